Source: an optimization exercise on an open RTL-to-GDS flow (aim: small area, a short achievable clock period and few clock cycles). Production flows keep margins and buffers that such runs may drop. Where RTL was checked, it was by simulation tests only, not by an equivalence proof against the original. Runs are listed by start time; runs that overlapped did not see each other's results, and the first one shown may already differ from the original design. The series may have gaps, and a smaller design here may also do less where the tests do not look. The RTL of runs 7 and 8 was laid out without a check of its function.

## design/flow/run.sh

```bash
#!/bin/bash
# synth_recipe.tcl (not shown) runs the flow's synth.tcl, then flattens the netlist and writes it again
# the make line also repeats each setting of config.mk as NAME=value (left out here)
make -C /OpenROAD-flow-scripts/flow DESIGN_CONFIG=/design/flow/config.mk WORK_HOME=/design/flow/orfs CLKGATE_MAP_FILE= SYNTH_SCRIPT=/design/flow/synth_recipe.tcl finish
```

## design/flow/design.v

```verilog
`timescale 1ns/100ps
`default_nettype none
module Milestone_1 (
	input  logic            Clock,
	input  logic            resetn,
	input  logic            start,
	input  logic   [15:0]   SRAM_read_data,
	output logic   [17:0]   SRAM_address,
	output logic   [15:0]   SRAM_write_data,
	output logic            SRAM_we_n,
	output logic            stop
);
localparam [17:0] U_BASE = 18'd38400;
localparam [17:0] V_BASE = 18'd57600;
localparam [17:0] RGB_BASE = 18'd146944;
logic        run;
logic [3:0]  ph;
logic [6:0]  m;
logic [15:0] ycnt;
logic [17:0] waddr;
logic [15:0] yreg;
logic [7:0]  uw [0:5];
logic [7:0]  vw [0:5];
logic [7:0]  ulo, vlo;
logic [8:0]  opu, opv;
logic        negu, negv;
logic [7:0]  bhold;
logic [3:0] nph;
logic [6:0] nm;
logic       row_end, last_row;
assign row_end  = (ph == 4'd3) && (m == 7'd81);
assign last_row = (ycnt == 16'd38400);
always_comb begin
	if (ph == 4'd9) begin
		nph = 4'd0;
		nm  = m + 7'd1;
	end else if (row_end) begin
		nph = 4'd9;
		nm  = 7'd0;
	end else begin
		nph = ph + 4'd1;
		nm  = m;
	end
end
logic        n_rd_y, n_wr, n_rd_uv;
logic [17:0] uv_addr;
logic [1:0]  uv_off;
logic        uv_isv;
always_comb begin
	n_rd_y  = 1'b0;
	n_wr    = 1'b0;
	n_rd_uv = 1'b0;
	uv_off  = 2'd0;
	uv_isv  = 1'b0;
	case (nph)
		4'd0: n_rd_y = (nm <= 7'd80);
		4'd1: begin
			if (nm == 7'd1) begin n_rd_uv = 1'b1; uv_isv = 1'b1; uv_off = 2'd0; end
			else n_wr = 1'b1;
		end
		4'd2: begin
			if (nm == 7'd1) begin n_rd_uv = 1'b1; uv_isv = 1'b0; uv_off = 2'd1; end
			else n_wr = 1'b1;
		end
		4'd3: begin
			if (nm == 7'd1) begin n_rd_uv = 1'b1; uv_isv = 1'b1; uv_off = 2'd1; end
			else n_wr = 1'b1;
		end
		4'd4: begin n_rd_uv = (nm <= 7'd78); uv_isv = 1'b0; uv_off = 2'd2; end
		4'd5: begin n_rd_uv = (nm <= 7'd78); uv_isv = 1'b1; uv_off = 2'd2; end
		4'd6: n_rd_y = 1'b1;
		4'd7, 4'd8: n_wr = 1'b1;
		4'd9: begin
			if (nm == 7'd0) begin n_rd_uv = 1'b1; uv_isv = 1'b0; uv_off = 2'd0; end
			else n_wr = 1'b1;
		end
		default: ;
	endcase
end
assign uv_addr = {3'd0, ycnt[15:1]} + (uv_isv ? V_BASE : U_BASE) + {16'd0, uv_off};
always_ff @(posedge Clock or negedge resetn) begin
	if (~resetn) begin
		run <= 1'b0;
		stop <= 1'b0;
		ph <= 4'd0;
		m <= 7'd0;
		ycnt <= 16'd0;
		waddr <= RGB_BASE;
		SRAM_address <= 18'd0;
		SRAM_we_n <= 1'b1;
	end else begin
		SRAM_we_n <= 1'b1;
		if (!run) begin
			if (start && !stop) begin
				run <= 1'b1;
				ph <= 4'd9;
				m <= 7'd0;
				SRAM_address <= U_BASE;  
			end
		end else if (row_end && last_row) begin
			run <= 1'b0;
			stop <= 1'b1;
		end else begin
			ph <= nph;
			m <= nm;
			if (n_rd_y) begin
				SRAM_address <= {2'd0, ycnt};
				ycnt <= ycnt + 16'd1;
			end else if (n_wr) begin
				SRAM_address <= waddr;
				waddr <= waddr + 18'd1;
				SRAM_we_n <= 1'b0;
			end else if (n_rd_uv) begin
				SRAM_address <= uv_addr;
			end
		end
	end
end
logic [7:0] rd_hi, rd_lo;
assign rd_hi = SRAM_read_data[15:8];
assign rd_lo = SRAM_read_data[7:0];
always_ff @(posedge Clock) begin
	if (ph == 4'd2 || ph == 4'd8) yreg <= SRAM_read_data;
	if (m == 7'd1 && ph == 4'd1) begin
		uw[0] <= rd_hi; uw[1] <= rd_hi; uw[2] <= rd_hi; uw[3] <= rd_lo;
	end else if (m == 7'd1 && ph == 4'd4) begin
		uw[4] <= rd_hi; uw[5] <= rd_lo;
	end else if (ph == 4'd1 || ph == 4'd6) begin
		uw[0] <= uw[1]; uw[1] <= uw[2]; uw[2] <= uw[3]; uw[3] <= uw[4]; uw[4] <= uw[5];
		if (ph == 4'd1) uw[5] <= (m >= 7'd80) ? uw[5] : ulo;
		else            uw[5] <= (m >= 7'd79) ? uw[5] : rd_hi;
	end
	if (ph == 4'd6) ulo <= rd_lo;
	if (m == 7'd1 && ph == 4'd3) begin
		vw[0] <= rd_hi; vw[1] <= rd_hi; vw[2] <= rd_hi; vw[3] <= rd_lo;
	end else if (m == 7'd1 && ph == 4'd5) begin
		vw[4] <= rd_hi; vw[5] <= rd_lo;
	end else if ((ph == 4'd1 && m != 7'd1) || ph == 4'd7) begin
		vw[0] <= vw[1]; vw[1] <= vw[2]; vw[2] <= vw[3]; vw[3] <= vw[4]; vw[4] <= vw[5];
		if (ph == 4'd1) vw[5] <= (m >= 7'd80) ? vw[5] : vlo;
		else            vw[5] <= (m >= 7'd79) ? vw[5] : rd_hi;
	end
	if (ph == 4'd7) vlo <= rd_lo;
end
logic        isel_v, ifirst;
logic [7:0]  ia, ib, ic, id, ie, ig;
logic [8:0]  p1, p2, p3;
logic signed [18:0] T, Tm, S, sp1, sp2, sp3, tlo;
assign isel_v = (ph == 4'd0) || (ph == 4'd6);
assign ifirst = (m == 7'd1) && (ph == 4'd5 || ph == 4'd6);
always_comb begin
	if (isel_v) begin
		ia = vw[0]; ib = vw[1]; ic = vw[2]; id = vw[3]; ie = vw[4]; ig = vw[5];
	end else begin
		ia = uw[0]; ib = uw[1]; ic = uw[2]; id = uw[3]; ie = uw[4]; ig = uw[5];
	end
	p1 = {1'b0, ia} + {1'b0, ig};
	p2 = {1'b0, ib} + {1'b0, ie};
	p3 = {1'b0, ic} + {1'b0, id};
	sp1 = {10'd0, p1};
	sp2 = {10'd0, p2};
	sp3 = {10'd0, p3};
	T  = sp3 * 19'sd159 - sp2 * 19'sd52;
	tlo = {3'd0, T[15:0]};
	if (ifirst && !isel_v)
		Tm = tlo;
	else if (ifirst && isel_v && p3 >= 9'd413)
		Tm = T - 19'sd65536;
	else
		Tm = T;
	S = Tm + sp1 * 19'sd21 + 19'sd128;
end
always_ff @(posedge Clock) begin
	if (ph == 4'd9 || ph == 4'd5) begin
		opu  <= S[16:8] - 9'd128;
		negu <= S[18];
	end
	if (ph == 4'd0 || ph == 4'd6) begin
		opv  <= S[16:8] - 9'd128;
		negv <= S[18];
	end
end
logic        e_even, e_first;
logic [7:0]  ey;
logic signed [8:0] ys, ou, ov, eyx, eu, ev, sopu, sopv;
logic signed [26:0] yt, sr, sg, sb;
logic [7:0]  cr, cg, cb, fr, fg, fb;
assign e_even  = (ph == 4'd0) || (ph == 4'd6);
assign e_first = (m == 7'd1);
always_comb begin
	ey = e_even ? yreg[15:8] : yreg[7:0];
	eyx = {1'b0, ey};
	eu = {{2{~uw[2][7]}}, uw[2][6:0]};
	ev = {{2{~vw[2][7]}}, vw[2][6:0]};
	sopu = opu;
	sopv = opv;
	ys = eyx - 9'sd16;
	ou = e_even ? eu : sopu;
	ov = e_even ? ev : sopv;
	yt = ys * 27'sd76284;
	sr = yt + ov * 27'sd104595;
	sg = yt - ou * 27'sd25624 - ov * 27'sd53281;
	sb = yt + ou * 27'sd132251;
end
function automatic [7:0] clip27(input logic signed [26:0] s);
	clip27 = s[26] ? 8'd0 : (|s[25:24]) ? 8'd255 : s[23:16];
endfunction
always_comb begin
	cr = clip27(sr);
	cg = clip27(sg);
	cb = clip27(sb);
	fr = cr; fg = cg; fb = cb;
	if (!e_even) begin
		if (negv) fr = 8'd0;
		if (negu) fb = 8'd255;
		if (negu) fg = 8'd0;
		else if (negv) fg = e_first ? 8'd0 : 8'd255;
	end
end
always_ff @(posedge Clock) begin
	bhold <= fb;
	if (e_even)
		SRAM_write_data <= {fr, fg};
	else if (ph == 4'd1 || ph == 4'd7)
		SRAM_write_data <= {bhold, fr};
	else
		SRAM_write_data <= {fg, fb};
end
endmodule
```

## design/flow/constraint.sdc

```tcl
create_clock -name core_clock -period 11.0 [get_ports {Clock}]
set_input_delay 2.2000 -clock core_clock [delete_from_list [all_inputs] [get_ports {Clock}]]
set_output_delay 2.2000 -clock core_clock [all_outputs]
set_load 0.01 [all_outputs]
```

## design/flow/config.mk

```make
export PLATFORM = sky130hd
export DESIGN_NAME = Milestone_1
export DESIGN_NICKNAME = Milestone_1
export VERILOG_FILES = /design/flow/design.v
export SDC_FILE = /design/flow/constraint.sdc
export NUM_CORES = 4
export LEC_CHECK = 0
export CAP_MARGIN = 20
export CORE_MARGIN = 2
export CORE_UTILIZATION = 40
export SLEW_MARGIN = 20
```

==> results of run 1 <==
==> state kept, by name, summed over array words and instances, names as in the netlist, 4 cells and up <==
register	flops
uw	48
vw	48
SRAM_address	18
waddr	18
SRAM_write_data	16
ycnt	16
yreg	16
opu	9
opv	9
bhold	8
ulo	8
vlo	8
m	7
ph	4
==> cell usage in the layout, fill, tap and decap left out, types with 14 or more instances in the layout <==
master,n
nor2b_1,18
nor3_1,42
mux2_2,22
edfxtp_1,148
a21o_1,42
o21a_1,17
fa_1,230
nand3_1,53
xor2_1,54
clkbuf_16,28
ha_1,569
dfrtp_1,59
dfxtp_1,24
nand4_1,14
nor2_1,129
a21oi_1,153
clkdlybuf4s50_1,53
o21bai_1,25
and3_1,22
mux2i_1,21
buf_4,53
o211ai_1,19
nand2b_1,25
o21ai_0,85
nand2_1,455
xnor2_1,100
inv_1,555
and2_1,33
==> final cells by class <==
type                    instances  area [um^2]
inverters                     557         2090
multi-input cells            2312        20500
clock inverters                12          106
flip-flops and latches        238         6590
fillers                      7116        40500
well taps                     959         1200
clock buffers                  40          806
repair buffers                111          990
==> critical path: cells and delay by family (launching register included) <==
kind | cells | cell delay (ns)
XOR/XNOR | 2 | 0.38
multiplexers | 2 | 0.71
flip-flops | 1 | 0.44
AO/OA/AOI/OAI | 7 | 1.48
buffers and inverters | 9 | 1.24
adder cells (fa/ha/maj) | 13 | 5.15
AND/OR/NAND/NOR | 6 | 0.89
==> through the flow <==
stage	setup slack, ns	util (%)	cell area [um^2]	instances	hold WS (ns)
2_1_floorplan	0.395	-	29400	3179	0.430
3_3_place_gp	0.414	43.0	31300	4177	0.461
3_5_place_dp	0.302	43.0	31300	4177	0.469
4_1_cts	0.306	44.2	32200	4229	0.486
5_1_grt	0.00767	44.3	32300	4229	0.506
6_report	0.583	44.3	32300	4229	0.486
==> routing by layer <==
metal / part of all wire [%] / vias to the layer above
met5: 0 / -
met4: 2.2 / 0
met3: 5.3 / 74
met2: 45 / 465
met1: 48 / 10443
li1: - / 10716
==> timing repair <==
| action | 4_1_cts | 5_1_grt |
|---|---|---|
| setup buffers | 0 | 0 |
| gates resized for setup | 0 | 18 |
| hold endpoints to repair | 0 | 0 |
| endpoints found under the setup margin | 0 | 22 |
==> kinds of logic (layout without fill, tap and decap cells) <==
family	Yosys count	count (layout)	share of synthesized area, %
xor+xnor	160	160	4.82
compound gates	453	453	9.97
mux	47	47	1.74
fa+ha+maj	799	799	39.9
flops	238	238	22.4
buf+inv	629	720	8.08
simple gates	853	853	13.1
==> worst max path at each step <==
stage	startpoint	endpoint	slack, ns	depth (start not counted)
4_1_cts	ph[1]	negu	0.31	45
5_1_grt	ph[1]	SRAM_write_data[15]	0.008	42
3_5_place_dp	ph[1]	negu	0.30	45
6_report	ph[1]	SRAM_write_data[15]	0.58	39
2_1_floorplan	ph[0]	SRAM_write_data[15]	0.40	50
3_3_place_gp	ph[1]	negu	0.41	45
==> flow_metrics.tcl, run 1 <==
set metrics [dict create \
    syn-cell-area_um2 29400 \
    syn-mean-instance-area_um2 9.24 \
    drt_pass1_iterations 5 \
    reg2reg_depth 39 \
    area.growth.synth_to_final_pct 9.92 \
    timing.final.crit_period_ns 10.42 \
    cp_slowest_cell "mux2i_1" \
    syn-instance-count 3179 \
    ctsHtreeMaxLevel 1 \
    hold_depth 1 \
    report.final.setup_viol 0 \
    worstHoldPathType "reg2reg" \
    overflow 0 \
    cap_violations 0 \
    die_w_um 275 \
    drc 0 \
    worst_r2r_endpoint "SRAM_write_data[15]" \
    gpl.final_weighted_congestion 0.904 \
    timing.slew.headroom_pct 33.8 \
    worst-setup-path-type "reg2reg" \
    syn_nets 3997 \
    use_met2_pct 33.1 \
    rows 99 \
    root_buffer "clkbuf_16" \
    ctsLongestPathBuffers 3 \
    tritoncts_num_sinks 238 \
    crit_path_end_kind "flop" \
    crit_path_max_incr_delay_ns 0.55 \
    met3_usage_pct 2.37 \
    yosys-top-cells-count "569 x ha_1, 556 x inv_1, 456 x nand2_1" \
    cts_hold_buffers 0 \
    die_height_um 275 \
    clk_pin_slew_worst_paths_ns 0.07 \
    hold_end "SRAM_address[15]" \
    num_io_pins 55 \
    yosysTopAreaCellShare_pct 24.2 \
    via_per_inst 5.13 \
    cp_data_arrival_time_ns 10.89 \
    grt_pass1_vias 21242 \
    totalWireLength_um 76100 \
    worstMarginPinSlew_ns 0.981 \
    dr.first_iter.drc_count 1491 \
    synthMostInstantiatedCell "ha_1" \
    hold_viol 0 \
    postSynth.asyncResetShare_pct 27.7 \
    cts_tree "done" \
    setup_repair_after_global_routing_missed_its_margin "false" \
    status "complete, no violations" \
    grtUsageMet1_pct 29.2 \
    antenna_found_initial 0 \
    drive_gt1_share_pct 5.38 \
    cpMostUsedCell "ha_1" \
    rrSetupSlack_ns 0.58 \
    number_of_pins_with_negative_max_slew_slack_in_the_final_report 0 \
    worstPathMaxFanout 36 \
    maximum_number_of_pins_on_one_net_before_global_route_repair 67 \
    synth_cell_type_count 81 \
    synth.yosys.warnings 3 \
    diodes 0 \
    max_clock_freq_mhz 96.0 \
    synth-edff-count 148 \
    grt-busiest-layer "met2" \
    per_cell_routed_wire_length_um 18.0 \
    fin_worst_skew_ns 0.0585 \
    reg2reg_from "ph[1]" \
    synth_top_cells_by_area "ha_1 24%, fa_1 16%, edfxtp_1 15%" \
    final_min_period_over_clock_period_pct 94.7 \
    via_count 21698 \
    place_hpwl_um 63500 \
    clock_latency_ns 0.61 \
    ant_nets 0 \
    floorplan.die_area_um2 75600 \
    postSynth.topFlopCell "edfxtp_1" \
    hp-start "SRAM_address[15]" \
    grt_pass1_wl_um 120000 \
    gr-usage-all-layers_pct 20.4 \
    setup.worst_path.start_class "flop" \
    yosys_register_bits 238 \
    core_region_area_um2 72800 \
    setup_total_negative_slack_ns 0 \
    timing.critical_path.required_ns 11.47 \
    synth_top_cell_by_area "ha_1" \
    cts-buffers-inserted 28 \
    initial_utilization_pct 40.3 \
    port_buffers 54 \
    design.final.nets 4066 \
    yosysSeqAreaShare_pct 22.4 \
]
Testbench counts, summed over its fixed seeds: cycles 772,804.
Power of run 1 is not shown: the default activity estimate is doubtful for this run.
==> run 2: changes to the inputs <==
--- a/design/flow/design.v
+++ b/design/flow/design.v
@@ -37,3 +37,3 @@
 	end else if (row_end) begin
-		nph = 4'd9;
+		nph = 4'd8;
 		nm  = 7'd0;
@@ -61,6 +61,2 @@
 		4'd2: begin
-			if (nm == 7'd1) begin n_rd_uv = 1'b1; uv_isv = 1'b0; uv_off = 2'd1; end
-			else n_wr = 1'b1;
-		end
-		4'd3: begin
 			if (nm == 7'd1) begin n_rd_uv = 1'b1; uv_isv = 1'b1; uv_off = 2'd1; end
@@ -68,2 +64,3 @@
 		end
+		4'd3: n_wr = (nm != 7'd1);
 		4'd4: begin n_rd_uv = (nm <= 7'd78); uv_isv = 1'b0; uv_off = 2'd2; end
@@ -71,5 +68,9 @@
 		4'd6: n_rd_y = 1'b1;
-		4'd7, 4'd8: n_wr = 1'b1;
+		4'd7: n_wr = 1'b1;
+		4'd8: begin
+			if (nm == 7'd0) begin n_rd_uv = 1'b1; uv_isv = 1'b0; uv_off = 2'd0; end
+			else n_wr = 1'b1;
+		end
 		4'd9: begin
-			if (nm == 7'd0) begin n_rd_uv = 1'b1; uv_isv = 1'b0; uv_off = 2'd0; end
+			if (nm == 7'd0) begin n_rd_uv = 1'b1; uv_isv = 1'b0; uv_off = 2'd1; end
 			else n_wr = 1'b1;
@@ -95,3 +96,3 @@
 				run <= 1'b1;
-				ph <= 4'd9;
+				ph <= 4'd8;
 				m <= 7'd0;
@@ -118,2 +119,15 @@
 end
+logic c_isel_v, c_tmode, c_first_i, c_ld_opu, c_ld_opv;
+logic c_cap_even, c_first_e, c_wsel_rg, c_wsel_bhr;
+always_ff @(posedge Clock) begin
+	c_isel_v   <= (nph == 4'd9) || (nph == 4'd5);
+	c_tmode    <= (nph == 4'd2) && (nm == 7'd1);
+	c_first_i  <= (nph == 4'd4 || nph == 4'd5) && (nm == 7'd1);
+	c_ld_opu   <= (nph == 4'd8) || (nph == 4'd4);
+	c_ld_opv   <= (nph == 4'd9) || (nph == 4'd5);
+	c_cap_even <= (nph == 4'd9) || (nph == 4'd5);
+	c_first_e  <= (nm == 7'd1);
+	c_wsel_rg  <= (nph == 4'd0) || (nph == 4'd6);
+	c_wsel_bhr <= (nph == 4'd1) || (nph == 4'd7);
+end
 logic [7:0] rd_hi, rd_lo;
@@ -123,5 +137,5 @@
 	if (ph == 4'd2 || ph == 4'd8) yreg <= SRAM_read_data;
-	if (m == 7'd1 && ph == 4'd1) begin
+	if (m == 7'd1 && ph == 4'd0) begin
 		uw[0] <= rd_hi; uw[1] <= rd_hi; uw[2] <= rd_hi; uw[3] <= rd_lo;
-	end else if (m == 7'd1 && ph == 4'd4) begin
+	end else if (m == 7'd1 && ph == 4'd1) begin
 		uw[4] <= rd_hi; uw[5] <= rd_lo;
@@ -135,5 +149,5 @@
 		vw[0] <= rd_hi; vw[1] <= rd_hi; vw[2] <= rd_hi; vw[3] <= rd_lo;
-	end else if (m == 7'd1 && ph == 4'd5) begin
+	end else if (m == 7'd1 && ph == 4'd4) begin
 		vw[4] <= rd_hi; vw[5] <= rd_lo;
-	end else if ((ph == 4'd1 && m != 7'd1) || ph == 4'd7) begin
+	end else if (ph == 4'd1 || ph == 4'd7) begin
 		vw[0] <= vw[1]; vw[1] <= vw[2]; vw[2] <= vw[3]; vw[3] <= vw[4]; vw[4] <= vw[5];
@@ -144,10 +158,10 @@
 end
-logic        isel_v, ifirst;
+logic        uadj;
 logic [7:0]  ia, ib, ic, id, ie, ig;
-logic [8:0]  p1, p2, p3;
-logic signed [18:0] T, Tm, S, sp1, sp2, sp3, tlo;
-assign isel_v = (ph == 4'd0) || (ph == 4'd6);
-assign ifirst = (m == 7'd1) && (ph == 4'd5 || ph == 4'd6);
-always_comb begin
-	if (isel_v) begin
+logic [8:0]  p1, p2, p3, p1m;
+logic [18:0] s_core, S;
+logic [8:0]  iop;
+logic        ineg, p3big;
+always_comb begin
+	if (c_isel_v) begin
 		ia = vw[0]; ib = vw[1]; ic = vw[2]; id = vw[3]; ie = vw[4]; ig = vw[5];
@@ -159,48 +173,101 @@
 	p3 = {1'b0, ic} + {1'b0, id};
-	sp1 = {10'd0, p1};
-	sp2 = {10'd0, p2};
-	sp3 = {10'd0, p3};
-	T  = sp3 * 19'sd159 - sp2 * 19'sd52;
-	tlo = {3'd0, T[15:0]};
-	if (ifirst && !isel_v)
-		Tm = tlo;
-	else if (ifirst && isel_v && p3 >= 9'd413)
-		Tm = T - 19'sd65536;
-	else
-		Tm = T;
-	S = Tm + sp1 * 19'sd21 + 19'sd128;
-end
-always_ff @(posedge Clock) begin
-	if (ph == 4'd9 || ph == 4'd5) begin
-		opu  <= S[16:8] - 9'd128;
-		negu <= S[18];
-	end
-	if (ph == 4'd0 || ph == 4'd6) begin
-		opv  <= S[16:8] - 9'd128;
-		negv <= S[18];
-	end
-end
-logic        e_even, e_first;
+	p1m = c_tmode ? 9'd0 : p1;
+end
+	assign s_core = {10'd0, ~p3}
+		+ {5'd0, p3, 5'd0}
+		+ {3'd0, p3, 7'd0}
+		+ {8'd0, ~p2, 2'd0}
+		+ {6'd0, p2, 4'd0}
+		+ {4'd0, ~p2, 6'd0}
+		+ {10'd0, p1m}
+		+ {8'd0, p1m, 2'd0}
+		+ {6'd0, p1m, 4'd0}
+		+ 19'd489029;
+assign S = s_core + (c_tmode ? 19'd0 : 19'd128);
+assign p3big = (p3 >= 9'd413);
+always_comb begin
+	iop  = S[16:8] - 9'd128;
+	ineg = S[18];
+	if (c_first_i && !c_isel_v) begin
+		iop[8] = iop[8] ^ uadj;
+		ineg = 1'b0;
+	end else if (c_first_i && c_isel_v && p3big) begin
+		iop[8] = ~iop[8];
+		ineg = ~(~S[18] & S[16]);
+	end
+end
+always_ff @(posedge Clock) begin
+	if (c_tmode) uadj <= S[18] | S[17] | S[16];
+	if (c_ld_opu) begin
+		opu  <= iop;
+		negu <= ineg;
+	end
+	if (c_ld_opv) begin
+		opv  <= iop;
+		negv <= ineg;
+	end
+end
+logic        e_even, e_negu, e_negv, e_first;
 logic [7:0]  ey;
-logic signed [8:0] ys, ou, ov, eyx, eu, ev, sopu, sopv;
-logic signed [26:0] yt, sr, sg, sb;
+logic [8:0]  xu, xv;
+logic [26:0] sr, sg, sb;
 logic [7:0]  cr, cg, cb, fr, fg, fb;
-assign e_even  = (ph == 4'd0) || (ph == 4'd6);
-assign e_first = (m == 7'd1);
-always_comb begin
-	ey = e_even ? yreg[15:8] : yreg[7:0];
-	eyx = {1'b0, ey};
-	eu = {{2{~uw[2][7]}}, uw[2][6:0]};
-	ev = {{2{~vw[2][7]}}, vw[2][6:0]};
-	sopu = opu;
-	sopv = opv;
-	ys = eyx - 9'sd16;
-	ou = e_even ? eu : sopu;
-	ov = e_even ? ev : sopv;
-	yt = ys * 27'sd76284;
-	sr = yt + ov * 27'sd104595;
-	sg = yt - ou * 27'sd25624 - ov * 27'sd53281;
-	sb = yt + ou * 27'sd132251;
-end
-function automatic [7:0] clip27(input logic signed [26:0] s);
+always_ff @(posedge Clock) begin
+	e_even  <= c_cap_even;
+	e_negu  <= negu;
+	e_negv  <= negv;
+	e_first <= c_first_e;
+	if (c_cap_even) begin
+		ey <= yreg[15:8];
+		xu <= {uw[2][7], ~uw[2][7], uw[2][6:0]};
+		xv <= {vw[2][7], ~vw[2][7], vw[2][6:0]};
+	end else begin
+		ey <= yreg[7:0];
+		xu <= {~opu[8], opu[7:0]};
+		xv <= {~opv[8], opv[7:0]};
+	end
+end
+	assign sr = {17'd0, ~ey, 2'd0}
+		+ {10'd0, ey, 9'd0}
+		+ {8'd0, ey, 11'd0}
+		+ {6'd0, ey, 13'd0}
+		+ {3'd0, ey, 16'd0}
+		+ {18'd0, ~xv}
+		+ {16'd0, xv, 2'd0}
+		+ {14'd0, xv, 4'd0}
+		+ {11'd0, xv, 7'd0}
+		+ {7'd0, ~xv, 11'd0}
+		+ {5'd0, xv, 13'd0}
+		+ {3'd0, ~xv, 15'd0}
+		+ {1'd0, xv, 17'd0}
+		+ 27'd88428357;
+	assign sg = {17'd0, ~ey, 2'd0}
+		+ {10'd0, ey, 9'd0}
+		+ {8'd0, ey, 11'd0}
+		+ {6'd0, ey, 13'd0}
+		+ {3'd0, ey, 16'd0}
+		+ {15'd0, xu, 3'd0}
+		+ {13'd0, ~xu, 5'd0}
+		+ {8'd0, ~xu, 10'd0}
+		+ {5'd0, xu, 13'd0}
+		+ {3'd0, ~xu, 15'd0}
+		+ {18'd0, ~xv}
+		+ {13'd0, ~xv, 5'd0}
+		+ {6'd0, ~xv, 12'd0}
+		+ {4'd0, xv, 14'd0}
+		+ {2'd0, ~xv, 16'd0}
+		+ 27'd100312965;
+	assign sb = {17'd0, ~ey, 2'd0}
+		+ {10'd0, ey, 9'd0}
+		+ {8'd0, ey, 11'd0}
+		+ {6'd0, ey, 13'd0}
+		+ {3'd0, ey, 16'd0}
+		+ {18'd0, ~xu}
+		+ {16'd0, ~xu, 2'd0}
+		+ {13'd0, xu, 5'd0}
+		+ {11'd0, xu, 7'd0}
+		+ {8'd0, xu, 10'd0}
+		+ {1'd0, xu, 17'd0}
+		+ 27'd99137353;
+function automatic [7:0] clip27(input logic [26:0] s);
 	clip27 = s[26] ? 8'd0 : (|s[25:24]) ? 8'd255 : s[23:16];
@@ -213,6 +280,6 @@
 	if (!e_even) begin
-		if (negv) fr = 8'd0;
-		if (negu) fb = 8'd255;
-		if (negu) fg = 8'd0;
-		else if (negv) fg = e_first ? 8'd0 : 8'd255;
+		if (e_negv) fr = 8'd0;
+		if (e_negu) fb = 8'd255;
+		if (e_negu) fg = 8'd0;
+		else if (e_negv) fg = e_first ? 8'd0 : 8'd255;
 	end
@@ -221,5 +288,5 @@
 	bhold <= fb;
-	if (e_even)
+	if (c_wsel_rg)
 		SRAM_write_data <= {fr, fg};
-	else if (ph == 4'd1 || ph == 4'd7)
+	else if (c_wsel_bhr)
 		SRAM_write_data <= {bhold, fr};
==> flow_metrics.tcl, run 2 <==
set metrics [dict create \
    status "complete, no violations" \
    number_of_pins_with_negative_max_slew_slack_in_the_final_report 0 \
    setup_total_negative_slack_ns 0 \
    postSynth.topFlopCell "edfxtp_1" \
    post-place-cells 3163 \
    cp_data_arrival_time_ns 8.79 \
    cts_tree "done" \
    timing.final.crit_period_ns 8.45 \
    die_w_um 250 \
    num_io_pins 55 \
    syn_nets 2906 \
    floorplan.die_area_um2 62700 \
    grt_pass1_vias 17630 \
    place_hpwl_um 48200 \
    drive_gt1_share_pct 7.34 \
    initial_utilization_pct 40.3 \
    overflow 0 \
    dr.first_iter.drc_count 1171 \
    diodes 0 \
    synthMostInstantiatedCell "inv_1" \
    hold_viol 0 \
    finalWorstSetupSlack_ns 2.55 \
    timing.critical_path.required_ns 11.34 \
    finalNonFillerCells 3222 \
    synth_top_cell_by_area "edfxtp_1" \
    worstMarginPinSlew_ns 1.07 \
    cpMostUsedCell "fa_1" \
    worstHoldPathType "reg2reg" \
    report.final.setup_viol 0 \
    critPathBufInv 3 \
    final.fill_count 5642 \
    multi_input_gate_area_um2 15400 \
    crit_path_max_incr_delay_ns 0.82 \
    ant_nets 0 \
    gr-usage-all-layers_pct 19.5 \
    crit_path_cell_trace "buf_4, mux2_2, ha_1, nand3_1, o2111ai_1, o211ai_1, xor2_1, inv_1, fa_1, fa_1, fa_1, inv_1, fa_1, fa_1, ha_1, a21o_1, a21o_1, o311ai_0, nand3b_1, a21oi_1, xor2_1, xnor2_1, xnor2_1" \
    yosys-top-cells-count "340 x inv_1, 303 x ha_1, 255 x nand2_1" \
    design.final.nets 2940 \
    syn-cell-area_um2 24300 \
    rows 90 \
    synth_top_cells_by_area "edfxtp_1 18%, fa_1 17%, ha_1 16%" \
    via_count 17225 \
    clk_pin_slew_worst_paths_ns 0.06 \
    drc 0 \
    yosysTopAreaCellShare_pct 18.4 \
    via_per_inst 5.35 \
    syn-instance-count 2381 \
    final_min_period_over_clock_period_pct 76.8 \
    postSynth.asyncResetShare_pct 23.9 \
    mostFrequentLayoutCell "inv_1" \
    synth_cell_type_count 89 \
    antenna_found_initial 3 \
    layout_common_cells "340 x inv_1, 303 x ha_1, 255 x nand2_1, 203 x fa_1, 149 x edfxtp_1" \
    die_height_um 250 \
    max_clock_freq_mhz 118 \
    ctsHtreeMaxLevel 1 \
    worst-setup-path-type "reg2reg" \
    fin_worst_skew_ns 0.0202 \
    cts_repair_resize_count 0 \
    setup_repair_after_global_routing_missed_its_margin "false" \
    reg_top3 "uw (48), vw (48)" \
    grt_pass1_wl_um 97000 \
    area.growth.synth_to_final_pct 9.68 \
    port_buffers 54 \
    smallest_hold_slack_ns 0.326 \
    timing.slew.headroom_pct 28.5 \
    cp_slowest_cell "o311ai_0" \
    per_cell_routed_wire_length_um 18.9 \
    synth-edff-count 149 \
    sequential_cell_area_um2 7360 \
    place_ws_ns 2.48 \
    ctsLongestPathBuffers 3 \
    crit_path_end_kind "flop" \
    cts_hold_buffers 0 \
    cp_top_family "adder cells" \
    totalWireLength_um 60700 \
    synth.yosys.warnings 3 \
    core_region_area_um2 60200 \
    yosysSeqAreaShare_pct 30.3 \
    syn-mean-instance-area_um2 10.2 \
    maximum_number_of_pins_on_one_net_before_global_route_repair 67 \
    worstPathMaxFanout 57 \
    clock_latency_ns 0.61 \
    root_buffer "clkbuf_16" \
    tritoncts_num_sinks 276 \
    cts-buffers-inserted 31 \
    gpl.final_weighted_congestion 0.892 \
    cap_violations 0 \
    setup.worst_path.start_class "flop" \
    post_cts.repair.setup_buffers 0 \
    drt_pass1_iterations 6 \
    yosys_register_bits 276 \
]
-- run 2: metal layers --
metal / up-vias / track usage (%) / wire length [um]
met4: 4 / 4.47 / 1290
met3: 76 / 2.51 / 2890
met1: 8535 / 27.2 / 28000
met5: - / 0 / 27
met2: 361 / 32.1 / 28500
li1: 8249 / - / -
-- run 2: logic make-up (layout without fill, tap and decap cells) --
kind of cell	Yosys count	after routing	share of synthesized area (%)
AO/OA/AOI/OAI	398	398	10.8
XOR/XNOR	113	113	4.07
adder cells (fa/ha/maj)	506	506	32.3
buffers and inverters	406	465	6.51
flip-flops	276	276	30.3
multiplexers	103	103	4.64
AND/OR/NAND/NOR	579	579	11.4
-- run 2: path summary, 6_finish.rpt --
check / start / to / slack (ns) / depth (start not counted)
min in group asynchronous: resetn / SRAM_address[17] / 1.79 / 2
setup reg to reg: c_cap_even / opv[8] / 2.55 / 23
setup / recovery: c_cap_even / opv[8] / 2.55 / 23
hold / removal: c_first_e / e_first / 0.33 / 0
max in group asynchronous: resetn / m[2] / 8.64 / 2
hold reg to reg: c_first_e / e_first / 0.33 / 0
-- run 2: final cells by class --
cell class              instances  area share (%)
multi-input cells            1699            57.8
flip-flops and latches        276            27.6
inverters                     341            4.80
well taps                     782            3.67
clock buffers                  43            3.19
repair buffers                 66            2.42
clock inverters                15           0.503
-- run 2: per-stage QoR --
stage,cell area (um^2),utilization (%)
after floorplan,24300,-
after global placement,25600,42.5
final,26600,44.2
after detailed placement,25600,42.5
after global routing,26600,44.2
after CTS,26600,44.2
Testbench counts for the RTL of run 2, summed over its fixed seeds: cycles 773,764.
Power of run 2 is not shown: the default activity estimate is doubtful for this run.
==> run 3: changes to the inputs <==
--- a/design/flow/design.v
+++ b/design/flow/design.v
@@ -55,5 +55,8 @@
 	case (nph)
-		4'd0: n_rd_y = (nm <= 7'd80);
+		4'd0: begin
+			if (nm == 7'd1) begin n_rd_uv = 1'b1; uv_isv = 1'b1; uv_off = 2'd0; end
+			else n_rd_y = (nm <= 7'd80);
+		end
 		4'd1: begin
-			if (nm == 7'd1) begin n_rd_uv = 1'b1; uv_isv = 1'b1; uv_off = 2'd0; end
+			if (nm == 7'd1) begin n_rd_uv = 1'b1; uv_isv = 1'b1; uv_off = 2'd1; end
 			else n_wr = 1'b1;
@@ -61,3 +64,3 @@
 		4'd2: begin
-			if (nm == 7'd1) begin n_rd_uv = 1'b1; uv_isv = 1'b1; uv_off = 2'd1; end
+			if (nm == 7'd1) n_rd_y = 1'b1;
 			else n_wr = 1'b1;
@@ -119,7 +122,10 @@
 end
-logic c_isel_v, c_tmode, c_first_i, c_ld_opu, c_ld_opv;
+logic c_isel_v, c_tmode, c_tmode2, c_isv2, c_first_i, c_ld_opu, c_ld_opv, c_ld_uadj;
 logic c_cap_even, c_first_e, c_wsel_rg, c_wsel_bhr;
 always_ff @(posedge Clock) begin
-	c_isel_v   <= (nph == 4'd9) || (nph == 4'd5);
+	c_isel_v   <= (nph == 4'd8) || (nph == 4'd4);
 	c_tmode    <= (nph == 4'd2) && (nm == 7'd1);
+	c_tmode2   <= c_tmode;
+	c_ld_uadj  <= c_tmode;
+	c_isv2     <= (nph == 4'd9) || (nph == 4'd5);
 	c_first_i  <= (nph == 4'd4 || nph == 4'd5) && (nm == 7'd1);
@@ -136,3 +142,3 @@
 always_ff @(posedge Clock) begin
-	if (ph == 4'd2 || ph == 4'd8) yreg <= SRAM_read_data;
+	if (ph == 4'd8 || (ph == 4'd2 && m != 7'd1) || (ph == 4'd4 && m == 7'd1)) yreg <= SRAM_read_data;
 	if (m == 7'd1 && ph == 4'd0) begin
@@ -147,5 +153,5 @@
 	if (ph == 4'd6) ulo <= rd_lo;
-	if (m == 7'd1 && ph == 4'd3) begin
+	if (m == 7'd1 && ph == 4'd2) begin
 		vw[0] <= rd_hi; vw[1] <= rd_hi; vw[2] <= rd_hi; vw[3] <= rd_lo;
-	end else if (m == 7'd1 && ph == 4'd4) begin
+	end else if (m == 7'd1 && ph == 4'd3) begin
 		vw[4] <= rd_hi; vw[5] <= rd_lo;
@@ -160,3 +166,3 @@
 logic [7:0]  ia, ib, ic, id, ie, ig;
-logic [8:0]  p1, p2, p3, p1m;
+logic [8:0]  q1, q2, q3, p1m, p2, p3;
 logic [18:0] s_core, S;
@@ -170,6 +176,11 @@
 	end
-	p1 = {1'b0, ia} + {1'b0, ig};
-	p2 = {1'b0, ib} + {1'b0, ie};
-	p3 = {1'b0, ic} + {1'b0, id};
-	p1m = c_tmode ? 9'd0 : p1;
+	q1 = {1'b0, ia} + {1'b0, ig};
+	q2 = {1'b0, ib} + {1'b0, ie};
+	q3 = {1'b0, ic} + {1'b0, id};
+end
+always_ff @(posedge Clock) begin
+	p1m   <= c_tmode ? 9'd0 : q1;
+	p2    <= q2;
+	p3    <= q3;
+	p3big <= (q3 >= 9'd413);
 end
@@ -185,4 +196,3 @@
 		+ 19'd489029;
-assign S = s_core + (c_tmode ? 19'd0 : 19'd128);
-assign p3big = (p3 >= 9'd413);
+assign S = s_core + (c_tmode2 ? 19'd0 : 19'd128);
 always_comb begin
@@ -190,6 +200,6 @@
 	ineg = S[18];
-	if (c_first_i && !c_isel_v) begin
+	if (c_first_i && !c_isv2) begin
 		iop[8] = iop[8] ^ uadj;
 		ineg = 1'b0;
-	end else if (c_first_i && c_isel_v && p3big) begin
+	end else if (c_first_i && c_isv2 && p3big) begin
 		iop[8] = ~iop[8];
@@ -199,3 +209,3 @@
 always_ff @(posedge Clock) begin
-	if (c_tmode) uadj <= S[18] | S[17] | S[16];
+	if (c_ld_uadj) uadj <= S[18] | S[17] | S[16];
 	if (c_ld_opu) begin
@@ -210,3 +220,4 @@
 logic        e_even, e_negu, e_negv, e_first;
-logic [7:0]  ey;
+logic [7:0]  cy;
+logic [24:0] yt_n, yt;
 logic [8:0]  xu, xv;
@@ -219,4 +230,4 @@
 	e_first <= c_first_e;
+	yt <= yt_n;
 	if (c_cap_even) begin
-		ey <= yreg[15:8];
 		xu <= {uw[2][7], ~uw[2][7], uw[2][6:0]};
@@ -224,3 +235,2 @@
 	end else begin
-		ey <= yreg[7:0];
 		xu <= {~opu[8], opu[7:0]};
@@ -229,7 +239,10 @@
 end
-	assign sr = {17'd0, ~ey, 2'd0}
-		+ {10'd0, ey, 9'd0}
-		+ {8'd0, ey, 11'd0}
-		+ {6'd0, ey, 13'd0}
-		+ {3'd0, ey, 16'd0}
+assign cy = c_cap_even ? yreg[15:8] : yreg[7:0];
+	assign yt_n = {15'd0, ~cy, 2'd0}
+		+ {8'd0, cy, 9'd0}
+		+ {6'd0, cy, 11'd0}
+		+ {4'd0, cy, 13'd0}
+		+ {1'd0, cy, 16'd0}
+		+ 25'd33553412;
+	assign sr = {2'd0, yt}
 		+ {18'd0, ~xv}
@@ -242,8 +255,4 @@
 		+ {1'd0, xv, 17'd0}
-		+ 27'd88428357;
-	assign sg = {17'd0, ~ey, 2'd0}
-		+ {10'd0, ey, 9'd0}
-		+ {8'd0, ey, 11'd0}
-		+ {6'd0, ey, 13'd0}
-		+ {3'd0, ey, 16'd0}
+		+ 27'd88429377;
+	assign sg = {2'd0, yt}
 		+ {15'd0, xu, 3'd0}
@@ -258,8 +267,4 @@
 		+ {2'd0, ~xv, 16'd0}
-		+ 27'd100312965;
-	assign sb = {17'd0, ~ey, 2'd0}
-		+ {10'd0, ey, 9'd0}
-		+ {8'd0, ey, 11'd0}
-		+ {6'd0, ey, 13'd0}
-		+ {3'd0, ey, 16'd0}
+		+ 27'd100313985;
+	assign sb = {2'd0, yt}
 		+ {18'd0, ~xu}
@@ -270,3 +275,3 @@
 		+ {1'd0, xu, 17'd0}
-		+ 27'd99137353;
+		+ 27'd99138373;
 function automatic [7:0] clip27(input logic [26:0] s);
--- a/design/flow/config.mk
+++ b/design/flow/config.mk
@@ -7,2 +7,3 @@
 export LEC_CHECK = 0
+export ABC_CLOCK_PERIOD_IN_PS = 4500
 export CAP_MARGIN = 20
@@ -10,2 +11,3 @@
 export CORE_UTILIZATION = 40
+export SETUP_SLACK_MARGIN = 5
 export SLEW_MARGIN = 20
==> flow_metrics.tcl, run 3 <==
set metrics [dict create \
    status "complete, no violations" \
    cts-buffers-inserted 37 \
    overflow 0 \
    die_height_um 255 \
    area.growth.synth_to_final_pct 11.1 \
    reg_top3 "uw (48), vw (48), yt (23)" \
    synth_top_cells_by_area "edfxtp_1 18%, ha_1 16%, fa_1 16%" \
    cp_slowest_cell "or4_1" \
    finalCoreUtilization_pct 44.8 \
    totalWireLength_um 62500 \
    num_io_pins 55 \
    max_clock_freq_mhz 177 \
    postSynth.topFlopCell "edfxtp_1" \
    drc 0 \
    number_of_pins_with_negative_max_slew_slack_in_the_final_report 0 \
    crit_path_cell_trace "inv_1, fa_1, inv_1, fa_1, inv_1, fa_1, inv_1, fa_1, ha_1, and3_1, a221oi_1, o31ai_2, o21ai_2, a21oi_1, or4_1, and2_1, o21ai_0, o221a_2" \
    postSynth.asyncResetShare_pct 20.6 \
    timing.final.crit_period_ns 5.64 \
    reg2reg_from "xu[1]" \
    worstHoldPathType "reg2reg" \
    reg2reg_depth 18 \
    diodes 0 \
    dr.first_iter.drc_count 1211 \
    cts_hold_buffers 0 \
    cts_tree "done" \
    maximum_number_of_pins_on_one_net_before_global_route_repair 67 \
    rows 92 \
    worstMarginPinSlew_ns 1.07 \
    via_per_inst 5.25 \
    yosys_register_bits 320 \
    yosysSeqAreaShare_pct 32.6 \
    drt_pass1_iterations 6 \
    syn_nets 2979 \
    core_region_area_um2 62700 \
    clock_latency_ns 0.55 \
    ctsHtreeMaxLevel 2 \
    setup.worst_path.start_class "flop" \
    crit_path_end_kind "flop" \
    drive_gt1_share_pct 8.02 \
    final.fill_count 5895 \
    layout.cell_area.non_filler_um2 28100 \
    ant_nets 0 \
    floorplan.die_area_um2 65300 \
    clk_pin_slew_worst_paths_ns 0.06 \
    worst-setup-path-type "reg2reg" \
    layout_common_cells "351 x inv_1, 326 x ha_1, 260 x nand2_1, 203 x fa_1, 149 x edfxtp_1" \
    timing.critical_path.required_ns 11.49 \
    cap_violations 0 \
    report.final.setup_viol 0 \
    worst_setup_path_startpoint "xu[1]" \
    worstPathMaxFanout 6 \
    synthMostInstantiatedCell "inv_1" \
    syn-mean-instance-area_um2 10.4 \
    root_buffer "clkbuf_16" \
    synth-edff-count 149 \
    mostFrequentLayoutCell "inv_1" \
    syn-instance-count 2431 \
    place_hpwl_um 49500 \
    grt_pass1_wl_um 99700 \
    place_ws_ns 4.77 \
    setup_repair_after_global_routing_missed_its_margin "false" \
    design.final.nets 3025 \
    hold_depth 0 \
    cp_data_arrival_time_ns 6.13 \
    gpl.final_weighted_congestion 0.902 \
    die_w_um 255 \
    yosys-top-cells-count "352 x inv_1, 326 x ha_1, 261 x nand2_1" \
    yosysTopAreaCellShare_pct 17.7 \
    gr-usage-all-layers_pct 19.1 \
    initial_utilization_pct 40.3 \
    synth_cell_type_count 85 \
    syn-cell-area_um2 25300 \
    timing.slew.headroom_pct 28.5 \
    per_cell_routed_wire_length_um 18.6 \
    fin_worst_skew_ns 0.0128 \
    dpl-instance-area_um2 26700 \
    setup_total_negative_slack_ns 0 \
    ctsLongestPathBuffers 3 \
    antenna_found_initial 0 \
    final_min_period_over_clock_period_pct 51.2 \
    hp-start "c_first_e" \
    hold_viol 0 \
    grt_pass1_vias 18153 \
    finalWorstSetupSlack_ns 5.36 \
    synth.yosys.warnings 3 \
    via_count 17611 \
    synth_top_cell_by_area "edfxtp_1" \
    tritoncts_num_sinks 320 \
    crit_path_max_incr_delay_ns 0.60 \
    port_buffers 54 \
]
[run 3: kinds of logic after synthesis]
| family | Yosys count | synth area share, % |
|---|---|---|
| XOR/XNOR | 107 | 3.71 |
| adder cells (fa/ha/maj) | 529 | 32.2 |
| AND/OR/NAND/NOR | 545 | 10.0 |
| multiplexers | 105 | 4.54 |
| AO/OA/AOI/OAI | 407 | 10.6 |
| buffers and inverters | 418 | 6.32 |
| flip-flops | 320 | 32.6 |
[run 3: path summary, 6_finish.rpt]
| kind | to | slack, ns |
|---|---|---|
| max reg2reg | SRAM_write_data[4] | 5.36 |
| min | e_first | 0.32 |
| min in group asynchronous | m[6] | 1.83 |
| min reg2reg | e_first | 0.32 |
| max | SRAM_write_data[4] | 5.36 |
| max in group asynchronous | SRAM_address[12] | 8.59 |
[run 3: critical path, delay by kind of cell (launching register included)]
kind / cells / cell delay, ns
buf+inv: 4 / 0.38
compound gates: 6 / 1.30
flops: 1 / 0.45
fa+ha+maj: 5 / 2.40
simple gates: 3 / 1.03
[run 3: metal layers]
| metal | up-vias | share of wire [%] | track usage, % |
|---|---|---|---|
| li1 | 8416 | - | - |
| met1 | 8739 | 46 | 26.4 |
| met2 | 391 | 48 | 32.1 |
| met3 | 65 | 4.2 | 2.19 |
| met4 | 0 | 1.9 | 4.61 |
| met5 | - | 0 | 0 |
[run 3: final cells by class]
type,instances,area [um^2],area share [%]
timing repair buffer,73,678,2.41
inverter,352,1330,4.72
clock inverter,15,148,0.525
clock buffer,53,1140,4.07
tap,846,1060,3.77
sequential,320,8240,29.3
multi-input combinational,1693,15500,55.2
[run 3: timing repair]
| item | CTS | global route |
|---|---|---|
| setup buffers | 0 | 5 |
| resized for setup | 4 | 12 |
| pin swaps | 0 | 0 |
| cloned | 0 | 0 |
| endpoints found under the setup margin | 15 | 21 |
[run 3: per-stage QoR]
stage                     std cells  hold WS [ns]
after global routing           3352         0.338
after floorplan                2431         0.310
after CTS                      3347         0.327
after detailed placement       3279         0.314
final                          3352         0.324
after global placement         3279         0.314
Testbench counts for the RTL of run 3, summed over its fixed seeds: cycles 773,764.
Power of run 3 is left out: the tool's default activity adds up to more than one toggle a clock period on the data nets, which glitch-free logic cannot reach.
==> run 4: changes to the inputs <==
==> design/flow/design.v (replaced) <==
`timescale 1ns/100ps
`default_nettype none
module Milestone_1 (
	input  logic            Clock,
	input  logic            resetn,
	input  logic            start,
	input  logic   [15:0]   SRAM_read_data,
	output logic   [17:0]   SRAM_address,
	output logic   [15:0]   SRAM_write_data,
	output logic            SRAM_we_n,
	output logic            stop
);
localparam [17:0] U_BASE = 18'd38400;
localparam [17:0] V_BASE = 18'd57600;
localparam [17:0] RGB_BASE = 18'd146944;
logic        run, pre, xg, xga;
logic [2:0]  p, pa;
logic [7:0]  kk, kka;
logic [15:0] ycnt;
logic [17:0] waddr;
logic [15:0] yreg;
logic [7:0]  uw [0:5];
logic [7:0]  vw [0:5];
logic [7:0]  uhi, ulo, vlo;
logic [8:0]  opu, opv;
logic        negu, negv;
logic [7:0]  bhold;
logic [2:0] np;
logic [7:0] nkk;
logic       nxg, row_end, last_row;
assign row_end  = (p == 3'd4) && (kk == 8'd160) && !xg;
assign last_row = (ycnt == 16'd38400) && !pre;
always_comb begin
	nxg = 1'b0;
	nkk = kka;
	np  = pa + 3'd1;
	if (xga) begin
		nkk = 8'd0;
		np  = 3'd0;
	end else if (pa == 3'd4) begin
		np = 3'd0;
		if (kka == 8'd160) begin
			nxg = 1'b1;
			np  = 3'd7;
		end else begin
			nkk = kka + 8'd1;
		end
	end
end
logic        n_rd_y, n_wr, n_rd_uv;
logic [17:0] uv_addr;
logic [1:0]  uv_off;
logic        uv_isv;
always_comb begin
	n_rd_y  = 1'b0;
	n_wr    = 1'b0;
	n_rd_uv = 1'b0;
	uv_off  = 2'd2;
	uv_isv  = 1'b0;
	if (xga) begin
		n_rd_uv = 1'b1; uv_isv = 1'b1; uv_off = 2'd0;
	end else if (kka == 8'd0) begin
		case (pa)
			3'd0: begin n_rd_uv = 1'b1; uv_isv = 1'b1; uv_off = 2'd1; end
			3'd1: n_rd_y = 1'b1;
			3'd2: begin n_rd_uv = 1'b1; uv_isv = 1'b0; uv_off = 2'd2; end
			default: ;
		endcase
	end else begin
		case (pa)
			3'd0: begin
				if (!kka[0]) begin
					uv_isv = 1'b0;
					if (kka == 8'd160) begin n_rd_uv = 1'b1; uv_off = 2'd0; end
					else n_rd_uv = (kka <= 8'd154);
				end else begin
					uv_isv = 1'b1;
					n_rd_uv = (kka <= 8'd155);
				end
			end
			3'd1: begin
				if (kka == 8'd160) begin n_rd_uv = 1'b1; uv_isv = 1'b0; uv_off = 2'd1; end
				else n_rd_y = 1'b1;
			end
			default: n_wr = !pre;
		endcase
	end
end
assign uv_addr = {3'd0, ycnt[15:1]} + (uv_isv ? V_BASE : U_BASE) + {16'd0, uv_off};
always_ff @(posedge Clock or negedge resetn) begin
	if (~resetn) begin
		run <= 1'b0;
		stop <= 1'b0;
		pre <= 1'b0;
		xg <= 1'b0;
		p <= 3'd0;
		kk <= 8'd0;
		pa <= 3'd0;
		kka <= 8'd0;
		xga <= 1'b0;
		ycnt <= 16'd0;
		waddr <= RGB_BASE;
		SRAM_address <= 18'd0;
		SRAM_we_n <= 1'b1;
	end else begin
		SRAM_we_n <= 1'b1;
		if (!run) begin
			if (start && !stop) begin
				run <= 1'b1;
				pre <= 1'b1;
				p <= 3'd0;
				kk <= 8'd160;
				pa <= 3'd1;
				kka <= 8'd160;
				SRAM_address <= U_BASE;
			end
		end else if (row_end && last_row) begin
			run <= 1'b0;
			stop <= 1'b1;
		end else begin
			p <= pa;
			kk <= kka;
			xg <= xga;
			pa <= np;
			kka <= nkk;
			xga <= nxg;
			if (xga) pre <= 1'b0;
			if (n_rd_y) begin
				SRAM_address <= {2'd0, ycnt};
				ycnt <= ycnt + 16'd1;
			end else if (n_wr) begin
				SRAM_address <= waddr;
				waddr <= waddr + 18'd1;
				SRAM_we_n <= 1'b0;
			end else if (n_rd_uv) begin
				SRAM_address <= uv_addr;
			end
		end
	end
end
logic c_s1v, c_tmode, c_tm2, c_isv2, c_first_i, c_ld_opu, c_ld_opv;
logic c_cap_even, c_first_e, c_w1, c_w2;
always_ff @(posedge Clock) begin
	c_s1v      <= (pa == 3'd3);
	c_tmode    <= (pa == 3'd1) && (kka == 8'd0);
	c_tm2      <= c_tmode;
	c_isv2     <= (pa == 3'd4);
	c_first_i  <= (kka == 8'd0) && !xga;
	c_ld_opu   <= (pa == 3'd3);
	c_ld_opv   <= (pa == 3'd4);
	c_cap_even <= (pa == 3'd4);
	c_first_e  <= (kka == 8'd1);
	c_w1       <= (pa == 3'd1);
	c_w2       <= (pa == 3'd2);
end
logic [7:0] rd_hi, rd_lo;
assign rd_hi = SRAM_read_data[15:8];
assign rd_lo = SRAM_read_data[7:0];
always_ff @(posedge Clock) begin
	if (p == 3'd3 && kk <= 8'd159 && !xg) yreg <= SRAM_read_data;
	if (kk == 8'd160 && p == 3'd2 && !xg) begin
		uw[0] <= rd_hi; uw[1] <= rd_hi; uw[2] <= rd_hi; uw[3] <= rd_lo;
	end else if (kk == 8'd160 && p == 3'd3 && !xg) begin
		uw[4] <= rd_hi; uw[5] <= rd_lo;
	end else if (p == 3'd1 && kk != 8'd0 && !xg) begin
		uw[0] <= uw[1]; uw[1] <= uw[2]; uw[2] <= uw[3]; uw[3] <= uw[4]; uw[4] <= uw[5];
		uw[5] <= (kk >= 8'd157) ? uw[5] : (kk[0] ? uhi : ulo);
	end
	if (!xg && ((p == 3'd2 && !kk[0] && kk != 8'd0 && kk <= 8'd154) || (p == 3'd4 && kk == 8'd0))) begin
		uhi <= rd_hi;
		ulo <= rd_lo;
	end
	if (kk == 8'd0 && p == 3'd1 && !xg) begin
		vw[0] <= rd_hi; vw[1] <= rd_hi; vw[2] <= rd_hi; vw[3] <= rd_lo;
	end else if (kk == 8'd0 && p == 3'd2 && !xg) begin
		vw[4] <= rd_hi; vw[5] <= rd_lo;
	end else if (p == 3'd2 && kk != 8'd0 && !xg) begin
		vw[0] <= vw[1]; vw[1] <= vw[2]; vw[2] <= vw[3]; vw[3] <= vw[4]; vw[4] <= vw[5];
		vw[5] <= (kk >= 8'd157) ? vw[5] : (kk[0] ? rd_hi : vlo);
	end
	if (p == 3'd2 && kk[0] && kk <= 8'd155 && !xg) vlo <= rd_lo;
end
logic        uadj;
logic [7:0]  ia, ib, ic, id, ie, ig;
logic [8:0]  q1, q2, q3, p1m, p2, p3;
logic [0:0]  ntm;
logic [18:0] ira, irb, S;
logic [8:0]  iop;
logic        ineg, p3big;
always_comb begin
	if (c_s1v) begin
		ia = vw[0]; ib = vw[1]; ic = vw[2]; id = vw[3]; ie = vw[4]; ig = vw[5];
	end else begin
		ia = uw[0]; ib = uw[1]; ic = uw[2]; id = uw[3]; ie = uw[4]; ig = uw[5];
	end
	q1 = {1'b0, ia} + {1'b0, ig};
	q2 = {1'b0, ib} + {1'b0, ie};
	q3 = {1'b0, ic} + {1'b0, id};
end
always_ff @(posedge Clock) begin
	p1m   <= c_tmode ? 9'd0 : q1;
	p2    <= q2;
	p3    <= q3;
	p3big <= (q3 >= 9'd413);
end
assign ntm = ~c_tm2;
wire it_s0, it_c0, it_s1, it_c1, it_s2, it_c2, it_s3, it_c3, it_s4, it_c4, it_s5, it_c5, it_s6, it_c6, it_s7, it_c7, it_s8, it_c8, it_s9, it_c9, it_s10, it_c10, it_s11, it_c11, it_s12, it_c12, it_s13, it_c13, it_s14, it_c14, it_s15, it_c15, it_s16, it_c16, it_s17, it_c17, it_s18, it_c18, it_s19, it_c19, it_s20, it_c20, it_s21, it_c21, it_s22, it_c22, it_s23, it_c23, it_s24, it_c24, it_s25, it_c25, it_s26, it_c26, it_s27, it_c27, it_s28, it_c28, it_s29, it_c29, it_s30, it_c30, it_s31, it_c31, it_s32, it_c32, it_s33, it_c33, it_s34, it_c34, it_s35, it_c35, it_s36, it_c36, it_s37, it_c37, it_s38, it_c38, it_s39, it_c39, it_s40, it_c40, it_s41, it_c41, it_s42, it_c42, it_s43, it_c43, it_s44, it_c44, it_s45, it_c45, it_s46, it_c46, it_s47, it_c47, it_s48, it_c48, it_s49, it_c49, it_s50, it_c50, it_s51, it_c51, it_s52, it_c52, it_s53, it_c53, it_s54, it_c54, it_s55, it_c55, it_s56, it_c56, it_s57, it_c57, it_s58, it_c58, it_s59, it_c59, it_s60, it_c60, it_s61, it_c61, it_s62, it_c62, it_s63, it_c63, it_s64, it_c64, it_s65, it_c65, it_s66, it_c66, it_s67, it_c67, it_s68, it_c68, it_s69, it_c69, it_s70, it_c70;
assign it_s0 = ~p3[7] ^ p3[2];
assign it_c0 = ~p3[7] & p3[2];
assign it_s1 = ~p3[8] ^ p3[3];
assign it_c1 = ~p3[8] & p3[3];
assign it_s2 = ~p3[5] ^ p3[0];
assign it_c2 = ~p3[5] & p3[0];
assign it_s3 = ~p3[6] ^ p3[1] ^ ~p2[4];
assign it_c3 = (~p3[6] & p3[1]) | (~p3[6] & ~p2[4]) | (p3[1] & ~p2[4]);
assign it_s4 = p2[2] ^ ~p2[0] ^ p1m[6];
assign it_c4 = (p2[2] & ~p2[0]) | (p2[2] & p1m[6]) | (~p2[0] & p1m[6]);
assign it_s5 = p3[0] ^ ~p2[5] ^ p2[3];
assign it_c5 = (p3[0] & ~p2[5]) | (p3[0] & p2[3]) | (~p2[5] & p2[3]);
assign it_s6 = ~p2[1] ^ p1m[7] ^ p1m[5];
assign it_c6 = (~p2[1] & p1m[7]) | (~p2[1] & p1m[5]) | (p1m[7] & p1m[5]);
assign it_s7 = p1m[3] ^ ntm[0];
assign it_c7 = p1m[3] & ntm[0];
assign it_s8 = p3[1] ^ ~p2[6] ^ p2[4];
assign it_c8 = (p3[1] & ~p2[6]) | (p3[1] & p2[4]) | (~p2[6] & p2[4]);
assign it_s9 = ~p2[2] ^ p1m[8] ^ p1m[6];
assign it_c9 = (~p2[2] & p1m[8]) | (~p2[2] & p1m[6]) | (p1m[8] & p1m[6]);
assign it_s10 = p1m[4] ^ it_c0 ^ it_s1;
assign it_c10 = (p1m[4] & it_c0) | (p1m[4] & it_s1) | (it_c0 & it_s1);
assign it_s11 = p3[4] ^ p3[2] ^ ~p2[7];
assign it_c11 = (p3[4] & p3[2]) | (p3[4] & ~p2[7]) | (p3[2] & ~p2[7]);
assign it_s12 = p2[5] ^ ~p2[3] ^ p1m[7];
assign it_c12 = (p2[5] & ~p2[3]) | (p2[5] & p1m[7]) | (~p2[3] & p1m[7]);
assign it_s13 = p1m[5] ^ 1'b1 ^ it_c1;
assign it_c13 = (p1m[5] & 1'b1) | (p1m[5] & it_c1) | (1'b1 & it_c1);
assign it_s14 = p3[5] ^ p3[3] ^ ~p2[8];
assign it_c14 = (p3[5] & p3[3]) | (p3[5] & ~p2[8]) | (p3[3] & ~p2[8]);
assign it_s15 = p2[6] ^ ~p2[4] ^ p1m[8];
assign it_c15 = (p2[6] & ~p2[4]) | (p2[6] & p1m[8]) | (~p2[4] & p1m[8]);
assign it_s16 = p1m[6] ^ 1'b1;
assign it_c16 = p1m[6] & 1'b1;
assign it_s17 = p3[6] ^ p3[4] ^ p2[7];
assign it_c17 = (p3[6] & p3[4]) | (p3[6] & p2[7]) | (p3[4] & p2[7]);
assign it_s18 = p3[7] ^ p3[5];
assign it_c18 = p3[7] & p3[5];
assign it_s19 = ~p3[2] ^ ~p2[0];
assign it_c19 = ~p3[2] & ~p2[0];
assign it_s20 = ~p3[3] ^ ~p2[1];
assign it_c20 = ~p3[3] & ~p2[1];
assign it_s21 = ~p3[4] ^ ~p2[2] ^ p2[0];
assign it_c21 = (~p3[4] & ~p2[2]) | (~p3[4] & p2[0]) | (~p2[2] & p2[0]);
assign it_s22 = p1m[4] ^ p1m[2];
assign it_c22 = p1m[4] & p1m[2];
assign it_s23 = ~p2[3] ^ p2[1] ^ p1m[5];
assign it_c23 = (~p2[3] & p2[1]) | (~p2[3] & p1m[5]) | (p2[1] & p1m[5]);
assign it_s24 = p1m[3] ^ p1m[1] ^ it_s2;
assign it_c24 = (p1m[3] & p1m[1]) | (p1m[3] & it_s2) | (p1m[1] & it_s2);
assign it_s25 = p1m[4] ^ p1m[2] ^ 1'b1;
assign it_c25 = (p1m[4] & p1m[2]) | (p1m[4] & 1'b1) | (p1m[2] & 1'b1);
assign it_s26 = it_c2 ^ it_s3 ^ it_s4;
assign it_c26 = (it_c2 & it_s3) | (it_c2 & it_s4) | (it_s3 & it_s4);
assign it_s27 = it_s0 ^ it_c3 ^ it_c4;
assign it_c27 = (it_s0 & it_c3) | (it_s0 & it_c4) | (it_c3 & it_c4);
assign it_s28 = it_s5 ^ it_s6 ^ it_s7;
assign it_c28 = (it_s5 & it_s6) | (it_s5 & it_s7) | (it_s6 & it_s7);
assign it_s29 = it_c5 ^ it_c6 ^ it_c7;
assign it_c29 = (it_c5 & it_c6) | (it_c5 & it_c7) | (it_c6 & it_c7);
assign it_s30 = it_s8 ^ it_s9 ^ it_s10;
assign it_c30 = (it_s8 & it_s9) | (it_s8 & it_s10) | (it_s9 & it_s10);
assign it_s31 = it_c8 ^ it_c9 ^ it_c10;
assign it_c31 = (it_c8 & it_c9) | (it_c8 & it_c10) | (it_c9 & it_c10);
assign it_s32 = it_s11 ^ it_s12 ^ it_s13;
assign it_c32 = (it_s11 & it_s12) | (it_s11 & it_s13) | (it_s12 & it_s13);
assign it_s33 = it_c11 ^ it_c12 ^ it_c13;
assign it_c33 = (it_c11 & it_c12) | (it_c11 & it_c13) | (it_c12 & it_c13);
assign it_s34 = it_s14 ^ it_s15 ^ it_s16;
assign it_c34 = (it_s14 & it_s15) | (it_s14 & it_s16) | (it_s15 & it_s16);
assign it_s35 = ~p2[5] ^ p1m[7] ^ it_c14;
assign it_c35 = (~p2[5] & p1m[7]) | (~p2[5] & it_c14) | (p1m[7] & it_c14);
assign it_s36 = it_c15 ^ it_c16 ^ it_s17;
assign it_c36 = (it_c15 & it_c16) | (it_c15 & it_s17) | (it_c16 & it_s17);
assign it_s37 = p2[8] ^ ~p2[6] ^ p1m[8];
assign it_c37 = (p2[8] & ~p2[6]) | (p2[8] & p1m[8]) | (~p2[6] & p1m[8]);
assign it_s38 = 1'b1 ^ it_c17 ^ it_s18;
assign it_c38 = (1'b1 & it_c17) | (1'b1 & it_s18) | (it_c17 & it_s18);
assign it_s39 = p3[8] ^ p3[6] ^ ~p2[7];
assign it_c39 = (p3[8] & p3[6]) | (p3[8] & ~p2[7]) | (p3[6] & ~p2[7]);
assign it_s40 = 1'b1 ^ it_c18;
assign it_c40 = 1'b1 & it_c18;
assign it_s41 = p3[7] ^ ~p2[8];
assign it_c41 = p3[7] & ~p2[8];
assign it_s42 = p1m[2] ^ p1m[0];
assign it_c42 = p1m[2] & p1m[0];
assign it_s43 = p1m[3] ^ p1m[1] ^ it_c19;
assign it_c43 = (p1m[3] & p1m[1]) | (p1m[3] & it_c19) | (p1m[1] & it_c19);
assign it_s44 = p1m[0] ^ it_c20 ^ it_s21;
assign it_c44 = (p1m[0] & it_c20) | (p1m[0] & it_s21) | (it_c20 & it_s21);
assign it_s45 = it_c21 ^ it_c22 ^ it_s23;
assign it_c45 = (it_c21 & it_c22) | (it_c21 & it_s23) | (it_c22 & it_s23);
assign it_s46 = it_c23 ^ it_c24 ^ it_s25;
assign it_c46 = (it_c23 & it_c24) | (it_c23 & it_s25) | (it_c24 & it_s25);
assign it_s47 = it_c25 ^ it_c26 ^ it_s27;
assign it_c47 = (it_c25 & it_c26) | (it_c25 & it_s27) | (it_c26 & it_s27);
assign it_s48 = it_c27 ^ it_c28 ^ it_s29;
assign it_c48 = (it_c27 & it_c28) | (it_c27 & it_s29) | (it_c28 & it_s29);
assign it_s49 = it_c29 ^ it_c30 ^ it_s31;
assign it_c49 = (it_c29 & it_c30) | (it_c29 & it_s31) | (it_c30 & it_s31);
assign it_s50 = it_c31 ^ it_c32 ^ it_s33;
assign it_c50 = (it_c31 & it_c32) | (it_c31 & it_s33) | (it_c32 & it_s33);
assign it_s51 = it_c33 ^ it_c34 ^ it_s35;
assign it_c51 = (it_c33 & it_c34) | (it_c33 & it_s35) | (it_c34 & it_s35);
assign it_s52 = it_c35 ^ it_c36 ^ it_s37;
assign it_c52 = (it_c35 & it_c36) | (it_c35 & it_s37) | (it_c36 & it_s37);
assign it_s53 = it_c37 ^ it_c38 ^ it_s39;
assign it_c53 = (it_c37 & it_c38) | (it_c37 & it_s39) | (it_c38 & it_s39);
assign it_s54 = 1'b1 ^ it_c39 ^ it_c40;
assign it_c54 = (1'b1 & it_c39) | (1'b1 & it_c40) | (it_c39 & it_c40);
assign it_s55 = ~p3[0] ^ p1m[0];
assign it_c55 = ~p3[0] & p1m[0];
assign it_s56 = ~p3[1] ^ p1m[1];
assign it_c56 = ~p3[1] & p1m[1];
assign it_s57 = 1'b1 ^ it_s19 ^ it_s42;
assign it_c57 = (1'b1 & it_s19) | (1'b1 & it_s42) | (it_s19 & it_s42);
assign it_s58 = it_s20 ^ it_c42 ^ it_s43;
assign it_c58 = (it_s20 & it_c42) | (it_s20 & it_s43) | (it_c42 & it_s43);
assign it_s59 = it_s22 ^ it_c43 ^ it_s44;
assign it_c59 = (it_s22 & it_c43) | (it_s22 & it_s44) | (it_c43 & it_s44);
assign it_s60 = it_s24 ^ it_c44 ^ it_s45;
assign it_c60 = (it_s24 & it_c44) | (it_s24 & it_s45) | (it_c44 & it_s45);
assign it_s61 = it_s26 ^ it_c45 ^ it_s46;
assign it_c61 = (it_s26 & it_c45) | (it_s26 & it_s46) | (it_c45 & it_s46);
assign it_s62 = it_s28 ^ it_c46 ^ it_s47;
assign it_c62 = (it_s28 & it_c46) | (it_s28 & it_s47) | (it_c46 & it_s47);
assign it_s63 = it_s30 ^ it_c47 ^ it_s48;
assign it_c63 = (it_s30 & it_c47) | (it_s30 & it_s48) | (it_c47 & it_s48);
assign it_s64 = it_s32 ^ it_c48 ^ it_s49;
assign it_c64 = (it_s32 & it_c48) | (it_s32 & it_s49) | (it_c48 & it_s49);
assign it_s65 = it_s34 ^ it_c49 ^ it_s50;
assign it_c65 = (it_s34 & it_c49) | (it_s34 & it_s50) | (it_c49 & it_s50);
assign it_s66 = it_s36 ^ it_c50 ^ it_s51;
assign it_c66 = (it_s36 & it_c50) | (it_s36 & it_s51) | (it_c50 & it_s51);
assign it_s67 = it_s38 ^ it_c51 ^ it_s52;
assign it_c67 = (it_s38 & it_c51) | (it_s38 & it_s52) | (it_c51 & it_s52);
assign it_s68 = it_s40 ^ it_c52 ^ it_s53;
assign it_c68 = (it_s40 & it_c52) | (it_s40 & it_s53) | (it_c52 & it_s53);
assign it_s69 = it_s41 ^ it_c53 ^ it_s54;
assign it_c69 = (it_s41 & it_c53) | (it_s41 & it_s54) | (it_c53 & it_s54);
assign it_s70 = p3[8] ^ it_c41 ^ it_c54;
assign it_c70 = (p3[8] & it_c41) | (p3[8] & it_c54) | (it_c41 & it_c54);
assign ira = {1'b1, 1'b1, 1'b1, it_c69, it_c68, it_c67, it_c66, it_c65, it_c64, it_c63, it_c62, it_c61, it_c60, it_c59, it_c58, it_c57, it_c56, it_c55, 1'b1};
assign irb = {1'b0, 1'b0, it_c70, it_s70, it_s69, it_s68, it_s67, it_s66, it_s65, it_s64, it_s63, it_s62, it_s61, it_s60, it_s59, it_s58, it_s57, it_s56, it_s55};
assign S = ira + irb;
always_comb begin
	iop  = S[16:8] - 9'd128;
	ineg = S[18];
	if (c_first_i && !c_isv2) begin
		iop[8] = iop[8] ^ uadj;
		ineg = 1'b0;
	end else if (c_first_i && c_isv2 && p3big) begin
		iop[8] = ~iop[8];
		ineg = ~(~S[18] & S[16]);
	end
end
always_ff @(posedge Clock) begin
	if (c_tm2) uadj <= S[18] | S[17] | S[16];
	if (c_ld_opu) begin
		opu  <= iop;
		negu <= ineg;
	end
	if (c_ld_opv) begin
		opv  <= iop;
		negv <= ineg;
	end
end
logic        e_even, e_negu, e_negv, e_first;
logic [7:0]  cy;
logic [24:0] yta, ytb, yt_n, yt;
logic [8:0]  xu, xv;
assign cy = c_cap_even ? yreg[15:8] : yreg[7:0];
wire ey_s0, ey_c0, ey_s1, ey_c1, ey_s2, ey_c2, ey_s3, ey_c3, ey_s4, ey_c4, ey_s5, ey_c5, ey_s6, ey_c6, ey_s7, ey_c7, ey_s8, ey_c8, ey_s9, ey_c9, ey_s10, ey_c10, ey_s11, ey_c11, ey_s12, ey_c12, ey_s13, ey_c13, ey_s14, ey_c14, ey_s15, ey_c15, ey_s16, ey_c16, ey_s17, ey_c17, ey_s18, ey_c18, ey_s19, ey_c19, ey_s20, ey_c20, ey_s21, ey_c21, ey_s22, ey_c22, ey_s23, ey_c23;
assign ey_s0 = cy[7] ^ cy[5];
assign ey_c0 = cy[7] & cy[5];
assign ey_s1 = cy[6] ^ cy[4];
assign ey_c1 = cy[6] & cy[4];
assign ey_s2 = cy[7] ^ cy[5];
assign ey_c2 = cy[7] & cy[5];
assign ey_s3 = cy[4] ^ cy[2];
assign ey_c3 = cy[4] & cy[2];
assign ey_s4 = cy[5] ^ cy[3] ^ cy[1];
assign ey_c4 = (cy[5] & cy[3]) | (cy[5] & cy[1]) | (cy[3] & cy[1]);
assign ey_s5 = cy[6] ^ cy[4] ^ cy[2];
assign ey_c5 = (cy[6] & cy[4]) | (cy[6] & cy[2]) | (cy[4] & cy[2]);
assign ey_s6 = cy[3] ^ cy[0] ^ 1'b1;
assign ey_c6 = (cy[3] & cy[0]) | (cy[3] & 1'b1) | (cy[0] & 1'b1);
assign ey_s7 = cy[1] ^ 1'b1 ^ ey_c0;
assign ey_c7 = (cy[1] & 1'b1) | (cy[1] & ey_c0) | (1'b1 & ey_c0);
assign ey_s8 = cy[2] ^ 1'b1 ^ ey_c1;
assign ey_c8 = (cy[2] & 1'b1) | (cy[2] & ey_c1) | (1'b1 & ey_c1);
assign ey_s9 = cy[6] ^ cy[3] ^ 1'b1;
assign ey_c9 = (cy[6] & cy[3]) | (cy[6] & 1'b1) | (cy[3] & 1'b1);
assign ey_s10 = cy[7] ^ cy[4];
assign ey_c10 = cy[7] & cy[4];
assign ey_s11 = cy[2] ^ cy[0];
assign ey_c11 = cy[2] & cy[0];
assign ey_s12 = cy[3] ^ cy[1] ^ 1'b1;
assign ey_c12 = (cy[3] & cy[1]) | (cy[3] & 1'b1) | (cy[1] & 1'b1);
assign ey_s13 = cy[0] ^ 1'b1 ^ ey_s3;
assign ey_c13 = (cy[0] & 1'b1) | (cy[0] & ey_s3) | (1'b1 & ey_s3);
assign ey_s14 = 1'b1 ^ ey_c3 ^ ey_s4;
assign ey_c14 = (1'b1 & ey_c3) | (1'b1 & ey_s4) | (ey_c3 & ey_s4);
assign ey_s15 = 1'b1 ^ ey_c4 ^ ey_s5;
assign ey_c15 = (1'b1 & ey_c4) | (1'b1 & ey_s5) | (ey_c4 & ey_s5);
assign ey_s16 = ey_s0 ^ ey_c5 ^ ey_s6;
assign ey_c16 = (ey_s0 & ey_c5) | (ey_s0 & ey_s6) | (ey_c5 & ey_s6);
assign ey_s17 = ey_s1 ^ ey_c6 ^ ey_s7;
assign ey_c17 = (ey_s1 & ey_c6) | (ey_s1 & ey_s7) | (ey_c6 & ey_s7);
assign ey_s18 = ey_s2 ^ ey_c7 ^ ey_s8;
assign ey_c18 = (ey_s2 & ey_c7) | (ey_s2 & ey_s8) | (ey_c7 & ey_s8);
assign ey_s19 = ey_c2 ^ ey_c8 ^ ey_s9;
assign ey_c19 = (ey_c2 & ey_c8) | (ey_c2 & ey_s9) | (ey_c8 & ey_s9);
assign ey_s20 = 1'b1 ^ ey_c9 ^ ey_s10;
assign ey_c20 = (1'b1 & ey_c9) | (1'b1 & ey_s10) | (ey_c9 & ey_s10);
assign ey_s21 = cy[5] ^ 1'b1 ^ ey_c10;
assign ey_c21 = (cy[5] & 1'b1) | (cy[5] & ey_c10) | (1'b1 & ey_c10);
assign ey_s22 = cy[6] ^ 1'b1;
assign ey_c22 = cy[6] & 1'b1;
assign ey_s23 = cy[7] ^ 1'b1;
assign ey_c23 = cy[7] & 1'b1;
assign yta = {1'b1, ey_c22, ey_c21, ey_c20, ey_c19, ey_c18, ey_c17, ey_c16, ey_c15, ey_c14, ey_c13, ey_c12, ey_c11, 1'b1, cy[1], ~cy[7], ~cy[6], ~cy[5], ~cy[4], ~cy[3], ~cy[2], ~cy[1], ~cy[0], 1'b0, 1'b0};
assign ytb = {ey_c23, ey_s23, ey_s22, ey_s21, ey_s20, ey_s19, ey_s18, ey_s17, ey_s16, ey_s15, ey_s14, ey_s13, ey_s12, ey_s11, 1'b1, cy[0], 1'b0, 1'b0, 1'b0, 1'b0, 1'b0, 1'b0, 1'b1, 1'b0, 1'b0};
assign yt_n = yta + ytb;
always_ff @(posedge Clock) begin
	e_even  <= c_cap_even;
	e_negu  <= negu;
	e_negv  <= negv;
	e_first <= c_first_e;
	yt <= yt_n;
	if (c_cap_even) begin
		xu <= {uw[2][7], ~uw[2][7], uw[2][6:0]};
		xv <= {vw[2][7], ~vw[2][7], vw[2][6:0]};
	end else begin
		xu <= {~opu[8], opu[7:0]};
		xv <= {~opv[8], opv[7:0]};
	end
end
logic [26:0] ra, rb, ga, gb, ba, bb;
logic [16:0] rlo, glo, blo;
wire er_s0, er_c0, er_s1, er_c1, er_s2, er_c2, er_s3, er_c3, er_s4, er_c4, er_s5, er_c5, er_s6, er_c6, er_s7, er_c7, er_s8, er_c8, er_s9, er_c9, er_s10, er_c10, er_s11, er_c11, er_s12, er_c12, er_s13, er_c13, er_s14, er_c14, er_s15, er_c15, er_s16, er_c16, er_s17, er_c17, er_s18, er_c18, er_s19, er_c19, er_s20, er_c20, er_s21, er_c21, er_s22, er_c22, er_s23, er_c23, er_s24, er_c24, er_s25, er_c25, er_s26, er_c26, er_s27, er_c27, er_s28, er_c28, er_s29, er_c29, er_s30, er_c30, er_s31, er_c31, er_s32, er_c32, er_s33, er_c33, er_s34, er_c34, er_s35, er_c35, er_s36, er_c36, er_s37, er_c37, er_s38, er_c38, er_s39, er_c39, er_s40, er_c40, er_s41, er_c41, er_s42, er_c42, er_s43, er_c43, er_s44, er_c44, er_s45, er_c45, er_s46, er_c46, er_s47, er_c47, er_s48, er_c48, er_s49, er_c49, er_s50, er_c50, er_s51, er_c51, er_s52, er_c52, er_s53, er_c53, er_s54, er_c54, er_s55, er_c55, er_s56, er_c56, er_s57, er_c57, er_s58, er_c58, er_s59, er_c59, er_s60, er_c60, er_s61, er_c61, er_s62, er_c62, er_s63, er_c63, er_s64, er_c64, er_s65, er_c65, er_s66, er_c66, er_s67, er_c67;
assign er_s0 = yt[6] ^ ~xv[6];
assign er_c0 = yt[6] & ~xv[6];
assign er_s1 = yt[7] ^ ~xv[7] ^ xv[5];
assign er_c1 = (yt[7] & ~xv[7]) | (yt[7] & xv[5]) | (~xv[7] & xv[5]);
assign er_s2 = yt[8] ^ ~xv[8] ^ xv[6];
assign er_c2 = (yt[8] & ~xv[8]) | (yt[8] & xv[6]) | (~xv[8] & xv[6]);
assign er_s3 = xv[4] ^ xv[1];
assign er_c3 = xv[4] & xv[1];
assign er_s4 = yt[9] ^ xv[7] ^ xv[5];
assign er_c4 = (yt[9] & xv[7]) | (yt[9] & xv[5]) | (xv[7] & xv[5]);
assign er_s5 = xv[2] ^ 1'b1;
assign er_c5 = xv[2] & 1'b1;
assign er_s6 = yt[10] ^ xv[8] ^ xv[6];
assign er_c6 = (yt[10] & xv[8]) | (yt[10] & xv[6]) | (xv[8] & xv[6]);
assign er_s7 = yt[11] ^ xv[7];
assign er_c7 = yt[11] & xv[7];
assign er_s8 = yt[12] ^ xv[8] ^ xv[5];
assign er_c8 = (yt[12] & xv[8]) | (yt[12] & xv[5]) | (xv[8] & xv[5]);
assign er_s9 = yt[13] ^ xv[6];
assign er_c9 = yt[13] & xv[6];
assign er_s10 = yt[14] ^ xv[7] ^ ~xv[3];
assign er_c10 = (yt[14] & xv[7]) | (yt[14] & ~xv[3]) | (xv[7] & ~xv[3]);
assign er_s11 = yt[15] ^ xv[8] ^ ~xv[4];
assign er_c11 = (yt[15] & xv[8]) | (yt[15] & ~xv[4]) | (xv[8] & ~xv[4]);
assign er_s12 = yt[16] ^ ~xv[5] ^ xv[3];
assign er_c12 = (yt[16] & ~xv[5]) | (yt[16] & xv[3]) | (~xv[5] & xv[3]);
assign er_s13 = yt[17] ^ ~xv[6] ^ xv[4];
assign er_c13 = (yt[17] & ~xv[6]) | (yt[17] & xv[4]) | (~xv[6] & xv[4]);
assign er_s14 = yt[18] ^ ~xv[7] ^ xv[5];
assign er_c14 = (yt[18] & ~xv[7]) | (yt[18] & xv[5]) | (~xv[7] & xv[5]);
assign er_s15 = ~xv[3] ^ xv[1];
assign er_c15 = ~xv[3] & xv[1];
assign er_s16 = yt[19] ^ ~xv[8] ^ xv[6];
assign er_c16 = (yt[19] & ~xv[8]) | (yt[19] & xv[6]) | (~xv[8] & xv[6]);
assign er_s17 = ~xv[4] ^ xv[2];
assign er_c17 = ~xv[4] & xv[2];
assign er_s18 = yt[20] ^ xv[7] ^ ~xv[5];
assign er_c18 = (yt[20] & xv[7]) | (yt[20] & ~xv[5]) | (xv[7] & ~xv[5]);
assign er_s19 = yt[21] ^ xv[8];
assign er_c19 = yt[21] & xv[8];
assign er_s20 = yt[22] ^ ~xv[7];
assign er_c20 = yt[22] & ~xv[7];
assign er_s21 = yt[4] ^ ~xv[4];
assign er_c21 = yt[4] & ~xv[4];
assign er_s22 = yt[5] ^ ~xv[5] ^ xv[3];
assign er_c22 = (yt[5] & ~xv[5]) | (yt[5] & xv[3]) | (~xv[5] & xv[3]);
assign er_s23 = xv[4] ^ xv[2] ^ 1'b1;
assign er_c23 = (xv[4] & xv[2]) | (xv[4] & 1'b1) | (xv[2] & 1'b1);
assign er_s24 = xv[3] ^ xv[0] ^ er_c0;
assign er_c24 = (xv[3] & xv[0]) | (xv[3] & er_c0) | (xv[0] & er_c0);
assign er_s25 = 1'b1 ^ er_c1 ^ er_s2;
assign er_c25 = (1'b1 & er_c1) | (1'b1 & er_s2) | (er_c1 & er_s2);
assign er_s26 = er_c2 ^ er_c3 ^ er_s4;
assign er_c26 = (er_c2 & er_c3) | (er_c2 & er_s4) | (er_c3 & er_s4);
assign er_s27 = xv[3] ^ er_c4 ^ er_c5;
assign er_c27 = (xv[3] & er_c4) | (xv[3] & er_c5) | (er_c4 & er_c5);
assign er_s28 = xv[4] ^ ~xv[0] ^ er_c6;
assign er_c28 = (xv[4] & ~xv[0]) | (xv[4] & er_c6) | (~xv[0] & er_c6);
assign er_s29 = ~xv[1] ^ 1'b1 ^ er_c7;
assign er_c29 = (~xv[1] & 1'b1) | (~xv[1] & er_c7) | (1'b1 & er_c7);
assign er_s30 = ~xv[2] ^ xv[0] ^ er_c8;
assign er_c30 = (~xv[2] & xv[0]) | (~xv[2] & er_c8) | (xv[0] & er_c8);
assign er_s31 = xv[1] ^ 1'b1 ^ er_c9;
assign er_c31 = (xv[1] & 1'b1) | (xv[1] & er_c9) | (1'b1 & er_c9);
assign er_s32 = xv[2] ^ ~xv[0] ^ er_c10;
assign er_c32 = (xv[2] & ~xv[0]) | (xv[2] & er_c10) | (~xv[0] & er_c10);
assign er_s33 = ~xv[1] ^ 1'b1 ^ er_c11;
assign er_c33 = (~xv[1] & 1'b1) | (~xv[1] & er_c11) | (1'b1 & er_c11);
assign er_s34 = ~xv[2] ^ xv[0] ^ er_c12;
assign er_c34 = (~xv[2] & xv[0]) | (~xv[2] & er_c12) | (xv[0] & er_c12);
assign er_s35 = 1'b1 ^ er_c13 ^ er_s14;
assign er_c35 = (1'b1 & er_c13) | (1'b1 & er_s14) | (er_c13 & er_s14);
assign er_s36 = er_c14 ^ er_c15 ^ er_s16;
assign er_c36 = (er_c14 & er_c15) | (er_c14 & er_s16) | (er_c15 & er_s16);
assign er_s37 = xv[3] ^ er_c16 ^ er_c17;
assign er_c37 = (xv[3] & er_c16) | (xv[3] & er_c17) | (er_c16 & er_c17);
assign er_s38 = ~xv[6] ^ xv[4] ^ er_c18;
assign er_c38 = (~xv[6] & xv[4]) | (~xv[6] & er_c18) | (xv[4] & er_c18);
assign er_s39 = xv[5] ^ 1'b1 ^ er_c19;
assign er_c39 = (xv[5] & 1'b1) | (xv[5] & er_c19) | (1'b1 & er_c19);
assign er_s40 = yt[23] ^ ~xv[8] ^ xv[6];
assign er_c40 = (yt[23] & ~xv[8]) | (yt[23] & xv[6]) | (~xv[8] & xv[6]);
assign er_s41 = yt[24] ^ xv[7];
assign er_c41 = yt[24] & xv[7];
assign er_s42 = yt[0] ^ ~xv[0];
assign er_c42 = yt[0] & ~xv[0];
assign er_s43 = yt[1] ^ ~xv[1];
assign er_c43 = yt[1] & ~xv[1];
assign er_s44 = yt[2] ^ ~xv[2] ^ xv[0];
assign er_c44 = (yt[2] & ~xv[2]) | (yt[2] & xv[0]) | (~xv[2] & xv[0]);
assign er_s45 = yt[3] ^ ~xv[3] ^ xv[1];
assign er_c45 = (yt[3] & ~xv[3]) | (yt[3] & xv[1]) | (~xv[3] & xv[1]);
assign er_s46 = xv[2] ^ xv[0] ^ er_s21;
assign er_c46 = (xv[2] & xv[0]) | (xv[2] & er_s21) | (xv[0] & er_s21);
assign er_s47 = xv[1] ^ er_c21 ^ er_s22;
assign er_c47 = (xv[1] & er_c21) | (xv[1] & er_s22) | (er_c21 & er_s22);
assign er_s48 = er_s0 ^ er_c22 ^ er_s23;
assign er_c48 = (er_s0 & er_c22) | (er_s0 & er_s23) | (er_c22 & er_s23);
assign er_s49 = er_s1 ^ er_c23 ^ er_s24;
assign er_c49 = (er_s1 & er_c23) | (er_s1 & er_s24) | (er_c23 & er_s24);
assign er_s50 = er_s3 ^ er_c24 ^ er_s25;
assign er_c50 = (er_s3 & er_c24) | (er_s3 & er_s25) | (er_c24 & er_s25);
assign er_s51 = er_s5 ^ er_c25 ^ er_s26;
assign er_c51 = (er_s5 & er_c25) | (er_s5 & er_s26) | (er_c25 & er_s26);
assign er_s52 = er_s6 ^ er_c26 ^ er_s27;
assign er_c52 = (er_s6 & er_c26) | (er_s6 & er_s27) | (er_c26 & er_s27);
assign er_s53 = er_s7 ^ er_c27 ^ er_s28;
assign er_c53 = (er_s7 & er_c27) | (er_s7 & er_s28) | (er_c27 & er_s28);
assign er_s54 = er_s8 ^ er_c28 ^ er_s29;
assign er_c54 = (er_s8 & er_c28) | (er_s8 & er_s29) | (er_c28 & er_s29);
assign er_s55 = er_s9 ^ er_c29 ^ er_s30;
assign er_c55 = (er_s9 & er_c29) | (er_s9 & er_s30) | (er_c29 & er_s30);
assign er_s56 = er_s10 ^ er_c30 ^ er_s31;
assign er_c56 = (er_s10 & er_c30) | (er_s10 & er_s31) | (er_c30 & er_s31);
assign er_s57 = er_s11 ^ er_c31 ^ er_s32;
assign er_c57 = (er_s11 & er_c31) | (er_s11 & er_s32) | (er_c31 & er_s32);
assign er_s58 = er_s12 ^ er_c32 ^ er_s33;
assign er_c58 = (er_s12 & er_c32) | (er_s12 & er_s33) | (er_c32 & er_s33);
assign er_s59 = er_s13 ^ er_c33 ^ er_s34;
assign er_c59 = (er_s13 & er_c33) | (er_s13 & er_s34) | (er_c33 & er_s34);
assign er_s60 = er_s15 ^ er_c34 ^ er_s35;
assign er_c60 = (er_s15 & er_c34) | (er_s15 & er_s35) | (er_c34 & er_s35);
assign er_s61 = er_s17 ^ er_c35 ^ er_s36;
assign er_c61 = (er_s17 & er_c35) | (er_s17 & er_s36) | (er_c35 & er_s36);
assign er_s62 = er_s18 ^ er_c36 ^ er_s37;
assign er_c62 = (er_s18 & er_c36) | (er_s18 & er_s37) | (er_c36 & er_s37);
assign er_s63 = er_s19 ^ er_c37 ^ er_s38;
assign er_c63 = (er_s19 & er_c37) | (er_s19 & er_s38) | (er_c37 & er_s38);
assign er_s64 = er_s20 ^ er_c38 ^ er_s39;
assign er_c64 = (er_s20 & er_c38) | (er_s20 & er_s39) | (er_c38 & er_s39);
assign er_s65 = er_c20 ^ er_c39 ^ er_s40;
assign er_c65 = (er_c20 & er_c39) | (er_c20 & er_s40) | (er_c39 & er_s40);
assign er_s66 = 1'b1 ^ er_c40 ^ er_s41;
assign er_c66 = (1'b1 & er_c40) | (1'b1 & er_s41) | (er_c40 & er_s41);
assign er_s67 = xv[8] ^ er_c41;
assign er_c67 = xv[8] & er_c41;
assign ra = {1'b1, er_c66, er_c65, er_c64, er_c63, er_c62, er_c61, er_c60, er_c59, er_c58, er_c57, er_c56, er_c55, er_c54, er_c53, er_c52, er_c51, er_c50, er_c49, er_c48, er_c47, er_c46, er_c45, er_c44, er_c43, er_c42, 1'b1};
assign rb = {er_c67, er_s67, er_s66, er_s65, er_s64, er_s63, er_s62, er_s61, er_s60, er_s59, er_s58, er_s57, er_s56, er_s55, er_s54, er_s53, er_s52, er_s51, er_s50, er_s49, er_s48, er_s47, er_s46, er_s45, er_s44, er_s43, er_s42};
wire eg_s0, eg_c0, eg_s1, eg_c1, eg_s2, eg_c2, eg_s3, eg_c3, eg_s4, eg_c4, eg_s5, eg_c5, eg_s6, eg_c6, eg_s7, eg_c7, eg_s8, eg_c8, eg_s9, eg_c9, eg_s10, eg_c10, eg_s11, eg_c11, eg_s12, eg_c12, eg_s13, eg_c13, eg_s14, eg_c14, eg_s15, eg_c15, eg_s16, eg_c16, eg_s17, eg_c17, eg_s18, eg_c18, eg_s19, eg_c19, eg_s20, eg_c20, eg_s21, eg_c21, eg_s22, eg_c22, eg_s23, eg_c23, eg_s24, eg_c24, eg_s25, eg_c25, eg_s26, eg_c26, eg_s27, eg_c27, eg_s28, eg_c28, eg_s29, eg_c29, eg_s30, eg_c30, eg_s31, eg_c31, eg_s32, eg_c32, eg_s33, eg_c33, eg_s34, eg_c34, eg_s35, eg_c35, eg_s36, eg_c36, eg_s37, eg_c37, eg_s38, eg_c38, eg_s39, eg_c39, eg_s40, eg_c40, eg_s41, eg_c41, eg_s42, eg_c42, eg_s43, eg_c43, eg_s44, eg_c44, eg_s45, eg_c45, eg_s46, eg_c46, eg_s47, eg_c47, eg_s48, eg_c48, eg_s49, eg_c49, eg_s50, eg_c50, eg_s51, eg_c51, eg_s52, eg_c52, eg_s53, eg_c53, eg_s54, eg_c54, eg_s55, eg_c55, eg_s56, eg_c56, eg_s57, eg_c57, eg_s58, eg_c58, eg_s59, eg_c59, eg_s60, eg_c60, eg_s61, eg_c61, eg_s62, eg_c62, eg_s63, eg_c63, eg_s64, eg_c64, eg_s65, eg_c65, eg_s66, eg_c66, eg_s67, eg_c67, eg_s68, eg_c68, eg_s69, eg_c69, eg_s70, eg_c70, eg_s71, eg_c71, eg_s72, eg_c72, eg_s73, eg_c73, eg_s74, eg_c74, eg_s75, eg_c75, eg_s76, eg_c76, eg_s77, eg_c77, eg_s78, eg_c78, eg_s79, eg_c79, eg_s80, eg_c80, eg_s81, eg_c81, eg_s82, eg_c82, eg_s83, eg_c83, eg_s84, eg_c84, eg_s85, eg_c85, eg_s86, eg_c86, eg_s87, eg_c87, eg_s88, eg_c88, eg_s89, eg_c89, eg_s90, eg_c90, eg_s91, eg_c91;
assign eg_s0 = yt[13] ^ ~xu[8];
assign eg_c0 = yt[13] & ~xu[8];
assign eg_s1 = yt[15] ^ ~xu[5];
assign eg_c1 = yt[15] & ~xu[5];
assign eg_s2 = yt[16] ^ ~xu[6] ^ xu[3];
assign eg_c2 = (yt[16] & ~xu[6]) | (yt[16] & xu[3]) | (~xu[6] & xu[3]);
assign eg_s3 = yt[17] ^ ~xu[7] ^ xu[4];
assign eg_c3 = (yt[17] & ~xu[7]) | (yt[17] & xu[4]) | (~xu[7] & xu[4]);
assign eg_s4 = ~xu[2] ^ ~xv[5];
assign eg_c4 = ~xu[2] & ~xv[5];
assign eg_s5 = yt[18] ^ ~xu[8] ^ xu[5];
assign eg_c5 = (yt[18] & ~xu[8]) | (yt[18] & xu[5]) | (~xu[8] & xu[5]);
assign eg_s6 = ~xu[3] ^ ~xv[6];
assign eg_c6 = ~xu[3] & ~xv[6];
assign eg_s7 = yt[19] ^ xu[6] ^ ~xu[4];
assign eg_c7 = (yt[19] & xu[6]) | (yt[19] & ~xu[4]) | (xu[6] & ~xu[4]);
assign eg_s8 = ~xv[7] ^ xv[5];
assign eg_c8 = ~xv[7] & xv[5];
assign eg_s9 = yt[20] ^ xu[7] ^ ~xu[5];
assign eg_c9 = (yt[20] & xu[7]) | (yt[20] & ~xu[5]) | (xu[7] & ~xu[5]);
assign eg_s10 = ~xv[8] ^ xv[6];
assign eg_c10 = ~xv[8] & xv[6];
assign eg_s11 = yt[21] ^ xu[8] ^ ~xu[6];
assign eg_c11 = (yt[21] & xu[8]) | (yt[21] & ~xu[6]) | (xu[8] & ~xu[6]);
assign eg_s12 = yt[5] ^ xu[2];
assign eg_c12 = yt[5] & xu[2];
assign eg_s13 = yt[6] ^ xu[3] ^ ~xu[1];
assign eg_c13 = (yt[6] & xu[3]) | (yt[6] & ~xu[1]) | (xu[3] & ~xu[1]);
assign eg_s14 = yt[7] ^ xu[4] ^ ~xu[2];
assign eg_c14 = (yt[7] & xu[4]) | (yt[7] & ~xu[2]) | (xu[4] & ~xu[2]);
assign eg_s15 = ~xv[7] ^ ~xv[2];
assign eg_c15 = ~xv[7] & ~xv[2];
assign eg_s16 = yt[8] ^ xu[5] ^ ~xu[3];
assign eg_c16 = (yt[8] & xu[5]) | (yt[8] & ~xu[3]) | (xu[5] & ~xu[3]);
assign eg_s17 = ~xv[8] ^ ~xv[3] ^ 1'b1;
assign eg_c17 = (~xv[8] & ~xv[3]) | (~xv[8] & 1'b1) | (~xv[3] & 1'b1);
assign eg_s18 = yt[9] ^ xu[6] ^ ~xu[4];
assign eg_c18 = (yt[9] & xu[6]) | (yt[9] & ~xu[4]) | (xu[6] & ~xu[4]);
assign eg_s19 = ~xv[4] ^ 1'b1;
assign eg_c19 = ~xv[4] & 1'b1;
assign eg_s20 = yt[10] ^ xu[7] ^ ~xu[5];
assign eg_c20 = (yt[10] & xu[7]) | (yt[10] & ~xu[5]) | (xu[7] & ~xu[5]);
assign eg_s21 = ~xu[0] ^ ~xv[5];
assign eg_c21 = ~xu[0] & ~xv[5];
assign eg_s22 = yt[11] ^ xu[8] ^ ~xu[6];
assign eg_c22 = (yt[11] & xu[8]) | (yt[11] & ~xu[6]) | (xu[8] & ~xu[6]);
assign eg_s23 = ~xu[1] ^ ~xv[6] ^ 1'b1;
assign eg_c23 = (~xu[1] & ~xv[6]) | (~xu[1] & 1'b1) | (~xv[6] & 1'b1);
assign eg_s24 = yt[12] ^ ~xu[7] ^ ~xu[2];
assign eg_c24 = (yt[12] & ~xu[7]) | (yt[12] & ~xu[2]) | (~xu[7] & ~xu[2]);
assign eg_s25 = ~xv[7] ^ ~xv[0];
assign eg_c25 = ~xv[7] & ~xv[0];
assign eg_s26 = ~xu[3] ^ xu[0] ^ ~xv[8];
assign eg_c26 = (~xu[3] & xu[0]) | (~xu[3] & ~xv[8]) | (xu[0] & ~xv[8]);
assign eg_s27 = ~xv[1] ^ 1'b1 ^ eg_s0;
assign eg_c27 = (~xv[1] & 1'b1) | (~xv[1] & eg_s0) | (1'b1 & eg_s0);
assign eg_s28 = yt[14] ^ ~xu[4] ^ xu[1];
assign eg_c28 = (yt[14] & ~xu[4]) | (yt[14] & xu[1]) | (~xu[4] & xu[1]);
assign eg_s29 = ~xv[2] ^ xv[0] ^ eg_c0;
assign eg_c29 = (~xv[2] & xv[0]) | (~xv[2] & eg_c0) | (xv[0] & eg_c0);
assign eg_s30 = xu[2] ^ ~xu[0] ^ ~xv[3];
assign eg_c30 = (xu[2] & ~xu[0]) | (xu[2] & ~xv[3]) | (~xu[0] & ~xv[3]);
assign eg_s31 = xv[1] ^ 1'b1 ^ eg_s1;
assign eg_c31 = (xv[1] & 1'b1) | (xv[1] & eg_s1) | (1'b1 & eg_s1);
assign eg_s32 = ~xu[1] ^ ~xv[4] ^ xv[2];
assign eg_c32 = (~xu[1] & ~xv[4]) | (~xu[1] & xv[2]) | (~xv[4] & xv[2]);
assign eg_s33 = ~xv[0] ^ eg_c1 ^ eg_s2;
assign eg_c33 = (~xv[0] & eg_c1) | (~xv[0] & eg_s2) | (eg_c1 & eg_s2);
assign eg_s34 = xv[3] ^ ~xv[1] ^ 1'b1;
assign eg_c34 = (xv[3] & ~xv[1]) | (xv[3] & 1'b1) | (~xv[1] & 1'b1);
assign eg_s35 = eg_c2 ^ eg_s3 ^ eg_s4;
assign eg_c35 = (eg_c2 & eg_s3) | (eg_c2 & eg_s4) | (eg_s3 & eg_s4);
assign eg_s36 = xv[4] ^ ~xv[2] ^ eg_c3;
assign eg_c36 = (xv[4] & ~xv[2]) | (xv[4] & eg_c3) | (~xv[2] & eg_c3);
assign eg_s37 = eg_c4 ^ eg_s5 ^ eg_s6;
assign eg_c37 = (eg_c4 & eg_s5) | (eg_c4 & eg_s6) | (eg_s5 & eg_s6);
assign eg_s38 = ~xv[3] ^ 1'b1 ^ eg_c5;
assign eg_c38 = (~xv[3] & 1'b1) | (~xv[3] & eg_c5) | (1'b1 & eg_c5);
assign eg_s39 = eg_c6 ^ eg_s7 ^ eg_s8;
assign eg_c39 = (eg_c6 & eg_s7) | (eg_c6 & eg_s8) | (eg_s7 & eg_s8);
assign eg_s40 = ~xv[4] ^ 1'b1 ^ eg_c7;
assign eg_c40 = (~xv[4] & 1'b1) | (~xv[4] & eg_c7) | (1'b1 & eg_c7);
assign eg_s41 = eg_c8 ^ eg_s9 ^ eg_s10;
assign eg_c41 = (eg_c8 & eg_s9) | (eg_c8 & eg_s10) | (eg_s9 & eg_s10);
assign eg_s42 = xv[7] ^ ~xv[5] ^ 1'b1;
assign eg_c42 = (xv[7] & ~xv[5]) | (xv[7] & 1'b1) | (~xv[5] & 1'b1);
assign eg_s43 = eg_c9 ^ eg_c10 ^ eg_s11;
assign eg_c43 = (eg_c9 & eg_c10) | (eg_c9 & eg_s11) | (eg_c10 & eg_s11);
assign eg_s44 = yt[22] ^ ~xu[7] ^ xv[8];
assign eg_c44 = (yt[22] & ~xu[7]) | (yt[22] & xv[8]) | (~xu[7] & xv[8]);
assign eg_s45 = ~xv[6] ^ 1'b1 ^ eg_c11;
assign eg_c45 = (~xv[6] & 1'b1) | (~xv[6] & eg_c11) | (1'b1 & eg_c11);
assign eg_s46 = yt[23] ^ ~xu[8] ^ ~xv[7];
assign eg_c46 = (yt[23] & ~xu[8]) | (yt[23] & ~xv[7]) | (~xu[8] & ~xv[7]);
assign eg_s47 = ~xu[0] ^ ~xv[5];
assign eg_c47 = ~xu[0] & ~xv[5];
assign eg_s48 = ~xv[6] ^ ~xv[1] ^ eg_c12;
assign eg_c48 = (~xv[6] & ~xv[1]) | (~xv[6] & eg_c12) | (~xv[1] & eg_c12);
assign eg_s49 = 1'b1 ^ eg_c13 ^ eg_s14;
assign eg_c49 = (1'b1 & eg_c13) | (1'b1 & eg_s14) | (eg_c13 & eg_s14);
assign eg_s50 = eg_c14 ^ eg_c15 ^ eg_s16;
assign eg_c50 = (eg_c14 & eg_c15) | (eg_c14 & eg_s16) | (eg_c15 & eg_s16);
assign eg_s51 = eg_c16 ^ eg_c17 ^ eg_s18;
assign eg_c51 = (eg_c16 & eg_c17) | (eg_c16 & eg_s18) | (eg_c17 & eg_s18);
assign eg_s52 = eg_c18 ^ eg_c19 ^ eg_s20;
assign eg_c52 = (eg_c18 & eg_c19) | (eg_c18 & eg_s20) | (eg_c19 & eg_s20);
assign eg_s53 = eg_c20 ^ eg_c21 ^ eg_s22;
assign eg_c53 = (eg_c20 & eg_c21) | (eg_c20 & eg_s22) | (eg_c21 & eg_s22);
assign eg_s54 = eg_c22 ^ eg_c23 ^ eg_s24;
assign eg_c54 = (eg_c22 & eg_c23) | (eg_c22 & eg_s24) | (eg_c23 & eg_s24);
assign eg_s55 = eg_c24 ^ eg_c25 ^ eg_s26;
assign eg_c55 = (eg_c24 & eg_c25) | (eg_c24 & eg_s26) | (eg_c25 & eg_s26);
assign eg_s56 = eg_c26 ^ eg_c27 ^ eg_s28;
assign eg_c56 = (eg_c26 & eg_c27) | (eg_c26 & eg_s28) | (eg_c27 & eg_s28);
assign eg_s57 = eg_c28 ^ eg_c29 ^ eg_s30;
assign eg_c57 = (eg_c28 & eg_c29) | (eg_c28 & eg_s30) | (eg_c29 & eg_s30);
assign eg_s58 = eg_c30 ^ eg_c31 ^ eg_s32;
assign eg_c58 = (eg_c30 & eg_c31) | (eg_c30 & eg_s32) | (eg_c31 & eg_s32);
assign eg_s59 = eg_c32 ^ eg_c33 ^ eg_s34;
assign eg_c59 = (eg_c32 & eg_c33) | (eg_c32 & eg_s34) | (eg_c33 & eg_s34);
assign eg_s60 = eg_c34 ^ eg_c35 ^ eg_s36;
assign eg_c60 = (eg_c34 & eg_c35) | (eg_c34 & eg_s36) | (eg_c35 & eg_s36);
assign eg_s61 = eg_c36 ^ eg_c37 ^ eg_s38;
assign eg_c61 = (eg_c36 & eg_c37) | (eg_c36 & eg_s38) | (eg_c37 & eg_s38);
assign eg_s62 = eg_c38 ^ eg_c39 ^ eg_s40;
assign eg_c62 = (eg_c38 & eg_c39) | (eg_c38 & eg_s40) | (eg_c39 & eg_s40);
assign eg_s63 = eg_c40 ^ eg_c41 ^ eg_s42;
assign eg_c63 = (eg_c40 & eg_c41) | (eg_c40 & eg_s42) | (eg_c41 & eg_s42);
assign eg_s64 = eg_c42 ^ eg_c43 ^ eg_s44;
assign eg_c64 = (eg_c42 & eg_c43) | (eg_c42 & eg_s44) | (eg_c43 & eg_s44);
assign eg_s65 = 1'b1 ^ eg_c44 ^ eg_c45;
assign eg_c65 = (1'b1 & eg_c44) | (1'b1 & eg_c45) | (eg_c44 & eg_c45);
assign eg_s66 = yt[24] ^ ~xv[8] ^ 1'b1;
assign eg_c66 = (yt[24] & ~xv[8]) | (yt[24] & 1'b1) | (~xv[8] & 1'b1);
assign eg_s67 = yt[0] ^ ~xv[0];
assign eg_c67 = yt[0] & ~xv[0];
assign eg_s68 = yt[1] ^ ~xv[1];
assign eg_c68 = yt[1] & ~xv[1];
assign eg_s69 = yt[2] ^ ~xv[2];
assign eg_c69 = yt[2] & ~xv[2];
assign eg_s70 = yt[3] ^ xu[0] ^ ~xv[3];
assign eg_c70 = (yt[3] & xu[0]) | (yt[3] & ~xv[3]) | (xu[0] & ~xv[3]);
assign eg_s71 = yt[4] ^ xu[1] ^ ~xv[4];
assign eg_c71 = (yt[4] & xu[1]) | (yt[4] & ~xv[4]) | (xu[1] & ~xv[4]);
assign eg_s72 = ~xv[0] ^ eg_s12 ^ eg_s47;
assign eg_c72 = (~xv[0] & eg_s12) | (~xv[0] & eg_s47) | (eg_s12 & eg_s47);
assign eg_s73 = eg_s13 ^ eg_c47 ^ eg_s48;
assign eg_c73 = (eg_s13 & eg_c47) | (eg_s13 & eg_s48) | (eg_c47 & eg_s48);
assign eg_s74 = eg_s15 ^ eg_c48 ^ eg_s49;
assign eg_c74 = (eg_s15 & eg_c48) | (eg_s15 & eg_s49) | (eg_c48 & eg_s49);
assign eg_s75 = eg_s17 ^ eg_c49 ^ eg_s50;
assign eg_c75 = (eg_s17 & eg_c49) | (eg_s17 & eg_s50) | (eg_c49 & eg_s50);
assign eg_s76 = eg_s19 ^ eg_c50 ^ eg_s51;
assign eg_c76 = (eg_s19 & eg_c50) | (eg_s19 & eg_s51) | (eg_c50 & eg_s51);
assign eg_s77 = eg_s21 ^ eg_c51 ^ eg_s52;
assign eg_c77 = (eg_s21 & eg_c51) | (eg_s21 & eg_s52) | (eg_c51 & eg_s52);
assign eg_s78 = eg_s23 ^ eg_c52 ^ eg_s53;
assign eg_c78 = (eg_s23 & eg_c52) | (eg_s23 & eg_s53) | (eg_c52 & eg_s53);
assign eg_s79 = eg_s25 ^ eg_c53 ^ eg_s54;
assign eg_c79 = (eg_s25 & eg_c53) | (eg_s25 & eg_s54) | (eg_c53 & eg_s54);
assign eg_s80 = eg_s27 ^ eg_c54 ^ eg_s55;
assign eg_c80 = (eg_s27 & eg_c54) | (eg_s27 & eg_s55) | (eg_c54 & eg_s55);
assign eg_s81 = eg_s29 ^ eg_c55 ^ eg_s56;
assign eg_c81 = (eg_s29 & eg_c55) | (eg_s29 & eg_s56) | (eg_c55 & eg_s56);
assign eg_s82 = eg_s31 ^ eg_c56 ^ eg_s57;
assign eg_c82 = (eg_s31 & eg_c56) | (eg_s31 & eg_s57) | (eg_c56 & eg_s57);
assign eg_s83 = eg_s33 ^ eg_c57 ^ eg_s58;
assign eg_c83 = (eg_s33 & eg_c57) | (eg_s33 & eg_s58) | (eg_c57 & eg_s58);
assign eg_s84 = eg_s35 ^ eg_c58 ^ eg_s59;
assign eg_c84 = (eg_s35 & eg_c58) | (eg_s35 & eg_s59) | (eg_c58 & eg_s59);
assign eg_s85 = eg_s37 ^ eg_c59 ^ eg_s60;
assign eg_c85 = (eg_s37 & eg_c59) | (eg_s37 & eg_s60) | (eg_c59 & eg_s60);
assign eg_s86 = eg_s39 ^ eg_c60 ^ eg_s61;
assign eg_c86 = (eg_s39 & eg_c60) | (eg_s39 & eg_s61) | (eg_c60 & eg_s61);
assign eg_s87 = eg_s41 ^ eg_c61 ^ eg_s62;
assign eg_c87 = (eg_s41 & eg_c61) | (eg_s41 & eg_s62) | (eg_c61 & eg_s62);
assign eg_s88 = eg_s43 ^ eg_c62 ^ eg_s63;
assign eg_c88 = (eg_s43 & eg_c62) | (eg_s43 & eg_s63) | (eg_c62 & eg_s63);
assign eg_s89 = eg_s45 ^ eg_c63 ^ eg_s64;
assign eg_c89 = (eg_s45 & eg_c63) | (eg_s45 & eg_s64) | (eg_c63 & eg_s64);
assign eg_s90 = eg_s46 ^ eg_c64 ^ eg_s65;
assign eg_c90 = (eg_s46 & eg_c64) | (eg_s46 & eg_s65) | (eg_c64 & eg_s65);
assign eg_s91 = eg_c46 ^ eg_c65 ^ eg_s66;
assign eg_c91 = (eg_c46 & eg_c65) | (eg_c46 & eg_s66) | (eg_c65 & eg_s66);
assign ga = {1'b1, eg_c66, eg_c90, eg_c89, eg_c88, eg_c87, eg_c86, eg_c85, eg_c84, eg_c83, eg_c82, eg_c81, eg_c80, eg_c79, eg_c78, eg_c77, eg_c76, eg_c75, eg_c74, eg_c73, eg_c72, eg_c71, eg_c70, eg_c69, eg_c68, eg_c67, 1'b1};
assign gb = {1'b0, eg_c91, eg_s91, eg_s90, eg_s89, eg_s88, eg_s87, eg_s86, eg_s85, eg_s84, eg_s83, eg_s82, eg_s81, eg_s80, eg_s79, eg_s78, eg_s77, eg_s76, eg_s75, eg_s74, eg_s73, eg_s72, eg_s71, eg_s70, eg_s69, eg_s68, eg_s67};
wire eb_s0, eb_c0, eb_s1, eb_c1, eb_s2, eb_c2, eb_s3, eb_c3, eb_s4, eb_c4, eb_s5, eb_c5, eb_s6, eb_c6, eb_s7, eb_c7, eb_s8, eb_c8, eb_s9, eb_c9, eb_s10, eb_c10, eb_s11, eb_c11, eb_s12, eb_c12, eb_s13, eb_c13, eb_s14, eb_c14, eb_s15, eb_c15, eb_s16, eb_c16, eb_s17, eb_c17, eb_s18, eb_c18, eb_s19, eb_c19, eb_s20, eb_c20, eb_s21, eb_c21, eb_s22, eb_c22, eb_s23, eb_c23, eb_s24, eb_c24, eb_s25, eb_c25, eb_s26, eb_c26, eb_s27, eb_c27, eb_s28, eb_c28, eb_s29, eb_c29, eb_s30, eb_c30, eb_s31, eb_c31, eb_s32, eb_c32, eb_s33, eb_c33, eb_s34, eb_c34, eb_s35, eb_c35, eb_s36, eb_c36, eb_s37, eb_c37, eb_s38, eb_c38, eb_s39, eb_c39, eb_s40, eb_c40, eb_s41, eb_c41, eb_s42, eb_c42, eb_s43, eb_c43, eb_s44, eb_c44, eb_s45, eb_c45, eb_s46, eb_c46, eb_s47, eb_c47, eb_s48, eb_c48, eb_s49, eb_c49, eb_s50, eb_c50, eb_s51, eb_c51, eb_s52, eb_c52, eb_s53, eb_c53, eb_s54, eb_c54, eb_s55, eb_c55, eb_s56, eb_c56, eb_s57, eb_c57, eb_s58, eb_c58;
assign eb_s0 = yt[6] ^ ~xu[6];
assign eb_c0 = yt[6] & ~xu[6];
assign eb_s1 = yt[7] ^ ~xu[7] ^ ~xu[5];
assign eb_c1 = (yt[7] & ~xu[7]) | (yt[7] & ~xu[5]) | (~xu[7] & ~xu[5]);
assign eb_s2 = yt[8] ^ ~xu[8] ^ ~xu[6];
assign eb_c2 = (yt[8] & ~xu[8]) | (yt[8] & ~xu[6]) | (~xu[8] & ~xu[6]);
assign eb_s3 = xu[3] ^ xu[1];
assign eb_c3 = xu[3] & xu[1];
assign eb_s4 = yt[9] ^ ~xu[7] ^ xu[4];
assign eb_c4 = (yt[9] & ~xu[7]) | (yt[9] & xu[4]) | (~xu[7] & xu[4]);
assign eb_s5 = xu[2] ^ 1'b1;
assign eb_c5 = xu[2] & 1'b1;
assign eb_s6 = yt[10] ^ ~xu[8] ^ xu[5];
assign eb_c6 = (yt[10] & ~xu[8]) | (yt[10] & xu[5]) | (~xu[8] & xu[5]);
assign eb_s7 = xu[3] ^ xu[0];
assign eb_c7 = xu[3] & xu[0];
assign eb_s8 = yt[11] ^ xu[6] ^ xu[4];
assign eb_c8 = (yt[11] & xu[6]) | (yt[11] & xu[4]) | (xu[6] & xu[4]);
assign eb_s9 = xu[1] ^ 1'b1;
assign eb_c9 = xu[1] & 1'b1;
assign eb_s10 = yt[12] ^ xu[7] ^ xu[5];
assign eb_c10 = (yt[12] & xu[7]) | (yt[12] & xu[5]) | (xu[7] & xu[5]);
assign eb_s11 = xu[2] ^ 1'b1;
assign eb_c11 = xu[2] & 1'b1;
assign eb_s12 = yt[13] ^ xu[8] ^ xu[6];
assign eb_c12 = (yt[13] & xu[8]) | (yt[13] & xu[6]) | (xu[8] & xu[6]);
assign eb_s13 = xu[3] ^ 1'b1;
assign eb_c13 = xu[3] & 1'b1;
assign eb_s14 = yt[14] ^ xu[7];
assign eb_c14 = yt[14] & xu[7];
assign eb_s15 = yt[15] ^ xu[8];
assign eb_c15 = yt[15] & xu[8];
assign eb_s16 = yt[2] ^ ~xu[2];
assign eb_c16 = yt[2] & ~xu[2];
assign eb_s17 = yt[3] ^ ~xu[3];
assign eb_c17 = yt[3] & ~xu[3];
assign eb_s18 = yt[4] ^ ~xu[4];
assign eb_c18 = yt[4] & ~xu[4];
assign eb_s19 = yt[5] ^ ~xu[5] ^ ~xu[3];
assign eb_c19 = (yt[5] & ~xu[5]) | (yt[5] & ~xu[3]) | (~xu[5] & ~xu[3]);
assign eb_s20 = ~xu[4] ^ xu[1] ^ 1'b1;
assign eb_c20 = (~xu[4] & xu[1]) | (~xu[4] & 1'b1) | (xu[1] & 1'b1);
assign eb_s21 = xu[2] ^ xu[0] ^ eb_c0;
assign eb_c21 = (xu[2] & xu[0]) | (xu[2] & eb_c0) | (xu[0] & eb_c0);
assign eb_s22 = 1'b1 ^ eb_c1 ^ eb_s2;
assign eb_c22 = (1'b1 & eb_c1) | (1'b1 & eb_s2) | (eb_c1 & eb_s2);
assign eb_s23 = eb_c2 ^ eb_c3 ^ eb_s4;
assign eb_c23 = (eb_c2 & eb_c3) | (eb_c2 & eb_s4) | (eb_c3 & eb_s4);
assign eb_s24 = eb_c4 ^ eb_c5 ^ eb_s6;
assign eb_c24 = (eb_c4 & eb_c5) | (eb_c4 & eb_s6) | (eb_c5 & eb_s6);
assign eb_s25 = eb_c6 ^ eb_c7 ^ eb_s8;
assign eb_c25 = (eb_c6 & eb_c7) | (eb_c6 & eb_s8) | (eb_c7 & eb_s8);
assign eb_s26 = eb_c8 ^ eb_c9 ^ eb_s10;
assign eb_c26 = (eb_c8 & eb_c9) | (eb_c8 & eb_s10) | (eb_c9 & eb_s10);
assign eb_s27 = eb_c10 ^ eb_c11 ^ eb_s12;
assign eb_c27 = (eb_c10 & eb_c11) | (eb_c10 & eb_s12) | (eb_c11 & eb_s12);
assign eb_s28 = xu[4] ^ eb_c12 ^ eb_c13;
assign eb_c28 = (xu[4] & eb_c12) | (xu[4] & eb_c13) | (eb_c12 & eb_c13);
assign eb_s29 = xu[5] ^ 1'b1 ^ eb_c14;
assign eb_c29 = (xu[5] & 1'b1) | (xu[5] & eb_c14) | (1'b1 & eb_c14);
assign eb_s30 = yt[16] ^ xu[6];
assign eb_c30 = yt[16] & xu[6];
assign eb_s31 = yt[17] ^ xu[7];
assign eb_c31 = yt[17] & xu[7];
assign eb_s32 = yt[18] ^ xu[8];
assign eb_c32 = yt[18] & xu[8];
assign eb_s33 = yt[19] ^ xu[2];
assign eb_c33 = yt[19] & xu[2];
assign eb_s34 = yt[0] ^ ~xu[0];
assign eb_c34 = yt[0] & ~xu[0];
assign eb_s35 = yt[1] ^ ~xu[1];
assign eb_c35 = yt[1] & ~xu[1];
assign eb_s36 = ~xu[0] ^ 1'b1 ^ eb_s16;
assign eb_c36 = (~xu[0] & 1'b1) | (~xu[0] & eb_s16) | (1'b1 & eb_s16);
assign eb_s37 = ~xu[1] ^ eb_c16 ^ eb_s17;
assign eb_c37 = (~xu[1] & eb_c16) | (~xu[1] & eb_s17) | (eb_c16 & eb_s17);
assign eb_s38 = ~xu[2] ^ eb_c17 ^ eb_s18;
assign eb_c38 = (~xu[2] & eb_c17) | (~xu[2] & eb_s18) | (eb_c17 & eb_s18);
assign eb_s39 = xu[0] ^ eb_c18 ^ eb_s19;
assign eb_c39 = (xu[0] & eb_c18) | (xu[0] & eb_s19) | (eb_c18 & eb_s19);
assign eb_s40 = eb_s0 ^ eb_c19 ^ eb_s20;
assign eb_c40 = (eb_s0 & eb_c19) | (eb_s0 & eb_s20) | (eb_c19 & eb_s20);
assign eb_s41 = eb_s1 ^ eb_c20 ^ eb_s21;
assign eb_c41 = (eb_s1 & eb_c20) | (eb_s1 & eb_s21) | (eb_c20 & eb_s21);
assign eb_s42 = eb_s3 ^ eb_c21 ^ eb_s22;
assign eb_c42 = (eb_s3 & eb_c21) | (eb_s3 & eb_s22) | (eb_c21 & eb_s22);
assign eb_s43 = eb_s5 ^ eb_c22 ^ eb_s23;
assign eb_c43 = (eb_s5 & eb_c22) | (eb_s5 & eb_s23) | (eb_c22 & eb_s23);
assign eb_s44 = eb_s7 ^ eb_c23 ^ eb_s24;
assign eb_c44 = (eb_s7 & eb_c23) | (eb_s7 & eb_s24) | (eb_c23 & eb_s24);
assign eb_s45 = eb_s9 ^ eb_c24 ^ eb_s25;
assign eb_c45 = (eb_s9 & eb_c24) | (eb_s9 & eb_s25) | (eb_c24 & eb_s25);
assign eb_s46 = eb_s11 ^ eb_c25 ^ eb_s26;
assign eb_c46 = (eb_s11 & eb_c25) | (eb_s11 & eb_s26) | (eb_c25 & eb_s26);
assign eb_s47 = eb_s13 ^ eb_c26 ^ eb_s27;
assign eb_c47 = (eb_s13 & eb_c26) | (eb_s13 & eb_s27) | (eb_c26 & eb_s27);
assign eb_s48 = eb_s14 ^ eb_c27 ^ eb_s28;
assign eb_c48 = (eb_s14 & eb_c27) | (eb_s14 & eb_s28) | (eb_c27 & eb_s28);
assign eb_s49 = eb_s15 ^ eb_c28 ^ eb_s29;
assign eb_c49 = (eb_s15 & eb_c28) | (eb_s15 & eb_s29) | (eb_c28 & eb_s29);
assign eb_s50 = eb_c15 ^ eb_c29 ^ eb_s30;
assign eb_c50 = (eb_c15 & eb_c29) | (eb_c15 & eb_s30) | (eb_c29 & eb_s30);
assign eb_s51 = xu[0] ^ eb_c30 ^ eb_s31;
assign eb_c51 = (xu[0] & eb_c30) | (xu[0] & eb_s31) | (eb_c30 & eb_s31);
assign eb_s52 = xu[1] ^ eb_c31 ^ eb_s32;
assign eb_c52 = (xu[1] & eb_c31) | (xu[1] & eb_s32) | (eb_c31 & eb_s32);
assign eb_s53 = 1'b1 ^ eb_c32 ^ eb_s33;
assign eb_c53 = (1'b1 & eb_c32) | (1'b1 & eb_s33) | (eb_c32 & eb_s33);
assign eb_s54 = yt[20] ^ xu[3] ^ eb_c33;
assign eb_c54 = (yt[20] & xu[3]) | (yt[20] & eb_c33) | (xu[3] & eb_c33);
assign eb_s55 = yt[21] ^ xu[4] ^ 1'b1;
assign eb_c55 = (yt[21] & xu[4]) | (yt[21] & 1'b1) | (xu[4] & 1'b1);
assign eb_s56 = yt[22] ^ xu[5] ^ 1'b1;
assign eb_c56 = (yt[22] & xu[5]) | (yt[22] & 1'b1) | (xu[5] & 1'b1);
assign eb_s57 = yt[23] ^ xu[6] ^ 1'b1;
assign eb_c57 = (yt[23] & xu[6]) | (yt[23] & 1'b1) | (xu[6] & 1'b1);
assign eb_s58 = yt[24] ^ xu[7] ^ 1'b1;
assign eb_c58 = (yt[24] & xu[7]) | (yt[24] & 1'b1) | (xu[7] & 1'b1);
assign ba = {1'b1, xu[8], eb_c57, eb_c56, eb_c55, eb_c54, eb_c53, eb_c52, eb_c51, eb_c50, eb_c49, eb_c48, eb_c47, eb_c46, eb_c45, eb_c44, eb_c43, eb_c42, eb_c41, eb_c40, eb_c39, eb_c38, eb_c37, eb_c36, eb_c35, eb_c34, 1'b1};
assign bb = {1'b0, eb_c58, eb_s58, eb_s57, eb_s56, eb_s55, eb_s54, eb_s53, eb_s52, eb_s51, eb_s50, eb_s49, eb_s48, eb_s47, eb_s46, eb_s45, eb_s44, eb_s43, eb_s42, eb_s41, eb_s40, eb_s39, eb_s38, eb_s37, eb_s36, eb_s35, eb_s34};
assign rlo = {1'b0, ra[15:0]} + {1'b0, rb[15:0]};
assign glo = {1'b0, ga[15:0]} + {1'b0, gb[15:0]};
assign blo = {1'b0, ba[15:0]} + {1'b0, bb[15:0]};
logic [10:0] rha, rhb, gha, ghb, bha, bhb;
logic        rc, gc, bc;
logic        e2_even, e2_negu, e2_negv, e2_first;
always_ff @(posedge Clock) begin
	rha <= ra[26:16]; rhb <= rb[26:16]; rc <= rlo[16];
	gha <= ga[26:16]; ghb <= gb[26:16]; gc <= glo[16];
	bha <= ba[26:16]; bhb <= bb[26:16]; bc <= blo[16];
	e2_even  <= e_even;
	e2_negu  <= e_negu;
	e2_negv  <= e_negv;
	e2_first <= e_first;
end
logic [10:0] hr, hg, hb;
logic [7:0]  cr, cg, cb, fr, fg, fb;
assign hr = rha + rhb + {10'd0, rc};
assign hg = gha + ghb + {10'd0, gc};
assign hb = bha + bhb + {10'd0, bc};
function automatic [7:0] clip11(input logic [10:0] h);
	clip11 = h[10] ? 8'd0 : (|h[9:8]) ? 8'd255 : h[7:0];
endfunction
always_comb begin
	cr = clip11(hr);
	cg = clip11(hg);
	cb = clip11(hb);
	fr = cr; fg = cg; fb = cb;
	if (!e2_even) begin
		if (e2_negv) fr = 8'd0;
		if (e2_negu) fb = 8'd255;
		if (e2_negu) fg = 8'd0;
		else if (e2_negv) fg = e2_first ? 8'd0 : 8'd255;
	end
end
always_ff @(posedge Clock) begin
	bhold <= fb;
	if (c_w1)
		SRAM_write_data <= {fr, fg};
	else if (c_w2)
		SRAM_write_data <= {bhold, fr};
	else
		SRAM_write_data <= {fg, fb};
end
endmodule
==> flow_metrics.tcl, run 4 <==
set metrics [dict create \
    ctsLongestPathBuffers 3 \
    sequential_cell_area_um2 10200 \
    initial_utilization_pct 40.6 \
    cts_hold_buffers 0 \
    gpl.final_weighted_congestion 0.897 \
    yosysTopAreaCellShare_pct 18.0 \
    die_w_um 260 \
    worst-setup-path-type "reg2reg" \
    rows 93 \
    synth_top_cell_by_area "edfxtp_1" \
    postSynth.asyncResetShare_pct 19.5 \
    post_cts.repair.setup_buffers 0 \
    reg_top3 "uw (48), vw (48), yt (23)" \
    clock_latency_ns 0.60 \
    antenna_found_initial 1 \
    timing.slew.headroom_pct 33.1 \
    multi_input_gate_area_um2 14200 \
    syn-cell-area_um2 26200 \
    ctsHtreeMaxLevel 2 \
    per_cell_routed_wire_length_um 18.5 \
    synth_top_cells_by_area "edfxtp_1 18%, fa_1 16%, dfxtp_1 13%" \
    worstHoldPathType "reg2reg" \
    crit_path_end_kind "flop" \
    hold_viol 0 \
    syn-instance-count 2463 \
    cap_violations 0 \
    layout_common_cells "426 x inv_1, 252 x nand2_1, 239 x ha_1, 211 x fa_1, 171 x dfxtp_1" \
    die_height_um 260 \
    worstMarginPinSlew_ns 1.00 \
    smallest_hold_slack_ns 0.325 \
    drc 0 \
    setup_total_negative_slack_ns 0 \
    drive_gt1_share_pct 7.49 \
    gr-usage-all-layers_pct 19.1 \
    final.fill_count 5990 \
    floorplan.die_area_um2 67500 \
    yosys_register_bits 410 \
    grt_pass1_vias 17703 \
    setup.worst_path.start_class "flop" \
    port_buffers 54 \
    setup_repair_after_global_routing_missed_its_margin "false" \
    syn-mean-instance-area_um2 10.6 \
    place_hpwl_um 48900 \
    synth.yosys.warnings 3 \
    timing.final.crit_period_ns 4.99 \
    totalWireLength_um 63400 \
    maximum_number_of_pins_on_one_net_before_global_route_repair 81 \
    cp_data_arrival_time_ns 5.34 \
    clk_pin_slew_worst_paths_ns 0.06 \
    tritoncts_num_sinks 410 \
    design.final.nets 2998 \
    syn_nets 2932 \
    finalCoreUtilization_pct 45.2 \
    postSynth.topFlopCell "dfxtp_1" \
    yosysSeqAreaShare_pct 38.9 \
    cts_repair_resize_count 0 \
    synth_cell_type_count 77 \
    area.growth.synth_to_final_pct 11.4 \
    drt_pass1_iterations 5 \
    core_region_area_um2 64600 \
    via_count 17350 \
    cts_tree "done" \
    yosys-top-cells-count "426 x inv_1, 253 x nand2_1, 239 x ha_1" \
    grt_pass1_wl_um 100000 \
    max_clock_freq_mhz 200 \
    number_of_pins_with_negative_max_slew_slack_in_the_final_report 0 \
    fin_worst_skew_ns 0.0445 \
    ant_nets 0 \
    overflow 0 \
    report.final.setup_viol 0 \
    num_io_pins 55 \
    mostFrequentLayoutCell "inv_1" \
    root_buffer "clkbuf_16" \
    via_per_inst 5.07 \
    timing.critical_path.required_ns 11.35 \
    dr.first_iter.drc_count 867 \
    cts-buffers-inserted 46 \
    synthMostInstantiatedCell "inv_1" \
    status "complete, no violations" \
    synth-edff-count 157 \
    final_min_period_over_clock_period_pct 45.3 \
    worstPathMaxFanout 4 \
]
[run 4: cells by family after synthesis]
kind of cell | count (synthesis) | share of synthesized area (%)
AO/OA/AOI/OAI | 352 | 9.05
XOR/XNOR | 102 | 3.41
adder cells (fa/ha/maj) | 451 | 27.6
buffers and inverters | 478 | 6.87
flip-flops | 410 | 38.9
multiplexers | 107 | 4.47
AND/OR/NAND/NOR | 563 | 9.71
[run 4: area by class of cell]
| cell class | instances | share of cell area (%) |
|---|---|---|
| multi-input combinational | 1575 | 48.7 |
| sequential | 410 | 34.9 |
| inverter | 426 | 5.48 |
| clock buffer | 63 | 4.37 |
| tap | 855 | 3.67 |
| timing repair buffer | 70 | 2.27 |
| clock inverter | 20 | 0.545 |
| antenna | 1 | 0.00858 |
[run 4: layer usage]
metal / wire (um) / vias up / track usage [%]
li1: - / 8338 / -
met1: 29400 / 8561 / 26.3
met2: 29800 / 364 / 31.8
met3: 2560 / 87 / 2.27
met4: 1570 / 0 / 5.51
met5: 0 / - / 0
[run 4: metrics by stage]
stage / instances / instance area, um^2 / setup slack (ns)
floorplan: 2463 / 26200 / 6.38
global placement: 3336 / 27700 / 6.16
detailed placement: 3336 / 27700 / 6.08
CTS: 3419 / 29200 / 6.00
global route: 3419 / 29200 / 5.73
finish: 3420 / 29200 / 6.01
[run 4: final timing paths]
check,start,to,slack (ns),cells after the start
worst max-delay path,p3[8],negu,6.01,17
worst min-delay path,e_first,e2_first,0.32,0
worst max register to register,p3[8],negu,6.01,17
worst min register to register,e_first,e2_first,0.32,0
max in group asynchronous,resetn,kka[5],8.84,1
min in group asynchronous,resetn,kk[3],1.62,1
[run 4: critical path, stage by stage, from the launching register on]
cell and delay, ns:
dfxtp_1 0.31, inv_1 0.08, ha_1 0.31, inv_1 0.05, fa_1 0.47, inv_1 0.05, fa_1 0.40, fa_1 0.53
fa_1 0.41, ha_1 0.34, a211oi_1 0.29, nand2b_1 0.08, a211o_1 0.27, a31o_2 0.26, a21oi_1 0.23, o21bai_1 0.14
maj3_1 0.34, o32ai_1 0.17
Testbench counts for the RTL of run 4, summed over its fixed seeds: cycles 773,784.
Power of run 4 is not shown: the default activity estimate is doubtful for this run.
==> run 5: too many edits to list; what changed since run 4 <==
design/flow/design.v: 939 -> 983 lines; modules unchanged: 0
  Milestone_1: edited, 937 -> 981 lines, shown in part
==> module Milestone_1, changes in run 5, first 59 of 1163 lines <==
@@ -18,3 +18,3 @@
 logic [17:0] waddr;
-logic [15:0] yreg;
+logic [7:0]  cyr, ylo;
 logic [7:0]  uw [0:5];
@@ -34,3 +34,6 @@
 	np  = pa + 3'd1;
-	if (xga) begin
+	if (xga && pa == 3'd5) begin
+		nxg = 1'b1;
+		np  = 3'd6;
+	end else if (xga) begin
 		nkk = 8'd0;
@@ -41,3 +44,3 @@
 			nxg = 1'b1;
-			np  = 3'd7;
+			np  = 3'd5;
 		end else begin
@@ -58,6 +61,5 @@
 	if (xga) begin
-		n_rd_uv = 1'b1; uv_isv = 1'b1; uv_off = 2'd0;
+		n_rd_uv = 1'b1; uv_isv = 1'b1; uv_off = (pa == 3'd5) ? 2'd0 : 2'd1;
 	end else if (kka == 8'd0) begin
 		case (pa)
-			3'd0: begin n_rd_uv = 1'b1; uv_isv = 1'b1; uv_off = 2'd1; end
 			3'd1: n_rd_y = 1'b1;
@@ -138,9 +140,10 @@
 end
-logic c_s1v, c_tmode, c_tm2, c_isv2, c_first_i, c_ld_opu, c_ld_opv;
+logic c_s1v, c_tmode, c_tm2, c_tm3, c_isv3, c_first_i, c_ld_opu, c_ld_opv;
 logic c_cap_even, c_first_e, c_w1, c_w2;
 always_ff @(posedge Clock) begin
-	c_s1v      <= (pa == 3'd3);
-	c_tmode    <= (pa == 3'd1) && (kka == 8'd0);
+	c_s1v      <= (pa == 3'd2);
+	c_tmode    <= (pa == 3'd0) && (kka == 8'd0) && !xga;
 	c_tm2      <= c_tmode;
-	c_isv2     <= (pa == 3'd4);
+	c_tm3      <= c_tm2;
+	c_isv3     <= (pa == 3'd4);
 	c_first_i  <= (kka == 8'd0) && !xga;
@@ -153,7 +156,13 @@
 end
-logic [7:0] rd_hi, rd_lo;
+logic [7:0] rd_hi, rd_lo, vin;
 assign rd_hi = SRAM_read_data[15:8];
 assign rd_lo = SRAM_read_data[7:0];
+assign vin = (kk >= 8'd157) ? vw[5] : (kk[0] ? rd_hi : vlo);
 always_ff @(posedge Clock) begin
-	if (p == 3'd3 && kk <= 8'd159 && !xg) yreg <= SRAM_read_data;
+	if (p == 3'd3 && kk <= 8'd159 && !xg) begin
+		cyr <= rd_hi;
+		ylo <= rd_lo;
+	end else if (p == 3'd4 && !xg) begin
+		cyr <= ylo;
+	end
 	if (kk == 8'd160 && p == 3'd2 && !xg) begin
@@ -162,3 +171,3 @@
 		uw[4] <= rd_hi; uw[5] <= rd_lo;
==> flow_metrics.tcl, run 5 <==
set metrics [dict create \
    timing.final.crit_period_ns 4.67 \
    per_cell_routed_wire_length_um 19.0 \
    max_clock_freq_mhz 214 \
    postSynth.asyncResetShare_pct 19.0 \
    cap_violations 0 \
    yosys-top-cells-count "412 x inv_1, 303 x nand2_1, 245 x fa_1" \
    floorplan.die_area_um2 68000 \
    synth_cell_type_count 77 \
    cts_tree "done" \
    syn-instance-count 2461 \
    worst-setup-path-type "reg2reg" \
    die_w_um 261 \
    timing.critical_path.required_ns 11.49 \
    registers.top_by_ff_count "uw" \
    synth-edff-count 149 \
    grt_pass1_wl_um 104000 \
    synth.yosys.warnings 3 \
    antenna_found_initial 2 \
    layout.cell_area.non_filler_um2 29600 \
    hold_viol 0 \
    yosys_register_bits 420 \
    grt_pass1_vias 18329 \
    status "complete, no violations" \
    maximum_number_of_pins_on_one_net_before_global_route_repair 81 \
    synth_top_cell_by_area "fa_1" \
    final_min_period_over_clock_period_pct 42.5 \
    setup.worst_path.start_class "flop" \
    area.growth.synth_to_final_pct 12.2 \
    port_buffers 54 \
    ctsHtreeMaxLevel 2 \
    timing.slew.headroom_pct 30.8 \
    gpl.final_weighted_congestion 0.905 \
    cp_data_arrival_time_ns 5.16 \
    num_io_pins 55 \
    smallest_hold_slack_ns 0.322 \
    totalWireLength_um 65300 \
    number_of_pins_with_negative_max_slew_slack_in_the_final_report 0 \
    yosysTopAreaCellShare_pct 18.6 \
    mostFrequentLayoutCell "inv_1" \
    yosysSeqAreaShare_pct 39.1 \
    setup_repair_after_global_routing_missed_its_margin "false" \
    syn_nets 2940 \
    drive_gt1_share_pct 7.67 \
    rows 94 \
    reg_top3 "uw (48), vw (40)" \
    postSynth.topFlopCell "dfxtp_1" \
    cts_hold_buffers 0 \
    worstHoldPathType "reg2reg" \
    ctsLongestPathBuffers 3 \
    drc 0 \
    layout_common_cells "412 x inv_1, 303 x nand2_1, 245 x fa_1, 215 x ha_1, 190 x dfxtp_1" \
    via_count 17434 \
    root_buffer "clkbuf_16" \
    worstPathMaxFanout 8 \
    report.final.setup_viol 0 \
    core_region_area_um2 65500 \
    syn-cell-area_um2 26400 \
    synth_top_cells_by_area "fa_1 19%, edfxtp_1 17%, dfxtp_1 15%" \
    post_cts.repair.setup_buffers 0 \
    cts_repair_resize_count 0 \
    place_hpwl_um 50400 \
    sequential_cell_area_um2 10300 \
    dpl-instance-area_um2 27900 \
    hold_depth 0 \
    worstMarginPinSlew_ns 1.03 \
    initial_utilization_pct 40.2 \
    multi_input_gate_area_um2 14300 \
    via_per_inst 5.08 \
    flip_flop_count_of_the_largest_register_all_copies_and_words_added 48 \
    finalCoreUtilization_pct 45.1 \
    synthMostInstantiatedCell "inv_1" \
    tritoncts_num_sinks 420 \
    design.final.nets 3006 \
    reg2reg_depth 15 \
    syn-mean-instance-area_um2 10.7 \
    cts-buffers-inserted 49 \
    overflow 0 \
    clk_pin_slew_worst_paths_ns 0.07 \
    clock_latency_ns 0.60 \
    final.fill_count 6026 \
    drt_pass1_iterations 8 \
    fin_worst_skew_ns 0.0168 \
    ant_nets 0 \
    gr-usage-all-layers_pct 19.8 \
    die_height_um 261 \
    setup_total_negative_slack_ns 0 \
    dr.first_iter.drc_count 990 \
    crit_path_end_kind "flop" \
]
[run 5: changes by cell type after synthesis, moves of 12 or more]
cell	change
dfxtp_1	+18
fa_1	+34
ha_1	-24
inv_1	-14
mux2_2	-12
nand2_1	+50
nor2_1	-22
nor3_1	-18
o21ai_0	+17
o221ai_1	-15
[run 5: stage by stage]
stage	worst slack, ns	cells
after floorplan	6.84	2461
after global placement	5.85	3340
after detailed placement	5.79	3340
after CTS	6.39	3431
after global routing	5.87	3431
final	6.33	3433
[run 5: kinds of logic (layout without fill, tap and decap cells)]
family / Yosys count / count (layout) / share of synthesized area [%]
AND/OR/NAND/NOR: 585 / 585 / 10.1
XOR/XNOR: 86 / 86 / 2.86
flip-flops: 420 / 420 / 39.1
other: 0 / 2 / 0
buffers and inverters: 474 / 580 / 6.80
AO/OA/AOI/OAI: 344 / 344 / 8.48
multiplexers: 91 / 91 / 3.76
adder cells (fa/ha/maj): 461 / 461 / 28.9
[run 5: worst paths after layout]
check / from / endpoint / slack [ns]
setup / recovery: kka[0] / SRAM_address[16] / 6.33
hold / removal: e_negv / e2_negv / 0.32
setup reg to reg: kka[0] / SRAM_address[16] / 6.33
hold reg to reg: e_negv / e2_negv / 0.32
max in group asynchronous: resetn / ycnt[2] / 8.86
min in group asynchronous: resetn / kk[2] / 1.62
[run 5: cell type report]
class	instances	area share [%]
timing repair buffer	76	2.39
tap	864	3.66
antenna	2	0.0169
clock inverter	25	1.01
clock buffer	66	4.60
inverter	413	5.24
sequential	420	34.9
multi-input combinational	1567	48.2
[run 5: per-layer routing]
metal  vias up  share of wire (%)  wire length, um  global-route usage, %
met3       108                3.6             2360                   2.61
li1       8241                  -                -                      -
met5         -                  0                0                      0
met1      8741                 43            27900                   25.0
met2       344                 51            33200                   35.4
met4         0                2.8             1830                   5.51
[run 5: critical path: stages (launching register included)]
cell and delay (ns):
dfrtp_1 0.45, inv_1 0.16, ha_1 0.17, or4b_4 0.50, nor3_1 0.75, nand2_1 0.12
o21ai_0 0.11, a21oi_1 0.15, fa_1 0.48, and4_1 0.26, a31oi_1 0.24, o21ai_0 0.18
a221o_1 0.37, a211oi_1 0.27, nor3_1 0.07, mux2_2 0.28
Testbench counts for the RTL of run 5, summed over its fixed seeds: cycles 774,744.
Power of run 5 is not shown: the default activity estimate is doubtful for this run.
==> run 6: changes to the inputs <==
--- a/design/flow/design.v
+++ b/design/flow/design.v
@@ -52,3 +52,4 @@
 end
-logic        n_rd_y, n_wr, n_rd_uv;
+logic        n_rd_y, n_wr, n_rd_uv, b_rd_y, b_wr, b_rd_uv, b_isv;
+logic [1:0]  b_off;
 logic [17:0] uv_addr;
@@ -62,6 +63,6 @@
 	uv_isv  = 1'b0;
-	if (xga) begin
-		n_rd_uv = 1'b1; uv_isv = 1'b1; uv_off = (pa == 3'd5) ? 2'd0 : 2'd1;
-	end else if (kka == 8'd0) begin
-		case (pa)
+	if (nxg) begin
+		n_rd_uv = 1'b1; uv_isv = 1'b1; uv_off = (np == 3'd5) ? 2'd0 : 2'd1;
+	end else if (nkk == 8'd0) begin
+		case (np)
 			3'd1: n_rd_y = 1'b1;
@@ -71,11 +72,11 @@
 	end else begin
-		case (pa)
+		case (np)
 			3'd0: begin
-				if (!kka[0]) begin
+				if (!nkk[0]) begin
 					uv_isv = 1'b0;
-					if (kka == 8'd160) begin n_rd_uv = 1'b1; uv_off = 2'd0; end
-					else n_rd_uv = (kka <= 8'd154);
+					if (nkk == 8'd160) begin n_rd_uv = 1'b1; uv_off = 2'd0; end
+					else n_rd_uv = (nkk <= 8'd154);
 				end else begin
 					uv_isv = 1'b1;
-					n_rd_uv = (kka <= 8'd155);
+					n_rd_uv = (nkk <= 8'd155);
 				end
@@ -83,6 +84,6 @@
 			3'd1: begin
-				if (kka == 8'd160) begin n_rd_uv = 1'b1; uv_isv = 1'b0; uv_off = 2'd1; end
+				if (nkk == 8'd160) begin n_rd_uv = 1'b1; uv_isv = 1'b0; uv_off = 2'd1; end
 				else n_rd_y = 1'b1;
 			end
-			default: n_wr = !pre;
+			default: n_wr = 1'b1;
 		endcase
@@ -90,3 +91,3 @@
 end
-assign uv_addr = {3'd0, ycnt[15:1]} + (uv_isv ? V_BASE : U_BASE) + {16'd0, uv_off};
+assign uv_addr = {3'd0, ycnt[15:1]} + (b_isv ? V_BASE : U_BASE) + {16'd0, b_off};
 always_ff @(posedge Clock or negedge resetn) begin
@@ -104,2 +105,7 @@
 		waddr <= RGB_BASE;
+		b_rd_y <= 1'b0;
+		b_wr <= 1'b0;
+		b_rd_uv <= 1'b0;
+		b_isv <= 1'b0;
+		b_off <= 2'd0;
 		SRAM_address <= 18'd0;
@@ -117,2 +123,7 @@
 				SRAM_address <= U_BASE;
+				b_rd_y <= 1'b0;
+				b_wr <= 1'b0;
+				b_rd_uv <= 1'b1;
+				b_isv <= 1'b0;
+				b_off <= 2'd1;
 			end
@@ -129,6 +140,11 @@
 			if (xga) pre <= 1'b0;
-			if (n_rd_y) begin
+			b_rd_y <= n_rd_y;
+			b_wr <= n_wr;
+			b_rd_uv <= n_rd_uv;
+			b_isv <= uv_isv;
+			b_off <= uv_off;
+			if (b_rd_y) begin
 				SRAM_address <= {2'd0, ycnt};
 				ycnt <= ycnt + 16'd1;
-			end else if (n_wr) begin
+			end else if (b_wr && !pre) begin
 				SRAM_address <= waddr;
@@ -136,3 +152,3 @@
 				SRAM_we_n <= 1'b0;
-			end else if (n_rd_uv) begin
+			end else if (b_rd_uv) begin
 				SRAM_address <= uv_addr;
==> flow_metrics.tcl, run 6 <==
set metrics [dict create \
    synth_top_cell_by_area "fa_1" \
    worstMarginPinSlew_ns 0.942 \
    timing.final.crit_period_ns 4.43 \
    drt_pass1_iterations 5 \
    die_w_um 262 \
    cp_data_arrival_time_ns 4.91 \
    ctsHtreeMaxLevel 2 \
    setup_repair_after_global_routing_missed_its_margin "false" \
    final_min_period_over_clock_period_pct 40.3 \
    worstPathMaxFanout 7 \
    setup.worst_path.start_class "primary input" \
    overflow 0 \
    post_cts.repair.setup_buffers 0 \
    yosys-top-cells-count "418 x inv_1, 329 x nand2_1, 245 x fa_1" \
    postSynth.topFlopCell "dfxtp_1" \
    synth-edff-count 149 \
    ant_nets 0 \
    finalCoreUtilization_pct 45.3 \
    die_height_um 262 \
    cap_violations 0 \
    drc 0 \
    root_buffer "clkbuf_16" \
    layout_common_cells "418 x inv_1, 329 x nand2_1, 245 x fa_1, 214 x ha_1, 190 x dfxtp_1" \
    crit_path_max_incr_delay_ns 0.54 \
    timing.critical_path.required_ns 11.48 \
    cp_slowest_cell "clkdlybuf4s50_1" \
    totalWireLength_um 65100 \
    tritoncts_num_sinks 426 \
    crit_path_end_kind "flop" \
    clk_pin_slew_worst_paths_ns 0.06 \
    gr-usage-all-layers_pct 19.6 \
    fin_worst_skew_ns 0.0289 \
    syn_nets 2999 \
    registers.top_by_ff_count "uw" \
    syn-mean-instance-area_um2 10.6 \
    synth.yosys.warnings 3 \
    max_clock_freq_mhz 226 \
    cts_tree "done" \
    grt_pass1_wl_um 104000 \
    clock_latency_ns 0.62 \
    place_hpwl_um 50600 \
    sequential_cell_area_um2 10500 \
    number_of_pins_with_negative_max_slew_slack_in_the_final_report 0 \
    synth_top_cells_by_area "fa_1 18%, edfxtp_1 17%, dfxtp_1 14%" \
    synth_cell_type_count 78 \
    via_per_inst 5.08 \
    cpMostUsedCell "a21oi_1" \
    drive_gt1_share_pct 6.98 \
    synthMostInstantiatedCell "inv_1" \
    rows 94 \
    via_count 17734 \
    area.growth.synth_to_final_pct 12.0 \
    per_cell_routed_wire_length_um 18.7 \
    yosysTopAreaCellShare_pct 18.4 \
    grt_pass1_vias 18720 \
    cts-buffers-inserted 50 \
    cp_top_family "compound AO/OA/AOI/OAI gates" \
    status "complete, no violations" \
    floorplan.die_area_um2 68700 \
    syn-cell-area_um2 26600 \
    setup_total_negative_slack_ns 0 \
    ctsLongestPathBuffers 3 \
    mostFrequentLayoutCell "inv_1" \
    maximum_number_of_pins_on_one_net_before_global_route_repair 53 \
    final.fill_count 6163 \
    report.final.setup_viol 0 \
    design.final.nets 3059 \
    port_buffers 54 \
    hold_viol 0 \
    core_region_area_um2 65900 \
    gpl.final_weighted_congestion 0.935 \
    crit_path_cell_trace "clkdlybuf4s50_1, mux2i_1, nand2_1, o21ai_0, mux2i_1, ha_1, fa_1, a21o_1, a21oi_1, o21bai_1, a21oi_1, o21bai_1, a21oi_1, nor2_1" \
    yosys_register_bits 426 \
    dr.first_iter.drc_count 1017 \
    flip_flop_count_of_the_largest_register_all_copies_and_words_added 48 \
    cts_repair_resize_count 0 \
    timing.slew.headroom_pct 37.1 \
    cts_hold_buffers 0 \
    multi_input_gate_area_um2 14300 \
    worstHoldPathType "reg2reg" \
    num_io_pins 55 \
    reg_top3 "uw (48), vw (40)" \
    postSynth.asyncResetShare_pct 20.2 \
    initial_utilization_pct 40.4 \
    syn-instance-count 2521 \
    worst-setup-path-type "in2reg" \
    critPathBufInv 1 \
    yosysSeqAreaShare_pct 39.3 \
    antenna_found_initial 3 \
]
[run 6: path summary, 6_finish.rpt]
kind,start,to,slack (ns),cells past startpoint
setup / recovery,SRAM_read_data[8],p1m[8],6.57,14
hold / removal,c_first_e,e_first,0.33,0
setup reg to reg,ey[0],gc,6.78,12
hold reg to reg,c_first_e,e_first,0.33,0
max in group asynchronous,resetn,ycnt[11],8.44,2
min in group asynchronous,resetn,SRAM_address[4],1.52,1
[run 6: area by class of cell]
cell class / instances / area share (%)
flip-flops and latches: 426 / 35.1
repair buffers: 78 / 2.41
well taps: 864 / 3.62
clock inverters: 38 / 1.19
multi-input cells: 1604 / 48.0
clock buffers: 56 / 4.41
diodes: 1 / 0.00839
inverters: 421 / 5.30
[run 6: cells by family after synthesis]
kind of cell | share of synthesized area [%]
DFF | 39.3
muxes | 3.61
buffers and inverters | 7.04
xor gates and xnor gates | 2.79
adders and majority gates | 28.5
and+or+nand+nor | 10.5
AOI/OAI and AO/OA | 8.26
[run 6: metal layers]
metal	global-route usage (%)	vias up	wire, um
met2	33.0	443	31200
met5	0	-	0
met1	25.6	8780	28700
met4	6.69	0	2130
li1	-	8382	-
met3	3.40	129	3040
[run 6: worst reg2reg max path, stage by stage, from the launching register on]
cell and delay, ns:
dfxtp_1 0.75, inv_1 0.37, fa_1 0.56, fa_1 0.49
inv_1 0.05, fa_1 0.45, ha_1 0.34, a21o_1 0.18
a21o_1 0.17, a221oi_1 0.30, o21ai_0 0.17, a31oi_1 0.19
o21ai_0 0.10
[run 6: per-stage QoR]
step / cell area, um^2 / worst slack, ns / std cells / hold slack (ns)
after floorplan: 26600 / 6.84 / 2521 / 0.310
after detailed placement: 28200 / 5.95 / 3393 / 0.312
after global placement: 28200 / 6.02 / 3393 / 0.314
after CTS: 29800 / 6.59 / 3487 / 0.325
final: 29800 / 6.57 / 3488 / 0.327
after global routing: 29800 / 6.31 / 3487 / 0.335
Testbench counts for the RTL of run 6, summed over its fixed seeds: cycles 774,744.
Power of run 6 is not shown: default switching activity piles up to over one toggle a cycle in this logic, so the estimate is an artifact.
==> run 7: changes to the inputs <==
==> design/flow/design.v (replaced) <==
`timescale 1ns/100ps
`default_nettype none
module Milestone_1 (
	input  logic            Clock,
	input  logic            resetn,
	input  logic            start,
	input  logic   [15:0]   SRAM_read_data,
	output logic   [17:0]   SRAM_address,
	output logic   [15:0]   SRAM_write_data,
	output logic            SRAM_we_n,
	output logic            stop
);
localparam [17:0] U_BASE = 18'd38400;
localparam [17:0] V_BASE = 18'd57600;
localparam [17:0] RGB_BASE = 18'd146944;
logic        run, pre, xg, xga;
logic [2:0]  p, pa;
logic [7:0]  kk, kka;
logic [15:0] ycnt;
logic [17:0] waddr;
logic [7:0]  cyr, ylo;
logic [7:0]  uw [0:5];
logic [7:0]  vw [0:5];
logic [7:0]  uhi, ulo, vlo;
logic [8:0]  opu, opv;
logic        negu, negv;
logic [7:0]  bhold;
logic [2:0] np;
logic [7:0] nkk;
logic       nxg, row_end, last_row;
assign row_end  = (p == 3'd4) && (kk == 8'd160) && !xg;
assign last_row = (ycnt == 16'd38400) && !pre;
always_comb begin
	nxg = 1'b0;
	nkk = kka;
	np  = pa + 3'd1;
	if (xga && pa == 3'd5) begin
		nxg = 1'b1;
		np  = 3'd6;
	end else if (xga) begin
		nkk = 8'd0;
		np  = 3'd0;
	end else if (pa == 3'd4) begin
		np = 3'd0;
		if (kka == 8'd160) begin
			nxg = 1'b1;
			np  = 3'd5;
		end else begin
			nkk = kka + 8'd1;
		end
	end
end
logic        n_rd_y, n_wr, n_rd_uv, b_rd_y, b_wr, b_rd_uv, b_isv;
logic [1:0]  b_off;
logic [17:0] uv_addr;
logic [1:0]  uv_off;
logic        uv_isv;
always_comb begin
	n_rd_y  = 1'b0;
	n_wr    = 1'b0;
	n_rd_uv = 1'b0;
	uv_off  = 2'd2;
	uv_isv  = 1'b0;
	if (nxg) begin
		n_rd_uv = 1'b1; uv_isv = 1'b1; uv_off = (np == 3'd5) ? 2'd0 : 2'd1;
	end else if (nkk == 8'd0) begin
		case (np)
			3'd1: n_rd_y = 1'b1;
			3'd2: begin n_rd_uv = 1'b1; uv_isv = 1'b0; uv_off = 2'd2; end
			default: ;
		endcase
	end else begin
		case (np)
			3'd0: begin
				if (!nkk[0]) begin
					uv_isv = 1'b0;
					if (nkk == 8'd160) begin n_rd_uv = 1'b1; uv_off = 2'd0; end
					else n_rd_uv = (nkk <= 8'd154);
				end else begin
					uv_isv = 1'b1;
					n_rd_uv = (nkk <= 8'd155);
				end
			end
			3'd1: begin
				if (nkk == 8'd160) begin n_rd_uv = 1'b1; uv_isv = 1'b0; uv_off = 2'd1; end
				else n_rd_y = 1'b1;
			end
			default: n_wr = 1'b1;
		endcase
	end
end
assign uv_addr = {3'd0, ycnt[15:1]} + (b_isv ? V_BASE : U_BASE) + {16'd0, b_off};
always_ff @(posedge Clock or negedge resetn) begin
	if (~resetn) begin
		run <= 1'b0;
		stop <= 1'b0;
		pre <= 1'b0;
		xg <= 1'b0;
		p <= 3'd0;
		kk <= 8'd0;
		pa <= 3'd0;
		kka <= 8'd0;
		xga <= 1'b0;
		ycnt <= 16'd0;
		waddr <= RGB_BASE;
		b_rd_y <= 1'b0;
		b_wr <= 1'b0;
		b_rd_uv <= 1'b0;
		b_isv <= 1'b0;
		b_off <= 2'd0;
		SRAM_address <= 18'd0;
		SRAM_we_n <= 1'b1;
	end else begin
		SRAM_we_n <= 1'b1;
		if (!run) begin
			if (start && !stop) begin
				run <= 1'b1;
				pre <= 1'b1;
				p <= 3'd0;
				kk <= 8'd160;
				pa <= 3'd1;
				kka <= 8'd160;
				SRAM_address <= U_BASE;
				b_rd_y <= 1'b0;
				b_wr <= 1'b0;
				b_rd_uv <= 1'b1;
				b_isv <= 1'b0;
				b_off <= 2'd1;
			end
		end else if (row_end && last_row) begin
			run <= 1'b0;
			stop <= 1'b1;
		end else begin
			p <= pa;
			kk <= kka;
			xg <= xga;
			pa <= np;
			kka <= nkk;
			xga <= nxg;
			if (xga) pre <= 1'b0;
			b_rd_y <= n_rd_y;
			b_wr <= n_wr;
			b_rd_uv <= n_rd_uv;
			b_isv <= uv_isv;
			b_off <= uv_off;
			if (b_rd_y) begin
				SRAM_address <= {2'd0, ycnt};
				ycnt <= ycnt + 16'd1;
			end else if (b_wr && !pre) begin
				SRAM_address <= waddr;
				waddr <= waddr + 18'd1;
				SRAM_we_n <= 1'b0;
			end else if (b_rd_uv) begin
				SRAM_address <= uv_addr;
			end
		end
	end
end
logic c_s1v, c_tmode, c_tm2, c_tm3, c_isv3, c_first_i, c_ld_opu, c_ld_opv;
logic c_cap_even, c_first_e, c_w1, c_w2;
always_ff @(posedge Clock) begin
	c_s1v      <= (pa == 3'd2);
	c_tmode    <= (pa == 3'd0) && (kka == 8'd0) && !xga;
	c_tm2      <= c_tmode;
	c_tm3      <= c_tm2;
	c_isv3     <= (pa == 3'd4);
	c_first_i  <= (kka == 8'd0) && !xga;
	c_ld_opu   <= (pa == 3'd3);
	c_ld_opv   <= (pa == 3'd4);
	c_cap_even <= (pa == 3'd4);
	c_first_e  <= (kka == 8'd1);
	c_w1       <= (pa == 3'd1);
	c_w2       <= (pa == 3'd2);
end
logic [7:0] rd_hi, rd_lo, vin;
assign rd_hi = SRAM_read_data[15:8];
assign rd_lo = SRAM_read_data[7:0];
assign vin = (kk >= 8'd157) ? vw[5] : (kk[0] ? rd_hi : vlo);
always_ff @(posedge Clock) begin
	if (p == 3'd3 && kk <= 8'd159 && !xg) begin
		cyr <= rd_hi;
		ylo <= rd_lo;
	end else if (p == 3'd4 && !xg) begin
		cyr <= ylo;
	end
	if (kk == 8'd160 && p == 3'd2 && !xg) begin
		uw[0] <= rd_hi; uw[1] <= rd_hi; uw[2] <= rd_hi; uw[3] <= rd_lo;
	end else if (kk == 8'd160 && p == 3'd3 && !xg) begin
		uw[4] <= rd_hi; uw[5] <= rd_lo;
	end else if (p == 3'd0 && kk != 8'd0 && !xg) begin
		uw[0] <= uw[1]; uw[1] <= uw[2]; uw[2] <= uw[3]; uw[3] <= uw[4]; uw[4] <= uw[5];
		uw[5] <= (kk >= 8'd157) ? uw[5] : (kk[0] ? uhi : ulo);
	end
	if (!xg && ((p == 3'd2 && !kk[0] && kk != 8'd0 && kk <= 8'd154) || (p == 3'd4 && kk == 8'd0))) begin
		uhi <= rd_hi;
		ulo <= rd_lo;
	end
	if (kk == 8'd0 && p == 3'd0 && !xg) begin
		vw[1] <= rd_hi; vw[2] <= rd_hi; vw[3] <= rd_hi; vw[4] <= rd_lo;
	end else if (kk == 8'd0 && p == 3'd1 && !xg) begin
		vw[5] <= rd_hi;
	end else if (p == 3'd2 && !xg) begin
		vw[0] <= vw[1]; vw[1] <= vw[2]; vw[2] <= vw[3]; vw[3] <= vw[4]; vw[4] <= vw[5];
		vw[5] <= vin;
	end
	if (!xg && ((p == 3'd2 && kk[0] && kk <= 8'd155) || (p == 3'd1 && kk == 8'd0))) vlo <= rd_lo;
end
logic        uadj;
logic [7:0]  ia, ib, ic, id, ie, ig;
logic [8:0]  q1, q2, q3, p1, p1m, p2, p3;
logic [0:0]  ntm;
logic [18:0] ira, irb, ira_r, irb_r, S;
logic [8:0]  iop;
logic        ineg, p3big, p3big2;
always_comb begin
	if (c_s1v) begin
		ia = vw[1]; ib = vw[2]; ic = vw[3]; id = vw[4]; ie = vw[5]; ig = vin;
	end else begin
		ia = uw[0]; ib = uw[1]; ic = uw[2]; id = uw[3]; ie = uw[4]; ig = uw[5];
	end
	q1 = {1'b0, ia} + {1'b0, ig};
	q2 = {1'b0, ib} + {1'b0, ie};
	q3 = {1'b0, ic} + {1'b0, id};
end
always_ff @(posedge Clock) begin
	p1    <= q1;
	p2    <= q2;
	p3    <= q3;
	p3big <= (q3 >= 9'd413);
end
assign ntm = ~c_tm2;
assign p1m = c_tm2 ? 9'd0 : p1;
wire it_s0, it_c0, it_s1, it_c1, it_s2, it_c2, it_s3, it_c3, it_s4, it_c4, it_s5, it_c5, it_s6, it_c6, it_s7, it_c7, it_s8, it_c8, it_s9, it_c9, it_s10, it_c10, it_s11, it_c11, it_s12, it_c12, it_s13, it_c13, it_s14, it_c14, it_s15, it_c15, it_s16, it_c16, it_s17, it_c17, it_s18, it_c18, it_s19, it_c19, it_s20, it_c20, it_s21, it_c21, it_s22, it_c22, it_s23, it_c23, it_s24, it_c24, it_s25, it_c25, it_s26, it_c26, it_s27, it_c27, it_s28, it_c28, it_s29, it_c29, it_s30, it_c30, it_s31, it_c31, it_s32, it_c32, it_s33, it_c33, it_s34, it_c34, it_s35, it_c35, it_s36, it_c36, it_s37, it_c37, it_s38, it_c38, it_s39, it_c39, it_s40, it_c40, it_s41, it_c41, it_s42, it_c42, it_s43, it_c43, it_s44, it_c44, it_s45, it_c45, it_s46, it_c46, it_s47, it_c47, it_s48, it_c48, it_s49, it_c49, it_s50, it_c50, it_s51, it_c51, it_s52, it_c52, it_s53, it_c53, it_s54, it_c54, it_s55, it_c55, it_s56, it_c56, it_s57, it_c57, it_s58, it_c58, it_s59, it_c59, it_s60, it_c60, it_s61, it_c61, it_s62, it_c62, it_s63, it_c63, it_s64, it_c64, it_s65, it_c65, it_s66, it_c66, it_s67, it_c67, it_s68, it_c68, it_s69, it_c69, it_s70, it_c70;
assign it_s0 = ~p3[7] ^ p3[2];
assign it_c0 = ~p3[7] & p3[2];
assign it_s1 = ~p3[8] ^ p3[3];
assign it_c1 = ~p3[8] & p3[3];
assign it_s2 = ~p3[5] ^ p3[0];
assign it_c2 = ~p3[5] & p3[0];
assign it_s3 = ~p3[6] ^ p3[1] ^ ~p2[4];
assign it_c3 = (~p3[6] & p3[1]) | (~p3[6] & ~p2[4]) | (p3[1] & ~p2[4]);
assign it_s4 = p2[2] ^ ~p2[0] ^ p1m[6];
assign it_c4 = (p2[2] & ~p2[0]) | (p2[2] & p1m[6]) | (~p2[0] & p1m[6]);
assign it_s5 = p3[0] ^ ~p2[5] ^ p2[3];
assign it_c5 = (p3[0] & ~p2[5]) | (p3[0] & p2[3]) | (~p2[5] & p2[3]);
assign it_s6 = ~p2[1] ^ p1m[7] ^ p1m[5];
assign it_c6 = (~p2[1] & p1m[7]) | (~p2[1] & p1m[5]) | (p1m[7] & p1m[5]);
assign it_s7 = p1m[3] ^ ntm[0];
assign it_c7 = p1m[3] & ntm[0];
assign it_s8 = p3[1] ^ ~p2[6] ^ p2[4];
assign it_c8 = (p3[1] & ~p2[6]) | (p3[1] & p2[4]) | (~p2[6] & p2[4]);
assign it_s9 = ~p2[2] ^ p1m[8] ^ p1m[6];
assign it_c9 = (~p2[2] & p1m[8]) | (~p2[2] & p1m[6]) | (p1m[8] & p1m[6]);
assign it_s10 = p1m[4] ^ it_c0 ^ it_s1;
assign it_c10 = (p1m[4] & it_c0) | (p1m[4] & it_s1) | (it_c0 & it_s1);
assign it_s11 = p3[4] ^ p3[2] ^ ~p2[7];
assign it_c11 = (p3[4] & p3[2]) | (p3[4] & ~p2[7]) | (p3[2] & ~p2[7]);
assign it_s12 = p2[5] ^ ~p2[3] ^ p1m[7];
assign it_c12 = (p2[5] & ~p2[3]) | (p2[5] & p1m[7]) | (~p2[3] & p1m[7]);
assign it_s13 = p1m[5] ^ 1'b1 ^ it_c1;
assign it_c13 = (p1m[5] & 1'b1) | (p1m[5] & it_c1) | (1'b1 & it_c1);
assign it_s14 = p3[5] ^ p3[3] ^ ~p2[8];
assign it_c14 = (p3[5] & p3[3]) | (p3[5] & ~p2[8]) | (p3[3] & ~p2[8]);
assign it_s15 = p2[6] ^ ~p2[4] ^ p1m[8];
assign it_c15 = (p2[6] & ~p2[4]) | (p2[6] & p1m[8]) | (~p2[4] & p1m[8]);
assign it_s16 = p1m[6] ^ 1'b1;
assign it_c16 = p1m[6] & 1'b1;
assign it_s17 = p3[6] ^ p3[4] ^ p2[7];
assign it_c17 = (p3[6] & p3[4]) | (p3[6] & p2[7]) | (p3[4] & p2[7]);
assign it_s18 = p3[7] ^ p3[5];
assign it_c18 = p3[7] & p3[5];
assign it_s19 = ~p3[2] ^ ~p2[0];
assign it_c19 = ~p3[2] & ~p2[0];
assign it_s20 = ~p3[3] ^ ~p2[1];
assign it_c20 = ~p3[3] & ~p2[1];
assign it_s21 = ~p3[4] ^ ~p2[2] ^ p2[0];
assign it_c21 = (~p3[4] & ~p2[2]) | (~p3[4] & p2[0]) | (~p2[2] & p2[0]);
assign it_s22 = p1m[4] ^ p1m[2];
assign it_c22 = p1m[4] & p1m[2];
assign it_s23 = ~p2[3] ^ p2[1] ^ p1m[5];
assign it_c23 = (~p2[3] & p2[1]) | (~p2[3] & p1m[5]) | (p2[1] & p1m[5]);
assign it_s24 = p1m[3] ^ p1m[1] ^ it_s2;
assign it_c24 = (p1m[3] & p1m[1]) | (p1m[3] & it_s2) | (p1m[1] & it_s2);
assign it_s25 = p1m[4] ^ p1m[2] ^ 1'b1;
assign it_c25 = (p1m[4] & p1m[2]) | (p1m[4] & 1'b1) | (p1m[2] & 1'b1);
assign it_s26 = it_c2 ^ it_s3 ^ it_s4;
assign it_c26 = (it_c2 & it_s3) | (it_c2 & it_s4) | (it_s3 & it_s4);
assign it_s27 = it_s0 ^ it_c3 ^ it_c4;
assign it_c27 = (it_s0 & it_c3) | (it_s0 & it_c4) | (it_c3 & it_c4);
assign it_s28 = it_s5 ^ it_s6 ^ it_s7;
assign it_c28 = (it_s5 & it_s6) | (it_s5 & it_s7) | (it_s6 & it_s7);
assign it_s29 = it_c5 ^ it_c6 ^ it_c7;
assign it_c29 = (it_c5 & it_c6) | (it_c5 & it_c7) | (it_c6 & it_c7);
assign it_s30 = it_s8 ^ it_s9 ^ it_s10;
assign it_c30 = (it_s8 & it_s9) | (it_s8 & it_s10) | (it_s9 & it_s10);
assign it_s31 = it_c8 ^ it_c9 ^ it_c10;
assign it_c31 = (it_c8 & it_c9) | (it_c8 & it_c10) | (it_c9 & it_c10);
assign it_s32 = it_s11 ^ it_s12 ^ it_s13;
assign it_c32 = (it_s11 & it_s12) | (it_s11 & it_s13) | (it_s12 & it_s13);
assign it_s33 = it_c11 ^ it_c12 ^ it_c13;
assign it_c33 = (it_c11 & it_c12) | (it_c11 & it_c13) | (it_c12 & it_c13);
assign it_s34 = it_s14 ^ it_s15 ^ it_s16;
assign it_c34 = (it_s14 & it_s15) | (it_s14 & it_s16) | (it_s15 & it_s16);
assign it_s35 = ~p2[5] ^ p1m[7] ^ it_c14;
assign it_c35 = (~p2[5] & p1m[7]) | (~p2[5] & it_c14) | (p1m[7] & it_c14);
assign it_s36 = it_c15 ^ it_c16 ^ it_s17;
assign it_c36 = (it_c15 & it_c16) | (it_c15 & it_s17) | (it_c16 & it_s17);
assign it_s37 = p2[8] ^ ~p2[6] ^ p1m[8];
assign it_c37 = (p2[8] & ~p2[6]) | (p2[8] & p1m[8]) | (~p2[6] & p1m[8]);
assign it_s38 = 1'b1 ^ it_c17 ^ it_s18;
assign it_c38 = (1'b1 & it_c17) | (1'b1 & it_s18) | (it_c17 & it_s18);
assign it_s39 = p3[8] ^ p3[6] ^ ~p2[7];
assign it_c39 = (p3[8] & p3[6]) | (p3[8] & ~p2[7]) | (p3[6] & ~p2[7]);
assign it_s40 = 1'b1 ^ it_c18;
assign it_c40 = 1'b1 & it_c18;
assign it_s41 = p3[7] ^ ~p2[8];
assign it_c41 = p3[7] & ~p2[8];
assign it_s42 = p1m[2] ^ p1m[0];
assign it_c42 = p1m[2] & p1m[0];
assign it_s43 = p1m[3] ^ p1m[1] ^ it_c19;
assign it_c43 = (p1m[3] & p1m[1]) | (p1m[3] & it_c19) | (p1m[1] & it_c19);
assign it_s44 = p1m[0] ^ it_c20 ^ it_s21;
assign it_c44 = (p1m[0] & it_c20) | (p1m[0] & it_s21) | (it_c20 & it_s21);
assign it_s45 = it_c21 ^ it_c22 ^ it_s23;
assign it_c45 = (it_c21 & it_c22) | (it_c21 & it_s23) | (it_c22 & it_s23);
assign it_s46 = it_c23 ^ it_c24 ^ it_s25;
assign it_c46 = (it_c23 & it_c24) | (it_c23 & it_s25) | (it_c24 & it_s25);
assign it_s47 = it_c25 ^ it_c26 ^ it_s27;
assign it_c47 = (it_c25 & it_c26) | (it_c25 & it_s27) | (it_c26 & it_s27);
assign it_s48 = it_c27 ^ it_c28 ^ it_s29;
assign it_c48 = (it_c27 & it_c28) | (it_c27 & it_s29) | (it_c28 & it_s29);
assign it_s49 = it_c29 ^ it_c30 ^ it_s31;
assign it_c49 = (it_c29 & it_c30) | (it_c29 & it_s31) | (it_c30 & it_s31);
assign it_s50 = it_c31 ^ it_c32 ^ it_s33;
assign it_c50 = (it_c31 & it_c32) | (it_c31 & it_s33) | (it_c32 & it_s33);
assign it_s51 = it_c33 ^ it_c34 ^ it_s35;
assign it_c51 = (it_c33 & it_c34) | (it_c33 & it_s35) | (it_c34 & it_s35);
assign it_s52 = it_c35 ^ it_c36 ^ it_s37;
assign it_c52 = (it_c35 & it_c36) | (it_c35 & it_s37) | (it_c36 & it_s37);
assign it_s53 = it_c37 ^ it_c38 ^ it_s39;
assign it_c53 = (it_c37 & it_c38) | (it_c37 & it_s39) | (it_c38 & it_s39);
assign it_s54 = 1'b1 ^ it_c39 ^ it_c40;
assign it_c54 = (1'b1 & it_c39) | (1'b1 & it_c40) | (it_c39 & it_c40);
assign it_s55 = ~p3[0] ^ p1m[0];
assign it_c55 = ~p3[0] & p1m[0];
assign it_s56 = ~p3[1] ^ p1m[1];
assign it_c56 = ~p3[1] & p1m[1];
assign it_s57 = 1'b1 ^ it_s19 ^ it_s42;
assign it_c57 = (1'b1 & it_s19) | (1'b1 & it_s42) | (it_s19 & it_s42);
assign it_s58 = it_s20 ^ it_c42 ^ it_s43;
assign it_c58 = (it_s20 & it_c42) | (it_s20 & it_s43) | (it_c42 & it_s43);
assign it_s59 = it_s22 ^ it_c43 ^ it_s44;
assign it_c59 = (it_s22 & it_c43) | (it_s22 & it_s44) | (it_c43 & it_s44);
assign it_s60 = it_s24 ^ it_c44 ^ it_s45;
assign it_c60 = (it_s24 & it_c44) | (it_s24 & it_s45) | (it_c44 & it_s45);
assign it_s61 = it_s26 ^ it_c45 ^ it_s46;
assign it_c61 = (it_s26 & it_c45) | (it_s26 & it_s46) | (it_c45 & it_s46);
assign it_s62 = it_s28 ^ it_c46 ^ it_s47;
assign it_c62 = (it_s28 & it_c46) | (it_s28 & it_s47) | (it_c46 & it_s47);
assign it_s63 = it_s30 ^ it_c47 ^ it_s48;
assign it_c63 = (it_s30 & it_c47) | (it_s30 & it_s48) | (it_c47 & it_s48);
assign it_s64 = it_s32 ^ it_c48 ^ it_s49;
assign it_c64 = (it_s32 & it_c48) | (it_s32 & it_s49) | (it_c48 & it_s49);
assign it_s65 = it_s34 ^ it_c49 ^ it_s50;
assign it_c65 = (it_s34 & it_c49) | (it_s34 & it_s50) | (it_c49 & it_s50);
assign it_s66 = it_s36 ^ it_c50 ^ it_s51;
assign it_c66 = (it_s36 & it_c50) | (it_s36 & it_s51) | (it_c50 & it_s51);
assign it_s67 = it_s38 ^ it_c51 ^ it_s52;
assign it_c67 = (it_s38 & it_c51) | (it_s38 & it_s52) | (it_c51 & it_s52);
assign it_s68 = it_s40 ^ it_c52 ^ it_s53;
assign it_c68 = (it_s40 & it_c52) | (it_s40 & it_s53) | (it_c52 & it_s53);
assign it_s69 = it_s41 ^ it_c53 ^ it_s54;
assign it_c69 = (it_s41 & it_c53) | (it_s41 & it_s54) | (it_c53 & it_s54);
assign it_s70 = p3[8] ^ it_c41 ^ it_c54;
assign it_c70 = (p3[8] & it_c41) | (p3[8] & it_c54) | (it_c41 & it_c54);
assign ira = {1'b1, 1'b1, 1'b1, it_c69, it_c68, it_c67, it_c66, it_c65, it_c64, it_c63, it_c62, it_c61, it_c60, it_c59, it_c58, it_c57, it_c56, it_c55, 1'b1};
assign irb = {1'b0, 1'b0, it_c70, it_s70, it_s69, it_s68, it_s67, it_s66, it_s65, it_s64, it_s63, it_s62, it_s61, it_s60, it_s59, it_s58, it_s57, it_s56, it_s55};
always_ff @(posedge Clock) begin
	ira_r  <= ira;
	irb_r  <= irb;
	p3big2 <= p3big;
end
assign S = ira_r + irb_r;
always_comb begin
	iop  = S[16:8] - 9'd128;
	ineg = S[18];
	if (c_first_i && !c_isv3) begin
		iop[8] = iop[8] ^ uadj;
		ineg = 1'b0;
	end else if (c_first_i && c_isv3 && p3big2) begin
		iop[8] = ~iop[8];
		ineg = ~(~S[18] & S[16]);
	end
end
always_ff @(posedge Clock) begin
	if (c_tm3) uadj <= S[18] | S[17] | S[16];
	if (c_ld_opu) begin
		opu  <= iop;
		negu <= ineg;
	end
	if (c_ld_opv) begin
		opv  <= iop;
		negv <= ineg;
	end
end
logic        e_even, e_negu, e_negv, e_first;
logic [24:0] yta, ytb, yt_n, yt;
logic [8:0]  xu, xv;
always_ff @(posedge Clock) begin
	e_even  <= c_cap_even;
	e_negu  <= negu;
	e_negv  <= negv;
	e_first <= c_first_e;
	yt <= yt_n;
	if (c_cap_even) begin
		xu <= {uw[2][7], ~uw[2][7], uw[2][6:0]};
		xv <= {vw[2][7], ~vw[2][7], vw[2][6:0]};
	end else begin
		xu <= {~opu[8], opu[7:0]};
		xv <= {~opv[8], opv[7:0]};
	end
end
wire ey_s0, ey_c0, ey_s1, ey_c1, ey_s2, ey_c2, ey_s3, ey_c3, ey_s4, ey_c4, ey_s5, ey_c5, ey_s6, ey_c6, ey_s7, ey_c7, ey_s8, ey_c8, ey_s9, ey_c9, ey_s10, ey_c10, ey_s11, ey_c11, ey_s12, ey_c12, ey_s13, ey_c13, ey_s14, ey_c14, ey_s15, ey_c15, ey_s16, ey_c16, ey_s17, ey_c17, ey_s18, ey_c18, ey_s19, ey_c19, ey_s20, ey_c20, ey_s21, ey_c21, ey_s22, ey_c22, ey_s23, ey_c23;
assign ey_s0 = cyr[7] ^ cyr[5];
assign ey_c0 = cyr[7] & cyr[5];
assign ey_s1 = cyr[6] ^ cyr[4];
assign ey_c1 = cyr[6] & cyr[4];
assign ey_s2 = cyr[7] ^ cyr[5];
assign ey_c2 = cyr[7] & cyr[5];
assign ey_s3 = cyr[4] ^ cyr[2];
assign ey_c3 = cyr[4] & cyr[2];
assign ey_s4 = cyr[5] ^ cyr[3] ^ cyr[1];
assign ey_c4 = (cyr[5] & cyr[3]) | (cyr[5] & cyr[1]) | (cyr[3] & cyr[1]);
assign ey_s5 = cyr[6] ^ cyr[4] ^ cyr[2];
assign ey_c5 = (cyr[6] & cyr[4]) | (cyr[6] & cyr[2]) | (cyr[4] & cyr[2]);
assign ey_s6 = cyr[3] ^ cyr[0] ^ 1'b1;
assign ey_c6 = (cyr[3] & cyr[0]) | (cyr[3] & 1'b1) | (cyr[0] & 1'b1);
assign ey_s7 = cyr[1] ^ 1'b1 ^ ey_c0;
assign ey_c7 = (cyr[1] & 1'b1) | (cyr[1] & ey_c0) | (1'b1 & ey_c0);
assign ey_s8 = cyr[2] ^ 1'b1 ^ ey_c1;
assign ey_c8 = (cyr[2] & 1'b1) | (cyr[2] & ey_c1) | (1'b1 & ey_c1);
assign ey_s9 = cyr[6] ^ cyr[3] ^ 1'b1;
assign ey_c9 = (cyr[6] & cyr[3]) | (cyr[6] & 1'b1) | (cyr[3] & 1'b1);
assign ey_s10 = cyr[7] ^ cyr[4];
assign ey_c10 = cyr[7] & cyr[4];
assign ey_s11 = cyr[2] ^ cyr[0];
assign ey_c11 = cyr[2] & cyr[0];
assign ey_s12 = cyr[3] ^ cyr[1] ^ 1'b1;
assign ey_c12 = (cyr[3] & cyr[1]) | (cyr[3] & 1'b1) | (cyr[1] & 1'b1);
assign ey_s13 = cyr[0] ^ 1'b1 ^ ey_s3;
assign ey_c13 = (cyr[0] & 1'b1) | (cyr[0] & ey_s3) | (1'b1 & ey_s3);
assign ey_s14 = 1'b1 ^ ey_c3 ^ ey_s4;
assign ey_c14 = (1'b1 & ey_c3) | (1'b1 & ey_s4) | (ey_c3 & ey_s4);
assign ey_s15 = 1'b1 ^ ey_c4 ^ ey_s5;
assign ey_c15 = (1'b1 & ey_c4) | (1'b1 & ey_s5) | (ey_c4 & ey_s5);
assign ey_s16 = ey_s0 ^ ey_c5 ^ ey_s6;
assign ey_c16 = (ey_s0 & ey_c5) | (ey_s0 & ey_s6) | (ey_c5 & ey_s6);
assign ey_s17 = ey_s1 ^ ey_c6 ^ ey_s7;
assign ey_c17 = (ey_s1 & ey_c6) | (ey_s1 & ey_s7) | (ey_c6 & ey_s7);
assign ey_s18 = ey_s2 ^ ey_c7 ^ ey_s8;
assign ey_c18 = (ey_s2 & ey_c7) | (ey_s2 & ey_s8) | (ey_c7 & ey_s8);
assign ey_s19 = ey_c2 ^ ey_c8 ^ ey_s9;
assign ey_c19 = (ey_c2 & ey_c8) | (ey_c2 & ey_s9) | (ey_c8 & ey_s9);
assign ey_s20 = 1'b1 ^ ey_c9 ^ ey_s10;
assign ey_c20 = (1'b1 & ey_c9) | (1'b1 & ey_s10) | (ey_c9 & ey_s10);
assign ey_s21 = cyr[5] ^ 1'b1 ^ ey_c10;
assign ey_c21 = (cyr[5] & 1'b1) | (cyr[5] & ey_c10) | (1'b1 & ey_c10);
assign ey_s22 = cyr[6] ^ 1'b1;
assign ey_c22 = cyr[6] & 1'b1;
assign ey_s23 = cyr[7] ^ 1'b1;
assign ey_c23 = cyr[7] & 1'b1;
assign yta = {1'b1, ey_c22, ey_c21, ey_c20, ey_c19, ey_c18, ey_c17, ey_c16, ey_c15, ey_c14, ey_c13, ey_c12, ey_c11, 1'b1, cyr[1], ~cyr[7], ~cyr[6], ~cyr[5], ~cyr[4], ~cyr[3], ~cyr[2], ~cyr[1], ~cyr[0], 1'b0, 1'b0};
assign ytb = {ey_c23, ey_s23, ey_s22, ey_s21, ey_s20, ey_s19, ey_s18, ey_s17, ey_s16, ey_s15, ey_s14, ey_s13, ey_s12, ey_s11, 1'b1, cyr[0], 1'b0, 1'b0, 1'b0, 1'b0, 1'b0, 1'b0, 1'b1, 1'b0, 1'b0};
assign yt_n = yta + ytb;
logic [26:0] ra, rb, ga, gb, ba, bb;
logic [16:0] rlo, glo, blo;
wire er_s0, er_c0, er_s1, er_c1, er_s2, er_c2, er_s3, er_c3, er_s4, er_c4, er_s5, er_c5, er_s6, er_c6, er_s7, er_c7, er_s8, er_c8, er_s9, er_c9, er_s10, er_c10, er_s11, er_c11, er_s12, er_c12, er_s13, er_c13, er_s14, er_c14, er_s15, er_c15, er_s16, er_c16, er_s17, er_c17, er_s18, er_c18, er_s19, er_c19, er_s20, er_c20, er_s21, er_c21, er_s22, er_c22, er_s23, er_c23, er_s24, er_c24, er_s25, er_c25, er_s26, er_c26, er_s27, er_c27, er_s28, er_c28, er_s29, er_c29, er_s30, er_c30, er_s31, er_c31, er_s32, er_c32, er_s33, er_c33, er_s34, er_c34, er_s35, er_c35, er_s36, er_c36, er_s37, er_c37, er_s38, er_c38, er_s39, er_c39, er_s40, er_c40, er_s41, er_c41, er_s42, er_c42, er_s43, er_c43, er_s44, er_c44, er_s45, er_c45, er_s46, er_c46, er_s47, er_c47, er_s48, er_c48, er_s49, er_c49, er_s50, er_c50, er_s51, er_c51, er_s52, er_c52, er_s53, er_c53, er_s54, er_c54, er_s55, er_c55, er_s56, er_c56, er_s57, er_c57, er_s58, er_c58, er_s59, er_c59, er_s60, er_c60, er_s61, er_c61, er_s62, er_c62, er_s63, er_c63, er_s64, er_c64, er_s65, er_c65, er_s66, er_c66, er_s67, er_c67;
assign er_s0 = yt[6] ^ ~xv[6];
assign er_c0 = yt[6] & ~xv[6];
assign er_s1 = yt[7] ^ ~xv[7] ^ xv[5];
assign er_c1 = (yt[7] & ~xv[7]) | (yt[7] & xv[5]) | (~xv[7] & xv[5]);
assign er_s2 = yt[8] ^ ~xv[8] ^ xv[6];
assign er_c2 = (yt[8] & ~xv[8]) | (yt[8] & xv[6]) | (~xv[8] & xv[6]);
assign er_s3 = xv[4] ^ xv[1];
assign er_c3 = xv[4] & xv[1];
assign er_s4 = yt[9] ^ xv[7] ^ xv[5];
assign er_c4 = (yt[9] & xv[7]) | (yt[9] & xv[5]) | (xv[7] & xv[5]);
assign er_s5 = xv[2] ^ 1'b1;
assign er_c5 = xv[2] & 1'b1;
assign er_s6 = yt[10] ^ xv[8] ^ xv[6];
assign er_c6 = (yt[10] & xv[8]) | (yt[10] & xv[6]) | (xv[8] & xv[6]);
assign er_s7 = yt[11] ^ xv[7];
assign er_c7 = yt[11] & xv[7];
assign er_s8 = yt[12] ^ xv[8] ^ xv[5];
assign er_c8 = (yt[12] & xv[8]) | (yt[12] & xv[5]) | (xv[8] & xv[5]);
assign er_s9 = yt[13] ^ xv[6];
assign er_c9 = yt[13] & xv[6];
assign er_s10 = yt[14] ^ xv[7] ^ ~xv[3];
assign er_c10 = (yt[14] & xv[7]) | (yt[14] & ~xv[3]) | (xv[7] & ~xv[3]);
assign er_s11 = yt[15] ^ xv[8] ^ ~xv[4];
assign er_c11 = (yt[15] & xv[8]) | (yt[15] & ~xv[4]) | (xv[8] & ~xv[4]);
assign er_s12 = yt[16] ^ ~xv[5] ^ xv[3];
assign er_c12 = (yt[16] & ~xv[5]) | (yt[16] & xv[3]) | (~xv[5] & xv[3]);
assign er_s13 = yt[17] ^ ~xv[6] ^ xv[4];
assign er_c13 = (yt[17] & ~xv[6]) | (yt[17] & xv[4]) | (~xv[6] & xv[4]);
assign er_s14 = yt[18] ^ ~xv[7] ^ xv[5];
assign er_c14 = (yt[18] & ~xv[7]) | (yt[18] & xv[5]) | (~xv[7] & xv[5]);
assign er_s15 = ~xv[3] ^ xv[1];
assign er_c15 = ~xv[3] & xv[1];
assign er_s16 = yt[19] ^ ~xv[8] ^ xv[6];
assign er_c16 = (yt[19] & ~xv[8]) | (yt[19] & xv[6]) | (~xv[8] & xv[6]);
assign er_s17 = ~xv[4] ^ xv[2];
assign er_c17 = ~xv[4] & xv[2];
assign er_s18 = yt[20] ^ xv[7] ^ ~xv[5];
assign er_c18 = (yt[20] & xv[7]) | (yt[20] & ~xv[5]) | (xv[7] & ~xv[5]);
assign er_s19 = yt[21] ^ xv[8];
assign er_c19 = yt[21] & xv[8];
assign er_s20 = yt[22] ^ ~xv[7];
assign er_c20 = yt[22] & ~xv[7];
assign er_s21 = yt[4] ^ ~xv[4];
assign er_c21 = yt[4] & ~xv[4];
assign er_s22 = yt[5] ^ ~xv[5] ^ xv[3];
assign er_c22 = (yt[5] & ~xv[5]) | (yt[5] & xv[3]) | (~xv[5] & xv[3]);
assign er_s23 = xv[4] ^ xv[2] ^ 1'b1;
assign er_c23 = (xv[4] & xv[2]) | (xv[4] & 1'b1) | (xv[2] & 1'b1);
assign er_s24 = xv[3] ^ xv[0] ^ er_c0;
assign er_c24 = (xv[3] & xv[0]) | (xv[3] & er_c0) | (xv[0] & er_c0);
assign er_s25 = 1'b1 ^ er_c1 ^ er_s2;
assign er_c25 = (1'b1 & er_c1) | (1'b1 & er_s2) | (er_c1 & er_s2);
assign er_s26 = er_c2 ^ er_c3 ^ er_s4;
assign er_c26 = (er_c2 & er_c3) | (er_c2 & er_s4) | (er_c3 & er_s4);
assign er_s27 = xv[3] ^ er_c4 ^ er_c5;
assign er_c27 = (xv[3] & er_c4) | (xv[3] & er_c5) | (er_c4 & er_c5);
assign er_s28 = xv[4] ^ ~xv[0] ^ er_c6;
assign er_c28 = (xv[4] & ~xv[0]) | (xv[4] & er_c6) | (~xv[0] & er_c6);
assign er_s29 = ~xv[1] ^ 1'b1 ^ er_c7;
assign er_c29 = (~xv[1] & 1'b1) | (~xv[1] & er_c7) | (1'b1 & er_c7);
assign er_s30 = ~xv[2] ^ xv[0] ^ er_c8;
assign er_c30 = (~xv[2] & xv[0]) | (~xv[2] & er_c8) | (xv[0] & er_c8);
assign er_s31 = xv[1] ^ 1'b1 ^ er_c9;
assign er_c31 = (xv[1] & 1'b1) | (xv[1] & er_c9) | (1'b1 & er_c9);
assign er_s32 = xv[2] ^ ~xv[0] ^ er_c10;
assign er_c32 = (xv[2] & ~xv[0]) | (xv[2] & er_c10) | (~xv[0] & er_c10);
assign er_s33 = ~xv[1] ^ 1'b1 ^ er_c11;
assign er_c33 = (~xv[1] & 1'b1) | (~xv[1] & er_c11) | (1'b1 & er_c11);
assign er_s34 = ~xv[2] ^ xv[0] ^ er_c12;
assign er_c34 = (~xv[2] & xv[0]) | (~xv[2] & er_c12) | (xv[0] & er_c12);
assign er_s35 = 1'b1 ^ er_c13 ^ er_s14;
assign er_c35 = (1'b1 & er_c13) | (1'b1 & er_s14) | (er_c13 & er_s14);
assign er_s36 = er_c14 ^ er_c15 ^ er_s16;
assign er_c36 = (er_c14 & er_c15) | (er_c14 & er_s16) | (er_c15 & er_s16);
assign er_s37 = xv[3] ^ er_c16 ^ er_c17;
assign er_c37 = (xv[3] & er_c16) | (xv[3] & er_c17) | (er_c16 & er_c17);
assign er_s38 = ~xv[6] ^ xv[4] ^ er_c18;
assign er_c38 = (~xv[6] & xv[4]) | (~xv[6] & er_c18) | (xv[4] & er_c18);
assign er_s39 = xv[5] ^ 1'b1 ^ er_c19;
assign er_c39 = (xv[5] & 1'b1) | (xv[5] & er_c19) | (1'b1 & er_c19);
assign er_s40 = yt[23] ^ ~xv[8] ^ xv[6];
assign er_c40 = (yt[23] & ~xv[8]) | (yt[23] & xv[6]) | (~xv[8] & xv[6]);
assign er_s41 = yt[24] ^ xv[7];
assign er_c41 = yt[24] & xv[7];
assign er_s42 = yt[0] ^ ~xv[0];
assign er_c42 = yt[0] & ~xv[0];
assign er_s43 = yt[1] ^ ~xv[1];
assign er_c43 = yt[1] & ~xv[1];
assign er_s44 = yt[2] ^ ~xv[2] ^ xv[0];
assign er_c44 = (yt[2] & ~xv[2]) | (yt[2] & xv[0]) | (~xv[2] & xv[0]);
assign er_s45 = yt[3] ^ ~xv[3] ^ xv[1];
assign er_c45 = (yt[3] & ~xv[3]) | (yt[3] & xv[1]) | (~xv[3] & xv[1]);
assign er_s46 = xv[2] ^ xv[0] ^ er_s21;
assign er_c46 = (xv[2] & xv[0]) | (xv[2] & er_s21) | (xv[0] & er_s21);
assign er_s47 = xv[1] ^ er_c21 ^ er_s22;
assign er_c47 = (xv[1] & er_c21) | (xv[1] & er_s22) | (er_c21 & er_s22);
assign er_s48 = er_s0 ^ er_c22 ^ er_s23;
assign er_c48 = (er_s0 & er_c22) | (er_s0 & er_s23) | (er_c22 & er_s23);
assign er_s49 = er_s1 ^ er_c23 ^ er_s24;
assign er_c49 = (er_s1 & er_c23) | (er_s1 & er_s24) | (er_c23 & er_s24);
assign er_s50 = er_s3 ^ er_c24 ^ er_s25;
assign er_c50 = (er_s3 & er_c24) | (er_s3 & er_s25) | (er_c24 & er_s25);
assign er_s51 = er_s5 ^ er_c25 ^ er_s26;
assign er_c51 = (er_s5 & er_c25) | (er_s5 & er_s26) | (er_c25 & er_s26);
assign er_s52 = er_s6 ^ er_c26 ^ er_s27;
assign er_c52 = (er_s6 & er_c26) | (er_s6 & er_s27) | (er_c26 & er_s27);
assign er_s53 = er_s7 ^ er_c27 ^ er_s28;
assign er_c53 = (er_s7 & er_c27) | (er_s7 & er_s28) | (er_c27 & er_s28);
assign er_s54 = er_s8 ^ er_c28 ^ er_s29;
assign er_c54 = (er_s8 & er_c28) | (er_s8 & er_s29) | (er_c28 & er_s29);
assign er_s55 = er_s9 ^ er_c29 ^ er_s30;
assign er_c55 = (er_s9 & er_c29) | (er_s9 & er_s30) | (er_c29 & er_s30);
assign er_s56 = er_s10 ^ er_c30 ^ er_s31;
assign er_c56 = (er_s10 & er_c30) | (er_s10 & er_s31) | (er_c30 & er_s31);
assign er_s57 = er_s11 ^ er_c31 ^ er_s32;
assign er_c57 = (er_s11 & er_c31) | (er_s11 & er_s32) | (er_c31 & er_s32);
assign er_s58 = er_s12 ^ er_c32 ^ er_s33;
assign er_c58 = (er_s12 & er_c32) | (er_s12 & er_s33) | (er_c32 & er_s33);
assign er_s59 = er_s13 ^ er_c33 ^ er_s34;
assign er_c59 = (er_s13 & er_c33) | (er_s13 & er_s34) | (er_c33 & er_s34);
assign er_s60 = er_s15 ^ er_c34 ^ er_s35;
assign er_c60 = (er_s15 & er_c34) | (er_s15 & er_s35) | (er_c34 & er_s35);
assign er_s61 = er_s17 ^ er_c35 ^ er_s36;
assign er_c61 = (er_s17 & er_c35) | (er_s17 & er_s36) | (er_c35 & er_s36);
assign er_s62 = er_s18 ^ er_c36 ^ er_s37;
assign er_c62 = (er_s18 & er_c36) | (er_s18 & er_s37) | (er_c36 & er_s37);
assign er_s63 = er_s19 ^ er_c37 ^ er_s38;
assign er_c63 = (er_s19 & er_c37) | (er_s19 & er_s38) | (er_c37 & er_s38);
assign er_s64 = er_s20 ^ er_c38 ^ er_s39;
assign er_c64 = (er_s20 & er_c38) | (er_s20 & er_s39) | (er_c38 & er_s39);
assign er_s65 = er_c20 ^ er_c39 ^ er_s40;
assign er_c65 = (er_c20 & er_c39) | (er_c20 & er_s40) | (er_c39 & er_s40);
assign er_s66 = 1'b1 ^ er_c40 ^ er_s41;
assign er_c66 = (1'b1 & er_c40) | (1'b1 & er_s41) | (er_c40 & er_s41);
assign er_s67 = xv[8] ^ er_c41;
assign er_c67 = xv[8] & er_c41;
assign ra = {1'b1, er_c66, er_c65, er_c64, er_c63, er_c62, er_c61, er_c60, er_c59, er_c58, er_c57, er_c56, er_c55, er_c54, er_c53, er_c52, er_c51, er_c50, er_c49, er_c48, er_c47, er_c46, er_c45, er_c44, er_c43, er_c42, 1'b1};
assign rb = {er_c67, er_s67, er_s66, er_s65, er_s64, er_s63, er_s62, er_s61, er_s60, er_s59, er_s58, er_s57, er_s56, er_s55, er_s54, er_s53, er_s52, er_s51, er_s50, er_s49, er_s48, er_s47, er_s46, er_s45, er_s44, er_s43, er_s42};
wire eg_s0, eg_c0, eg_s1, eg_c1, eg_s2, eg_c2, eg_s3, eg_c3, eg_s4, eg_c4, eg_s5, eg_c5, eg_s6, eg_c6, eg_s7, eg_c7, eg_s8, eg_c8, eg_s9, eg_c9, eg_s10, eg_c10, eg_s11, eg_c11, eg_s12, eg_c12, eg_s13, eg_c13, eg_s14, eg_c14, eg_s15, eg_c15, eg_s16, eg_c16, eg_s17, eg_c17, eg_s18, eg_c18, eg_s19, eg_c19, eg_s20, eg_c20, eg_s21, eg_c21, eg_s22, eg_c22, eg_s23, eg_c23, eg_s24, eg_c24, eg_s25, eg_c25, eg_s26, eg_c26, eg_s27, eg_c27, eg_s28, eg_c28, eg_s29, eg_c29, eg_s30, eg_c30, eg_s31, eg_c31, eg_s32, eg_c32, eg_s33, eg_c33, eg_s34, eg_c34, eg_s35, eg_c35, eg_s36, eg_c36, eg_s37, eg_c37, eg_s38, eg_c38, eg_s39, eg_c39, eg_s40, eg_c40, eg_s41, eg_c41, eg_s42, eg_c42, eg_s43, eg_c43, eg_s44, eg_c44, eg_s45, eg_c45, eg_s46, eg_c46, eg_s47, eg_c47, eg_s48, eg_c48, eg_s49, eg_c49, eg_s50, eg_c50, eg_s51, eg_c51, eg_s52, eg_c52, eg_s53, eg_c53, eg_s54, eg_c54, eg_s55, eg_c55, eg_s56, eg_c56, eg_s57, eg_c57, eg_s58, eg_c58, eg_s59, eg_c59, eg_s60, eg_c60, eg_s61, eg_c61, eg_s62, eg_c62, eg_s63, eg_c63, eg_s64, eg_c64, eg_s65, eg_c65, eg_s66, eg_c66, eg_s67, eg_c67, eg_s68, eg_c68, eg_s69, eg_c69, eg_s70, eg_c70, eg_s71, eg_c71, eg_s72, eg_c72, eg_s73, eg_c73, eg_s74, eg_c74, eg_s75, eg_c75, eg_s76, eg_c76, eg_s77, eg_c77, eg_s78, eg_c78, eg_s79, eg_c79, eg_s80, eg_c80, eg_s81, eg_c81, eg_s82, eg_c82, eg_s83, eg_c83, eg_s84, eg_c84, eg_s85, eg_c85, eg_s86, eg_c86, eg_s87, eg_c87, eg_s88, eg_c88, eg_s89, eg_c89, eg_s90, eg_c90, eg_s91, eg_c91;
assign eg_s0 = yt[13] ^ ~xu[8];
assign eg_c0 = yt[13] & ~xu[8];
assign eg_s1 = yt[15] ^ ~xu[5];
assign eg_c1 = yt[15] & ~xu[5];
assign eg_s2 = yt[16] ^ ~xu[6] ^ xu[3];
assign eg_c2 = (yt[16] & ~xu[6]) | (yt[16] & xu[3]) | (~xu[6] & xu[3]);
assign eg_s3 = yt[17] ^ ~xu[7] ^ xu[4];
assign eg_c3 = (yt[17] & ~xu[7]) | (yt[17] & xu[4]) | (~xu[7] & xu[4]);
assign eg_s4 = ~xu[2] ^ ~xv[5];
assign eg_c4 = ~xu[2] & ~xv[5];
assign eg_s5 = yt[18] ^ ~xu[8] ^ xu[5];
assign eg_c5 = (yt[18] & ~xu[8]) | (yt[18] & xu[5]) | (~xu[8] & xu[5]);
assign eg_s6 = ~xu[3] ^ ~xv[6];
assign eg_c6 = ~xu[3] & ~xv[6];
assign eg_s7 = yt[19] ^ xu[6] ^ ~xu[4];
assign eg_c7 = (yt[19] & xu[6]) | (yt[19] & ~xu[4]) | (xu[6] & ~xu[4]);
assign eg_s8 = ~xv[7] ^ xv[5];
assign eg_c8 = ~xv[7] & xv[5];
assign eg_s9 = yt[20] ^ xu[7] ^ ~xu[5];
assign eg_c9 = (yt[20] & xu[7]) | (yt[20] & ~xu[5]) | (xu[7] & ~xu[5]);
assign eg_s10 = ~xv[8] ^ xv[6];
assign eg_c10 = ~xv[8] & xv[6];
assign eg_s11 = yt[21] ^ xu[8] ^ ~xu[6];
assign eg_c11 = (yt[21] & xu[8]) | (yt[21] & ~xu[6]) | (xu[8] & ~xu[6]);
assign eg_s12 = yt[5] ^ xu[2];
assign eg_c12 = yt[5] & xu[2];
assign eg_s13 = yt[6] ^ xu[3] ^ ~xu[1];
assign eg_c13 = (yt[6] & xu[3]) | (yt[6] & ~xu[1]) | (xu[3] & ~xu[1]);
assign eg_s14 = yt[7] ^ xu[4] ^ ~xu[2];
assign eg_c14 = (yt[7] & xu[4]) | (yt[7] & ~xu[2]) | (xu[4] & ~xu[2]);
assign eg_s15 = ~xv[7] ^ ~xv[2];
assign eg_c15 = ~xv[7] & ~xv[2];
assign eg_s16 = yt[8] ^ xu[5] ^ ~xu[3];
assign eg_c16 = (yt[8] & xu[5]) | (yt[8] & ~xu[3]) | (xu[5] & ~xu[3]);
assign eg_s17 = ~xv[8] ^ ~xv[3] ^ 1'b1;
assign eg_c17 = (~xv[8] & ~xv[3]) | (~xv[8] & 1'b1) | (~xv[3] & 1'b1);
assign eg_s18 = yt[9] ^ xu[6] ^ ~xu[4];
assign eg_c18 = (yt[9] & xu[6]) | (yt[9] & ~xu[4]) | (xu[6] & ~xu[4]);
assign eg_s19 = ~xv[4] ^ 1'b1;
assign eg_c19 = ~xv[4] & 1'b1;
assign eg_s20 = yt[10] ^ xu[7] ^ ~xu[5];
assign eg_c20 = (yt[10] & xu[7]) | (yt[10] & ~xu[5]) | (xu[7] & ~xu[5]);
assign eg_s21 = ~xu[0] ^ ~xv[5];
assign eg_c21 = ~xu[0] & ~xv[5];
assign eg_s22 = yt[11] ^ xu[8] ^ ~xu[6];
assign eg_c22 = (yt[11] & xu[8]) | (yt[11] & ~xu[6]) | (xu[8] & ~xu[6]);
assign eg_s23 = ~xu[1] ^ ~xv[6] ^ 1'b1;
assign eg_c23 = (~xu[1] & ~xv[6]) | (~xu[1] & 1'b1) | (~xv[6] & 1'b1);
assign eg_s24 = yt[12] ^ ~xu[7] ^ ~xu[2];
assign eg_c24 = (yt[12] & ~xu[7]) | (yt[12] & ~xu[2]) | (~xu[7] & ~xu[2]);
assign eg_s25 = ~xv[7] ^ ~xv[0];
assign eg_c25 = ~xv[7] & ~xv[0];
assign eg_s26 = ~xu[3] ^ xu[0] ^ ~xv[8];
assign eg_c26 = (~xu[3] & xu[0]) | (~xu[3] & ~xv[8]) | (xu[0] & ~xv[8]);
assign eg_s27 = ~xv[1] ^ 1'b1 ^ eg_s0;
assign eg_c27 = (~xv[1] & 1'b1) | (~xv[1] & eg_s0) | (1'b1 & eg_s0);
assign eg_s28 = yt[14] ^ ~xu[4] ^ xu[1];
assign eg_c28 = (yt[14] & ~xu[4]) | (yt[14] & xu[1]) | (~xu[4] & xu[1]);
assign eg_s29 = ~xv[2] ^ xv[0] ^ eg_c0;
assign eg_c29 = (~xv[2] & xv[0]) | (~xv[2] & eg_c0) | (xv[0] & eg_c0);
assign eg_s30 = xu[2] ^ ~xu[0] ^ ~xv[3];
assign eg_c30 = (xu[2] & ~xu[0]) | (xu[2] & ~xv[3]) | (~xu[0] & ~xv[3]);
assign eg_s31 = xv[1] ^ 1'b1 ^ eg_s1;
assign eg_c31 = (xv[1] & 1'b1) | (xv[1] & eg_s1) | (1'b1 & eg_s1);
assign eg_s32 = ~xu[1] ^ ~xv[4] ^ xv[2];
assign eg_c32 = (~xu[1] & ~xv[4]) | (~xu[1] & xv[2]) | (~xv[4] & xv[2]);
assign eg_s33 = ~xv[0] ^ eg_c1 ^ eg_s2;
assign eg_c33 = (~xv[0] & eg_c1) | (~xv[0] & eg_s2) | (eg_c1 & eg_s2);
assign eg_s34 = xv[3] ^ ~xv[1] ^ 1'b1;
assign eg_c34 = (xv[3] & ~xv[1]) | (xv[3] & 1'b1) | (~xv[1] & 1'b1);
assign eg_s35 = eg_c2 ^ eg_s3 ^ eg_s4;
assign eg_c35 = (eg_c2 & eg_s3) | (eg_c2 & eg_s4) | (eg_s3 & eg_s4);
assign eg_s36 = xv[4] ^ ~xv[2] ^ eg_c3;
assign eg_c36 = (xv[4] & ~xv[2]) | (xv[4] & eg_c3) | (~xv[2] & eg_c3);
assign eg_s37 = eg_c4 ^ eg_s5 ^ eg_s6;
assign eg_c37 = (eg_c4 & eg_s5) | (eg_c4 & eg_s6) | (eg_s5 & eg_s6);
assign eg_s38 = ~xv[3] ^ 1'b1 ^ eg_c5;
assign eg_c38 = (~xv[3] & 1'b1) | (~xv[3] & eg_c5) | (1'b1 & eg_c5);
assign eg_s39 = eg_c6 ^ eg_s7 ^ eg_s8;
assign eg_c39 = (eg_c6 & eg_s7) | (eg_c6 & eg_s8) | (eg_s7 & eg_s8);
assign eg_s40 = ~xv[4] ^ 1'b1 ^ eg_c7;
assign eg_c40 = (~xv[4] & 1'b1) | (~xv[4] & eg_c7) | (1'b1 & eg_c7);
assign eg_s41 = eg_c8 ^ eg_s9 ^ eg_s10;
assign eg_c41 = (eg_c8 & eg_s9) | (eg_c8 & eg_s10) | (eg_s9 & eg_s10);
assign eg_s42 = xv[7] ^ ~xv[5] ^ 1'b1;
assign eg_c42 = (xv[7] & ~xv[5]) | (xv[7] & 1'b1) | (~xv[5] & 1'b1);
assign eg_s43 = eg_c9 ^ eg_c10 ^ eg_s11;
assign eg_c43 = (eg_c9 & eg_c10) | (eg_c9 & eg_s11) | (eg_c10 & eg_s11);
assign eg_s44 = yt[22] ^ ~xu[7] ^ xv[8];
assign eg_c44 = (yt[22] & ~xu[7]) | (yt[22] & xv[8]) | (~xu[7] & xv[8]);
assign eg_s45 = ~xv[6] ^ 1'b1 ^ eg_c11;
assign eg_c45 = (~xv[6] & 1'b1) | (~xv[6] & eg_c11) | (1'b1 & eg_c11);
assign eg_s46 = yt[23] ^ ~xu[8] ^ ~xv[7];
assign eg_c46 = (yt[23] & ~xu[8]) | (yt[23] & ~xv[7]) | (~xu[8] & ~xv[7]);
assign eg_s47 = ~xu[0] ^ ~xv[5];
assign eg_c47 = ~xu[0] & ~xv[5];
assign eg_s48 = ~xv[6] ^ ~xv[1] ^ eg_c12;
assign eg_c48 = (~xv[6] & ~xv[1]) | (~xv[6] & eg_c12) | (~xv[1] & eg_c12);
assign eg_s49 = 1'b1 ^ eg_c13 ^ eg_s14;
assign eg_c49 = (1'b1 & eg_c13) | (1'b1 & eg_s14) | (eg_c13 & eg_s14);
assign eg_s50 = eg_c14 ^ eg_c15 ^ eg_s16;
assign eg_c50 = (eg_c14 & eg_c15) | (eg_c14 & eg_s16) | (eg_c15 & eg_s16);
assign eg_s51 = eg_c16 ^ eg_c17 ^ eg_s18;
assign eg_c51 = (eg_c16 & eg_c17) | (eg_c16 & eg_s18) | (eg_c17 & eg_s18);
assign eg_s52 = eg_c18 ^ eg_c19 ^ eg_s20;
assign eg_c52 = (eg_c18 & eg_c19) | (eg_c18 & eg_s20) | (eg_c19 & eg_s20);
assign eg_s53 = eg_c20 ^ eg_c21 ^ eg_s22;
assign eg_c53 = (eg_c20 & eg_c21) | (eg_c20 & eg_s22) | (eg_c21 & eg_s22);
assign eg_s54 = eg_c22 ^ eg_c23 ^ eg_s24;
assign eg_c54 = (eg_c22 & eg_c23) | (eg_c22 & eg_s24) | (eg_c23 & eg_s24);
assign eg_s55 = eg_c24 ^ eg_c25 ^ eg_s26;
assign eg_c55 = (eg_c24 & eg_c25) | (eg_c24 & eg_s26) | (eg_c25 & eg_s26);
assign eg_s56 = eg_c26 ^ eg_c27 ^ eg_s28;
assign eg_c56 = (eg_c26 & eg_c27) | (eg_c26 & eg_s28) | (eg_c27 & eg_s28);
assign eg_s57 = eg_c28 ^ eg_c29 ^ eg_s30;
assign eg_c57 = (eg_c28 & eg_c29) | (eg_c28 & eg_s30) | (eg_c29 & eg_s30);
assign eg_s58 = eg_c30 ^ eg_c31 ^ eg_s32;
assign eg_c58 = (eg_c30 & eg_c31) | (eg_c30 & eg_s32) | (eg_c31 & eg_s32);
assign eg_s59 = eg_c32 ^ eg_c33 ^ eg_s34;
assign eg_c59 = (eg_c32 & eg_c33) | (eg_c32 & eg_s34) | (eg_c33 & eg_s34);
assign eg_s60 = eg_c34 ^ eg_c35 ^ eg_s36;
assign eg_c60 = (eg_c34 & eg_c35) | (eg_c34 & eg_s36) | (eg_c35 & eg_s36);
assign eg_s61 = eg_c36 ^ eg_c37 ^ eg_s38;
assign eg_c61 = (eg_c36 & eg_c37) | (eg_c36 & eg_s38) | (eg_c37 & eg_s38);
assign eg_s62 = eg_c38 ^ eg_c39 ^ eg_s40;
assign eg_c62 = (eg_c38 & eg_c39) | (eg_c38 & eg_s40) | (eg_c39 & eg_s40);
assign eg_s63 = eg_c40 ^ eg_c41 ^ eg_s42;
assign eg_c63 = (eg_c40 & eg_c41) | (eg_c40 & eg_s42) | (eg_c41 & eg_s42);
assign eg_s64 = eg_c42 ^ eg_c43 ^ eg_s44;
assign eg_c64 = (eg_c42 & eg_c43) | (eg_c42 & eg_s44) | (eg_c43 & eg_s44);
assign eg_s65 = 1'b1 ^ eg_c44 ^ eg_c45;
assign eg_c65 = (1'b1 & eg_c44) | (1'b1 & eg_c45) | (eg_c44 & eg_c45);
assign eg_s66 = yt[24] ^ ~xv[8] ^ 1'b1;
assign eg_c66 = (yt[24] & ~xv[8]) | (yt[24] & 1'b1) | (~xv[8] & 1'b1);
assign eg_s67 = yt[0] ^ ~xv[0];
assign eg_c67 = yt[0] & ~xv[0];
assign eg_s68 = yt[1] ^ ~xv[1];
assign eg_c68 = yt[1] & ~xv[1];
assign eg_s69 = yt[2] ^ ~xv[2];
assign eg_c69 = yt[2] & ~xv[2];
assign eg_s70 = yt[3] ^ xu[0] ^ ~xv[3];
assign eg_c70 = (yt[3] & xu[0]) | (yt[3] & ~xv[3]) | (xu[0] & ~xv[3]);
assign eg_s71 = yt[4] ^ xu[1] ^ ~xv[4];
assign eg_c71 = (yt[4] & xu[1]) | (yt[4] & ~xv[4]) | (xu[1] & ~xv[4]);
assign eg_s72 = ~xv[0] ^ eg_s12 ^ eg_s47;
assign eg_c72 = (~xv[0] & eg_s12) | (~xv[0] & eg_s47) | (eg_s12 & eg_s47);
assign eg_s73 = eg_s13 ^ eg_c47 ^ eg_s48;
assign eg_c73 = (eg_s13 & eg_c47) | (eg_s13 & eg_s48) | (eg_c47 & eg_s48);
assign eg_s74 = eg_s15 ^ eg_c48 ^ eg_s49;
assign eg_c74 = (eg_s15 & eg_c48) | (eg_s15 & eg_s49) | (eg_c48 & eg_s49);
assign eg_s75 = eg_s17 ^ eg_c49 ^ eg_s50;
assign eg_c75 = (eg_s17 & eg_c49) | (eg_s17 & eg_s50) | (eg_c49 & eg_s50);
assign eg_s76 = eg_s19 ^ eg_c50 ^ eg_s51;
assign eg_c76 = (eg_s19 & eg_c50) | (eg_s19 & eg_s51) | (eg_c50 & eg_s51);
assign eg_s77 = eg_s21 ^ eg_c51 ^ eg_s52;
assign eg_c77 = (eg_s21 & eg_c51) | (eg_s21 & eg_s52) | (eg_c51 & eg_s52);
assign eg_s78 = eg_s23 ^ eg_c52 ^ eg_s53;
assign eg_c78 = (eg_s23 & eg_c52) | (eg_s23 & eg_s53) | (eg_c52 & eg_s53);
assign eg_s79 = eg_s25 ^ eg_c53 ^ eg_s54;
assign eg_c79 = (eg_s25 & eg_c53) | (eg_s25 & eg_s54) | (eg_c53 & eg_s54);
assign eg_s80 = eg_s27 ^ eg_c54 ^ eg_s55;
assign eg_c80 = (eg_s27 & eg_c54) | (eg_s27 & eg_s55) | (eg_c54 & eg_s55);
assign eg_s81 = eg_s29 ^ eg_c55 ^ eg_s56;
assign eg_c81 = (eg_s29 & eg_c55) | (eg_s29 & eg_s56) | (eg_c55 & eg_s56);
assign eg_s82 = eg_s31 ^ eg_c56 ^ eg_s57;
assign eg_c82 = (eg_s31 & eg_c56) | (eg_s31 & eg_s57) | (eg_c56 & eg_s57);
assign eg_s83 = eg_s33 ^ eg_c57 ^ eg_s58;
assign eg_c83 = (eg_s33 & eg_c57) | (eg_s33 & eg_s58) | (eg_c57 & eg_s58);
assign eg_s84 = eg_s35 ^ eg_c58 ^ eg_s59;
assign eg_c84 = (eg_s35 & eg_c58) | (eg_s35 & eg_s59) | (eg_c58 & eg_s59);
assign eg_s85 = eg_s37 ^ eg_c59 ^ eg_s60;
assign eg_c85 = (eg_s37 & eg_c59) | (eg_s37 & eg_s60) | (eg_c59 & eg_s60);
assign eg_s86 = eg_s39 ^ eg_c60 ^ eg_s61;
assign eg_c86 = (eg_s39 & eg_c60) | (eg_s39 & eg_s61) | (eg_c60 & eg_s61);
assign eg_s87 = eg_s41 ^ eg_c61 ^ eg_s62;
assign eg_c87 = (eg_s41 & eg_c61) | (eg_s41 & eg_s62) | (eg_c61 & eg_s62);
assign eg_s88 = eg_s43 ^ eg_c62 ^ eg_s63;
assign eg_c88 = (eg_s43 & eg_c62) | (eg_s43 & eg_s63) | (eg_c62 & eg_s63);
assign eg_s89 = eg_s45 ^ eg_c63 ^ eg_s64;
assign eg_c89 = (eg_s45 & eg_c63) | (eg_s45 & eg_s64) | (eg_c63 & eg_s64);
assign eg_s90 = eg_s46 ^ eg_c64 ^ eg_s65;
assign eg_c90 = (eg_s46 & eg_c64) | (eg_s46 & eg_s65) | (eg_c64 & eg_s65);
assign eg_s91 = eg_c46 ^ eg_c65 ^ eg_s66;
assign eg_c91 = (eg_c46 & eg_c65) | (eg_c46 & eg_s66) | (eg_c65 & eg_s66);
assign ga = {1'b1, eg_c66, eg_c90, eg_c89, eg_c88, eg_c87, eg_c86, eg_c85, eg_c84, eg_c83, eg_c82, eg_c81, eg_c80, eg_c79, eg_c78, eg_c77, eg_c76, eg_c75, eg_c74, eg_c73, eg_c72, eg_c71, eg_c70, eg_c69, eg_c68, eg_c67, 1'b1};
assign gb = {1'b0, eg_c91, eg_s91, eg_s90, eg_s89, eg_s88, eg_s87, eg_s86, eg_s85, eg_s84, eg_s83, eg_s82, eg_s81, eg_s80, eg_s79, eg_s78, eg_s77, eg_s76, eg_s75, eg_s74, eg_s73, eg_s72, eg_s71, eg_s70, eg_s69, eg_s68, eg_s67};
wire eb_s0, eb_c0, eb_s1, eb_c1, eb_s2, eb_c2, eb_s3, eb_c3, eb_s4, eb_c4, eb_s5, eb_c5, eb_s6, eb_c6, eb_s7, eb_c7, eb_s8, eb_c8, eb_s9, eb_c9, eb_s10, eb_c10, eb_s11, eb_c11, eb_s12, eb_c12, eb_s13, eb_c13, eb_s14, eb_c14, eb_s15, eb_c15, eb_s16, eb_c16, eb_s17, eb_c17, eb_s18, eb_c18, eb_s19, eb_c19, eb_s20, eb_c20, eb_s21, eb_c21, eb_s22, eb_c22, eb_s23, eb_c23, eb_s24, eb_c24, eb_s25, eb_c25, eb_s26, eb_c26, eb_s27, eb_c27, eb_s28, eb_c28, eb_s29, eb_c29, eb_s30, eb_c30, eb_s31, eb_c31, eb_s32, eb_c32, eb_s33, eb_c33, eb_s34, eb_c34, eb_s35, eb_c35, eb_s36, eb_c36, eb_s37, eb_c37, eb_s38, eb_c38, eb_s39, eb_c39, eb_s40, eb_c40, eb_s41, eb_c41, eb_s42, eb_c42, eb_s43, eb_c43, eb_s44, eb_c44, eb_s45, eb_c45, eb_s46, eb_c46, eb_s47, eb_c47, eb_s48, eb_c48, eb_s49, eb_c49, eb_s50, eb_c50, eb_s51, eb_c51, eb_s52, eb_c52, eb_s53, eb_c53, eb_s54, eb_c54, eb_s55, eb_c55, eb_s56, eb_c56, eb_s57, eb_c57, eb_s58, eb_c58;
assign eb_s0 = yt[6] ^ ~xu[6];
assign eb_c0 = yt[6] & ~xu[6];
assign eb_s1 = yt[7] ^ ~xu[7] ^ ~xu[5];
assign eb_c1 = (yt[7] & ~xu[7]) | (yt[7] & ~xu[5]) | (~xu[7] & ~xu[5]);
assign eb_s2 = yt[8] ^ ~xu[8] ^ ~xu[6];
assign eb_c2 = (yt[8] & ~xu[8]) | (yt[8] & ~xu[6]) | (~xu[8] & ~xu[6]);
assign eb_s3 = xu[3] ^ xu[1];
assign eb_c3 = xu[3] & xu[1];
assign eb_s4 = yt[9] ^ ~xu[7] ^ xu[4];
assign eb_c4 = (yt[9] & ~xu[7]) | (yt[9] & xu[4]) | (~xu[7] & xu[4]);
assign eb_s5 = xu[2] ^ 1'b1;
assign eb_c5 = xu[2] & 1'b1;
assign eb_s6 = yt[10] ^ ~xu[8] ^ xu[5];
assign eb_c6 = (yt[10] & ~xu[8]) | (yt[10] & xu[5]) | (~xu[8] & xu[5]);
assign eb_s7 = xu[3] ^ xu[0];
assign eb_c7 = xu[3] & xu[0];
assign eb_s8 = yt[11] ^ xu[6] ^ xu[4];
assign eb_c8 = (yt[11] & xu[6]) | (yt[11] & xu[4]) | (xu[6] & xu[4]);
assign eb_s9 = xu[1] ^ 1'b1;
assign eb_c9 = xu[1] & 1'b1;
assign eb_s10 = yt[12] ^ xu[7] ^ xu[5];
assign eb_c10 = (yt[12] & xu[7]) | (yt[12] & xu[5]) | (xu[7] & xu[5]);
assign eb_s11 = xu[2] ^ 1'b1;
assign eb_c11 = xu[2] & 1'b1;
assign eb_s12 = yt[13] ^ xu[8] ^ xu[6];
assign eb_c12 = (yt[13] & xu[8]) | (yt[13] & xu[6]) | (xu[8] & xu[6]);
assign eb_s13 = xu[3] ^ 1'b1;
assign eb_c13 = xu[3] & 1'b1;
assign eb_s14 = yt[14] ^ xu[7];
assign eb_c14 = yt[14] & xu[7];
assign eb_s15 = yt[15] ^ xu[8];
assign eb_c15 = yt[15] & xu[8];
assign eb_s16 = yt[2] ^ ~xu[2];
assign eb_c16 = yt[2] & ~xu[2];
assign eb_s17 = yt[3] ^ ~xu[3];
assign eb_c17 = yt[3] & ~xu[3];
assign eb_s18 = yt[4] ^ ~xu[4];
assign eb_c18 = yt[4] & ~xu[4];
assign eb_s19 = yt[5] ^ ~xu[5] ^ ~xu[3];
assign eb_c19 = (yt[5] & ~xu[5]) | (yt[5] & ~xu[3]) | (~xu[5] & ~xu[3]);
assign eb_s20 = ~xu[4] ^ xu[1] ^ 1'b1;
assign eb_c20 = (~xu[4] & xu[1]) | (~xu[4] & 1'b1) | (xu[1] & 1'b1);
assign eb_s21 = xu[2] ^ xu[0] ^ eb_c0;
assign eb_c21 = (xu[2] & xu[0]) | (xu[2] & eb_c0) | (xu[0] & eb_c0);
assign eb_s22 = 1'b1 ^ eb_c1 ^ eb_s2;
assign eb_c22 = (1'b1 & eb_c1) | (1'b1 & eb_s2) | (eb_c1 & eb_s2);
assign eb_s23 = eb_c2 ^ eb_c3 ^ eb_s4;
assign eb_c23 = (eb_c2 & eb_c3) | (eb_c2 & eb_s4) | (eb_c3 & eb_s4);
assign eb_s24 = eb_c4 ^ eb_c5 ^ eb_s6;
assign eb_c24 = (eb_c4 & eb_c5) | (eb_c4 & eb_s6) | (eb_c5 & eb_s6);
assign eb_s25 = eb_c6 ^ eb_c7 ^ eb_s8;
assign eb_c25 = (eb_c6 & eb_c7) | (eb_c6 & eb_s8) | (eb_c7 & eb_s8);
assign eb_s26 = eb_c8 ^ eb_c9 ^ eb_s10;
assign eb_c26 = (eb_c8 & eb_c9) | (eb_c8 & eb_s10) | (eb_c9 & eb_s10);
assign eb_s27 = eb_c10 ^ eb_c11 ^ eb_s12;
assign eb_c27 = (eb_c10 & eb_c11) | (eb_c10 & eb_s12) | (eb_c11 & eb_s12);
assign eb_s28 = xu[4] ^ eb_c12 ^ eb_c13;
assign eb_c28 = (xu[4] & eb_c12) | (xu[4] & eb_c13) | (eb_c12 & eb_c13);
assign eb_s29 = xu[5] ^ 1'b1 ^ eb_c14;
assign eb_c29 = (xu[5] & 1'b1) | (xu[5] & eb_c14) | (1'b1 & eb_c14);
assign eb_s30 = yt[16] ^ xu[6];
assign eb_c30 = yt[16] & xu[6];
assign eb_s31 = yt[17] ^ xu[7];
assign eb_c31 = yt[17] & xu[7];
assign eb_s32 = yt[18] ^ xu[8];
assign eb_c32 = yt[18] & xu[8];
assign eb_s33 = yt[19] ^ xu[2];
assign eb_c33 = yt[19] & xu[2];
assign eb_s34 = yt[0] ^ ~xu[0];
assign eb_c34 = yt[0] & ~xu[0];
assign eb_s35 = yt[1] ^ ~xu[1];
assign eb_c35 = yt[1] & ~xu[1];
assign eb_s36 = ~xu[0] ^ 1'b1 ^ eb_s16;
assign eb_c36 = (~xu[0] & 1'b1) | (~xu[0] & eb_s16) | (1'b1 & eb_s16);
assign eb_s37 = ~xu[1] ^ eb_c16 ^ eb_s17;
assign eb_c37 = (~xu[1] & eb_c16) | (~xu[1] & eb_s17) | (eb_c16 & eb_s17);
assign eb_s38 = ~xu[2] ^ eb_c17 ^ eb_s18;
assign eb_c38 = (~xu[2] & eb_c17) | (~xu[2] & eb_s18) | (eb_c17 & eb_s18);
assign eb_s39 = xu[0] ^ eb_c18 ^ eb_s19;
assign eb_c39 = (xu[0] & eb_c18) | (xu[0] & eb_s19) | (eb_c18 & eb_s19);
assign eb_s40 = eb_s0 ^ eb_c19 ^ eb_s20;
assign eb_c40 = (eb_s0 & eb_c19) | (eb_s0 & eb_s20) | (eb_c19 & eb_s20);
assign eb_s41 = eb_s1 ^ eb_c20 ^ eb_s21;
assign eb_c41 = (eb_s1 & eb_c20) | (eb_s1 & eb_s21) | (eb_c20 & eb_s21);
assign eb_s42 = eb_s3 ^ eb_c21 ^ eb_s22;
assign eb_c42 = (eb_s3 & eb_c21) | (eb_s3 & eb_s22) | (eb_c21 & eb_s22);
assign eb_s43 = eb_s5 ^ eb_c22 ^ eb_s23;
assign eb_c43 = (eb_s5 & eb_c22) | (eb_s5 & eb_s23) | (eb_c22 & eb_s23);
assign eb_s44 = eb_s7 ^ eb_c23 ^ eb_s24;
assign eb_c44 = (eb_s7 & eb_c23) | (eb_s7 & eb_s24) | (eb_c23 & eb_s24);
assign eb_s45 = eb_s9 ^ eb_c24 ^ eb_s25;
assign eb_c45 = (eb_s9 & eb_c24) | (eb_s9 & eb_s25) | (eb_c24 & eb_s25);
assign eb_s46 = eb_s11 ^ eb_c25 ^ eb_s26;
assign eb_c46 = (eb_s11 & eb_c25) | (eb_s11 & eb_s26) | (eb_c25 & eb_s26);
assign eb_s47 = eb_s13 ^ eb_c26 ^ eb_s27;
assign eb_c47 = (eb_s13 & eb_c26) | (eb_s13 & eb_s27) | (eb_c26 & eb_s27);
assign eb_s48 = eb_s14 ^ eb_c27 ^ eb_s28;
assign eb_c48 = (eb_s14 & eb_c27) | (eb_s14 & eb_s28) | (eb_c27 & eb_s28);
assign eb_s49 = eb_s15 ^ eb_c28 ^ eb_s29;
assign eb_c49 = (eb_s15 & eb_c28) | (eb_s15 & eb_s29) | (eb_c28 & eb_s29);
assign eb_s50 = eb_c15 ^ eb_c29 ^ eb_s30;
assign eb_c50 = (eb_c15 & eb_c29) | (eb_c15 & eb_s30) | (eb_c29 & eb_s30);
assign eb_s51 = xu[0] ^ eb_c30 ^ eb_s31;
assign eb_c51 = (xu[0] & eb_c30) | (xu[0] & eb_s31) | (eb_c30 & eb_s31);
assign eb_s52 = xu[1] ^ eb_c31 ^ eb_s32;
assign eb_c52 = (xu[1] & eb_c31) | (xu[1] & eb_s32) | (eb_c31 & eb_s32);
assign eb_s53 = 1'b1 ^ eb_c32 ^ eb_s33;
assign eb_c53 = (1'b1 & eb_c32) | (1'b1 & eb_s33) | (eb_c32 & eb_s33);
assign eb_s54 = yt[20] ^ xu[3] ^ eb_c33;
assign eb_c54 = (yt[20] & xu[3]) | (yt[20] & eb_c33) | (xu[3] & eb_c33);
assign eb_s55 = yt[21] ^ xu[4] ^ 1'b1;
assign eb_c55 = (yt[21] & xu[4]) | (yt[21] & 1'b1) | (xu[4] & 1'b1);
assign eb_s56 = yt[22] ^ xu[5] ^ 1'b1;
assign eb_c56 = (yt[22] & xu[5]) | (yt[22] & 1'b1) | (xu[5] & 1'b1);
assign eb_s57 = yt[23] ^ xu[6] ^ 1'b1;
assign eb_c57 = (yt[23] & xu[6]) | (yt[23] & 1'b1) | (xu[6] & 1'b1);
assign eb_s58 = yt[24] ^ xu[7] ^ 1'b1;
assign eb_c58 = (yt[24] & xu[7]) | (yt[24] & 1'b1) | (xu[7] & 1'b1);
assign ba = {1'b1, xu[8], eb_c57, eb_c56, eb_c55, eb_c54, eb_c53, eb_c52, eb_c51, eb_c50, eb_c49, eb_c48, eb_c47, eb_c46, eb_c45, eb_c44, eb_c43, eb_c42, eb_c41, eb_c40, eb_c39, eb_c38, eb_c37, eb_c36, eb_c35, eb_c34, 1'b1};
assign bb = {1'b0, eb_c58, eb_s58, eb_s57, eb_s56, eb_s55, eb_s54, eb_s53, eb_s52, eb_s51, eb_s50, eb_s49, eb_s48, eb_s47, eb_s46, eb_s45, eb_s44, eb_s43, eb_s42, eb_s41, eb_s40, eb_s39, eb_s38, eb_s37, eb_s36, eb_s35, eb_s34};
assign rlo = {1'b0, ra[15:0]} + {1'b0, rb[15:0]};
assign glo = {1'b0, ga[15:0]} + {1'b0, gb[15:0]};
assign blo = {1'b0, ba[15:0]} + {1'b0, bb[15:0]};
logic [10:0] rha, rhb, gha, ghb, bha, bhb;
logic        rc, gc, bc;
logic        e2_even, e2_negu, e2_negv, e2_first;
always_ff @(posedge Clock) begin
	rha <= ra[26:16]; rhb <= rb[26:16]; rc <= rlo[16];
	gha <= ga[26:16]; ghb <= gb[26:16]; gc <= glo[16];
	bha <= ba[26:16]; bhb <= bb[26:16]; bc <= blo[16];
	e2_even  <= e_even;
	e2_negu  <= e_negu;
	e2_negv  <= e_negv;
	e2_first <= e_first;
end
logic [10:0] hr, hg, hb;
logic [7:0]  cr, cg, cb, fr, fg, fb;
assign hr = rha + rhb + {10'd0, rc};
assign hg = gha + ghb + {10'd0, gc};
assign hb = bha + bhb + {10'd0, bc};
function automatic [7:0] clip11(input logic [10:0] h);
	clip11 = h[10] ? 8'd0 : (|h[9:8]) ? 8'd255 : h[7:0];
endfunction
always_comb begin
	cr = clip11(hr);
	cg = clip11(hg);
	cb = clip11(hb);
	fr = cr; fg = cg; fb = cb;
	if (!e2_even) begin
		if (e2_negv) fr = 8'd0;
		if (e2_negu) fb = 8'd255;
		if (e2_negu) fg = 8'd0;
		else if (e2_negv) fg = e2_first ? 8'd0 : 8'd255;
	end
end
always_ff @(posedge Clock) begin
	bhold <= fb;
	if (c_w1)
		SRAM_write_data <= {fr, fg};
	else if (c_w2)
		SRAM_write_data <= {bhold, fr};
	else
		SRAM_write_data <= {fg, fb};
end
endmodule
==> flow_metrics.tcl, run 7 <==
set metrics [dict create \
    status "complete, no violations" \
    ctsHtreeMaxLevel 2 \
    registers.top_by_ff_count "uw" \
    crit_path_end_kind "flop" \
    ctsLongestPathBuffers 3 \
    cts_tree "done" \
    core_region_area_um2 67000 \
    grt_pass1_vias 18573 \
    top_signal_layer_used "met4" \
    synth_top_family_by_area "adder cells" \
    timing.slew.headroom_pct 30.1 \
    synth_top_cell_by_area "edfxtp_1" \
    die_w_um 264 \
    cp_data_arrival_time_ns 5.03 \
    worst-setup-path-type "in2reg" \
    overflow 0 \
    syn-cell-area_um2 27000 \
    cap_violations 0 \
    yosysSeqAreaShare_pct 39.9 \
    rows 95 \
    timing.final.crit_period_ns 4.51 \
    synth_top_cells_by_area "edfxtp_1 17%, fa_1 16%, dfxtp_1 15%" \
    max_clock_freq_mhz 222 \
    setup_repair_after_global_routing_missed_its_margin "false" \
    number_of_pins_with_negative_max_slew_slack_in_the_final_report 0 \
    syn-instance-count 2567 \
    postSynth.topFlopCell "dfxtp_1" \
    synth-edff-count 149 \
    gr-usage-all-layers_pct 18.6 \
    num_io_pins 55 \
    hold_viol 0 \
    setup_total_negative_slack_ns 0 \
    cts_repair_resize_count 0 \
    diodes 0 \
    per_cell_routed_wire_length_um 18.1 \
    synthAdderAreaFrac_pct 26.6 \
    routedLengthMet1_um 27700 \
    die_height_um 264 \
    met2WireLength_um 31600 \
    cts-buffers-inserted 50 \
    port_buffers 54 \
    grt_pass1_wl_um 102000 \
    worstHoldPathType "reg2reg" \
    synth.yosys.warnings 3 \
    place_ws_ns 5.86 \
    via_count 17979 \
    ant_nets 0 \
    report.final.setup_viol 0 \
    reg_top3 "uw (48), vw (40), yt (23)" \
    flip_flop_count_of_the_largest_register_all_copies_and_words_added 48 \
    yosys_register_bits 442 \
    clock_latency_ns 0.63 \
    final_min_period_over_clock_period_pct 41.0 \
    synth-compound-area-share_pct 8.27 \
    post_synth_xor_area_fraction_pct 3.30 \
    yosys-top-cells-count "421 x inv_1, 306 x nand2_1, 237 x ha_1" \
    yosys.area_share.simple_pct 10.9 \
    gpl.final_weighted_congestion 0.890 \
    drc 0 \
    worstMarginPinSlew_ns 1.05 \
    yosysTopAreaCellShare_pct 16.5 \
    initial_utilization_pct 40.3 \
    drive_gt1_share_pct 7.60 \
    met3_length_um 2310 \
    postSynth.asyncResetShare_pct 19.5 \
    syn_nets 3034 \
    post_cts.repair.setup_buffers 0 \
    clk_pin_slew_worst_paths_ns 0.06 \
    design.final.nets 3095 \
    tritoncts_num_sinks 442 \
    finalWorstSetupSlack_ns 6.49 \
    totalWireLength_um 64100 \
    layout_common_cells "421 x inv_1, 306 x nand2_1, 237 x ha_1, 211 x fa_1, 206 x dfxtp_1" \
    root_buffer "clkbuf_16" \
    synthMostInstantiatedCell "inv_1" \
    fin_worst_skew_ns 0.0378 \
    floorplan.die_area_um2 69700 \
    dr.first_iter.drc_count 1034 \
    syn-mean-instance-area_um2 10.5 \
    synth_cell_type_count 86 \
    worstPathMaxFanout 7 \
    timing.critical_path.required_ns 11.51 \
    place_hpwl_um 49800 \
    mostFrequentLayoutCell "inv_1" \
    setup.worst_path.start_class "primary input" \
    synth_mux_area_share_pct 4.33 \
    via_per_inst 5.07 \
    drt_pass1_iterations 7 \
    area.growth.synth_to_final_pct 12.0 \
    cts_hold_buffers 0 \
    maximum_number_of_pins_on_one_net_before_global_route_repair 75 \
    antenna_found_initial 0 \
]
[run 7: metal layers]
metal | GRT usage [%] | vias to the layer above
met2 | 32.4 | 393
met3 | 2.44 | 137
met4 | 7.60 | 0
li1 | - | 8618
met1 | 23.4 | 8831
met5 | 0 | -
[run 7: cell families (layout without fill, tap and decap cells)]
kind of cell,count (synthesis),in the layout
AOI/OAI and AO/OA,348,348
xor gates and xnor gates,102,102
adders and majority gates,449,449
buffers and inverters,480,583
DFF,442,442
muxes,107,107
and+or+nand+nor,639,639
[run 7: final timing paths]
check | startpoint | endpoint | slack (ns) | cells after the start
setup / recovery | SRAM_read_data[8] | p1[8] | 6.49 | 14
hold / removal | c_tmode | c_tm2 | 0.32 | 0
setup reg to reg | bha[0] | SRAM_write_data[4] | 7.05 | 12
hold reg to reg | c_tmode | c_tm2 | 0.32 | 0
max in group asynchronous | resetn | pa[2] | 8.37 | 2
min in group asynchronous | resetn | kk[7] | 1.41 | 1
[run 7: area by class of cell]
| type | instances | area (um^2) |
|---|---|---|
| Clock buffer | 74 | 1510 |
| Clock inverter | 20 | 244 |
| Fill cell | 6271 | 36700 |
| Inverter | 423 | 1590 |
| Multi-Input combinational cell | 1645 | 14500 |
| Sequential cell | 442 | 10800 |
| Tap cell | 873 | 1090 |
| Timing Repair Buffer | 66 | 628 |
[run 7: critical path, cell delays in order]
cell	delay, ns
clkdlybuf4s50_1	0.56
mux2i_1	0.21
a21oi_1	0.10
mux2_2	0.31
ha_1	0.20
fa_1	0.40
a21oi_1	0.16
nor2_1	0.05
nor2_1	0.15
o21bai_1	0.09
a21oi_1	0.24
nor2b_1	0.08
o21ai_0	0.19
nand2b_1	0.08
[run 7: stage by stage]
stage	utilization, %	cell area [um^2]	std cells	hold WS [ns]
after CTS	45.2	30300	3543	0.326
after global routing	45.2	30300	3543	0.332
final	45.2	30300	3543	0.324
after global placement	42.6	28500	3449	0.310
after detailed placement	42.6	28500	3449	0.312
after floorplan	-	27000	2567	0.310
Power of run 7 is left out for the same reason.
--- run 8: outline of the changes from run 7 ---
design/flow/design.v: 968 -> 1042 lines; modules unchanged: 0
  Milestone_1: edited, 966 -> 1040 lines, shown in part
==> module Milestone_1, changes in run 8, first 26 of 1397 lines <==
@@ -207,3 +207,4 @@
 logic [7:0]  ia, ib, ic, id, ie, ig;
-logic [8:0]  q1, q2, q3, p1, p1m, p2, p3;
+logic [8:0]  q2, q3, p2, p3;
+logic [7:0]  ar, gr, am, gm;
 logic [0:0]  ntm;
@@ -218,3 +219,2 @@
 	end
-	q1 = {1'b0, ia} + {1'b0, ig};
 	q2 = {1'b0, ib} + {1'b0, ie};
@@ -223,3 +223,4 @@
 always_ff @(posedge Clock) begin
-	p1    <= q1;
+	ar    <= ia;
+	gr    <= ig;
 	p2    <= q2;
@@ -229,148 +230,189 @@
 assign ntm = ~c_tm2;
-assign p1m = c_tm2 ? 9'd0 : p1;
-wire it_s0, it_c0, it_s1, it_c1, it_s2, it_c2, it_s3, it_c3, it_s4, it_c4, it_s5, it_c5, it_s6, it_c6, it_s7, it_c7, it_s8, it_c8, it_s9, it_c9, it_s10, it_c10, it_s11, it_c11, it_s12, it_c12, it_s13, it_c13, it_s14, it_c14, it_s15, it_c15, it_s16, it_c16, it_s17, it_c17, it_s18, it_c18, it_s19, it_c19, it_s20, it_c20, it_s21, it_c21, it_s22, it_c22, it_s23, it_c23, it_s24, it_c24, it_s25, it_c25, it_s26, it_c26, it_s27, it_c27, it_s28, it_c28, it_s29, it_c29, it_s30, it_c30, it_s31, it_c31, it_s32, it_c32, it_s33, it_c33, it_s34, it_c34, it_s35, it_c35, it_s36, it_c36, it_s37, it_c37, it_s38, it_c38, it_s39, it_c39, it_s40, it_c40, it_s41, it_c41, it_s42, it_c42, it_s43, it_c43, it_s44, it_c44, it_s45, it_c45, it_s46, it_c46, it_s47, it_c47, it_s48, it_c48, it_s49, it_c49, it_s50, it_c50, it_s51, it_c51, it_s52, it_c52, it_s53, it_c53, it_s54, it_c54, it_s55, it_c55, it_s56, it_c56, it_s57, it_c57, it_s58, it_c58, it_s59, it_c59, it_s60, it_c60, it_s61, it_c61, it_s62, it_c62, it_s63, it_c63, it_s64, it_c64, it_s65, it_c65, it_s66, it_c66, it_s67, it_c67, it_s68, it_c68, it_s69, it_c69, it_s70, it_c70;
-assign it_s0 = ~p3[7] ^ p3[2];
-assign it_c0 = ~p3[7] & p3[2];
-assign it_s1 = ~p3[8] ^ p3[3];
-assign it_c1 = ~p3[8] & p3[3];
-assign it_s2 = ~p3[5] ^ p3[0];
-assign it_c2 = ~p3[5] & p3[0];
==> flow_metrics.tcl, run 8 <==
set metrics [dict create \
    overflow 0 \
    timing.slew.headroom_pct 29.9 \
    final_min_period_over_clock_period_pct 39.0 \
    ctsHtreeMaxLevel 2 \
    core_region_area_um2 68200 \
    drive_gt1_share_pct 7.57 \
    port_buffers 54 \
    worstPathMaxFanout 27 \
    place_hpwl_um 50100 \
    root_buffer "clkbuf_16" \
    clk_pin_slew_worst_paths_ns 0.06 \
    worstMarginPinSlew_ns 1.05 \
    cts_hold_buffers 0 \
    hold_viol 0 \
    dr.first_iter.drc_count 1218 \
    status "complete, no violations" \
    layout.cell_area.non_filler_um2 30600 \
    max_clock_freq_mhz 233 \
    fin_worst_skew_ns 0.0676 \
    worstHoldPathType "reg2reg" \
    maximum_number_of_pins_on_one_net_before_global_route_repair 77 \
    drt_pass1_iterations 7 \
    diodes 0 \
    per_cell_routed_wire_length_um 18.4 \
    synth_top_cells_by_area "fa_1 19%, edfxtp_1 16%, dfxtp_1 15%" \
    syn_nets 3050 \
    synth-compound-area-share_pct 8.71 \
    via_count 17822 \
    cp_data_arrival_time_ns 4.78 \
    yosysSeqAreaShare_pct 38.7 \
    synth-edff-count 149 \
    rrSetupSlack_ns 6.90 \
    cts_repair_resize_count 0 \
    worst_setup_path_startpoint "start" \
    synth_cell_type_count 107 \
    synthAdderAreaFrac_pct 28.7 \
    syn-cell-area_um2 27500 \
    synth_mux_area_share_pct 3.47 \
    setup.worst_path.start_class "primary input" \
    setup_total_negative_slack_ns 0 \
    worst-setup-path-type "in2reg" \
    yosys_register_bits 434 \
    syn-mean-instance-area_um2 10.7 \
    die_height_um 266 \
    number_of_pins_with_negative_max_slew_slack_in_the_final_report 0 \
    area.growth.synth_to_final_pct 11.3 \
    antenna_found_initial 1 \
    design.final.nets 3102 \
    final.fill_count 6410 \
    ant_nets 0 \
    layout_common_cells "447 x inv_1, 316 x nand2_1, 264 x fa_1, 207 x ha_1, 198 x dfxtp_1" \
    gpl.final_weighted_congestion 0.966 \
    num_io_pins 55 \
    report.final.setup_viol 0 \
    rows 96 \
    postSynth.asyncResetShare_pct 19.8 \
    timing.final.crit_period_ns 4.29 \
    registers.top_by_ff_count "uw" \
    reg2reg_from "ey[7]" \
    sequential_cell_area_um2 10600 \
    tritoncts_num_sinks 434 \
    cts-buffers-inserted 50 \
    reg_top3 "uw (48), vw (40)" \
    flip_flop_count_of_the_largest_register_all_copies_and_words_added 48 \
    timing.critical_path.required_ns 11.49 \
    cts_tree "done" \
    ctsLongestPathBuffers 3 \
    crit_path_end_kind "flop" \
    synth_top_cell_by_area "fa_1" \
    post_synth_xor_area_fraction_pct 2.58 \
    setup_repair_after_global_routing_missed_its_margin "false" \
    cp-endpoint "SRAM_address[15]" \
    via_per_inst 5.04 \
    cap_violations 0 \
    gr-usage-all-layers_pct 18.9 \
    dpl-instance-area_um2 28900 \
    synth.yosys.warnings 3 \
    totalWireLength_um 65100 \
    grt_pass1_vias 18523 \
    yosys.area_share.simple_pct 10.5 \
    grt_pass1_wl_um 104000 \
    synthMostInstantiatedCell "inv_1" \
    post_cts.repair.setup_buffers 0 \
    initial_utilization_pct 40.3 \
    yosysTopAreaCellShare_pct 19.2 \
    drc 0 \
    worst_r2r_endpoint "gc" \
    mostFrequentLayoutCell "inv_1" \
    multi_input_gate_area_um2 14800 \
    floorplan.die_area_um2 70800 \
    syn-instance-count 2560 \
    reg2reg_depth 13 \
    clock_latency_ns 0.64 \
    postSynth.topFlopCell "dfxtp_1" \
    die_w_um 266 \
    yosys-top-cells-count "447 x inv_1, 316 x nand2_1, 264 x fa_1" \
    synth_top_family_by_area "adder cells" \
]
==> run 8: cell types whose count changed in the layout (fill, tap and decap cells not counted), moves of 10 or more <==
cell / previous run / this run
o21ai_0: 91 / 109
inv_1: 421 / 447
a21o_1: 15 / 27
nand3_1: 53 / 41
fa_1: 211 / 264
ha_1: 237 / 207
xnor2_1: 71 / 50
mux2_2: 80 / 57
nor2_1: 113 / 77
nand2_1: 306 / 316
==> run 8: worst min-delay path by stage <==
stage               startpoint  endpoint  slack (ns)  cells past startpoint
CTS                     e_even   e2_even        0.33                      0
detailed placement      e_even   e2_even        0.31                      0
global route            e_even   e2_even        0.33                      0
floorplan              c_tmode     c_tm2        0.31                      0
global placement       c_tmode     c_tm2        0.31                      0
finish                  e_even   e2_even        0.32                      0
==> run 8: critical path, stage by stage <==
cell	delay (ns)
clkdlybuf4s50_1	0.46
nor3b_1	0.70
nor2_4	0.12
or2_1	0.62
a2111oi_0	0.53
a21oi_1	0.14
==> run 8: cell type report <==
| cell class | instances | share of cell area, % |
|---|---|---|
| clock buffer | 64 | 4.40 |
| clock inverter | 30 | 1.16 |
| inverter | 450 | 5.54 |
| multi-input combinational | 1610 | 48.5 |
| sequential | 434 | 34.7 |
| tap | 882 | 3.61 |
| timing repair buffer | 66 | 2.05 |
==> run 8: cells by family after synthesis <==
| family | after synthesis |
|---|---|
| buffers and inverters | 516 |
| XOR/XNOR | 81 |
| adder cells (fa/ha/maj) | 472 |
| multiplexers | 88 |
| AND/OR/NAND/NOR | 602 |
| flip-flops | 434 |
| AO/OA/AOI/OAI | 367 |
==> run 8: stage by stage <==
stage          hold slack, ns  utilization [%]  setup slack, ns  cells
6_report                0.325             44.8             6.71   3536
5_1_grt                 0.329             44.8             6.55   3536
4_1_cts                 0.325             44.8             6.74   3536
3_5_place_dp            0.312             42.3             6.09   3442
3_3_place_gp            0.313             42.3             6.13   3442
2_1_floorplan           0.310                -             7.23   2560
==> run 8: per-layer routing <==
metal / global-route usage, % / share of wire (%)
met5: 0 / 0.020
met3: 2.95 / 3.9
met1: 25.7 / 46
met2: 31.7 / 48
met4: 4.56 / 2.1
Power of run 8 is left out for the same reason.
==> run 9: changes to the inputs <==
==> design/flow/design.v (replaced) <==
`timescale 1ns/100ps
`default_nettype none
module Milestone_1 (
	input  logic            Clock,
	input  logic            resetn,
	input  logic            start,
	input  logic   [15:0]   SRAM_read_data,
	output logic   [17:0]   SRAM_address,
	output logic   [15:0]   SRAM_write_data,
	output logic            SRAM_we_n,
	output logic            stop
);
localparam [17:0] U_BASE = 18'd38400;
localparam [17:0] V_BASE = 18'd57600;
localparam [17:0] RGB_BASE = 18'd146944;
logic        run, pre, xg, xga;
logic [2:0]  p, pa;
logic [7:0]  kk, kka;
logic [15:0] ycnt;
logic [17:0] waddr;
logic [7:0]  cyr, ylo;
logic [7:0]  uw [0:5];
logic [7:0]  vw [0:5];
logic [7:0]  uhi, ulo, vlo;
logic [8:0]  opu, opv;
logic        negu, negv;
logic [7:0]  bhold;
logic [2:0] np;
logic [7:0] nkk;
logic       nxg, row_end, last_row;
assign row_end  = (p == 3'd4) && (kk == 8'd160) && !xg;
assign last_row = (ycnt == 16'd38400) && !pre;
always_comb begin
	nxg = 1'b0;
	nkk = kka;
	np  = pa + 3'd1;
	if (xga && pa == 3'd5) begin
		nxg = 1'b1;
		np  = 3'd6;
	end else if (xga) begin
		nkk = 8'd0;
		np  = 3'd0;
	end else if (pa == 3'd4) begin
		np = 3'd0;
		if (kka == 8'd160) begin
			nxg = 1'b1;
			np  = 3'd5;
		end else begin
			nkk = kka + 8'd1;
		end
	end
end
logic        n_rd_y, n_wr, n_rd_uv, b_rd_y, b_wr, b_rd_uv, b_isv;
logic [1:0]  b_off;
logic [17:0] uv_addr;
logic [1:0]  uv_off;
logic        uv_isv;
always_comb begin
	n_rd_y  = 1'b0;
	n_wr    = 1'b0;
	n_rd_uv = 1'b0;
	uv_off  = 2'd2;
	uv_isv  = 1'b0;
	if (nxg) begin
		n_rd_uv = 1'b1; uv_isv = 1'b1; uv_off = (np == 3'd5) ? 2'd0 : 2'd1;
	end else if (nkk == 8'd0) begin
		case (np)
			3'd1: n_rd_y = 1'b1;
			3'd2: begin n_rd_uv = 1'b1; uv_isv = 1'b0; uv_off = 2'd2; end
			default: ;
		endcase
	end else begin
		case (np)
			3'd0: begin
				if (!nkk[0]) begin
					uv_isv = 1'b0;
					if (nkk == 8'd160) begin n_rd_uv = 1'b1; uv_off = 2'd0; end
					else n_rd_uv = (nkk <= 8'd154);
				end else begin
					uv_isv = 1'b1;
					n_rd_uv = (nkk <= 8'd155);
				end
			end
			3'd1: begin
				if (nkk == 8'd160) begin n_rd_uv = 1'b1; uv_isv = 1'b0; uv_off = 2'd1; end
				else n_rd_y = 1'b1;
			end
			default: n_wr = 1'b1;
		endcase
	end
end
assign uv_addr = {3'd0, ycnt[15:1]} + (b_isv ? V_BASE : U_BASE) + {16'd0, b_off};
always_ff @(posedge Clock or negedge resetn) begin
	if (~resetn) begin
		run <= 1'b0;
		stop <= 1'b0;
		pre <= 1'b0;
		xg <= 1'b0;
		p <= 3'd0;
		kk <= 8'd0;
		pa <= 3'd0;
		kka <= 8'd0;
		xga <= 1'b0;
		ycnt <= 16'd0;
		waddr <= RGB_BASE;
		b_rd_y <= 1'b0;
		b_wr <= 1'b0;
		b_rd_uv <= 1'b0;
		b_isv <= 1'b0;
		b_off <= 2'd0;
		SRAM_address <= 18'd0;
		SRAM_we_n <= 1'b1;
	end else begin
		SRAM_we_n <= 1'b1;
		if (!run) begin
			run <= start && !stop;
			pre <= 1'b1;
			begin
				p <= 3'd0;
				kk <= 8'd160;
				pa <= 3'd1;
				kka <= 8'd160;
				SRAM_address <= U_BASE;
				b_rd_y <= 1'b0;
				b_wr <= 1'b0;
				b_rd_uv <= 1'b1;
				b_isv <= 1'b0;
				b_off <= 2'd1;
			end
		end else if (row_end && last_row) begin
			run <= 1'b0;
			stop <= 1'b1;
		end else begin
			p <= pa;
			kk <= kka;
			xg <= xga;
			pa <= np;
			kka <= nkk;
			xga <= nxg;
			if (xga) pre <= 1'b0;
			b_rd_y <= n_rd_y;
			b_wr <= n_wr;
			b_rd_uv <= n_rd_uv;
			b_isv <= uv_isv;
			b_off <= uv_off;
			if (b_rd_y) begin
				SRAM_address <= {2'd0, ycnt};
				ycnt <= ycnt + 16'd1;
			end else if (b_wr && !pre) begin
				SRAM_address <= waddr;
				waddr <= waddr + 18'd1;
				SRAM_we_n <= 1'b0;
			end else if (b_rd_uv) begin
				SRAM_address <= uv_addr;
			end
		end
	end
end
logic c_s1v, c_tmode, c_tm2, c_tm3, c_isv3, c_first_i, c_ld_opu, c_ld_opv;
logic c_cap_even, c_first_e, c_w1, c_w2;
always_ff @(posedge Clock) begin
	c_s1v      <= (pa == 3'd2);
	c_tmode    <= (pa == 3'd0) && (kka == 8'd0) && !xga;
	c_tm2      <= c_tmode;
	c_tm3      <= c_tm2;
	c_isv3     <= (pa == 3'd4);
	c_first_i  <= (kka == 8'd0) && !xga;
	c_ld_opu   <= (pa == 3'd3);
	c_ld_opv   <= (pa == 3'd4);
	c_cap_even <= (pa == 3'd4);
	c_first_e  <= (kka == 8'd1);
	c_w1       <= (pa == 3'd1);
	c_w2       <= (pa == 3'd2);
end
logic [7:0] rd_hi, rd_lo, vin;
assign rd_hi = SRAM_read_data[15:8];
assign rd_lo = SRAM_read_data[7:0];
assign vin = (kk >= 8'd157) ? vw[5] : (kk[0] ? rd_hi : vlo);
always_ff @(posedge Clock) begin
	if (p == 3'd3 && kk <= 8'd159 && !xg) begin
		cyr <= rd_hi;
		ylo <= rd_lo;
	end else if (p == 3'd4 && !xg) begin
		cyr <= ylo;
	end
	if (kk == 8'd160 && p == 3'd2 && !xg) begin
		uw[0] <= rd_hi; uw[1] <= rd_hi; uw[2] <= rd_hi; uw[3] <= rd_lo;
	end else if (kk == 8'd160 && p == 3'd3 && !xg) begin
		uw[4] <= rd_hi; uw[5] <= rd_lo;
	end else if (p == 3'd0 && kk != 8'd0 && !xg) begin
		uw[0] <= uw[1]; uw[1] <= uw[2]; uw[2] <= uw[3]; uw[3] <= uw[4]; uw[4] <= uw[5];
		uw[5] <= (kk >= 8'd157) ? uw[5] : (kk[0] ? uhi : ulo);
	end
	if (!xg && ((p == 3'd2 && !kk[0] && kk != 8'd0 && kk <= 8'd154) || (p == 3'd4 && kk == 8'd0))) begin
		uhi <= rd_hi;
		ulo <= rd_lo;
	end
	if (kk == 8'd0 && p == 3'd0 && !xg) begin
		vw[1] <= rd_hi; vw[2] <= rd_hi; vw[3] <= rd_hi; vw[4] <= rd_lo;
	end else if (kk == 8'd0 && p == 3'd1 && !xg) begin
		vw[5] <= rd_hi;
	end else if (p == 3'd2 && !xg) begin
		vw[0] <= vw[1]; vw[1] <= vw[2]; vw[2] <= vw[3]; vw[3] <= vw[4]; vw[4] <= vw[5];
		vw[5] <= vin;
	end
	if (!xg && ((p == 3'd2 && kk[0] && kk <= 8'd155) || (p == 3'd1 && kk == 8'd0))) vlo <= rd_lo;
end
logic        uadj;
logic [7:0]  ia, ib, ic, id, ie, ig;
logic [8:0]  q2, q3, p2, p3;
logic [7:0]  ar, gr, am, gm;
logic [0:0]  ntm;
logic [18:0] ira, irb, ira_r, irb_r, S;
logic [8:0]  iop;
logic        ineg, p3big, p3big2;
always_comb begin
	if (c_s1v) begin
		ia = vw[1]; ib = vw[2]; ic = vw[3]; id = vw[4]; ie = vw[5]; ig = vin;
	end else begin
		ia = uw[0]; ib = uw[1]; ic = uw[2]; id = uw[3]; ie = uw[4]; ig = uw[5];
	end
	q2 = {1'b0, ib} + {1'b0, ie};
	q3 = {1'b0, ic} + {1'b0, id};
end
always_ff @(posedge Clock) begin
	ar    <= ia;
	gr    <= ig;
	p2    <= q2;
	p3    <= q3;
	p3big <= (q3 >= 9'd413);
end
assign ntm = ~c_tm2;
assign am = c_tm2 ? 8'd0 : ar;
assign gm = c_tm2 ? 8'd0 : gr;
wire it_s0, it_c0, it_s1, it_c1, it_s2, it_c2, it_s3, it_c3, it_s4, it_c4, it_s5, it_c5, it_s6, it_c6, it_s7, it_c7, it_s8, it_c8, it_s9, it_c9, it_s10, it_c10, it_s11, it_c11, it_s12, it_c12, it_s13, it_c13, it_s14, it_c14, it_s15, it_c15, it_s16, it_c16, it_s17, it_c17, it_s18, it_c18, it_s19, it_c19, it_s20, it_c20, it_s21, it_c21, it_s22, it_c22, it_s23, it_c23, it_s24, it_c24, it_s25, it_c25, it_s26, it_c26, it_s27, it_c27, it_s28, it_c28, it_s29, it_c29, it_s30, it_c30, it_s31, it_c31, it_s32, it_c32, it_s33, it_c33, it_s34, it_c34, it_s35, it_c35, it_s36, it_c36, it_s37, it_c37, it_s38, it_c38, it_s39, it_c39, it_s40, it_c40, it_s41, it_c41, it_s42, it_c42, it_s43, it_c43, it_s44, it_c44, it_s45, it_c45, it_s46, it_c46, it_s47, it_c47, it_s48, it_c48, it_s49, it_c49, it_s50, it_c50, it_s51, it_c51, it_s52, it_c52, it_s53, it_c53, it_s54, it_c54, it_s55, it_c55, it_s56, it_c56, it_s57, it_c57, it_s58, it_c58, it_s59, it_c59, it_s60, it_c60, it_s61, it_c61, it_s62, it_c62, it_s63, it_c63, it_s64, it_c64, it_s65, it_c65, it_s66, it_c66, it_s67, it_c67, it_s68, it_c68, it_s69, it_c69, it_s70, it_c70, it_s71, it_c71, it_s72, it_c72, it_s73, it_c73, it_s74, it_c74, it_s75, it_c75, it_s76, it_c76, it_s77, it_c77, it_s78, it_c78, it_s79, it_c79, it_s80, it_c80, it_s81, it_c81, it_s82, it_c82, it_s83, it_c83, it_s84, it_c84, it_s85, it_c85, it_s86, it_c86, it_s87, it_c87, it_s88, it_c88, it_s89, it_c89, it_s90, it_c90;
assign it_s0 = ~p3[5] ^ p3[0];
assign it_c0 = ~p3[5] & p3[0];
assign it_s1 = ~p3[6] ^ p3[1] ^ ~p2[4];
assign it_c1 = (~p3[6] & p3[1]) | (~p3[6] & ~p2[4]) | (p3[1] & ~p2[4]);
assign it_s2 = p2[2] ^ ~p2[0] ^ am[6];
assign it_c2 = (p2[2] & ~p2[0]) | (p2[2] & am[6]) | (~p2[0] & am[6]);
assign it_s3 = ~p3[7] ^ p3[2] ^ p3[0];
assign it_c3 = (~p3[7] & p3[2]) | (~p3[7] & p3[0]) | (p3[2] & p3[0]);
assign it_s4 = ~p2[5] ^ p2[3] ^ ~p2[1];
assign it_c4 = (~p2[5] & p2[3]) | (~p2[5] & ~p2[1]) | (p2[3] & ~p2[1]);
assign it_s5 = am[7] ^ am[5] ^ am[3];
assign it_c5 = (am[7] & am[5]) | (am[7] & am[3]) | (am[5] & am[3]);
assign it_s6 = ~p3[8] ^ p3[3] ^ p3[1];
assign it_c6 = (~p3[8] & p3[3]) | (~p3[8] & p3[1]) | (p3[3] & p3[1]);
assign it_s7 = ~p2[6] ^ p2[4] ^ ~p2[2];
assign it_c7 = (~p2[6] & p2[4]) | (~p2[6] & ~p2[2]) | (p2[4] & ~p2[2]);
assign it_s8 = p3[4] ^ p3[2] ^ ~p2[7];
assign it_c8 = (p3[4] & p3[2]) | (p3[4] & ~p2[7]) | (p3[2] & ~p2[7]);
assign it_s9 = p2[5] ^ ~p2[3];
assign it_c9 = p2[5] & ~p2[3];
assign it_s10 = p3[5] ^ p3[3];
assign it_c10 = p3[5] & p3[3];
assign it_s11 = ~p3[2] ^ ~p2[0];
assign it_c11 = ~p3[2] & ~p2[0];
assign it_s12 = ~p3[3] ^ ~p2[1];
assign it_c12 = ~p3[3] & ~p2[1];
assign it_s13 = ~p3[4] ^ ~p2[2] ^ p2[0];
assign it_c13 = (~p3[4] & ~p2[2]) | (~p3[4] & p2[0]) | (~p2[2] & p2[0]);
assign it_s14 = am[4] ^ am[2] ^ am[0];
assign it_c14 = (am[4] & am[2]) | (am[4] & am[0]) | (am[2] & am[0]);
assign it_s15 = ~p2[3] ^ p2[1] ^ am[5];
assign it_c15 = (~p2[3] & p2[1]) | (~p2[3] & am[5]) | (p2[1] & am[5]);
assign it_s16 = am[3] ^ am[1] ^ gm[5];
assign it_c16 = (am[3] & am[1]) | (am[3] & gm[5]) | (am[1] & gm[5]);
assign it_s17 = gm[3] ^ gm[1];
assign it_c17 = gm[3] & gm[1];
assign it_s18 = am[4] ^ am[2] ^ gm[6];
assign it_c18 = (am[4] & am[2]) | (am[4] & gm[6]) | (am[2] & gm[6]);
assign it_s19 = gm[4] ^ gm[2] ^ 1'b1;
assign it_c19 = (gm[4] & gm[2]) | (gm[4] & 1'b1) | (gm[2] & 1'b1);
assign it_s20 = it_c0 ^ it_s1 ^ it_s2;
assign it_c20 = (it_c0 & it_s1) | (it_c0 & it_s2) | (it_s1 & it_s2);
assign it_s21 = gm[7] ^ gm[5] ^ gm[3];
assign it_c21 = (gm[7] & gm[5]) | (gm[7] & gm[3]) | (gm[5] & gm[3]);
assign it_s22 = ntm[0] ^ it_c1 ^ it_c2;
assign it_c22 = (ntm[0] & it_c1) | (ntm[0] & it_c2) | (it_c1 & it_c2);
assign it_s23 = it_s3 ^ it_s4 ^ it_s5;
assign it_c23 = (it_s3 & it_s4) | (it_s3 & it_s5) | (it_s4 & it_s5);
assign it_s24 = am[6] ^ am[4] ^ gm[6];
assign it_c24 = (am[6] & am[4]) | (am[6] & gm[6]) | (am[4] & gm[6]);
assign it_s25 = gm[4] ^ it_c3 ^ it_c4;
assign it_c25 = (gm[4] & it_c3) | (gm[4] & it_c4) | (it_c3 & it_c4);
assign it_s26 = it_c5 ^ it_s6 ^ it_s7;
assign it_c26 = (it_c5 & it_s6) | (it_c5 & it_s7) | (it_s6 & it_s7);
assign it_s27 = am[7] ^ am[5] ^ gm[7];
assign it_c27 = (am[7] & am[5]) | (am[7] & gm[7]) | (am[5] & gm[7]);
assign it_s28 = gm[5] ^ 1'b1 ^ it_c6;
assign it_c28 = (gm[5] & 1'b1) | (gm[5] & it_c6) | (1'b1 & it_c6);
assign it_s29 = it_c7 ^ it_s8 ^ it_s9;
assign it_c29 = (it_c7 & it_s8) | (it_c7 & it_s9) | (it_s8 & it_s9);
assign it_s30 = ~p2[8] ^ p2[6] ^ ~p2[4];
assign it_c30 = (~p2[8] & p2[6]) | (~p2[8] & ~p2[4]) | (p2[6] & ~p2[4]);
assign it_s31 = am[6] ^ gm[6] ^ 1'b1;
assign it_c31 = (am[6] & gm[6]) | (am[6] & 1'b1) | (gm[6] & 1'b1);
assign it_s32 = it_c8 ^ it_c9 ^ it_s10;
assign it_c32 = (it_c8 & it_c9) | (it_c8 & it_s10) | (it_c9 & it_s10);
assign it_s33 = p3[6] ^ p3[4] ^ p2[7];
assign it_c33 = (p3[6] & p3[4]) | (p3[6] & p2[7]) | (p3[4] & p2[7]);
assign it_s34 = ~p2[5] ^ am[7] ^ gm[7];
assign it_c34 = (~p2[5] & am[7]) | (~p2[5] & gm[7]) | (am[7] & gm[7]);
assign it_s35 = p3[7] ^ p3[5];
assign it_c35 = p3[7] & p3[5];
assign it_s36 = am[2] ^ am[0] ^ gm[2];
assign it_c36 = (am[2] & am[0]) | (am[2] & gm[2]) | (am[0] & gm[2]);
assign it_s37 = am[3] ^ am[1] ^ gm[3];
assign it_c37 = (am[3] & am[1]) | (am[3] & gm[3]) | (am[1] & gm[3]);
assign it_s38 = gm[1] ^ it_c11;
assign it_c38 = gm[1] & it_c11;
assign it_s39 = gm[4] ^ gm[2] ^ gm[0];
assign it_c39 = (gm[4] & gm[2]) | (gm[4] & gm[0]) | (gm[2] & gm[0]);
assign it_s40 = it_c12 ^ it_s13 ^ it_s14;
assign it_c40 = (it_c12 & it_s13) | (it_c12 & it_s14) | (it_s13 & it_s14);
assign it_s41 = it_s0 ^ it_c13 ^ it_c14;
assign it_c41 = (it_s0 & it_c13) | (it_s0 & it_c14) | (it_c13 & it_c14);
assign it_s42 = it_s15 ^ it_s16 ^ it_s17;
assign it_c42 = (it_s15 & it_s16) | (it_s15 & it_s17) | (it_s16 & it_s17);
assign it_s43 = it_c15 ^ it_c16 ^ it_c17;
assign it_c43 = (it_c15 & it_c16) | (it_c15 & it_c17) | (it_c16 & it_c17);
assign it_s44 = it_s18 ^ it_s19 ^ it_s20;
assign it_c44 = (it_s18 & it_s19) | (it_s18 & it_s20) | (it_s19 & it_s20);
assign it_s45 = it_c18 ^ it_c19 ^ it_c20;
assign it_c45 = (it_c18 & it_c19) | (it_c18 & it_c20) | (it_c19 & it_c20);
assign it_s46 = it_s21 ^ it_s22 ^ it_s23;
assign it_c46 = (it_s21 & it_s22) | (it_s21 & it_s23) | (it_s22 & it_s23);
assign it_s47 = it_c21 ^ it_c22 ^ it_c23;
assign it_c47 = (it_c21 & it_c22) | (it_c21 & it_c23) | (it_c22 & it_c23);
assign it_s48 = it_s24 ^ it_s25 ^ it_s26;
assign it_c48 = (it_s24 & it_s25) | (it_s24 & it_s26) | (it_s25 & it_s26);
assign it_s49 = it_c24 ^ it_c25 ^ it_c26;
assign it_c49 = (it_c24 & it_c25) | (it_c24 & it_c26) | (it_c25 & it_c26);
assign it_s50 = it_s27 ^ it_s28 ^ it_s29;
assign it_c50 = (it_s27 & it_s28) | (it_s27 & it_s29) | (it_s28 & it_s29);
assign it_s51 = it_c27 ^ it_c28 ^ it_c29;
assign it_c51 = (it_c27 & it_c28) | (it_c27 & it_c29) | (it_c28 & it_c29);
assign it_s52 = it_s30 ^ it_s31 ^ it_s32;
assign it_c52 = (it_s30 & it_s31) | (it_s30 & it_s32) | (it_s31 & it_s32);
assign it_s53 = it_c10 ^ it_c30 ^ it_c31;
assign it_c53 = (it_c10 & it_c30) | (it_c10 & it_c31) | (it_c30 & it_c31);
assign it_s54 = it_c32 ^ it_s33 ^ it_s34;
assign it_c54 = (it_c32 & it_s33) | (it_c32 & it_s34) | (it_s33 & it_s34);
assign it_s55 = p2[8] ^ ~p2[6] ^ 1'b1;
assign it_c55 = (p2[8] & ~p2[6]) | (p2[8] & 1'b1) | (~p2[6] & 1'b1);
assign it_s56 = it_c33 ^ it_c34 ^ it_s35;
assign it_c56 = (it_c33 & it_c34) | (it_c33 & it_s35) | (it_c34 & it_s35);
assign it_s57 = p3[8] ^ p3[6] ^ ~p2[7];
assign it_c57 = (p3[8] & p3[6]) | (p3[8] & ~p2[7]) | (p3[6] & ~p2[7]);
assign it_s58 = 1'b1 ^ it_c35;
assign it_c58 = 1'b1 & it_c35;
assign it_s59 = p3[7] ^ ~p2[8];
assign it_c59 = p3[7] & ~p2[8];
assign it_s60 = ~p3[0] ^ am[0];
assign it_c60 = ~p3[0] & am[0];
assign it_s61 = ~p3[1] ^ am[1];
assign it_c61 = ~p3[1] & am[1];
assign it_s62 = gm[0] ^ 1'b1 ^ it_s11;
assign it_c62 = (gm[0] & 1'b1) | (gm[0] & it_s11) | (1'b1 & it_s11);
assign it_s63 = it_s12 ^ it_c36 ^ it_s37;
assign it_c63 = (it_s12 & it_c36) | (it_s12 & it_s37) | (it_c36 & it_s37);
assign it_s64 = it_c37 ^ it_c38 ^ it_s39;
assign it_c64 = (it_c37 & it_c38) | (it_c37 & it_s39) | (it_c38 & it_s39);
assign it_s65 = it_c39 ^ it_c40 ^ it_s41;
assign it_c65 = (it_c39 & it_c40) | (it_c39 & it_s41) | (it_c40 & it_s41);
assign it_s66 = it_c41 ^ it_c42 ^ it_s43;
assign it_c66 = (it_c41 & it_c42) | (it_c41 & it_s43) | (it_c42 & it_s43);
assign it_s67 = it_c43 ^ it_c44 ^ it_s45;
assign it_c67 = (it_c43 & it_c44) | (it_c43 & it_s45) | (it_c44 & it_s45);
assign it_s68 = it_c45 ^ it_c46 ^ it_s47;
assign it_c68 = (it_c45 & it_c46) | (it_c45 & it_s47) | (it_c46 & it_s47);
assign it_s69 = it_c47 ^ it_c48 ^ it_s49;
assign it_c69 = (it_c47 & it_c48) | (it_c47 & it_s49) | (it_c48 & it_s49);
assign it_s70 = it_c49 ^ it_c50 ^ it_s51;
assign it_c70 = (it_c49 & it_c50) | (it_c49 & it_s51) | (it_c50 & it_s51);
assign it_s71 = it_c51 ^ it_c52 ^ it_s53;
assign it_c71 = (it_c51 & it_c52) | (it_c51 & it_s53) | (it_c52 & it_s53);
assign it_s72 = it_c53 ^ it_c54 ^ it_s55;
assign it_c72 = (it_c53 & it_c54) | (it_c53 & it_s55) | (it_c54 & it_s55);
assign it_s73 = it_c55 ^ it_c56 ^ it_s57;
assign it_c73 = (it_c55 & it_c56) | (it_c55 & it_s57) | (it_c56 & it_s57);
assign it_s74 = 1'b1 ^ it_c57 ^ it_c58;
assign it_c74 = (1'b1 & it_c57) | (1'b1 & it_c58) | (it_c57 & it_c58);
assign it_s75 = gm[0] ^ 1'b1;
assign it_c75 = gm[0] & 1'b1;
assign it_s76 = gm[1] ^ it_c60 ^ it_s61;
assign it_c76 = (gm[1] & it_c60) | (gm[1] & it_s61) | (it_c60 & it_s61);
assign it_s77 = it_s36 ^ it_c61 ^ it_s62;
assign it_c77 = (it_s36 & it_c61) | (it_s36 & it_s62) | (it_c61 & it_s62);
assign it_s78 = it_s38 ^ it_c62 ^ it_s63;
assign it_c78 = (it_s38 & it_c62) | (it_s38 & it_s63) | (it_c62 & it_s63);
assign it_s79 = it_s40 ^ it_c63 ^ it_s64;
assign it_c79 = (it_s40 & it_c63) | (it_s40 & it_s64) | (it_c63 & it_s64);
assign it_s80 = it_s42 ^ it_c64 ^ it_s65;
assign it_c80 = (it_s42 & it_c64) | (it_s42 & it_s65) | (it_c64 & it_s65);
assign it_s81 = it_s44 ^ it_c65 ^ it_s66;
assign it_c81 = (it_s44 & it_c65) | (it_s44 & it_s66) | (it_c65 & it_s66);
assign it_s82 = it_s46 ^ it_c66 ^ it_s67;
assign it_c82 = (it_s46 & it_c66) | (it_s46 & it_s67) | (it_c66 & it_s67);
assign it_s83 = it_s48 ^ it_c67 ^ it_s68;
assign it_c83 = (it_s48 & it_c67) | (it_s48 & it_s68) | (it_c67 & it_s68);
assign it_s84 = it_s50 ^ it_c68 ^ it_s69;
assign it_c84 = (it_s50 & it_c68) | (it_s50 & it_s69) | (it_c68 & it_s69);
assign it_s85 = it_s52 ^ it_c69 ^ it_s70;
assign it_c85 = (it_s52 & it_c69) | (it_s52 & it_s70) | (it_c69 & it_s70);
assign it_s86 = it_s54 ^ it_c70 ^ it_s71;
assign it_c86 = (it_s54 & it_c70) | (it_s54 & it_s71) | (it_c70 & it_s71);
assign it_s87 = it_s56 ^ it_c71 ^ it_s72;
assign it_c87 = (it_s56 & it_c71) | (it_s56 & it_s72) | (it_c71 & it_s72);
assign it_s88 = it_s58 ^ it_c72 ^ it_s73;
assign it_c88 = (it_s58 & it_c72) | (it_s58 & it_s73) | (it_c72 & it_s73);
assign it_s89 = it_s59 ^ it_c73 ^ it_s74;
assign it_c89 = (it_s59 & it_c73) | (it_s59 & it_s74) | (it_c73 & it_s74);
assign it_s90 = p3[8] ^ it_c59 ^ it_c74;
assign it_c90 = (p3[8] & it_c59) | (p3[8] & it_c74) | (it_c59 & it_c74);
assign ira = {1'b1, 1'b1, 1'b1, it_c89, it_c88, it_c87, it_c86, it_c85, it_c84, it_c83, it_c82, it_c81, it_c80, it_c79, it_c78, it_c77, it_c76, it_c75, it_s60};
assign irb = {1'b0, 1'b0, it_c90, it_s90, it_s89, it_s88, it_s87, it_s86, it_s85, it_s84, it_s83, it_s82, it_s81, it_s80, it_s79, it_s78, it_s77, it_s76, it_s75};
always_ff @(posedge Clock) begin
	ira_r  <= ira;
	irb_r  <= irb;
	p3big2 <= p3big;
end
assign S = ira_r + irb_r;
always_comb begin
	iop  = S[16:8] - 9'd128;
	ineg = S[18];
	if (c_first_i && !c_isv3) begin
		iop[8] = iop[8] ^ uadj;
		ineg = 1'b0;
	end else if (c_first_i && c_isv3 && p3big2) begin
		iop[8] = ~iop[8];
		ineg = ~(~S[18] & S[16]);
	end
end
always_ff @(posedge Clock) begin
	if (c_tm3) uadj <= S[18] | S[17] | S[16];
	if (c_ld_opu) begin
		opu  <= iop;
		negu <= ineg;
	end
	if (c_ld_opv) begin
		opv  <= iop;
		negv <= ineg;
	end
end
logic        e_even, e_negu, e_negv, e_first;
logic [24:0] yta, ytb, yt_n, yt;
logic [8:0]  xu, xv;
always_ff @(posedge Clock) begin
	e_even  <= c_cap_even;
	e_negu  <= negu;
	e_negv  <= negv;
	e_first <= c_first_e;
	yt <= yt_n;
	if (c_cap_even) begin
		xu <= {uw[2][7], ~uw[2][7], uw[2][6:0]};
		xv <= {vw[2][7], ~vw[2][7], vw[2][6:0]};
	end else begin
		xu <= {~opu[8], opu[7:0]};
		xv <= {~opv[8], opv[7:0]};
	end
end
wire ey_s0, ey_c0, ey_s1, ey_c1, ey_s2, ey_c2, ey_s3, ey_c3, ey_s4, ey_c4, ey_s5, ey_c5, ey_s6, ey_c6, ey_s7, ey_c7, ey_s8, ey_c8, ey_s9, ey_c9, ey_s10, ey_c10, ey_s11, ey_c11, ey_s12, ey_c12, ey_s13, ey_c13, ey_s14, ey_c14, ey_s15, ey_c15, ey_s16, ey_c16, ey_s17, ey_c17, ey_s18, ey_c18, ey_s19, ey_c19, ey_s20, ey_c20, ey_s21, ey_c21, ey_s22, ey_c22, ey_s23, ey_c23;
assign ey_s0 = cyr[7] ^ cyr[5];
assign ey_c0 = cyr[7] & cyr[5];
assign ey_s1 = cyr[6] ^ cyr[4];
assign ey_c1 = cyr[6] & cyr[4];
assign ey_s2 = cyr[7] ^ cyr[5];
assign ey_c2 = cyr[7] & cyr[5];
assign ey_s3 = cyr[4] ^ cyr[2];
assign ey_c3 = cyr[4] & cyr[2];
assign ey_s4 = cyr[5] ^ cyr[3] ^ cyr[1];
assign ey_c4 = (cyr[5] & cyr[3]) | (cyr[5] & cyr[1]) | (cyr[3] & cyr[1]);
assign ey_s5 = cyr[6] ^ cyr[4] ^ cyr[2];
assign ey_c5 = (cyr[6] & cyr[4]) | (cyr[6] & cyr[2]) | (cyr[4] & cyr[2]);
assign ey_s6 = cyr[3] ^ cyr[0] ^ 1'b1;
assign ey_c6 = (cyr[3] & cyr[0]) | (cyr[3] & 1'b1) | (cyr[0] & 1'b1);
assign ey_s7 = cyr[1] ^ 1'b1 ^ ey_c0;
assign ey_c7 = (cyr[1] & 1'b1) | (cyr[1] & ey_c0) | (1'b1 & ey_c0);
assign ey_s8 = cyr[2] ^ 1'b1 ^ ey_c1;
assign ey_c8 = (cyr[2] & 1'b1) | (cyr[2] & ey_c1) | (1'b1 & ey_c1);
assign ey_s9 = cyr[6] ^ cyr[3] ^ 1'b1;
assign ey_c9 = (cyr[6] & cyr[3]) | (cyr[6] & 1'b1) | (cyr[3] & 1'b1);
assign ey_s10 = cyr[7] ^ cyr[4];
assign ey_c10 = cyr[7] & cyr[4];
assign ey_s11 = cyr[2] ^ cyr[0];
assign ey_c11 = cyr[2] & cyr[0];
assign ey_s12 = cyr[3] ^ cyr[1] ^ 1'b1;
assign ey_c12 = (cyr[3] & cyr[1]) | (cyr[3] & 1'b1) | (cyr[1] & 1'b1);
assign ey_s13 = cyr[0] ^ 1'b1 ^ ey_s3;
assign ey_c13 = (cyr[0] & 1'b1) | (cyr[0] & ey_s3) | (1'b1 & ey_s3);
assign ey_s14 = 1'b1 ^ ey_c3 ^ ey_s4;
assign ey_c14 = (1'b1 & ey_c3) | (1'b1 & ey_s4) | (ey_c3 & ey_s4);
assign ey_s15 = 1'b1 ^ ey_c4 ^ ey_s5;
assign ey_c15 = (1'b1 & ey_c4) | (1'b1 & ey_s5) | (ey_c4 & ey_s5);
assign ey_s16 = ey_s0 ^ ey_c5 ^ ey_s6;
assign ey_c16 = (ey_s0 & ey_c5) | (ey_s0 & ey_s6) | (ey_c5 & ey_s6);
assign ey_s17 = ey_s1 ^ ey_c6 ^ ey_s7;
assign ey_c17 = (ey_s1 & ey_c6) | (ey_s1 & ey_s7) | (ey_c6 & ey_s7);
assign ey_s18 = ey_s2 ^ ey_c7 ^ ey_s8;
assign ey_c18 = (ey_s2 & ey_c7) | (ey_s2 & ey_s8) | (ey_c7 & ey_s8);
assign ey_s19 = ey_c2 ^ ey_c8 ^ ey_s9;
assign ey_c19 = (ey_c2 & ey_c8) | (ey_c2 & ey_s9) | (ey_c8 & ey_s9);
assign ey_s20 = 1'b1 ^ ey_c9 ^ ey_s10;
assign ey_c20 = (1'b1 & ey_c9) | (1'b1 & ey_s10) | (ey_c9 & ey_s10);
assign ey_s21 = cyr[5] ^ 1'b1 ^ ey_c10;
assign ey_c21 = (cyr[5] & 1'b1) | (cyr[5] & ey_c10) | (1'b1 & ey_c10);
assign ey_s22 = cyr[6] ^ 1'b1;
assign ey_c22 = cyr[6] & 1'b1;
assign ey_s23 = cyr[7] ^ 1'b1;
assign ey_c23 = cyr[7] & 1'b1;
assign yta = {1'b1, ey_c22, ey_c21, ey_c20, ey_c19, ey_c18, ey_c17, ey_c16, ey_c15, ey_c14, ey_c13, ey_c12, ey_c11, 1'b1, cyr[1], ~cyr[7], ~cyr[6], ~cyr[5], ~cyr[4], ~cyr[3], ~cyr[2], ~cyr[1], ~cyr[0], 1'b0, 1'b0};
assign ytb = {ey_c23, ey_s23, ey_s22, ey_s21, ey_s20, ey_s19, ey_s18, ey_s17, ey_s16, ey_s15, ey_s14, ey_s13, ey_s12, ey_s11, 1'b1, cyr[0], 1'b0, 1'b0, 1'b0, 1'b0, 1'b0, 1'b0, 1'b1, 1'b0, 1'b0};
assign yt_n = yta + ytb;
logic [26:0] ra, rb, ga, gb, ba, bb;
logic [16:0] rlo, glo, blo;
wire er_s0, er_c0, er_s1, er_c1, er_s2, er_c2, er_s3, er_c3, er_s4, er_c4, er_s5, er_c5, er_s6, er_c6, er_s7, er_c7, er_s8, er_c8, er_s9, er_c9, er_s10, er_c10, er_s11, er_c11, er_s12, er_c12, er_s13, er_c13, er_s14, er_c14, er_s15, er_c15, er_s16, er_c16, er_s17, er_c17, er_s18, er_c18, er_s19, er_c19, er_s20, er_c20, er_s21, er_c21, er_s22, er_c22, er_s23, er_c23, er_s24, er_c24, er_s25, er_c25, er_s26, er_c26, er_s27, er_c27, er_s28, er_c28, er_s29, er_c29, er_s30, er_c30, er_s31, er_c31, er_s32, er_c32, er_s33, er_c33, er_s34, er_c34, er_s35, er_c35, er_s36, er_c36, er_s37, er_c37, er_s38, er_c38, er_s39, er_c39, er_s40, er_c40, er_s41, er_c41, er_s42, er_c42, er_s43, er_c43, er_s44, er_c44, er_s45, er_c45, er_s46, er_c46, er_s47, er_c47, er_s48, er_c48, er_s49, er_c49, er_s50, er_c50, er_s51, er_c51, er_s52, er_c52, er_s53, er_c53, er_s54, er_c54, er_s55, er_c55, er_s56, er_c56, er_s57, er_c57, er_s58, er_c58, er_s59, er_c59, er_s60, er_c60, er_s61, er_c61, er_s62, er_c62, er_s63, er_c63, er_s64, er_c64, er_s65, er_c65, er_s66, er_c66, er_s67, er_c67;
assign er_s0 = yt[6] ^ ~xv[6];
assign er_c0 = yt[6] & ~xv[6];
assign er_s1 = yt[7] ^ ~xv[7] ^ xv[5];
assign er_c1 = (yt[7] & ~xv[7]) | (yt[7] & xv[5]) | (~xv[7] & xv[5]);
assign er_s2 = yt[8] ^ ~xv[8] ^ xv[6];
assign er_c2 = (yt[8] & ~xv[8]) | (yt[8] & xv[6]) | (~xv[8] & xv[6]);
assign er_s3 = xv[4] ^ xv[1];
assign er_c3 = xv[4] & xv[1];
assign er_s4 = yt[9] ^ xv[7] ^ xv[5];
assign er_c4 = (yt[9] & xv[7]) | (yt[9] & xv[5]) | (xv[7] & xv[5]);
assign er_s5 = xv[2] ^ 1'b1;
assign er_c5 = xv[2] & 1'b1;
assign er_s6 = yt[10] ^ xv[8] ^ xv[6];
assign er_c6 = (yt[10] & xv[8]) | (yt[10] & xv[6]) | (xv[8] & xv[6]);
assign er_s7 = yt[11] ^ xv[7];
assign er_c7 = yt[11] & xv[7];
assign er_s8 = yt[12] ^ xv[8] ^ xv[5];
assign er_c8 = (yt[12] & xv[8]) | (yt[12] & xv[5]) | (xv[8] & xv[5]);
assign er_s9 = yt[13] ^ xv[6];
assign er_c9 = yt[13] & xv[6];
assign er_s10 = yt[14] ^ xv[7] ^ ~xv[3];
assign er_c10 = (yt[14] & xv[7]) | (yt[14] & ~xv[3]) | (xv[7] & ~xv[3]);
assign er_s11 = yt[15] ^ xv[8] ^ ~xv[4];
assign er_c11 = (yt[15] & xv[8]) | (yt[15] & ~xv[4]) | (xv[8] & ~xv[4]);
assign er_s12 = yt[16] ^ ~xv[5] ^ xv[3];
assign er_c12 = (yt[16] & ~xv[5]) | (yt[16] & xv[3]) | (~xv[5] & xv[3]);
assign er_s13 = yt[17] ^ ~xv[6] ^ xv[4];
assign er_c13 = (yt[17] & ~xv[6]) | (yt[17] & xv[4]) | (~xv[6] & xv[4]);
assign er_s14 = yt[18] ^ ~xv[7] ^ xv[5];
assign er_c14 = (yt[18] & ~xv[7]) | (yt[18] & xv[5]) | (~xv[7] & xv[5]);
assign er_s15 = ~xv[3] ^ xv[1];
assign er_c15 = ~xv[3] & xv[1];
assign er_s16 = yt[19] ^ ~xv[8] ^ xv[6];
assign er_c16 = (yt[19] & ~xv[8]) | (yt[19] & xv[6]) | (~xv[8] & xv[6]);
assign er_s17 = ~xv[4] ^ xv[2];
assign er_c17 = ~xv[4] & xv[2];
assign er_s18 = yt[20] ^ xv[7] ^ ~xv[5];
assign er_c18 = (yt[20] & xv[7]) | (yt[20] & ~xv[5]) | (xv[7] & ~xv[5]);
assign er_s19 = yt[21] ^ xv[8];
assign er_c19 = yt[21] & xv[8];
assign er_s20 = yt[22] ^ ~xv[7];
assign er_c20 = yt[22] & ~xv[7];
assign er_s21 = yt[4] ^ ~xv[4];
assign er_c21 = yt[4] & ~xv[4];
assign er_s22 = yt[5] ^ ~xv[5] ^ xv[3];
assign er_c22 = (yt[5] & ~xv[5]) | (yt[5] & xv[3]) | (~xv[5] & xv[3]);
assign er_s23 = xv[4] ^ xv[2] ^ 1'b1;
assign er_c23 = (xv[4] & xv[2]) | (xv[4] & 1'b1) | (xv[2] & 1'b1);
assign er_s24 = xv[3] ^ xv[0] ^ er_c0;
assign er_c24 = (xv[3] & xv[0]) | (xv[3] & er_c0) | (xv[0] & er_c0);
assign er_s25 = 1'b1 ^ er_c1 ^ er_s2;
assign er_c25 = (1'b1 & er_c1) | (1'b1 & er_s2) | (er_c1 & er_s2);
assign er_s26 = er_c2 ^ er_c3 ^ er_s4;
assign er_c26 = (er_c2 & er_c3) | (er_c2 & er_s4) | (er_c3 & er_s4);
assign er_s27 = xv[3] ^ er_c4 ^ er_c5;
assign er_c27 = (xv[3] & er_c4) | (xv[3] & er_c5) | (er_c4 & er_c5);
assign er_s28 = xv[4] ^ ~xv[0] ^ er_c6;
assign er_c28 = (xv[4] & ~xv[0]) | (xv[4] & er_c6) | (~xv[0] & er_c6);
assign er_s29 = ~xv[1] ^ 1'b1 ^ er_c7;
assign er_c29 = (~xv[1] & 1'b1) | (~xv[1] & er_c7) | (1'b1 & er_c7);
assign er_s30 = ~xv[2] ^ xv[0] ^ er_c8;
assign er_c30 = (~xv[2] & xv[0]) | (~xv[2] & er_c8) | (xv[0] & er_c8);
assign er_s31 = xv[1] ^ 1'b1 ^ er_c9;
assign er_c31 = (xv[1] & 1'b1) | (xv[1] & er_c9) | (1'b1 & er_c9);
assign er_s32 = xv[2] ^ ~xv[0] ^ er_c10;
assign er_c32 = (xv[2] & ~xv[0]) | (xv[2] & er_c10) | (~xv[0] & er_c10);
assign er_s33 = ~xv[1] ^ 1'b1 ^ er_c11;
assign er_c33 = (~xv[1] & 1'b1) | (~xv[1] & er_c11) | (1'b1 & er_c11);
assign er_s34 = ~xv[2] ^ xv[0] ^ er_c12;
assign er_c34 = (~xv[2] & xv[0]) | (~xv[2] & er_c12) | (xv[0] & er_c12);
assign er_s35 = 1'b1 ^ er_c13 ^ er_s14;
assign er_c35 = (1'b1 & er_c13) | (1'b1 & er_s14) | (er_c13 & er_s14);
assign er_s36 = er_c14 ^ er_c15 ^ er_s16;
assign er_c36 = (er_c14 & er_c15) | (er_c14 & er_s16) | (er_c15 & er_s16);
assign er_s37 = xv[3] ^ er_c16 ^ er_c17;
assign er_c37 = (xv[3] & er_c16) | (xv[3] & er_c17) | (er_c16 & er_c17);
assign er_s38 = ~xv[6] ^ xv[4] ^ er_c18;
assign er_c38 = (~xv[6] & xv[4]) | (~xv[6] & er_c18) | (xv[4] & er_c18);
assign er_s39 = xv[5] ^ 1'b1 ^ er_c19;
assign er_c39 = (xv[5] & 1'b1) | (xv[5] & er_c19) | (1'b1 & er_c19);
assign er_s40 = yt[23] ^ ~xv[8] ^ xv[6];
assign er_c40 = (yt[23] & ~xv[8]) | (yt[23] & xv[6]) | (~xv[8] & xv[6]);
assign er_s41 = yt[24] ^ xv[7];
assign er_c41 = yt[24] & xv[7];
assign er_s42 = yt[0] ^ ~xv[0];
assign er_c42 = yt[0] & ~xv[0];
assign er_s43 = yt[1] ^ ~xv[1];
assign er_c43 = yt[1] & ~xv[1];
assign er_s44 = yt[2] ^ ~xv[2] ^ xv[0];
assign er_c44 = (yt[2] & ~xv[2]) | (yt[2] & xv[0]) | (~xv[2] & xv[0]);
assign er_s45 = yt[3] ^ ~xv[3] ^ xv[1];
assign er_c45 = (yt[3] & ~xv[3]) | (yt[3] & xv[1]) | (~xv[3] & xv[1]);
assign er_s46 = xv[2] ^ xv[0] ^ er_s21;
assign er_c46 = (xv[2] & xv[0]) | (xv[2] & er_s21) | (xv[0] & er_s21);
assign er_s47 = xv[1] ^ er_c21 ^ er_s22;
assign er_c47 = (xv[1] & er_c21) | (xv[1] & er_s22) | (er_c21 & er_s22);
assign er_s48 = er_s0 ^ er_c22 ^ er_s23;
assign er_c48 = (er_s0 & er_c22) | (er_s0 & er_s23) | (er_c22 & er_s23);
assign er_s49 = er_s1 ^ er_c23 ^ er_s24;
assign er_c49 = (er_s1 & er_c23) | (er_s1 & er_s24) | (er_c23 & er_s24);
assign er_s50 = er_s3 ^ er_c24 ^ er_s25;
assign er_c50 = (er_s3 & er_c24) | (er_s3 & er_s25) | (er_c24 & er_s25);
assign er_s51 = er_s5 ^ er_c25 ^ er_s26;
assign er_c51 = (er_s5 & er_c25) | (er_s5 & er_s26) | (er_c25 & er_s26);
assign er_s52 = er_s6 ^ er_c26 ^ er_s27;
assign er_c52 = (er_s6 & er_c26) | (er_s6 & er_s27) | (er_c26 & er_s27);
assign er_s53 = er_s7 ^ er_c27 ^ er_s28;
assign er_c53 = (er_s7 & er_c27) | (er_s7 & er_s28) | (er_c27 & er_s28);
assign er_s54 = er_s8 ^ er_c28 ^ er_s29;
assign er_c54 = (er_s8 & er_c28) | (er_s8 & er_s29) | (er_c28 & er_s29);
assign er_s55 = er_s9 ^ er_c29 ^ er_s30;
assign er_c55 = (er_s9 & er_c29) | (er_s9 & er_s30) | (er_c29 & er_s30);
assign er_s56 = er_s10 ^ er_c30 ^ er_s31;
assign er_c56 = (er_s10 & er_c30) | (er_s10 & er_s31) | (er_c30 & er_s31);
assign er_s57 = er_s11 ^ er_c31 ^ er_s32;
assign er_c57 = (er_s11 & er_c31) | (er_s11 & er_s32) | (er_c31 & er_s32);
assign er_s58 = er_s12 ^ er_c32 ^ er_s33;
assign er_c58 = (er_s12 & er_c32) | (er_s12 & er_s33) | (er_c32 & er_s33);
assign er_s59 = er_s13 ^ er_c33 ^ er_s34;
assign er_c59 = (er_s13 & er_c33) | (er_s13 & er_s34) | (er_c33 & er_s34);
assign er_s60 = er_s15 ^ er_c34 ^ er_s35;
assign er_c60 = (er_s15 & er_c34) | (er_s15 & er_s35) | (er_c34 & er_s35);
assign er_s61 = er_s17 ^ er_c35 ^ er_s36;
assign er_c61 = (er_s17 & er_c35) | (er_s17 & er_s36) | (er_c35 & er_s36);
assign er_s62 = er_s18 ^ er_c36 ^ er_s37;
assign er_c62 = (er_s18 & er_c36) | (er_s18 & er_s37) | (er_c36 & er_s37);
assign er_s63 = er_s19 ^ er_c37 ^ er_s38;
assign er_c63 = (er_s19 & er_c37) | (er_s19 & er_s38) | (er_c37 & er_s38);
assign er_s64 = er_s20 ^ er_c38 ^ er_s39;
assign er_c64 = (er_s20 & er_c38) | (er_s20 & er_s39) | (er_c38 & er_s39);
assign er_s65 = er_c20 ^ er_c39 ^ er_s40;
assign er_c65 = (er_c20 & er_c39) | (er_c20 & er_s40) | (er_c39 & er_s40);
assign er_s66 = 1'b1 ^ er_c40 ^ er_s41;
assign er_c66 = (1'b1 & er_c40) | (1'b1 & er_s41) | (er_c40 & er_s41);
assign er_s67 = xv[8] ^ er_c41;
assign er_c67 = xv[8] & er_c41;
assign ra = {1'b1, er_c66, er_c65, er_c64, er_c63, er_c62, er_c61, er_c60, er_c59, er_c58, er_c57, er_c56, er_c55, er_c54, er_c53, er_c52, er_c51, er_c50, er_c49, er_c48, er_c47, er_c46, er_c45, er_c44, er_c43, er_c42, 1'b1};
assign rb = {er_c67, er_s67, er_s66, er_s65, er_s64, er_s63, er_s62, er_s61, er_s60, er_s59, er_s58, er_s57, er_s56, er_s55, er_s54, er_s53, er_s52, er_s51, er_s50, er_s49, er_s48, er_s47, er_s46, er_s45, er_s44, er_s43, er_s42};
wire eg_s0, eg_c0, eg_s1, eg_c1, eg_s2, eg_c2, eg_s3, eg_c3, eg_s4, eg_c4, eg_s5, eg_c5, eg_s6, eg_c6, eg_s7, eg_c7, eg_s8, eg_c8, eg_s9, eg_c9, eg_s10, eg_c10, eg_s11, eg_c11, eg_s12, eg_c12, eg_s13, eg_c13, eg_s14, eg_c14, eg_s15, eg_c15, eg_s16, eg_c16, eg_s17, eg_c17, eg_s18, eg_c18, eg_s19, eg_c19, eg_s20, eg_c20, eg_s21, eg_c21, eg_s22, eg_c22, eg_s23, eg_c23, eg_s24, eg_c24, eg_s25, eg_c25, eg_s26, eg_c26, eg_s27, eg_c27, eg_s28, eg_c28, eg_s29, eg_c29, eg_s30, eg_c30, eg_s31, eg_c31, eg_s32, eg_c32, eg_s33, eg_c33, eg_s34, eg_c34, eg_s35, eg_c35, eg_s36, eg_c36, eg_s37, eg_c37, eg_s38, eg_c38, eg_s39, eg_c39, eg_s40, eg_c40, eg_s41, eg_c41, eg_s42, eg_c42, eg_s43, eg_c43, eg_s44, eg_c44, eg_s45, eg_c45, eg_s46, eg_c46, eg_s47, eg_c47, eg_s48, eg_c48, eg_s49, eg_c49, eg_s50, eg_c50, eg_s51, eg_c51, eg_s52, eg_c52, eg_s53, eg_c53, eg_s54, eg_c54, eg_s55, eg_c55, eg_s56, eg_c56, eg_s57, eg_c57, eg_s58, eg_c58, eg_s59, eg_c59, eg_s60, eg_c60, eg_s61, eg_c61, eg_s62, eg_c62, eg_s63, eg_c63, eg_s64, eg_c64, eg_s65, eg_c65, eg_s66, eg_c66, eg_s67, eg_c67, eg_s68, eg_c68, eg_s69, eg_c69, eg_s70, eg_c70, eg_s71, eg_c71, eg_s72, eg_c72, eg_s73, eg_c73, eg_s74, eg_c74, eg_s75, eg_c75, eg_s76, eg_c76, eg_s77, eg_c77, eg_s78, eg_c78, eg_s79, eg_c79, eg_s80, eg_c80, eg_s81, eg_c81, eg_s82, eg_c82, eg_s83, eg_c83, eg_s84, eg_c84, eg_s85, eg_c85, eg_s86, eg_c86, eg_s87, eg_c87, eg_s88, eg_c88, eg_s89, eg_c89, eg_s90, eg_c90, eg_s91, eg_c91;
assign eg_s0 = yt[13] ^ ~xu[8];
assign eg_c0 = yt[13] & ~xu[8];
assign eg_s1 = yt[15] ^ ~xu[5];
assign eg_c1 = yt[15] & ~xu[5];
assign eg_s2 = yt[16] ^ ~xu[6] ^ xu[3];
assign eg_c2 = (yt[16] & ~xu[6]) | (yt[16] & xu[3]) | (~xu[6] & xu[3]);
assign eg_s3 = yt[17] ^ ~xu[7] ^ xu[4];
assign eg_c3 = (yt[17] & ~xu[7]) | (yt[17] & xu[4]) | (~xu[7] & xu[4]);
assign eg_s4 = ~xu[2] ^ ~xv[5];
assign eg_c4 = ~xu[2] & ~xv[5];
assign eg_s5 = yt[18] ^ ~xu[8] ^ xu[5];
assign eg_c5 = (yt[18] & ~xu[8]) | (yt[18] & xu[5]) | (~xu[8] & xu[5]);
assign eg_s6 = ~xu[3] ^ ~xv[6];
assign eg_c6 = ~xu[3] & ~xv[6];
assign eg_s7 = yt[19] ^ xu[6] ^ ~xu[4];
assign eg_c7 = (yt[19] & xu[6]) | (yt[19] & ~xu[4]) | (xu[6] & ~xu[4]);
assign eg_s8 = ~xv[7] ^ xv[5];
assign eg_c8 = ~xv[7] & xv[5];
assign eg_s9 = yt[20] ^ xu[7] ^ ~xu[5];
assign eg_c9 = (yt[20] & xu[7]) | (yt[20] & ~xu[5]) | (xu[7] & ~xu[5]);
assign eg_s10 = ~xv[8] ^ xv[6];
assign eg_c10 = ~xv[8] & xv[6];
assign eg_s11 = yt[21] ^ xu[8] ^ ~xu[6];
assign eg_c11 = (yt[21] & xu[8]) | (yt[21] & ~xu[6]) | (xu[8] & ~xu[6]);
assign eg_s12 = yt[5] ^ xu[2];
assign eg_c12 = yt[5] & xu[2];
assign eg_s13 = yt[6] ^ xu[3] ^ ~xu[1];
assign eg_c13 = (yt[6] & xu[3]) | (yt[6] & ~xu[1]) | (xu[3] & ~xu[1]);
assign eg_s14 = yt[7] ^ xu[4] ^ ~xu[2];
assign eg_c14 = (yt[7] & xu[4]) | (yt[7] & ~xu[2]) | (xu[4] & ~xu[2]);
assign eg_s15 = ~xv[7] ^ ~xv[2];
assign eg_c15 = ~xv[7] & ~xv[2];
assign eg_s16 = yt[8] ^ xu[5] ^ ~xu[3];
assign eg_c16 = (yt[8] & xu[5]) | (yt[8] & ~xu[3]) | (xu[5] & ~xu[3]);
assign eg_s17 = ~xv[8] ^ ~xv[3] ^ 1'b1;
assign eg_c17 = (~xv[8] & ~xv[3]) | (~xv[8] & 1'b1) | (~xv[3] & 1'b1);
assign eg_s18 = yt[9] ^ xu[6] ^ ~xu[4];
assign eg_c18 = (yt[9] & xu[6]) | (yt[9] & ~xu[4]) | (xu[6] & ~xu[4]);
assign eg_s19 = ~xv[4] ^ 1'b1;
assign eg_c19 = ~xv[4] & 1'b1;
assign eg_s20 = yt[10] ^ xu[7] ^ ~xu[5];
assign eg_c20 = (yt[10] & xu[7]) | (yt[10] & ~xu[5]) | (xu[7] & ~xu[5]);
assign eg_s21 = ~xu[0] ^ ~xv[5];
assign eg_c21 = ~xu[0] & ~xv[5];
assign eg_s22 = yt[11] ^ xu[8] ^ ~xu[6];
assign eg_c22 = (yt[11] & xu[8]) | (yt[11] & ~xu[6]) | (xu[8] & ~xu[6]);
assign eg_s23 = ~xu[1] ^ ~xv[6] ^ 1'b1;
assign eg_c23 = (~xu[1] & ~xv[6]) | (~xu[1] & 1'b1) | (~xv[6] & 1'b1);
assign eg_s24 = yt[12] ^ ~xu[7] ^ ~xu[2];
assign eg_c24 = (yt[12] & ~xu[7]) | (yt[12] & ~xu[2]) | (~xu[7] & ~xu[2]);
assign eg_s25 = ~xv[7] ^ ~xv[0];
assign eg_c25 = ~xv[7] & ~xv[0];
assign eg_s26 = ~xu[3] ^ xu[0] ^ ~xv[8];
assign eg_c26 = (~xu[3] & xu[0]) | (~xu[3] & ~xv[8]) | (xu[0] & ~xv[8]);
assign eg_s27 = ~xv[1] ^ 1'b1 ^ eg_s0;
assign eg_c27 = (~xv[1] & 1'b1) | (~xv[1] & eg_s0) | (1'b1 & eg_s0);
assign eg_s28 = yt[14] ^ ~xu[4] ^ xu[1];
assign eg_c28 = (yt[14] & ~xu[4]) | (yt[14] & xu[1]) | (~xu[4] & xu[1]);
assign eg_s29 = ~xv[2] ^ xv[0] ^ eg_c0;
assign eg_c29 = (~xv[2] & xv[0]) | (~xv[2] & eg_c0) | (xv[0] & eg_c0);
assign eg_s30 = xu[2] ^ ~xu[0] ^ ~xv[3];
assign eg_c30 = (xu[2] & ~xu[0]) | (xu[2] & ~xv[3]) | (~xu[0] & ~xv[3]);
assign eg_s31 = xv[1] ^ 1'b1 ^ eg_s1;
assign eg_c31 = (xv[1] & 1'b1) | (xv[1] & eg_s1) | (1'b1 & eg_s1);
assign eg_s32 = ~xu[1] ^ ~xv[4] ^ xv[2];
assign eg_c32 = (~xu[1] & ~xv[4]) | (~xu[1] & xv[2]) | (~xv[4] & xv[2]);
assign eg_s33 = ~xv[0] ^ eg_c1 ^ eg_s2;
assign eg_c33 = (~xv[0] & eg_c1) | (~xv[0] & eg_s2) | (eg_c1 & eg_s2);
assign eg_s34 = xv[3] ^ ~xv[1] ^ 1'b1;
assign eg_c34 = (xv[3] & ~xv[1]) | (xv[3] & 1'b1) | (~xv[1] & 1'b1);
assign eg_s35 = eg_c2 ^ eg_s3 ^ eg_s4;
assign eg_c35 = (eg_c2 & eg_s3) | (eg_c2 & eg_s4) | (eg_s3 & eg_s4);
assign eg_s36 = xv[4] ^ ~xv[2] ^ eg_c3;
assign eg_c36 = (xv[4] & ~xv[2]) | (xv[4] & eg_c3) | (~xv[2] & eg_c3);
assign eg_s37 = eg_c4 ^ eg_s5 ^ eg_s6;
assign eg_c37 = (eg_c4 & eg_s5) | (eg_c4 & eg_s6) | (eg_s5 & eg_s6);
assign eg_s38 = ~xv[3] ^ 1'b1 ^ eg_c5;
assign eg_c38 = (~xv[3] & 1'b1) | (~xv[3] & eg_c5) | (1'b1 & eg_c5);
assign eg_s39 = eg_c6 ^ eg_s7 ^ eg_s8;
assign eg_c39 = (eg_c6 & eg_s7) | (eg_c6 & eg_s8) | (eg_s7 & eg_s8);
assign eg_s40 = ~xv[4] ^ 1'b1 ^ eg_c7;
assign eg_c40 = (~xv[4] & 1'b1) | (~xv[4] & eg_c7) | (1'b1 & eg_c7);
assign eg_s41 = eg_c8 ^ eg_s9 ^ eg_s10;
assign eg_c41 = (eg_c8 & eg_s9) | (eg_c8 & eg_s10) | (eg_s9 & eg_s10);
assign eg_s42 = xv[7] ^ ~xv[5] ^ 1'b1;
assign eg_c42 = (xv[7] & ~xv[5]) | (xv[7] & 1'b1) | (~xv[5] & 1'b1);
assign eg_s43 = eg_c9 ^ eg_c10 ^ eg_s11;
assign eg_c43 = (eg_c9 & eg_c10) | (eg_c9 & eg_s11) | (eg_c10 & eg_s11);
assign eg_s44 = yt[22] ^ ~xu[7] ^ xv[8];
assign eg_c44 = (yt[22] & ~xu[7]) | (yt[22] & xv[8]) | (~xu[7] & xv[8]);
assign eg_s45 = ~xv[6] ^ 1'b1 ^ eg_c11;
assign eg_c45 = (~xv[6] & 1'b1) | (~xv[6] & eg_c11) | (1'b1 & eg_c11);
assign eg_s46 = yt[23] ^ ~xu[8] ^ ~xv[7];
assign eg_c46 = (yt[23] & ~xu[8]) | (yt[23] & ~xv[7]) | (~xu[8] & ~xv[7]);
assign eg_s47 = ~xu[0] ^ ~xv[5];
assign eg_c47 = ~xu[0] & ~xv[5];
assign eg_s48 = ~xv[6] ^ ~xv[1] ^ eg_c12;
assign eg_c48 = (~xv[6] & ~xv[1]) | (~xv[6] & eg_c12) | (~xv[1] & eg_c12);
assign eg_s49 = 1'b1 ^ eg_c13 ^ eg_s14;
assign eg_c49 = (1'b1 & eg_c13) | (1'b1 & eg_s14) | (eg_c13 & eg_s14);
assign eg_s50 = eg_c14 ^ eg_c15 ^ eg_s16;
assign eg_c50 = (eg_c14 & eg_c15) | (eg_c14 & eg_s16) | (eg_c15 & eg_s16);
assign eg_s51 = eg_c16 ^ eg_c17 ^ eg_s18;
assign eg_c51 = (eg_c16 & eg_c17) | (eg_c16 & eg_s18) | (eg_c17 & eg_s18);
assign eg_s52 = eg_c18 ^ eg_c19 ^ eg_s20;
assign eg_c52 = (eg_c18 & eg_c19) | (eg_c18 & eg_s20) | (eg_c19 & eg_s20);
assign eg_s53 = eg_c20 ^ eg_c21 ^ eg_s22;
assign eg_c53 = (eg_c20 & eg_c21) | (eg_c20 & eg_s22) | (eg_c21 & eg_s22);
assign eg_s54 = eg_c22 ^ eg_c23 ^ eg_s24;
assign eg_c54 = (eg_c22 & eg_c23) | (eg_c22 & eg_s24) | (eg_c23 & eg_s24);
assign eg_s55 = eg_c24 ^ eg_c25 ^ eg_s26;
assign eg_c55 = (eg_c24 & eg_c25) | (eg_c24 & eg_s26) | (eg_c25 & eg_s26);
assign eg_s56 = eg_c26 ^ eg_c27 ^ eg_s28;
assign eg_c56 = (eg_c26 & eg_c27) | (eg_c26 & eg_s28) | (eg_c27 & eg_s28);
assign eg_s57 = eg_c28 ^ eg_c29 ^ eg_s30;
assign eg_c57 = (eg_c28 & eg_c29) | (eg_c28 & eg_s30) | (eg_c29 & eg_s30);
assign eg_s58 = eg_c30 ^ eg_c31 ^ eg_s32;
assign eg_c58 = (eg_c30 & eg_c31) | (eg_c30 & eg_s32) | (eg_c31 & eg_s32);
assign eg_s59 = eg_c32 ^ eg_c33 ^ eg_s34;
assign eg_c59 = (eg_c32 & eg_c33) | (eg_c32 & eg_s34) | (eg_c33 & eg_s34);
assign eg_s60 = eg_c34 ^ eg_c35 ^ eg_s36;
assign eg_c60 = (eg_c34 & eg_c35) | (eg_c34 & eg_s36) | (eg_c35 & eg_s36);
assign eg_s61 = eg_c36 ^ eg_c37 ^ eg_s38;
assign eg_c61 = (eg_c36 & eg_c37) | (eg_c36 & eg_s38) | (eg_c37 & eg_s38);
assign eg_s62 = eg_c38 ^ eg_c39 ^ eg_s40;
assign eg_c62 = (eg_c38 & eg_c39) | (eg_c38 & eg_s40) | (eg_c39 & eg_s40);
assign eg_s63 = eg_c40 ^ eg_c41 ^ eg_s42;
assign eg_c63 = (eg_c40 & eg_c41) | (eg_c40 & eg_s42) | (eg_c41 & eg_s42);
assign eg_s64 = eg_c42 ^ eg_c43 ^ eg_s44;
assign eg_c64 = (eg_c42 & eg_c43) | (eg_c42 & eg_s44) | (eg_c43 & eg_s44);
assign eg_s65 = 1'b1 ^ eg_c44 ^ eg_c45;
assign eg_c65 = (1'b1 & eg_c44) | (1'b1 & eg_c45) | (eg_c44 & eg_c45);
assign eg_s66 = yt[24] ^ ~xv[8] ^ 1'b1;
assign eg_c66 = (yt[24] & ~xv[8]) | (yt[24] & 1'b1) | (~xv[8] & 1'b1);
assign eg_s67 = yt[0] ^ ~xv[0];
assign eg_c67 = yt[0] & ~xv[0];
assign eg_s68 = yt[1] ^ ~xv[1];
assign eg_c68 = yt[1] & ~xv[1];
assign eg_s69 = yt[2] ^ ~xv[2];
assign eg_c69 = yt[2] & ~xv[2];
assign eg_s70 = yt[3] ^ xu[0] ^ ~xv[3];
assign eg_c70 = (yt[3] & xu[0]) | (yt[3] & ~xv[3]) | (xu[0] & ~xv[3]);
assign eg_s71 = yt[4] ^ xu[1] ^ ~xv[4];
assign eg_c71 = (yt[4] & xu[1]) | (yt[4] & ~xv[4]) | (xu[1] & ~xv[4]);
assign eg_s72 = ~xv[0] ^ eg_s12 ^ eg_s47;
assign eg_c72 = (~xv[0] & eg_s12) | (~xv[0] & eg_s47) | (eg_s12 & eg_s47);
assign eg_s73 = eg_s13 ^ eg_c47 ^ eg_s48;
assign eg_c73 = (eg_s13 & eg_c47) | (eg_s13 & eg_s48) | (eg_c47 & eg_s48);
assign eg_s74 = eg_s15 ^ eg_c48 ^ eg_s49;
assign eg_c74 = (eg_s15 & eg_c48) | (eg_s15 & eg_s49) | (eg_c48 & eg_s49);
assign eg_s75 = eg_s17 ^ eg_c49 ^ eg_s50;
assign eg_c75 = (eg_s17 & eg_c49) | (eg_s17 & eg_s50) | (eg_c49 & eg_s50);
assign eg_s76 = eg_s19 ^ eg_c50 ^ eg_s51;
assign eg_c76 = (eg_s19 & eg_c50) | (eg_s19 & eg_s51) | (eg_c50 & eg_s51);
assign eg_s77 = eg_s21 ^ eg_c51 ^ eg_s52;
assign eg_c77 = (eg_s21 & eg_c51) | (eg_s21 & eg_s52) | (eg_c51 & eg_s52);
assign eg_s78 = eg_s23 ^ eg_c52 ^ eg_s53;
assign eg_c78 = (eg_s23 & eg_c52) | (eg_s23 & eg_s53) | (eg_c52 & eg_s53);
assign eg_s79 = eg_s25 ^ eg_c53 ^ eg_s54;
assign eg_c79 = (eg_s25 & eg_c53) | (eg_s25 & eg_s54) | (eg_c53 & eg_s54);
assign eg_s80 = eg_s27 ^ eg_c54 ^ eg_s55;
assign eg_c80 = (eg_s27 & eg_c54) | (eg_s27 & eg_s55) | (eg_c54 & eg_s55);
assign eg_s81 = eg_s29 ^ eg_c55 ^ eg_s56;
assign eg_c81 = (eg_s29 & eg_c55) | (eg_s29 & eg_s56) | (eg_c55 & eg_s56);
assign eg_s82 = eg_s31 ^ eg_c56 ^ eg_s57;
assign eg_c82 = (eg_s31 & eg_c56) | (eg_s31 & eg_s57) | (eg_c56 & eg_s57);
assign eg_s83 = eg_s33 ^ eg_c57 ^ eg_s58;
assign eg_c83 = (eg_s33 & eg_c57) | (eg_s33 & eg_s58) | (eg_c57 & eg_s58);
assign eg_s84 = eg_s35 ^ eg_c58 ^ eg_s59;
assign eg_c84 = (eg_s35 & eg_c58) | (eg_s35 & eg_s59) | (eg_c58 & eg_s59);
assign eg_s85 = eg_s37 ^ eg_c59 ^ eg_s60;
assign eg_c85 = (eg_s37 & eg_c59) | (eg_s37 & eg_s60) | (eg_c59 & eg_s60);
assign eg_s86 = eg_s39 ^ eg_c60 ^ eg_s61;
assign eg_c86 = (eg_s39 & eg_c60) | (eg_s39 & eg_s61) | (eg_c60 & eg_s61);
assign eg_s87 = eg_s41 ^ eg_c61 ^ eg_s62;
assign eg_c87 = (eg_s41 & eg_c61) | (eg_s41 & eg_s62) | (eg_c61 & eg_s62);
assign eg_s88 = eg_s43 ^ eg_c62 ^ eg_s63;
assign eg_c88 = (eg_s43 & eg_c62) | (eg_s43 & eg_s63) | (eg_c62 & eg_s63);
assign eg_s89 = eg_s45 ^ eg_c63 ^ eg_s64;
assign eg_c89 = (eg_s45 & eg_c63) | (eg_s45 & eg_s64) | (eg_c63 & eg_s64);
assign eg_s90 = eg_s46 ^ eg_c64 ^ eg_s65;
assign eg_c90 = (eg_s46 & eg_c64) | (eg_s46 & eg_s65) | (eg_c64 & eg_s65);
assign eg_s91 = eg_c46 ^ eg_c65 ^ eg_s66;
assign eg_c91 = (eg_c46 & eg_c65) | (eg_c46 & eg_s66) | (eg_c65 & eg_s66);
assign ga = {1'b1, eg_c66, eg_c90, eg_c89, eg_c88, eg_c87, eg_c86, eg_c85, eg_c84, eg_c83, eg_c82, eg_c81, eg_c80, eg_c79, eg_c78, eg_c77, eg_c76, eg_c75, eg_c74, eg_c73, eg_c72, eg_c71, eg_c70, eg_c69, eg_c68, eg_c67, 1'b1};
assign gb = {1'b0, eg_c91, eg_s91, eg_s90, eg_s89, eg_s88, eg_s87, eg_s86, eg_s85, eg_s84, eg_s83, eg_s82, eg_s81, eg_s80, eg_s79, eg_s78, eg_s77, eg_s76, eg_s75, eg_s74, eg_s73, eg_s72, eg_s71, eg_s70, eg_s69, eg_s68, eg_s67};
wire eb_s0, eb_c0, eb_s1, eb_c1, eb_s2, eb_c2, eb_s3, eb_c3, eb_s4, eb_c4, eb_s5, eb_c5, eb_s6, eb_c6, eb_s7, eb_c7, eb_s8, eb_c8, eb_s9, eb_c9, eb_s10, eb_c10, eb_s11, eb_c11, eb_s12, eb_c12, eb_s13, eb_c13, eb_s14, eb_c14, eb_s15, eb_c15, eb_s16, eb_c16, eb_s17, eb_c17, eb_s18, eb_c18, eb_s19, eb_c19, eb_s20, eb_c20, eb_s21, eb_c21, eb_s22, eb_c22, eb_s23, eb_c23, eb_s24, eb_c24, eb_s25, eb_c25, eb_s26, eb_c26, eb_s27, eb_c27, eb_s28, eb_c28, eb_s29, eb_c29, eb_s30, eb_c30, eb_s31, eb_c31, eb_s32, eb_c32, eb_s33, eb_c33, eb_s34, eb_c34, eb_s35, eb_c35, eb_s36, eb_c36, eb_s37, eb_c37, eb_s38, eb_c38, eb_s39, eb_c39, eb_s40, eb_c40, eb_s41, eb_c41, eb_s42, eb_c42, eb_s43, eb_c43, eb_s44, eb_c44, eb_s45, eb_c45, eb_s46, eb_c46, eb_s47, eb_c47, eb_s48, eb_c48, eb_s49, eb_c49, eb_s50, eb_c50, eb_s51, eb_c51, eb_s52, eb_c52, eb_s53, eb_c53, eb_s54, eb_c54, eb_s55, eb_c55, eb_s56, eb_c56, eb_s57, eb_c57, eb_s58, eb_c58;
assign eb_s0 = yt[6] ^ ~xu[6];
assign eb_c0 = yt[6] & ~xu[6];
assign eb_s1 = yt[7] ^ ~xu[7] ^ ~xu[5];
assign eb_c1 = (yt[7] & ~xu[7]) | (yt[7] & ~xu[5]) | (~xu[7] & ~xu[5]);
assign eb_s2 = yt[8] ^ ~xu[8] ^ ~xu[6];
assign eb_c2 = (yt[8] & ~xu[8]) | (yt[8] & ~xu[6]) | (~xu[8] & ~xu[6]);
assign eb_s3 = xu[3] ^ xu[1];
assign eb_c3 = xu[3] & xu[1];
assign eb_s4 = yt[9] ^ ~xu[7] ^ xu[4];
assign eb_c4 = (yt[9] & ~xu[7]) | (yt[9] & xu[4]) | (~xu[7] & xu[4]);
assign eb_s5 = xu[2] ^ 1'b1;
assign eb_c5 = xu[2] & 1'b1;
assign eb_s6 = yt[10] ^ ~xu[8] ^ xu[5];
assign eb_c6 = (yt[10] & ~xu[8]) | (yt[10] & xu[5]) | (~xu[8] & xu[5]);
assign eb_s7 = xu[3] ^ xu[0];
assign eb_c7 = xu[3] & xu[0];
assign eb_s8 = yt[11] ^ xu[6] ^ xu[4];
assign eb_c8 = (yt[11] & xu[6]) | (yt[11] & xu[4]) | (xu[6] & xu[4]);
assign eb_s9 = xu[1] ^ 1'b1;
assign eb_c9 = xu[1] & 1'b1;
assign eb_s10 = yt[12] ^ xu[7] ^ xu[5];
assign eb_c10 = (yt[12] & xu[7]) | (yt[12] & xu[5]) | (xu[7] & xu[5]);
assign eb_s11 = xu[2] ^ 1'b1;
assign eb_c11 = xu[2] & 1'b1;
assign eb_s12 = yt[13] ^ xu[8] ^ xu[6];
assign eb_c12 = (yt[13] & xu[8]) | (yt[13] & xu[6]) | (xu[8] & xu[6]);
assign eb_s13 = xu[3] ^ 1'b1;
assign eb_c13 = xu[3] & 1'b1;
assign eb_s14 = yt[14] ^ xu[7];
assign eb_c14 = yt[14] & xu[7];
assign eb_s15 = yt[15] ^ xu[8];
assign eb_c15 = yt[15] & xu[8];
assign eb_s16 = yt[2] ^ ~xu[2];
assign eb_c16 = yt[2] & ~xu[2];
assign eb_s17 = yt[3] ^ ~xu[3];
assign eb_c17 = yt[3] & ~xu[3];
assign eb_s18 = yt[4] ^ ~xu[4];
assign eb_c18 = yt[4] & ~xu[4];
assign eb_s19 = yt[5] ^ ~xu[5] ^ ~xu[3];
assign eb_c19 = (yt[5] & ~xu[5]) | (yt[5] & ~xu[3]) | (~xu[5] & ~xu[3]);
assign eb_s20 = ~xu[4] ^ xu[1] ^ 1'b1;
assign eb_c20 = (~xu[4] & xu[1]) | (~xu[4] & 1'b1) | (xu[1] & 1'b1);
assign eb_s21 = xu[2] ^ xu[0] ^ eb_c0;
assign eb_c21 = (xu[2] & xu[0]) | (xu[2] & eb_c0) | (xu[0] & eb_c0);
assign eb_s22 = 1'b1 ^ eb_c1 ^ eb_s2;
assign eb_c22 = (1'b1 & eb_c1) | (1'b1 & eb_s2) | (eb_c1 & eb_s2);
assign eb_s23 = eb_c2 ^ eb_c3 ^ eb_s4;
assign eb_c23 = (eb_c2 & eb_c3) | (eb_c2 & eb_s4) | (eb_c3 & eb_s4);
assign eb_s24 = eb_c4 ^ eb_c5 ^ eb_s6;
assign eb_c24 = (eb_c4 & eb_c5) | (eb_c4 & eb_s6) | (eb_c5 & eb_s6);
assign eb_s25 = eb_c6 ^ eb_c7 ^ eb_s8;
assign eb_c25 = (eb_c6 & eb_c7) | (eb_c6 & eb_s8) | (eb_c7 & eb_s8);
assign eb_s26 = eb_c8 ^ eb_c9 ^ eb_s10;
assign eb_c26 = (eb_c8 & eb_c9) | (eb_c8 & eb_s10) | (eb_c9 & eb_s10);
assign eb_s27 = eb_c10 ^ eb_c11 ^ eb_s12;
assign eb_c27 = (eb_c10 & eb_c11) | (eb_c10 & eb_s12) | (eb_c11 & eb_s12);
assign eb_s28 = xu[4] ^ eb_c12 ^ eb_c13;
assign eb_c28 = (xu[4] & eb_c12) | (xu[4] & eb_c13) | (eb_c12 & eb_c13);
assign eb_s29 = xu[5] ^ 1'b1 ^ eb_c14;
assign eb_c29 = (xu[5] & 1'b1) | (xu[5] & eb_c14) | (1'b1 & eb_c14);
assign eb_s30 = yt[16] ^ xu[6];
assign eb_c30 = yt[16] & xu[6];
assign eb_s31 = yt[17] ^ xu[7];
assign eb_c31 = yt[17] & xu[7];
assign eb_s32 = yt[18] ^ xu[8];
assign eb_c32 = yt[18] & xu[8];
assign eb_s33 = yt[19] ^ xu[2];
assign eb_c33 = yt[19] & xu[2];
assign eb_s34 = yt[0] ^ ~xu[0];
assign eb_c34 = yt[0] & ~xu[0];
assign eb_s35 = yt[1] ^ ~xu[1];
assign eb_c35 = yt[1] & ~xu[1];
assign eb_s36 = ~xu[0] ^ 1'b1 ^ eb_s16;
assign eb_c36 = (~xu[0] & 1'b1) | (~xu[0] & eb_s16) | (1'b1 & eb_s16);
assign eb_s37 = ~xu[1] ^ eb_c16 ^ eb_s17;
assign eb_c37 = (~xu[1] & eb_c16) | (~xu[1] & eb_s17) | (eb_c16 & eb_s17);
assign eb_s38 = ~xu[2] ^ eb_c17 ^ eb_s18;
assign eb_c38 = (~xu[2] & eb_c17) | (~xu[2] & eb_s18) | (eb_c17 & eb_s18);
assign eb_s39 = xu[0] ^ eb_c18 ^ eb_s19;
assign eb_c39 = (xu[0] & eb_c18) | (xu[0] & eb_s19) | (eb_c18 & eb_s19);
assign eb_s40 = eb_s0 ^ eb_c19 ^ eb_s20;
assign eb_c40 = (eb_s0 & eb_c19) | (eb_s0 & eb_s20) | (eb_c19 & eb_s20);
assign eb_s41 = eb_s1 ^ eb_c20 ^ eb_s21;
assign eb_c41 = (eb_s1 & eb_c20) | (eb_s1 & eb_s21) | (eb_c20 & eb_s21);
assign eb_s42 = eb_s3 ^ eb_c21 ^ eb_s22;
assign eb_c42 = (eb_s3 & eb_c21) | (eb_s3 & eb_s22) | (eb_c21 & eb_s22);
assign eb_s43 = eb_s5 ^ eb_c22 ^ eb_s23;
assign eb_c43 = (eb_s5 & eb_c22) | (eb_s5 & eb_s23) | (eb_c22 & eb_s23);
assign eb_s44 = eb_s7 ^ eb_c23 ^ eb_s24;
assign eb_c44 = (eb_s7 & eb_c23) | (eb_s7 & eb_s24) | (eb_c23 & eb_s24);
assign eb_s45 = eb_s9 ^ eb_c24 ^ eb_s25;
assign eb_c45 = (eb_s9 & eb_c24) | (eb_s9 & eb_s25) | (eb_c24 & eb_s25);
assign eb_s46 = eb_s11 ^ eb_c25 ^ eb_s26;
assign eb_c46 = (eb_s11 & eb_c25) | (eb_s11 & eb_s26) | (eb_c25 & eb_s26);
assign eb_s47 = eb_s13 ^ eb_c26 ^ eb_s27;
assign eb_c47 = (eb_s13 & eb_c26) | (eb_s13 & eb_s27) | (eb_c26 & eb_s27);
assign eb_s48 = eb_s14 ^ eb_c27 ^ eb_s28;
assign eb_c48 = (eb_s14 & eb_c27) | (eb_s14 & eb_s28) | (eb_c27 & eb_s28);
assign eb_s49 = eb_s15 ^ eb_c28 ^ eb_s29;
assign eb_c49 = (eb_s15 & eb_c28) | (eb_s15 & eb_s29) | (eb_c28 & eb_s29);
assign eb_s50 = eb_c15 ^ eb_c29 ^ eb_s30;
assign eb_c50 = (eb_c15 & eb_c29) | (eb_c15 & eb_s30) | (eb_c29 & eb_s30);
assign eb_s51 = xu[0] ^ eb_c30 ^ eb_s31;
assign eb_c51 = (xu[0] & eb_c30) | (xu[0] & eb_s31) | (eb_c30 & eb_s31);
assign eb_s52 = xu[1] ^ eb_c31 ^ eb_s32;
assign eb_c52 = (xu[1] & eb_c31) | (xu[1] & eb_s32) | (eb_c31 & eb_s32);
assign eb_s53 = 1'b1 ^ eb_c32 ^ eb_s33;
assign eb_c53 = (1'b1 & eb_c32) | (1'b1 & eb_s33) | (eb_c32 & eb_s33);
assign eb_s54 = yt[20] ^ xu[3] ^ eb_c33;
assign eb_c54 = (yt[20] & xu[3]) | (yt[20] & eb_c33) | (xu[3] & eb_c33);
assign eb_s55 = yt[21] ^ xu[4] ^ 1'b1;
assign eb_c55 = (yt[21] & xu[4]) | (yt[21] & 1'b1) | (xu[4] & 1'b1);
assign eb_s56 = yt[22] ^ xu[5] ^ 1'b1;
assign eb_c56 = (yt[22] & xu[5]) | (yt[22] & 1'b1) | (xu[5] & 1'b1);
assign eb_s57 = yt[23] ^ xu[6] ^ 1'b1;
assign eb_c57 = (yt[23] & xu[6]) | (yt[23] & 1'b1) | (xu[6] & 1'b1);
assign eb_s58 = yt[24] ^ xu[7] ^ 1'b1;
assign eb_c58 = (yt[24] & xu[7]) | (yt[24] & 1'b1) | (xu[7] & 1'b1);
assign ba = {1'b1, xu[8], eb_c57, eb_c56, eb_c55, eb_c54, eb_c53, eb_c52, eb_c51, eb_c50, eb_c49, eb_c48, eb_c47, eb_c46, eb_c45, eb_c44, eb_c43, eb_c42, eb_c41, eb_c40, eb_c39, eb_c38, eb_c37, eb_c36, eb_c35, eb_c34, 1'b1};
assign bb = {1'b0, eb_c58, eb_s58, eb_s57, eb_s56, eb_s55, eb_s54, eb_s53, eb_s52, eb_s51, eb_s50, eb_s49, eb_s48, eb_s47, eb_s46, eb_s45, eb_s44, eb_s43, eb_s42, eb_s41, eb_s40, eb_s39, eb_s38, eb_s37, eb_s36, eb_s35, eb_s34};
assign rlo = {1'b0, ra[15:0]} + {1'b0, rb[15:0]};
assign glo = {1'b0, ga[15:0]} + {1'b0, gb[15:0]};
assign blo = {1'b0, ba[15:0]} + {1'b0, bb[15:0]};
logic [10:0] rha, rhb, gha, ghb, bha, bhb;
logic        rc, gc, bc;
logic        e2_even, e2_negu, e2_negv, e2_first;
always_ff @(posedge Clock) begin
	rha <= ra[26:16]; rhb <= rb[26:16]; rc <= rlo[16];
	gha <= ga[26:16]; ghb <= gb[26:16]; gc <= glo[16];
	bha <= ba[26:16]; bhb <= bb[26:16]; bc <= blo[16];
	e2_even  <= e_even;
	e2_negu  <= e_negu;
	e2_negv  <= e_negv;
	e2_first <= e_first;
end
logic [10:0] hr, hg, hb;
logic [7:0]  cr, cg, cb, fr, fg, fb;
assign hr = rha + rhb + {10'd0, rc};
assign hg = gha + ghb + {10'd0, gc};
assign hb = bha + bhb + {10'd0, bc};
function automatic [7:0] clip11(input logic [10:0] h);
	clip11 = h[10] ? 8'd0 : (|h[9:8]) ? 8'd255 : h[7:0];
endfunction
always_comb begin
	cr = clip11(hr);
	cg = clip11(hg);
	cb = clip11(hb);
	fr = cr; fg = cg; fb = cb;
	if (!e2_even) begin
		if (e2_negv) fr = 8'd0;
		if (e2_negu) fb = 8'd255;
		if (e2_negu) fg = 8'd0;
		else if (e2_negv) fg = e2_first ? 8'd0 : 8'd255;
	end
end
always_ff @(posedge Clock) begin
	bhold <= fb;
	if (c_w1)
		SRAM_write_data <= {fr, fg};
	else if (c_w2)
		SRAM_write_data <= {bhold, fr};
	else
		SRAM_write_data <= {fg, fb};
end
endmodule
==> flow_metrics.tcl, run 9 <==
set metrics [dict create \
    status "complete, no violations" \
    die_height_um 267 \
    ant_nets 0 \
    via_per_inst 5.06 \
    synth_top_cell_by_area "fa_1" \
    setup_total_negative_slack_ns 0 \
    cts_repair_resize_count 0 \
    mostFrequentLayoutCell "inv_1" \
    syn-instance-count 2626 \
    ctsLongestPathBuffers 3 \
    number_of_pins_with_negative_max_slew_slack_in_the_final_report 0 \
    area.growth.synth_to_final_pct 11.4 \
    place_hpwl_um 52400 \
    crit_path_end_kind "output pin" \
    cts-buffers-inserted 50 \
    tritoncts_num_sinks 450 \
    cp_top_family "flip-flops" \
    met3_usage_pct 2.59 \
    report.final.setup_viol 0 \
    floorplan.die_area_um2 71100 \
    hp-start "e_negv" \
    cap_violations 0 \
    syn-mean-instance-area_um2 10.5 \
    yosysSeqAreaShare_pct 39.6 \
    synth_cell_type_count 89 \
    antenna_found_initial 1 \
    reg_top3 "uw (48), vw (40), yt (23)" \
    overflow 0 \
    clk_pin_slew_worst_paths_ns 0.06 \
    final_min_period_over_clock_period_pct 35.0 \
    hold_viol 0 \
    setup_repair_after_global_routing_missed_its_margin "false" \
    syn_nets 3106 \
    setup.worst_path.start_class "flop" \
    cp_data_arrival_time_ns 1.65 \
    worst_setup_path_startpoint "SRAM_we_n" \
    worstHoldPathType "reg2reg" \
    timing.slew.headroom_pct 28.4 \
    timing.critical_path.required_ns 8.80 \
    cts_hold_buffers 0 \
    port_buffers 54 \
    ctsHtreeMaxLevel 2 \
    die_w_um 267 \
    clock_latency_ns 0.62 \
    gr-usage-all-layers_pct 19.4 \
    cp_slowest_cell "dfstp_2" \
    initial_utilization_pct 40.3 \
    synth.yosys.warnings 3 \
    drt_pass1_iterations 5 \
    fin_worst_skew_ns 0.0640 \
    use_met2_pct 31.7 \
    root_buffer "clkbuf_16" \
    registers.top_by_ff_count "uw" \
    synth-edff-count 149 \
    drive_gt1_share_pct 6.84 \
    yosysTopAreaCellShare_pct 16.7 \
    core_region_area_um2 68500 \
    worstMarginPinSlew_ns 1.07 \
    crit_path_cell_trace "clkdlybuf4s50_1" \
    totalWireLength_um 67000 \
    num_io_pins 55 \
    worstPathMaxFanout 1 \
    maximum_number_of_pins_on_one_net_before_global_route_repair 86 \
    critPathBufInv 1 \
    post_cts.repair.setup_buffers 0 \
    diodes 0 \
    timing.final.crit_period_ns 3.85 \
    gpl.final_weighted_congestion 0.943 \
    drc 0 \
    layout_common_cells "451 x inv_1, 303 x nand2_1, 231 x ha_1, 230 x fa_1, 214 x dfxtp_1" \
    final.fill_count 6413 \
    grt_pass1_vias 19080 \
    yosys_register_bits 450 \
    syn-cell-area_um2 27600 \
    per_cell_routed_wire_length_um 18.6 \
    cts_tree "done" \
    postSynth.topFlopCell "dfxtp_1" \
    via_count 18217 \
    flip_flop_count_of_the_largest_register_all_copies_and_words_added 48 \
    yosys-top-cells-count "451 x inv_1, 303 x nand2_1, 231 x ha_1" \
    max_clock_freq_mhz 260 \
    dr.first_iter.drc_count 1121 \
    crit_path_max_incr_delay_ns 0.52 \
    rows 96 \
    design.final.nets 3157 \
    synthMostInstantiatedCell "inv_1" \
    synth_top_cells_by_area "fa_1 17%, edfxtp_1 16%, dfxtp_1 16%" \
    grtUsageMet1_pct 26.2 \
    grt-busiest-layer "met2" \
    worst-setup-path-type "reg2out" \
    postSynth.asyncResetShare_pct 19.1 \
    reg2reg_from "xu[2]" \
    grt_pass1_wl_um 107000 \
]
run 9: cell types whose count changed in the layout (fill, tap and decap cells not counted), sizes merged, moves of 13 or more:
cell   before  now
dfxtp     199  215
nand2     317  304
ha        207  231
nor2       80  118
a21oi      74   97
fa        264  230
xnor2      50   71
run 9: cell type report:
type | instances | area [um^2] | area share, %
Clock buffer | 65 | 1380 | 4.48
Sequential cell | 450 | 10900 | 35.6
Tap cell | 882 | 1100 | 3.59
Timing Repair Buffer | 67 | 639 | 2.08
Clock inverter | 29 | 318 | 1.03
Inverter | 452 | 1700 | 5.52
Multi-Input combinational cell | 1656 | 14700 | 47.7
run 9: path summary, 6_finish.rpt:
path	slack, ns	endpoint	depth (start not counted)
worst min register to register	0.33	e2_negv	0
worst max-delay path	7.15	SRAM_we_n	1
worst min-delay path	0.33	e2_negv	0
max in group asynchronous	8.69	kka[2]	2
min in group asynchronous	1.37	kk[0]	1
worst max register to register	7.32	gc	11
run 9: kinds of logic after synthesis:
group / share of synthesized area [%]
AOI/OAI and AO/OA: 8.61
xor gates and xnor gates: 3.17
adders and majority gates: 27.2
buffers and inverters: 7.23
DFF: 39.6
muxes: 3.46
and+or+nand+nor: 10.7
run 9: through the flow:
stage | hold WS [ns] | utilization [%] | instance area (um^2) | worst slack [ns] | cells
finish | 0.327 | 44.9 | 30700 | 7.15 | 3601
global route | 0.333 | 44.9 | 30700 | 7.04 | 3601
CTS | 0.327 | 44.9 | 30700 | 7.11 | 3601
detailed placement | 0.313 | 42.4 | 29000 | 7.34 | 3507
global placement | 0.314 | 42.4 | 29000 | 7.46 | 3507
floorplan | 0.310 | - | 27600 | 7.67 | 2626
run 9: per-layer routing:
metal | share of wire [%] | wire (um)
met3 | 4.7 | 3160
met2 | 47 | 31400
met4 | 3.6 | 2410
met1 | 45 | 30000
met5 | 0.019 | 13
Testbench counts for the RTL of run 9, summed over its fixed seeds: cycles 774,744.
Power of run 9 is not shown: the default activity estimate is doubtful for this run.
==> run 10: changes to the inputs <==
--- a/design/flow/config.mk
+++ b/design/flow/config.mk
@@ -10,3 +10,3 @@
 export CORE_MARGIN = 2
-export CORE_UTILIZATION = 40
+export CORE_UTILIZATION = 65
 export SETUP_SLACK_MARGIN = 5
==> flow_metrics.tcl, run 10 <==
set metrics [dict create \
    crit_path_max_incr_delay_ns 0.52 \
    yosys-top-cells-count "451 x inv_1, 303 x nand2_1, 231 x ha_1" \
    cp_data_arrival_time_ns 1.62 \
    cts-buffers-inserted 47 \
    die_height_um 210 \
    syn_nets 3106 \
    setup.worst_path.start_class "flop" \
    synthAdderAreaFrac_pct 27.2 \
    flip_flop_count_of_the_largest_register_all_copies_and_words_added 48 \
    final_min_period_over_clock_period_pct 34.7 \
    totalWireLength_um 65000 \
    via_count 18544 \
    synth_top_cell_by_area "fa_1" \
    gpl.final_weighted_congestion 0.976 \
    synth-compound-area-share_pct 8.61 \
    registers.top_by_ff_count "uw" \
    final.fill_count 3022 \
    yosys_register_bits 450 \
    synth.yosys.warnings 3 \
    cts_repair_resize_count 0 \
    finalCoreUtilization_pct 72.1 \
    timing.critical_path.required_ns 8.80 \
    synth_top_cells_by_area "fa_1 17%, edfxtp_1 16%, dfxtp_1 16%" \
    overflow 0 \
    hold_viol 0 \
    place_hpwl_um 50100 \
    crit_path_end_kind "output pin" \
    root_buffer "clkbuf_16" \
    worstPathMaxFanout 1 \
    yosysTopAreaCellShare_pct 16.7 \
    initial_utilization_pct 65.8 \
    finalWorstSetupSlack_ns 7.18 \
    clock_latency_ns 0.61 \
    drt_pass1_iterations 5 \
    critPathBufInv 1 \
    status "complete, no violations" \
    setup_total_negative_slack_ns 0 \
    smallest_hold_slack_ns 0.327 \
    synth-edff-count 149 \
    layout_common_cells "451 x inv_1, 303 x nand2_1, 231 x ha_1, 230 x fa_1, 214 x dfxtp_1" \
    post_cts.repair.setup_buffers 0 \
    timing.final.crit_period_ns 3.82 \
    crit_path_cell_trace "clkdlybuf4s50_1" \
    core_region_area_um2 41900 \
    postSynth.topFlopCell "dfxtp_1" \
    synth_cell_type_count 89 \
    grt_pass1_vias 19460 \
    floorplan.die_area_um2 44100 \
    yosys.area_share.simple_pct 10.7 \
    ant_nets 0 \
    rows 75 \
    cp_top_family "buffers and inverters" \
    syn-cell-area_um2 27600 \
    worst-setup-path-type "reg2out" \
    drive_gt1_share_pct 6.78 \
    clk_pin_slew_worst_paths_ns 0.06 \
    design.final.nets 3153 \
    synthMostInstantiatedCell "inv_1" \
    number_of_pins_with_negative_max_slew_slack_in_the_final_report 0 \
    setup_repair_after_global_routing_missed_its_margin "false" \
    die_w_um 210 \
    postSynth.asyncResetShare_pct 19.1 \
    dr.first_iter.drc_count 1312 \
    maximum_number_of_pins_on_one_net_before_global_route_repair 69 \
    yosysSeqAreaShare_pct 39.6 \
    mostFrequentLayoutCell "inv_1" \
    post_synth_xor_area_fraction_pct 3.17 \
    reg_top3 "uw (48), vw (40), yt (23)" \
    cts_tree "done" \
    routedLengthMet1_um 28400 \
    cp_slowest_cell "clkdlybuf4s50_1" \
    gr-usage-all-layers_pct 30.8 \
    worstHoldPathType "reg2reg" \
    report.final.setup_viol 0 \
    top_signal_layer_used "met4" \
    tritoncts_num_sinks 450 \
    met3_length_um 3660 \
    max_clock_freq_mhz 262 \
    ctsLongestPathBuffers 3 \
    synth_mux_area_share_pct 3.46 \
    timing.slew.headroom_pct 29.1 \
    ctsHtreeMaxLevel 2 \
    port_buffers 54 \
    per_cell_routed_wire_length_um 20.0 \
    antenna_found_initial 0 \
    fin_worst_skew_ns 0.0344 \
    drc 0 \
    syn-mean-instance-area_um2 10.5 \
    num_io_pins 55 \
    worstMarginPinSlew_ns 1.06 \
    via_per_inst 5.70 \
    area.growth.synth_to_final_pct 9.54 \
    met2WireLength_um 30400 \
    cap_violations 0 \
    place_ws_ns 7.30 \
    syn-instance-count 2626 \
    cts_hold_buffers 0 \
    synth_top_family_by_area "adder cells" \
    grt_pass1_wl_um 105000 \
]
## run 10: cell counts after synthesis
No cell type changed its count.
## run 10: final timing paths
path,startpoint,endpoint,slack [ns],cells after the start
max in group asynchronous,resetn,waddr[8],8.39,2
worst max register to register,c_s1v,p3big,7.25,10
worst min register to register,e_even,e2_even,0.33,0
worst max-delay path,SRAM_we_n,SRAM_we_n,7.18,1
min in group asynchronous,resetn,p[2],1.45,1
worst min-delay path,e_even,e2_even,0.33,0
## run 10: cell type report
type                            count  area [um^2]  area share, %
Multi-Input combinational cell   1656        14700           48.5
Sequential cell                   450        10900           36.2
Inverter                          452         1700           5.61
Clock buffer                       61         1350           4.47
Tap cell                          539          674           2.23
Timing Repair Buffer               66          628           2.08
Clock inverter                     27          272          0.898
Antenna cell                        1         2.50        0.00828
## run 10: metal layers
metal | vias to the layer above | GRT usage [%]
met4 | 0 | 12.1
met3 | 140 | 4.11
met2 | 594 | 49.7
met5 | - | 0
li1 | 8720 | -
met1 | 9090 | 42.9
## run 10: kinds of logic (layout without fill, tap and decap cells)
group | after synthesis | after routing
other cells | 0 | 1
compound gates | 373 | 373
buf+inv | 520 | 606
flops | 450 | 450
fa+ha+maj | 462 | 462
simple gates | 633 | 633
mux | 88 | 88
xor+xnor | 100 | 100
## run 10: per-stage QoR
stage,std cells,area [um^2]
2_1_floorplan,2626,27600
3_3_place_gp,3163,28600
3_5_place_dp,3163,28600
4_1_cts,3251,30200
5_1_grt,3251,30200
6_report,3252,30200
Power of run 10 is not shown: the default activity estimate is doubtful for this run.
==> run 11: changes to the inputs <==
--- a/design/flow/design.v
+++ b/design/flow/design.v
@@ -96,17 +96,4 @@
 		stop <= 1'b0;
-		pre <= 1'b0;
-		xg <= 1'b0;
-		p <= 3'd0;
-		kk <= 8'd0;
-		pa <= 3'd0;
-		kka <= 8'd0;
-		xga <= 1'b0;
 		ycnt <= 16'd0;
 		waddr <= RGB_BASE;
-		b_rd_y <= 1'b0;
-		b_wr <= 1'b0;
-		b_rd_uv <= 1'b0;
-		b_isv <= 1'b0;
-		b_off <= 2'd0;
-		SRAM_address <= 18'd0;
 		SRAM_we_n <= 1'b1;
@@ -116,15 +103,2 @@
 			run <= start && !stop;
-			pre <= 1'b1;
-			begin
-				p <= 3'd0;
-				kk <= 8'd160;
-				pa <= 3'd1;
-				kka <= 8'd160;
-				SRAM_address <= U_BASE;
-				b_rd_y <= 1'b0;
-				b_wr <= 1'b0;
-				b_rd_uv <= 1'b1;
-				b_isv <= 1'b0;
-				b_off <= 2'd1;
-			end
 		end else if (row_end && last_row) begin
@@ -132,27 +106,45 @@
 			stop <= 1'b1;
-		end else begin
-			p <= pa;
-			kk <= kka;
-			xg <= xga;
-			pa <= np;
-			kka <= nkk;
-			xga <= nxg;
-			if (xga) pre <= 1'b0;
-			b_rd_y <= n_rd_y;
-			b_wr <= n_wr;
-			b_rd_uv <= n_rd_uv;
-			b_isv <= uv_isv;
-			b_off <= uv_off;
-			if (b_rd_y) begin
-				SRAM_address <= {2'd0, ycnt};
-				ycnt <= ycnt + 16'd1;
-			end else if (b_wr && !pre) begin
-				SRAM_address <= waddr;
-				waddr <= waddr + 18'd1;
-				SRAM_we_n <= 1'b0;
-			end else if (b_rd_uv) begin
-				SRAM_address <= uv_addr;
-			end
+		end else if (b_rd_y) begin
+			ycnt <= ycnt + 16'd1;
+		end else if (b_wr && !pre) begin
+			waddr <= waddr + 18'd1;
+			SRAM_we_n <= 1'b0;
 		end
 	end
+end
+always_ff @(posedge Clock) begin
+	if (!run) begin
+		pre <= 1'b1;
+		xg <= 1'b0;
+		xga <= 1'b0;
+		p <= 3'd0;
+		kk <= 8'd160;
+		pa <= 3'd1;
+		kka <= 8'd160;
+		SRAM_address <= U_BASE;
+		b_rd_y <= 1'b0;
+		b_wr <= 1'b0;
+		b_rd_uv <= 1'b1;
+		b_isv <= 1'b0;
+		b_off <= 2'd1;
+	end else begin
+		p <= pa;
+		kk <= kka;
+		xg <= xga;
+		pa <= np;
+		kka <= nkk;
+		xga <= nxg;
+		if (xga) pre <= 1'b0;
+		b_rd_y <= n_rd_y;
+		b_wr <= n_wr;
+		b_rd_uv <= n_rd_uv;
+		b_isv <= uv_isv;
+		b_off <= uv_off;
+		if (b_rd_y)
+			SRAM_address <= {2'd0, ycnt};
+		else if (b_wr && !pre)
+			SRAM_address <= waddr;
+		else if (b_rd_uv)
+			SRAM_address <= uv_addr;
+	end
 end
--- a/design/flow/config.mk
+++ b/design/flow/config.mk
@@ -10,3 +10,3 @@
 export CORE_MARGIN = 2
-export CORE_UTILIZATION = 65
+export CORE_UTILIZATION = 40
 export SETUP_SLACK_MARGIN = 5
==> flow_metrics.tcl, run 11 <==
set metrics [dict create \
    status "complete, no violations" \
    synth_top_cells_by_area "dfxtp_1 20%, fa_1 17%, edfxtp_1 17%" \
    crit_path_cell_trace "clkdlybuf4s50_1" \
    reg2reg_from "xu[6]" \
    max_clock_freq_mhz 259 \
    cap_violations 0 \
    hp-start "p3big" \
    timing.final.crit_period_ns 3.86 \
    clk_pin_slew_worst_paths_ns 0.06 \
    yosys-top-cells-count "446 x inv_1, 292 x nand2_1, 264 x dfxtp_1" \
    setup.worst_path.start_class "flop" \
    yosysTopAreaCellShare_pct 19.6 \
    layout_common_cells "446 x inv_1, 292 x nand2_1, 262 x dfxtp_1, 231 x ha_1, 230 x fa_1" \
    antenna_found_initial 0 \
    worstHoldPathType "reg2reg" \
    sequential_cell_area_um2 10700 \
    design.final.nets 3102 \
    cts_hold_buffers 0 \
    cts_tree "done" \
    synth_cell_type_count 81 \
    floorplan.die_area_um2 69600 \
    cts-buffers-inserted 51 \
    overflow 0 \
    number_of_pins_with_negative_max_slew_slack_in_the_final_report 0 \
    totalWireLength_um 64900 \
    post-place-cells 3440 \
    layout.cell_area.non_filler_um2 30400 \
    yosys_register_bits 450 \
    multi_input_gate_area_um2 14400 \
    postSynth.topFlopCell "dfxtp_1" \
    ctsLongestPathBuffers 3 \
    timing.critical_path.required_ns 8.80 \
    per_cell_routed_wire_length_um 18.4 \
    die_height_um 264 \
    maximum_number_of_pins_on_one_net_before_global_route_repair 52 \
    rows 95 \
    num_io_pins 55 \
    finalNonFillerCells 3537 \
    cp_slowest_cell "clkdlybuf4s50_1" \
    cp_data_arrival_time_ns 1.66 \
    final_min_period_over_clock_period_pct 35.1 \
    post_cts.repair.setup_buffers 0 \
    synthMostInstantiatedCell "inv_1" \
    mostFrequentLayoutCell "inv_1" \
    via_per_inst 4.98 \
    setup_repair_after_global_routing_missed_its_margin "false" \
    gpl.final_weighted_congestion 0.926 \
    critPathBufInv 1 \
    report.final.setup_viol 0 \
    synth.yosys.warnings 3 \
    reg2reg_depth 14 \
    tritoncts_num_sinks 450 \
    root_buffer "clkbuf_16" \
    fin_worst_skew_ns 0.0488 \
    rrSetupSlack_ns 7.39 \
    via_count 17630 \
    grt_pass1_wl_um 104000 \
    worst-setup-path-type "reg2out" \
    core_region_area_um2 67000 \
    synth_top_cell_by_area "dfxtp_1" \
    gr-usage-all-layers_pct 19.0 \
    clock_latency_ns 0.63 \
    setup_total_negative_slack_ns 0 \
    cp_top_family "buffers and inverters" \
    worstMarginPinSlew_ns 0.908 \
    synth-edff-count 149 \
    syn-instance-count 2560 \
    dr.first_iter.drc_count 1121 \
    registers.top_by_ff_count "uw" \
    postSynth.asyncResetShare_pct 8.22 \
    initial_utilization_pct 40.3 \
    hold_depth 0 \
    hold_end "p3big2" \
    drt_pass1_iterations 5 \
    cts_repair_resize_count 0 \
    final.fill_count 6217 \
    port_buffers 54 \
    worst_r2r_endpoint "gc" \
    dpl-instance-area_um2 28500 \
    ant_nets 0 \
    place_hpwl_um 51300 \
    worstPathMaxFanout 1 \
    reg_top3 "uw (48), vw (40), yt (23)" \
    area.growth.synth_to_final_pct 12.4 \
    grt_pass1_vias 18375 \
    die_w_um 264 \
    yosysSeqAreaShare_pct 39.6 \
    syn-mean-instance-area_um2 10.6 \
    crit_path_max_incr_delay_ns 0.52 \
    syn-cell-area_um2 27000 \
    hold_viol 0 \
    crit_path_end_kind "output pin" \
    syn_nets 3040 \
    ctsHtreeMaxLevel 2 \
    drc 0 \
    drive_gt1_share_pct 7.36 \
    flip_flop_count_of_the_largest_register_all_copies_and_words_added 48 \
    timing.slew.headroom_pct 39.4 \
]
==> run 11: changes by cell type after synthesis, sizes merged, moves of 7 or more <==
| cell | previous run | this run |
|---|---|---|
| nor2 | 118 | 105 |
| clkbuf | 40 | 56 |
| nand4 | 9 | 16 |
| dfxtp | 215 | 264 |
| xnor2 | 71 | 80 |
| buf | 28 | 5 |
| nand2 | 304 | 292 |
| o311ai | 0 | 9 |
| dfrtp | 79 | 30 |
| o21ai | 124 | 95 |
| nor4 | 16 | 9 |
| nand2b | 23 | 31 |
| a21oi | 97 | 81 |
| and3 | 24 | 12 |
==> run 11: cell type report <==
type / count / share of cell area [%]
sequential: 450 / 35.2
tap: 873 / 3.60
antenna: 1 / 0.00824
clock buffer: 78 / 5.13
multi-input combinational: 1602 / 47.5
timing repair buffer: 70 / 2.17
clock inverter: 16 / 0.894
inverter: 447 / 5.52
==> run 11: logic make-up (layout without fill, tap and decap cells) <==
| logic type | Yosys count | after routing | share of synthesized area [%] |
|---|---|---|---|
| other cells | 0 | 1 | 0 |
| xor+xnor | 109 | 109 | 3.53 |
| fa+ha+maj | 461 | 461 | 27.7 |
| mux | 96 | 96 | 3.86 |
| buf+inv | 508 | 611 | 7.07 |
| compound gates | 341 | 341 | 8.12 |
| flops | 450 | 450 | 39.6 |
| simple gates | 595 | 595 | 10.1 |
==> run 11: worst max-delay path by stage <==
stage                             from        end  slack (ns)  depth (start not counted)
CTS                          SRAM_we_n  SRAM_we_n        7.09                          1
detailed placement  SRAM_read_data[15]   vw[5][7]        7.40                          4
finish                       SRAM_we_n  SRAM_we_n        7.14                          1
global placement                 xu[1]         gc        7.48                          8
floorplan                        c_tm2   irb_r[8]        7.68                         11
global route                 SRAM_we_n  SRAM_we_n        7.10                          1
==> run 11: metrics by stage <==
stage          worst slack, ns  hold WS (ns)  utilization, %
6_report                  7.14         0.293            45.3
5_1_grt                   7.10         0.308            45.3
4_1_cts                   7.09         0.277            45.3
3_5_place_dp              7.40         0.312            42.6
3_3_place_gp              7.48         0.315            42.6
2_1_floorplan             7.68         0.310               -
==> run 11: per-layer routing <==
| layer | up-vias | share of wire [%] | global-route usage, % | wire, um |
|---|---|---|---|---|
| met1 | 8671 | 43 | 23.6 | 27700 |
| met2 | 341 | 51 | 33.8 | 32900 |
| met4 | 0 | 3.4 | 6.73 | 2240 |
| met3 | 132 | 3.3 | 2.38 | 2110 |
| li1 | 8486 | - | - | - |
| met5 | - | 0 | 0 | 0 |
Testbench counts for the RTL of run 11, summed over its fixed seeds: cycles 774,744.
Power of run 11 is not shown: the default activity estimate is doubtful for this run.
==> run 12: changes to the inputs <==
==> design/flow/flow/run.sh (new file) <==
#!/bin/bash
set -euo pipefail
export BUFFER_PORTS_ARGS="-buffer_cell sky130_fd_sc_hd__buf_2"
bash standard.sh > standard_flow.log 2>&1
==> design/flow/standard.sh (new file) <==
#!/bin/bash
# synth_recipe.tcl (not shown) runs the flow's synth.tcl, then flattens the netlist and writes it again
# the make line also repeats each setting of config.mk as NAME=value (left out here)
make -C /OpenROAD-flow-scripts/flow DESIGN_CONFIG=/design/flow/config.mk WORK_HOME=/design/flow/orfs CLKGATE_MAP_FILE= SYNTH_SCRIPT=/design/flow/synth_recipe.tcl "${@:-finish}"
removed: design/flow/run.sh
==> flow_metrics.tcl, run 12 <==
set metrics [dict create \
    drc 0 \
    cap_violations 0 \
    setup_total_negative_slack_ns 0 \
    design.final.nets 3099 \
    synth.yosys.warnings 3 \
    synth_mux_area_share_pct 3.86 \
    final.fill_count 6245 \
    sequential_cell_area_um2 10700 \
    worstHoldPathType "reg2reg" \
    post-place-cells 3437 \
    multi_input_gate_area_um2 14400 \
    initial_utilization_pct 40.3 \
    ctsLongestPathBuffers 3 \
    synthAdderAreaFrac_pct 27.7 \
    syn-mean-instance-area_um2 10.6 \
    postSynth.asyncResetShare_pct 8.22 \
    place_hpwl_um 51500 \
    yosys_register_bits 450 \
    layout_common_cells "446 x inv_1, 291 x nand2_1, 263 x dfxtp_1, 231 x ha_1, 230 x fa_1" \
    drt_pass1_iterations 5 \
    clock_latency_ns 0.63 \
    totalWireLength_um 65200 \
    synth_cell_type_count 81 \
    via_count 17823 \
    die_height_um 264 \
    registers.top_by_ff_count "uw" \
    reg_top3 "uw (48), vw (40), yt (23)" \
    hold_viol 0 \
    fin_worst_skew_ns 0.0646 \
    synth_top_family_by_area "adder cells" \
    timing.final.crit_period_ns 3.62 \
    finalNonFillerCells 3534 \
    synth_top_cell_by_area "dfxtp_1" \
    syn_nets 3040 \
    max_clock_freq_mhz 276 \
    final_min_period_over_clock_period_pct 32.9 \
    synth-edff-count 149 \
    tritoncts_num_sinks 450 \
    worst-setup-path-type "reg2reg" \
    antenna_found_initial 1 \
    synthMostInstantiatedCell "inv_1" \
    report.final.setup_viol 0 \
    yosysSeqAreaShare_pct 39.6 \
    yosys.area_share.simple_pct 10.1 \
    overflow 0 \
    grt_pass1_vias 18791 \
    core_region_area_um2 67000 \
    synth_top_cells_by_area "dfxtp_1 20%, fa_1 17%, edfxtp_1 17%" \
    setup_repair_after_global_routing_missed_its_margin "false" \
    rows 95 \
    post_cts.repair.setup_buffers 0 \
    timing.critical_path.required_ns 11.53 \
    floorplan.die_area_um2 69600 \
    cts-buffers-inserted 52 \
    worstMarginPinSlew_ns 1.11 \
    cp_data_arrival_time_ns 4.15 \
    cts_hold_buffers 0 \
    area.growth.synth_to_final_pct 11.2 \
    num_io_pins 55 \
    yosys-top-cells-count "446 x inv_1, 292 x nand2_1, 264 x dfxtp_1" \
    maximum_number_of_pins_on_one_net_before_global_route_repair 52 \
    timing.slew.headroom_pct 25.9 \
    diodes 0 \
    port_buffers 54 \
    flip_flop_count_of_the_largest_register_all_copies_and_words_added 48 \
    drive_gt1_share_pct 9.55 \
    per_cell_routed_wire_length_um 18.4 \
    yosysTopAreaCellShare_pct 19.6 \
    crit_path_end_kind "flop" \
    grt_pass1_wl_um 104000 \
    number_of_pins_with_negative_max_slew_slack_in_the_final_report 0 \
    cts_tree "done" \
    syn-cell-area_um2 27000 \
    setup.worst_path.start_class "flop" \
    gr-usage-all-layers_pct 18.9 \
    syn-instance-count 2560 \
    status "complete, no violations" \
    postSynth.topFlopCell "dfxtp_1" \
    post_synth_xor_area_fraction_pct 3.53 \
    dr.first_iter.drc_count 1035 \
    via_per_inst 5.04 \
    cts_repair_resize_count 0 \
    clk_pin_slew_worst_paths_ns 0.06 \
    ant_nets 0 \
    ctsHtreeMaxLevel 2 \
    root_buffer "clkbuf_16" \
    worstPathMaxFanout 6 \
    mostFrequentLayoutCell "inv_1" \
    die_w_um 264 \
    gpl.final_weighted_congestion 0.935 \
    synth-compound-area-share_pct 8.12 \
]
## run 12: changes by cell type in the layout (fill, tap and decap cells not counted), sizes merged
| cell | before | now |
|---|---|---|
| clkinvlp | 0 | 5 |
| clkinv | 9 | 19 |
| bufinv | 5 | 3 |
| clkdlybuf4s50 | 53 | 0 |
| clkbuf | 79 | 65 |
| buf | 16 | 66 |
| inv | 449 | 451 |
| diode | 1 | 0 |
## run 12: final timing paths
path                            startpoint       end  slack [ns]  cells past startpoint
worst max-delay path                cyr[2]    yt[23]        7.38                     13
worst min-delay path                e_negv   e2_negv        0.32                      0
worst max register to register      cyr[2]    yt[23]        7.38                     13
worst min register to register      e_negv   e2_negv        0.32                      0
max in group asynchronous           resetn  ycnt[10]        8.76                      1
min in group asynchronous           resetn  waddr[8]        1.68                      1
## run 12: cells by family after synthesis
family	count (synthesis)
AO/OA/AOI/OAI	341
buffers and inverters	508
flip-flops	450
multiplexers	96
adder cells (fa/ha/maj)	461
XOR/XNOR	109
AND/OR/NAND/NOR	595
## run 12: per-layer routing
layer	GRT usage (%)	share of wire, %	vias to the layer above
met3	2.15	3.7	120
li1	-	-	8500
met1	23.8	43	8802
met2	33.4	50	401
met5	0	0	-
met4	6.68	3.4	0
## run 12: stage by stage
step | utilization, % | hold slack [ns] | setup slack [ns] | area [um^2]
6_report | 44.8 | 0.324 | 7.38 | 30000
2_1_floorplan | - | 0.310 | 7.68 | 27000
5_1_grt | 44.8 | 0.328 | 7.14 | 30000
3_3_place_gp | 42.1 | 0.313 | 7.43 | 28200
3_5_place_dp | 42.1 | 0.312 | 7.35 | 28200
4_1_cts | 44.8 | 0.327 | 7.32 | 30000
## run 12: final cells by class
type	instances	area share (%)
flip-flops and latches	450	35.6
clock buffers	65	4.86
repair buffers	66	1.19
multi-input cells	1602	48.0
well taps	873	3.64
inverters	447	5.58
clock inverters	31	1.09
## run 12: worst max-delay path: stages (launching register included)
cell and delay, ns:
edfxtp_1 0.48, inv_1 0.15, fa_1 0.43, inv_1 0.10, fa_1 0.44, ha_1 0.36
a21o_1 0.18, a21o_1 0.17, a21oi_1 0.24, o221ai_1 0.23, nor3_1 0.26, o21bai_1 0.15
a21oi_1 0.20, xnor2_1 0.14
Power of run 12 is not shown: the default activity estimate is doubtful for this run.
==> run 13: changes to the inputs <==
==> design/flow/flow/run.sh (replaced) <==
#!/bin/bash
set -euo pipefail
export BUFFER_PORTS_ARGS="-buffer_cell sky130_fd_sc_hd__buf_2"
export SETUP_SLACK_MARGIN=7.6
bash standard.sh > standard_flow.log 2>&1
--- a/design/flow/config.mk
+++ b/design/flow/config.mk
@@ -11,3 +11,2 @@
 export CORE_UTILIZATION = 40
-export SETUP_SLACK_MARGIN = 5
 export SLEW_MARGIN = 20
==> flow_metrics.tcl, run 13 <==
set metrics [dict create \
    status "complete, no violations" \
    drc 0 \
    layout_common_cells "432 x inv_1, 291 x nand2_1, 245 x dfxtp_1, 230 x ha_1, 228 x fa_1" \
    fin_worst_skew_ns 0.0642 \
    synth_cell_type_count 81 \
    setup_repair_after_global_routing_missed_its_margin "true" \
    flip_flop_count_of_the_largest_register_all_copies_and_words_added 48 \
    multi_input_gate_area_um2 14500 \
    via_per_inst 5.03 \
    cap_violations 0 \
    synthMostInstantiatedCell "inv_1" \
    tritoncts_num_sinks 450 \
    reg2reg_from "cyr[2]" \
    clock_latency_ns 0.63 \
    timing.slew.headroom_pct 29.0 \
    cts-buffers-inserted 52 \
    number_of_pins_with_negative_max_slew_slack_in_the_final_report 0 \
    num_io_pins 55 \
    floorplan.die_area_um2 69600 \
    yosysSeqAreaShare_pct 39.6 \
    grt_pass1_wl_um 104000 \
    ctsHtreeMaxLevel 2 \
    postSynth.topFlopCell "dfxtp_1" \
    rows 95 \
    cp_slowest_cell "dfstp_2" \
    drt_pass1_iterations 5 \
    setup_total_negative_slack_ns 0 \
    gpl.final_weighted_congestion 0.935 \
    totalWireLength_um 65900 \
    hold_depth 0 \
    mostFrequentLayoutCell "inv_1" \
    registers.top_by_ff_count "uw" \
    setup.worst_path.start_class "flop" \
    ctsLongestPathBuffers 3 \
    initial_utilization_pct 40.3 \
    diodes 0 \
    timing.final.crit_period_ns 3.45 \
    syn-mean-instance-area_um2 10.6 \
    report.final.setup_viol 0 \
    syn_nets 3040 \
    port_buffers 54 \
    worst-setup-path-type "reg2out" \
    final_min_period_over_clock_period_pct 31.3 \
    design.final.nets 3132 \
    yosys-top-cells-count "446 x inv_1, 292 x nand2_1, 264 x dfxtp_1" \
    clk_pin_slew_worst_paths_ns 0.06 \
    cts_hold_buffers 0 \
    syn-cell-area_um2 27000 \
    dr.first_iter.drc_count 957 \
    drive_gt1_share_pct 12.4 \
    yosysTopAreaCellShare_pct 19.6 \
    place_hpwl_um 51500 \
    crit_path_max_incr_delay_ns 0.53 \
    syn-instance-count 2560 \
    grt_pass1_vias 18839 \
    critPathBufInv 1 \
    synth-edff-count 149 \
    reg2reg_depth 13 \
    yosys_register_bits 450 \
    synth.yosys.warnings 3 \
    hold_end "e2_negv" \
    reg_top3 "uw (48), vw (40), yt (23)" \
    root_buffer "clkbuf_16" \
    gr-usage-all-layers_pct 19.0 \
    synth_top_cell_by_area "dfxtp_1" \
    cp_top_family "flip-flops" \
    worst_r2r_endpoint "yt[22]" \
    worstPathMaxFanout 1 \
    die_height_um 264 \
    core_region_area_um2 67000 \
    area.growth.synth_to_final_pct 12.7 \
    per_cell_routed_wire_length_um 18.5 \
    die_w_um 264 \
    postSynth.asyncResetShare_pct 8.22 \
    ant_nets 0 \
    cp_data_arrival_time_ns 1.25 \
    crit_path_cell_trace "buf_6" \
    hp-start "e_negv" \
    cts_tree "done" \
    hold_viol 0 \
    overflow 0 \
    max_clock_freq_mhz 290 \
    crit_path_end_kind "output pin" \
    via_count 17940 \
    final.fill_count 6209 \
    rrSetupSlack_ns 7.71 \
    timing.critical_path.required_ns 8.80 \
    worstHoldPathType "reg2reg" \
    worstMarginPinSlew_ns 1.06 \
    maximum_number_of_pins_on_one_net_before_global_route_repair 52 \
    antenna_found_initial 1 \
    sequential_cell_area_um2 10700 \
    synth_top_cells_by_area "dfxtp_1 20%, fa_1 17%, edfxtp_1 17%" \
]
[run 13: per-layer routing]
metal  vias to the layer above  GRT usage (%)  wire length (um)
met4                         0           6.96              2370
li1                       8565              -                 -
met2                       399           33.6             32900
met3                       121           2.15              2710
met5                         -              0                 0
met1                      8855           23.8             27900
[run 13: metrics by stage]
step | setup WS (ns) | instance area [um^2] | hold slack [ns] | std cells | util [%]
after floorplan | 7.68 | 27000 | 0.310 | 2560 | -
after global placement | 7.43 | 28200 | 0.313 | 3437 | 42.1
after detailed placement | 7.35 | 28200 | 0.312 | 3437 | 42.1
after CTS | 7.52 | 30200 | 0.327 | 3544 | 45.0
after global routing | 7.51 | 30500 | 0.328 | 3567 | 45.4
final | 7.55 | 30500 | 0.324 | 3567 | 45.4
[run 13: worst max path at each step]
stage / from / to / cells past startpoint
final: SRAM_we_n / SRAM_we_n / 1
after global routing: SRAM_we_n / SRAM_we_n / 1
after CTS: SRAM_we_n / SRAM_we_n / 1
after detailed placement: kk[0] / vw[1][5] / 6
after global placement: kk[0] / vw[5][4] / 5
after floorplan: c_tm2 / irb_r[8] / 11
[run 13: cell type report]
cell class                 count  share of cell area (%)
timing repair buffer          98                    2.01
clock buffer                  65                    4.80
clock inverter                31                    1.08
tap                          873                    3.59
sequential                   450                    35.2
inverter                     447                    5.64
multi-input combinational   1603                    47.7
[run 13: kinds of logic after synthesis]
group | Yosys count | share of synthesized area, %
DFF | 450 | 39.6
and+or+nand+nor | 595 | 10.1
AOI/OAI and AO/OA | 341 | 8.12
muxes | 96 | 3.86
buffers and inverters | 508 | 7.07
adders and majority gates | 461 | 27.7
xor gates and xnor gates | 109 | 3.53
[run 13: what timing repair did]
action / 4_1_cts / 5_1_grt
gates resized for setup: 21 / 41
buffers inserted: 11 / 22
gates cloned: 0 / 1
setup endpoints to repair: 68 / 66
pin swaps: 1 / 11
Power of run 13 is not shown: the default activity estimate is doubtful for this run.
==> run 14: changes to the inputs <==
--- a/design/flow/config.mk
+++ b/design/flow/config.mk
@@ -11,2 +11,3 @@
 export CORE_UTILIZATION = 40
+export CTS_BUF_LIST = sky130_fd_sc_hd__clkbuf_4 sky130_fd_sc_hd__clkbuf_8
 export SLEW_MARGIN = 20
==> flow_metrics.tcl, run 14 <==
set metrics [dict create \
    via_count 18211 \
    hold_viol 0 \
    rrSetupSlack_ns 7.73 \
    die_w_um 264 \
    syn-mean-instance-area_um2 10.6 \
    crit_path_end_kind "output pin" \
    setup.worst_path.start_class "flop" \
    yosysTopAreaCellShare_pct 19.6 \
    cap_violations 0 \
    tritoncts_num_sinks 450 \
    timing.critical_path.required_ns 8.80 \
    ant_nets 0 \
    cp_top_family "flip-flops" \
    yosysSeqAreaShare_pct 39.6 \
    area.growth.synth_to_final_pct 12.9 \
    cp_slowest_cell "dfstp_2" \
    rows 95 \
    final_min_period_over_clock_period_pct 31.9 \
    status "complete, no violations" \
    dpl-instance-area_um2 28200 \
    flip_flop_count_of_the_largest_register_all_copies_and_words_added 48 \
    cts_tree "done" \
    antenna_found_initial 2 \
    report.final.setup_viol 0 \
    core_region_area_um2 67000 \
    number_of_pins_with_negative_max_slew_slack_in_the_final_report 0 \
    worstPathMaxFanout 1 \
    overflow 0 \
    gr-usage-all-layers_pct 19.3 \
    postSynth.topFlopCell "dfxtp_1" \
    floorplan.die_area_um2 69600 \
    yosys_register_bits 450 \
    setup_repair_after_global_routing_missed_its_margin "true" \
    postSynth.asyncResetShare_pct 8.22 \
    layout_common_cells "432 x inv_1, 290 x nand2_1, 230 x ha_1, 228 x fa_1, 226 x dfxtp_1" \
    gpl.final_weighted_congestion 0.935 \
    drive_gt1_share_pct 14.6 \
    clock_latency_ns 0.70 \
    port_buffers 54 \
    grt_pass1_wl_um 105000 \
    synth.yosys.warnings 3 \
    crit_path_cell_trace "buf_6" \
    synth_top_cells_by_area "dfxtp_1 20%, fa_1 17%, edfxtp_1 17%" \
    mostFrequentLayoutCell "inv_1" \
    timing.slew.headroom_pct 29.7 \
    syn-cell-area_um2 27000 \
    cp_data_arrival_time_ns 1.31 \
    registers.top_by_ff_count "uw" \
    drc 0 \
    worstMarginPinSlew_ns 1.05 \
    via_per_inst 5.03 \
    ctsHtreeMaxLevel 3 \
    layout.cell_area.non_filler_um2 30500 \
    synthMostInstantiatedCell "inv_1" \
    ctsLongestPathBuffers 3 \
    clk_pin_slew_worst_paths_ns 0.06 \
    synth_cell_type_count 81 \
    per_cell_routed_wire_length_um 18.3 \
    design.final.nets 3160 \
    worstHoldPathType "reg2reg" \
    synth_top_cell_by_area "dfxtp_1" \
    worst-setup-path-type "reg2out" \
    syn_nets 3040 \
    setup_total_negative_slack_ns 0 \
    reg_top3 "uw (48), vw (40), yt (23)" \
    drt_pass1_iterations 6 \
    finalCoreUtilization_pct 45.5 \
    crit_path_max_incr_delay_ns 0.53 \
    dr.first_iter.drc_count 1039 \
    place_hpwl_um 51500 \
    die_height_um 264 \
    final.fill_count 6241 \
    totalWireLength_um 66300 \
    maximum_number_of_pins_on_one_net_before_global_route_repair 52 \
    fin_worst_skew_ns 0.0606 \
    syn-instance-count 2560 \
    cts-buffers-inserted 81 \
    yosys-top-cells-count "446 x inv_1, 292 x nand2_1, 264 x dfxtp_1" \
    cts_hold_buffers 0 \
    synth-edff-count 149 \
    initial_utilization_pct 40.3 \
    num_io_pins 55 \
    multi_input_gate_area_um2 14500 \
    root_buffer "clkbuf_8" \
    grt_pass1_vias 19180 \
    critPathBufInv 1 \
    max_clock_freq_mhz 285 \
    sequential_cell_area_um2 10700 \
    timing.final.crit_period_ns 3.51 \
]
run 14: cell counts after synthesis:
No cell type changed its count.
run 14: cell type report:
cell class                      count  share of cell area [%]
Multi-Input combinational cell   1603                    47.6
Sequential cell                   450                    35.2
Inverter                          447                    5.63
Clock buffer                      123                    4.93
Tap cell                          873                    3.58
Timing Repair Buffer               97                    2.24
Clock inverter                     24                   0.755
Antenna cell                        5                  0.0410
run 14: timing repair:
action | in CTS | in global routing
pin swaps | 0 | 8
cloned | 0 | 1
endpoints found under the setup margin | 82 | 79
setup buffers | 9 | 23
resized for setup | 43 | 51
run 14: cells by family after synthesis:
logic type | share of synthesized area [%]
and+or+nand+nor | 10.1
buffers and inverters | 7.07
adders and majority gates | 27.7
DFF | 39.6
AOI/OAI and AO/OA | 8.12
xor gates and xnor gates | 3.53
muxes | 3.86
run 14: metal layers:
layer,track usage (%),routed length (um),up-vias
li1,-,-,8640
met1,23.9,28000,8984
met2,33.3,32800,433
met3,2.99,2780,154
met4,8.26,2760,0
met5,0,0,-
run 14: per-stage QoR:
| stage | cells | hold slack (ns) | setup WS, ns |
|---|---|---|---|
| 5_1_grt | 3622 | 0.328 | 7.43 |
| 3_3_place_gp | 3437 | 0.313 | 7.43 |
| 4_1_cts | 3593 | 0.323 | 7.43 |
| 6_report | 3622 | 0.316 | 7.49 |
| 3_5_place_dp | 3437 | 0.312 | 7.35 |
| 2_1_floorplan | 2560 | 0.310 | 7.68 |
run 14: path summary, 6_finish.rpt:
kind / startpoint / endpoint / cells after the start
hold / removal: c_tmode / c_tm2 / 0
hold reg to reg: c_tmode / c_tm2 / 0
max in group asynchronous: resetn / run / 1
min in group asynchronous: resetn / ycnt[4] / 1
setup / recovery: SRAM_we_n / SRAM_we_n / 1
setup reg to reg: xu[2] / gc / 11
Power of run 14 is not shown: the default activity estimate is doubtful for this run.
==> run 15: changes to the inputs <==
--- a/design/flow/config.mk
+++ b/design/flow/config.mk
@@ -11,3 +11,4 @@
 export CORE_UTILIZATION = 40
-export CTS_BUF_LIST = sky130_fd_sc_hd__clkbuf_4 sky130_fd_sc_hd__clkbuf_8
+export CTS_CLUSTER_DIAMETER = 100
+export CTS_CLUSTER_SIZE = 25
 export SLEW_MARGIN = 20
==> flow_metrics.tcl, run 15 <==
set metrics [dict create \
    reg2reg_depth 13 \
    layout.cell_area.non_filler_um2 29500 \
    initial_utilization_pct 40.3 \
    cp_data_arrival_time_ns 1.21 \
    path_depth 1 \
    max_clock_freq_mhz 293 \
    cts_tree "done" \
    mostFrequentLayoutCell "inv_1" \
    core_region_area_um2 67000 \
    drt_pass1_iterations 5 \
    dr.first_iter.drc_count 1088 \
    setup_repair_after_global_routing_missed_its_margin "true" \
    synth-edff-count 149 \
    via_per_inst 5.04 \
    drc 0 \
    dpl-instance-area_um2 28200 \
    crit_path_max_incr_delay_ns 0.54 \
    die_height_um 264 \
    grt_pass1_wl_um 103000 \
    critPathBufInv 1 \
    timing.critical_path.required_ns 8.80 \
    die_w_um 264 \
    worstPathMaxFanout 1 \
    cp_top_family "flip-flops" \
    finalCoreUtilization_pct 44.0 \
    totalWireLength_um 65000 \
    postSynth.topFlopCell "dfxtp_1" \
    ctsLongestPathBuffers 3 \
    yosys.area_share.simple_pct 10.1 \
    routedLengthMet1_um 27700 \
    worst_r2r_endpoint "yt[22]" \
    tritoncts_num_sinks 450 \
    postSynth.asyncResetShare_pct 8.22 \
    cp_slowest_cell "dfstp_2" \
    syn_nets 3040 \
    synth_mux_area_share_pct 3.86 \
    yosys_register_bits 450 \
    hold_end "e2_negv" \
    met3_length_um 2580 \
    crit_path_end_kind "output pin" \
    hold_viol 0 \
    num_io_pins 55 \
    rrSetupSlack_ns 7.71 \
    floorplan.die_area_um2 69600 \
    design.final.nets 3108 \
    per_cell_routed_wire_length_um 18.5 \
    syn-instance-count 2560 \
    yosysTopAreaCellShare_pct 19.6 \
    synth_top_cells_by_area "dfxtp_1 20%, fa_1 17%, edfxtp_1 17%" \
    hp-start "e_negv" \
    diodes 0 \
    via_count 17741 \
    hold_depth 0 \
    flip_flop_count_of_the_largest_register_all_copies_and_words_added 48 \
    synth_top_family_by_area "adder cells" \
    synth_cell_type_count 81 \
    registers.top_by_ff_count "uw" \
    port_buffers 54 \
    antenna_found_initial 2 \
    setup_total_negative_slack_ns 0 \
    syn-mean-instance-area_um2 10.6 \
    synth.yosys.warnings 3 \
    top_signal_layer_used "met4" \
    met2WireLength_um 32500 \
    layout_common_cells "434 x inv_1, 290 x nand2_1, 245 x dfxtp_1, 231 x ha_1, 228 x fa_1" \
    report.final.setup_viol 0 \
    ant_nets 0 \
    drive_gt1_share_pct 10.7 \
    synth_top_cell_by_area "dfxtp_1" \
    fin_worst_skew_ns 0.0255 \
    syn-cell-area_um2 27000 \
    place_hpwl_um 51500 \
    reg2reg_from "cyr[2]" \
    post_synth_xor_area_fraction_pct 3.53 \
    synthAdderAreaFrac_pct 27.7 \
    rows 95 \
    timing.final.crit_period_ns 3.41 \
    number_of_pins_with_negative_max_slew_slack_in_the_final_report 0 \
    clock_latency_ns 0.59 \
    crit_path_cell_trace "buf_6" \
    worstHoldPathType "reg2reg" \
    worstMarginPinSlew_ns 1.06 \
    yosysSeqAreaShare_pct 39.6 \
    cap_violations 0 \
    overflow 0 \
    setup.worst_path.start_class "flop" \
    clk_pin_slew_worst_paths_ns 0.09 \
    maximum_number_of_pins_on_one_net_before_global_route_repair 52 \
    yosys-top-cells-count "446 x inv_1, 292 x nand2_1, 264 x dfxtp_1" \
    smallest_hold_slack_ns 0.332 \
    final_min_period_over_clock_period_pct 31.0 \
    gpl.final_weighted_congestion 0.935 \
    reg_top3 "uw (48), vw (40), yt (23)" \
    synth-compound-area-share_pct 8.12 \
    root_buffer "clkbuf_16" \
    synthMostInstantiatedCell "inv_1" \
    ctsHtreeMaxLevel 1 \
    worst-setup-path-type "reg2out" \
    area.growth.synth_to_final_pct 9.22 \
    timing.slew.headroom_pct 29.5 \
    status "complete, no violations" \
    cts-buffers-inserted 24 \
    gr-usage-all-layers_pct 18.6 \
    grt_pass1_vias 18473 \
]
## run 15: cell counts after synthesis
No cell type changed its count.
## run 15: stage by stage
| stage | worst slack [ns] | cells |
|---|---|---|
| floorplan | 7.68 | 2560 |
| global placement | 7.43 | 3437 |
| detailed placement | 7.35 | 3437 |
| CTS | 7.55 | 3492 |
| global route | 7.49 | 3518 |
| finish | 7.59 | 3518 |
## run 15: layout make-up
| type | count | area, um^2 |
|---|---|---|
| clock inverter | 11 | 116 |
| inverter | 447 | 1720 |
| clock buffer | 32 | 673 |
| tap | 873 | 1090 |
| sequential | 450 | 10700 |
| fill | 6293 | 37500 |
| multi-input combinational | 1602 | 14500 |
| timing repair buffer | 103 | 664 |
## run 15: cells by family after synthesis
family | count (synthesis)
AND/OR/NAND/NOR | 595
buffers and inverters | 508
adder cells (fa/ha/maj) | 461
flip-flops | 450
AO/OA/AOI/OAI | 341
XOR/XNOR | 109
multiplexers | 96
## run 15: layer usage
layer | GRT usage [%] | up-vias
li1 | - | 8481
met2 | 33.1 | 397
met1 | 24.0 | 8763
met5 | 0 | -
met4 | 5.85 | 0
met3 | 1.72 | 100
## run 15: how the worst max path moves through the flow
stage,start,endpoint
finish,SRAM_we_n,SRAM_we_n
floorplan,c_tm2,irb_r[8]
global placement,kk[0],vw[5][4]
global route,cyr[4],yt[23]
detailed placement,kk[0],vw[1][5]
CTS,SRAM_we_n,SRAM_we_n
## run 15: repair_timing
| action | in CTS | in global routing |
|---|---|---|
| endpoints found under the setup margin | 69 | 64 |
| buffers inserted | 12 | 26 |
| hold buffers | 0 | 0 |
| pin swaps | 2 | 9 |
| resized for setup | 23 | 39 |
Power of run 15 is not shown: the default activity estimate is doubtful for this run.
## Run 16: large edit since run 15, in outline
design/flow/design.v: 1002 -> 1034 lines; modules unchanged: 0
  Milestone_1: edited, 1000 -> 1032 lines, shown in part
==> module Milestone_1 as of run 16, first 74 of 1032 lines <==
module Milestone_1 (
	input  logic            Clock,
	input  logic            resetn,
	input  logic            start,
	input  logic   [15:0]   SRAM_read_data,
	output logic   [17:0]   SRAM_address,
	output logic   [15:0]   SRAM_write_data,
	output logic            SRAM_we_n,
	output logic            stop
);
localparam [17:0] U_BASE = 18'd38400;
localparam [17:0] V_BASE = 18'd57600;
localparam [17:0] RGB_BASE = 18'd146944;
logic        run, pre, xg, xga;
logic [2:0]  p, pa;
logic [7:0]  kk, kka;
logic [15:0] ycnt;
logic [17:0] waddr;
logic [7:0]  cyr, ylo;
logic [7:0]  uw [0:5];
logic [7:0]  vw [0:5];
logic [7:0]  uhi, ulo, vlo;
logic [8:0]  opu, opv;
logic        negu, negv;
logic [7:0]  bhold;
logic [2:0] np;
logic [7:0] nkk;
logic       nxg, row_end, last_row;
assign row_end  = (p == 3'd4) && (kk == 8'd160) && !xg;
assign last_row = (ycnt == 16'd38400) && !pre;
always_comb begin
	nxg = 1'b0;
	nkk = kka;
	np  = pa + 3'd1;
	if (xga && pa == 3'd5) begin
		nxg = 1'b1;
		np  = 3'd6;
	end else if (xga) begin
		nkk = 8'd0;
		np  = 3'd0;
	end else if (pa == 3'd4) begin
		np = 3'd0;
		if (kka == 8'd160) begin
			nxg = 1'b1;
			np  = 3'd5;
		end else begin
			nkk = kka + 8'd1;
		end
	end
end
logic        n_rd_y, n_wr, n_rd_uv, b_rd_y, b_wr, b_rd_uv, b_isv;
logic [1:0]  b_off;
logic [17:0] uv_addr;
logic [1:0]  uv_off;
logic        uv_isv;
always_comb begin
	n_rd_y  = 1'b0;
	n_wr    = 1'b0;
	n_rd_uv = 1'b0;
	uv_off  = 2'd2;
	uv_isv  = 1'b0;
	if (nxg) begin
		n_rd_uv = 1'b1; uv_isv = 1'b1; uv_off = (np == 3'd5) ? 2'd0 : 2'd1;
	end else if (nkk == 8'd0) begin
		case (np)
			3'd1: n_rd_y = 1'b1;
			3'd2: begin n_rd_uv = 1'b1; uv_isv = 1'b0; uv_off = 2'd2; end
			default: ;
		endcase
	end else begin
		case (np)
			3'd0: begin
				if (!nkk[0]) begin
					uv_isv = 1'b0;
==> flow_metrics.tcl, run 16 <==
set metrics [dict create \
    tritoncts_num_sinks 434 \
    syn-cell-area_um2 26700 \
    antenna_found_initial 0 \
    path_depth 1 \
    rows 94 \
    cp_data_arrival_time_ns 1.20 \
    syn-mean-instance-area_um2 10.7 \
    reg2reg_depth 12 \
    port_buffers 54 \
    yosys.area_share.simple_pct 10.6 \
    die_w_um 262 \
    die_height_um 262 \
    cts-buffers-inserted 24 \
    synth-edff-count 149 \
    fin_worst_skew_ns 0.0196 \
    yosysTopAreaCellShare_pct 19.8 \
    hold_end "e2_even" \
    final.fill_count 6067 \
    core_region_area_um2 66000 \
    maximum_number_of_pins_on_one_net_before_global_route_repair 38 \
    clk_pin_slew_worst_paths_ns 0.10 \
    via_per_inst 5.00 \
    mostFrequentLayoutCell "inv_1" \
    worstMarginPinSlew_ns 0.978 \
    grtUsageMet1_pct 25.0 \
    area.growth.synth_to_final_pct 9.79 \
    postSynth.asyncResetShare_pct 8.53 \
    layout.cell_area.non_filler_um2 29300 \
    synth_top_cells_by_area "fa_1 20%, dfxtp_1 19%, edfxtp_1 17%" \
    synth-compound-area-share_pct 7.59 \
    worstHoldPathType "reg2reg" \
    cp_top_family "flip-flops" \
    report.final.setup_viol 0 \
    worst-setup-path-type "reg2out" \
    drt_pass1_iterations 5 \
    ant_nets 0 \
    met3_usage_pct 3.33 \
    per_cell_routed_wire_length_um 18.4 \
    hp-start "e_even" \
    timing.final.crit_period_ns 3.40 \
    status "complete, no violations" \
    gpl.final_weighted_congestion 0.930 \
    layout_common_cells "437 x inv_1, 285 x nand2_1, 264 x fa_1, 219 x dfxtp_1, 207 x ha_1" \
    grt-busiest-layer "met2" \
    syn-instance-count 2496 \
    worstPathMaxFanout 1 \
    rrSetupSlack_ns 7.71 \
    setup_total_negative_slack_ns 0 \
    num_io_pins 55 \
    drc 0 \
    drive_gt1_share_pct 11.5 \
    place_hpwl_um 50300 \
    floorplan.die_area_um2 68900 \
    dr.first_iter.drc_count 959 \
    number_of_pins_with_negative_max_slew_slack_in_the_final_report 0 \
    root_buffer "clkbuf_16" \
    timing.slew.headroom_pct 33.9 \
    cap_violations 0 \
    crit_path_cell_trace "buf_6" \
    synth.yosys.warnings 3 \
    synthAdderAreaFrac_pct 29.5 \
    grt_pass1_vias 18097 \
    critPathBufInv 1 \
    cp_slowest_cell "dfstp_2" \
    synth_mux_area_share_pct 3.63 \
    overflow 0 \
    crit_path_end_kind "output pin" \
    hold_viol 0 \
    post_synth_xor_area_fraction_pct 2.69 \
    finalCoreUtilization_pct 44.4 \
    cts_tree "done" \
    grt_pass1_wl_um 101000 \
    registers.top_by_ff_count "uw" \
    yosys-top-cells-count "448 x inv_1, 286 x nand2_1, 264 x fa_1" \
    setup_repair_after_global_routing_missed_its_margin "true" \
    crit_path_max_incr_delay_ns 0.53 \
    dpl-instance-area_um2 27900 \
    yosysSeqAreaShare_pct 38.8 \
    ctsLongestPathBuffers 3 \
    ctsHtreeMaxLevel 1 \
    smallest_hold_slack_ns 0.334 \
    reg_top3 "uw (48), vw (40)" \
    syn_nets 2986 \
    initial_utilization_pct 40.5 \
    cts_hold_buffers 0 \
    yosys_register_bits 434 \
    flip_flop_count_of_the_largest_register_all_copies_and_words_added 48 \
    worst_r2r_endpoint "rc" \
    totalWireLength_um 63600 \
    synth_top_family_by_area "adder cells" \
    hold_depth 0 \
    max_clock_freq_mhz 294 \
    final_min_period_over_clock_period_pct 30.9 \
    setup.worst_path.start_class "flop" \
    reg2reg_from "ey[0]" \
    postSynth.topFlopCell "dfxtp_1" \
    diodes 0 \
    gr-usage-all-layers_pct 18.5 \
    synth_cell_type_count 78 \
    clock_latency_ns 0.59 \
    timing.critical_path.required_ns 8.80 \
    synth_top_cell_by_area "fa_1" \
    design.final.nets 3074 \
    use_met2_pct 30.1 \
    synthMostInstantiatedCell "inv_1" \
    via_count 17340 \
]
run 16: cell types whose count changed in the layout (fill, tap and decap cells not counted), moves of 17 or more:
cell / delta
a21oi_1: -21
buf_4: +17
dfxtp_1: -26
fa_1: +36
ha_1: -24
xnor2_1: -26
run 16: worst max-delay path by stage:
stage                 to  slack, ns      start
4_1_cts        SRAM_we_n       7.57  SRAM_we_n
3_5_place_dp    vw[1][0]       6.92      kk[0]
3_3_place_gp    vw[1][0]       7.08      kk[0]
5_1_grt        SRAM_we_n       7.55  SRAM_we_n
2_1_floorplan         rc       7.63      ey[0]
6_report       SRAM_we_n       7.60  SRAM_we_n
run 16: per-stage QoR:
stage | worst slack [ns] | cells
global placement | 7.08 | 3369
CTS | 7.57 | 3438
detailed placement | 6.92 | 3369
global route | 7.55 | 3466
finish | 7.60 | 3466
floorplan | 7.63 | 2496
run 16: cells by family (layout without fill, tap and decap cells):
logic type      count (synthesis)  in the layout
compound gates                308            308
buf+inv                       506            612
xor+xnor                       82             82
mux                            89             89
flops                         434            434
simple gates                  606            606
fa+ha+maj                     471            471
run 16: timing repair:
item                                    4_1_cts  5_1_grt
setup buffers                                25       28
endpoints found under the setup margin      119      106
gates resized for setup                      42       41
pin swaps                                     1        4
run 16: final cells by class:
type                       count  area [um^2]  area share (%)
timing repair buffer         118          764            2.61
sequential                   434        10400            35.6
multi-input combinational   1556        14500            49.5
inverter                     450         1730            5.90
clock inverter                12          158           0.538
tap                          864         1080            3.69
clock buffer                  32          631            2.15
run 16: worst register-to-register path, stage by stage, from the launching register on:
cell and delay [ns]:
dfxtp_4 0.44, clkinvlp_4 0.14, buf_4 0.16, fa_1 0.53
inv_1 0.05, fa_1 0.48, inv_1 0.05, fa_1 0.36
inv_1 0.07, ha_1 0.24, a21o_1 0.20, a2111oi_2 0.35
a21oi_1 0.11
run 16: routing by layer:
layer / up-vias / wire [um] / share of wire (%)
li1: 8292 / - / -
met1: 8535 / 28700 / 45
met2: 407 / 29200 / 46
met3: 106 / 3530 / 5.6
met4: 0 / 2190 / 3.4
met5: - / 0 / 0
Testbench counts for the RTL of run 16, summed over its fixed seeds: cycles 774,744.
Power of run 16 is not shown: the default activity estimate is doubtful for this run.
==> run 17: changes to the inputs <==
--- a/design/flow/config.mk
+++ b/design/flow/config.mk
@@ -10,3 +10,3 @@
 export CORE_MARGIN = 2
-export CORE_UTILIZATION = 40
+export CORE_UTILIZATION = 55
 export CTS_CLUSTER_DIAMETER = 100
==> flow_metrics.tcl, run 17 <==
set metrics [dict create \
    status "complete, no violations" \
    drive_gt1_share_pct 10.8 \
    rows 80 \
    drt_pass1_iterations 5 \
    synthAdderAreaFrac_pct 29.5 \
    drc 0 \
    report.final.setup_viol 0 \
    postSynth.topFlopCell "dfxtp_1" \
    grt_pass1_vias 17453 \
    antenna_found_initial 1 \
    syn-mean-instance-area_um2 10.7 \
    finalCoreUtilization_pct 60.3 \
    syn-cell-area_um2 26700 \
    cts_tree "done" \
    reg_top3 "uw (48), vw (40)" \
    area.growth.synth_to_final_pct 8.00 \
    setup_repair_after_global_routing_missed_its_margin "true" \
    crit_path_max_incr_delay_ns 0.54 \
    per_cell_routed_wire_length_um 19.8 \
    synth_top_cell_by_area "fa_1" \
    layout_common_cells "438 x inv_1, 285 x nand2_1, 263 x fa_1, 219 x dfxtp_1, 206 x ha_1" \
    hold_viol 0 \
    via_count 17276 \
    synth_mux_area_share_pct 3.63 \
    totalWireLength_um 63500 \
    tritoncts_num_sinks 434 \
    timing.final.crit_period_ns 3.41 \
    crit_path_end_kind "output pin" \
    synthMostInstantiatedCell "inv_1" \
    initial_utilization_pct 55.8 \
    syn_nets 2986 \
    post_synth_xor_area_fraction_pct 2.69 \
    synth.yosys.warnings 3 \
    critPathBufInv 1 \
    fin_worst_skew_ns 0.0370 \
    floorplan.die_area_um2 50300 \
    worstHoldPathType "reg2reg" \
    yosys_register_bits 434 \
    setup_total_negative_slack_ns 0 \
    worstPathMaxFanout 1 \
    number_of_pins_with_negative_max_slew_slack_in_the_final_report 0 \
    port_buffers 54 \
    dpl-instance-area_um2 27600 \
    registers.top_by_ff_count "uw" \
    synth-edff-count 149 \
    finalWorstSetupSlack_ns 7.59 \
    setup.worst_path.start_class "flop" \
    final_min_period_over_clock_period_pct 31.0 \
    ant_nets 0 \
    core_region_area_um2 47800 \
    place_hpwl_um 49600 \
    num_io_pins 55 \
    yosysTopAreaCellShare_pct 19.8 \
    overflow 0 \
    max_clock_freq_mhz 293 \
    synth_cell_type_count 78 \
    yosysSeqAreaShare_pct 38.8 \
    synth-compound-area-share_pct 7.59 \
    clk_pin_slew_worst_paths_ns 0.10 \
    synth_top_cells_by_area "fa_1 20%, dfxtp_1 19%, edfxtp_1 17%" \
    maximum_number_of_pins_on_one_net_before_global_route_repair 43 \
    design.final.nets 3061 \
    place_ws_ns 7.01 \
    yosys.area_share.simple_pct 10.6 \
    cts_hold_buffers 0 \
    cp_top_family "flip-flops" \
    synth_top_family_by_area "adder cells" \
    flip_flop_count_of_the_largest_register_all_copies_and_words_added 48 \
    timing.critical_path.required_ns 8.80 \
    die_height_um 224 \
    ctsLongestPathBuffers 3 \
    yosys-top-cells-count "448 x inv_1, 286 x nand2_1, 264 x fa_1" \
    layout.cell_area.non_filler_um2 28800 \
    dr.first_iter.drc_count 1352 \
    postSynth.asyncResetShare_pct 8.53 \
    worst-setup-path-type "reg2out" \
    crit_path_cell_trace "buf_6" \
    worstMarginPinSlew_ns 0.971 \
    mostFrequentLayoutCell "inv_1" \
    syn-instance-count 2496 \
    root_buffer "clkbuf_16" \
    clock_latency_ns 0.59 \
    die_w_um 224 \
    ctsHtreeMaxLevel 1 \
    via_per_inst 5.39 \
    timing.slew.headroom_pct 34.4 \
    cts-buffers-inserted 22 \
    gpl.final_weighted_congestion 0.928 \
    grt_pass1_wl_um 100000 \
    gr-usage-all-layers_pct 25.8 \
    cp_slowest_cell "dfstp_2" \
    cap_violations 0 \
    cp_data_arrival_time_ns 1.21 \
]
==> run 17: cell count changes in the layout (fill, tap and decap cells not counted), sizes merged <==
cell,before,now
clkbuf,32,36
inv,443,439
clkinvlp,12,10
diode,0,2
clkinv,6,5
bufinv,1,0
buf,118,106
==> run 17: worst register-to-register path, stage by stage, from the launching register on <==
cell and delay (ns):
dfxtp_4 0.38, inv_1 0.12, fa_2 0.60, inv_1 0.06, fa_1 0.48, inv_1 0.05
fa_1 0.47, inv_1 0.04, ha_1 0.30, a21o_1 0.20, a2111oi_2 0.35, a21oi_1 0.10
==> run 17: layout make-up <==
cell class                 count  area, um^2
fill                        4026       19000
multi-input combinational   1556       14500
sequential                   434       10400
inverter                     450        1730
tap                          615         769
timing repair buffer         107         704
clock buffer                  35         609
clock inverter                 4        68.8
antenna                        2        5.00
==> run 17: logic make-up (layout without fill, tap and decap cells) <==
logic type,Yosys count,count (layout)
adders and majority gates,471,471
DFF,434,434
other,0,2
and+or+nand+nor,606,606
AOI/OAI and AO/OA,308,308
muxes,89,89
buffers and inverters,506,596
xor gates and xnor gates,82,82
==> run 17: repair_timing <==
| action | 4_1_cts | 5_1_grt |
|---|---|---|
| cloned | 0 | 1 |
| setup buffers | 25 | 16 |
| endpoints found under the hold margin | 0 | 0 |
| gates resized for setup | 46 | 34 |
| pin swaps | 1 | 6 |
| setup endpoints to repair | 114 | 88 |
==> run 17: layer usage <==
metal  track usage (%)  vias up  wire (um)
li1                  -     8261          -
met1              37.9     8490      29500
met2              41.3      425      29100
met3              2.40      100       2840
met4              7.14        0       2010
met5                 0        -          0
==> run 17: stage by stage <==
step | instances | hold WS (ns)
after floorplan | 2496 | 0.310
after global placement | 3120 | 0.311
after detailed placement | 3120 | 0.314
after CTS | 3184 | 0.341
after global routing | 3201 | 0.347
final | 3203 | 0.340
==> run 17: worst paths after layout <==
check / depth (start not counted) / slack (ns) / end / start
worst max-delay path: 1 / 7.59 / SRAM_we_n / SRAM_we_n
worst min-delay path: 0 / 0.34 / e_first / c_first_e
worst max register to register: 11 / 7.74 / bc / xu[7]
worst min register to register: 0 / 0.34 / e_first / c_first_e
max in group asynchronous: 1 / 8.75 / ycnt[6] / resetn
min in group asynchronous: 1 / 1.70 / waddr[16] / resetn
Power of run 17 is not shown: the default activity estimate is doubtful for this run.
==> run 18: changes to the inputs <==
--- a/design/flow/design.v
+++ b/design/flow/design.v
@@ -15,3 +15,3 @@
 localparam [17:0] RGB_BASE = 18'd146944;
-logic        run, pre, xg, xga;
+logic        run, pre;
 logic [2:0]  p, pa;
@@ -29,23 +29,11 @@
 logic [7:0] nkk;
-logic       nxg, row_end, last_row;
-assign row_end  = (p == 3'd4) && (kk == 8'd160) && !xg;
+logic       row_end, last_row;
+assign row_end  = (p == 3'd4) && (kk == 8'd160);
 assign last_row = (ycnt == 16'd38400) && !pre;
 always_comb begin
-	nxg = 1'b0;
 	nkk = kka;
 	np  = pa + 3'd1;
-	if (xga && pa == 3'd5) begin
-		nxg = 1'b1;
-		np  = 3'd6;
-	end else if (xga) begin
-		nkk = 8'd0;
+	if (pa == 3'd4) begin
 		np  = 3'd0;
-	end else if (pa == 3'd4) begin
-		np = 3'd0;
-		if (kka == 8'd160) begin
-			nxg = 1'b1;
-			np  = 3'd5;
-		end else begin
-			nkk = kka + 8'd1;
-		end
+		nkk = (kka == 8'd160) ? 8'd0 : kka + 8'd1;
 	end
@@ -63,5 +51,3 @@
 	uv_isv  = 1'b0;
-	if (nxg) begin
-		n_rd_uv = 1'b1; uv_isv = 1'b1; uv_off = (np == 3'd5) ? 2'd0 : 2'd1;
-	end else if (nkk == 8'd0) begin
+	if (nkk == 8'd0) begin
 		case (np)
@@ -74,6 +60,8 @@
 			3'd0: begin
-				if (!nkk[0]) begin
+				if (nkk == 8'd158) begin n_rd_uv = 1'b1; uv_isv = 1'b0; uv_off = pre ? 2'd0 : 2'd1; end
+				else if (nkk == 8'd159) begin n_rd_uv = 1'b1; uv_isv = 1'b0; uv_off = pre ? 2'd1 : 2'd2; end
+				else if (nkk == 8'd160) begin n_rd_uv = 1'b1; uv_isv = 1'b1; uv_off = 2'd0; end
+				else if (!nkk[0]) begin
 					uv_isv = 1'b0;
-					if (nkk == 8'd160) begin n_rd_uv = 1'b1; uv_off = 2'd0; end
-					else n_rd_uv = (nkk <= 8'd154);
+					n_rd_uv = (nkk <= 8'd154);
 				end else begin
@@ -84,4 +72,4 @@
 			3'd1: begin
-				if (nkk == 8'd160) begin n_rd_uv = 1'b1; uv_isv = 1'b0; uv_off = 2'd1; end
-				else n_rd_y = 1'b1;
+				if (nkk == 8'd160) begin n_rd_uv = 1'b1; uv_isv = 1'b1; uv_off = 2'd1; end
+				else n_rd_y = !pre;
 			end
@@ -117,8 +105,6 @@
 		pre <= 1'b1;
-		xg <= 1'b0;
-		xga <= 1'b0;
 		p <= 3'd0;
-		kk <= 8'd160;
+		kk <= 8'd158;
 		pa <= 3'd1;
-		kka <= 8'd160;
+		kka <= 8'd158;
 		SRAM_address <= U_BASE;
@@ -126,5 +112,5 @@
 		b_wr <= 1'b0;
-		b_rd_uv <= 1'b1;
+		b_rd_uv <= 1'b0;
 		b_isv <= 1'b0;
-		b_off <= 2'd1;
+		b_off <= 2'd0;
 	end else begin
@@ -132,7 +118,5 @@
 		kk <= kka;
-		xg <= xga;
 		pa <= np;
 		kka <= nkk;
-		xga <= nxg;
-		if (xga) pre <= 1'b0;
+		if (p == 3'd4 && kk == 8'd160) pre <= 1'b0;
 		b_rd_y <= n_rd_y;
@@ -154,3 +138,3 @@
 	c_s1v      <= (pa == 3'd2);
-	c_tmode    <= (pa == 3'd0) && (kka == 8'd0) && !xga;
+	c_tmode    <= (pa == 3'd0) && (kka == 8'd0);
 	c_tm2      <= c_tmode;
@@ -158,3 +142,3 @@
 	c_isv3     <= (pa == 3'd4);
-	c_first_i  <= (kka == 8'd0) && !xga;
+	c_first_i  <= (kka == 8'd0);
 	c_ld_opu   <= (pa == 3'd3);
@@ -171,13 +155,13 @@
 always_ff @(posedge Clock) begin
-	if (p == 3'd3 && kk <= 8'd159 && !xg) begin
+	if (p == 3'd3 && kk <= 8'd159) begin
 		cyr <= rd_hi;
 		ylo <= rd_lo;
-	end else if (p == 3'd4 && !xg) begin
+	end else if (p == 3'd4) begin
 		cyr <= ylo;
 	end
-	if (kk == 8'd160 && p == 3'd2 && !xg) begin
-		uw[0] <= rd_hi; uw[1] <= rd_hi; uw[2] <= rd_hi; uw[3] <= rd_lo;
-	end else if (kk == 8'd160 && p == 3'd3 && !xg) begin
+	if (kk == 8'd159 && p == 3'd4) begin
+		uw[0] <= uhi; uw[1] <= uhi; uw[2] <= uhi; uw[3] <= ulo;
+	end else if (kk == 8'd159 && p == 3'd2) begin
 		uw[4] <= rd_hi; uw[5] <= rd_lo;
-	end else if (p == 3'd0 && kk != 8'd0 && !xg) begin
+	end else if (p == 3'd0 && kk != 8'd0 && kk != 8'd160) begin
 		uw[0] <= uw[1]; uw[1] <= uw[2]; uw[2] <= uw[3]; uw[3] <= uw[4]; uw[4] <= uw[5];
@@ -185,3 +169,3 @@
 	end
-	if (!xg && ((p == 3'd2 && !kk[0] && kk != 8'd0 && kk <= 8'd154) || (p == 3'd4 && kk == 8'd0))) begin
+	if ((p == 3'd2 && !kk[0] && kk != 8'd0 && (kk <= 8'd154 || kk == 8'd158)) || (p == 3'd4 && kk == 8'd0)) begin
 		uhi <= rd_hi;
@@ -189,7 +173,7 @@
 	end
-	if (kk == 8'd0 && p == 3'd0 && !xg) begin
+	if (kk == 8'd160 && p == 3'd2) begin
 		vw[1] <= rd_hi; vw[2] <= rd_hi; vw[3] <= rd_hi; vw[4] <= rd_lo;
-	end else if (kk == 8'd0 && p == 3'd1 && !xg) begin
+	end else if (kk == 8'd160 && p == 3'd3) begin
 		vw[5] <= rd_hi;
-	end else if (p == 3'd2 && !xg) begin
+	end else if (p == 3'd2) begin
 		vw[0] <= vw[1]; vw[1] <= vw[2]; vw[2] <= vw[3]; vw[3] <= vw[4]; vw[4] <= vw[5];
@@ -197,3 +181,3 @@
 	end
-	if (!xg && ((p == 3'd2 && kk[0] && kk <= 8'd155) || (p == 3'd1 && kk == 8'd0))) vlo <= rd_lo;
+	if ((p == 3'd2 && kk[0] && kk <= 8'd155) || (p == 3'd3 && kk == 8'd160)) vlo <= rd_lo;
 end
==> flow_metrics.tcl, run 18 <==
set metrics [dict create \
    cts-buffers-inserted 21 \
    totalWireLength_um 65200 \
    hold_viol 0 \
    drt_pass1_iterations 7 \
    final.fill_count 4067 \
    cp_data_arrival_time_ns 3.86 \
    gpl.final_weighted_congestion 0.903 \
    status "complete, no violations" \
    cap_violations 0 \
    reg_top3 "uw (48), vw (40)" \
    postSynth.topFlopCell "dfxtp_1" \
    floorplan.die_area_um2 50600 \
    cts_tree "done" \
    die_w_um 225 \
    grt_pass1_wl_um 103000 \
    ant_nets 0 \
    grt_pass1_vias 17434 \
    timing.critical_path.required_ns 11.45 \
    via_per_inst 5.47 \
    max_clock_freq_mhz 294 \
    core_region_area_um2 47900 \
    yosysTopAreaCellShare_pct 19.7 \
    num_io_pins 55 \
    via_count 17451 \
    clk_pin_slew_worst_paths_ns 0.10 \
    initial_utilization_pct 55.9 \
    layout_common_cells "459 x inv_1, 259 x fa_1, 250 x nand2_1, 219 x dfxtp_1, 205 x ha_1" \
    use_met2_pct 40.8 \
    design.final.nets 3050 \
    setup_repair_after_global_routing_missed_its_margin "true" \
    synth.yosys.warnings 3 \
    place_hpwl_um 51300 \
    grt-busiest-layer "met2" \
    postSynth.asyncResetShare_pct 8.56 \
    final_min_period_over_clock_period_pct 30.9 \
    maximum_number_of_pins_on_one_net_before_global_route_repair 48 \
    root_buffer "clkbuf_16" \
    report.final.setup_viol 0 \
    worstPathMaxFanout 4 \
    yosysSeqAreaShare_pct 38.5 \
    worstHoldPathType "reg2reg" \
    syn-cell-area_um2 26800 \
    crit_path_end_kind "flop" \
    port_buffers 54 \
    syn_nets 2986 \
    overflow 0 \
    ctsHtreeMaxLevel 1 \
    syn-instance-count 2496 \
    ctsLongestPathBuffers 3 \
    area.growth.synth_to_final_pct 7.61 \
    synth_top_cell_by_area "fa_1" \
    syn-mean-instance-area_um2 10.7 \
    fin_worst_skew_ns 0.0302 \
    met3_usage_pct 3.70 \
    gr-usage-all-layers_pct 26.6 \
    antenna_found_initial 3 \
    timing.slew.headroom_pct 31.8 \
    flip_flop_count_of_the_largest_register_all_copies_and_words_added 48 \
    synth_top_cells_by_area "fa_1 20%, dfxtp_1 18%, edfxtp_1 17%" \
    rows 80 \
    multi_input_gate_area_um2 14600 \
    timing.final.crit_period_ns 3.40 \
    drive_gt1_share_pct 11.0 \
    yosys_register_bits 432 \
    clock_latency_ns 0.57 \
    setup_total_negative_slack_ns 0 \
    per_cell_routed_wire_length_um 20.4 \
    worstMarginPinSlew_ns 1.02 \
    dr.first_iter.drc_count 1313 \
    registers.top_by_ff_count "uw" \
    setup.worst_path.start_class "flop" \
    tritoncts_num_sinks 432 \
    worst-setup-path-type "reg2reg" \
    mostFrequentLayoutCell "inv_1" \
    synth-edff-count 149 \
    synthMostInstantiatedCell "inv_1" \
    drc 0 \
    grtUsageMet1_pct 40.0 \
    synth_cell_type_count 84 \
    sequential_cell_area_um2 10400 \
    die_height_um 225 \
    number_of_pins_with_negative_max_slew_slack_in_the_final_report 0 \
    yosys-top-cells-count "477 x inv_1, 264 x fa_1, 250 x nand2_1" \
]
run 18: cell count changes after synthesis, sizes merged, moves of 9 or more:
| cell | change |
|---|---|
| a211oi | -11 |
| a21o | -9 |
| a221o | +18 |
| and3 | +12 |
| inv | +29 |
| mux2 | -19 |
| nand2 | -37 |
| nor2 | -53 |
| nor3 | -13 |
| o21ai | +35 |
run 18: kinds of logic after synthesis:
| logic type | Yosys count | share of synthesized area, % |
|---|---|---|
| xor+xnor | 85 | 2.78 |
| buf+inv | 542 | 7.68 |
| fa+ha+maj | 471 | 29.4 |
| flops | 432 | 38.5 |
| simple gates | 542 | 10.0 |
| compound gates | 352 | 8.75 |
| mux | 72 | 2.89 |
run 18: metrics by stage:
step | util [%] | instances | instance area, um^2 | hold WS (ns) | setup WS [ns]
after global placement | 57.9 | 3116 | 27800 | 0.314 | 7.19
final | 60.2 | 3189 | 28900 | 0.330 | 7.60
after detailed placement | 57.9 | 3116 | 27800 | 0.314 | 7.10
after global routing | 60.2 | 3189 | 28900 | 0.343 | 7.48
after floorplan | - | 2496 | 26800 | 0.310 | 7.56
after CTS | 59.8 | 3178 | 28700 | 0.337 | 7.40
run 18: critical path, cell delays in order (launching register included):
cell and delay, ns:
dfxtp_4 0.37, buf_6 0.13, fa_2 0.43, fa_2 0.58
inv_1 0.06, fa_1 0.45, fa_1 0.50, inv_1 0.05
ha_1 0.28, or3_1 0.30, o21ai_1 0.08, a21oi_1 0.05
run 18: layer usage:
layer	up-vias	routed length, um
met1	8622	30800
met3	75	3810
met4	0	1590
li1	8284	-
met5	-	0
met2	470	29000
run 18: area by class of cell:
cell class	count	share of cell area, %
tap	615	2.67
inverter	479	6.43
multi-input combinational	1522	50.5
clock inverter	3	0.0997
clock buffer	33	1.98
timing repair buffer	104	2.30
antenna	1	0.00867
sequential	432	36.1
run 18: final timing paths:
kind / startpoint / end / slack [ns] / cells past startpoint
max in group asynchronous: resetn / waddr[3] / 8.73 / 1
setup reg to reg: ey[0] / gc / 7.60 / 11
hold / removal: e_negu / e2_negu / 0.33 / 0
min in group asynchronous: resetn / stop / 1.72 / 1
setup / recovery: ey[0] / gc / 7.60 / 11
hold reg to reg: e_negu / e2_negu / 0.33 / 0
run 18: repair_timing:
item | 4_1_cts | 5_1_grt
gates resized for setup | 48 | 32
buffers inserted | 26 | 10
setup endpoints to repair | 11 | 20
hold buffers | 0 | 0
pin swaps | 10 | 14
hold endpoints to repair | 0 | 0
Testbench counts for the RTL of run 18, summed over its fixed seeds: cycles 772,864.
Power of run 18 is not shown: default switching activity piles up to over one toggle a cycle in this logic, so the estimate is an artifact.
==> run 19: changes to the inputs <==
==> design/flow/flow/run.sh (replaced) <==
#!/bin/bash
set -euo pipefail
export BUFFER_PORTS_ARGS="-buffer_cell sky130_fd_sc_hd__buf_2"
export SETUP_SLACK_MARGIN=7.9
bash standard.sh > standard_flow.log 2>&1
==> flow_metrics.tcl, run 19 <==
set metrics [dict create \
    worst-setup-path-type "reg2reg" \
    timing.final.crit_period_ns 3.41 \
    via_per_inst 5.47 \
    fin_worst_skew_ns 0.0193 \
    rrSetupSlack_ns 7.59 \
    drc 0 \
    die_height_um 225 \
    ctsHtreeMaxLevel 1 \
    worstHoldPathType "reg2reg" \
    mostFrequentLayoutCell "inv_1" \
    postSynth.topFlopCell "dfxtp_1" \
    status "complete, no violations" \
    synth_top_cell_by_area "fa_1" \
    rows 80 \
    number_of_pins_with_negative_max_slew_slack_in_the_final_report 0 \
    hold_viol 0 \
    initial_utilization_pct 55.9 \
    gr-usage-all-layers_pct 26.5 \
    dr.first_iter.drc_count 1388 \
    yosys_register_bits 432 \
    clock_latency_ns 0.56 \
    root_buffer "clkbuf_16" \
    yosysTopAreaCellShare_pct 19.7 \
    tritoncts_num_sinks 432 \
    area.growth.synth_to_final_pct 9.95 \
    timing.slew.headroom_pct 29.4 \
    antenna_found_initial 2 \
    post-place-cells 3116 \
    max_clock_freq_mhz 293 \
    num_io_pins 55 \
    setup_repair_after_global_routing_missed_its_margin "true" \
    synth_top_cells_by_area "fa_1 20%, dfxtp_1 18%, edfxtp_1 17%" \
    floorplan.die_area_um2 50600 \
    via_count 17563 \
    syn_nets 2986 \
    layout_common_cells "449 x inv_1, 249 x nand2_1, 246 x fa_1, 201 x ha_1, 188 x dfxtp_1" \
    overflow 0 \
    drt_pass1_iterations 5 \
    syn-instance-count 2496 \
    cap_violations 0 \
    port_buffers 54 \
    setup_total_negative_slack_ns 0 \
    cpMostUsedCell "fa_1" \
    ant_nets 0 \
    worst_setup_path_startpoint "ey[3]" \
    cp-endpoint "gc" \
    per_cell_routed_wire_length_um 20.7 \
    grt_pass1_vias 17796 \
    crit_path_end_kind "flop" \
    reg2reg_from "ey[3]" \
    gpl.final_weighted_congestion 0.913 \
    timing.critical_path.required_ns 11.45 \
    final.fill_count 3957 \
    die_w_um 225 \
    totalWireLength_um 66400 \
    postSynth.asyncResetShare_pct 8.56 \
    syn-cell-area_um2 26800 \
    ctsLongestPathBuffers 3 \
    synthMostInstantiatedCell "inv_1" \
    syn-mean-instance-area_um2 10.7 \
    finalCoreUtilization_pct 61.5 \
    final_min_period_over_clock_period_pct 31.0 \
    synth.yosys.warnings 3 \
    cts_hold_buffers 0 \
    core_region_area_um2 47900 \
    worstPathMaxFanout 5 \
    yosysSeqAreaShare_pct 38.5 \
    report.final.setup_viol 0 \
    flip_flop_count_of_the_largest_register_all_copies_and_words_added 48 \
    place_hpwl_um 51500 \
    cts-buffers-inserted 21 \
    maximum_number_of_pins_on_one_net_before_global_route_repair 50 \
    grt_pass1_wl_um 103000 \
    synth-edff-count 149 \
    setup.worst_path.start_class "flop" \
    cp_slowest_cell "fa_1" \
    clk_pin_slew_worst_paths_ns 0.10 \
    reg_top3 "uw (48), vw (40)" \
    registers.top_by_ff_count "uw" \
    sequential_cell_area_um2 10400 \
    cts_tree "done" \
    multi_input_gate_area_um2 14800 \
    worst_r2r_endpoint "gc" \
    crit_path_cell_trace "inv_2, fa_1, inv_2, fa_2, inv_1, fa_1, fa_1, inv_1, ha_2, or3_1, o21ai_1, a21oi_1" \
    reg2reg_depth 12 \
    synth_cell_type_count 84 \
    cp_data_arrival_time_ns 3.86 \
    design.final.nets 3074 \
    crit_path_max_incr_delay_ns 0.60 \
    yosys-top-cells-count "477 x inv_1, 264 x fa_1, 250 x nand2_1" \
    drive_gt1_share_pct 14.8 \
    worstMarginPinSlew_ns 1.06 \
    finalNonFillerCells 3212 \
]
-- run 19: worst min-delay path by stage --
| stage | from | to | cells after the start |
|---|---|---|---|
| after global routing | e_negv | e2_negv | 0 |
| after CTS | e_negv | e2_negv | 0 |
| after global placement | p3big | p3big2 | 0 |
| after detailed placement | e_negv | e2_negv | 0 |
| final | e_negv | e2_negv | 0 |
| after floorplan | c_tmode | c_tm2 | 0 |
-- run 19: stage by stage --
step	setup WS, ns	cell area (um^2)	hold slack (ns)
finish	7.59	29500	0.334
global route	7.44	29500	0.342
floorplan	7.56	26900	0.309
detailed placement	7.19	27800	0.312
global placement	7.22	27800	0.314
CTS	7.51	28900	0.335
-- run 19: timing repair --
item                       in CTS  in global routing
setup endpoints to repair      75                115
pin swaps                      11                 40
buffers inserted               30                 28
cloned                          0                  2
gates resized for setup        97                 88
-- run 19: cell type report --
class / instances / area share, %
inverter: 479 / 6.31
timing repair buffer: 127 / 3.61
clock buffer: 32 / 1.92
tap: 615 / 2.61
antenna: 1 / 0.00848
clock inverter: 3 / 0.0806
sequential: 432 / 35.4
multi-input combinational: 1523 / 50.0
-- run 19: logic make-up after synthesis --
family | synth area share [%]
fa+ha+maj | 29.4
compound gates | 8.75
buf+inv | 7.68
flops | 38.5
mux | 2.89
xor+xnor | 2.78
simple gates | 10.0
-- run 19: layer usage --
metal | wire (um) | up-vias | share of wire [%] | global-route usage (%)
li1 | - | 8327 | - | -
met1 | 31600 | 8669 | 48 | 40.1
met2 | 29700 | 473 | 45 | 41.3
met3 | 3370 | 94 | 5.1 | 3.19
met4 | 1720 | 0 | 2.6 | 5.66
met5 | 0 | - | 0 | 0
-- run 19: worst max-delay path, delay by kind of cell, from the launching register on --
kind            cells  cell delay [ns]
flops               1             0.37
buf+inv             4             0.29
compound gates      2             0.13
fa+ha+maj           5             2.16
simple gates        1             0.36
Power of run 19 is left out for the same reason.
==> run 20: changes to the inputs <==
==> design/flow/flow/run.sh (replaced) <==
#!/bin/bash
set -euo pipefail
export BUFFER_PORTS_ARGS="-buffer_cell sky130_fd_sc_hd__buf_2"
export SETUP_SLACK_MARGIN=7.6
bash standard.sh > standard_flow.log 2>&1
--- a/design/flow/config.mk
+++ b/design/flow/config.mk
@@ -11,4 +11,4 @@
 export CORE_UTILIZATION = 55
-export CTS_CLUSTER_DIAMETER = 100
-export CTS_CLUSTER_SIZE = 25
+export CTS_CLUSTER_DIAMETER = 80
+export CTS_CLUSTER_SIZE = 32
 export SLEW_MARGIN = 20
==> flow_metrics.tcl, run 20 <==
set metrics [dict create \
    timing.final.crit_period_ns 3.44 \
    via_count 17485 \
    setup_repair_after_global_routing_missed_its_margin "true" \
    postSynth.asyncResetShare_pct 8.56 \
    mostFrequentLayoutCell "inv_1" \
    overflow 0 \
    clock_latency_ns 0.61 \
    clk_pin_slew_worst_paths_ns 0.10 \
    crit_path_end_kind "output pin" \
    totalWireLength_um 65300 \
    grt_pass1_wl_um 103000 \
    flip_flop_count_of_the_largest_register_all_copies_and_words_added 48 \
    drive_gt1_share_pct 11.8 \
    yosysSeqAreaShare_pct 38.5 \
    ctsHtreeMaxLevel 1 \
    tritoncts_num_sinks 432 \
    num_io_pins 55 \
    grt_pass1_vias 17546 \
    syn-instance-count 2496 \
    synth_top_cell_by_area "fa_1" \
    cts_tree "done" \
    worstMarginPinSlew_ns 1.01 \
    syn_nets 2986 \
    hold_viol 0 \
    multi_input_gate_area_um2 14600 \
    cap_violations 0 \
    syn-mean-instance-area_um2 10.7 \
    die_height_um 225 \
    reg_top3 "uw (48), vw (40)" \
    registers.top_by_ff_count "uw" \
    setup.worst_path.start_class "flop" \
    synth-compound-area-share_pct 8.75 \
    synth-edff-count 149 \
    dpl-instance-area_um2 27800 \
    final.fill_count 3998 \
    postSynth.topFlopCell "dfxtp_1" \
    post_synth_xor_area_fraction_pct 2.78 \
    core_region_area_um2 47900 \
    root_buffer "clkbuf_16" \
    layout.cell_area.non_filler_um2 29400 \
    synth_cell_type_count 84 \
    rows 80 \
    yosys-top-cells-count "477 x inv_1, 264 x fa_1, 250 x nand2_1" \
    synth_mux_area_share_pct 2.89 \
    ant_nets 0 \
    per_cell_routed_wire_length_um 20.4 \
    drt_pass1_iterations 7 \
    status "complete, no violations" \
    final_min_period_over_clock_period_pct 31.3 \
    area.growth.synth_to_final_pct 9.47 \
    yosys.area_share.simple_pct 10.0 \
    maximum_number_of_pins_on_one_net_before_global_route_repair 48 \
    dr.first_iter.drc_count 1255 \
    number_of_pins_with_negative_max_slew_slack_in_the_final_report 0 \
    worstPathMaxFanout 1 \
    syn-cell-area_um2 26800 \
    report.final.setup_viol 0 \
    max_clock_freq_mhz 291 \
    synth.yosys.warnings 3 \
    fin_worst_skew_ns 0.0287 \
    cts-buffers-inserted 28 \
    gpl.final_weighted_congestion 0.903 \
    cp_slowest_cell "dfstp_2" \
    place_hpwl_um 51300 \
    synth_top_cells_by_area "fa_1 20%, dfxtp_1 18%, edfxtp_1 17%" \
    layout_common_cells "459 x inv_1, 262 x fa_1, 250 x nand2_1, 219 x dfxtp_1, 204 x ha_1" \
    yosys_register_bits 432 \
    floorplan.die_area_um2 50600 \
    antenna_found_initial 2 \
    crit_path_max_incr_delay_ns 0.54 \
    yosysTopAreaCellShare_pct 19.7 \
    timing.slew.headroom_pct 32.7 \
    synth_top_family_by_area "adder cells" \
    worstHoldPathType "reg2reg" \
    ctsLongestPathBuffers 3 \
    cp_data_arrival_time_ns 1.24 \
    timing.critical_path.required_ns 8.80 \
    synthMostInstantiatedCell "inv_1" \
    worst-setup-path-type "reg2out" \
    design.final.nets 3056 \
    initial_utilization_pct 55.9 \
    die_w_um 225 \
    synthAdderAreaFrac_pct 29.4 \
    setup_total_negative_slack_ns 0 \
    gr-usage-all-layers_pct 26.7 \
    port_buffers 54 \
    cp_top_family "flip-flops" \
    critPathBufInv 1 \
    crit_path_cell_trace "buf_6" \
    via_per_inst 5.46 \
    drc 0 \
    sequential_cell_area_um2 10400 \
]
-- run 20: cell counts after synthesis --
Identical to the previous run, type by type.
-- run 20: what timing repair did --
action / CTS / global route
endpoints found under the hold margin: 0 / 0
hold buffers: 0 / 0
endpoints found under the setup margin: 11 / 21
setup buffers: 26 / 9
resized for setup: 49 / 27
pin swaps: 13 / 11
-- run 20: final timing paths --
| path | from | endpoint | slack [ns] | cells after the start |
|---|---|---|---|---|
| max | SRAM_we_n | SRAM_we_n | 7.56 | 1 |
| min | e_negv | e2_negv | 0.34 | 0 |
| max reg2reg | ey[3] | gc | 7.60 | 12 |
| min reg2reg | e_negv | e2_negv | 0.34 | 0 |
| max in group asynchronous | resetn | ycnt[5] | 8.78 | 1 |
| min in group asynchronous | resetn | stop | 1.68 | 1 |
-- run 20: kinds of logic (layout without fill, tap and decap cells) --
logic type	Yosys count	count (layout)
flops	432	432
fa+ha+maj	471	471
compound gates	352	352
buf+inv	542	634
simple gates	542	542
other cells	0	1
mux	72	72
xor+xnor	85	85
-- run 20: layout make-up --
type                            instances  share of cell area [%]
Clock buffer                           29                    2.47
Timing Repair Buffer                  103                    2.29
Clock inverter                         23                    1.25
Sequential cell                       432                    35.4
Inverter                              479                    6.32
Antenna cell                            1                 0.00852
Multi-Input combinational cell       1522                    49.6
Tap cell                              615                    2.62
-- run 20: per-layer routing --
| layer | global-route usage, % | wire [um] | vias to the layer above |
|---|---|---|---|
| met5 | 0 | 0 | - |
| met4 | 6.17 | 1620 | 0 |
| met3 | 3.70 | 3600 | 73 |
| met2 | 41.2 | 29300 | 466 |
| met1 | 40.0 | 30800 | 8638 |
| li1 | - | - | 8308 |
-- run 20: per-stage QoR --
step,worst slack [ns],util (%),cells,hold WS (ns)
after floorplan,7.56,-,2496,0.310
after global placement,7.19,57.9,3116,0.314
after detailed placement,7.10,57.9,3116,0.314
after CTS,7.40,60.9,3194,0.339
after global routing,7.43,61.3,3204,0.348
final,7.56,61.3,3204,0.339
Power of run 20 is left out for the same reason.

## static timing again, ports no longer ideal
Ports are ideal in the flow. The routed layouts listed here were re-timed in OpenROAD. Step 1 assumes that a clkbuf_16 drives the clock port and a buf_2 every other input. Step 2 moves the port delays by t, midway between the first and last clock arrival at a register: inputs arrive t later, outputs are due t later. That takes back most of the time a late clock gives input paths. Slacks: no drivers / after step 1 / after step 2; pairs: no drivers / after step 1.
| run | t, ns | setup slack, ns | pins driven straight from the clock port |
|---|---|---|---|
| run 1 | 0.645 | 0.583 / 0.583 / 0.583 | 1 |
| run 2 | 0.652 | 2.551 / 2.551 / 2.551 | 1 |
| run 3 | 0.601 | 5.365 / 5.365 / 5.365 | 1 |
| run 4 | 0.646 | 6.012 / 6.012 / 6.012 | 1 |
| run 5 | 0.659 | 6.327 / 6.327 / 5.750 | 1 |
| run 6 | 0.661 | 6.571 / 6.609 / 5.948 | 1 |
| run 7 | 0.669 | 6.487 / 6.523 / 5.854 | 1 |
| run 8 | 0.667 | 6.714 / 6.741 / 6.074 | 1 |
| run 9 | 0.651 | 7.147 / 7.086 / 7.319 | 1 |
| run 10 | 0.647 | 7.182 / 7.125 / 7.246 | 1 |
| run 11 | 0.665 | 7.143 / 7.081 / 7.386 | 1 |
| run 12 | 0.661 | 7.383 / 7.383 / 7.383 | 1 |
| run 13 | 0.662 | 7.553 / 7.491 / 7.714 | 1 |
| run 14 | 0.733 | 7.495 / 7.437 / 7.730 | 1 |
| run 15 | 0.635 | 7.585 / 7.527 / 7.714 | 1 |
| run 16 | 0.641 | 7.599 / 7.540 / 7.708 | 1 |
| run 17 | 0.624 | 7.587 / 7.531 / 7.506 | 1 |
| run 18 | 0.615 | 7.600 / 7.555 / 7.600 | 1 |
| run 19 | 0.610 | 7.590 / 7.555 / 7.590 | 1 |
| run 20 | 0.655 | 7.562 / 7.505 / 7.598 | 1 |
After both steps every run listed still meets setup and hold. For run 8, which loses most, drivers alone change the setup slack by +0.027 ns; drivers and shift together by -0.640 ns.
